From an optimization exercise on the open Yosys and OpenROAD flow, aimed at small area, a short achievable clock period and few clock cycles; shortcuts taken in it are not production practice. Where RTL was checked, it was by simulation tests only, not by an equivalence proof against the original. Order is by start time. A run may have started before the one above it ended, and the first run may already hold edits. The series may have gaps, and a smaller design here may also do less where the tests do not look. For runs 2 to 8, 12, 13, 17 to 20, 23 and 32, only the layout was checked, not whether the RTL still works. Power figures rest on the tool's default switching activity, not on a simulated workload.

===== flow/config.mk =====
export PLATFORM = sky130hd
export DESIGN_NAME = alu_unit
export DESIGN_NICKNAME = alu_unit
export VERILOG_FILES = /design/flow/design.v
export SDC_FILE = /design/flow/constraint.sdc
export NUM_CORES = 4
export LEC_CHECK = 0
export CAP_MARGIN = 20
export CORE_MARGIN = 2
export CORE_UTILIZATION = 40
export SLEW_MARGIN = 20

===== flow/constraint.sdc =====
create_clock -name core_clock -period 70.0 [get_ports {clk}]
set_input_delay 14.0000 -clock core_clock [delete_from_list [all_inputs] [get_ports {clk}]]
set_output_delay 14.0000 -clock core_clock [all_outputs]
set_load 0.01 [all_outputs]

===== flow/design.v =====
`timescale 1ns / 1ps
module full_adder(
    input a,
    input b,
    input cin,
    output reg Propagate,
    output reg Generate,
    output reg Sum
    );
always@*
begin
    Propagate = a ^ b;
    Generate = a & b;    
    Sum = cin ^ (a ^ b);
end
endmodule
`timescale 1ns / 1ps
module four_bit_cla_adder(
    input [3:0] a,
    input [3:0] b,
    input cin,
    output reg [3:0] r,
    output reg gout,
    output reg pout
    );
wire p0, g0, p1, g1, c1, p2, g2, c2, p3, g3, c3;
wire [3:0] temp_sum;
assign c1 = g0 | (p0 & cin);
assign c2 = g1 | (g0 & p1) | (p1 & p0 & cin);
assign c3 = g2 | (g1 & p2) | (g0 & p1 & p2) | (p2 & p1 & p0 & cin);
full_adder f0(.a(a[0]), .b(b[0]), .cin(cin), .Propagate(p0), .Generate(g0), .Sum(temp_sum[0]));
full_adder f1(.a(a[1]), .b(b[1]), .cin(c1), .Propagate(p1), .Generate(g1), .Sum(temp_sum[1]));
full_adder f2(.a(a[2]), .b(b[2]), .cin(c2), .Propagate(p2), .Generate(g2), .Sum(temp_sum[2]));
full_adder f3(.a(a[3]), .b(b[3]), .cin(c3), .Propagate(p3), .Generate(g3), .Sum(temp_sum[3]));
always@*
begin
    r = temp_sum;
    gout = (g0 & p1 & p2 & p3) | (g1 & p2 & p3) | (g2 & p3) | g3;
    pout = p0 & p1 & p2 & p3;
end
endmodule
`timescale 1ns / 1ps
module sixteen_bit_cla_adder(
    input [15:0] a,
    input [15:0] b,
    input cin,
    output reg [15:0] r,
    output reg cout
    );
wire [3:0] a0;
wire [3:0] a1;
wire [3:0] a2;
wire [3:0] a3;
wire [3:0] b0;
wire [3:0] b1;
wire [3:0] b2;
wire [3:0] b3;
wire gw, gx, gy, gz;
wire pw, px, py, pz;
wire c4, c8, c12;
wire [3:0]r4;
wire [3:0]r8; 
wire [3:0]r12; 
wire [3:0]r16;
assign a0 = a[3:0];
assign a1 = a[7:4];
assign a2 = a[11:8];
assign a3 = a[15:12];
assign b0 = b[3:0];
assign b1 = b[7:4];
assign b2 = b[11:8];
assign b3 = b[15:12];
four_bit_cla_adder fb0(.a(a0), .b(b0), .cin(cin), .r(r4), .gout(gw), .pout(pw));
four_bit_cla_adder fb1(.a(a1), .b(b1), .cin(c4), .r(r8), .gout(gx), .pout(px));
four_bit_cla_adder fb2(.a(a2), .b(b2), .cin(c8), .r(r12), .gout(gy), .pout(py));
four_bit_cla_adder fb3(.a(a3), .b(b3), .cin(c12), .r(r16), .gout(gz), .pout(pz));
assign c4 = gw | (cin & pw);
assign c8 = gx | (gw & px) | (cin & pw & px);
assign c12 = gy | (gx & py) | (gw & px & py) | (cin & pw & px & py);
always@*
begin
r = { r16, r12, r8, r4 };
cout = gz | (gy & pz) | (gx & py & pz) | (gw & px & py & pz) | (cin & pw & px & py & pz);
end
endmodule
`timescale 1ns / 1ps
module subtracter(
    input [15:0] a,
    input [15:0] b,
    input cin,
    output reg [15:0] r,
    output reg cout
    );
wire [15:0] flip_b;
wire [15:0] temp_r;
wire temp_cout;
assign flip_b = ~b + 1;
sixteen_bit_cla_adder adder_for_subtract(.a(a), .b(flip_b), .cin(cin), .r(temp_r), .cout(temp_cout));
always@*
begin
    if (a >= b) 
    begin
        r = temp_r;
        cout = temp_cout;
    end
    else
    begin  
        r = 0;
        cout = 1;
    end
end
endmodule
`timescale 1ns / 1ps
module multiplier(
    input [15:0] a,
    input [15:0] b,
    output reg [15:0] r
    );
reg [31:0] extend_r;
reg [31:0] extend_a;
wire [15:0] zeros;
integer i;
assign zeros = 16'b0;
always@*
begin
    extend_r = 0;
    extend_a = { zeros, a };
    for (i = 0; i <= 16; i = i + 1)
    begin
        if (b[i] == 1)
        begin
            extend_r = extend_r + extend_a;
        end
        extend_a = extend_a << 1;
    end
    r = extend_r[15:0];
end
endmodule
`timescale 1ns / 1ps
module divider(
    input [15:0] a,
    input [15:0] b,
    output reg [15:0] q,
    output reg [15:0] r
    );
integer i;
reg signed [33:0] remainder;
reg [31:0] divisor;
always@*
begin
    remainder = a;
    divisor = { b, 16'b0 };
    q = 0;
    for (i = 0; i <= 16; i = i + 1)
    begin
        remainder = remainder - divisor;
        if (remainder >= 0)
        begin
            q = q << 1;
            q[0] = 1;
        end
        else
        begin
            remainder = remainder + divisor;
            q = q << 1;
            q[0] = 0;
        end
        divisor = divisor >> 1;
    end
    r = remainder;
end
endmodule
`timescale 1ns / 1ps
module alu(
    input [15:0] a,
    input [15:0] b,
    input [2:0] op,
    output reg [15:0] r
    );
wire [15:0] add_result;
wire [15:0] sub_result;
wire [15:0] mul_result;
wire [15:0] div_result;
wire carry, remainder;
sixteen_bit_cla_adder adder(.a(a), .b(b), .cin(1'b0), .r(add_result), .cout());
subtracter subtracter(.a(a), .b(b), .cin(1'b0), .r(sub_result), .cout());
multiplier multiplier(.a(a), .b(b), .r(mul_result));
divider divider(.a(a), .b(b), .q(div_result), .r(remainder));
always@*
begin
    case(op)
        3'b000:
        begin
            r = 16'b0;
        end
        3'b001:
        begin
            r = add_result;
        end
        3'b010:
        begin
            r = sub_result;
        end
        3'b011:
        begin
            r = mul_result;
        end
        3'b100:
        begin
            r = div_result;
        end
        default: r = 16'b0;
    endcase
end
endmodule
`timescale 1ns / 1ps
module alu_unit(
    input clk,
    input rst,
    input in_valid,
    output in_ready,
    input [15:0] a,
    input [15:0] b,
    input [2:0] op,
    output reg out_valid,
    output reg [15:0] r
    );
reg [15:0] a_q;
reg [15:0] b_q;
reg [2:0] op_q;
reg v_q;
wire [15:0] alu_r;
assign in_ready = 1'b1;
alu alu(.a(a_q), .b(b_q), .op(op_q), .r(alu_r));
always@(posedge clk)
begin
    if (rst)
    begin
        v_q <= 1'b0;
        out_valid <= 1'b0;
    end
    else
    begin
        v_q <= in_valid;
        out_valid <= v_q;
    end
end
always@(posedge clk)
begin
    if (in_valid)
    begin
        a_q <= a;
        b_q <= b;
        op_q <= op;
    end
    if (v_q)
        r <= alu_r;
end
endmodule

===== flow/run.sh =====
#!/bin/bash
# synth_recipe.tcl (not shown) runs the flow's synth.tcl, then flattens the netlist and writes it again
# the make line also repeats each setting of config.mk as NAME=value (left out here)
make -C /OpenROAD-flow-scripts/flow DESIGN_CONFIG=/design/flow/config.mk WORK_HOME=/design/flow/orfs CLKGATE_MAP_FILE= SYNTH_SCRIPT=/design/flow/synth_recipe.tcl finish

==> flow_summary.yaml, run 1 <==
outcome:
  outcome: "timing/DRC/antenna clean"
cts:
  clkLatencyLatePin_ns: 0.37
  clkSlewWorstSetupHoldPaths_ns: 0.11
  cts.path.max_buffers: 2
  cts_tree: "yes"
  htree_levels: 2
  cts_buffers: 5
  clock-sinks: 53
  cts-root-buf: "clkbuf_16"
synthesis:
  yosys.area_share.simple_pct: 20.9
  synth_nets: 6698
  synth-seq-cells: 53
  synth_compound_area_share_pct: 29.2
  yosys_warnings: 10
  yosysSeqAreaShare_pct: 3.68
  synth_fa_ha_area_share_pct: 21.8
  synth_edf_count: 51
  ys_async_sr_fraction_pct: 0
  avgSynthCellArea_um2: 7.19
  ys.flop_type: "edfxtp_1"
  synth_top_family_by_area: "compound AO/OA/AOI/OAI gates"
  synth_area_um2: 42800
  ys_types: 140
  synth_xor_xnor_area_share_pct: 15.6
  synth.area.mux_share_pct: 3.21
  synthCells: 5945
worst_setup_path:
  slowest_stage: "a21oi_1"
  cpMostUsedCell: "o21bai_1"
  timing.rr.end: "r[0]"
  crit_fanout: 31
  r2r-start: "b_q[1]"
  start_kind: "flop"
  cp-end-kind: "flop"
  cp_data_required_time_ns: 70.08
  path_class: "reg -> reg"
  regToRegSetupSlack_ns: 5.15
  cp_slowest_stage_delay_ns: 0.57
  crit_path_start: "b_q[1]"
  cp-endpoint: "r[0]"
  crit_family: "compound AO/OA/AOI/OAI gates"
  reg2regPathDepth: 375
  worst_ep_arrival_time_ns: 64.93
  path_buf_inv: 14
  worst-path-stages: 375
global_route:
  overflow: 0
  grt_pass1_vias: 40000
  antenna_found_initial: 5
  grt_max_degree: 45
  grt_pass1_wl_um: 217000
  grt_usage_pct: 24.5
timing:
  holdWs_ns: 0.739
  setup_viol: 0
  final.period_utilization_pct: 92.6
  clock.fmax_mhz: 15.4
  skew_ns: 0.0333
  relSlewSlack_pct: 27.3
  min_period_ns: 64.85
  max_slew.worst_pin.slew_ns: 1.09
  hold_viol: 0
  slew_violations: 0
  setup_tns_ns: 0
routing:
  vias: 43600
  routedWlPerCell_um: 18.8
  wl_met2_um: 64200
  via_per_inst: 5.82
  drt_wl_total_um: 140000
  m1WireLength_um: 65300
  ant_nets: 0
  drtIter0Drc: 3083
  top_layer_used: "met5"
  drc: 0
  first_pass_iters: 9
  wl_met3_um: 6980
final_layout:
  multi_input_area_um2: 39400
  final_common_cell: "ha_1"
  fillCellCount: 10800
  area_growth_syn_to_layout_pct: 9.94
  drive_above_1_share_pct: 8.84
  nNetsFinal: 6847
  final_cell_mix: "ha_1 (663), a21oi_1 (637), nor2_1 (521)"
  register_area_um2: 1570
floorplanning:
  initial_core_util_pct: 40.4
  row_count: 119
  die-area_um2: 110000
  die_h_um: 331
  core_um2: 106000
  die_w_um: 331
  io_pins: 56
min_path:
  hold_path_class: "reg -> reg"
job:
  maxCapViolations: 0
placement:
  io_buffers: 54
  finalWeightedCongestion: 0.934
  dpl.hpwl_um: 108000
-- what timing repair did --
item                                   4_1_cts  5_1_grt
setup endpoints to repair                    1        2
endpoints found under the hold margin        0        0
gates resized for setup                     16      120
setup buffers                                0       79
pin swaps                                    1       53
gates cloned                                 0        6
hold buffers                                 0        0
-- final cells by class --
cell class                 instances  area share [%]
antenna                            1         0.00532
clock buffer                       6           0.295
clock inverter                     2          0.0799
inverter                         468            3.75
multi-input combinational       5278            83.8
sequential                        53            3.35
tap                             1391            3.70
timing repair buffer             288            5.04
-- sequential cells by signal, summed over array words and instances (netlist names) --
register and flops:
r 16, out_valid 1, a_q 16, b_q 16
op_q 3, v_q 1
-- per-layer routing --
metal / vias up / track usage [%]
li1: 21900 / -
met1: 20400 / 33.5
met2: 1103 / 41.5
met3: 196 / 1.88
met4: 2 / 6.31
met5: - / 0
-- kinds of logic after synthesis --
logic type / after synthesis
multiplexers: 127
adder cells (fa/ha/maj): 715
AND/OR/NAND/NOR: 1746
other: 1
XOR/XNOR: 744
AO/OA/AOI/OAI: 1942
flip-flops: 53
buffers and inverters: 617
-- worst min-delay path by stage --
| stage | to | slack [ns] | from | cells after the start |
|---|---|---|---|---|
| floorplan | r[12] | 0.60 | op_q[2] | 2 |
| global placement | r[7] | 1.04 | v_q | 0 |
| detailed placement | r[7] | 0.76 | v_q | 0 |
| CTS | r[8] | 0.75 | v_q | 0 |
| global route | r[8] | 0.77 | v_q | 0 |
| finish | r[8] | 0.74 | v_q | 0 |
-- worst register-to-register path, delay by kind of cell (launching register included) --
kind,cells,cell delay [ns]
xor gates and xnor gates,20,3.36
DFF,1,0.40
and+or+nand+nor,96,15.55
muxes,7,1.49
adders and majority gates,18,6.05
buffers and inverters,14,2.28
AOI/OAI and AO/OA,220,35.39
-- cells in the mapped netlist (all sizes together) (15+ instances only) --
cell	n	share of area (%)
xnor2	512	11
nand2	355	3.1
nor2b	75	1.1
clkbuf	91	0.80
a21boi	32	0.57
o21ai	405	4.8
nor3b	15	0.28
and4	21	0.43
nand2b	105	1.5
edfxtp	51	3.6
nor2	530	4.7
inv	464	4.1
a31o	15	0.31
a211o	15	0.31
o31ai	43	0.77
a21o	162	2.8
nand3b	15	0.26
nor4b	16	0.36
a21oi	686	8.1
a211oi	52	0.96
ha	664	19
a31oi	30	0.47
o221ai	30	0.64
nand3	142	1.7
and2	73	1.1
mux2	52	1.4
or3	30	0.45
a2111oi	26	0.67
mux2i	74	1.8
buf	58	0.73
o2111ai	18	0.38
nand4	42	0.65
nor3	114	1.5
nor4	61	1.1
and3	45	0.66
or4	18	0.34
xor2	224	4.6
o21a	44	0.77
o211ai	44	0.80
a22oi	15	0.28
o22ai	15	0.25
fa	51	2.4
or2	50	0.73
o21bai	164	2.9
-- per-stage QoR --
step / std cells / util (%) / instance area, um^2 / setup WS [ns]
4_1_cts: 7400 / 43.3 / 45800 / 0.0462
6_report: 7487 / 44.5 / 47000 / 5.15
2_1_floorplan: 5945 / - / 42800 / 0.0607
5_1_grt: 7486 / 44.5 / 47000 / -0.350
3_3_place_gp: 7392 / 43.1 / 45600 / 0.545
3_5_place_dp: 7392 / 43.1 / 45600 / -1.17
Testbench counts, summed over its fixed seeds: cycles 4,016.
Power of run 1 is left out: the tool's default activity adds up to more than one toggle a clock period on the data nets, which glitch-free logic cannot reach.
==> run 2: changes to the inputs <==
==> flow/design.v (replaced) <==
`timescale 1ns / 1ps
module alu_unit(
    input clk,
    input rst,
    input in_valid,
    output in_ready,
    input [15:0] a,
    input [15:0] b,
    input [2:0] op,
    output reg out_valid,
    output reg [15:0] r
    );
assign in_ready = 1'b1;
reg [15:0] a_q, b_q;
reg [2:0] op_q;
reg v0;
always @(posedge clk) begin
    a_q <= a;
    b_q <= b;
    op_q <= op;
    v0 <= in_valid & ~rst;
end
wire mul0 = op_q == 3'd3;
wire div0 = op_q == 3'd4;
wire add0 = op_q == 3'd1;
wire sub0 = op_q == 3'd2;
wire [15:0] y0 = mul0 ? a_q : (add0 ? b_q : ~b_q);
wire [15:0] x16 = mul0 ? 16'd0 : a_q;
wire [15:0] aux16 = b_q;
wire [1:0] s15;
wire g15_0_0 = (x16[15] & y0[0]) | ((div0 | sub0) & (x16[15] ^ y0[0]));
wire p15_0_0 = x16[15] ^ y0[0];
assign s15[0] = p15_0_0 ^ (div0 | sub0);
assign s15[1] = g15_0_0;
wire sel15 = mul0 ? aux16[15] : (div0 & s15[1] & &y0[15:1]);
wire [15:0] x15 = sel15 ? {s15[0:0], x16[14:0]} : x16;
wire [2:0] s14;
wire g14_0_0 = (x15[14] & y0[0]) | ((div0 | sub0) & (x15[14] ^ y0[0]));
wire p14_0_0 = x15[14] ^ y0[0];
wire g14_1_1 = x15[15] & y0[1];
wire p14_1_1 = x15[15] ^ y0[1];
wire g14_1_0 = g14_1_1 | (p14_1_1 & g14_0_0);
wire p14_1_0 = p14_1_1 & p14_0_0;
assign s14[0] = p14_0_0 ^ (div0 | sub0);
assign s14[1] = p14_1_1 ^ g14_0_0;
assign s14[2] = g14_1_0;
wire sel14 = mul0 ? aux16[14] : (div0 & s14[2] & &y0[15:2]);
wire [15:0] x14 = sel14 ? {s14[1:0], x15[13:0]} : x15;
wire [3:0] s13;
wire g13_0_0 = (x14[13] & y0[0]) | ((div0 | sub0) & (x14[13] ^ y0[0]));
wire p13_0_0 = x14[13] ^ y0[0];
wire g13_1_1 = x14[14] & y0[1];
wire p13_1_1 = x14[14] ^ y0[1];
wire g13_2_2 = x14[15] & y0[2];
wire p13_2_2 = x14[15] ^ y0[2];
wire g13_1_0 = g13_1_1 | (p13_1_1 & g13_0_0);
wire p13_1_0 = p13_1_1 & p13_0_0;
wire g13_2_0 = g13_2_2 | (p13_2_2 & g13_1_0);
wire p13_2_0 = p13_2_2 & p13_1_0;
assign s13[0] = p13_0_0 ^ (div0 | sub0);
assign s13[1] = p13_1_1 ^ g13_0_0;
assign s13[2] = p13_2_2 ^ g13_1_0;
assign s13[3] = g13_2_0;
wire sel13 = mul0 ? aux16[13] : (div0 & s13[3] & &y0[15:3]);
wire [15:0] x13 = sel13 ? {s13[2:0], x14[12:0]} : x14;
wire [4:0] s12;
wire g12_0_0 = (x13[12] & y0[0]) | ((div0 | sub0) & (x13[12] ^ y0[0]));
wire p12_0_0 = x13[12] ^ y0[0];
wire g12_1_1 = x13[13] & y0[1];
wire p12_1_1 = x13[13] ^ y0[1];
wire g12_2_2 = x13[14] & y0[2];
wire p12_2_2 = x13[14] ^ y0[2];
wire g12_3_3 = x13[15] & y0[3];
wire p12_3_3 = x13[15] ^ y0[3];
wire g12_1_0 = g12_1_1 | (p12_1_1 & g12_0_0);
wire p12_1_0 = p12_1_1 & p12_0_0;
wire g12_3_2 = g12_3_3 | (p12_3_3 & g12_2_2);
wire p12_3_2 = p12_3_3 & p12_2_2;
wire g12_3_0 = g12_3_2 | (p12_3_2 & g12_1_0);
wire p12_3_0 = p12_3_2 & p12_1_0;
wire g12_2_0 = g12_2_2 | (p12_2_2 & g12_1_0);
wire p12_2_0 = p12_2_2 & p12_1_0;
assign s12[0] = p12_0_0 ^ (div0 | sub0);
assign s12[1] = p12_1_1 ^ g12_0_0;
assign s12[2] = p12_2_2 ^ g12_1_0;
assign s12[3] = p12_3_3 ^ g12_2_0;
assign s12[4] = g12_3_0;
wire sel12 = mul0 ? aux16[12] : (div0 & s12[4] & &y0[15:4]);
wire [15:0] x12 = sel12 ? {s12[3:0], x13[11:0]} : x13;
wire [5:0] s11;
wire g11_0_0 = (x12[11] & y0[0]) | ((div0 | sub0) & (x12[11] ^ y0[0]));
wire p11_0_0 = x12[11] ^ y0[0];
wire g11_1_1 = x12[12] & y0[1];
wire p11_1_1 = x12[12] ^ y0[1];
wire g11_2_2 = x12[13] & y0[2];
wire p11_2_2 = x12[13] ^ y0[2];
wire g11_3_3 = x12[14] & y0[3];
wire p11_3_3 = x12[14] ^ y0[3];
wire g11_4_4 = x12[15] & y0[4];
wire p11_4_4 = x12[15] ^ y0[4];
wire g11_1_0 = g11_1_1 | (p11_1_1 & g11_0_0);
wire p11_1_0 = p11_1_1 & p11_0_0;
wire g11_3_2 = g11_3_3 | (p11_3_3 & g11_2_2);
wire p11_3_2 = p11_3_3 & p11_2_2;
wire g11_3_0 = g11_3_2 | (p11_3_2 & g11_1_0);
wire p11_3_0 = p11_3_2 & p11_1_0;
wire g11_2_0 = g11_2_2 | (p11_2_2 & g11_1_0);
wire p11_2_0 = p11_2_2 & p11_1_0;
wire g11_4_0 = g11_4_4 | (p11_4_4 & g11_3_0);
wire p11_4_0 = p11_4_4 & p11_3_0;
assign s11[0] = p11_0_0 ^ (div0 | sub0);
assign s11[1] = p11_1_1 ^ g11_0_0;
assign s11[2] = p11_2_2 ^ g11_1_0;
assign s11[3] = p11_3_3 ^ g11_2_0;
assign s11[4] = p11_4_4 ^ g11_3_0;
assign s11[5] = g11_4_0;
wire sel11 = mul0 ? aux16[11] : (div0 & s11[5] & &y0[15:5]);
wire [15:0] x11 = sel11 ? {s11[4:0], x12[10:0]} : x12;
wire [6:0] s10;
wire g10_0_0 = (x11[10] & y0[0]) | ((div0 | sub0) & (x11[10] ^ y0[0]));
wire p10_0_0 = x11[10] ^ y0[0];
wire g10_1_1 = x11[11] & y0[1];
wire p10_1_1 = x11[11] ^ y0[1];
wire g10_2_2 = x11[12] & y0[2];
wire p10_2_2 = x11[12] ^ y0[2];
wire g10_3_3 = x11[13] & y0[3];
wire p10_3_3 = x11[13] ^ y0[3];
wire g10_4_4 = x11[14] & y0[4];
wire p10_4_4 = x11[14] ^ y0[4];
wire g10_5_5 = x11[15] & y0[5];
wire p10_5_5 = x11[15] ^ y0[5];
wire g10_1_0 = g10_1_1 | (p10_1_1 & g10_0_0);
wire p10_1_0 = p10_1_1 & p10_0_0;
wire g10_3_2 = g10_3_3 | (p10_3_3 & g10_2_2);
wire p10_3_2 = p10_3_3 & p10_2_2;
wire g10_5_4 = g10_5_5 | (p10_5_5 & g10_4_4);
wire p10_5_4 = p10_5_5 & p10_4_4;
wire g10_3_0 = g10_3_2 | (p10_3_2 & g10_1_0);
wire p10_3_0 = p10_3_2 & p10_1_0;
wire g10_5_0 = g10_5_4 | (p10_5_4 & g10_3_0);
wire p10_5_0 = p10_5_4 & p10_3_0;
wire g10_2_0 = g10_2_2 | (p10_2_2 & g10_1_0);
wire p10_2_0 = p10_2_2 & p10_1_0;
wire g10_4_0 = g10_4_4 | (p10_4_4 & g10_3_0);
wire p10_4_0 = p10_4_4 & p10_3_0;
assign s10[0] = p10_0_0 ^ (div0 | sub0);
assign s10[1] = p10_1_1 ^ g10_0_0;
assign s10[2] = p10_2_2 ^ g10_1_0;
assign s10[3] = p10_3_3 ^ g10_2_0;
assign s10[4] = p10_4_4 ^ g10_3_0;
assign s10[5] = p10_5_5 ^ g10_4_0;
assign s10[6] = g10_5_0;
wire sel10 = mul0 ? aux16[10] : (div0 & s10[6] & &y0[15:6]);
wire [15:0] x10 = sel10 ? {s10[5:0], x11[9:0]} : x11;
wire [7:0] s9;
wire g9_0_0 = (x10[9] & y0[0]) | ((div0 | sub0) & (x10[9] ^ y0[0]));
wire p9_0_0 = x10[9] ^ y0[0];
wire g9_1_1 = x10[10] & y0[1];
wire p9_1_1 = x10[10] ^ y0[1];
wire g9_2_2 = x10[11] & y0[2];
wire p9_2_2 = x10[11] ^ y0[2];
wire g9_3_3 = x10[12] & y0[3];
wire p9_3_3 = x10[12] ^ y0[3];
wire g9_4_4 = x10[13] & y0[4];
wire p9_4_4 = x10[13] ^ y0[4];
wire g9_5_5 = x10[14] & y0[5];
wire p9_5_5 = x10[14] ^ y0[5];
wire g9_6_6 = x10[15] & y0[6];
wire p9_6_6 = x10[15] ^ y0[6];
wire g9_1_0 = g9_1_1 | (p9_1_1 & g9_0_0);
wire p9_1_0 = p9_1_1 & p9_0_0;
wire g9_3_2 = g9_3_3 | (p9_3_3 & g9_2_2);
wire p9_3_2 = p9_3_3 & p9_2_2;
wire g9_5_4 = g9_5_5 | (p9_5_5 & g9_4_4);
wire p9_5_4 = p9_5_5 & p9_4_4;
wire g9_3_0 = g9_3_2 | (p9_3_2 & g9_1_0);
wire p9_3_0 = p9_3_2 & p9_1_0;
wire g9_5_0 = g9_5_4 | (p9_5_4 & g9_3_0);
wire p9_5_0 = p9_5_4 & p9_3_0;
wire g9_2_0 = g9_2_2 | (p9_2_2 & g9_1_0);
wire p9_2_0 = p9_2_2 & p9_1_0;
wire g9_4_0 = g9_4_4 | (p9_4_4 & g9_3_0);
wire p9_4_0 = p9_4_4 & p9_3_0;
wire g9_6_0 = g9_6_6 | (p9_6_6 & g9_5_0);
wire p9_6_0 = p9_6_6 & p9_5_0;
assign s9[0] = p9_0_0 ^ (div0 | sub0);
assign s9[1] = p9_1_1 ^ g9_0_0;
assign s9[2] = p9_2_2 ^ g9_1_0;
assign s9[3] = p9_3_3 ^ g9_2_0;
assign s9[4] = p9_4_4 ^ g9_3_0;
assign s9[5] = p9_5_5 ^ g9_4_0;
assign s9[6] = p9_6_6 ^ g9_5_0;
assign s9[7] = g9_6_0;
wire sel9 = mul0 ? aux16[9] : (div0 & s9[7] & &y0[15:7]);
wire [15:0] x9 = sel9 ? {s9[6:0], x10[8:0]} : x10;
wire [8:0] s8;
wire g8_0_0 = (x9[8] & y0[0]) | ((div0 | sub0) & (x9[8] ^ y0[0]));
wire p8_0_0 = x9[8] ^ y0[0];
wire g8_1_1 = x9[9] & y0[1];
wire p8_1_1 = x9[9] ^ y0[1];
wire g8_2_2 = x9[10] & y0[2];
wire p8_2_2 = x9[10] ^ y0[2];
wire g8_3_3 = x9[11] & y0[3];
wire p8_3_3 = x9[11] ^ y0[3];
wire g8_4_4 = x9[12] & y0[4];
wire p8_4_4 = x9[12] ^ y0[4];
wire g8_5_5 = x9[13] & y0[5];
wire p8_5_5 = x9[13] ^ y0[5];
wire g8_6_6 = x9[14] & y0[6];
wire p8_6_6 = x9[14] ^ y0[6];
wire g8_7_7 = x9[15] & y0[7];
wire p8_7_7 = x9[15] ^ y0[7];
wire g8_1_0 = g8_1_1 | (p8_1_1 & g8_0_0);
wire p8_1_0 = p8_1_1 & p8_0_0;
wire g8_3_2 = g8_3_3 | (p8_3_3 & g8_2_2);
wire p8_3_2 = p8_3_3 & p8_2_2;
wire g8_5_4 = g8_5_5 | (p8_5_5 & g8_4_4);
wire p8_5_4 = p8_5_5 & p8_4_4;
wire g8_7_6 = g8_7_7 | (p8_7_7 & g8_6_6);
wire p8_7_6 = p8_7_7 & p8_6_6;
wire g8_3_0 = g8_3_2 | (p8_3_2 & g8_1_0);
wire p8_3_0 = p8_3_2 & p8_1_0;
wire g8_7_4 = g8_7_6 | (p8_7_6 & g8_5_4);
wire p8_7_4 = p8_7_6 & p8_5_4;
wire g8_7_0 = g8_7_4 | (p8_7_4 & g8_3_0);
wire p8_7_0 = p8_7_4 & p8_3_0;
wire g8_5_0 = g8_5_4 | (p8_5_4 & g8_3_0);
wire p8_5_0 = p8_5_4 & p8_3_0;
wire g8_2_0 = g8_2_2 | (p8_2_2 & g8_1_0);
wire p8_2_0 = p8_2_2 & p8_1_0;
wire g8_4_0 = g8_4_4 | (p8_4_4 & g8_3_0);
wire p8_4_0 = p8_4_4 & p8_3_0;
wire g8_6_0 = g8_6_6 | (p8_6_6 & g8_5_0);
wire p8_6_0 = p8_6_6 & p8_5_0;
assign s8[0] = p8_0_0 ^ (div0 | sub0);
assign s8[1] = p8_1_1 ^ g8_0_0;
assign s8[2] = p8_2_2 ^ g8_1_0;
assign s8[3] = p8_3_3 ^ g8_2_0;
assign s8[4] = p8_4_4 ^ g8_3_0;
assign s8[5] = p8_5_5 ^ g8_4_0;
assign s8[6] = p8_6_6 ^ g8_5_0;
assign s8[7] = p8_7_7 ^ g8_6_0;
assign s8[8] = g8_7_0;
wire sel8 = mul0 ? aux16[8] : (div0 & s8[8] & &y0[15:8]);
wire [15:0] x8 = sel8 ? {s8[7:0], x9[7:0]} : x9;
reg [15:0] xr1, y1, aux1;
reg mul1, div1, add1, sub1, v1;
always @(posedge clk) begin
    xr1 <= x8;
    y1 <= y0;
    aux1 <= {sel15, sel14, sel13, sel12, sel11, sel10, sel9, sel8, aux16[7:0]};
    mul1 <= mul0;
    div1 <= div0;
    add1 <= add0;
    sub1 <= sub0;
    v1 <= v0 & ~rst;
end
wire [9:0] s7;
wire g7_0_0 = (xr1[7] & y1[0]) | ((div1 | sub1) & (xr1[7] ^ y1[0]));
wire p7_0_0 = xr1[7] ^ y1[0];
wire g7_1_1 = xr1[8] & y1[1];
wire p7_1_1 = xr1[8] ^ y1[1];
wire g7_2_2 = xr1[9] & y1[2];
wire p7_2_2 = xr1[9] ^ y1[2];
wire g7_3_3 = xr1[10] & y1[3];
wire p7_3_3 = xr1[10] ^ y1[3];
wire g7_4_4 = xr1[11] & y1[4];
wire p7_4_4 = xr1[11] ^ y1[4];
wire g7_5_5 = xr1[12] & y1[5];
wire p7_5_5 = xr1[12] ^ y1[5];
wire g7_6_6 = xr1[13] & y1[6];
wire p7_6_6 = xr1[13] ^ y1[6];
wire g7_7_7 = xr1[14] & y1[7];
wire p7_7_7 = xr1[14] ^ y1[7];
wire g7_8_8 = xr1[15] & y1[8];
wire p7_8_8 = xr1[15] ^ y1[8];
wire g7_1_0 = g7_1_1 | (p7_1_1 & g7_0_0);
wire p7_1_0 = p7_1_1 & p7_0_0;
wire g7_3_2 = g7_3_3 | (p7_3_3 & g7_2_2);
wire p7_3_2 = p7_3_3 & p7_2_2;
wire g7_5_4 = g7_5_5 | (p7_5_5 & g7_4_4);
wire p7_5_4 = p7_5_5 & p7_4_4;
wire g7_7_6 = g7_7_7 | (p7_7_7 & g7_6_6);
wire p7_7_6 = p7_7_7 & p7_6_6;
wire g7_3_0 = g7_3_2 | (p7_3_2 & g7_1_0);
wire p7_3_0 = p7_3_2 & p7_1_0;
wire g7_7_4 = g7_7_6 | (p7_7_6 & g7_5_4);
wire p7_7_4 = p7_7_6 & p7_5_4;
wire g7_7_0 = g7_7_4 | (p7_7_4 & g7_3_0);
wire p7_7_0 = p7_7_4 & p7_3_0;
wire g7_5_0 = g7_5_4 | (p7_5_4 & g7_3_0);
wire p7_5_0 = p7_5_4 & p7_3_0;
wire g7_2_0 = g7_2_2 | (p7_2_2 & g7_1_0);
wire p7_2_0 = p7_2_2 & p7_1_0;
wire g7_4_0 = g7_4_4 | (p7_4_4 & g7_3_0);
wire p7_4_0 = p7_4_4 & p7_3_0;
wire g7_6_0 = g7_6_6 | (p7_6_6 & g7_5_0);
wire p7_6_0 = p7_6_6 & p7_5_0;
wire g7_8_0 = g7_8_8 | (p7_8_8 & g7_7_0);
wire p7_8_0 = p7_8_8 & p7_7_0;
assign s7[0] = p7_0_0 ^ (div1 | sub1);
assign s7[1] = p7_1_1 ^ g7_0_0;
assign s7[2] = p7_2_2 ^ g7_1_0;
assign s7[3] = p7_3_3 ^ g7_2_0;
assign s7[4] = p7_4_4 ^ g7_3_0;
assign s7[5] = p7_5_5 ^ g7_4_0;
assign s7[6] = p7_6_6 ^ g7_5_0;
assign s7[7] = p7_7_7 ^ g7_6_0;
assign s7[8] = p7_8_8 ^ g7_7_0;
assign s7[9] = g7_8_0;
wire sel7 = mul1 ? aux1[7] : (div1 & s7[9] & &y1[15:9]);
wire [15:0] x7 = sel7 ? {s7[8:0], xr1[6:0]} : xr1;
wire [10:0] s6;
wire g6_0_0 = (x7[6] & y1[0]) | ((div1 | sub1) & (x7[6] ^ y1[0]));
wire p6_0_0 = x7[6] ^ y1[0];
wire g6_1_1 = x7[7] & y1[1];
wire p6_1_1 = x7[7] ^ y1[1];
wire g6_2_2 = x7[8] & y1[2];
wire p6_2_2 = x7[8] ^ y1[2];
wire g6_3_3 = x7[9] & y1[3];
wire p6_3_3 = x7[9] ^ y1[3];
wire g6_4_4 = x7[10] & y1[4];
wire p6_4_4 = x7[10] ^ y1[4];
wire g6_5_5 = x7[11] & y1[5];
wire p6_5_5 = x7[11] ^ y1[5];
wire g6_6_6 = x7[12] & y1[6];
wire p6_6_6 = x7[12] ^ y1[6];
wire g6_7_7 = x7[13] & y1[7];
wire p6_7_7 = x7[13] ^ y1[7];
wire g6_8_8 = x7[14] & y1[8];
wire p6_8_8 = x7[14] ^ y1[8];
wire g6_9_9 = x7[15] & y1[9];
wire p6_9_9 = x7[15] ^ y1[9];
wire g6_1_0 = g6_1_1 | (p6_1_1 & g6_0_0);
wire p6_1_0 = p6_1_1 & p6_0_0;
wire g6_3_2 = g6_3_3 | (p6_3_3 & g6_2_2);
wire p6_3_2 = p6_3_3 & p6_2_2;
wire g6_5_4 = g6_5_5 | (p6_5_5 & g6_4_4);
wire p6_5_4 = p6_5_5 & p6_4_4;
wire g6_7_6 = g6_7_7 | (p6_7_7 & g6_6_6);
wire p6_7_6 = p6_7_7 & p6_6_6;
wire g6_9_8 = g6_9_9 | (p6_9_9 & g6_8_8);
wire p6_9_8 = p6_9_9 & p6_8_8;
wire g6_3_0 = g6_3_2 | (p6_3_2 & g6_1_0);
wire p6_3_0 = p6_3_2 & p6_1_0;
wire g6_7_4 = g6_7_6 | (p6_7_6 & g6_5_4);
wire p6_7_4 = p6_7_6 & p6_5_4;
wire g6_7_0 = g6_7_4 | (p6_7_4 & g6_3_0);
wire p6_7_0 = p6_7_4 & p6_3_0;
wire g6_5_0 = g6_5_4 | (p6_5_4 & g6_3_0);
wire p6_5_0 = p6_5_4 & p6_3_0;
wire g6_9_0 = g6_9_8 | (p6_9_8 & g6_7_0);
wire p6_9_0 = p6_9_8 & p6_7_0;
wire g6_2_0 = g6_2_2 | (p6_2_2 & g6_1_0);
wire p6_2_0 = p6_2_2 & p6_1_0;
wire g6_4_0 = g6_4_4 | (p6_4_4 & g6_3_0);
wire p6_4_0 = p6_4_4 & p6_3_0;
wire g6_6_0 = g6_6_6 | (p6_6_6 & g6_5_0);
wire p6_6_0 = p6_6_6 & p6_5_0;
wire g6_8_0 = g6_8_8 | (p6_8_8 & g6_7_0);
wire p6_8_0 = p6_8_8 & p6_7_0;
assign s6[0] = p6_0_0 ^ (div1 | sub1);
assign s6[1] = p6_1_1 ^ g6_0_0;
assign s6[2] = p6_2_2 ^ g6_1_0;
assign s6[3] = p6_3_3 ^ g6_2_0;
assign s6[4] = p6_4_4 ^ g6_3_0;
assign s6[5] = p6_5_5 ^ g6_4_0;
assign s6[6] = p6_6_6 ^ g6_5_0;
assign s6[7] = p6_7_7 ^ g6_6_0;
assign s6[8] = p6_8_8 ^ g6_7_0;
assign s6[9] = p6_9_9 ^ g6_8_0;
assign s6[10] = g6_9_0;
wire sel6 = mul1 ? aux1[6] : (div1 & s6[10] & &y1[15:10]);
wire [15:0] x6 = sel6 ? {s6[9:0], x7[5:0]} : x7;
wire [11:0] s5;
wire g5_0_0 = (x6[5] & y1[0]) | ((div1 | sub1) & (x6[5] ^ y1[0]));
wire p5_0_0 = x6[5] ^ y1[0];
wire g5_1_1 = x6[6] & y1[1];
wire p5_1_1 = x6[6] ^ y1[1];
wire g5_2_2 = x6[7] & y1[2];
wire p5_2_2 = x6[7] ^ y1[2];
wire g5_3_3 = x6[8] & y1[3];
wire p5_3_3 = x6[8] ^ y1[3];
wire g5_4_4 = x6[9] & y1[4];
wire p5_4_4 = x6[9] ^ y1[4];
wire g5_5_5 = x6[10] & y1[5];
wire p5_5_5 = x6[10] ^ y1[5];
wire g5_6_6 = x6[11] & y1[6];
wire p5_6_6 = x6[11] ^ y1[6];
wire g5_7_7 = x6[12] & y1[7];
wire p5_7_7 = x6[12] ^ y1[7];
wire g5_8_8 = x6[13] & y1[8];
wire p5_8_8 = x6[13] ^ y1[8];
wire g5_9_9 = x6[14] & y1[9];
wire p5_9_9 = x6[14] ^ y1[9];
wire g5_10_10 = x6[15] & y1[10];
wire p5_10_10 = x6[15] ^ y1[10];
wire g5_1_0 = g5_1_1 | (p5_1_1 & g5_0_0);
wire p5_1_0 = p5_1_1 & p5_0_0;
wire g5_3_2 = g5_3_3 | (p5_3_3 & g5_2_2);
wire p5_3_2 = p5_3_3 & p5_2_2;
wire g5_5_4 = g5_5_5 | (p5_5_5 & g5_4_4);
wire p5_5_4 = p5_5_5 & p5_4_4;
wire g5_7_6 = g5_7_7 | (p5_7_7 & g5_6_6);
wire p5_7_6 = p5_7_7 & p5_6_6;
wire g5_9_8 = g5_9_9 | (p5_9_9 & g5_8_8);
wire p5_9_8 = p5_9_9 & p5_8_8;
wire g5_3_0 = g5_3_2 | (p5_3_2 & g5_1_0);
wire p5_3_0 = p5_3_2 & p5_1_0;
wire g5_7_4 = g5_7_6 | (p5_7_6 & g5_5_4);
wire p5_7_4 = p5_7_6 & p5_5_4;
wire g5_7_0 = g5_7_4 | (p5_7_4 & g5_3_0);
wire p5_7_0 = p5_7_4 & p5_3_0;
wire g5_5_0 = g5_5_4 | (p5_5_4 & g5_3_0);
wire p5_5_0 = p5_5_4 & p5_3_0;
wire g5_9_0 = g5_9_8 | (p5_9_8 & g5_7_0);
wire p5_9_0 = p5_9_8 & p5_7_0;
wire g5_2_0 = g5_2_2 | (p5_2_2 & g5_1_0);
wire p5_2_0 = p5_2_2 & p5_1_0;
wire g5_4_0 = g5_4_4 | (p5_4_4 & g5_3_0);
wire p5_4_0 = p5_4_4 & p5_3_0;
wire g5_6_0 = g5_6_6 | (p5_6_6 & g5_5_0);
wire p5_6_0 = p5_6_6 & p5_5_0;
wire g5_8_0 = g5_8_8 | (p5_8_8 & g5_7_0);
wire p5_8_0 = p5_8_8 & p5_7_0;
wire g5_10_0 = g5_10_10 | (p5_10_10 & g5_9_0);
wire p5_10_0 = p5_10_10 & p5_9_0;
assign s5[0] = p5_0_0 ^ (div1 | sub1);
assign s5[1] = p5_1_1 ^ g5_0_0;
assign s5[2] = p5_2_2 ^ g5_1_0;
assign s5[3] = p5_3_3 ^ g5_2_0;
assign s5[4] = p5_4_4 ^ g5_3_0;
assign s5[5] = p5_5_5 ^ g5_4_0;
assign s5[6] = p5_6_6 ^ g5_5_0;
assign s5[7] = p5_7_7 ^ g5_6_0;
assign s5[8] = p5_8_8 ^ g5_7_0;
assign s5[9] = p5_9_9 ^ g5_8_0;
assign s5[10] = p5_10_10 ^ g5_9_0;
assign s5[11] = g5_10_0;
wire sel5 = mul1 ? aux1[5] : (div1 & s5[11] & &y1[15:11]);
wire [15:0] x5 = sel5 ? {s5[10:0], x6[4:0]} : x6;
wire [12:0] s4;
wire g4_0_0 = (x5[4] & y1[0]) | ((div1 | sub1) & (x5[4] ^ y1[0]));
wire p4_0_0 = x5[4] ^ y1[0];
wire g4_1_1 = x5[5] & y1[1];
wire p4_1_1 = x5[5] ^ y1[1];
wire g4_2_2 = x5[6] & y1[2];
wire p4_2_2 = x5[6] ^ y1[2];
wire g4_3_3 = x5[7] & y1[3];
wire p4_3_3 = x5[7] ^ y1[3];
wire g4_4_4 = x5[8] & y1[4];
wire p4_4_4 = x5[8] ^ y1[4];
wire g4_5_5 = x5[9] & y1[5];
wire p4_5_5 = x5[9] ^ y1[5];
wire g4_6_6 = x5[10] & y1[6];
wire p4_6_6 = x5[10] ^ y1[6];
wire g4_7_7 = x5[11] & y1[7];
wire p4_7_7 = x5[11] ^ y1[7];
wire g4_8_8 = x5[12] & y1[8];
wire p4_8_8 = x5[12] ^ y1[8];
wire g4_9_9 = x5[13] & y1[9];
wire p4_9_9 = x5[13] ^ y1[9];
wire g4_10_10 = x5[14] & y1[10];
wire p4_10_10 = x5[14] ^ y1[10];
wire g4_11_11 = x5[15] & y1[11];
wire p4_11_11 = x5[15] ^ y1[11];
wire g4_1_0 = g4_1_1 | (p4_1_1 & g4_0_0);
wire p4_1_0 = p4_1_1 & p4_0_0;
wire g4_3_2 = g4_3_3 | (p4_3_3 & g4_2_2);
wire p4_3_2 = p4_3_3 & p4_2_2;
wire g4_5_4 = g4_5_5 | (p4_5_5 & g4_4_4);
wire p4_5_4 = p4_5_5 & p4_4_4;
wire g4_7_6 = g4_7_7 | (p4_7_7 & g4_6_6);
wire p4_7_6 = p4_7_7 & p4_6_6;
wire g4_9_8 = g4_9_9 | (p4_9_9 & g4_8_8);
wire p4_9_8 = p4_9_9 & p4_8_8;
wire g4_11_10 = g4_11_11 | (p4_11_11 & g4_10_10);
wire p4_11_10 = p4_11_11 & p4_10_10;
wire g4_3_0 = g4_3_2 | (p4_3_2 & g4_1_0);
wire p4_3_0 = p4_3_2 & p4_1_0;
wire g4_7_4 = g4_7_6 | (p4_7_6 & g4_5_4);
wire p4_7_4 = p4_7_6 & p4_5_4;
wire g4_11_8 = g4_11_10 | (p4_11_10 & g4_9_8);
wire p4_11_8 = p4_11_10 & p4_9_8;
wire g4_7_0 = g4_7_4 | (p4_7_4 & g4_3_0);
wire p4_7_0 = p4_7_4 & p4_3_0;
wire g4_11_0 = g4_11_8 | (p4_11_8 & g4_7_0);
wire p4_11_0 = p4_11_8 & p4_7_0;
wire g4_5_0 = g4_5_4 | (p4_5_4 & g4_3_0);
wire p4_5_0 = p4_5_4 & p4_3_0;
wire g4_9_0 = g4_9_8 | (p4_9_8 & g4_7_0);
wire p4_9_0 = p4_9_8 & p4_7_0;
wire g4_2_0 = g4_2_2 | (p4_2_2 & g4_1_0);
wire p4_2_0 = p4_2_2 & p4_1_0;
wire g4_4_0 = g4_4_4 | (p4_4_4 & g4_3_0);
wire p4_4_0 = p4_4_4 & p4_3_0;
wire g4_6_0 = g4_6_6 | (p4_6_6 & g4_5_0);
wire p4_6_0 = p4_6_6 & p4_5_0;
wire g4_8_0 = g4_8_8 | (p4_8_8 & g4_7_0);
wire p4_8_0 = p4_8_8 & p4_7_0;
wire g4_10_0 = g4_10_10 | (p4_10_10 & g4_9_0);
wire p4_10_0 = p4_10_10 & p4_9_0;
assign s4[0] = p4_0_0 ^ (div1 | sub1);
assign s4[1] = p4_1_1 ^ g4_0_0;
assign s4[2] = p4_2_2 ^ g4_1_0;
assign s4[3] = p4_3_3 ^ g4_2_0;
assign s4[4] = p4_4_4 ^ g4_3_0;
assign s4[5] = p4_5_5 ^ g4_4_0;
assign s4[6] = p4_6_6 ^ g4_5_0;
assign s4[7] = p4_7_7 ^ g4_6_0;
assign s4[8] = p4_8_8 ^ g4_7_0;
assign s4[9] = p4_9_9 ^ g4_8_0;
assign s4[10] = p4_10_10 ^ g4_9_0;
assign s4[11] = p4_11_11 ^ g4_10_0;
assign s4[12] = g4_11_0;
wire sel4 = mul1 ? aux1[4] : (div1 & s4[12] & &y1[15:12]);
wire [15:0] x4 = sel4 ? {s4[11:0], x5[3:0]} : x5;
wire [13:0] s3;
wire g3_0_0 = (x4[3] & y1[0]) | ((div1 | sub1) & (x4[3] ^ y1[0]));
wire p3_0_0 = x4[3] ^ y1[0];
wire g3_1_1 = x4[4] & y1[1];
wire p3_1_1 = x4[4] ^ y1[1];
wire g3_2_2 = x4[5] & y1[2];
wire p3_2_2 = x4[5] ^ y1[2];
wire g3_3_3 = x4[6] & y1[3];
wire p3_3_3 = x4[6] ^ y1[3];
wire g3_4_4 = x4[7] & y1[4];
wire p3_4_4 = x4[7] ^ y1[4];
wire g3_5_5 = x4[8] & y1[5];
wire p3_5_5 = x4[8] ^ y1[5];
wire g3_6_6 = x4[9] & y1[6];
wire p3_6_6 = x4[9] ^ y1[6];
wire g3_7_7 = x4[10] & y1[7];
wire p3_7_7 = x4[10] ^ y1[7];
wire g3_8_8 = x4[11] & y1[8];
wire p3_8_8 = x4[11] ^ y1[8];
wire g3_9_9 = x4[12] & y1[9];
wire p3_9_9 = x4[12] ^ y1[9];
wire g3_10_10 = x4[13] & y1[10];
wire p3_10_10 = x4[13] ^ y1[10];
wire g3_11_11 = x4[14] & y1[11];
wire p3_11_11 = x4[14] ^ y1[11];
wire g3_12_12 = x4[15] & y1[12];
wire p3_12_12 = x4[15] ^ y1[12];
wire g3_1_0 = g3_1_1 | (p3_1_1 & g3_0_0);
wire p3_1_0 = p3_1_1 & p3_0_0;
wire g3_3_2 = g3_3_3 | (p3_3_3 & g3_2_2);
wire p3_3_2 = p3_3_3 & p3_2_2;
wire g3_5_4 = g3_5_5 | (p3_5_5 & g3_4_4);
wire p3_5_4 = p3_5_5 & p3_4_4;
wire g3_7_6 = g3_7_7 | (p3_7_7 & g3_6_6);
wire p3_7_6 = p3_7_7 & p3_6_6;
wire g3_9_8 = g3_9_9 | (p3_9_9 & g3_8_8);
wire p3_9_8 = p3_9_9 & p3_8_8;
wire g3_11_10 = g3_11_11 | (p3_11_11 & g3_10_10);
wire p3_11_10 = p3_11_11 & p3_10_10;
wire g3_3_0 = g3_3_2 | (p3_3_2 & g3_1_0);
wire p3_3_0 = p3_3_2 & p3_1_0;
wire g3_7_4 = g3_7_6 | (p3_7_6 & g3_5_4);
wire p3_7_4 = p3_7_6 & p3_5_4;
wire g3_11_8 = g3_11_10 | (p3_11_10 & g3_9_8);
wire p3_11_8 = p3_11_10 & p3_9_8;
wire g3_7_0 = g3_7_4 | (p3_7_4 & g3_3_0);
wire p3_7_0 = p3_7_4 & p3_3_0;
wire g3_11_0 = g3_11_8 | (p3_11_8 & g3_7_0);
wire p3_11_0 = p3_11_8 & p3_7_0;
wire g3_5_0 = g3_5_4 | (p3_5_4 & g3_3_0);
wire p3_5_0 = p3_5_4 & p3_3_0;
wire g3_9_0 = g3_9_8 | (p3_9_8 & g3_7_0);
wire p3_9_0 = p3_9_8 & p3_7_0;
wire g3_2_0 = g3_2_2 | (p3_2_2 & g3_1_0);
wire p3_2_0 = p3_2_2 & p3_1_0;
wire g3_4_0 = g3_4_4 | (p3_4_4 & g3_3_0);
wire p3_4_0 = p3_4_4 & p3_3_0;
wire g3_6_0 = g3_6_6 | (p3_6_6 & g3_5_0);
wire p3_6_0 = p3_6_6 & p3_5_0;
wire g3_8_0 = g3_8_8 | (p3_8_8 & g3_7_0);
wire p3_8_0 = p3_8_8 & p3_7_0;
wire g3_10_0 = g3_10_10 | (p3_10_10 & g3_9_0);
wire p3_10_0 = p3_10_10 & p3_9_0;
wire g3_12_0 = g3_12_12 | (p3_12_12 & g3_11_0);
wire p3_12_0 = p3_12_12 & p3_11_0;
assign s3[0] = p3_0_0 ^ (div1 | sub1);
assign s3[1] = p3_1_1 ^ g3_0_0;
assign s3[2] = p3_2_2 ^ g3_1_0;
assign s3[3] = p3_3_3 ^ g3_2_0;
assign s3[4] = p3_4_4 ^ g3_3_0;
assign s3[5] = p3_5_5 ^ g3_4_0;
assign s3[6] = p3_6_6 ^ g3_5_0;
assign s3[7] = p3_7_7 ^ g3_6_0;
assign s3[8] = p3_8_8 ^ g3_7_0;
assign s3[9] = p3_9_9 ^ g3_8_0;
assign s3[10] = p3_10_10 ^ g3_9_0;
assign s3[11] = p3_11_11 ^ g3_10_0;
assign s3[12] = p3_12_12 ^ g3_11_0;
assign s3[13] = g3_12_0;
wire sel3 = mul1 ? aux1[3] : (div1 & s3[13] & &y1[15:13]);
wire [15:0] x3 = sel3 ? {s3[12:0], x4[2:0]} : x4;
wire [14:0] s2;
wire g2_0_0 = (x3[2] & y1[0]) | ((div1 | sub1) & (x3[2] ^ y1[0]));
wire p2_0_0 = x3[2] ^ y1[0];
wire g2_1_1 = x3[3] & y1[1];
wire p2_1_1 = x3[3] ^ y1[1];
wire g2_2_2 = x3[4] & y1[2];
wire p2_2_2 = x3[4] ^ y1[2];
wire g2_3_3 = x3[5] & y1[3];
wire p2_3_3 = x3[5] ^ y1[3];
wire g2_4_4 = x3[6] & y1[4];
wire p2_4_4 = x3[6] ^ y1[4];
wire g2_5_5 = x3[7] & y1[5];
wire p2_5_5 = x3[7] ^ y1[5];
wire g2_6_6 = x3[8] & y1[6];
wire p2_6_6 = x3[8] ^ y1[6];
wire g2_7_7 = x3[9] & y1[7];
wire p2_7_7 = x3[9] ^ y1[7];
wire g2_8_8 = x3[10] & y1[8];
wire p2_8_8 = x3[10] ^ y1[8];
wire g2_9_9 = x3[11] & y1[9];
wire p2_9_9 = x3[11] ^ y1[9];
wire g2_10_10 = x3[12] & y1[10];
wire p2_10_10 = x3[12] ^ y1[10];
wire g2_11_11 = x3[13] & y1[11];
wire p2_11_11 = x3[13] ^ y1[11];
wire g2_12_12 = x3[14] & y1[12];
wire p2_12_12 = x3[14] ^ y1[12];
wire g2_13_13 = x3[15] & y1[13];
wire p2_13_13 = x3[15] ^ y1[13];
wire g2_1_0 = g2_1_1 | (p2_1_1 & g2_0_0);
wire p2_1_0 = p2_1_1 & p2_0_0;
wire g2_3_2 = g2_3_3 | (p2_3_3 & g2_2_2);
wire p2_3_2 = p2_3_3 & p2_2_2;
wire g2_5_4 = g2_5_5 | (p2_5_5 & g2_4_4);
wire p2_5_4 = p2_5_5 & p2_4_4;
wire g2_7_6 = g2_7_7 | (p2_7_7 & g2_6_6);
wire p2_7_6 = p2_7_7 & p2_6_6;
wire g2_9_8 = g2_9_9 | (p2_9_9 & g2_8_8);
wire p2_9_8 = p2_9_9 & p2_8_8;
wire g2_11_10 = g2_11_11 | (p2_11_11 & g2_10_10);
wire p2_11_10 = p2_11_11 & p2_10_10;
wire g2_13_12 = g2_13_13 | (p2_13_13 & g2_12_12);
wire p2_13_12 = p2_13_13 & p2_12_12;
wire g2_3_0 = g2_3_2 | (p2_3_2 & g2_1_0);
wire p2_3_0 = p2_3_2 & p2_1_0;
wire g2_7_4 = g2_7_6 | (p2_7_6 & g2_5_4);
wire p2_7_4 = p2_7_6 & p2_5_4;
wire g2_11_8 = g2_11_10 | (p2_11_10 & g2_9_8);
wire p2_11_8 = p2_11_10 & p2_9_8;
wire g2_7_0 = g2_7_4 | (p2_7_4 & g2_3_0);
wire p2_7_0 = p2_7_4 & p2_3_0;
wire g2_11_0 = g2_11_8 | (p2_11_8 & g2_7_0);
wire p2_11_0 = p2_11_8 & p2_7_0;
wire g2_5_0 = g2_5_4 | (p2_5_4 & g2_3_0);
wire p2_5_0 = p2_5_4 & p2_3_0;
wire g2_9_0 = g2_9_8 | (p2_9_8 & g2_7_0);
wire p2_9_0 = p2_9_8 & p2_7_0;
wire g2_13_0 = g2_13_12 | (p2_13_12 & g2_11_0);
wire p2_13_0 = p2_13_12 & p2_11_0;
wire g2_2_0 = g2_2_2 | (p2_2_2 & g2_1_0);
wire p2_2_0 = p2_2_2 & p2_1_0;
wire g2_4_0 = g2_4_4 | (p2_4_4 & g2_3_0);
wire p2_4_0 = p2_4_4 & p2_3_0;
wire g2_6_0 = g2_6_6 | (p2_6_6 & g2_5_0);
wire p2_6_0 = p2_6_6 & p2_5_0;
wire g2_8_0 = g2_8_8 | (p2_8_8 & g2_7_0);
wire p2_8_0 = p2_8_8 & p2_7_0;
wire g2_10_0 = g2_10_10 | (p2_10_10 & g2_9_0);
wire p2_10_0 = p2_10_10 & p2_9_0;
wire g2_12_0 = g2_12_12 | (p2_12_12 & g2_11_0);
wire p2_12_0 = p2_12_12 & p2_11_0;
assign s2[0] = p2_0_0 ^ (div1 | sub1);
assign s2[1] = p2_1_1 ^ g2_0_0;
assign s2[2] = p2_2_2 ^ g2_1_0;
assign s2[3] = p2_3_3 ^ g2_2_0;
assign s2[4] = p2_4_4 ^ g2_3_0;
assign s2[5] = p2_5_5 ^ g2_4_0;
assign s2[6] = p2_6_6 ^ g2_5_0;
assign s2[7] = p2_7_7 ^ g2_6_0;
assign s2[8] = p2_8_8 ^ g2_7_0;
assign s2[9] = p2_9_9 ^ g2_8_0;
assign s2[10] = p2_10_10 ^ g2_9_0;
assign s2[11] = p2_11_11 ^ g2_10_0;
assign s2[12] = p2_12_12 ^ g2_11_0;
assign s2[13] = p2_13_13 ^ g2_12_0;
assign s2[14] = g2_13_0;
wire sel2 = mul1 ? aux1[2] : (div1 & s2[14] & &y1[15:14]);
wire [15:0] x2 = sel2 ? {s2[13:0], x3[1:0]} : x3;
wire [15:0] s1;
wire g1_0_0 = (x2[1] & y1[0]) | ((div1 | sub1) & (x2[1] ^ y1[0]));
wire p1_0_0 = x2[1] ^ y1[0];
wire g1_1_1 = x2[2] & y1[1];
wire p1_1_1 = x2[2] ^ y1[1];
wire g1_2_2 = x2[3] & y1[2];
wire p1_2_2 = x2[3] ^ y1[2];
wire g1_3_3 = x2[4] & y1[3];
wire p1_3_3 = x2[4] ^ y1[3];
wire g1_4_4 = x2[5] & y1[4];
wire p1_4_4 = x2[5] ^ y1[4];
wire g1_5_5 = x2[6] & y1[5];
wire p1_5_5 = x2[6] ^ y1[5];
wire g1_6_6 = x2[7] & y1[6];
wire p1_6_6 = x2[7] ^ y1[6];
wire g1_7_7 = x2[8] & y1[7];
wire p1_7_7 = x2[8] ^ y1[7];
wire g1_8_8 = x2[9] & y1[8];
wire p1_8_8 = x2[9] ^ y1[8];
wire g1_9_9 = x2[10] & y1[9];
wire p1_9_9 = x2[10] ^ y1[9];
wire g1_10_10 = x2[11] & y1[10];
wire p1_10_10 = x2[11] ^ y1[10];
wire g1_11_11 = x2[12] & y1[11];
wire p1_11_11 = x2[12] ^ y1[11];
wire g1_12_12 = x2[13] & y1[12];
wire p1_12_12 = x2[13] ^ y1[12];
wire g1_13_13 = x2[14] & y1[13];
wire p1_13_13 = x2[14] ^ y1[13];
wire g1_14_14 = x2[15] & y1[14];
wire p1_14_14 = x2[15] ^ y1[14];
wire g1_1_0 = g1_1_1 | (p1_1_1 & g1_0_0);
wire p1_1_0 = p1_1_1 & p1_0_0;
wire g1_3_2 = g1_3_3 | (p1_3_3 & g1_2_2);
wire p1_3_2 = p1_3_3 & p1_2_2;
wire g1_5_4 = g1_5_5 | (p1_5_5 & g1_4_4);
wire p1_5_4 = p1_5_5 & p1_4_4;
wire g1_7_6 = g1_7_7 | (p1_7_7 & g1_6_6);
wire p1_7_6 = p1_7_7 & p1_6_6;
wire g1_9_8 = g1_9_9 | (p1_9_9 & g1_8_8);
wire p1_9_8 = p1_9_9 & p1_8_8;
wire g1_11_10 = g1_11_11 | (p1_11_11 & g1_10_10);
wire p1_11_10 = p1_11_11 & p1_10_10;
wire g1_13_12 = g1_13_13 | (p1_13_13 & g1_12_12);
wire p1_13_12 = p1_13_13 & p1_12_12;
wire g1_3_0 = g1_3_2 | (p1_3_2 & g1_1_0);
wire p1_3_0 = p1_3_2 & p1_1_0;
wire g1_7_4 = g1_7_6 | (p1_7_6 & g1_5_4);
wire p1_7_4 = p1_7_6 & p1_5_4;
wire g1_11_8 = g1_11_10 | (p1_11_10 & g1_9_8);
wire p1_11_8 = p1_11_10 & p1_9_8;
wire g1_7_0 = g1_7_4 | (p1_7_4 & g1_3_0);
wire p1_7_0 = p1_7_4 & p1_3_0;
wire g1_11_0 = g1_11_8 | (p1_11_8 & g1_7_0);
wire p1_11_0 = p1_11_8 & p1_7_0;
wire g1_5_0 = g1_5_4 | (p1_5_4 & g1_3_0);
wire p1_5_0 = p1_5_4 & p1_3_0;
wire g1_9_0 = g1_9_8 | (p1_9_8 & g1_7_0);
wire p1_9_0 = p1_9_8 & p1_7_0;
wire g1_13_0 = g1_13_12 | (p1_13_12 & g1_11_0);
wire p1_13_0 = p1_13_12 & p1_11_0;
wire g1_2_0 = g1_2_2 | (p1_2_2 & g1_1_0);
wire p1_2_0 = p1_2_2 & p1_1_0;
wire g1_4_0 = g1_4_4 | (p1_4_4 & g1_3_0);
wire p1_4_0 = p1_4_4 & p1_3_0;
wire g1_6_0 = g1_6_6 | (p1_6_6 & g1_5_0);
wire p1_6_0 = p1_6_6 & p1_5_0;
wire g1_8_0 = g1_8_8 | (p1_8_8 & g1_7_0);
wire p1_8_0 = p1_8_8 & p1_7_0;
wire g1_10_0 = g1_10_10 | (p1_10_10 & g1_9_0);
wire p1_10_0 = p1_10_10 & p1_9_0;
wire g1_12_0 = g1_12_12 | (p1_12_12 & g1_11_0);
wire p1_12_0 = p1_12_12 & p1_11_0;
wire g1_14_0 = g1_14_14 | (p1_14_14 & g1_13_0);
wire p1_14_0 = p1_14_14 & p1_13_0;
assign s1[0] = p1_0_0 ^ (div1 | sub1);
assign s1[1] = p1_1_1 ^ g1_0_0;
assign s1[2] = p1_2_2 ^ g1_1_0;
assign s1[3] = p1_3_3 ^ g1_2_0;
assign s1[4] = p1_4_4 ^ g1_3_0;
assign s1[5] = p1_5_5 ^ g1_4_0;
assign s1[6] = p1_6_6 ^ g1_5_0;
assign s1[7] = p1_7_7 ^ g1_6_0;
assign s1[8] = p1_8_8 ^ g1_7_0;
assign s1[9] = p1_9_9 ^ g1_8_0;
assign s1[10] = p1_10_10 ^ g1_9_0;
assign s1[11] = p1_11_11 ^ g1_10_0;
assign s1[12] = p1_12_12 ^ g1_11_0;
assign s1[13] = p1_13_13 ^ g1_12_0;
assign s1[14] = p1_14_14 ^ g1_13_0;
assign s1[15] = g1_14_0;
wire sel1 = mul1 ? aux1[1] : (div1 & s1[15] & &y1[15:15]);
wire [15:0] x1 = sel1 ? {s1[14:0], x2[0:0]} : x2;
wire [16:0] s0;
wire g0_0_0 = (x1[0] & y1[0]) | ((div1 | sub1) & (x1[0] ^ y1[0]));
wire p0_0_0 = x1[0] ^ y1[0];
wire g0_1_1 = x1[1] & y1[1];
wire p0_1_1 = x1[1] ^ y1[1];
wire g0_2_2 = x1[2] & y1[2];
wire p0_2_2 = x1[2] ^ y1[2];
wire g0_3_3 = x1[3] & y1[3];
wire p0_3_3 = x1[3] ^ y1[3];
wire g0_4_4 = x1[4] & y1[4];
wire p0_4_4 = x1[4] ^ y1[4];
wire g0_5_5 = x1[5] & y1[5];
wire p0_5_5 = x1[5] ^ y1[5];
wire g0_6_6 = x1[6] & y1[6];
wire p0_6_6 = x1[6] ^ y1[6];
wire g0_7_7 = x1[7] & y1[7];
wire p0_7_7 = x1[7] ^ y1[7];
wire g0_8_8 = x1[8] & y1[8];
wire p0_8_8 = x1[8] ^ y1[8];
wire g0_9_9 = x1[9] & y1[9];
wire p0_9_9 = x1[9] ^ y1[9];
wire g0_10_10 = x1[10] & y1[10];
wire p0_10_10 = x1[10] ^ y1[10];
wire g0_11_11 = x1[11] & y1[11];
wire p0_11_11 = x1[11] ^ y1[11];
wire g0_12_12 = x1[12] & y1[12];
wire p0_12_12 = x1[12] ^ y1[12];
wire g0_13_13 = x1[13] & y1[13];
wire p0_13_13 = x1[13] ^ y1[13];
wire g0_14_14 = x1[14] & y1[14];
wire p0_14_14 = x1[14] ^ y1[14];
wire g0_15_15 = x1[15] & y1[15];
wire p0_15_15 = x1[15] ^ y1[15];
wire g0_1_0 = g0_1_1 | (p0_1_1 & g0_0_0);
wire p0_1_0 = p0_1_1 & p0_0_0;
wire g0_3_2 = g0_3_3 | (p0_3_3 & g0_2_2);
wire p0_3_2 = p0_3_3 & p0_2_2;
wire g0_5_4 = g0_5_5 | (p0_5_5 & g0_4_4);
wire p0_5_4 = p0_5_5 & p0_4_4;
wire g0_7_6 = g0_7_7 | (p0_7_7 & g0_6_6);
wire p0_7_6 = p0_7_7 & p0_6_6;
wire g0_9_8 = g0_9_9 | (p0_9_9 & g0_8_8);
wire p0_9_8 = p0_9_9 & p0_8_8;
wire g0_11_10 = g0_11_11 | (p0_11_11 & g0_10_10);
wire p0_11_10 = p0_11_11 & p0_10_10;
wire g0_13_12 = g0_13_13 | (p0_13_13 & g0_12_12);
wire p0_13_12 = p0_13_13 & p0_12_12;
wire g0_15_14 = g0_15_15 | (p0_15_15 & g0_14_14);
wire p0_15_14 = p0_15_15 & p0_14_14;
wire g0_3_0 = g0_3_2 | (p0_3_2 & g0_1_0);
wire p0_3_0 = p0_3_2 & p0_1_0;
wire g0_7_4 = g0_7_6 | (p0_7_6 & g0_5_4);
wire p0_7_4 = p0_7_6 & p0_5_4;
wire g0_11_8 = g0_11_10 | (p0_11_10 & g0_9_8);
wire p0_11_8 = p0_11_10 & p0_9_8;
wire g0_15_12 = g0_15_14 | (p0_15_14 & g0_13_12);
wire p0_15_12 = p0_15_14 & p0_13_12;
wire g0_7_0 = g0_7_4 | (p0_7_4 & g0_3_0);
wire p0_7_0 = p0_7_4 & p0_3_0;
wire g0_15_8 = g0_15_12 | (p0_15_12 & g0_11_8);
wire p0_15_8 = p0_15_12 & p0_11_8;
wire g0_15_0 = g0_15_8 | (p0_15_8 & g0_7_0);
wire p0_15_0 = p0_15_8 & p0_7_0;
wire g0_11_0 = g0_11_8 | (p0_11_8 & g0_7_0);
wire p0_11_0 = p0_11_8 & p0_7_0;
wire g0_5_0 = g0_5_4 | (p0_5_4 & g0_3_0);
wire p0_5_0 = p0_5_4 & p0_3_0;
wire g0_9_0 = g0_9_8 | (p0_9_8 & g0_7_0);
wire p0_9_0 = p0_9_8 & p0_7_0;
wire g0_13_0 = g0_13_12 | (p0_13_12 & g0_11_0);
wire p0_13_0 = p0_13_12 & p0_11_0;
wire g0_2_0 = g0_2_2 | (p0_2_2 & g0_1_0);
wire p0_2_0 = p0_2_2 & p0_1_0;
wire g0_4_0 = g0_4_4 | (p0_4_4 & g0_3_0);
wire p0_4_0 = p0_4_4 & p0_3_0;
wire g0_6_0 = g0_6_6 | (p0_6_6 & g0_5_0);
wire p0_6_0 = p0_6_6 & p0_5_0;
wire g0_8_0 = g0_8_8 | (p0_8_8 & g0_7_0);
wire p0_8_0 = p0_8_8 & p0_7_0;
wire g0_10_0 = g0_10_10 | (p0_10_10 & g0_9_0);
wire p0_10_0 = p0_10_10 & p0_9_0;
wire g0_12_0 = g0_12_12 | (p0_12_12 & g0_11_0);
wire p0_12_0 = p0_12_12 & p0_11_0;
wire g0_14_0 = g0_14_14 | (p0_14_14 & g0_13_0);
wire p0_14_0 = p0_14_14 & p0_13_0;
assign s0[0] = p0_0_0 ^ (div1 | sub1);
assign s0[1] = p0_1_1 ^ g0_0_0;
assign s0[2] = p0_2_2 ^ g0_1_0;
assign s0[3] = p0_3_3 ^ g0_2_0;
assign s0[4] = p0_4_4 ^ g0_3_0;
assign s0[5] = p0_5_5 ^ g0_4_0;
assign s0[6] = p0_6_6 ^ g0_5_0;
assign s0[7] = p0_7_7 ^ g0_6_0;
assign s0[8] = p0_8_8 ^ g0_7_0;
assign s0[9] = p0_9_9 ^ g0_8_0;
assign s0[10] = p0_10_10 ^ g0_9_0;
assign s0[11] = p0_11_11 ^ g0_10_0;
assign s0[12] = p0_12_12 ^ g0_11_0;
assign s0[13] = p0_13_13 ^ g0_12_0;
assign s0[14] = p0_14_14 ^ g0_13_0;
assign s0[15] = p0_15_15 ^ g0_14_0;
assign s0[16] = g0_15_0;
wire sel0 = mul1 ? aux1[0] : (div1 & s0[16] & 1'b1) | add1 | (sub1 & s0[16]);
wire [15:0] x0 = sel0 ? s0[15:0] : x1;
wire [15:0] q = {aux1[15:8], sel7, sel6, sel5, sel4, sel3, sel2, sel1, sel0};
wire [15:0] res = div1 ? q :
                  (mul1 | add1 | (sub1 & sel0)) ? x0 : 16'd0;
always @(posedge clk) begin
    r <= res;
    out_valid <= v1 & ~rst;
end
endmodule
--- a/flow/config.mk
+++ b/flow/config.mk
@@ -5,6 +5,7 @@
 export SDC_FILE = /design/flow/constraint.sdc
 export NUM_CORES = 4
 export LEC_CHECK = 0
+export ABC_AREA = 1
 export CAP_MARGIN = 20
 export CORE_MARGIN = 2
 export CORE_UTILIZATION = 40
==> flow_summary.yaml, run 2 <==
synthesis:
  synth_area_um2: 9870
  yosysSeqAreaShare_pct: 21.5
  synth_top_cell_by_area: "dfxtp_1"
  ys_async_sr_fraction_pct: 0
  synth_top_area_share_pct: 21.5
  synth-seq-cells: 106
  synth_most_common_cell: "nand2_1"
  avgSynthCellArea_um2: 7.63
  synthTopCellsByArea: "dfxtp_1 (21%), fa_1 (18%), nand2_1 (14%)"
  synth_nets: 1517
  ys_types: 54
  ys.flop_type: "dfxtp_1"
  synth_common_cells: "nand2_1 (374), inv_1 (139), nand3_1 (125)"
  yosys_warnings: 1
  synth_edf_count: 0
  synthCells: 1294
worst_setup_path:
  cp_data_required_time_ns: 70.25
  regToRegSetupSlack_ns: 47.74
  path_class: "reg -> reg"
  cp-end-kind: "flop"
  cpMostUsedCell: "nand2_1"
  reg2regPathDepth: 126
  crit_path_start: "div1"
  cp_slowest_stage_delay_ns: 0.61
  start_kind: "flop"
  worst_ep_arrival_time_ns: 22.51
  r2r-start: "div1"
  timing.rr.end: "r[3]"
  slowest_stage: "nand2_1"
  crit_fanout: 27
timing:
  min_period_ns: 22.26
  relSlewSlack_pct: 45.9
  rsz0062_at_grt: "false"
  hold_viol: 0
  max_slew.worst_pin.slew_ns: 0.810
  slew_violations: 0
  skew_ns: 0.0124
  holdWs_ns: 0.359
  setup_viol: 0
  clock.fmax_mhz: 44.9
  fin_ws_ns: 47.74
  setup_tns_ns: 0
  final.period_utilization_pct: 31.8
job:
  maxCapViolations: 0
routing:
  vias: 8501
  drtIter0Drc: 567
  drt_wl_total_um: 27900
  drc: 0
  first_pass_iters: 5
  via_per_inst: 5.09
  ant_nets: 0
  routedWlPerCell_um: 16.7
final_layout:
  instances_no_fill: 1671
  nNetsFinal: 1565
  final_common_cell: "nand2_1"
  fin_area_um2: 11000
  final_util_pct: 45.5
  area_growth_syn_to_layout_pct: 11.9
  final_cell_mix: "nand2_1 (374), inv_1 (139), nand3_1 (125)"
  drive_above_1_share_pct: 6.68
  n_antenna_cell: 0
global_route:
  grt_usage_pct: 22.5
  antenna_found_initial: 0
  grt_pass1_vias: 8532
  grt_pass1_wl_um: 45300
  overflow: 0
  grt_max_degree: 29
cts:
  cts.path.max_buffers: 2
  cts_tree: "yes"
  cts_setup_buffers: 0
  htree_levels: 3
  cts_hold_buf: 0
  ctsResizeCount: 0
  clkSlewWorstSetupHoldPaths_ns: 0.08
  clkLatencyLatePin_ns: 0.36
  cts-root-buf: "clkbuf_16"
  cts_buffers: 9
  clock-sinks: 106
floorplanning:
  core_um2: 24200
  die_w_um: 161
  row_count: 57
  die_h_um: 161
  die-area_um2: 26000
  initial_core_util_pct: 40.7
  io_pins: 56
placement:
  placed_cells: 1655
  dpl_cell_area_um2: 10700
  finalWeightedCongestion: 0.924
  dpl.hpwl_um: 22700
  post-place-ws_ns: 47.84
  io_buffers: 54
min_path:
  worstHoldEndpoint: "aux1[2]"
  min-delay-start: "b_q[2]"
  hold_path_class: "reg -> reg"
  hold_depth: 0
power:
  p_leak_nw: 5.53
  total_power_mw: 0.250
  peakVddDrop_mv: 0.0122
  power_density_nw_per_um2: 22.7
outcome:
  outcome: "timing/DRC/antenna clean"
run 2: final cells by class:
| class | instances | area (um^2) |
|---|---|---|
| clock buffers | 10 | 239 |
| clock inverters | 6 | 57.6 |
| fillers | 2474 | 13200 |
| inverters | 150 | 568 |
| multi-input cells | 1014 | 7050 |
| flip-flops and latches | 106 | 2120 |
| well taps | 324 | 405 |
| repair buffers | 61 | 593 |
run 2: critical path: cells and delay by family, from the launching register on:
kind | cells | cell delay [ns]
AOI/OAI and AO/OA | 26 | 4.95
adders and majority gates | 13 | 4.82
buffers and inverters | 14 | 3.13
DFF | 1 | 0.31
and+or+nand+nor | 73 | 8.87
run 2: how the worst max path moves through the flow:
stage	endpoint	slack [ns]
floorplan	r[15]	52.67
global placement	r[3]	48.71
detailed placement	r[3]	47.84
CTS	r[3]	47.83
global route	r[3]	44.93
finish	r[3]	47.74
run 2: per-layer routing:
layer  vias up  track usage, %  share of wire (%)
met3        42            2.62                4.6
met5         -               0                  0
met4         0            6.01                2.1
met2       219            38.4                 48
met1      3991            30.3                 46
li1       4249               -                  -
run 2: logic make-up (layout without fill, tap and decap cells):
group / after synthesis / after routing / synth area share, %
AND/OR/NAND/NOR: 652 / 652 / 29.2
adder cells (fa/ha/maj): 185 / 185 / 30.1
buffers and inverters: 174 / 227 / 7.04
AO/OA/AOI/OAI: 129 / 129 / 7.82
flip-flops: 106 / 106 / 21.5
XOR/XNOR: 46 / 46 / 4.08
other: 1 / 1 / 0.0380
multiplexers: 1 / 1 / 0.228
run 2: where the power goes:
| group | switching (mW) | internal (mW) |
|---|---|---|
| Sequential | 0.00608 | 0.0653 |
| Clock | 0.0254 | 0.0259 |
| Combinational | 0.0748 | 0.0531 |
| Total | 0.106 | 0.144 |
==> run 3: changes to the inputs <==
--- a/flow/design.v
+++ b/flow/design.v
@@ -116,19 +116,31 @@
 assign s11[5] = g11_4_0;
 wire sel11 = mul0 ? aux16[11] : (div0 & s11[5] & &y0[15:5]);
 wire [15:0] x11 = sel11 ? {s11[4:0], x12[10:0]} : x12;
+reg [15:0] xr1, y1, aux1;
+reg mul1, div1, add1, sub1, v1;
+always @(posedge clk) begin
+    xr1 <= x11;
+    y1 <= y0;
+    aux1 <= {sel15, sel14, sel13, sel12, sel11, aux16[10:0]};
+    mul1 <= mul0;
+    div1 <= div0;
+    add1 <= add0;
+    sub1 <= sub0;
+    v1 <= v0 & ~rst;
+end
 wire [6:0] s10;
-wire g10_0_0 = (x11[10] & y0[0]) | ((div0 | sub0) & (x11[10] ^ y0[0]));
-wire p10_0_0 = x11[10] ^ y0[0];
-wire g10_1_1 = x11[11] & y0[1];
-wire p10_1_1 = x11[11] ^ y0[1];
-wire g10_2_2 = x11[12] & y0[2];
-wire p10_2_2 = x11[12] ^ y0[2];
-wire g10_3_3 = x11[13] & y0[3];
-wire p10_3_3 = x11[13] ^ y0[3];
-wire g10_4_4 = x11[14] & y0[4];
-wire p10_4_4 = x11[14] ^ y0[4];
-wire g10_5_5 = x11[15] & y0[5];
-wire p10_5_5 = x11[15] ^ y0[5];
+wire g10_0_0 = (xr1[10] & y1[0]) | ((div1 | sub1) & (xr1[10] ^ y1[0]));
+wire p10_0_0 = xr1[10] ^ y1[0];
+wire g10_1_1 = xr1[11] & y1[1];
+wire p10_1_1 = xr1[11] ^ y1[1];
+wire g10_2_2 = xr1[12] & y1[2];
+wire p10_2_2 = xr1[12] ^ y1[2];
+wire g10_3_3 = xr1[13] & y1[3];
+wire p10_3_3 = xr1[13] ^ y1[3];
+wire g10_4_4 = xr1[14] & y1[4];
+wire p10_4_4 = xr1[14] ^ y1[4];
+wire g10_5_5 = xr1[15] & y1[5];
+wire p10_5_5 = xr1[15] ^ y1[5];
 wire g10_1_0 = g10_1_1 | (p10_1_1 & g10_0_0);
 wire p10_1_0 = p10_1_1 & p10_0_0;
 wire g10_3_2 = g10_3_3 | (p10_3_3 & g10_2_2);
@@ -143,30 +155,30 @@
 wire p10_2_0 = p10_2_2 & p10_1_0;
 wire g10_4_0 = g10_4_4 | (p10_4_4 & g10_3_0);
 wire p10_4_0 = p10_4_4 & p10_3_0;
-assign s10[0] = p10_0_0 ^ (div0 | sub0);
+assign s10[0] = p10_0_0 ^ (div1 | sub1);
 assign s10[1] = p10_1_1 ^ g10_0_0;
 assign s10[2] = p10_2_2 ^ g10_1_0;
 assign s10[3] = p10_3_3 ^ g10_2_0;
 assign s10[4] = p10_4_4 ^ g10_3_0;
 assign s10[5] = p10_5_5 ^ g10_4_0;
 assign s10[6] = g10_5_0;
-wire sel10 = mul0 ? aux16[10] : (div0 & s10[6] & &y0[15:6]);
-wire [15:0] x10 = sel10 ? {s10[5:0], x11[9:0]} : x11;
+wire sel10 = mul1 ? aux1[10] : (div1 & s10[6] & &y1[15:6]);
+wire [15:0] x10 = sel10 ? {s10[5:0], xr1[9:0]} : xr1;
 wire [7:0] s9;
-wire g9_0_0 = (x10[9] & y0[0]) | ((div0 | sub0) & (x10[9] ^ y0[0]));
-wire p9_0_0 = x10[9] ^ y0[0];
-wire g9_1_1 = x10[10] & y0[1];
-wire p9_1_1 = x10[10] ^ y0[1];
-wire g9_2_2 = x10[11] & y0[2];
-wire p9_2_2 = x10[11] ^ y0[2];
-wire g9_3_3 = x10[12] & y0[3];
-wire p9_3_3 = x10[12] ^ y0[3];
-wire g9_4_4 = x10[13] & y0[4];
-wire p9_4_4 = x10[13] ^ y0[4];
-wire g9_5_5 = x10[14] & y0[5];
-wire p9_5_5 = x10[14] ^ y0[5];
-wire g9_6_6 = x10[15] & y0[6];
-wire p9_6_6 = x10[15] ^ y0[6];
+wire g9_0_0 = (x10[9] & y1[0]) | ((div1 | sub1) & (x10[9] ^ y1[0]));
+wire p9_0_0 = x10[9] ^ y1[0];
+wire g9_1_1 = x10[10] & y1[1];
+wire p9_1_1 = x10[10] ^ y1[1];
+wire g9_2_2 = x10[11] & y1[2];
+wire p9_2_2 = x10[11] ^ y1[2];
+wire g9_3_3 = x10[12] & y1[3];
+wire p9_3_3 = x10[12] ^ y1[3];
+wire g9_4_4 = x10[13] & y1[4];
+wire p9_4_4 = x10[13] ^ y1[4];
+wire g9_5_5 = x10[14] & y1[5];
+wire p9_5_5 = x10[14] ^ y1[5];
+wire g9_6_6 = x10[15] & y1[6];
+wire p9_6_6 = x10[15] ^ y1[6];
 wire g9_1_0 = g9_1_1 | (p9_1_1 & g9_0_0);
 wire p9_1_0 = p9_1_1 & p9_0_0;
 wire g9_3_2 = g9_3_3 | (p9_3_3 & g9_2_2);
@@ -183,7 +195,7 @@
 wire p9_4_0 = p9_4_4 & p9_3_0;
 wire g9_6_0 = g9_6_6 | (p9_6_6 & g9_5_0);
 wire p9_6_0 = p9_6_6 & p9_5_0;
-assign s9[0] = p9_0_0 ^ (div0 | sub0);
+assign s9[0] = p9_0_0 ^ (div1 | sub1);
 assign s9[1] = p9_1_1 ^ g9_0_0;
 assign s9[2] = p9_2_2 ^ g9_1_0;
 assign s9[3] = p9_3_3 ^ g9_2_0;
@@ -191,25 +203,25 @@
 assign s9[5] = p9_5_5 ^ g9_4_0;
 assign s9[6] = p9_6_6 ^ g9_5_0;
 assign s9[7] = g9_6_0;
-wire sel9 = mul0 ? aux16[9] : (div0 & s9[7] & &y0[15:7]);
+wire sel9 = mul1 ? aux1[9] : (div1 & s9[7] & &y1[15:7]);
 wire [15:0] x9 = sel9 ? {s9[6:0], x10[8:0]} : x10;
 wire [8:0] s8;
-wire g8_0_0 = (x9[8] & y0[0]) | ((div0 | sub0) & (x9[8] ^ y0[0]));
-wire p8_0_0 = x9[8] ^ y0[0];
-wire g8_1_1 = x9[9] & y0[1];
-wire p8_1_1 = x9[9] ^ y0[1];
-wire g8_2_2 = x9[10] & y0[2];
-wire p8_2_2 = x9[10] ^ y0[2];
-wire g8_3_3 = x9[11] & y0[3];
-wire p8_3_3 = x9[11] ^ y0[3];
-wire g8_4_4 = x9[12] & y0[4];
-wire p8_4_4 = x9[12] ^ y0[4];
-wire g8_5_5 = x9[13] & y0[5];
-wire p8_5_5 = x9[13] ^ y0[5];
-wire g8_6_6 = x9[14] & y0[6];
-wire p8_6_6 = x9[14] ^ y0[6];
-wire g8_7_7 = x9[15] & y0[7];
-wire p8_7_7 = x9[15] ^ y0[7];
+wire g8_0_0 = (x9[8] & y1[0]) | ((div1 | sub1) & (x9[8] ^ y1[0]));
+wire p8_0_0 = x9[8] ^ y1[0];
+wire g8_1_1 = x9[9] & y1[1];
+wire p8_1_1 = x9[9] ^ y1[1];
+wire g8_2_2 = x9[10] & y1[2];
+wire p8_2_2 = x9[10] ^ y1[2];
+wire g8_3_3 = x9[11] & y1[3];
+wire p8_3_3 = x9[11] ^ y1[3];
+wire g8_4_4 = x9[12] & y1[4];
+wire p8_4_4 = x9[12] ^ y1[4];
+wire g8_5_5 = x9[13] & y1[5];
+wire p8_5_5 = x9[13] ^ y1[5];
+wire g8_6_6 = x9[14] & y1[6];
+wire p8_6_6 = x9[14] ^ y1[6];
+wire g8_7_7 = x9[15] & y1[7];
+wire p8_7_7 = x9[15] ^ y1[7];
 wire g8_1_0 = g8_1_1 | (p8_1_1 & g8_0_0);
 wire p8_1_0 = p8_1_1 & p8_0_0;
 wire g8_3_2 = g8_3_3 | (p8_3_3 & g8_2_2);
@@ -232,7 +244,7 @@
 wire p8_4_0 = p8_4_4 & p8_3_0;
 wire g8_6_0 = g8_6_6 | (p8_6_6 & g8_5_0);
 wire p8_6_0 = p8_6_6 & p8_5_0;
-assign s8[0] = p8_0_0 ^ (div0 | sub0);
+assign s8[0] = p8_0_0 ^ (div1 | sub1);
 assign s8[1] = p8_1_1 ^ g8_0_0;
 assign s8[2] = p8_2_2 ^ g8_1_0;
 assign s8[3] = p8_3_3 ^ g8_2_0;
@@ -241,39 +253,27 @@
 assign s8[6] = p8_6_6 ^ g8_5_0;
 assign s8[7] = p8_7_7 ^ g8_6_0;
 assign s8[8] = g8_7_0;
-wire sel8 = mul0 ? aux16[8] : (div0 & s8[8] & &y0[15:8]);
+wire sel8 = mul1 ? aux1[8] : (div1 & s8[8] & &y1[15:8]);
 wire [15:0] x8 = sel8 ? {s8[7:0], x9[7:0]} : x9;
-reg [15:0] xr1, y1, aux1;
-reg mul1, div1, add1, sub1, v1;
-always @(posedge clk) begin
-    xr1 <= x8;
-    y1 <= y0;
-    aux1 <= {sel15, sel14, sel13, sel12, sel11, sel10, sel9, sel8, aux16[7:0]};
-    mul1 <= mul0;
-    div1 <= div0;
-    add1 <= add0;
-    sub1 <= sub0;
-    v1 <= v0 & ~rst;
-end
 wire [9:0] s7;
-wire g7_0_0 = (xr1[7] & y1[0]) | ((div1 | sub1) & (xr1[7] ^ y1[0]));
-wire p7_0_0 = xr1[7] ^ y1[0];
-wire g7_1_1 = xr1[8] & y1[1];
-wire p7_1_1 = xr1[8] ^ y1[1];
-wire g7_2_2 = xr1[9] & y1[2];
-wire p7_2_2 = xr1[9] ^ y1[2];
-wire g7_3_3 = xr1[10] & y1[3];
-wire p7_3_3 = xr1[10] ^ y1[3];
-wire g7_4_4 = xr1[11] & y1[4];
-wire p7_4_4 = xr1[11] ^ y1[4];
-wire g7_5_5 = xr1[12] & y1[5];
-wire p7_5_5 = xr1[12] ^ y1[5];
-wire g7_6_6 = xr1[13] & y1[6];
-wire p7_6_6 = xr1[13] ^ y1[6];
-wire g7_7_7 = xr1[14] & y1[7];
-wire p7_7_7 = xr1[14] ^ y1[7];
-wire g7_8_8 = xr1[15] & y1[8];
-wire p7_8_8 = xr1[15] ^ y1[8];
+wire g7_0_0 = (x8[7] & y1[0]) | ((div1 | sub1) & (x8[7] ^ y1[0]));
+wire p7_0_0 = x8[7] ^ y1[0];
+wire g7_1_1 = x8[8] & y1[1];
+wire p7_1_1 = x8[8] ^ y1[1];
+wire g7_2_2 = x8[9] & y1[2];
+wire p7_2_2 = x8[9] ^ y1[2];
+wire g7_3_3 = x8[10] & y1[3];
+wire p7_3_3 = x8[10] ^ y1[3];
+wire g7_4_4 = x8[11] & y1[4];
+wire p7_4_4 = x8[11] ^ y1[4];
+wire g7_5_5 = x8[12] & y1[5];
+wire p7_5_5 = x8[12] ^ y1[5];
+wire g7_6_6 = x8[13] & y1[6];
+wire p7_6_6 = x8[13] ^ y1[6];
+wire g7_7_7 = x8[14] & y1[7];
+wire p7_7_7 = x8[14] ^ y1[7];
+wire g7_8_8 = x8[15] & y1[8];
+wire p7_8_8 = x8[15] ^ y1[8];
 wire g7_1_0 = g7_1_1 | (p7_1_1 & g7_0_0);
 wire p7_1_0 = p7_1_1 & p7_0_0;
 wire g7_3_2 = g7_3_3 | (p7_3_3 & g7_2_2);
@@ -309,7 +309,7 @@
 assign s7[8] = p7_8_8 ^ g7_7_0;
 assign s7[9] = g7_8_0;
 wire sel7 = mul1 ? aux1[7] : (div1 & s7[9] & &y1[15:9]);
-wire [15:0] x7 = sel7 ? {s7[8:0], xr1[6:0]} : xr1;
+wire [15:0] x7 = sel7 ? {s7[8:0], x8[6:0]} : x8;
 wire [10:0] s6;
 wire g6_0_0 = (x7[6] & y1[0]) | ((div1 | sub1) & (x7[6] ^ y1[0]));
 wire p6_0_0 = x7[6] ^ y1[0];
@@ -439,31 +439,43 @@
 assign s5[11] = g5_10_0;
 wire sel5 = mul1 ? aux1[5] : (div1 & s5[11] & &y1[15:11]);
 wire [15:0] x5 = sel5 ? {s5[10:0], x6[4:0]} : x6;
+reg [15:0] xr2, y2, aux2;
+reg mul2, div2, add2, sub2, v2;
+always @(posedge clk) begin
+    xr2 <= x5;
+    y2 <= y1;
+    aux2 <= {aux1[15:11], sel10, sel9, sel8, sel7, sel6, sel5, aux1[4:0]};
+    mul2 <= mul1;
+    div2 <= div1;
+    add2 <= add1;
+    sub2 <= sub1;
+    v2 <= v1 & ~rst;
+end
 wire [12:0] s4;
-wire g4_0_0 = (x5[4] & y1[0]) | ((div1 | sub1) & (x5[4] ^ y1[0]));
-wire p4_0_0 = x5[4] ^ y1[0];
-wire g4_1_1 = x5[5] & y1[1];
-wire p4_1_1 = x5[5] ^ y1[1];
-wire g4_2_2 = x5[6] & y1[2];
-wire p4_2_2 = x5[6] ^ y1[2];
-wire g4_3_3 = x5[7] & y1[3];
-wire p4_3_3 = x5[7] ^ y1[3];
-wire g4_4_4 = x5[8] & y1[4];
-wire p4_4_4 = x5[8] ^ y1[4];
-wire g4_5_5 = x5[9] & y1[5];
-wire p4_5_5 = x5[9] ^ y1[5];
-wire g4_6_6 = x5[10] & y1[6];
-wire p4_6_6 = x5[10] ^ y1[6];
-wire g4_7_7 = x5[11] & y1[7];
-wire p4_7_7 = x5[11] ^ y1[7];
-wire g4_8_8 = x5[12] & y1[8];
-wire p4_8_8 = x5[12] ^ y1[8];
-wire g4_9_9 = x5[13] & y1[9];
-wire p4_9_9 = x5[13] ^ y1[9];
-wire g4_10_10 = x5[14] & y1[10];
-wire p4_10_10 = x5[14] ^ y1[10];
-wire g4_11_11 = x5[15] & y1[11];
-wire p4_11_11 = x5[15] ^ y1[11];
+wire g4_0_0 = (xr2[4] & y2[0]) | ((div2 | sub2) & (xr2[4] ^ y2[0]));
+wire p4_0_0 = xr2[4] ^ y2[0];
+wire g4_1_1 = xr2[5] & y2[1];
+wire p4_1_1 = xr2[5] ^ y2[1];
+wire g4_2_2 = xr2[6] & y2[2];
+wire p4_2_2 = xr2[6] ^ y2[2];
+wire g4_3_3 = xr2[7] & y2[3];
+wire p4_3_3 = xr2[7] ^ y2[3];
+wire g4_4_4 = xr2[8] & y2[4];
+wire p4_4_4 = xr2[8] ^ y2[4];
+wire g4_5_5 = xr2[9] & y2[5];
+wire p4_5_5 = xr2[9] ^ y2[5];
+wire g4_6_6 = xr2[10] & y2[6];
+wire p4_6_6 = xr2[10] ^ y2[6];
+wire g4_7_7 = xr2[11] & y2[7];
+wire p4_7_7 = xr2[11] ^ y2[7];
+wire g4_8_8 = xr2[12] & y2[8];
+wire p4_8_8 = xr2[12] ^ y2[8];
+wire g4_9_9 = xr2[13] & y2[9];
+wire p4_9_9 = xr2[13] ^ y2[9];
+wire g4_10_10 = xr2[14] & y2[10];
+wire p4_10_10 = xr2[14] ^ y2[10];
+wire g4_11_11 = xr2[15] & y2[11];
+wire p4_11_11 = xr2[15] ^ y2[11];
 wire g4_1_0 = g4_1_1 | (p4_1_1 & g4_0_0);
 wire p4_1_0 = p4_1_1 & p4_0_0;
 wire g4_3_2 = g4_3_3 | (p4_3_3 & g4_2_2);
@@ -500,7 +512,7 @@
 wire p4_8_0 = p4_8_8 & p4_7_0;
 wire g4_10_0 = g4_10_10 | (p4_10_10 & g4_9_0);
 wire p4_10_0 = p4_10_10 & p4_9_0;
-assign s4[0] = p4_0_0 ^ (div1 | sub1);
+assign s4[0] = p4_0_0 ^ (div2 | sub2);
 assign s4[1] = p4_1_1 ^ g4_0_0;
 assign s4[2] = p4_2_2 ^ g4_1_0;
 assign s4[3] = p4_3_3 ^ g4_2_0;
@@ -513,35 +525,35 @@
 assign s4[10] = p4_10_10 ^ g4_9_0;
 assign s4[11] = p4_11_11 ^ g4_10_0;
 assign s4[12] = g4_11_0;
-wire sel4 = mul1 ? aux1[4] : (div1 & s4[12] & &y1[15:12]);
-wire [15:0] x4 = sel4 ? {s4[11:0], x5[3:0]} : x5;
+wire sel4 = mul2 ? aux2[4] : (div2 & s4[12] & &y2[15:12]);
+wire [15:0] x4 = sel4 ? {s4[11:0], xr2[3:0]} : xr2;
 wire [13:0] s3;
-wire g3_0_0 = (x4[3] & y1[0]) | ((div1 | sub1) & (x4[3] ^ y1[0]));
-wire p3_0_0 = x4[3] ^ y1[0];
-wire g3_1_1 = x4[4] & y1[1];
-wire p3_1_1 = x4[4] ^ y1[1];
-wire g3_2_2 = x4[5] & y1[2];
-wire p3_2_2 = x4[5] ^ y1[2];
-wire g3_3_3 = x4[6] & y1[3];
-wire p3_3_3 = x4[6] ^ y1[3];
-wire g3_4_4 = x4[7] & y1[4];
-wire p3_4_4 = x4[7] ^ y1[4];
-wire g3_5_5 = x4[8] & y1[5];
-wire p3_5_5 = x4[8] ^ y1[5];
-wire g3_6_6 = x4[9] & y1[6];
-wire p3_6_6 = x4[9] ^ y1[6];
-wire g3_7_7 = x4[10] & y1[7];
-wire p3_7_7 = x4[10] ^ y1[7];
-wire g3_8_8 = x4[11] & y1[8];
-wire p3_8_8 = x4[11] ^ y1[8];
-wire g3_9_9 = x4[12] & y1[9];
-wire p3_9_9 = x4[12] ^ y1[9];
-wire g3_10_10 = x4[13] & y1[10];
-wire p3_10_10 = x4[13] ^ y1[10];
-wire g3_11_11 = x4[14] & y1[11];
-wire p3_11_11 = x4[14] ^ y1[11];
-wire g3_12_12 = x4[15] & y1[12];
-wire p3_12_12 = x4[15] ^ y1[12];
+wire g3_0_0 = (x4[3] & y2[0]) | ((div2 | sub2) & (x4[3] ^ y2[0]));
+wire p3_0_0 = x4[3] ^ y2[0];
+wire g3_1_1 = x4[4] & y2[1];
+wire p3_1_1 = x4[4] ^ y2[1];
+wire g3_2_2 = x4[5] & y2[2];
+wire p3_2_2 = x4[5] ^ y2[2];
+wire g3_3_3 = x4[6] & y2[3];
+wire p3_3_3 = x4[6] ^ y2[3];
+wire g3_4_4 = x4[7] & y2[4];
+wire p3_4_4 = x4[7] ^ y2[4];
+wire g3_5_5 = x4[8] & y2[5];
+wire p3_5_5 = x4[8] ^ y2[5];
+wire g3_6_6 = x4[9] & y2[6];
+wire p3_6_6 = x4[9] ^ y2[6];
+wire g3_7_7 = x4[10] & y2[7];
+wire p3_7_7 = x4[10] ^ y2[7];
+wire g3_8_8 = x4[11] & y2[8];
+wire p3_8_8 = x4[11] ^ y2[8];
+wire g3_9_9 = x4[12] & y2[9];
+wire p3_9_9 = x4[12] ^ y2[9];
+wire g3_10_10 = x4[13] & y2[10];
+wire p3_10_10 = x4[13] ^ y2[10];
+wire g3_11_11 = x4[14] & y2[11];
+wire p3_11_11 = x4[14] ^ y2[11];
+wire g3_12_12 = x4[15] & y2[12];
+wire p3_12_12 = x4[15] ^ y2[12];
 wire g3_1_0 = g3_1_1 | (p3_1_1 & g3_0_0);
 wire p3_1_0 = p3_1_1 & p3_0_0;
 wire g3_3_2 = g3_3_3 | (p3_3_3 & g3_2_2);
@@ -580,7 +592,7 @@
 wire p3_10_0 = p3_10_10 & p3_9_0;
 wire g3_12_0 = g3_12_12 | (p3_12_12 & g3_11_0);
 wire p3_12_0 = p3_12_12 & p3_11_0;
-assign s3[0] = p3_0_0 ^ (div1 | sub1);
+assign s3[0] = p3_0_0 ^ (div2 | sub2);
 assign s3[1] = p3_1_1 ^ g3_0_0;
 assign s3[2] = p3_2_2 ^ g3_1_0;
 assign s3[3] = p3_3_3 ^ g3_2_0;
@@ -594,37 +606,37 @@
 assign s3[11] = p3_11_11 ^ g3_10_0;
 assign s3[12] = p3_12_12 ^ g3_11_0;
 assign s3[13] = g3_12_0;
-wire sel3 = mul1 ? aux1[3] : (div1 & s3[13] & &y1[15:13]);
+wire sel3 = mul2 ? aux2[3] : (div2 & s3[13] & &y2[15:13]);
 wire [15:0] x3 = sel3 ? {s3[12:0], x4[2:0]} : x4;
 wire [14:0] s2;
-wire g2_0_0 = (x3[2] & y1[0]) | ((div1 | sub1) & (x3[2] ^ y1[0]));
-wire p2_0_0 = x3[2] ^ y1[0];
-wire g2_1_1 = x3[3] & y1[1];
-wire p2_1_1 = x3[3] ^ y1[1];
-wire g2_2_2 = x3[4] & y1[2];
-wire p2_2_2 = x3[4] ^ y1[2];
-wire g2_3_3 = x3[5] & y1[3];
-wire p2_3_3 = x3[5] ^ y1[3];
-wire g2_4_4 = x3[6] & y1[4];
-wire p2_4_4 = x3[6] ^ y1[4];
-wire g2_5_5 = x3[7] & y1[5];
-wire p2_5_5 = x3[7] ^ y1[5];
-wire g2_6_6 = x3[8] & y1[6];
-wire p2_6_6 = x3[8] ^ y1[6];
-wire g2_7_7 = x3[9] & y1[7];
-wire p2_7_7 = x3[9] ^ y1[7];
-wire g2_8_8 = x3[10] & y1[8];
-wire p2_8_8 = x3[10] ^ y1[8];
-wire g2_9_9 = x3[11] & y1[9];
-wire p2_9_9 = x3[11] ^ y1[9];
-wire g2_10_10 = x3[12] & y1[10];
-wire p2_10_10 = x3[12] ^ y1[10];
-wire g2_11_11 = x3[13] & y1[11];
-wire p2_11_11 = x3[13] ^ y1[11];
-wire g2_12_12 = x3[14] & y1[12];
-wire p2_12_12 = x3[14] ^ y1[12];
-wire g2_13_13 = x3[15] & y1[13];
-wire p2_13_13 = x3[15] ^ y1[13];
+wire g2_0_0 = (x3[2] & y2[0]) | ((div2 | sub2) & (x3[2] ^ y2[0]));
+wire p2_0_0 = x3[2] ^ y2[0];
+wire g2_1_1 = x3[3] & y2[1];
+wire p2_1_1 = x3[3] ^ y2[1];
+wire g2_2_2 = x3[4] & y2[2];
+wire p2_2_2 = x3[4] ^ y2[2];
+wire g2_3_3 = x3[5] & y2[3];
+wire p2_3_3 = x3[5] ^ y2[3];
+wire g2_4_4 = x3[6] & y2[4];
+wire p2_4_4 = x3[6] ^ y2[4];
+wire g2_5_5 = x3[7] & y2[5];
+wire p2_5_5 = x3[7] ^ y2[5];
+wire g2_6_6 = x3[8] & y2[6];
+wire p2_6_6 = x3[8] ^ y2[6];
+wire g2_7_7 = x3[9] & y2[7];
+wire p2_7_7 = x3[9] ^ y2[7];
+wire g2_8_8 = x3[10] & y2[8];
+wire p2_8_8 = x3[10] ^ y2[8];
+wire g2_9_9 = x3[11] & y2[9];
+wire p2_9_9 = x3[11] ^ y2[9];
+wire g2_10_10 = x3[12] & y2[10];
+wire p2_10_10 = x3[12] ^ y2[10];
+wire g2_11_11 = x3[13] & y2[11];
+wire p2_11_11 = x3[13] ^ y2[11];
+wire g2_12_12 = x3[14] & y2[12];
+wire p2_12_12 = x3[14] ^ y2[12];
+wire g2_13_13 = x3[15] & y2[13];
+wire p2_13_13 = x3[15] ^ y2[13];
 wire g2_1_0 = g2_1_1 | (p2_1_1 & g2_0_0);
 wire p2_1_0 = p2_1_1 & p2_0_0;
 wire g2_3_2 = g2_3_3 | (p2_3_3 & g2_2_2);
@@ -667,7 +679,7 @@
 wire p2_10_0 = p2_10_10 & p2_9_0;
 wire g2_12_0 = g2_12_12 | (p2_12_12 & g2_11_0);
 wire p2_12_0 = p2_12_12 & p2_11_0;
-assign s2[0] = p2_0_0 ^ (div1 | sub1);
+assign s2[0] = p2_0_0 ^ (div2 | sub2);
 assign s2[1] = p2_1_1 ^ g2_0_0;
 assign s2[2] = p2_2_2 ^ g2_1_0;
 assign s2[3] = p2_3_3 ^ g2_2_0;
@@ -682,39 +694,39 @@
 assign s2[12] = p2_12_12 ^ g2_11_0;
 assign s2[13] = p2_13_13 ^ g2_12_0;
 assign s2[14] = g2_13_0;
-wire sel2 = mul1 ? aux1[2] : (div1 & s2[14] & &y1[15:14]);
+wire sel2 = mul2 ? aux2[2] : (div2 & s2[14] & &y2[15:14]);
 wire [15:0] x2 = sel2 ? {s2[13:0], x3[1:0]} : x3;
 wire [15:0] s1;
-wire g1_0_0 = (x2[1] & y1[0]) | ((div1 | sub1) & (x2[1] ^ y1[0]));
-wire p1_0_0 = x2[1] ^ y1[0];
-wire g1_1_1 = x2[2] & y1[1];
-wire p1_1_1 = x2[2] ^ y1[1];
-wire g1_2_2 = x2[3] & y1[2];
-wire p1_2_2 = x2[3] ^ y1[2];
-wire g1_3_3 = x2[4] & y1[3];
-wire p1_3_3 = x2[4] ^ y1[3];
-wire g1_4_4 = x2[5] & y1[4];
-wire p1_4_4 = x2[5] ^ y1[4];
-wire g1_5_5 = x2[6] & y1[5];
-wire p1_5_5 = x2[6] ^ y1[5];
-wire g1_6_6 = x2[7] & y1[6];
-wire p1_6_6 = x2[7] ^ y1[6];
-wire g1_7_7 = x2[8] & y1[7];
-wire p1_7_7 = x2[8] ^ y1[7];
-wire g1_8_8 = x2[9] & y1[8];
-wire p1_8_8 = x2[9] ^ y1[8];
-wire g1_9_9 = x2[10] & y1[9];
-wire p1_9_9 = x2[10] ^ y1[9];
-wire g1_10_10 = x2[11] & y1[10];
-wire p1_10_10 = x2[11] ^ y1[10];
-wire g1_11_11 = x2[12] & y1[11];
-wire p1_11_11 = x2[12] ^ y1[11];
-wire g1_12_12 = x2[13] & y1[12];
-wire p1_12_12 = x2[13] ^ y1[12];
-wire g1_13_13 = x2[14] & y1[13];
-wire p1_13_13 = x2[14] ^ y1[13];
-wire g1_14_14 = x2[15] & y1[14];
-wire p1_14_14 = x2[15] ^ y1[14];
+wire g1_0_0 = (x2[1] & y2[0]) | ((div2 | sub2) & (x2[1] ^ y2[0]));
+wire p1_0_0 = x2[1] ^ y2[0];
+wire g1_1_1 = x2[2] & y2[1];
+wire p1_1_1 = x2[2] ^ y2[1];
+wire g1_2_2 = x2[3] & y2[2];
+wire p1_2_2 = x2[3] ^ y2[2];
+wire g1_3_3 = x2[4] & y2[3];
+wire p1_3_3 = x2[4] ^ y2[3];
+wire g1_4_4 = x2[5] & y2[4];
+wire p1_4_4 = x2[5] ^ y2[4];
+wire g1_5_5 = x2[6] & y2[5];
+wire p1_5_5 = x2[6] ^ y2[5];
+wire g1_6_6 = x2[7] & y2[6];
+wire p1_6_6 = x2[7] ^ y2[6];
+wire g1_7_7 = x2[8] & y2[7];
+wire p1_7_7 = x2[8] ^ y2[7];
+wire g1_8_8 = x2[9] & y2[8];
+wire p1_8_8 = x2[9] ^ y2[8];
+wire g1_9_9 = x2[10] & y2[9];
+wire p1_9_9 = x2[10] ^ y2[9];
+wire g1_10_10 = x2[11] & y2[10];
+wire p1_10_10 = x2[11] ^ y2[10];
+wire g1_11_11 = x2[12] & y2[11];
+wire p1_11_11 = x2[12] ^ y2[11];
+wire g1_12_12 = x2[13] & y2[12];
+wire p1_12_12 = x2[13] ^ y2[12];
+wire g1_13_13 = x2[14] & y2[13];
+wire p1_13_13 = x2[14] ^ y2[13];
+wire g1_14_14 = x2[15] & y2[14];
+wire p1_14_14 = x2[15] ^ y2[14];
 wire g1_1_0 = g1_1_1 | (p1_1_1 & g1_0_0);
 wire p1_1_0 = p1_1_1 & p1_0_0;
 wire g1_3_2 = g1_3_3 | (p1_3_3 & g1_2_2);
@@ -759,7 +771,7 @@
 wire p1_12_0 = p1_12_12 & p1_11_0;
 wire g1_14_0 = g1_14_14 | (p1_14_14 & g1_13_0);
 wire p1_14_0 = p1_14_14 & p1_13_0;
-assign s1[0] = p1_0_0 ^ (div1 | sub1);
+assign s1[0] = p1_0_0 ^ (div2 | sub2);
 assign s1[1] = p1_1_1 ^ g1_0_0;
 assign s1[2] = p1_2_2 ^ g1_1_0;
 assign s1[3] = p1_3_3 ^ g1_2_0;
@@ -775,41 +787,41 @@
 assign s1[13] = p1_13_13 ^ g1_12_0;
 assign s1[14] = p1_14_14 ^ g1_13_0;
 assign s1[15] = g1_14_0;
-wire sel1 = mul1 ? aux1[1] : (div1 & s1[15] & &y1[15:15]);
+wire sel1 = mul2 ? aux2[1] : (div2 & s1[15] & &y2[15:15]);
 wire [15:0] x1 = sel1 ? {s1[14:0], x2[0:0]} : x2;
 wire [16:0] s0;
-wire g0_0_0 = (x1[0] & y1[0]) | ((div1 | sub1) & (x1[0] ^ y1[0]));
-wire p0_0_0 = x1[0] ^ y1[0];
-wire g0_1_1 = x1[1] & y1[1];
-wire p0_1_1 = x1[1] ^ y1[1];
-wire g0_2_2 = x1[2] & y1[2];
-wire p0_2_2 = x1[2] ^ y1[2];
-wire g0_3_3 = x1[3] & y1[3];
-wire p0_3_3 = x1[3] ^ y1[3];
-wire g0_4_4 = x1[4] & y1[4];
-wire p0_4_4 = x1[4] ^ y1[4];
-wire g0_5_5 = x1[5] & y1[5];
-wire p0_5_5 = x1[5] ^ y1[5];
-wire g0_6_6 = x1[6] & y1[6];
-wire p0_6_6 = x1[6] ^ y1[6];
-wire g0_7_7 = x1[7] & y1[7];
-wire p0_7_7 = x1[7] ^ y1[7];
-wire g0_8_8 = x1[8] & y1[8];
-wire p0_8_8 = x1[8] ^ y1[8];
-wire g0_9_9 = x1[9] & y1[9];
-wire p0_9_9 = x1[9] ^ y1[9];
-wire g0_10_10 = x1[10] & y1[10];
-wire p0_10_10 = x1[10] ^ y1[10];
-wire g0_11_11 = x1[11] & y1[11];
-wire p0_11_11 = x1[11] ^ y1[11];
-wire g0_12_12 = x1[12] & y1[12];
-wire p0_12_12 = x1[12] ^ y1[12];
-wire g0_13_13 = x1[13] & y1[13];
-wire p0_13_13 = x1[13] ^ y1[13];
-wire g0_14_14 = x1[14] & y1[14];
-wire p0_14_14 = x1[14] ^ y1[14];
-wire g0_15_15 = x1[15] & y1[15];
-wire p0_15_15 = x1[15] ^ y1[15];
+wire g0_0_0 = (x1[0] & y2[0]) | ((div2 | sub2) & (x1[0] ^ y2[0]));
+wire p0_0_0 = x1[0] ^ y2[0];
+wire g0_1_1 = x1[1] & y2[1];
+wire p0_1_1 = x1[1] ^ y2[1];
+wire g0_2_2 = x1[2] & y2[2];
+wire p0_2_2 = x1[2] ^ y2[2];
+wire g0_3_3 = x1[3] & y2[3];
+wire p0_3_3 = x1[3] ^ y2[3];
+wire g0_4_4 = x1[4] & y2[4];
+wire p0_4_4 = x1[4] ^ y2[4];
+wire g0_5_5 = x1[5] & y2[5];
+wire p0_5_5 = x1[5] ^ y2[5];
+wire g0_6_6 = x1[6] & y2[6];
+wire p0_6_6 = x1[6] ^ y2[6];
+wire g0_7_7 = x1[7] & y2[7];
+wire p0_7_7 = x1[7] ^ y2[7];
+wire g0_8_8 = x1[8] & y2[8];
+wire p0_8_8 = x1[8] ^ y2[8];
+wire g0_9_9 = x1[9] & y2[9];
+wire p0_9_9 = x1[9] ^ y2[9];
+wire g0_10_10 = x1[10] & y2[10];
+wire p0_10_10 = x1[10] ^ y2[10];
+wire g0_11_11 = x1[11] & y2[11];
+wire p0_11_11 = x1[11] ^ y2[11];
+wire g0_12_12 = x1[12] & y2[12];
+wire p0_12_12 = x1[12] ^ y2[12];
+wire g0_13_13 = x1[13] & y2[13];
+wire p0_13_13 = x1[13] ^ y2[13];
+wire g0_14_14 = x1[14] & y2[14];
+wire p0_14_14 = x1[14] ^ y2[14];
+wire g0_15_15 = x1[15] & y2[15];
+wire p0_15_15 = x1[15] ^ y2[15];
 wire g0_1_0 = g0_1_1 | (p0_1_1 & g0_0_0);
 wire p0_1_0 = p0_1_1 & p0_0_0;
 wire g0_3_2 = g0_3_3 | (p0_3_3 & g0_2_2);
@@ -862,7 +874,7 @@
 wire p0_12_0 = p0_12_12 & p0_11_0;
 wire g0_14_0 = g0_14_14 | (p0_14_14 & g0_13_0);
 wire p0_14_0 = p0_14_14 & p0_13_0;
-assign s0[0] = p0_0_0 ^ (div1 | sub1);
+assign s0[0] = p0_0_0 ^ (div2 | sub2);
 assign s0[1] = p0_1_1 ^ g0_0_0;
 assign s0[2] = p0_2_2 ^ g0_1_0;
 assign s0[3] = p0_3_3 ^ g0_2_0;
@@ -879,13 +891,13 @@
 assign s0[14] = p0_14_14 ^ g0_13_0;
 assign s0[15] = p0_15_15 ^ g0_14_0;
 assign s0[16] = g0_15_0;
-wire sel0 = mul1 ? aux1[0] : (div1 & s0[16] & 1'b1) | add1 | (sub1 & s0[16]);
+wire sel0 = mul2 ? aux2[0] : (div2 & s0[16] & 1'b1) | add2 | (sub2 & s0[16]);
 wire [15:0] x0 = sel0 ? s0[15:0] : x1;
-wire [15:0] q = {aux1[15:8], sel7, sel6, sel5, sel4, sel3, sel2, sel1, sel0};
-wire [15:0] res = div1 ? q :
-                  (mul1 | add1 | (sub1 & sel0)) ? x0 : 16'd0;
+wire [15:0] q = {aux2[15:5], sel4, sel3, sel2, sel1, sel0};
+wire [15:0] res = div2 ? q :
+                  (mul2 | add2 | (sub2 & sel0)) ? x0 : 16'd0;
 always @(posedge clk) begin
     r <= res;
-    out_valid <= v1 & ~rst;
+    out_valid <= v2 & ~rst;
 end
 endmodule
==> flow_summary.yaml, run 3 <==
outcome:
  outcome: "timing/DRC/antenna clean"
worst_setup_path:
  slowest_stage: "clkdlybuf4s50_1"
  path_class: "reg -> out"
  start_kind: "flop"
  path_buf_inv: 1
  regToRegSetupSlack_ns: 55.82
  cp-end-kind: "output port"
  timing.rr.end: "r[3]"
  path_cells: "clkdlybuf4s50_1"
  cp_data_required_time_ns: 56.00
  worst-path-stages: 1
  cp_slowest_stage_delay_ns: 0.56
  crit_family: "buffers and inverters"
  r2r-start: "div2"
  worst_ep_arrival_time_ns: 1.36
  crit_fanout: 1
  reg2regPathDepth: 79
global_route:
  grt_max_degree: 24
  grt_pass1_wl_um: 45900
  antenna_found_initial: 0
  overflow: 0
  grt_usage_pct: 20.3
  grt_pass1_vias: 9000
synthesis:
  ys.flop_type: "dfxtp_1"
  synth_edf_count: 0
  avgSynthCellArea_um2: 7.99
  synth-seq-cells: 159
  yosys_warnings: 1
  synth_nets: 1600
  synthTopCellsByArea: "dfxtp_1 (29%), fa_1 (16%), nand2_1 (13%)"
  synth_most_common_cell: "nand2_1"
  synth_common_cells: "nand2_1 (380), inv_1 (167), dfxtp_1 (159)"
  synth_top_area_share_pct: 28.9
  synth_top_cell_by_area: "dfxtp_1"
  yosysSeqAreaShare_pct: 28.9
  ys_types: 49
  synth_area_um2: 11000
  ys_async_sr_fraction_pct: 0
  synthCells: 1377
power:
  peakVddDrop_mv: 0.0158
  swShare_pct: 37.5
  clkPwrFrac_pct: 28.5
  internal_power_mw: 0.203
  combinationalPowerShare_pct: 38.9
  p_leak_nw: 6.22
  power_density_nw_per_um2: 26.1
  p_sw_mw: 0.122
  total_power_mw: 0.326
  power_frac_seq_pct: 32.6
cts:
  ctsResizeCount: 0
  clock-sinks: 159
  cts_setup_buffers: 0
  cts_tree: "yes"
  clkLatencyLatePin_ns: 0.43
  htree_levels: 4
  cts_hold_buf: 0
  clkSlewWorstSetupHoldPaths_ns: 0.08
  cts_buffers: 17
  cts-root-buf: "clkbuf_16"
  cts.path.max_buffers: 2
floorplanning:
  die_w_um: 170
  die-area_um2: 28900
  row_count: 60
  initial_core_util_pct: 40.8
  io_pins: 56
  core_um2: 27000
  die_h_um: 170
routing:
  wl_met3_um: 959
  drtIter0Drc: 547
  first_pass_iters: 6
  ant_nets: 0
  routedWlPerCell_um: 15.6
  top_layer_used: "met4"
  m1WireLength_um: 12500
  wl_met2_um: 13800
  drc: 0
  drt_wl_total_um: 27800
  vias: 8888
  via_per_inst: 4.98
placement:
  io_buffers: 54
  dpl_cell_area_um2: 11900
  post-place-ws_ns: 55.06
  finalWeightedCongestion: 0.946
  placed_cells: 1753
  dpl.hpwl_um: 22900
timing:
  setup_viol: 0
  relSlewSlack_pct: 48.3
  clock.fmax_mhz: 65.1
  rsz0062_at_grt: "false"
  holdWs_ns: 0.316
  hold_viol: 0
  skew_ns: 0.0192
  max_slew.worst_pin.slew_ns: 0.774
  setup_tns_ns: 0
  final.period_utilization_pct: 21.9
  fin_ws_ns: 54.64
  slew_violations: 0
  min_period_ns: 15.36
min_path:
  hold_depth: 0
  worstHoldEndpoint: "aux2[4]"
  min-delay-start: "aux1[4]"
  hold_path_class: "reg -> reg"
final_layout:
  final_cell_mix: "nand2_1 (380), inv_1 (167), dfxtp_1 (159)"
  final_common_cell: "nand2_1"
  area_growth_syn_to_layout_pct: 13.5
  nNetsFinal: 1654
  fin_area_um2: 12500
  n_antenna_cell: 0
  drive_above_1_share_pct: 6.65
  instances_no_fill: 1784
  final_util_pct: 46.3
job:
  maxCapViolations: 0
run 3: cell type report:
class                           count  area, um^2
Timing Repair Buffer               62         601
Fill cell                        2567       14500
Multi-Input combinational cell   1014        7030
Clock buffer                       18         439
Inverter                          177         664
Tap cell                          341         427
Clock inverter                     13         148
Sequential cell                   159        3180
run 3: cell families (layout without fill, tap and decap cells):
kind of cell               Yosys count  count (layout)  share of synthesized area (%)
buffers and inverters              204             270                           7.24
other                                1               1                         0.0341
DFF                                159             159                           28.9
xor gates and xnor gates            49              49                           3.90
adders and majority gates          185             185                           27.0
AOI/OAI and AO/OA                  107             107                           5.82
and+or+nand+nor                    671             671                           27.0
muxes                                1               1                         0.0909
run 3: metal layers:
metal	up-vias	GRT usage, %
li1	4514	-
met1	4161	26.0
met2	179	36.3
met3	34	2.28
met4	0	5.87
met5	-	0
run 3: power by group through the flow:
stage | clock network [mW] | registers (mW) | logic [mW]
final | 0.0927 | 0.106 | 0.127
after global routing | 0.0990 | 0.107 | 0.146
after CTS | 0.0948 | 0.106 | 0.127
after detailed placement | 0 | 0.108 | 0.126
after global placement | 0 | 0.108 | 0.125
after floorplan | 0 | 0.106 | 0.0950
run 3: worst max path at each step:
stage	start	endpoint	slack, ns
2_1_floorplan	out_valid	out_valid	55.67
3_3_place_gp	r[8]	r[8]	55.06
3_5_place_dp	r[8]	r[8]	55.06
4_1_cts	r[8]	r[8]	54.58
5_1_grt	div2	r[3]	54.30
6_report	r[8]	r[8]	54.64
run 3: worst reg2reg max path: cells and delay by family, from the launching register on:
kind / cells / cell delay [ns]
AOI/OAI and AO/OA: 14 / 2.89
adders and majority gates: 8 / 2.87
buffers and inverters: 10 / 2.19
DFF: 1 / 0.29
and+or+nand+nor: 47 / 5.79
==> run 4: changes to the inputs <==
==> flow/flow/run.sh (new file) <==
#!/bin/bash
# Standard layout flow, with its output logged to standard.log.
bash standard.sh > standard.log 2>&1
==> flow/standard.sh (new file) <==
#!/bin/bash
# synth_recipe.tcl (not shown) runs the flow's synth.tcl, then flattens the netlist and writes it again
# the make line also repeats each setting of config.mk as NAME=value (left out here)
make -C /OpenROAD-flow-scripts/flow DESIGN_CONFIG=/design/flow/config.mk WORK_HOME=/design/flow/orfs CLKGATE_MAP_FILE= SYNTH_SCRIPT=/design/flow/synth_recipe.tcl "${@:-finish}"
removed: flow/run.sh
==> flow_summary.yaml, run 4 <==
outcome:
  outcome: "timing/DRC/antenna clean"
synthesis:
  synth_area_um2: 11000
  ys_types: 49
  synth_edf_count: 0
  yosysSeqAreaShare_pct: 28.9
  yosys_warnings: 1
  ys_async_sr_fraction_pct: 0
  synth_most_common_cell: "nand2_1"
  synth_top_area_share_pct: 28.9
  synth_top_cell_by_area: "dfxtp_1"
  avgSynthCellArea_um2: 7.99
  synthCells: 1377
  synth-seq-cells: 159
  synthTopCellsByArea: "dfxtp_1 (29%), fa_1 (16%), nand2_1 (13%)"
  ys.flop_type: "dfxtp_1"
  synth_nets: 1600
  synth_common_cells: "nand2_1 (380), inv_1 (167), dfxtp_1 (159)"
worst_setup_path:
  cp-end-kind: "output port"
  cp_data_required_time_ns: 56.00
  start_kind: "flop"
  cp_slowest_stage_delay_ns: 0.56
  path_buf_inv: 1
  path_class: "reg -> out"
  crit_fanout: 1
  crit_family: "buffers and inverters"
  regToRegSetupSlack_ns: 55.82
  worst_ep_arrival_time_ns: 1.36
  path_cells: "clkdlybuf4s50_1"
  slowest_stage: "clkdlybuf4s50_1"
cts:
  clock-sinks: 159
  cts_setup_buffers: 0
  cts-root-buf: "clkbuf_16"
  cts.path.max_buffers: 2
  cts_tree: "yes"
  clkLatencyLatePin_ns: 0.43
  clkSlewWorstSetupHoldPaths_ns: 0.08
  cts_hold_buf: 0
  ctsResizeCount: 0
  htree_levels: 4
  cts_buffers: 17
final_layout:
  fillCellCount: 2567
  area_growth_syn_to_layout_pct: 13.5
  final_cell_mix: "nand2_1 (380), inv_1 (167), dfxtp_1 (159)"
  final_common_cell: "nand2_1"
  drive_above_1_share_pct: 6.65
  nNetsFinal: 1654
  n_antenna_cell: 0
timing:
  min_period_ns: 15.36
  max_slew.worst_pin.slew_ns: 0.774
  final.period_utilization_pct: 21.9
  clock.fmax_mhz: 65.1
  relSlewSlack_pct: 48.3
  rsz0062_at_grt: "false"
  slew_violations: 0
  setup_viol: 0
  hold_viol: 0
  skew_ns: 0.0192
  setup_tns_ns: 0
power:
  power_frac_seq_pct: 32.6
  p_leak_nw: 6.22
  combinationalPowerShare_pct: 38.9
  total_power_mw: 0.326
  p_sw_mw: 0.122
  clkPwrFrac_pct: 28.5
  swShare_pct: 37.5
  power_density_nw_per_um2: 26.1
  peakVddDrop_mv: 0.0158
  internal_power_mw: 0.203
global_route:
  grt_pass1_wl_um: 45900
  grt_usage_pct: 20.3
  antenna_found_initial: 0
  grt_pass1_vias: 9000
  overflow: 0
  grt_max_degree: 24
routing:
  drt_wl_total_um: 27800
  drtIter0Drc: 547
  ant_nets: 0
  drc: 0
  via_per_inst: 4.98
  first_pass_iters: 6
  routedWlPerCell_um: 15.6
  vias: 8888
floorplanning:
  die_h_um: 170
  core_um2: 27000
  io_pins: 56
  die-area_um2: 28900
  initial_core_util_pct: 40.8
  row_count: 60
  die_w_um: 170
job:
  maxCapViolations: 0
min_path:
  hold_path_class: "reg -> reg"
placement:
  finalWeightedCongestion: 0.946
  io_buffers: 54
  dpl.hpwl_um: 22900
[run 4: cell counts after synthesis]
No cell type changed its count.
[run 4: path summary, 6_finish.rpt]
check	startpoint	end	cells after the start
setup / recovery	r[8]	r[8]	1
hold / removal	aux1[4]	aux2[4]	0
setup reg to reg	div2	r[3]	79
hold reg to reg	aux1[4]	aux2[4]	0
[run 4: power by group through the flow]
stage | Clock [mW] | Combinational, mW | Sequential (mW)
after floorplan | 0 | 0.0950 | 0.106
final | 0.0927 | 0.127 | 0.106
after global placement | 0 | 0.125 | 0.108
after CTS | 0.0948 | 0.127 | 0.106
after global routing | 0.0990 | 0.146 | 0.107
after detailed placement | 0 | 0.126 | 0.108
[run 4: kinds of logic (layout without fill, tap and decap cells)]
kind of cell	count (synthesis)	count (layout)	synth area share, %
fa+ha+maj	185	185	27.0
flops	159	159	28.9
mux	1	1	0.0909
simple gates	671	671	27.0
other cells	1	1	0.0341
compound gates	107	107	5.82
buf+inv	204	270	7.24
xor+xnor	49	49	3.90
[run 4: stage by stage]
step | instance area [um^2] | std cells | setup WS [ns] | util [%] | hold WS (ns)
after global routing | 12500 | 1784 | 54.30 | 46.3 | 0.324
after floorplan | 11000 | 1377 | 55.67 | - | 0.310
after detailed placement | 11900 | 1753 | 55.06 | 44.2 | 0.313
after global placement | 11900 | 1753 | 55.06 | 44.2 | 0.311
final | 12500 | 1784 | 54.64 | 46.3 | 0.316
after CTS | 12500 | 1784 | 54.58 | 46.3 | 0.318
[run 4: cell type report]
class / instances / area, um^2 / share of cell area, %
Clock inverter: 13 / 148 / 1.18
Clock buffer: 18 / 439 / 3.52
Tap cell: 341 / 427 / 3.42
Timing Repair Buffer: 62 / 601 / 4.81
Multi-Input combinational cell: 1014 / 7030 / 56.3
Inverter: 177 / 664 / 5.32
Sequential cell: 159 / 3180 / 25.5
[run 4: per-layer routing]
metal,global-route usage [%],up-vias,wire (um)
met4,5.87,0,480
met2,36.3,179,13800
met1,26.0,4161,12500
met3,2.28,34,959
li1,-,4514,-
met5,0,-,0
==> run 5: changes to the inputs <==
==> flow/flow/run.sh (replaced) <==
#!/bin/bash
# Standard layout flow, with the resizer asked to leave 55 ns of setup
# slack (a 15 ns critical path) instead of the default margin.
bash standard.sh SETUP_SLACK_MARGIN=55 finish > standard.log 2>&1
==> flow_summary.yaml, run 5 <==
routing:
  routedWlPerCell_um: 15.6
  top_layer_used: "met4"
  m1WireLength_um: 12500
  first_pass_iters: 5
  drt_wl_total_um: 27900
  wl_met2_um: 13900
  wl_met3_um: 1010
  ant_nets: 0
  drtIter0Drc: 546
  drc: 0
  via_per_inst: 5.00
  vias: 8922
placement:
  placed_cells: 1753
  post-place-ws_ns: 55.06
  dpl.hpwl_um: 22900
  finalWeightedCongestion: 0.946
  io_buffers: 54
timing:
  final.period_utilization_pct: 21.4
  min_period_ns: 14.97
  clock.fmax_mhz: 66.8
  rsz0062_at_grt: "false"
  slew_violations: 0
  max_slew.worst_pin.slew_ns: 0.774
  hold_viol: 0
  setup_viol: 0
  holdWs_ns: 0.318
  setup_tns_ns: 0
  relSlewSlack_pct: 48.3
  skew_ns: 0.0191
  fin_ws_ns: 55.03
floorplanning:
  row_count: 60
  die-area_um2: 28900
  core_um2: 27000
  die_h_um: 170
  io_pins: 56
  initial_core_util_pct: 40.8
  die_w_um: 170
synthesis:
  synth_edf_count: 0
  synth_area_um2: 11000
  yosysSeqAreaShare_pct: 28.9
  yosys_warnings: 1
  synth_top_area_share_pct: 28.9
  ys.flop_type: "dfxtp_1"
  avgSynthCellArea_um2: 7.99
  synth_top_cell_by_area: "dfxtp_1"
  ys_async_sr_fraction_pct: 0
  synth_common_cells: "nand2_1 (380), inv_1 (167), dfxtp_1 (159)"
  ys_types: 49
  synth_nets: 1600
  synth_most_common_cell: "nand2_1"
  synthTopCellsByArea: "dfxtp_1 (29%), fa_1 (16%), nand2_1 (13%)"
  synthCells: 1377
  synth-seq-cells: 159
power:
  swShare_pct: 37.7
  p_sw_mw: 0.122
  power_frac_seq_pct: 32.7
  p_leak_nw: 6.24
  combinationalPowerShare_pct: 38.8
  internal_power_mw: 0.202
  clkPwrFrac_pct: 28.5
  peakVddDrop_mv: 0.0156
  power_density_nw_per_um2: 26.1
final_layout:
  nNetsFinal: 1654
  final_cell_mix: "nand2_1 (378), inv_1 (166), nand3_1 (158)"
  final_common_cell: "nand2_1"
  drive_above_1_share_pct: 8.32
  n_antenna_cell: 0
  instances_no_fill: 1784
  area_growth_syn_to_layout_pct: 13.1
  fillCellCount: 2570
worst_setup_path:
  crit_fanout: 1
  crit_family: "flip-flops"
  cp-end-kind: "output port"
  path_class: "reg -> out"
  worst_ep_arrival_time_ns: 0.97
  slowest_stage: "dfxtp_1"
  path_buf_inv: 1
  start_kind: "flop"
  path_cells: "clkdlybuf4s15_1"
  cp_data_required_time_ns: 56.00
  cp_slowest_stage_delay_ns: 0.31
cts:
  cts_hold_buf: 0
  cts-root-buf: "clkbuf_16"
  cts_buffers: 17
  htree_levels: 4
  clkLatencyLatePin_ns: 0.43
  cts.path.max_buffers: 2
  clock-sinks: 159
  clkSlewWorstSetupHoldPaths_ns: 0.08
  cts_tree: "yes"
outcome:
  outcome: "timing/DRC/antenna clean"
global_route:
  grt_max_degree: 24
  antenna_found_initial: 0
  grt_pass1_wl_um: 45900
  grt_pass1_vias: 9000
  overflow: 0
  grt_usage_pct: 20.3
job:
  maxCapViolations: 0
min_path:
  hold_path_class: "reg -> reg"
==> run 5: logic make-up after synthesis <==
| family | synth area share (%) |
|---|---|
| other cells | 0.0341 |
| xor+xnor | 3.90 |
| buf+inv | 7.24 |
| compound gates | 5.82 |
| fa+ha+maj | 27.0 |
| simple gates | 27.0 |
| mux | 0.0909 |
| flops | 28.9 |
==> run 5: worst paths after layout <==
path | end | cells after the start | slack, ns | startpoint
min reg2reg | aux2[4] | 0 | 0.32 | aux1[4]
max reg2reg | r[3] | 81 | 56.39 | div2
min | aux2[4] | 0 | 0.32 | aux1[4]
max | r[4] | 1 | 55.03 | r[4]
==> run 5: per-layer routing <==
metal	vias to the layer above	global-route usage, %
li1	4517	-
met3	31	2.28
met4	0	5.87
met5	-	0
met1	4173	26.0
met2	201	36.3
==> run 5: per-stage QoR <==
step	power [mW]	util, %	instance area, um^2
global placement	0.234	44.2	11900
global route	0.352	46.2	12500
finish	0.325	46.2	12500
CTS	0.328	46.3	12500
detailed placement	0.235	44.2	11900
floorplan	0.201	-	11000
==> run 5: what timing repair did <==
| item | CTS | global route |
|---|---|---|
| setup endpoints to repair | 17 | 34 |
| buffers inserted | 0 | 0 |
| resized for setup | 51 | 15 |
==> run 5: layout make-up <==
class | count | area [um^2] | area share, %
multi-input cells | 1014 | 7040 | 56.5
inverters | 177 | 672 | 5.40
well taps | 341 | 427 | 3.43
flip-flops and latches | 159 | 3190 | 25.6
repair buffers | 62 | 538 | 4.32
clock buffers | 18 | 439 | 3.53
clock inverters | 13 | 148 | 1.19
==> run 5: power groups by stage <==
stage | clock, mW | combinational [mW] | sequential (mW)
3_3_place_gp | 0 | 0.125 | 0.108
4_1_cts | 0.0948 | 0.126 | 0.106
2_1_floorplan | 0 | 0.0950 | 0.106
6_report | 0.0927 | 0.126 | 0.106
5_1_grt | 0.0990 | 0.146 | 0.107
3_5_place_dp | 0 | 0.126 | 0.108
--- run 6: outline of the changes from run 5 ---
flow/design.v: 903 -> 915 lines; modules unchanged: 0
  alu_unit: edited, 902 -> 914 lines, not shown
==> flow/flow/run.sh (replaced) <==
#!/bin/bash
# Standard layout flow with: plain buf_1 port buffers, and the resizer asked
# to leave 55 ns of setup slack (a 15 ns critical path).
bash standard.sh SETUP_SLACK_MARGIN=55 "BUFFER_PORTS_ARGS=-buffer_cell sky130_fd_sc_hd__buf_1" finish > standard.log 2>&1
==> flow_summary.yaml, run 6 <==
synthesis:
  synth_area_um2: 10800
  ys_types: 47
  synthCells: 1408
  yosysSeqAreaShare_pct: 26.4
  synth_common_cells: "nand2_1 (411), inv_1 (175), nand3_1 (151)"
  synth-seq-cells: 143
  synth_most_common_cell: "nand2_1"
  synthTopCellsByArea: "dfxtp_1 (26%), fa_1 (16%), nand2_1 (14%)"
  synth_top_cell_by_area: "dfxtp_1"
  yosys_warnings: 1
  synth_nets: 1631
  ys.flop_type: "dfxtp_1"
  synth_edf_count: 0
  synth_top_area_share_pct: 26.4
  ys_async_sr_fraction_pct: 0
  avgSynthCellArea_um2: 7.70
outcome:
  outcome: "timing/DRC/antenna clean"
routing:
  drc: 0
  ant_nets: 0
  drt_wl_total_um: 25700
  drtIter0Drc: 531
  via_per_inst: 4.90
  routedWlPerCell_um: 14.2
  first_pass_iters: 5
  vias: 8887
cts:
  clock-sinks: 143
  clkLatencyLatePin_ns: 0.42
  cts_tree: "yes"
  cts.path.max_buffers: 2
  cts_setup_buffers: 0
  htree_levels: 4
  clkSlewWorstSetupHoldPaths_ns: 0.07
  cts-root-buf: "clkbuf_16"
  cts_buffers: 17
timing:
  setup_tns_ns: 0
  clock.fmax_mhz: 67.2
  fin_ws_ns: 55.12
  slew_violations: 0
  setup_viol: 0
  final.period_utilization_pct: 21.3
  min_period_ns: 14.88
  skew_ns: 0.0136
  relSlewSlack_pct: 41.3
  rsz0062_at_grt: "false"
  hold_viol: 0
  max_slew.worst_pin.slew_ns: 0.877
final_layout:
  instances_no_fill: 1812
  n_antenna_cell: 0
  final_cell_mix: "nand2_1 (409), inv_1 (173), nand3_1 (151)"
  final_common_cell: "nand2_1"
  nNetsFinal: 1681
  drive_above_1_share_pct: 6.53
  area_growth_syn_to_layout_pct: 10.4
  final_util_pct: 44.6
floorplanning:
  die_h_um: 169
  core_um2: 26800
  die_w_um: 169
  die-area_um2: 28400
  io_pins: 56
  initial_core_util_pct: 40.5
  row_count: 60
global_route:
  grt_pass1_wl_um: 42900
  grt_usage_pct: 18.9
  antenna_found_initial: 0
  grt_pass1_vias: 8738
  overflow: 0
  grt_max_degree: 28
worst_setup_path:
  path_class: "reg -> out"
  path_buf_inv: 1
  slowest_stage: "dfxtp_1"
  path_cells: "buf_1"
  cp-end-kind: "output port"
  start_kind: "flop"
  cp_data_required_time_ns: 56.00
  crit_family: "flip-flops"
  crit_fanout: 1
  worst_ep_arrival_time_ns: 0.88
  cp_slowest_stage_delay_ns: 0.31
placement:
  io_buffers: 54
  dpl.hpwl_um: 21100
  post-place-ws_ns: 55.55
  finalWeightedCongestion: 0.904
  placed_cells: 1780
power:
  power_density_nw_per_um2: 25.4
  p_leak_nw: 6.08
  peakVddDrop_mv: 0.0146
min_path:
  hold_path_class: "reg -> reg"
job:
  maxCapViolations: 0
[run 6: area by class of cell]
class                   count  area, um^2
multi-input cells        1046        7120
flip-flops and latches    143        2860
fillers                  2722       14800
inverters                 189         717
repair buffers             61         255
well taps                 341         427
clock buffers              18         439
clock inverters            14         144
[run 6: what timing repair did]
action / 4_1_cts / 5_1_grt
hold buffers: 0 / 0
gates resized for setup: 0 / 6
setup endpoints to repair: 0 / 16
[run 6: path summary, 6_finish.rpt]
kind | from | slack, ns | endpoint | depth (start not counted)
max | r[14] | 55.12 | r[14] | 1
min | q1[14] | 0.33 | q2[14] | 0
max reg2reg | div2 | 56.51 | r[14] | 80
min reg2reg | q1[14] | 0.33 | q2[14] | 0
[run 6: routing by layer]
layer	up-vias	wire length (um)	GRT usage, %
met5	-	0	0
met4	0	350	4.31
met3	24	784	3.02
met2	162	12300	32.6
met1	4113	12200	25.0
li1	4588	-	-
[run 6: stage by stage]
| step | power (mW) | cell area (um^2) | hold WS [ns] |
|---|---|---|---|
| 3_3_place_gp | 0.216 | 11400 | 0.310 |
| 5_1_grt | 0.332 | 12000 | 0.331 |
| 4_1_cts | 0.307 | 11900 | 0.328 |
| 6_report | 0.304 | 12000 | 0.327 |
| 2_1_floorplan | 0.192 | 10800 | 0.310 |
| 3_5_place_dp | 0.219 | 11400 | 0.312 |
[run 6: kinds of logic after synthesis]
family,Yosys count,share of synthesized area (%)
buffers and inverters,219,8.07
DFF,143,26.4
other,1,0.0346
AOI/OAI and AO/OA,117,6.39
adders and majority gates,185,27.4
xor gates and xnor gates,47,3.80
muxes,1,0.0923
and+or+nand+nor,695,27.8
[run 6: power by group]
group | switching [mW] | internal (mW) | total, mW | leakage, nW
sequential | 0.00745 | 0.0885 | 0.0959 | 1.20
clock | 0.0385 | 0.0482 | 0.0867 | 0.277
combinational | 0.0710 | 0.0504 | 0.121 | 4.61
total | 0.117 | 0.187 | 0.304 | 6.08
==> run 7: changes to the inputs <==
==> flow/flow/run.sh (replaced) <==
#!/bin/bash
# Standard layout flow (buf_1 port buffers, clkbuf_8 clock buffers, resizer aims at 55 ns setup slack), logged to standard.log.
bash standard.sh SETUP_SLACK_MARGIN=55 "BUFFER_PORTS_ARGS=-buffer_cell sky130_fd_sc_hd__buf_1" CTS_BUF_LIST=sky130_fd_sc_hd__clkbuf_8 finish > standard.log 2>&1
==> flow_summary.yaml, run 7 <==
synthesis:
  yosysSeqAreaShare_pct: 26.4
  ys_async_sr_fraction_pct: 0
  synth.area.mux_share_pct: 0.0923
  synth_area_um2: 10800
  synth_top_area_share_pct: 26.4
  synth_nets: 1631
  synthTopCellsByArea: "dfxtp_1 (26%), fa_1 (16%), nand2_1 (14%)"
  synth_compound_area_share_pct: 6.39
  synthCells: 1408
  yosys_warnings: 1
  synth_most_common_cell: "nand2_1"
  synth_top_cell_by_area: "dfxtp_1"
  synth-seq-cells: 143
  ys_types: 47
  ys.flop_type: "dfxtp_1"
  synth_top_family_by_area: "simple AND/OR/NAND/NOR gates"
  yosys.area_share.simple_pct: 27.8
  synth_common_cells: "nand2_1 (411), inv_1 (175), nand3_1 (151)"
  avgSynthCellArea_um2: 7.70
  synth_edf_count: 0
  synth_xor_xnor_area_share_pct: 3.80
  synth_fa_ha_area_share_pct: 27.4
global_route:
  grt_max_degree: 28
  overflow: 0
  antenna_found_initial: 0
  grt_pass1_vias: 8675
  grt_pass1_wl_um: 42800
  grt_usage_pct: 18.8
timing:
  skew_ns: 0.0129
  relSlewSlack_pct: 39.3
  min_period_ns: 14.92
  holdWs_ns: 0.333
  slew_violations: 0
  rsz0062_at_grt: "false"
  clock.fmax_mhz: 67.0
  setup_viol: 0
  setup_tns_ns: 0
  hold_viol: 0
  final.period_utilization_pct: 21.3
  max_slew.worst_pin.slew_ns: 0.907
final_layout:
  final_common_cell: "nand2_1"
  register_area_um2: 2860
  area_growth_syn_to_layout_pct: 8.57
  instances_no_fill: 1812
  final_cell_mix: "nand2_1 (409), inv_1 (174), nand3_1 (151)"
  nNetsFinal: 1681
  multi_input_area_um2: 7120
  drive_above_1_share_pct: 6.46
  final_util_pct: 43.9
  n_antenna_cell: 0
  fillCellCount: 2747
worst_setup_path:
  worst_ep_arrival_time_ns: 0.92
  path_cells: "buf_1"
  crit_fanout: 1
  path_class: "reg -> out"
  start_kind: "flop"
  cp_slowest_stage_delay_ns: 0.32
  cp-end-kind: "output port"
  crit_family: "flip-flops"
  path_buf_inv: 1
  cp_data_required_time_ns: 56.00
  slowest_stage: "dfxtp_1"
floorplanning:
  die-area_um2: 28400
  core_um2: 26800
  die_w_um: 169
  initial_core_util_pct: 40.5
  row_count: 60
  io_pins: 56
  die_h_um: 169
routing:
  vias: 8844
  drt_wl_total_um: 25600
  routedWlPerCell_um: 14.1
  drtIter0Drc: 500
  drc: 0
  via_per_inst: 4.88
  first_pass_iters: 5
  ant_nets: 0
placement:
  io_buffers: 54
  placed_cells: 1780
  dpl.hpwl_um: 21100
  finalWeightedCongestion: 0.904
cts:
  clkSlewWorstSetupHoldPaths_ns: 0.09
  htree_levels: 4
  cts_tree: "yes"
  cts_buffers: 17
  cts-root-buf: "clkbuf_8"
  cts_setup_buffers: 0
  clock-sinks: 143
  cts.path.max_buffers: 2
  clkLatencyLatePin_ns: 0.44
min_path:
  hold_path_class: "reg -> reg"
power:
  power_density_nw_per_um2: 23.8
  peakVddDrop_mv: 0.0139
  p_leak_nw: 5.99
job:
  maxCapViolations: 0
outcome:
  outcome: "timing/DRC/antenna clean"
## run 7: cell type report
class	count	area share (%)
inverter	189	6.06
timing repair buffer	61	2.17
sequential	143	24.3
tap	341	3.62
multi-input combinational	1046	60.5
clock buffer	18	2.10
clock inverter	14	1.22
## run 7: cells by family after synthesis
logic type | count (synthesis)
flops | 143
xor+xnor | 47
mux | 1
simple gates | 695
other cells | 1
buf+inv | 219
compound gates | 117
fa+ha+maj | 185
## run 7: metal layers
metal  global-route usage [%]  share of wire (%)
met5                        0                  0
met4                     3.71                1.1
met3                     2.76                2.6
met2                     32.8                 48
met1                     25.0                 48
## run 7: what timing repair did
item                                    CTS  global route
endpoints found under the setup margin    0            16
resized for setup                         0             5
hold buffers                              0             0
## run 7: worst reg2reg max path, delay by kind of cell (launching register included)
kind	cells	cell delay, ns
AO/OA/AOI/OAI	11	2.29
adder cells (fa/ha/maj)	9	2.98
buffers and inverters	12	2.10
flip-flops	1	0.31
AND/OR/NAND/NOR	49	5.74
## run 7: where the power goes
group          leakage, nW  internal [mW]  switching, mW
combinational         4.61         0.0503         0.0709
sequential            1.20         0.0884        0.00747
clock                0.190         0.0274         0.0356
## run 7: worst paths after layout
check               from      to  slack (ns)  cells after the start
setup reg to reg    div2   r[14]       56.47                     81
hold / removal    q1[13]  q2[13]        0.33                      0
setup / recovery   r[15]   r[15]       55.08                      1
hold reg to reg   q1[13]  q2[13]        0.33                      0
## run 7: metrics by stage
stage | setup WS, ns | power (mW) | area (um^2)
2_1_floorplan | 55.67 | 0.192 | 10800
3_3_place_gp | 55.57 | 0.216 | 11400
3_5_place_dp | 55.55 | 0.219 | 11400
4_1_cts | 55.05 | 0.283 | 11800
5_1_grt | 55.00 | 0.307 | 11800
6_report | 55.08 | 0.280 | 11800
--- run 8: outline of the changes from run 7 ---
flow/design.v: 915 -> 953 lines; modules unchanged: 0
  alu_unit: edited, 914 -> 952 lines, not shown
==> flow/flow/run.sh (replaced) <==
#!/bin/bash
# Standard layout flow (buf_1 port buffers, resizer aims at 55 ns setup slack), logged to standard.log.
bash standard.sh SETUP_SLACK_MARGIN=55 "BUFFER_PORTS_ARGS=-buffer_cell sky130_fd_sc_hd__buf_1" finish > standard.log 2>&1
==> flow_summary.yaml, run 8 <==
worst_setup_path:
  start_kind: "flop"
  cp_data_required_time_ns: 56.00
  reg2regPathDepth: 105
  worst-path-stages: 1
  crit_fanout: 1
  regToRegSetupSlack_ns: 55.69
  crit_family: "flip-flops"
  path_buf_inv: 1
  cp_slowest_stage_delay_ns: 0.40
  path_cells: "buf_1"
  worst_ep_arrival_time_ns: 0.93
  cp-end-kind: "output port"
  path_class: "reg -> out"
  slowest_stage: "dfxtp_1"
final_layout:
  instances_no_fill: 1774
  drive_above_1_share_pct: 21.4
  fillCellCount: 2295
  area_growth_syn_to_layout_pct: 23.2
  final_cell_mix: "nand2_1 (346), inv_1 (149), nand3_1 (117)"
  nNetsFinal: 1647
  final_util_pct: 50.4
  final_common_cell: "nand2_1"
  n_antenna_cell: 0
  fin_area_um2: 11900
synthesis:
  avgSynthCellArea_um2: 7.22
  ys_types: 55
  synth_top_area_share_pct: 20.3
  synth_top_cell_by_area: "dfxtp_1"
  synth.area.mux_share_pct: 0.104
  synthCells: 1338
  ys.flop_type: "dfxtp_1"
  synth_area_um2: 9660
  ys_async_sr_fraction_pct: 0
  synth_top_family_by_area: "simple AND/OR/NAND/NOR gates"
  yosysSeqAreaShare_pct: 20.3
  synth_edf_count: 0
  synth_compound_area_share_pct: 8.08
  synth_most_common_cell: "nand2_1"
  synthTopCellsByArea: "dfxtp_1 (20%), nand2_1 (15%), ha_1 (13%)"
  synth_fa_ha_area_share_pct: 25.0
  synth_common_cells: "nand2_1 (393), inv_1 (158), nand3_1 (134)"
  synth_nets: 1535
  yosys.area_share.simple_pct: 32.4
  synth_xor_xnor_area_share_pct: 6.44
  synth-seq-cells: 98
  yosys_warnings: 1
floorplanning:
  io_pins: 56
  die_w_um: 159
  row_count: 56
  die_h_um: 159
  initial_core_util_pct: 40.9
  core_um2: 23600
  die-area_um2: 25400
placement:
  placed_cells: 1700
  dpl.hpwl_um: 21100
  post-place-ws_ns: 50.45
  finalWeightedCongestion: 0.900
  dpl_cell_area_um2: 10200
  io_buffers: 54
timing:
  clock.fmax_mhz: 67.0
  setup_viol: 0
  holdWs_ns: 0.326
  final.period_utilization_pct: 21.3
  setup_tns_ns: 0
  slew_violations: 0
  fin_ws_ns: 55.07
  rsz0062_at_grt: "false"
  hold_viol: 0
  min_period_ns: 14.93
  relSlewSlack_pct: 41.3
  max_slew.worst_pin.slew_ns: 0.873
  skew_ns: 0.0117
routing:
  drt_wl_total_um: 28500
  via_per_inst: 5.08
  drc: 0
  first_pass_iters: 5
  drtIter0Drc: 541
  routedWlPerCell_um: 16.1
  ant_nets: 0
  vias: 9004
power:
  p_leak_nw: 5.89
  power_density_nw_per_um2: 23.8
  total_power_mw: 0.283
  peakVddDrop_mv: 0.0120
cts:
  cts_buffers: 9
  clkSlewWorstSetupHoldPaths_ns: 0.07
  clock-sinks: 98
  cts-root-buf: "clkbuf_16"
  htree_levels: 3
  cts_hold_buf: 0
  cts_tree: "yes"
  cts.path.max_buffers: 2
  clkLatencyLatePin_ns: 0.35
global_route:
  grt_pass1_wl_um: 44000
  antenna_found_initial: 0
  overflow: 0
  grt_pass1_vias: 8642
  grt_max_degree: 21
  grt_usage_pct: 21.8
outcome:
  outcome: "timing/DRC/antenna clean"
job:
  maxCapViolations: 0
min_path:
  hold_path_class: "reg -> reg"
  hold_depth: 0
[run 8: cell families after synthesis]
| group | after synthesis |
|---|---|
| multiplexers | 1 |
| AND/OR/NAND/NOR | 692 |
| flip-flops | 98 |
| adder cells (fa/ha/maj) | 159 |
| XOR/XNOR | 68 |
| other | 1 |
| AO/OA/AOI/OAI | 131 |
| buffers and inverters | 188 |
[run 8: final timing paths]
check        startpoint    end
max reg2reg        mul1   r[2]
min reg2reg      a_q[2]  x1[2]
min              a_q[2]  x1[2]
max                r[8]   r[8]
[run 8: layout make-up]
type	instances	area, um^2	share of cell area (%)
Timing Repair Buffer	117	787	6.62
Clock buffer	11	233	1.96
Tap cell	319	399	3.36
Sequential cell	98	1980	16.6
Multi-Input combinational cell	1056	7780	65.4
Inverter	168	656	5.51
Clock inverter	5	61.3	0.515
[run 8: layer usage]
layer,GRT usage [%],wire length (um),up-vias
met1,27.9,12500,4203
met2,37.3,13600,221
met5,0,0,-
li1,-,-,4513
met3,3.44,1380,67
met4,7.23,991,0
[run 8: timing repair]
| item | 4_1_cts | 5_1_grt |
|---|---|---|
| pin swaps | 11 | 40 |
| setup buffers | 25 | 27 |
| gates resized for setup | 72 | 148 |
| cloned | 4 | 2 |
| setup endpoints to repair | 16 | 16 |
[run 8: power by group]
group	internal (mW)	leakage, nW	switching (mW)
combinational	0.0705	4.92	0.0959
clock	0.0281	0.145	0.0223
sequential	0.0604	0.821	0.00565
total	0.159	5.89	0.124
--- run 9: outline of the changes from run 8 ---
flow/design.v: 953 -> 915 lines; modules unchanged: 0
  alu_unit: edited, 952 -> 914 lines, not shown
==> flow/flow/run.sh (replaced) <==
#!/bin/bash
# Standard layout flow (buf_1 port buffers, clkbuf_8 clock buffers, resizer aims at 55 ns setup slack), logged to standard.log.
bash standard.sh SETUP_SLACK_MARGIN=55 "BUFFER_PORTS_ARGS=-buffer_cell sky130_fd_sc_hd__buf_1" CTS_BUF_LIST=sky130_fd_sc_hd__clkbuf_8 finish > standard.log 2>&1
==> flow_summary.yaml, run 9 <==
global_route:
  overflow: 0
  grt_pass1_vias: 8669
  antenna_found_initial: 0
  grt_max_degree: 26
  grt_usage_pct: 19.1
  grt_pass1_wl_um: 42500
worst_setup_path:
  cp_data_required_time_ns: 56.00
  path_buf_inv: 1
  slowest_stage: "dfxtp_2"
  cp-end-kind: "output port"
  path_cells: "buf_6"
  path_class: "reg -> out"
  worst_ep_arrival_time_ns: 0.95
  start_kind: "flop"
  timing.rr.end: "x2[6]"
  crit_family: "flip-flops"
  regToRegSetupSlack_ns: 56.18
  crit_path_start: "r[12]"
  r2r-start: "div1"
  reg2regPathDepth: 74
  cp_slowest_stage_delay_ns: 0.38
  crit_fanout: 1
routing:
  routedWlPerCell_um: 14.5
  first_pass_iters: 5
  vias: 8620
  ant_nets: 0
  via_per_inst: 4.90
  drtIter0Drc: 412
  drc: 0
  drt_wl_total_um: 25500
synthesis:
  synthCells: 1350
  ys.flop_type: "dfxtp_1"
  yosysSeqAreaShare_pct: 27.1
  ys_types: 47
  synth_most_common_cell: "nand2_1"
  synth_area_um2: 10600
  synth_edf_count: 0
  synth-seq-cells: 143
  synthTopCellsByArea: "dfxtp_1 (27%), fa_1 (16%), nand2_1 (14%)"
  avgSynthCellArea_um2: 7.82
  synth_nets: 1568
  synth_top_cell_by_area: "dfxtp_1"
  synth_common_cells: "nand2_1 (396), inv_1 (173), dfxtp_1 (143)"
  synth_top_area_share_pct: 27.1
  yosys_warnings: 1
  ys_async_sr_fraction_pct: 0
final_layout:
  final_common_cell: "nand2_1"
  final_cell_mix: "nand2_1 (391), inv_1 (169), nand3_1 (142), dfxtp_1 (142), ha_1 (98)"
  n_antenna_cell: 0
  area_growth_syn_to_layout_pct: 9.43
  fin_area_um2: 11500
  drive_above_1_share_pct: 7.24
  nNetsFinal: 1628
min_path:
  hold_depth: 0
  min-delay-start: "add1"
  hold_path_class: "reg -> reg"
  worstHoldEndpoint: "add2"
timing:
  min_period_ns: 14.95
  setup_viol: 0
  final.period_utilization_pct: 21.4
  max_slew.worst_pin.slew_ns: 0.812
  setup_tns_ns: 0
  rsz0062_at_grt: "true"
  skew_ns: 0.0178
  slew_violations: 0
  clock.fmax_mhz: 66.9
  holdWs_ns: 0.322
  relSlewSlack_pct: 45.8
  hold_viol: 0
cts:
  cts_hold_buf: 0
  clkSlewWorstSetupHoldPaths_ns: 0.09
  cts.path.max_buffers: 2
  cts_tree: "yes"
  clkLatencyLatePin_ns: 0.45
  clock-sinks: 143
  cts_buffers: 17
  htree_levels: 4
  cts-root-buf: "clkbuf_8"
power:
  power_density_nw_per_um2: 24.8
  p_leak_nw: 5.86
  peakVddDrop_mv: 0.0149
floorplanning:
  die_h_um: 166
  initial_core_util_pct: 40.6
  die_w_um: 166
  io_pins: 56
  die-area_um2: 27700
  row_count: 59
  core_um2: 26000
placement:
  io_buffers: 54
  finalWeightedCongestion: 0.912
  dpl_cell_area_um2: 11100
  dpl.hpwl_um: 20800
job:
  maxCapViolations: 0
outcome:
  outcome: "timing/DRC/antenna clean"
==> run 9: kinds of logic after synthesis <==
logic type,Yosys count,share of synthesized area [%]
simple gates,657,27.0
buf+inv,205,7.80
fa+ha+maj,180,27.2
flops,143,27.1
compound gates,103,5.73
xor+xnor,60,4.98
other cells,1,0.0355
mux,1,0.0949
==> run 9: metal layers <==
metal | wire (um) | vias up | GRT usage [%]
met4 | 592 | 0 | 5.70
li1 | - | 4407 | -
met5 | 0 | - | 0
met2 | 12200 | 164 | 32.9
met1 | 11800 | 4004 | 24.6
met3 | 892 | 45 | 3.37
==> run 9: what timing repair did <==
action / 4_1_cts / 5_1_grt
gates cloned: 0 / 0
buffers inserted: 0 / 6
setup endpoints to repair: 1 / 29
resized for setup: 2 / 16
==> run 9: final cells by class <==
| type | instances | area [um^2] |
|---|---|---|
| repair buffers | 66 | 300 |
| inverters | 180 | 691 |
| multi-input cells | 1002 | 6890 |
| flip-flops and latches | 143 | 2860 |
| clock buffers | 17 | 234 |
| clock inverters | 15 | 149 |
| fillers | 2664 | 14400 |
| well taps | 335 | 419 |
==> run 9: worst max path at each step <==
stage	endpoint	slack, ns	depth (start not counted)
detailed placement	x2[6]	55.07	72
finish	r[12]	55.05	1
floorplan	out_valid	55.67	0
global route	x2[6]	54.99	74
global placement	x2[6]	55.17	72
CTS	x2[6]	55.01	72
==> run 9: where the power goes <==
group | internal (mW) | switching [mW] | total (mW)
clock | 0.0292 | 0.0357 | 0.0649
combinational | 0.0521 | 0.0732 | 0.125
sequential | 0.0885 | 0.00822 | 0.0967
==> run 9: metrics by stage <==
stage                     util [%]  worst slack (ns)  instances  power, mW
after floorplan                  -             55.67       1350      0.194
after global placement        42.6             55.17       1720      0.221
after detailed placement      42.6             55.07       1720      0.223
after CTS                     44.1             55.01       1752      0.289
after global routing          44.4             54.99       1758      0.314
final                         44.4             55.05       1758      0.287
Testbench counts for the RTL of run 9, summed over its fixed seeds: cycles 4,032.
## Run 10: large edit since run 9, in outline
flow/design.v: 915 -> 952 lines; modules unchanged: 0
  alu_unit: edited, 914 -> 951 lines, shown in part
==> module alu_unit, changes in run 10, first 51 of 1178 lines <==
@@ -24,7 +24,7 @@
 wire add0 = op_q == 3'd1;
 wire sub0 = op_q == 3'd2;
 wire [15:0] y0 = b_q ^ {16{div0 | sub0}};
-wire [15:0] x0 = {a_q[15:11] & {5{~mul0}}, a_q[10:0]};
+wire [15:0] x0 = {a_q[15:7] & {9{~mul0}}, a_q[6:0]};
 wire [1:0] s15;
 wire g15_0_0 = (x0[15] & y0[0]) | ((div0 | sub0) & (x0[15] ^ y0[0]));
 wire p15_0_0 = x0[15] ^ y0[0];
@@ -74,10 +74,10 @@
 wire p12_1_0 = p12_1_1 & p12_0_0;
 wire g12_3_2 = g12_3_3 | (p12_3_3 & g12_2_2);
 wire p12_3_2 = p12_3_3 & p12_2_2;
-wire g12_3_0 = g12_3_2 | (p12_3_2 & g12_1_0);
-wire p12_3_0 = p12_3_2 & p12_1_0;
 wire g12_2_0 = g12_2_2 | (p12_2_2 & g12_1_0);
 wire p12_2_0 = p12_2_2 & p12_1_0;
+wire g12_3_0 = g12_3_2 | (p12_3_2 & g12_1_0);
+wire p12_3_0 = p12_3_2 & p12_1_0;
 assign s12[0] = p12_0_0 ^ (div0 | sub0);
 assign s12[1] = p12_1_1 ^ g12_0_0;
 assign s12[2] = p12_2_2 ^ g12_1_0;
@@ -100,10 +100,10 @@
 wire p11_1_0 = p11_1_1 & p11_0_0;
 wire g11_3_2 = g11_3_3 | (p11_3_3 & g11_2_2);
 wire p11_3_2 = p11_3_3 & p11_2_2;
-wire g11_3_0 = g11_3_2 | (p11_3_2 & g11_1_0);
-wire p11_3_0 = p11_3_2 & p11_1_0;
 wire g11_2_0 = g11_2_2 | (p11_2_2 & g11_1_0);
 wire p11_2_0 = p11_2_2 & p11_1_0;
+wire g11_3_0 = g11_3_2 | (p11_3_2 & g11_1_0);
+wire p11_3_0 = p11_3_2 & p11_1_0;
 wire g11_4_0 = g11_4_4 | (p11_4_4 & g11_3_0);
 wire p11_4_0 = p11_4_4 & p11_3_0;
 assign s11[0] = p11_0_0 ^ (div0 | sub0);
@@ -114,89 +114,76 @@
 assign s11[5] = g11_4_0;
 wire sel11 = mul0 ? a_q[11] : (div0 & s11[5] & &y0[15:5]);
 wire [15:0] x_11 = sel11 ? {s11[4:0], x_12[10:0]} : x_12;
-reg [15:0] x1, y1;
-reg [15:11] q1;
-reg mul1, div1, add1, sub1, v1;
-always @(posedge clk) begin
-    x1 <= x_11;
-    y1 <= y0;
-    q1 <= {sel15, sel14, sel13, sel12, sel11};
-    mul1 <= mul0;
-    div1 <= div0;
-    add1 <= add0;
-    sub1 <= sub0;
-    v1 <= v0 & ~rst;
==> flow_summary.yaml, run 10 <==
outcome:
  outcome: "timing/DRC/antenna clean"
floorplanning:
  io_pins: 56
  initial_core_util_pct: 40.9
  die_h_um: 159
  die_w_um: 159
  die-area_um2: 25200
  row_count: 56
  core_um2: 23500
synthesis:
  ys_async_sr_fraction_pct: 0
  synth_top_area_share_pct: 20.7
  synth_top_cell_by_area: "dfxtp_1"
  ys.flop_type: "dfxtp_1"
  synth_most_common_cell: "nand2_1"
  synthTopCellsByArea: "dfxtp_1 (21%), nand2_1 (15%), ha_1 (13%)"
  yosys_warnings: 1
  ys_types: 52
  synth_edf_count: 0
  yosysSeqAreaShare_pct: 20.7
  synth_area_um2: 9590
  synth-seq-cells: 99
  synthCells: 1334
  synth_nets: 1530
  avgSynthCellArea_um2: 7.19
  synth_common_cells: "nand2_1 (382), inv_1 (165), nand3_1 (142)"
timing:
  max_slew.worst_pin.slew_ns: 0.904
  min_period_ns: 14.94
  setup_viol: 0
  skew_ns: 0.0149
  holdWs_ns: 0.332
  rsz0062_at_grt: "false"
  fin_ws_ns: 55.06
  final.period_utilization_pct: 21.3
  hold_viol: 0
  clock.fmax_mhz: 66.9
  slew_violations: 0
  setup_tns_ns: 0
  relSlewSlack_pct: 39.6
final_layout:
  drive_above_1_share_pct: 13.7
  n_antenna_cell: 0
  final_common_cell: "nand2_1"
  area_growth_syn_to_layout_pct: 15.4
  fin_area_um2: 11100
  final_util_pct: 47.1
  nNetsFinal: 1625
  instances_no_fill: 1753
  final_cell_mix: "nand2_1 (373), inv_1 (157), nand3_1 (139)"
cts:
  clock-sinks: 99
  cts_tree: "yes"
  cts-root-buf: "clkbuf_8"
  clkLatencyLatePin_ns: 0.40
  htree_levels: 3
  cts_buffers: 9
  clkSlewWorstSetupHoldPaths_ns: 0.11
  cts.path.max_buffers: 2
worst_setup_path:
  regToRegSetupSlack_ns: 55.95
  cp-end-kind: "output port"
  timing.rr.end: "x1[15]"
  slowest_stage: "dfxtp_2"
  path_cells: "buf_1"
  reg2regPathDepth: 83
  crit_family: "flip-flops"
  cp_data_required_time_ns: 56.00
  r2r-start: "op_q[0]"
  cp_slowest_stage_delay_ns: 0.38
  crit_fanout: 1
  path_class: "reg -> out"
  start_kind: "flop"
  worst_ep_arrival_time_ns: 0.94
  path_buf_inv: 1
global_route:
  grt_pass1_vias: 8116
  grt_usage_pct: 20.9
  grt_max_degree: 25
  overflow: 0
  grt_pass1_wl_um: 42000
  antenna_found_initial: 0
power:
  internal_power_mw: 0.136
  p_sw_mw: 0.113
  combinationalPowerShare_pct: 55.5
  peakVddDrop_mv: 0.0108
  p_leak_nw: 5.66
  power_frac_seq_pct: 27.3
  total_power_mw: 0.249
  clkPwrFrac_pct: 17.2
  swShare_pct: 45.5
  power_density_nw_per_um2: 22.5
placement:
  dpl.hpwl_um: 20900
  dpl_cell_area_um2: 10100
  post-place-ws_ns: 51.27
  finalWeightedCongestion: 0.979
  io_buffers: 54
  placed_cells: 1686
routing:
  drc: 0
  via_per_inst: 4.98
  ant_nets: 0
  first_pass_iters: 5
  drtIter0Drc: 609
  drt_wl_total_um: 27000
  routedWlPerCell_um: 15.4
  vias: 8727
min_path:
  hold_depth: 0
  min-delay-start: "a_q[2]"
  hold_path_class: "reg -> reg"
  worstHoldEndpoint: "x1[2]"
job:
  maxCapViolations: 0
run 10: changes by cell type after synthesis, sizes merged, moves of 6 or more:
cell   change
dfxtp     -44
o21ai     +27
fa        -26
nor2      +19
xor2      +17
and2      +12
nand2      -8
inv        -6
nand4      -6
run 10: worst max-delay path by stage:
stage / startpoint / endpoint / slack [ns] / cells past startpoint
5_1_grt: sub1 / r[2] / 54.90 / 115
3_5_place_dp: div1 / r[7] / 51.27 / 117
4_1_cts: div1 / r[7] / 54.98 / 117
3_3_place_gp: div1 / r[7] / 52.02 / 117
6_report: r[8] / r[8] / 55.06 / 1
2_1_floorplan: out_valid / out_valid / 55.67 / 0
run 10: logic make-up after synthesis:
| kind of cell | share of synthesized area, % |
|---|---|
| simple gates | 31.3 |
| compound gates | 7.65 |
| fa+ha+maj | 25.0 |
| flops | 20.7 |
| buf+inv | 8.30 |
| xor+xnor | 6.97 |
| other cells | 0.0391 |
| mux | 0.104 |
run 10: power by group through the flow:
stage	Sequential, mW	Clock (mW)	Combinational (mW)
6_report	0.0681	0.0429	0.138
5_1_grt	0.0688	0.0462	0.159
4_1_cts	0.0681	0.0443	0.132
3_5_place_dp	0.0693	0	0.130
3_3_place_gp	0.0694	0	0.128
2_1_floorplan	0.0667	0	0.102
run 10: metal layers:
layer	part of all wire (%)	track usage [%]	vias to the layer above	wire, um
met2	48	35.0	240	12800
met3	4.7	2.80	50	1280
met4	2.7	7.09	0	726
met1	45	27.9	3988	12200
li1	-	-	4449	-
met5	0	0	-	0
run 10: area by class of cell:
| cell class | instances | area (um^2) |
|---|---|---|
| tap | 319 | 399 |
| fill | 2350 | 12400 |
| multi-input combinational | 1042 | 7140 |
| clock buffer | 9 | 124 |
| sequential | 99 | 2000 |
| clock inverter | 7 | 103 |
| timing repair buffer | 102 | 602 |
| inverter | 175 | 696 |
run 10: timing repair:
action                     in CTS  in global routing
setup endpoints to repair      25                 26
pin swaps                       0                 11
cloned                          0                  7
setup buffers                   2                 42
resized for setup              33                 67
hold buffers                    0                  0
Testbench counts for the RTL of run 10, summed over its fixed seeds: cycles 4,024.
==> run 11: changes to the inputs <==
==> flow/flow/run.sh (replaced) <==
#!/bin/bash
# Standard layout flow in two parts, logged to standard_1.log and
# standard_2.log: synthesis to placement with the default repair margin,
# then clock tree, routing and finish with the resizer asked to leave 55 ns
# of setup slack. Port buffers are buf_1, clock buffers clkbuf_8.
A=("BUFFER_PORTS_ARGS=-buffer_cell sky130_fd_sc_hd__buf_1" CTS_BUF_LIST=sky130_fd_sc_hd__clkbuf_8)
bash standard.sh "${A[@]}" place > standard_1.log 2>&1
bash standard.sh "${A[@]}" SETUP_SLACK_MARGIN=55 finish > standard_2.log 2>&1
==> flow_summary.yaml, run 11 <==
synthesis:
  synth_top_cell_by_area: "dfxtp_1"
  synth_nets: 1530
  synth_area_um2: 9590
  synth_top_area_share_pct: 20.7
  synth-seq-cells: 99
  yosys_warnings: 1
  yosysSeqAreaShare_pct: 20.7
  synth_common_cells: "nand2_1 (382), inv_1 (165), nand3_1 (142)"
  ys.flop_type: "dfxtp_1"
  avgSynthCellArea_um2: 7.19
  synthTopCellsByArea: "dfxtp_1 (21%), nand2_1 (15%), ha_1 (13%)"
  ys_types: 52
  synth_edf_count: 0
  synthCells: 1334
  ys_async_sr_fraction_pct: 0
  synth_most_common_cell: "nand2_1"
worst_setup_path:
  crit_path_start: "r[8]"
  start_kind: "flop"
  timing.rr.end: "x1[15]"
  crit_fanout: 1
  crit_family: "flip-flops"
  path_cells: "buf_1"
  worst-path-stages: 1
  cp_slowest_stage_delay_ns: 0.38
  slowest_stage: "dfxtp_2"
  path_class: "reg -> out"
  path_buf_inv: 1
  reg2regPathDepth: 83
  cp-endpoint: "r[8]"
  worst_ep_arrival_time_ns: 0.94
  r2r-start: "op_q[0]"
  regToRegSetupSlack_ns: 55.95
  cp_data_required_time_ns: 56.00
  cp-end-kind: "output port"
cts:
  cts.path.max_buffers: 2
  cts_hold_buf: 0
  clkSlewWorstSetupHoldPaths_ns: 0.11
  clkLatencyLatePin_ns: 0.40
  clock-sinks: 99
  cts-root-buf: "clkbuf_8"
  cts_buffers: 9
  cts_tree: "yes"
  htree_levels: 3
final_layout:
  area_growth_syn_to_layout_pct: 15.4
  final_util_pct: 47.1
  n_antenna_cell: 0
  instances_no_fill: 1753
  fin_area_um2: 11100
  fillCellCount: 2350
  drive_above_1_share_pct: 13.7
  final_common_cell: "nand2_1"
  final_cell_mix: "nand2_1 (373), inv_1 (157), nand3_1 (139)"
  nNetsFinal: 1625
  register_area_um2: 2000
  multi_input_area_um2: 7140
routing:
  routedWlPerCell_um: 15.4
  first_pass_iters: 5
  via_per_inst: 4.98
  drt_wl_total_um: 27000
  ant_nets: 0
  drtIter0Drc: 609
  vias: 8727
  drc: 0
power:
  total_power_mw: 0.249
  power_density_nw_per_um2: 22.5
  peakVddDrop_mv: 0.0108
  p_leak_nw: 5.66
timing:
  setup_viol: 0
  setup_tns_ns: 0
  slew_violations: 0
  max_slew.worst_pin.slew_ns: 0.904
  clock.fmax_mhz: 66.9
  final.period_utilization_pct: 21.3
  holdWs_ns: 0.332
  hold_viol: 0
  fin_ws_ns: 55.06
  rsz0062_at_grt: "false"
  relSlewSlack_pct: 39.6
  skew_ns: 0.0149
  min_period_ns: 14.94
global_route:
  grt_max_degree: 25
  antenna_found_initial: 0
  grt_usage_pct: 20.9
  overflow: 0
  grt_pass1_vias: 8116
  grt_pass1_wl_um: 42000
floorplanning:
  core_um2: 23500
  die-area_um2: 25200
  die_w_um: 159
  initial_core_util_pct: 40.9
  row_count: 56
  io_pins: 56
  die_h_um: 159
placement:
  io_buffers: 54
  dpl.hpwl_um: 20900
  placed_cells: 1686
  dpl_cell_area_um2: 10100
  post-place-ws_ns: 51.27
  finalWeightedCongestion: 0.979
min_path:
  hold_path_class: "reg -> reg"
job:
  maxCapViolations: 0
outcome:
  outcome: "timing/DRC/antenna clean"
run 11: cell counts in the layout (fill, tap and decap cells not counted):
Identical to the previous run, type by type.
run 11: cell type report:
type	instances	share of cell area, %
multi-input combinational	1042	64.6
inverter	175	6.29
timing repair buffer	102	5.44
clock inverter	7	0.927
clock buffer	9	1.12
sequential	99	18.0
tap	319	3.61
run 11: worst min-delay path by stage:
stage                      start     to  slack [ns]  cells after the start
final                     a_q[2]  x1[2]        0.33                      0
after global routing      a_q[5]  x1[5]        0.35                      0
after CTS                 a_q[2]  x1[2]        0.34                      0
after detailed placement  a_q[2]  x1[2]        0.31                      0
after global placement    a_q[1]  x1[1]        0.31                      0
after floorplan           a_q[0]  x1[0]        0.31                      0
run 11: kinds of logic (layout without fill, tap and decap cells):
logic type | after synthesis | count (layout) | share of synthesized area (%)
and+or+nand+nor | 678 | 685 | 31.3
buffers and inverters | 200 | 293 | 8.30
AOI/OAI and AO/OA | 125 | 125 | 7.65
muxes | 1 | 1 | 0.104
other | 1 | 1 | 0.0391
adders and majority gates | 158 | 158 | 25.0
DFF | 99 | 99 | 20.7
xor gates and xnor gates | 72 | 72 | 6.97
run 11: worst register-to-register path: cells and delay by family, from the launching register on:
family                   cells  cell delay (ns)
AND/OR/NAND/NOR             46             5.63
adder cells (fa/ha/maj)     12             4.76
AO/OA/AOI/OAI               16             2.08
buffers and inverters        6             0.58
XOR/XNOR                     3             0.54
flip-flops                   1             0.40
run 11: report_power, final:
group	switching, mW	total, mW	internal (mW)
Clock	0.0251	0.0429	0.0178
Combinational	0.0815	0.138	0.0569
Sequential	0.00681	0.0681	0.0613
run 11: routing by layer:
layer	wire, um	track usage [%]	up-vias
li1	-	-	4449
met1	12200	27.9	3988
met2	12800	35.0	240
met3	1280	2.80	50
met4	726	7.09	0
met5	0	0	-
run 11: what timing repair did:
item | CTS | global route
endpoints found under the setup margin | 25 | 26
gates cloned | 0 | 7
pin swaps | 0 | 11
setup buffers | 2 | 42
gates resized for setup | 33 | 67
==> run 12: changes to the inputs <==
--- a/flow/design.v
+++ b/flow/design.v
@@ -25,7 +25,7 @@
 wire add0 = op_q == 3'd1;
 wire sub0 = op_q == 3'd2;
 wire [15:0] y0 = b_q ^ {16{div0 | sub0}};
-wire [15:0] x0 = {a_q[15:7] & {9{~mul0}}, a_q[6:0]};
+wire [15:0] x0 = {a_q[15:6] & {10{~mul0}}, a_q[5:0]};
 wire [1:0] s15;
 wire g15_0_0 = (x0[15] & y0[0]) | ((div0 | sub0) & (x0[15] ^ y0[0]));
 wire p15_0_0 = x0[15] ^ y0[0];
@@ -303,41 +303,27 @@
 assign s7[9] = g7_8_0;
 wire sel7 = mul0 ? a_q[7] : (div0 & s7[9] & &y0[15:9]);
 wire [15:0] x_7 = sel7 ? {s7[8:0], x_8[6:0]} : x_8;
-reg [15:0] x1, y1;
-reg [15:7] q1;
-reg mul1, div1, add1, sub1, v1;
-always @(posedge clk) begin
-    x1 <= x_7;
-    y1 <= y0;
-    q1 <= {sel15, sel14, sel13, sel12, sel11, sel10, sel9, sel8, sel7};
-    mul1 <= mul0;
-    div1 <= div0;
-    add1 <= add0;
-    sub1 <= sub0;
-    v1 <= v0 & ~rst;
-end
-wire xl6 = ~mul1 & x1[6];
 wire [10:0] s6;
-wire g6_0_0 = (xl6 & y1[0]) | ((div1 | sub1) & (xl6 ^ y1[0]));
-wire p6_0_0 = xl6 ^ y1[0];
-wire g6_1_1 = x1[7] & y1[1];
-wire p6_1_1 = x1[7] ^ y1[1];
-wire g6_2_2 = x1[8] & y1[2];
-wire p6_2_2 = x1[8] ^ y1[2];
-wire g6_3_3 = x1[9] & y1[3];
-wire p6_3_3 = x1[9] ^ y1[3];
-wire g6_4_4 = x1[10] & y1[4];
-wire p6_4_4 = x1[10] ^ y1[4];
-wire g6_5_5 = x1[11] & y1[5];
-wire p6_5_5 = x1[11] ^ y1[5];
-wire g6_6_6 = x1[12] & y1[6];
-wire p6_6_6 = x1[12] ^ y1[6];
-wire g6_7_7 = x1[13] & y1[7];
-wire p6_7_7 = x1[13] ^ y1[7];
-wire g6_8_8 = x1[14] & y1[8];
-wire p6_8_8 = x1[14] ^ y1[8];
-wire g6_9_9 = x1[15] & y1[9];
-wire p6_9_9 = x1[15] ^ y1[9];
+wire g6_0_0 = (x_7[6] & y0[0]) | ((div0 | sub0) & (x_7[6] ^ y0[0]));
+wire p6_0_0 = x_7[6] ^ y0[0];
+wire g6_1_1 = x_7[7] & y0[1];
+wire p6_1_1 = x_7[7] ^ y0[1];
+wire g6_2_2 = x_7[8] & y0[2];
+wire p6_2_2 = x_7[8] ^ y0[2];
+wire g6_3_3 = x_7[9] & y0[3];
+wire p6_3_3 = x_7[9] ^ y0[3];
+wire g6_4_4 = x_7[10] & y0[4];
+wire p6_4_4 = x_7[10] ^ y0[4];
+wire g6_5_5 = x_7[11] & y0[5];
+wire p6_5_5 = x_7[11] ^ y0[5];
+wire g6_6_6 = x_7[12] & y0[6];
+wire p6_6_6 = x_7[12] ^ y0[6];
+wire g6_7_7 = x_7[13] & y0[7];
+wire p6_7_7 = x_7[13] ^ y0[7];
+wire g6_8_8 = x_7[14] & y0[8];
+wire p6_8_8 = x_7[14] ^ y0[8];
+wire g6_9_9 = x_7[15] & y0[9];
+wire p6_9_9 = x_7[15] ^ y0[9];
 wire g6_1_0 = g6_1_1 | (p6_1_1 & g6_0_0);
 wire p6_1_0 = p6_1_1 & p6_0_0;
 wire g6_3_2 = g6_3_3 | (p6_3_3 & g6_2_2);
@@ -368,7 +354,7 @@
 wire p6_8_0 = p6_8_8 & p6_7_0;
 wire g6_9_0 = g6_9_8 | (p6_9_8 & g6_7_0);
 wire p6_9_0 = p6_9_8 & p6_7_0;
-assign s6[0] = p6_0_0 ^ (div1 | sub1);
+assign s6[0] = p6_0_0 ^ (div0 | sub0);
 assign s6[1] = p6_1_1 ^ g6_0_0;
 assign s6[2] = p6_2_2 ^ g6_1_0;
 assign s6[3] = p6_3_3 ^ g6_2_0;
@@ -379,32 +365,45 @@
 assign s6[8] = p6_8_8 ^ g6_7_0;
 assign s6[9] = p6_9_9 ^ g6_8_0;
 assign s6[10] = g6_9_0;
-wire sel6 = mul1 ? x1[6] : (div1 & s6[10] & &y1[15:10]);
-wire [15:0] x_6 = sel6 ? {s6[9:0], x1[5:0]} : x1;
-wire xl5 = ~mul1 & x_6[5];
+wire sel6 = mul0 ? a_q[6] : (div0 & s6[10] & &y0[15:10]);
+wire [15:0] x_6 = sel6 ? {s6[9:0], x_7[5:0]} : x_7;
+reg [15:0] x1, y1;
+reg [15:6] q1;
+reg mul1, div1, add1, sub1, v1;
+always @(posedge clk) begin
+    x1 <= x_6;
+    y1 <= y0;
+    q1 <= {sel15, sel14, sel13, sel12, sel11, sel10, sel9, sel8, sel7, sel6};
+    mul1 <= mul0;
+    div1 <= div0;
+    add1 <= add0;
+    sub1 <= sub0;
+    v1 <= v0 & ~rst;
+end
+wire xl5 = ~mul1 & x1[5];
 wire [11:0] s5;
 wire g5_0_0 = (xl5 & y1[0]) | ((div1 | sub1) & (xl5 ^ y1[0]));
 wire p5_0_0 = xl5 ^ y1[0];
-wire g5_1_1 = x_6[6] & y1[1];
-wire p5_1_1 = x_6[6] ^ y1[1];
-wire g5_2_2 = x_6[7] & y1[2];
-wire p5_2_2 = x_6[7] ^ y1[2];
-wire g5_3_3 = x_6[8] & y1[3];
-wire p5_3_3 = x_6[8] ^ y1[3];
-wire g5_4_4 = x_6[9] & y1[4];
-wire p5_4_4 = x_6[9] ^ y1[4];
-wire g5_5_5 = x_6[10] & y1[5];
-wire p5_5_5 = x_6[10] ^ y1[5];
-wire g5_6_6 = x_6[11] & y1[6];
-wire p5_6_6 = x_6[11] ^ y1[6];
-wire g5_7_7 = x_6[12] & y1[7];
-wire p5_7_7 = x_6[12] ^ y1[7];
-wire g5_8_8 = x_6[13] & y1[8];
-wire p5_8_8 = x_6[13] ^ y1[8];
-wire g5_9_9 = x_6[14] & y1[9];
-wire p5_9_9 = x_6[14] ^ y1[9];
-wire g5_10_10 = x_6[15] & y1[10];
-wire p5_10_10 = x_6[15] ^ y1[10];
+wire g5_1_1 = x1[6] & y1[1];
+wire p5_1_1 = x1[6] ^ y1[1];
+wire g5_2_2 = x1[7] & y1[2];
+wire p5_2_2 = x1[7] ^ y1[2];
+wire g5_3_3 = x1[8] & y1[3];
+wire p5_3_3 = x1[8] ^ y1[3];
+wire g5_4_4 = x1[9] & y1[4];
+wire p5_4_4 = x1[9] ^ y1[4];
+wire g5_5_5 = x1[10] & y1[5];
+wire p5_5_5 = x1[10] ^ y1[5];
+wire g5_6_6 = x1[11] & y1[6];
+wire p5_6_6 = x1[11] ^ y1[6];
+wire g5_7_7 = x1[12] & y1[7];
+wire p5_7_7 = x1[12] ^ y1[7];
+wire g5_8_8 = x1[13] & y1[8];
+wire p5_8_8 = x1[13] ^ y1[8];
+wire g5_9_9 = x1[14] & y1[9];
+wire p5_9_9 = x1[14] ^ y1[9];
+wire g5_10_10 = x1[15] & y1[10];
+wire p5_10_10 = x1[15] ^ y1[10];
 wire g5_1_0 = g5_1_1 | (p5_1_1 & g5_0_0);
 wire p5_1_0 = p5_1_1 & p5_0_0;
 wire g5_3_2 = g5_3_3 | (p5_3_3 & g5_2_2);
@@ -451,8 +450,8 @@
 assign s5[9] = p5_9_9 ^ g5_8_0;
 assign s5[10] = p5_10_10 ^ g5_9_0;
 assign s5[11] = g5_10_0;
-wire sel5 = mul1 ? x_6[5] : (div1 & s5[11] & &y1[15:11]);
-wire [15:0] x_5 = sel5 ? {s5[10:0], x_6[4:0]} : x_6;
+wire sel5 = mul1 ? x1[5] : (div1 & s5[11] & &y1[15:11]);
+wire [15:0] x_5 = sel5 ? {s5[10:0], x1[4:0]} : x1;
 wire xl4 = ~mul1 & x_5[4];
 wire [12:0] s4;
 wire g4_0_0 = (xl4 & y1[0]) | ((div1 | sub1) & (xl4 ^ y1[0]));
@@ -942,7 +941,7 @@
 assign s0[16] = g0_15_0;
 wire sel0 = mul1 ? x_1[0] : (div1 & s0[16] & 1'b1) | add1 | (sub1 & s0[16]);
 wire [15:0] x_0 = sel0 ? s0[15:0] : {x_1[15:1], xl0};
-wire [15:0] q = {q1[15:7], sel6, sel5, sel4, sel3, sel2, sel1, sel0};
+wire [15:0] q = {q1[15:6], sel5, sel4, sel3, sel2, sel1, sel0};
 wire [15:0] res = div1 ? q :
                   (mul1 | add1 | (sub1 & sel0)) ? x_0 : 16'd0;
 always @(posedge clk) begin
==> flow/flow/run.sh (replaced) <==
#!/bin/bash
# Standard layout flow (buf_1 port buffers, clkbuf_8 clock buffers, resizer aims at 55 ns setup slack), logged to standard.log.
bash standard.sh SETUP_SLACK_MARGIN=55 "BUFFER_PORTS_ARGS=-buffer_cell sky130_fd_sc_hd__buf_1" CTS_BUF_LIST=sky130_fd_sc_hd__clkbuf_8 finish > standard.log 2>&1
==> flow_summary.yaml, run 12 <==
routing:
  via_per_inst: 5.06
  drt_wl_total_um: 29300
  first_pass_iters: 6
  vias: 9152
  ant_nets: 0
  routedWlPerCell_um: 16.2
  drc: 0
  drtIter0Drc: 612
synthesis:
  synthTopCellsByArea: "dfxtp_1 (21%), nand2_1 (14%), ha_1 (14%)"
  synth_most_common_cell: "nand2_1"
  synth_top_area_share_pct: 21.2
  ys_async_sr_fraction_pct: 0
  synth_common_cells: "nand2_1 (363), inv_1 (150), nand3_1 (122)"
  synth_area_um2: 9430
  yosysSeqAreaShare_pct: 21.2
  ys.flop_type: "dfxtp_1"
  ys_types: 50
  synthCells: 1294
  yosys_warnings: 1
  synth_top_cell_by_area: "dfxtp_1"
  synth-seq-cells: 100
  synth_nets: 1489
  avgSynthCellArea_um2: 7.28
  synth_edf_count: 0
power:
  combinationalPowerShare_pct: 60.7
  swShare_pct: 44.4
  clkPwrFrac_pct: 14.7
  p_sw_mw: 0.124
  power_frac_seq_pct: 24.5
  power_density_nw_per_um2: 22.4
  p_leak_nw: 6.09
  internal_power_mw: 0.155
  peakVddDrop_mv: 0.0135
final_layout:
  drive_above_1_share_pct: 29.3
  instances_no_fill: 1807
  nNetsFinal: 1679
  n_antenna_cell: 0
  final_common_cell: "nand2_1"
  area_growth_syn_to_layout_pct: 32.2
  fin_area_um2: 12500
  fillCellCount: 2104
  final_cell_mix: "nand2_1 (312), buf_4 (131), inv_1 (128)"
worst_setup_path:
  crit_fanout: 14
  cp-end-kind: "flop"
  cp_data_required_time_ns: 70.28
  worst_ep_arrival_time_ns: 15.70
  slowest_stage: "fa_1"
  path_class: "reg -> reg"
  reg2regPathDepth: 108
  r2r-start: "op_q[1]"
  cp_slowest_stage_delay_ns: 0.43
  cpMostUsedCell: "nand2_2"
  crit_path_start: "op_q[1]"
  start_kind: "flop"
cts:
  cts-root-buf: "clkbuf_8"
  clkSlewWorstSetupHoldPaths_ns: 0.12
  clkLatencyLatePin_ns: 0.40
  htree_levels: 3
  cts.path.max_buffers: 2
  cts_tree: "yes"
  clock-sinks: 100
  cts_buffers: 9
  cts_hold_buf: 0
placement:
  dpl.hpwl_um: 20000
  finalWeightedCongestion: 0.902
  io_buffers: 54
  dpl_cell_area_um2: 9980
  placed_cells: 1647
timing:
  max_slew.worst_pin.slew_ns: 0.894
  rsz0062_at_grt: "true"
  final.period_utilization_pct: 22.0
  setup_viol: 0
  min_period_ns: 15.41
  clock.fmax_mhz: 64.9
  relSlewSlack_pct: 40.3
  setup_tns_ns: 0
  slew_violations: 0
  hold_viol: 0
  holdWs_ns: 0.336
  skew_ns: 0.0255
floorplanning:
  die_w_um: 158
  row_count: 56
  die_h_um: 158
  core_um2: 23300
  io_pins: 56
  die-area_um2: 24800
  initial_core_util_pct: 40.4
min_path:
  min-delay-start: "a_q[3]"
  hold_path_class: "reg -> reg"
  hold_depth: 0
global_route:
  antenna_found_initial: 0
  grt_usage_pct: 23.0
  grt_pass1_vias: 8733
  grt_pass1_wl_um: 44300
  overflow: 0
  grt_max_degree: 31
job:
  maxCapViolations: 0
outcome:
  outcome: "timing/DRC/antenna clean"
[run 12: power groups by stage]
stage               Combinational [mW]  Clock [mW]  Sequential (mW)
global route                     0.190      0.0443           0.0692
detailed placement               0.133           0           0.0695
CTS                              0.151      0.0427           0.0684
global placement                 0.133           0           0.0696
floorplan                        0.106           0           0.0676
finish                           0.169      0.0411           0.0684
[run 12: path summary, 6_finish.rpt]
path / endpoint / slack (ns)
min reg2reg: x1[3] / 0.34
max: x1[10] / 54.59
max reg2reg: x1[10] / 54.59
min: x1[3] / 0.34
[run 12: logic make-up after synthesis]
| logic type | share of synthesized area [%] |
|---|---|
| adders and majority gates | 25.2 |
| AOI/OAI and AO/OA | 8.80 |
| muxes | 0.239 |
| other | 0.0398 |
| and+or+nand+nor | 30.1 |
| xor gates and xnor gates | 6.48 |
| buffers and inverters | 7.85 |
| DFF | 21.2 |
[run 12: worst max-delay path, delay by kind of cell (launching register included)]
| family | cells | cell delay (ns) |
|---|---|---|
| AND/OR/NAND/NOR | 57 | 6.00 |
| adder cells (fa/ha/maj) | 13 | 4.26 |
| AO/OA/AOI/OAI | 18 | 2.58 |
| buffers and inverters | 18 | 1.73 |
| flip-flops | 1 | 0.40 |
| XOR/XNOR | 2 | 0.27 |
[run 12: area by class of cell]
type                            count  area (um^2)  area share, %
Tap cell                          319          399           3.20
Clock buffer                        9          124          0.994
Multi-Input combinational cell   1008         7710           61.9
Inverter                          160          677           5.43
Sequential cell                   100         2020           16.2
Clock inverter                      6         83.8          0.673
Timing Repair Buffer              205         1450           11.6
[run 12: per-stage QoR]
step	utilization [%]	worst slack, ns	power, mW
global placement	42.8	51.29	0.203
global route	53.4	53.93	0.303
floorplan	-	55.01	0.173
detailed placement	42.8	51.35	0.203
finish	53.4	54.59	0.279
CTS	49.9	54.75	0.263
[run 12: timing repair]
action / CTS / global route
buffers inserted: 100 / 43
endpoints found under the hold margin: 0 / 0
resized for setup: 165 / 118
cloned: 1 / 1
setup endpoints to repair: 30 / 29
pin swaps: 95 / 83
[run 12: routing by layer]
layer | global-route usage [%] | vias to the layer above | wire length (um)
met3 | 3.36 | 78 | 1480
met2 | 39.7 | 286 | 14200
met5 | 0 | - | 0
met4 | 8.31 | 0 | 1070
met1 | 29.2 | 4263 | 12500
li1 | - | 4525 | -
==> run 13: changes to the inputs <==
--- a/flow/design.v
+++ b/flow/design.v
@@ -25,7 +25,7 @@
 wire add0 = op_q == 3'd1;
 wire sub0 = op_q == 3'd2;
 wire [15:0] y0 = b_q ^ {16{div0 | sub0}};
-wire [15:0] x0 = {a_q[15:6] & {10{~mul0}}, a_q[5:0]};
+wire [15:0] x0 = {a_q[15:7] & {9{~mul0}}, a_q[6:0]};
 wire [1:0] s15;
 wire g15_0_0 = (x0[15] & y0[0]) | ((div0 | sub0) & (x0[15] ^ y0[0]));
 wire p15_0_0 = x0[15] ^ y0[0];
@@ -75,10 +75,10 @@
 wire p12_1_0 = p12_1_1 & p12_0_0;
 wire g12_3_2 = g12_3_3 | (p12_3_3 & g12_2_2);
 wire p12_3_2 = p12_3_3 & p12_2_2;
-wire g12_2_0 = g12_2_2 | (p12_2_2 & g12_1_0);
-wire p12_2_0 = p12_2_2 & p12_1_0;
 wire g12_3_0 = g12_3_2 | (p12_3_2 & g12_1_0);
 wire p12_3_0 = p12_3_2 & p12_1_0;
+wire g12_2_0 = g12_2_2 | (p12_2_2 & g12_1_0);
+wire p12_2_0 = p12_2_2 & p12_1_0;
 assign s12[0] = p12_0_0 ^ (div0 | sub0);
 assign s12[1] = p12_1_1 ^ g12_0_0;
 assign s12[2] = p12_2_2 ^ g12_1_0;
@@ -101,10 +101,10 @@
 wire p11_1_0 = p11_1_1 & p11_0_0;
 wire g11_3_2 = g11_3_3 | (p11_3_3 & g11_2_2);
 wire p11_3_2 = p11_3_3 & p11_2_2;
-wire g11_2_0 = g11_2_2 | (p11_2_2 & g11_1_0);
-wire p11_2_0 = p11_2_2 & p11_1_0;
 wire g11_3_0 = g11_3_2 | (p11_3_2 & g11_1_0);
 wire p11_3_0 = p11_3_2 & p11_1_0;
+wire g11_2_0 = g11_2_2 | (p11_2_2 & g11_1_0);
+wire p11_2_0 = p11_2_2 & p11_1_0;
 wire g11_4_0 = g11_4_4 | (p11_4_4 & g11_3_0);
 wire p11_4_0 = p11_4_4 & p11_3_0;
 assign s11[0] = p11_0_0 ^ (div0 | sub0);
@@ -134,14 +134,14 @@
 wire p10_3_2 = p10_3_3 & p10_2_2;
 wire g10_5_4 = g10_5_5 | (p10_5_5 & g10_4_4);
 wire p10_5_4 = p10_5_5 & p10_4_4;
-wire g10_2_0 = g10_2_2 | (p10_2_2 & g10_1_0);
-wire p10_2_0 = p10_2_2 & p10_1_0;
 wire g10_3_0 = g10_3_2 | (p10_3_2 & g10_1_0);
 wire p10_3_0 = p10_3_2 & p10_1_0;
-wire g10_4_0 = g10_4_4 | (p10_4_4 & g10_3_0);
-wire p10_4_0 = p10_4_4 & p10_3_0;
 wire g10_5_0 = g10_5_4 | (p10_5_4 & g10_3_0);
 wire p10_5_0 = p10_5_4 & p10_3_0;
+wire g10_2_0 = g10_2_2 | (p10_2_2 & g10_1_0);
+wire p10_2_0 = p10_2_2 & p10_1_0;
+wire g10_4_0 = g10_4_4 | (p10_4_4 & g10_3_0);
+wire p10_4_0 = p10_4_4 & p10_3_0;
 assign s10[0] = p10_0_0 ^ (div0 | sub0);
 assign s10[1] = p10_1_1 ^ g10_0_0;
 assign s10[2] = p10_2_2 ^ g10_1_0;
@@ -172,18 +172,16 @@
 wire p9_3_2 = p9_3_3 & p9_2_2;
 wire g9_5_4 = g9_5_5 | (p9_5_5 & g9_4_4);
 wire p9_5_4 = p9_5_5 & p9_4_4;
-wire g9_2_0 = g9_2_2 | (p9_2_2 & g9_1_0);
-wire p9_2_0 = p9_2_2 & p9_1_0;
 wire g9_3_0 = g9_3_2 | (p9_3_2 & g9_1_0);
 wire p9_3_0 = p9_3_2 & p9_1_0;
-wire g9_6_4 = g9_6_6 | (p9_6_6 & g9_5_4);
-wire p9_6_4 = p9_6_6 & p9_5_4;
-wire g9_4_0 = g9_4_4 | (p9_4_4 & g9_3_0);
-wire p9_4_0 = p9_4_4 & p9_3_0;
 wire g9_5_0 = g9_5_4 | (p9_5_4 & g9_3_0);
 wire p9_5_0 = p9_5_4 & p9_3_0;
-wire g9_6_0 = g9_6_4 | (p9_6_4 & g9_3_0);
-wire p9_6_0 = p9_6_4 & p9_3_0;
+wire g9_2_0 = g9_2_2 | (p9_2_2 & g9_1_0);
+wire p9_2_0 = p9_2_2 & p9_1_0;
+wire g9_4_0 = g9_4_4 | (p9_4_4 & g9_3_0);
+wire p9_4_0 = p9_4_4 & p9_3_0;
+wire g9_6_0 = g9_6_6 | (p9_6_6 & g9_5_0);
+wire p9_6_0 = p9_6_6 & p9_5_0;
 assign s9[0] = p9_0_0 ^ (div0 | sub0);
 assign s9[1] = p9_1_1 ^ g9_0_0;
 assign s9[2] = p9_2_2 ^ g9_1_0;
@@ -219,22 +217,20 @@
 wire p8_5_4 = p8_5_5 & p8_4_4;
 wire g8_7_6 = g8_7_7 | (p8_7_7 & g8_6_6);
 wire p8_7_6 = p8_7_7 & p8_6_6;
-wire g8_2_0 = g8_2_2 | (p8_2_2 & g8_1_0);
-wire p8_2_0 = p8_2_2 & p8_1_0;
 wire g8_3_0 = g8_3_2 | (p8_3_2 & g8_1_0);
 wire p8_3_0 = p8_3_2 & p8_1_0;
-wire g8_6_4 = g8_6_6 | (p8_6_6 & g8_5_4);
-wire p8_6_4 = p8_6_6 & p8_5_4;
 wire g8_7_4 = g8_7_6 | (p8_7_6 & g8_5_4);
 wire p8_7_4 = p8_7_6 & p8_5_4;
-wire g8_4_0 = g8_4_4 | (p8_4_4 & g8_3_0);
-wire p8_4_0 = p8_4_4 & p8_3_0;
-wire g8_5_0 = g8_5_4 | (p8_5_4 & g8_3_0);
-wire p8_5_0 = p8_5_4 & p8_3_0;
-wire g8_6_0 = g8_6_4 | (p8_6_4 & g8_3_0);
-wire p8_6_0 = p8_6_4 & p8_3_0;
 wire g8_7_0 = g8_7_4 | (p8_7_4 & g8_3_0);
 wire p8_7_0 = p8_7_4 & p8_3_0;
+wire g8_5_0 = g8_5_4 | (p8_5_4 & g8_3_0);
+wire p8_5_0 = p8_5_4 & p8_3_0;
+wire g8_2_0 = g8_2_2 | (p8_2_2 & g8_1_0);
+wire p8_2_0 = p8_2_2 & p8_1_0;
+wire g8_4_0 = g8_4_4 | (p8_4_4 & g8_3_0);
+wire p8_4_0 = p8_4_4 & p8_3_0;
+wire g8_6_0 = g8_6_6 | (p8_6_6 & g8_5_0);
+wire p8_6_0 = p8_6_6 & p8_5_0;
 assign s8[0] = p8_0_0 ^ (div0 | sub0);
 assign s8[1] = p8_1_1 ^ g8_0_0;
 assign s8[2] = p8_2_2 ^ g8_1_0;
@@ -303,27 +299,41 @@
 assign s7[9] = g7_8_0;
 wire sel7 = mul0 ? a_q[7] : (div0 & s7[9] & &y0[15:9]);
 wire [15:0] x_7 = sel7 ? {s7[8:0], x_8[6:0]} : x_8;
+reg [15:0] x1, y1;
+reg [15:7] q1;
+reg mul1, div1, add1, sub1, v1;
+always @(posedge clk) begin
+    x1 <= x_7;
+    y1 <= y0;
+    q1 <= {sel15, sel14, sel13, sel12, sel11, sel10, sel9, sel8, sel7};
+    mul1 <= mul0;
+    div1 <= div0;
+    add1 <= add0;
+    sub1 <= sub0;
+    v1 <= v0 & ~rst;
+end
+wire xl6 = ~mul1 & x1[6];
 wire [10:0] s6;
-wire g6_0_0 = (x_7[6] & y0[0]) | ((div0 | sub0) & (x_7[6] ^ y0[0]));
-wire p6_0_0 = x_7[6] ^ y0[0];
-wire g6_1_1 = x_7[7] & y0[1];
-wire p6_1_1 = x_7[7] ^ y0[1];
-wire g6_2_2 = x_7[8] & y0[2];
-wire p6_2_2 = x_7[8] ^ y0[2];
-wire g6_3_3 = x_7[9] & y0[3];
-wire p6_3_3 = x_7[9] ^ y0[3];
-wire g6_4_4 = x_7[10] & y0[4];
-wire p6_4_4 = x_7[10] ^ y0[4];
-wire g6_5_5 = x_7[11] & y0[5];
-wire p6_5_5 = x_7[11] ^ y0[5];
-wire g6_6_6 = x_7[12] & y0[6];
-wire p6_6_6 = x_7[12] ^ y0[6];
-wire g6_7_7 = x_7[13] & y0[7];
-wire p6_7_7 = x_7[13] ^ y0[7];
-wire g6_8_8 = x_7[14] & y0[8];
-wire p6_8_8 = x_7[14] ^ y0[8];
-wire g6_9_9 = x_7[15] & y0[9];
-wire p6_9_9 = x_7[15] ^ y0[9];
+wire g6_0_0 = (xl6 & y1[0]) | ((div1 | sub1) & (xl6 ^ y1[0]));
+wire p6_0_0 = xl6 ^ y1[0];
+wire g6_1_1 = x1[7] & y1[1];
+wire p6_1_1 = x1[7] ^ y1[1];
+wire g6_2_2 = x1[8] & y1[2];
+wire p6_2_2 = x1[8] ^ y1[2];
+wire g6_3_3 = x1[9] & y1[3];
+wire p6_3_3 = x1[9] ^ y1[3];
+wire g6_4_4 = x1[10] & y1[4];
+wire p6_4_4 = x1[10] ^ y1[4];
+wire g6_5_5 = x1[11] & y1[5];
+wire p6_5_5 = x1[11] ^ y1[5];
+wire g6_6_6 = x1[12] & y1[6];
+wire p6_6_6 = x1[12] ^ y1[6];
+wire g6_7_7 = x1[13] & y1[7];
+wire p6_7_7 = x1[13] ^ y1[7];
+wire g6_8_8 = x1[14] & y1[8];
+wire p6_8_8 = x1[14] ^ y1[8];
+wire g6_9_9 = x1[15] & y1[9];
+wire p6_9_9 = x1[15] ^ y1[9];
 wire g6_1_0 = g6_1_1 | (p6_1_1 & g6_0_0);
 wire p6_1_0 = p6_1_1 & p6_0_0;
 wire g6_3_2 = g6_3_3 | (p6_3_3 & g6_2_2);
@@ -354,7 +364,7 @@
 wire p6_8_0 = p6_8_8 & p6_7_0;
 wire g6_9_0 = g6_9_8 | (p6_9_8 & g6_7_0);
 wire p6_9_0 = p6_9_8 & p6_7_0;
-assign s6[0] = p6_0_0 ^ (div0 | sub0);
+assign s6[0] = p6_0_0 ^ (div1 | sub1);
 assign s6[1] = p6_1_1 ^ g6_0_0;
 assign s6[2] = p6_2_2 ^ g6_1_0;
 assign s6[3] = p6_3_3 ^ g6_2_0;
@@ -365,45 +375,32 @@
 assign s6[8] = p6_8_8 ^ g6_7_0;
 assign s6[9] = p6_9_9 ^ g6_8_0;
 assign s6[10] = g6_9_0;
-wire sel6 = mul0 ? a_q[6] : (div0 & s6[10] & &y0[15:10]);
-wire [15:0] x_6 = sel6 ? {s6[9:0], x_7[5:0]} : x_7;
-reg [15:0] x1, y1;
-reg [15:6] q1;
-reg mul1, div1, add1, sub1, v1;
-always @(posedge clk) begin
-    x1 <= x_6;
-    y1 <= y0;
-    q1 <= {sel15, sel14, sel13, sel12, sel11, sel10, sel9, sel8, sel7, sel6};
-    mul1 <= mul0;
-    div1 <= div0;
-    add1 <= add0;
-    sub1 <= sub0;
-    v1 <= v0 & ~rst;
-end
-wire xl5 = ~mul1 & x1[5];
+wire sel6 = mul1 ? x1[6] : (div1 & s6[10] & &y1[15:10]);
+wire [15:0] x_6 = sel6 ? {s6[9:0], x1[5:0]} : x1;
+wire xl5 = ~mul1 & x_6[5];
 wire [11:0] s5;
 wire g5_0_0 = (xl5 & y1[0]) | ((div1 | sub1) & (xl5 ^ y1[0]));
 wire p5_0_0 = xl5 ^ y1[0];
-wire g5_1_1 = x1[6] & y1[1];
-wire p5_1_1 = x1[6] ^ y1[1];
-wire g5_2_2 = x1[7] & y1[2];
-wire p5_2_2 = x1[7] ^ y1[2];
-wire g5_3_3 = x1[8] & y1[3];
-wire p5_3_3 = x1[8] ^ y1[3];
-wire g5_4_4 = x1[9] & y1[4];
-wire p5_4_4 = x1[9] ^ y1[4];
-wire g5_5_5 = x1[10] & y1[5];
-wire p5_5_5 = x1[10] ^ y1[5];
-wire g5_6_6 = x1[11] & y1[6];
-wire p5_6_6 = x1[11] ^ y1[6];
-wire g5_7_7 = x1[12] & y1[7];
-wire p5_7_7 = x1[12] ^ y1[7];
-wire g5_8_8 = x1[13] & y1[8];
-wire p5_8_8 = x1[13] ^ y1[8];
-wire g5_9_9 = x1[14] & y1[9];
-wire p5_9_9 = x1[14] ^ y1[9];
-wire g5_10_10 = x1[15] & y1[10];
-wire p5_10_10 = x1[15] ^ y1[10];
+wire g5_1_1 = x_6[6] & y1[1];
+wire p5_1_1 = x_6[6] ^ y1[1];
+wire g5_2_2 = x_6[7] & y1[2];
+wire p5_2_2 = x_6[7] ^ y1[2];
+wire g5_3_3 = x_6[8] & y1[3];
+wire p5_3_3 = x_6[8] ^ y1[3];
+wire g5_4_4 = x_6[9] & y1[4];
+wire p5_4_4 = x_6[9] ^ y1[4];
+wire g5_5_5 = x_6[10] & y1[5];
+wire p5_5_5 = x_6[10] ^ y1[5];
+wire g5_6_6 = x_6[11] & y1[6];
+wire p5_6_6 = x_6[11] ^ y1[6];
+wire g5_7_7 = x_6[12] & y1[7];
+wire p5_7_7 = x_6[12] ^ y1[7];
+wire g5_8_8 = x_6[13] & y1[8];
+wire p5_8_8 = x_6[13] ^ y1[8];
+wire g5_9_9 = x_6[14] & y1[9];
+wire p5_9_9 = x_6[14] ^ y1[9];
+wire g5_10_10 = x_6[15] & y1[10];
+wire p5_10_10 = x_6[15] ^ y1[10];
 wire g5_1_0 = g5_1_1 | (p5_1_1 & g5_0_0);
 wire p5_1_0 = p5_1_1 & p5_0_0;
 wire g5_3_2 = g5_3_3 | (p5_3_3 & g5_2_2);
@@ -450,8 +447,8 @@
 assign s5[9] = p5_9_9 ^ g5_8_0;
 assign s5[10] = p5_10_10 ^ g5_9_0;
 assign s5[11] = g5_10_0;
-wire sel5 = mul1 ? x1[5] : (div1 & s5[11] & &y1[15:11]);
-wire [15:0] x_5 = sel5 ? {s5[10:0], x1[4:0]} : x1;
+wire sel5 = mul1 ? x_6[5] : (div1 & s5[11] & &y1[15:11]);
+wire [15:0] x_5 = sel5 ? {s5[10:0], x_6[4:0]} : x_6;
 wire xl4 = ~mul1 & x_5[4];
 wire [12:0] s4;
 wire g4_0_0 = (xl4 & y1[0]) | ((div1 | sub1) & (xl4 ^ y1[0]));
@@ -941,7 +938,7 @@
 assign s0[16] = g0_15_0;
 wire sel0 = mul1 ? x_1[0] : (div1 & s0[16] & 1'b1) | add1 | (sub1 & s0[16]);
 wire [15:0] x_0 = sel0 ? s0[15:0] : {x_1[15:1], xl0};
-wire [15:0] q = {q1[15:6], sel5, sel4, sel3, sel2, sel1, sel0};
+wire [15:0] q = {q1[15:7], sel6, sel5, sel4, sel3, sel2, sel1, sel0};
 wire [15:0] res = div1 ? q :
                   (mul1 | add1 | (sub1 & sel0)) ? x_0 : 16'd0;
 always @(posedge clk) begin
==> flow_summary.yaml, run 13 <==
synthesis:
  synth_most_common_cell: "nand2_1"
  yosys_warnings: 1
  synth_common_cells: "nand2_1 (401), inv_1 (164), nand3_1 (138)"
  yosysSeqAreaShare_pct: 20.6
  synth_top_area_share_pct: 20.6
  synth_nets: 1540
  avgSynthCellArea_um2: 7.15
  synth_area_um2: 9600
  synth-seq-cells: 99
  ys_async_sr_fraction_pct: 0
  synthTopCellsByArea: "dfxtp_1 (21%), nand2_1 (16%), ha_1 (13%)"
  ys_types: 52
  ys.flop_type: "dfxtp_1"
  synth_edf_count: 0
  synthCells: 1343
  synth_top_cell_by_area: "dfxtp_1"
final_layout:
  area_growth_syn_to_layout_pct: 19.9
  nNetsFinal: 1658
  drive_above_1_share_pct: 18.2
  n_antenna_cell: 0
  final_cell_mix: "nand2_1 (380), inv_1 (155), nand3_1 (131)"
  final_common_cell: "nand2_1"
worst_setup_path:
  cp_slowest_stage_delay_ns: 0.34
  cp-end-kind: "output port"
  slowest_stage: "dfxtp_1"
  path_class: "reg -> out"
  crit_fanout: 1
  path_cells: "buf_1"
  start_kind: "flop"
  worst_ep_arrival_time_ns: 0.89
  path_buf_inv: 1
  cp_data_required_time_ns: 56.00
  crit_family: "flip-flops"
global_route:
  overflow: 0
  grt_usage_pct: 22.2
  grt_pass1_vias: 8761
  grt_max_degree: 24
  grt_pass1_wl_um: 44600
  antenna_found_initial: 0
routing:
  ant_nets: 0
  first_pass_iters: 5
  via_per_inst: 5.10
  drt_wl_total_um: 28300
  vias: 9102
  routedWlPerCell_um: 15.8
  drc: 0
  drtIter0Drc: 490
timing:
  holdWs_ns: 0.328
  min_period_ns: 14.89
  hold_viol: 0
  final.period_utilization_pct: 21.3
  setup_viol: 0
  clock.fmax_mhz: 67.2
  max_slew.worst_pin.slew_ns: 0.688
  skew_ns: 0.0132
  setup_tns_ns: 0
  rsz0062_at_grt: "true"
  fin_ws_ns: 55.11
  relSlewSlack_pct: 54.1
  slew_violations: 0
power:
  total_power_mw: 0.247
  p_sw_mw: 0.111
  swShare_pct: 44.8
  combinationalPowerShare_pct: 58.1
  p_leak_nw: 5.85
  peakVddDrop_mv: 0.0127
  power_density_nw_per_um2: 21.4
  internal_power_mw: 0.136
  clkPwrFrac_pct: 14.9
  power_frac_seq_pct: 27.0
placement:
  dpl.hpwl_um: 21700
  post-place-ws_ns: 52.16
  io_buffers: 54
  finalWeightedCongestion: 0.964
min_path:
  hold_path_class: "reg -> reg"
cts:
  cts.path.max_buffers: 2
  clkLatencyLatePin_ns: 0.38
  cts-root-buf: "clkbuf_8"
  htree_levels: 3
  cts_buffers: 9
  cts_tree: "yes"
  clock-sinks: 99
  cts_hold_buf: 0
  clkSlewWorstSetupHoldPaths_ns: 0.10
floorplanning:
  io_pins: 56
  row_count: 56
  core_um2: 23500
  die_w_um: 159
  initial_core_util_pct: 40.8
  die_h_um: 159
  die-area_um2: 25300
job:
  maxCapViolations: 0
outcome:
  outcome: "timing/DRC/antenna clean"
## run 13: power groups by stage
stage	clock (mW)	combinational, mW	sequential (mW)
CTS	0.0382	0.133	0.0665
finish	0.0368	0.143	0.0666
global placement	0	0.127	0.0678
floorplan	0	0.0988	0.0665
detailed placement	0	0.129	0.0677
global route	0.0406	0.164	0.0672
## run 13: final timing paths
path | startpoint | end | slack [ns] | cells after the start
worst min register to register | a_q[5] | x1[5] | 0.33 | 0
worst min-delay path | a_q[5] | x1[5] | 0.33 | 0
worst max register to register | op_q[1] | x1[12] | 55.84 | 90
worst max-delay path | r[6] | r[6] | 55.11 | 1
## run 13: per-layer routing
layer,up-vias,part of all wire (%),GRT usage [%]
met4,0,2.3,6.53
met2,269,47,37.5
li1,4521,-,-
met3,45,5.3,3.81
met1,4267,46,29.2
met5,-,0,0
## run 13: timing repair
| action | 4_1_cts | 5_1_grt |
|---|---|---|
| endpoints found under the setup margin | 26 | 26 |
| setup buffers | 18 | 48 |
| resized for setup | 56 | 102 |
| pin swaps | 7 | 39 |
| gates cloned | 2 | 7 |
## run 13: final cells by class
cell class                      instances  area [um^2]
Fill cell                            2422        12000
Clock buffer                            9          124
Multi-Input combinational cell       1051         7450
Clock inverter                          7         70.1
Timing Repair Buffer                  128          796
Timing Repair inverter                  1         7.51
Inverter                              171          662
Sequential cell                        99         2000
Tap cell                              319          399
## run 13: kinds of logic after synthesis
group | count (synthesis) | share of synthesized area (%)
buffers and inverters | 199 | 8.25
adders and majority gates | 159 | 25.3
muxes | 1 | 0.104
and+or+nand+nor | 697 | 31.8
other | 1 | 0.0391
AOI/OAI and AO/OA | 120 | 7.63
DFF | 99 | 20.6
xor gates and xnor gates | 67 | 6.27
## run 13: metrics by stage
stage / util, % / area, um^2 / instances
global placement: 42.9 / 10100 / 1693
detailed placement: 42.9 / 10100 / 1694
finish: 48.9 / 11500 / 1785
CTS: 45.2 / 10700 / 1730
floorplan: - / 9600 / 1343
global route: 48.9 / 11500 / 1785
## run 13: worst reg2reg max path, delay by kind of cell (launching register included)
kind | cells | cell delay [ns]
buf+inv | 9 | 1.09
compound gates | 21 | 3.16
simple gates | 45 | 4.68
xor+xnor | 3 | 0.50
fa+ha+maj | 12 | 4.29
flops | 1 | 0.39
==> run 14: changes to the inputs <==
==> flow/design.v: back to that of run 10 <==
==> flow/flow/run.sh (replaced) <==
#!/bin/bash
# Layout flow: the standard flow, except that synthesis maps with the
# ABC script in flow/abc_area.script (area-oriented mapping, no ABC
# buffering/upsizing; the resizer later fixes timing on the placed design).
# Then: buf_1 port buffers, clkbuf_8 clock buffers, and the resizer asked
# to leave 55 ns of setup slack. Each part logs to its own file.
set -e
rm -rf scripts_abc
cp -r "$FLOW_HOME/scripts" scripts_abc
cp flow/abc_area.script scripts_abc/abc_area.script
A=("BUFFER_PORTS_ARGS=-buffer_cell sky130_fd_sc_hd__buf_1" CTS_BUF_LIST=sky130_fd_sc_hd__clkbuf_8 SETUP_SLACK_MARGIN=55 )
bash standard.sh "${A[@]}" SCRIPTS_DIR=$PWD/scripts_abc synth > synth.log 2>&1
bash standard.sh "${A[@]}" finish > standard.log 2>&1
==> flow/flow/abc_area.script (new file) <==
strash
dch
map -a
strash
dch
map -a
strash
dch -f
map -a
topo
stime -c
==> flow_summary.yaml, run 14 <==
synthesis:
  yosys_warnings: 1
  ys_types: 34
  avgSynthCellArea_um2: 7.96
  ys.flop_type: "dfxtp_1"
  synth_most_common_cell: "nand2_1"
  synth_nets: 1218
  synth_edf_count: 0
  synth_area_um2: 8140
  synth-seq-cells: 99
  synthTopCellsByArea: "dfxtp_1 (24%), ha_1 (16%), fa_1 (14%)"
  synth_top_cell_by_area: "dfxtp_1"
  synth_top_area_share_pct: 24.4
  synthCells: 1022
  ys_async_sr_fraction_pct: 0
  yosysSeqAreaShare_pct: 24.4
  synth_common_cells: "nand2_1 (199), clkinv_1 (123), nor2_1 (107)"
global_route:
  grt_max_degree: 21
  grt_usage_pct: 25.5
  antenna_found_initial: 0
  grt_pass1_vias: 8532
  grt_pass1_wl_um: 43400
  overflow: 0
worst_setup_path:
  cp-end-kind: "flop"
  cp_data_required_time_ns: 70.29
  start_kind: "flop"
  cp_slowest_stage_delay_ns: 0.74
  cpMostUsedCell: "buf_4"
  path_class: "reg -> reg"
  slowest_stage: "clkinv_1"
  reg2regPathDepth: 133
  regToRegSetupSlack_ns: 50.84
  crit_fanout: 11
  worst_ep_arrival_time_ns: 19.45
  r2r-start: "mul1"
  timing.rr.end: "r[15]"
floorplanning:
  row_count: 52
  die-area_um2: 21500
  die_h_um: 147
  io_pins: 56
  die_w_um: 147
  core_um2: 20100
  initial_core_util_pct: 40.5
min_path:
  worstHoldEndpoint: "x1[6]"
  hold_depth: 0
  hold_path_class: "reg -> reg"
  min-delay-start: "a_q[6]"
routing:
  drc: 0
  drt_wl_total_um: 30500
  routedWlPerCell_um: 18.2
  drtIter0Drc: 522
  ant_nets: 0
  vias: 8900
  first_pass_iters: 5
  via_per_inst: 5.32
final_layout:
  instances_no_fill: 1673
  n_antenna_cell: 0
  fillCellCount: 1500
  final_common_cell: "buf_4"
  drive_above_1_share_pct: 45.5
  nNetsFinal: 1594
  final_cell_mix: "buf_4 (277), nand2_1 (160), ha_1 (92)"
  area_growth_syn_to_layout_pct: 60.1
job:
  maxCapViolations: 0
power:
  p_leak_nw: 5.76
  power_density_nw_per_um2: 26.4
  peakVddDrop_mv: 0.0126
timing:
  final.period_utilization_pct: 27.4
  slew_violations: 0
  setup_viol: 0
  clock.fmax_mhz: 52.2
  relSlewSlack_pct: 28.3
  skew_ns: 0.0137
  max_slew.worst_pin.slew_ns: 1.07
  rsz0062_at_grt: "true"
  hold_viol: 0
  min_period_ns: 19.16
  setup_tns_ns: 0
placement:
  io_buffers: 54
  dpl.hpwl_um: 16600
  placed_cells: 1348
  finalWeightedCongestion: 0.868
cts:
  clock-sinks: 99
  cts-root-buf: "clkbuf_8"
  clkLatencyLatePin_ns: 0.40
  htree_levels: 3
  cts_tree: "yes"
  cts.path.max_buffers: 2
  cts_buffers: 9
  clkSlewWorstSetupHoldPaths_ns: 0.11
outcome:
  outcome: "timing/DRC/antenna clean"
## run 14: changes by cell type after synthesis, moves of 17 or more
cell	change
and2_1	-21
clkinv_1	+121
inv_1	-164
nand2_1	-202
nand3_1	-125
nor2_1	+42
o21ai_0	+70
or2_2	-17
## run 14: critical path: cells and delay by family (launching register included)
kind	cells	cell delay, ns
and+or+nand+nor	39	3.97
adders and majority gates	7	2.38
AOI/OAI and AO/OA	49	7.51
DFF	1	0.46
buffers and inverters	38	4.66
## run 14: how the worst max path moves through the flow
stage	cells after the start	slack [ns]	endpoint	from
3_3_place_gp	140	49.66	r[6]	mul1
2_1_floorplan	142	52.03	r[8]	div1
4_1_cts	145	52.13	r[5]	sub1
6_report	133	50.84	r[15]	mul1
3_5_place_dp	140	49.21	r[5]	mul1
5_1_grt	146	49.96	r[15]	div1
## run 14: cell families (layout without fill, tap and decap cells)
group	Yosys count	count (layout)	share of synthesized area, %
and+or+nand+nor	342	342	16.6
AOI/OAI and AO/OA	223	224	15.6
adders and majority gates	158	158	29.5
buffers and inverters	124	504	5.77
DFF	99	99	24.4
xor gates and xnor gates	71	71	7.64
muxes	4	4	0.492
other	1	1	0.0461
## run 14: power breakdown
group	internal, mW	total, mW	switching (mW)
clock	0.0142	0.0384	0.0242
sequential	0.0614	0.0682	0.00682
combinational	0.120	0.237	0.117
## run 14: area by class of cell
type	count	area (um^2)	share of cell area (%)
multi-input cells	800	7230	55.6
repair buffers	356	2630	20.2
flip-flops and latches	99	2000	15.3
inverters	123	561	4.30
well taps	270	338	2.59
clock buffers	9	124	0.951
clock inverters	7	80.1	0.615
repair inverters	9	61.3	0.471
## run 14: repair_timing
item                       CTS  global route
setup buffers              222            76
hold buffers                 0             0
cloned                      10             1
setup endpoints to repair   27            27
gates resized for setup    201           178
pin swaps                   79           123
## run 14: layer usage
layer  global-route usage, %  up-vias  wire, um
met5                       0        -         0
met4                    12.3        0      1960
met3                    4.06      160      2160
met2                    43.0      404     14900
met1                    31.8     4194     11500
li1                        -     4142         -
## run 14: through the flow
step | cell area, um^2 | util [%] | setup slack [ns] | total power [mW] | hold slack (ns)
floorplan | 8500 | - | 52.03 | 0.164 | 0.310
global placement | 9060 | 45.1 | 49.66 | 0.187 | 0.312
detailed placement | 9060 | 45.1 | 49.21 | 0.190 | 0.314
CTS | 11700 | 58.4 | 52.13 | 0.294 | 0.341
global route | 13000 | 64.8 | 49.96 | 0.365 | 0.342
finish | 13000 | 64.8 | 50.84 | 0.344 | 0.337
Testbench counts for the RTL of run 14, summed over its fixed seeds: cycles 4,024.
==> run 15: changes to the inputs <==
--- a/flow/flow/run.sh
+++ b/flow/flow/run.sh
@@ -8,6 +8,6 @@
 rm -rf scripts_abc
 cp -r "$FLOW_HOME/scripts" scripts_abc
 cp flow/abc_area.script scripts_abc/abc_area.script
-A=("BUFFER_PORTS_ARGS=-buffer_cell sky130_fd_sc_hd__buf_1" CTS_BUF_LIST=sky130_fd_sc_hd__clkbuf_8 SETUP_SLACK_MARGIN=55 )
+A=("BUFFER_PORTS_ARGS=-buffer_cell sky130_fd_sc_hd__buf_1" CTS_BUF_LIST=sky130_fd_sc_hd__clkbuf_8 SETUP_SLACK_MARGIN=55 ABC_CLOCK_PERIOD_IN_PS=13000)
 bash standard.sh "${A[@]}" SCRIPTS_DIR=$PWD/scripts_abc synth > synth.log 2>&1
 bash standard.sh "${A[@]}" finish > standard.log 2>&1
==> flow/flow/abc_area.script (replaced) <==
strash
dch
map -a
topo
stime -c
buffer -c
upsize -c
dnsize -c
==> flow_summary.yaml, run 15 <==
placement:
  finalWeightedCongestion: 0.869
  dpl.hpwl_um: 17500
  placed_cells: 1381
  dpl_cell_area_um2: 9380
  io_buffers: 54
  post-place-ws_ns: 50.84
timing:
  setup_viol: 0
  skew_ns: 0.0134
  fin_ws_ns: 53.01
  hold_viol: 0
  min_period_ns: 16.99
  final.period_utilization_pct: 24.3
  rsz0062_at_grt: "true"
  slew_violations: 0
  setup_tns_ns: 0
  relSlewSlack_pct: 48.7
  clock.fmax_mhz: 58.8
  max_slew.worst_pin.slew_ns: 0.768
cts:
  clock-sinks: 99
  clkLatencyLatePin_ns: 0.40
  htree_levels: 3
  cts_tree: "yes"
  cts-root-buf: "clkbuf_8"
  clkSlewWorstSetupHoldPaths_ns: 0.12
  cts_buffers: 9
  cts.path.max_buffers: 2
final_layout:
  area_growth_syn_to_layout_pct: 48.2
  fin_area_um2: 12900
  multi_input_area_um2: 7450
  fillCellCount: 1676
  n_antenna_cell: 0
  drive_above_1_share_pct: 40.9
  register_area_um2: 2000
  final_common_cell: "buf_4"
  nNetsFinal: 1564
  instances_no_fill: 1648
  final_cell_mix: "buf_4 (221), nand2_1 (175), ha_1 (91)"
synthesis:
  synth_most_common_cell: "nand2_1"
  ys_types: 59
  synthCells: 1066
  ys_async_sr_fraction_pct: 0
  yosys_warnings: 1
  ys.flop_type: "dfxtp_1"
  synth_common_cells: "nand2_1 (200), inv_1 (107), ha_1 (102)"
  synthTopCellsByArea: "dfxtp_1 (23%), ha_1 (15%), fa_1 (13%)"
  synth-seq-cells: 99
  avgSynthCellArea_um2: 8.14
  synth_top_area_share_pct: 22.8
  yosysSeqAreaShare_pct: 22.8
  synth_area_um2: 8680
  synth_nets: 1262
  synth_edf_count: 0
  synth_top_cell_by_area: "dfxtp_1"
floorplanning:
  die-area_um2: 22900
  core_um2: 21200
  die_w_um: 151
  die_h_um: 151
  row_count: 53
  io_pins: 56
  initial_core_util_pct: 41.0
job:
  maxCapViolations: 0
power:
  p_sw_mw: 0.153
  internal_power_mw: 0.183
  power_frac_seq_pct: 20.6
  power_density_nw_per_um2: 26.1
  swShare_pct: 45.5
  p_leak_nw: 5.89
  clkPwrFrac_pct: 12.0
  combinationalPowerShare_pct: 67.4
  peakVddDrop_mv: 0.0121
worst_setup_path:
  regToRegSetupSlack_ns: 53.01
  cp_data_required_time_ns: 70.30
  path_buf_inv: 31
  cp_slowest_stage_delay_ns: 0.37
  worst-path-stages: 116
  cpMostUsedCell: "buf_4"
  timing.rr.end: "r[4]"
  path_class: "reg -> reg"
  cp-endpoint: "r[4]"
  crit_path_start: "div1"
  worst_ep_arrival_time_ns: 17.30
  crit_fanout: 8
  crit_family: "compound AO/OA/AOI/OAI gates"
  start_kind: "flop"
  cp-end-kind: "flop"
  slowest_stage: "dfxtp_4"
  r2r-start: "div1"
  reg2regPathDepth: 116
global_route:
  grt_pass1_wl_um: 42900
  grt_usage_pct: 24.6
  antenna_found_initial: 0
  grt_max_degree: 22
  grt_pass1_vias: 8476
  overflow: 0
outcome:
  outcome: "timing/DRC/antenna clean"
routing:
  ant_nets: 0
  vias: 9038
  drtIter0Drc: 635
  first_pass_iters: 5
  via_per_inst: 5.48
  drc: 0
  drt_wl_total_um: 31400
  routedWlPerCell_um: 19.0
min_path:
  hold_path_class: "reg -> reg"
-- run 15: cell types whose count changed after synthesis, sizes merged, moves of 7 or more --
cell	delta
a21oi	+14
buf	+15
clkbuf	+7
clkinv	-119
inv	+116
o21ai	-9
o21bai	-8
-- run 15: logic make-up (layout without fill, tap and decap cells) --
kind of cell	after synthesis	after routing	synth area share (%)
other	1	1	0.0432
AOI/OAI and AO/OA	226	226	16.8
muxes	4	4	0.504
DFF	99	99	22.8
buffers and inverters	143	448	6.83
and+or+nand+nor	356	358	17.4
adders and majority gates	158	158	27.6
xor gates and xnor gates	79	79	8.06
-- run 15: through the flow --
stage               hold slack, ns  power (mW)  util, %
floorplan                    0.310       0.178        -
global placement             0.313       0.207     44.3
detailed placement           0.314       0.208     44.3
CTS                          0.343       0.299     56.0
global route                 0.343       0.356     60.8
finish                       0.339       0.335     60.8
-- run 15: how the worst min path moves through the flow --
stage / startpoint / end / cells past startpoint
finish: a_q[6] / x1[6] / 0
global placement: a_q[1] / x1[1] / 0
global route: a_q[5] / x1[5] / 0
floorplan: a_q[0] / x1[0] / 0
CTS: a_q[2] / x1[2] / 0
detailed placement: a_q[4] / x1[4] / 0
-- run 15: layer usage --
metal / wire length (um) / vias up / track usage (%)
met1: 11300 / 4230 / 28.5
li1: - / 4149 / -
met3: 2360 / 196 / 4.28
met5: 0 / - / 0
met4: 2380 / 0 / 12.5
met2: 15300 / 463 / 43.6
-- run 15: layout make-up --
class	count	share of cell area, %
multi-input cells	826	57.9
inverters	120	3.97
clock inverters	7	0.690
repair buffers	309	18.1
repair inverters	3	0.165
flip-flops and latches	99	15.6
clock buffers	9	0.962
well taps	275	2.67
-- run 15: timing repair --
item	4_1_cts	5_1_grt
endpoints found under the hold margin	0	0
hold buffers	0	0
gates resized for setup	184	111
endpoints found under the setup margin	26	26
buffers inserted	183	62
cloned	6	0
pin swaps	97	105
-- run 15: power groups by stage --
stage | Sequential, mW | Combinational (mW) | Clock, mW
6_report | 0.0693 | 0.226 | 0.0403
5_1_grt | 0.0698 | 0.243 | 0.0433
4_1_cts | 0.0684 | 0.190 | 0.0414
3_5_place_dp | 0.0695 | 0.138 | 0
3_3_place_gp | 0.0694 | 0.137 | 0
2_1_floorplan | 0.0674 | 0.111 | 0
==> run 16: changes to the inputs <==
==> flow/design.v: back to that of run 9 <==
--- a/flow/flow/run.sh
+++ b/flow/flow/run.sh
@@ -8,6 +8,6 @@
 rm -rf scripts_abc
 cp -r "$FLOW_HOME/scripts" scripts_abc
 cp flow/abc_area.script scripts_abc/abc_area.script
-A=("BUFFER_PORTS_ARGS=-buffer_cell sky130_fd_sc_hd__buf_1" CTS_BUF_LIST=sky130_fd_sc_hd__clkbuf_8 SETUP_SLACK_MARGIN=55 ABC_CLOCK_PERIOD_IN_PS=13000)
+A=("BUFFER_PORTS_ARGS=-buffer_cell sky130_fd_sc_hd__buf_1" CTS_BUF_LIST=sky130_fd_sc_hd__clkbuf_8 SETUP_SLACK_MARGIN=55 )
 bash standard.sh "${A[@]}" SCRIPTS_DIR=$PWD/scripts_abc synth > synth.log 2>&1
 bash standard.sh "${A[@]}" finish > standard.log 2>&1
==> flow/flow/abc_area.script (replaced) <==
strash
dch
map -a
strash
dch
map -a
strash
dch -f
map -a
topo
stime -c
==> flow_summary.yaml, run 16 <==
outcome:
  outcome: "timing/DRC/antenna clean"
worst_setup_path:
  path_class: "reg -> out"
  reg2regPathDepth: 84
  cp_slowest_stage_delay_ns: 0.36
  cp-end-kind: "output port"
  crit_fanout: 1
  worst_ep_arrival_time_ns: 0.96
  timing.rr.end: "r[14]"
  start_kind: "flop"
  crit_path_start: "r[3]"
  worst-path-stages: 1
  slowest_stage: "dfxtp_1"
  path_buf_inv: 1
  path_cells: "buf_2"
  cp_data_required_time_ns: 56.00
  regToRegSetupSlack_ns: 56.45
  crit_family: "flip-flops"
  r2r-start: "div2"
synthesis:
  synth_top_area_share_pct: 30.7
  synth_edf_count: 0
  synth-seq-cells: 143
  ys_types: 33
  ys_async_sr_fraction_pct: 0
  synthCells: 1054
  yosys_warnings: 1
  synth_nets: 1272
  yosysSeqAreaShare_pct: 30.7
  synth_most_common_cell: "nand2_1"
  synth_top_cell_by_area: "dfxtp_1"
  avgSynthCellArea_um2: 8.85
  ys.flop_type: "dfxtp_1"
  synth_common_cells: "nand2_1 (211), dfxtp_1 (143), clkinv_1 (123)"
  synthTopCellsByArea: "dfxtp_1 (31%), fa_1 (18%), ha_1 (13%)"
  synth_area_um2: 9320
final_layout:
  fin_area_um2: 10700
  nNetsFinal: 1370
  n_antenna_cell: 0
  drive_above_1_share_pct: 10.6
  final_common_cell: "nand2_1"
  area_growth_syn_to_layout_pct: 14.7
  final_cell_mix: "nand2_1 (211), dfxtp_1 (136), clkinv_1 (115)"
  fillCellCount: 2193
timing:
  clock.fmax_mhz: 66.8
  max_slew.worst_pin.slew_ns: 0.950
  relSlewSlack_pct: 36.2
  setup_viol: 0
  min_period_ns: 14.96
  slew_violations: 0
  final.period_utilization_pct: 21.4
  hold_viol: 0
  skew_ns: 0.0103
  setup_tns_ns: 0
  rsz0062_at_grt: "false"
cts:
  clkLatencyLatePin_ns: 0.45
  cts_buffers: 17
  cts-root-buf: "clkbuf_8"
  cts.path.max_buffers: 2
  clkSlewWorstSetupHoldPaths_ns: 0.09
  htree_levels: 4
  clock-sinks: 143
  cts_tree: "yes"
power:
  total_power_mw: 0.285
  peakVddDrop_mv: 0.0173
  p_leak_nw: 4.51
  power_density_nw_per_um2: 26.7
routing:
  drt_wl_total_um: 22600
  routedWlPerCell_um: 15.3
  drtIter0Drc: 412
  first_pass_iters: 5
  drc: 0
  via_per_inst: 4.91
  vias: 7250
  ant_nets: 0
placement:
  io_buffers: 54
  finalWeightedCongestion: 0.900
  dpl_cell_area_um2: 9950
  dpl.hpwl_um: 17600
global_route:
  grt_pass1_wl_um: 35900
  antenna_found_initial: 0
  grt_pass1_vias: 6920
  grt_usage_pct: 19.2
  overflow: 0
  grt_max_degree: 21
floorplanning:
  die_h_um: 157
  initial_core_util_pct: 40.9
  row_count: 55
  die_w_um: 157
  die-area_um2: 24500
  core_um2: 22800
  io_pins: 56
min_path:
  min-delay-start: "a_q[10]"
  worstHoldEndpoint: "x1[10]"
  hold_path_class: "reg -> reg"
  hold_depth: 0
job:
  maxCapViolations: 0
## run 16: cell count changes in the layout (fill, tap and decap cells not counted), moves of 22 or more
cell	change
inv_1	-90
dfxtp_1	+47
clkinv_1	+113
nor2_4	-22
fa_1	+38
o21ai_0	+55
nand2_1	+36
buf_6	-23
o21ai_2	-30
o21ai_1	-24
buf_4	-202
nand2_2	-22
## run 16: power breakdown
| part | leakage [nW] | internal (mW) | switching [mW] |
|---|---|---|---|
| clock | 0.187 | 0.0263 | 0.0356 |
| combinational | 3.12 | 0.0531 | 0.0710 |
| sequential | 1.20 | 0.0890 | 0.0104 |
## run 16: cell families after synthesis
| family | count (synthesis) | synth area share (%) |
|---|---|---|
| adder cells (fa/ha/maj) | 180 | 30.8 |
| AO/OA/AOI/OAI | 208 | 12.7 |
| XOR/XNOR | 66 | 6.20 |
| AND/OR/NAND/NOR | 326 | 13.9 |
| flip-flops | 143 | 30.7 |
| buffers and inverters | 124 | 5.03 |
| other | 1 | 0.0402 |
| multiplexers | 6 | 0.671 |
## run 16: worst max path at each step
stage | endpoint | slack [ns]
finish | r[3] | 55.04
global route | r[5] | 54.99
CTS | r[8] | 55.00
detailed placement | r[15] | 51.94
global placement | r[8] | 52.69
floorplan | r[11] | 55.16
## run 16: metal layers
metal,global-route usage [%],vias up,routed length [um]
li1,-,3693,-
met1,26.3,3347,10600
met2,30.1,180,10200
met3,4.10,30,1340
met4,6.82,0,507
met5,0,-,0
## run 16: layout make-up
class	count	area, um^2	share of cell area, %
Clock buffer	17	234	2.19
Clock inverter	15	154	1.44
Inverter	123	479	4.48
Multi-Input combinational cell	790	6160	57.7
Sequential cell	143	2870	26.9
Tap cell	313	392	3.66
Timing Repair Buffer	74	383	3.58
Timing Repair inverter	3	12.5	0.117
## run 16: per-stage QoR
step	cells	utilization (%)	setup WS (ns)	hold WS [ns]
2_1_floorplan	1054	-	55.16	0.310
3_3_place_gp	1424	43.7	52.69	0.310
3_5_place_dp	1424	43.7	51.94	0.312
4_1_cts	1470	46.2	55.00	0.334
5_1_grt	1478	46.9	54.99	0.337
6_report	1478	46.9	55.04	0.329
## run 16: timing repair
action                                  in CTS  in global routing
endpoints found under the setup margin      37                 29
setup buffers                               11                  5
gates cloned                                 3                  3
pin swaps                                    3                  3
hold buffers                                 0                  0
gates resized for setup                     39                 36
Testbench counts for the RTL of run 16, summed over its fixed seeds: cycles 4,032.
==> run 17: changes to the inputs <==
--- a/flow/design.v
+++ b/flow/design.v
@@ -25,7 +25,7 @@
 wire add0 = op_q == 3'd1;
 wire sub0 = op_q == 3'd2;
 wire [15:0] y0 = b_q ^ {16{div0 | sub0}};
-wire [15:0] x0 = {a_q[15:11] & {5{~mul0}}, a_q[10:0]};
+wire [15:0] x0 = {a_q[15:9] & {7{~mul0}}, a_q[8:0]};
 wire [1:0] s15;
 wire g15_0_0 = (x0[15] & y0[0]) | ((div0 | sub0) & (x0[15] ^ y0[0]));
 wire p15_0_0 = x0[15] ^ y0[0];
@@ -115,33 +115,19 @@
 assign s11[5] = g11_4_0;
 wire sel11 = mul0 ? a_q[11] : (div0 & s11[5] & &y0[15:5]);
 wire [15:0] x_11 = sel11 ? {s11[4:0], x_12[10:0]} : x_12;
-reg [15:0] x1, y1;
-reg [15:11] q1;
-reg mul1, div1, add1, sub1, v1;
-always @(posedge clk) begin
-    x1 <= x_11;
-    y1 <= y0;
-    q1 <= {sel15, sel14, sel13, sel12, sel11};
-    mul1 <= mul0;
-    div1 <= div0;
-    add1 <= add0;
-    sub1 <= sub0;
-    v1 <= v0 & ~rst;
-end
-wire xl10 = ~mul1 & x1[10];
 wire [6:0] s10;
-wire g10_0_0 = (xl10 & y1[0]) | ((div1 | sub1) & (xl10 ^ y1[0]));
-wire p10_0_0 = xl10 ^ y1[0];
-wire g10_1_1 = x1[11] & y1[1];
-wire p10_1_1 = x1[11] ^ y1[1];
-wire g10_2_2 = x1[12] & y1[2];
-wire p10_2_2 = x1[12] ^ y1[2];
-wire g10_3_3 = x1[13] & y1[3];
-wire p10_3_3 = x1[13] ^ y1[3];
-wire g10_4_4 = x1[14] & y1[4];
-wire p10_4_4 = x1[14] ^ y1[4];
-wire g10_5_5 = x1[15] & y1[5];
-wire p10_5_5 = x1[15] ^ y1[5];
+wire g10_0_0 = (x_11[10] & y0[0]) | ((div0 | sub0) & (x_11[10] ^ y0[0]));
+wire p10_0_0 = x_11[10] ^ y0[0];
+wire g10_1_1 = x_11[11] & y0[1];
+wire p10_1_1 = x_11[11] ^ y0[1];
+wire g10_2_2 = x_11[12] & y0[2];
+wire p10_2_2 = x_11[12] ^ y0[2];
+wire g10_3_3 = x_11[13] & y0[3];
+wire p10_3_3 = x_11[13] ^ y0[3];
+wire g10_4_4 = x_11[14] & y0[4];
+wire p10_4_4 = x_11[14] ^ y0[4];
+wire g10_5_5 = x_11[15] & y0[5];
+wire p10_5_5 = x_11[15] ^ y0[5];
 wire g10_1_0 = g10_1_1 | (p10_1_1 & g10_0_0);
 wire p10_1_0 = p10_1_1 & p10_0_0;
 wire g10_3_2 = g10_3_3 | (p10_3_3 & g10_2_2);
@@ -156,31 +142,30 @@
 wire p10_2_0 = p10_2_2 & p10_1_0;
 wire g10_4_0 = g10_4_4 | (p10_4_4 & g10_3_0);
 wire p10_4_0 = p10_4_4 & p10_3_0;
-assign s10[0] = p10_0_0 ^ (div1 | sub1);
+assign s10[0] = p10_0_0 ^ (div0 | sub0);
 assign s10[1] = p10_1_1 ^ g10_0_0;
 assign s10[2] = p10_2_2 ^ g10_1_0;
 assign s10[3] = p10_3_3 ^ g10_2_0;
 assign s10[4] = p10_4_4 ^ g10_3_0;
 assign s10[5] = p10_5_5 ^ g10_4_0;
 assign s10[6] = g10_5_0;
-wire sel10 = mul1 ? x1[10] : (div1 & s10[6] & &y1[15:6]);
-wire [15:0] x_10 = sel10 ? {s10[5:0], x1[9:0]} : x1;
-wire xl9 = ~mul1 & x_10[9];
+wire sel10 = mul0 ? a_q[10] : (div0 & s10[6] & &y0[15:6]);
+wire [15:0] x_10 = sel10 ? {s10[5:0], x_11[9:0]} : x_11;
 wire [7:0] s9;
-wire g9_0_0 = (xl9 & y1[0]) | ((div1 | sub1) & (xl9 ^ y1[0]));
-wire p9_0_0 = xl9 ^ y1[0];
-wire g9_1_1 = x_10[10] & y1[1];
-wire p9_1_1 = x_10[10] ^ y1[1];
-wire g9_2_2 = x_10[11] & y1[2];
-wire p9_2_2 = x_10[11] ^ y1[2];
-wire g9_3_3 = x_10[12] & y1[3];
-wire p9_3_3 = x_10[12] ^ y1[3];
-wire g9_4_4 = x_10[13] & y1[4];
-wire p9_4_4 = x_10[13] ^ y1[4];
-wire g9_5_5 = x_10[14] & y1[5];
-wire p9_5_5 = x_10[14] ^ y1[5];
-wire g9_6_6 = x_10[15] & y1[6];
-wire p9_6_6 = x_10[15] ^ y1[6];
+wire g9_0_0 = (x_10[9] & y0[0]) | ((div0 | sub0) & (x_10[9] ^ y0[0]));
+wire p9_0_0 = x_10[9] ^ y0[0];
+wire g9_1_1 = x_10[10] & y0[1];
+wire p9_1_1 = x_10[10] ^ y0[1];
+wire g9_2_2 = x_10[11] & y0[2];
+wire p9_2_2 = x_10[11] ^ y0[2];
+wire g9_3_3 = x_10[12] & y0[3];
+wire p9_3_3 = x_10[12] ^ y0[3];
+wire g9_4_4 = x_10[13] & y0[4];
+wire p9_4_4 = x_10[13] ^ y0[4];
+wire g9_5_5 = x_10[14] & y0[5];
+wire p9_5_5 = x_10[14] ^ y0[5];
+wire g9_6_6 = x_10[15] & y0[6];
+wire p9_6_6 = x_10[15] ^ y0[6];
 wire g9_1_0 = g9_1_1 | (p9_1_1 & g9_0_0);
 wire p9_1_0 = p9_1_1 & p9_0_0;
 wire g9_3_2 = g9_3_3 | (p9_3_3 & g9_2_2);
@@ -197,7 +182,7 @@
 wire p9_4_0 = p9_4_4 & p9_3_0;
 wire g9_6_0 = g9_6_6 | (p9_6_6 & g9_5_0);
 wire p9_6_0 = p9_6_6 & p9_5_0;
-assign s9[0] = p9_0_0 ^ (div1 | sub1);
+assign s9[0] = p9_0_0 ^ (div0 | sub0);
 assign s9[1] = p9_1_1 ^ g9_0_0;
 assign s9[2] = p9_2_2 ^ g9_1_0;
 assign s9[3] = p9_3_3 ^ g9_2_0;
@@ -205,26 +190,39 @@
 assign s9[5] = p9_5_5 ^ g9_4_0;
 assign s9[6] = p9_6_6 ^ g9_5_0;
 assign s9[7] = g9_6_0;
-wire sel9 = mul1 ? x_10[9] : (div1 & s9[7] & &y1[15:7]);
+wire sel9 = mul0 ? a_q[9] : (div0 & s9[7] & &y0[15:7]);
 wire [15:0] x_9 = sel9 ? {s9[6:0], x_10[8:0]} : x_10;
-wire xl8 = ~mul1 & x_9[8];
+reg [15:0] x1, y1;
+reg [15:9] q1;
+reg mul1, div1, add1, sub1, v1;
+always @(posedge clk) begin
+    x1 <= x_9;
+    y1 <= y0;
+    q1 <= {sel15, sel14, sel13, sel12, sel11, sel10, sel9};
+    mul1 <= mul0;
+    div1 <= div0;
+    add1 <= add0;
+    sub1 <= sub0;
+    v1 <= v0 & ~rst;
+end
+wire xl8 = ~mul1 & x1[8];
 wire [8:0] s8;
 wire g8_0_0 = (xl8 & y1[0]) | ((div1 | sub1) & (xl8 ^ y1[0]));
 wire p8_0_0 = xl8 ^ y1[0];
-wire g8_1_1 = x_9[9] & y1[1];
-wire p8_1_1 = x_9[9] ^ y1[1];
-wire g8_2_2 = x_9[10] & y1[2];
-wire p8_2_2 = x_9[10] ^ y1[2];
-wire g8_3_3 = x_9[11] & y1[3];
-wire p8_3_3 = x_9[11] ^ y1[3];
-wire g8_4_4 = x_9[12] & y1[4];
-wire p8_4_4 = x_9[12] ^ y1[4];
-wire g8_5_5 = x_9[13] & y1[5];
-wire p8_5_5 = x_9[13] ^ y1[5];
-wire g8_6_6 = x_9[14] & y1[6];
-wire p8_6_6 = x_9[14] ^ y1[6];
-wire g8_7_7 = x_9[15] & y1[7];
-wire p8_7_7 = x_9[15] ^ y1[7];
+wire g8_1_1 = x1[9] & y1[1];
+wire p8_1_1 = x1[9] ^ y1[1];
+wire g8_2_2 = x1[10] & y1[2];
+wire p8_2_2 = x1[10] ^ y1[2];
+wire g8_3_3 = x1[11] & y1[3];
+wire p8_3_3 = x1[11] ^ y1[3];
+wire g8_4_4 = x1[12] & y1[4];
+wire p8_4_4 = x1[12] ^ y1[4];
+wire g8_5_5 = x1[13] & y1[5];
+wire p8_5_5 = x1[13] ^ y1[5];
+wire g8_6_6 = x1[14] & y1[6];
+wire p8_6_6 = x1[14] ^ y1[6];
+wire g8_7_7 = x1[15] & y1[7];
+wire p8_7_7 = x1[15] ^ y1[7];
 wire g8_1_0 = g8_1_1 | (p8_1_1 & g8_0_0);
 wire p8_1_0 = p8_1_1 & p8_0_0;
 wire g8_3_2 = g8_3_3 | (p8_3_3 & g8_2_2);
@@ -256,8 +254,8 @@
 assign s8[6] = p8_6_6 ^ g8_5_0;
 assign s8[7] = p8_7_7 ^ g8_6_0;
 assign s8[8] = g8_7_0;
-wire sel8 = mul1 ? x_9[8] : (div1 & s8[8] & &y1[15:8]);
-wire [15:0] x_8 = sel8 ? {s8[7:0], x_9[7:0]} : x_9;
+wire sel8 = mul1 ? x1[8] : (div1 & s8[8] & &y1[15:8]);
+wire [15:0] x_8 = sel8 ? {s8[7:0], x1[7:0]} : x1;
 wire xl7 = ~mul1 & x_8[7];
 wire [9:0] s7;
 wire g7_0_0 = (xl7 & y1[0]) | ((div1 | sub1) & (xl7 ^ y1[0]));
@@ -445,45 +443,32 @@
 assign s5[11] = g5_10_0;
 wire sel5 = mul1 ? x_6[5] : (div1 & s5[11] & &y1[15:11]);
 wire [15:0] x_5 = sel5 ? {s5[10:0], x_6[4:0]} : x_6;
-reg [15:0] x2, y2;
-reg [15:5] q2;
-reg mul2, div2, add2, sub2, v2;
-always @(posedge clk) begin
-    x2 <= x_5;
-    y2 <= y1;
-    q2 <= {q1[15:11], sel10, sel9, sel8, sel7, sel6, sel5};
-    mul2 <= mul1;
-    div2 <= div1;
-    add2 <= add1;
-    sub2 <= sub1;
-    v2 <= v1 & ~rst;
-end
-wire xl4 = ~mul2 & x2[4];
+wire xl4 = ~mul1 & x_5[4];
 wire [12:0] s4;
-wire g4_0_0 = (xl4 & y2[0]) | ((div2 | sub2) & (xl4 ^ y2[0]));
-wire p4_0_0 = xl4 ^ y2[0];
-wire g4_1_1 = x2[5] & y2[1];
-wire p4_1_1 = x2[5] ^ y2[1];
-wire g4_2_2 = x2[6] & y2[2];
-wire p4_2_2 = x2[6] ^ y2[2];
-wire g4_3_3 = x2[7] & y2[3];
-wire p4_3_3 = x2[7] ^ y2[3];
-wire g4_4_4 = x2[8] & y2[4];
-wire p4_4_4 = x2[8] ^ y2[4];
-wire g4_5_5 = x2[9] & y2[5];
-wire p4_5_5 = x2[9] ^ y2[5];
-wire g4_6_6 = x2[10] & y2[6];
-wire p4_6_6 = x2[10] ^ y2[6];
-wire g4_7_7 = x2[11] & y2[7];
-wire p4_7_7 = x2[11] ^ y2[7];
-wire g4_8_8 = x2[12] & y2[8];
-wire p4_8_8 = x2[12] ^ y2[8];
-wire g4_9_9 = x2[13] & y2[9];
-wire p4_9_9 = x2[13] ^ y2[9];
-wire g4_10_10 = x2[14] & y2[10];
-wire p4_10_10 = x2[14] ^ y2[10];
-wire g4_11_11 = x2[15] & y2[11];
-wire p4_11_11 = x2[15] ^ y2[11];
+wire g4_0_0 = (xl4 & y1[0]) | ((div1 | sub1) & (xl4 ^ y1[0]));
+wire p4_0_0 = xl4 ^ y1[0];
+wire g4_1_1 = x_5[5] & y1[1];
+wire p4_1_1 = x_5[5] ^ y1[1];
+wire g4_2_2 = x_5[6] & y1[2];
+wire p4_2_2 = x_5[6] ^ y1[2];
+wire g4_3_3 = x_5[7] & y1[3];
+wire p4_3_3 = x_5[7] ^ y1[3];
+wire g4_4_4 = x_5[8] & y1[4];
+wire p4_4_4 = x_5[8] ^ y1[4];
+wire g4_5_5 = x_5[9] & y1[5];
+wire p4_5_5 = x_5[9] ^ y1[5];
+wire g4_6_6 = x_5[10] & y1[6];
+wire p4_6_6 = x_5[10] ^ y1[6];
+wire g4_7_7 = x_5[11] & y1[7];
+wire p4_7_7 = x_5[11] ^ y1[7];
+wire g4_8_8 = x_5[12] & y1[8];
+wire p4_8_8 = x_5[12] ^ y1[8];
+wire g4_9_9 = x_5[13] & y1[9];
+wire p4_9_9 = x_5[13] ^ y1[9];
+wire g4_10_10 = x_5[14] & y1[10];
+wire p4_10_10 = x_5[14] ^ y1[10];
+wire g4_11_11 = x_5[15] & y1[11];
+wire p4_11_11 = x_5[15] ^ y1[11];
 wire g4_1_0 = g4_1_1 | (p4_1_1 & g4_0_0);
 wire p4_1_0 = p4_1_1 & p4_0_0;
 wire g4_3_2 = g4_3_3 | (p4_3_3 & g4_2_2);
@@ -520,7 +505,7 @@
 wire p4_8_0 = p4_8_8 & p4_7_0;
 wire g4_10_0 = g4_10_10 | (p4_10_10 & g4_9_0);
 wire p4_10_0 = p4_10_10 & p4_9_0;
-assign s4[0] = p4_0_0 ^ (div2 | sub2);
+assign s4[0] = p4_0_0 ^ (div1 | sub1);
 assign s4[1] = p4_1_1 ^ g4_0_0;
 assign s4[2] = p4_2_2 ^ g4_1_0;
 assign s4[3] = p4_3_3 ^ g4_2_0;
@@ -533,36 +518,36 @@
 assign s4[10] = p4_10_10 ^ g4_9_0;
 assign s4[11] = p4_11_11 ^ g4_10_0;
 assign s4[12] = g4_11_0;
-wire sel4 = mul2 ? x2[4] : (div2 & s4[12] & &y2[15:12]);
-wire [15:0] x_4 = sel4 ? {s4[11:0], x2[3:0]} : x2;
-wire xl3 = ~mul2 & x_4[3];
+wire sel4 = mul1 ? x_5[4] : (div1 & s4[12] & &y1[15:12]);
+wire [15:0] x_4 = sel4 ? {s4[11:0], x_5[3:0]} : x_5;
+wire xl3 = ~mul1 & x_4[3];
 wire [13:0] s3;
-wire g3_0_0 = (xl3 & y2[0]) | ((div2 | sub2) & (xl3 ^ y2[0]));
-wire p3_0_0 = xl3 ^ y2[0];
-wire g3_1_1 = x_4[4] & y2[1];
-wire p3_1_1 = x_4[4] ^ y2[1];
-wire g3_2_2 = x_4[5] & y2[2];
-wire p3_2_2 = x_4[5] ^ y2[2];
-wire g3_3_3 = x_4[6] & y2[3];
-wire p3_3_3 = x_4[6] ^ y2[3];
-wire g3_4_4 = x_4[7] & y2[4];
-wire p3_4_4 = x_4[7] ^ y2[4];
-wire g3_5_5 = x_4[8] & y2[5];
-wire p3_5_5 = x_4[8] ^ y2[5];
-wire g3_6_6 = x_4[9] & y2[6];
-wire p3_6_6 = x_4[9] ^ y2[6];
-wire g3_7_7 = x_4[10] & y2[7];
-wire p3_7_7 = x_4[10] ^ y2[7];
-wire g3_8_8 = x_4[11] & y2[8];
-wire p3_8_8 = x_4[11] ^ y2[8];
-wire g3_9_9 = x_4[12] & y2[9];
-wire p3_9_9 = x_4[12] ^ y2[9];
-wire g3_10_10 = x_4[13] & y2[10];
-wire p3_10_10 = x_4[13] ^ y2[10];
-wire g3_11_11 = x_4[14] & y2[11];
-wire p3_11_11 = x_4[14] ^ y2[11];
-wire g3_12_12 = x_4[15] & y2[12];
-wire p3_12_12 = x_4[15] ^ y2[12];
+wire g3_0_0 = (xl3 & y1[0]) | ((div1 | sub1) & (xl3 ^ y1[0]));
+wire p3_0_0 = xl3 ^ y1[0];
+wire g3_1_1 = x_4[4] & y1[1];
+wire p3_1_1 = x_4[4] ^ y1[1];
+wire g3_2_2 = x_4[5] & y1[2];
+wire p3_2_2 = x_4[5] ^ y1[2];
+wire g3_3_3 = x_4[6] & y1[3];
+wire p3_3_3 = x_4[6] ^ y1[3];
+wire g3_4_4 = x_4[7] & y1[4];
+wire p3_4_4 = x_4[7] ^ y1[4];
+wire g3_5_5 = x_4[8] & y1[5];
+wire p3_5_5 = x_4[8] ^ y1[5];
+wire g3_6_6 = x_4[9] & y1[6];
+wire p3_6_6 = x_4[9] ^ y1[6];
+wire g3_7_7 = x_4[10] & y1[7];
+wire p3_7_7 = x_4[10] ^ y1[7];
+wire g3_8_8 = x_4[11] & y1[8];
+wire p3_8_8 = x_4[11] ^ y1[8];
+wire g3_9_9 = x_4[12] & y1[9];
+wire p3_9_9 = x_4[12] ^ y1[9];
+wire g3_10_10 = x_4[13] & y1[10];
+wire p3_10_10 = x_4[13] ^ y1[10];
+wire g3_11_11 = x_4[14] & y1[11];
+wire p3_11_11 = x_4[14] ^ y1[11];
+wire g3_12_12 = x_4[15] & y1[12];
+wire p3_12_12 = x_4[15] ^ y1[12];
 wire g3_1_0 = g3_1_1 | (p3_1_1 & g3_0_0);
 wire p3_1_0 = p3_1_1 & p3_0_0;
 wire g3_3_2 = g3_3_3 | (p3_3_3 & g3_2_2);
@@ -601,7 +586,7 @@
 wire p3_10_0 = p3_10_10 & p3_9_0;
 wire g3_12_0 = g3_12_12 | (p3_12_12 & g3_11_0);
 wire p3_12_0 = p3_12_12 & p3_11_0;
-assign s3[0] = p3_0_0 ^ (div2 | sub2);
+assign s3[0] = p3_0_0 ^ (div1 | sub1);
 assign s3[1] = p3_1_1 ^ g3_0_0;
 assign s3[2] = p3_2_2 ^ g3_1_0;
 assign s3[3] = p3_3_3 ^ g3_2_0;
@@ -615,38 +600,51 @@
 assign s3[11] = p3_11_11 ^ g3_10_0;
 assign s3[12] = p3_12_12 ^ g3_11_0;
 assign s3[13] = g3_12_0;
-wire sel3 = mul2 ? x_4[3] : (div2 & s3[13] & &y2[15:13]);
+wire sel3 = mul1 ? x_4[3] : (div1 & s3[13] & &y1[15:13]);
 wire [15:0] x_3 = sel3 ? {s3[12:0], x_4[2:0]} : x_4;
-wire xl2 = ~mul2 & x_3[2];
+reg [15:0] x2, y2;
+reg [15:3] q2;
+reg mul2, div2, add2, sub2, v2;
+always @(posedge clk) begin
+    x2 <= x_3;
+    y2 <= y1;
+    q2 <= {q1[15:9], sel8, sel7, sel6, sel5, sel4, sel3};
+    mul2 <= mul1;
+    div2 <= div1;
+    add2 <= add1;
+    sub2 <= sub1;
+    v2 <= v1 & ~rst;
+end
+wire xl2 = ~mul2 & x2[2];
 wire [14:0] s2;
 wire g2_0_0 = (xl2 & y2[0]) | ((div2 | sub2) & (xl2 ^ y2[0]));
 wire p2_0_0 = xl2 ^ y2[0];
-wire g2_1_1 = x_3[3] & y2[1];
-wire p2_1_1 = x_3[3] ^ y2[1];
-wire g2_2_2 = x_3[4] & y2[2];
-wire p2_2_2 = x_3[4] ^ y2[2];
-wire g2_3_3 = x_3[5] & y2[3];
-wire p2_3_3 = x_3[5] ^ y2[3];
-wire g2_4_4 = x_3[6] & y2[4];
-wire p2_4_4 = x_3[6] ^ y2[4];
-wire g2_5_5 = x_3[7] & y2[5];
-wire p2_5_5 = x_3[7] ^ y2[5];
-wire g2_6_6 = x_3[8] & y2[6];
-wire p2_6_6 = x_3[8] ^ y2[6];
-wire g2_7_7 = x_3[9] & y2[7];
-wire p2_7_7 = x_3[9] ^ y2[7];
-wire g2_8_8 = x_3[10] & y2[8];
-wire p2_8_8 = x_3[10] ^ y2[8];
-wire g2_9_9 = x_3[11] & y2[9];
-wire p2_9_9 = x_3[11] ^ y2[9];
-wire g2_10_10 = x_3[12] & y2[10];
-wire p2_10_10 = x_3[12] ^ y2[10];
-wire g2_11_11 = x_3[13] & y2[11];
-wire p2_11_11 = x_3[13] ^ y2[11];
-wire g2_12_12 = x_3[14] & y2[12];
-wire p2_12_12 = x_3[14] ^ y2[12];
-wire g2_13_13 = x_3[15] & y2[13];
-wire p2_13_13 = x_3[15] ^ y2[13];
+wire g2_1_1 = x2[3] & y2[1];
+wire p2_1_1 = x2[3] ^ y2[1];
+wire g2_2_2 = x2[4] & y2[2];
+wire p2_2_2 = x2[4] ^ y2[2];
+wire g2_3_3 = x2[5] & y2[3];
+wire p2_3_3 = x2[5] ^ y2[3];
+wire g2_4_4 = x2[6] & y2[4];
+wire p2_4_4 = x2[6] ^ y2[4];
+wire g2_5_5 = x2[7] & y2[5];
+wire p2_5_5 = x2[7] ^ y2[5];
+wire g2_6_6 = x2[8] & y2[6];
+wire p2_6_6 = x2[8] ^ y2[6];
+wire g2_7_7 = x2[9] & y2[7];
+wire p2_7_7 = x2[9] ^ y2[7];
+wire g2_8_8 = x2[10] & y2[8];
+wire p2_8_8 = x2[10] ^ y2[8];
+wire g2_9_9 = x2[11] & y2[9];
+wire p2_9_9 = x2[11] ^ y2[9];
+wire g2_10_10 = x2[12] & y2[10];
+wire p2_10_10 = x2[12] ^ y2[10];
+wire g2_11_11 = x2[13] & y2[11];
+wire p2_11_11 = x2[13] ^ y2[11];
+wire g2_12_12 = x2[14] & y2[12];
+wire p2_12_12 = x2[14] ^ y2[12];
+wire g2_13_13 = x2[15] & y2[13];
+wire p2_13_13 = x2[15] ^ y2[13];
 wire g2_1_0 = g2_1_1 | (p2_1_1 & g2_0_0);
 wire p2_1_0 = p2_1_1 & p2_0_0;
 wire g2_3_2 = g2_3_3 | (p2_3_3 & g2_2_2);
@@ -704,8 +702,8 @@
 assign s2[12] = p2_12_12 ^ g2_11_0;
 assign s2[13] = p2_13_13 ^ g2_12_0;
 assign s2[14] = g2_13_0;
-wire sel2 = mul2 ? x_3[2] : (div2 & s2[14] & &y2[15:14]);
-wire [15:0] x_2 = sel2 ? {s2[13:0], x_3[1:0]} : x_3;
+wire sel2 = mul2 ? x2[2] : (div2 & s2[14] & &y2[15:14]);
+wire [15:0] x_2 = sel2 ? {s2[13:0], x2[1:0]} : x2;
 wire xl1 = ~mul2 & x_2[1];
 wire [15:0] s1;
 wire g1_0_0 = (xl1 & y2[0]) | ((div2 | sub2) & (xl1 ^ y2[0]));
@@ -905,7 +903,7 @@
 assign s0[16] = g0_15_0;
 wire sel0 = mul2 ? x_1[0] : (div2 & s0[16] & 1'b1) | add2 | (sub2 & s0[16]);
 wire [15:0] x_0 = sel0 ? s0[15:0] : {x_1[15:1], xl0};
-wire [15:0] q = {q2[15:5], sel4, sel3, sel2, sel1, sel0};
+wire [15:0] q = {q2[15:3], sel2, sel1, sel0};
 wire [15:0] res = div2 ? q :
                   (mul2 | add2 | (sub2 & sel0)) ? x_0 : 16'd0;
 always @(posedge clk) begin
==> flow_summary.yaml, run 17 <==
worst_setup_path:
  worst-path-stages: 1
  worst_ep_arrival_time_ns: 0.94
  cp-end-kind: "output port"
  path_cells: "buf_1"
  path_class: "reg -> out"
  crit_family: "flip-flops"
  reg2regPathDepth: 81
  start_kind: "flop"
  cp_slowest_stage_delay_ns: 0.34
  slowest_stage: "dfxtp_1"
  path_buf_inv: 1
  crit_fanout: 1
  cp_data_required_time_ns: 56.00
timing:
  skew_ns: 0.0209
  final.period_utilization_pct: 21.3
  slew_violations: 0
  clock.fmax_mhz: 66.9
  setup_viol: 0
  max_slew.worst_pin.slew_ns: 0.930
  rsz0062_at_grt: "false"
  relSlewSlack_pct: 37.3
  hold_viol: 0
  setup_tns_ns: 0
  holdWs_ns: 0.320
  min_period_ns: 14.94
routing:
  first_pass_iters: 5
  vias: 7404
  drt_wl_total_um: 22400
  drtIter0Drc: 415
  via_per_inst: 4.97
  drc: 0
  routedWlPerCell_um: 15.0
  ant_nets: 0
power:
  power_density_nw_per_um2: 27.2
  p_leak_nw: 4.47
  peakVddDrop_mv: 0.0160
floorplanning:
  initial_core_util_pct: 40.4
  row_count: 56
  core_um2: 23300
  die_h_um: 157
  die-area_um2: 24700
  die_w_um: 157
  io_pins: 56
cts:
  clkSlewWorstSetupHoldPaths_ns: 0.09
  clock-sinks: 147
  cts_buffers: 17
  htree_levels: 4
  cts-root-buf: "clkbuf_8"
  clkLatencyLatePin_ns: 0.47
  cts_tree: "yes"
  cts.path.max_buffers: 2
outcome:
  outcome: "timing/DRC/antenna clean"
synthesis:
  synth_area_um2: 9390
  synth_nets: 1278
  synthCells: 1062
  ys_types: 35
  synth_top_cell_by_area: "dfxtp_1"
  synth_most_common_cell: "nand2_1"
  yosys_warnings: 1
  synth_common_cells: "nand2_1 (199), dfxtp_1 (147), clkinv_1 (133)"
  synth-seq-cells: 147
  ys.flop_type: "dfxtp_1"
  avgSynthCellArea_um2: 8.84
  synthTopCellsByArea: "dfxtp_1 (31%), fa_1 (17%), ha_1 (13%)"
  ys_async_sr_fraction_pct: 0
  synth_edf_count: 0
  synth_top_area_share_pct: 31.3
  yosysSeqAreaShare_pct: 31.3
global_route:
  grt_usage_pct: 19.6
  busiest_layer: "met2"
  met1_usage_pct: 26.3
  antenna_found_initial: 0
  met3_usage_pct: 4.32
  grt_pass1_vias: 7409
  grt_max_degree: 28
  overflow: 0
  use_met2_pct: 32.1
  grt_pass1_wl_um: 37600
final_layout:
  final_cell_mix: "nand2_1 (199), dfxtp_1 (144), clkinv_1 (126)"
  nNetsFinal: 1375
  area_growth_syn_to_layout_pct: 14.0
  drive_above_1_share_pct: 8.70
  n_antenna_cell: 0
  final_common_cell: "nand2_1"
job:
  maxCapViolations: 0
min_path:
  hold_path_class: "reg -> reg"
  hold_depth: 0
placement:
  io_buffers: 54
  finalWeightedCongestion: 0.906
  dpl.hpwl_um: 17500
-- run 17: changes by cell type in the layout (fill, tap and decap cells not counted), moves of 8 or more --
cell      change
o21ai_0      +12
xnor2_1       +8
clkinv_1     +11
buf_1         +8
a21oi_1      +18
dfxtp_1       +8
nand2_1      -12
nand3_1       -9
buf_2         -8
-- run 17: layer usage --
layer  routed length, um  share of wire (%)
met5                   0                  0
met4                 367                1.6
met1               10500                 47
met2               10500                 47
met3                1070                4.8
-- run 17: cells by family after synthesis --
kind of cell	Yosys count	synth area share, %
xor gates and xnor gates	67	6.25
and+or+nand+nor	301	12.7
DFF	147	31.3
adders and majority gates	178	30.1
buffers and inverters	134	5.40
AOI/OAI and AO/OA	227	13.4
other	1	0.0399
muxes	7	0.760
-- run 17: worst reg2reg max path, delay by kind of cell (launching register included) --
family	cells	cell delay (ns)
buf+inv	15	1.93
flops	1	0.33
mux	1	0.35
simple gates	15	1.36
fa+ha+maj	10	3.20
compound gates	40	6.49
-- run 17: cell type report --
cell class	count	area (um^2)
Tap cell	319	399
Timing Repair Buffer	77	402
Timing Repair inverter	1	5.00
Sequential cell	147	2950
Multi-Input combinational cell	782	6050
Fill cell	2322	12600
Inverter	133	514
Clock buffer	18	248
Clock inverter	14	139
-- run 17: power breakdown --
group	switching, mW	total, mW	internal [mW]
registers	0.00848	0.100	0.0919
logic	0.0702	0.124	0.0535
clock network	0.0373	0.0674	0.0300
-- run 17: metrics by stage --
| stage | power (mW) | utilization [%] | instances | cell area, um^2 | worst slack, ns |
|---|---|---|---|---|---|
| 2_1_floorplan | 0.193 | - | 1062 | 9390 | 55.26 |
| 3_3_place_gp | 0.221 | 43.2 | 1444 | 10100 | 54.07 |
| 3_5_place_dp | 0.223 | 43.2 | 1444 | 10100 | 53.33 |
| 4_1_cts | 0.292 | 45.2 | 1479 | 10500 | 55.02 |
| 5_1_grt | 0.319 | 46.0 | 1491 | 10700 | 54.96 |
| 6_report | 0.292 | 46.0 | 1491 | 10700 | 55.06 |
-- run 17: timing repair --
action | in CTS | in global routing
pin swaps | 0 | 2
hold buffers | 0 | 0
setup endpoints to repair | 14 | 23
gates cloned | 0 | 2
buffers inserted | 3 | 10
resized for setup | 14 | 37
-- run 17: final timing paths --
kind	startpoint	slack (ns)	end
worst min-delay path	a_q[2]	0.32	x1[2]
worst max register to register	x1[8]	56.21	x2[13]
worst min register to register	a_q[2]	0.32	x1[2]
worst max-delay path	r[7]	55.06	r[7]
==> run 18: changes to the inputs <==
--- a/flow/design.v
+++ b/flow/design.v
@@ -520,34 +520,47 @@
 assign s4[12] = g4_11_0;
 wire sel4 = mul1 ? x_5[4] : (div1 & s4[12] & &y1[15:12]);
 wire [15:0] x_4 = sel4 ? {s4[11:0], x_5[3:0]} : x_5;
-wire xl3 = ~mul1 & x_4[3];
+reg [15:0] x2, y2;
+reg [15:4] q2;
+reg mul2, div2, add2, sub2, v2;
+always @(posedge clk) begin
+    x2 <= x_4;
+    y2 <= y1;
+    q2 <= {q1[15:9], sel8, sel7, sel6, sel5, sel4};
+    mul2 <= mul1;
+    div2 <= div1;
+    add2 <= add1;
+    sub2 <= sub1;
+    v2 <= v1 & ~rst;
+end
+wire xl3 = ~mul2 & x2[3];
 wire [13:0] s3;
-wire g3_0_0 = (xl3 & y1[0]) | ((div1 | sub1) & (xl3 ^ y1[0]));
-wire p3_0_0 = xl3 ^ y1[0];
-wire g3_1_1 = x_4[4] & y1[1];
-wire p3_1_1 = x_4[4] ^ y1[1];
-wire g3_2_2 = x_4[5] & y1[2];
-wire p3_2_2 = x_4[5] ^ y1[2];
-wire g3_3_3 = x_4[6] & y1[3];
-wire p3_3_3 = x_4[6] ^ y1[3];
-wire g3_4_4 = x_4[7] & y1[4];
-wire p3_4_4 = x_4[7] ^ y1[4];
-wire g3_5_5 = x_4[8] & y1[5];
-wire p3_5_5 = x_4[8] ^ y1[5];
-wire g3_6_6 = x_4[9] & y1[6];
-wire p3_6_6 = x_4[9] ^ y1[6];
-wire g3_7_7 = x_4[10] & y1[7];
-wire p3_7_7 = x_4[10] ^ y1[7];
-wire g3_8_8 = x_4[11] & y1[8];
-wire p3_8_8 = x_4[11] ^ y1[8];
-wire g3_9_9 = x_4[12] & y1[9];
-wire p3_9_9 = x_4[12] ^ y1[9];
-wire g3_10_10 = x_4[13] & y1[10];
-wire p3_10_10 = x_4[13] ^ y1[10];
-wire g3_11_11 = x_4[14] & y1[11];
-wire p3_11_11 = x_4[14] ^ y1[11];
-wire g3_12_12 = x_4[15] & y1[12];
-wire p3_12_12 = x_4[15] ^ y1[12];
+wire g3_0_0 = (xl3 & y2[0]) | ((div2 | sub2) & (xl3 ^ y2[0]));
+wire p3_0_0 = xl3 ^ y2[0];
+wire g3_1_1 = x2[4] & y2[1];
+wire p3_1_1 = x2[4] ^ y2[1];
+wire g3_2_2 = x2[5] & y2[2];
+wire p3_2_2 = x2[5] ^ y2[2];
+wire g3_3_3 = x2[6] & y2[3];
+wire p3_3_3 = x2[6] ^ y2[3];
+wire g3_4_4 = x2[7] & y2[4];
+wire p3_4_4 = x2[7] ^ y2[4];
+wire g3_5_5 = x2[8] & y2[5];
+wire p3_5_5 = x2[8] ^ y2[5];
+wire g3_6_6 = x2[9] & y2[6];
+wire p3_6_6 = x2[9] ^ y2[6];
+wire g3_7_7 = x2[10] & y2[7];
+wire p3_7_7 = x2[10] ^ y2[7];
+wire g3_8_8 = x2[11] & y2[8];
+wire p3_8_8 = x2[11] ^ y2[8];
+wire g3_9_9 = x2[12] & y2[9];
+wire p3_9_9 = x2[12] ^ y2[9];
+wire g3_10_10 = x2[13] & y2[10];
+wire p3_10_10 = x2[13] ^ y2[10];
+wire g3_11_11 = x2[14] & y2[11];
+wire p3_11_11 = x2[14] ^ y2[11];
+wire g3_12_12 = x2[15] & y2[12];
+wire p3_12_12 = x2[15] ^ y2[12];
 wire g3_1_0 = g3_1_1 | (p3_1_1 & g3_0_0);
 wire p3_1_0 = p3_1_1 & p3_0_0;
 wire g3_3_2 = g3_3_3 | (p3_3_3 & g3_2_2);
@@ -586,7 +599,7 @@
 wire p3_10_0 = p3_10_10 & p3_9_0;
 wire g3_12_0 = g3_12_12 | (p3_12_12 & g3_11_0);
 wire p3_12_0 = p3_12_12 & p3_11_0;
-assign s3[0] = p3_0_0 ^ (div1 | sub1);
+assign s3[0] = p3_0_0 ^ (div2 | sub2);
 assign s3[1] = p3_1_1 ^ g3_0_0;
 assign s3[2] = p3_2_2 ^ g3_1_0;
 assign s3[3] = p3_3_3 ^ g3_2_0;
@@ -600,51 +613,38 @@
 assign s3[11] = p3_11_11 ^ g3_10_0;
 assign s3[12] = p3_12_12 ^ g3_11_0;
 assign s3[13] = g3_12_0;
-wire sel3 = mul1 ? x_4[3] : (div1 & s3[13] & &y1[15:13]);
-wire [15:0] x_3 = sel3 ? {s3[12:0], x_4[2:0]} : x_4;
-reg [15:0] x2, y2;
-reg [15:3] q2;
-reg mul2, div2, add2, sub2, v2;
-always @(posedge clk) begin
-    x2 <= x_3;
-    y2 <= y1;
-    q2 <= {q1[15:9], sel8, sel7, sel6, sel5, sel4, sel3};
-    mul2 <= mul1;
-    div2 <= div1;
-    add2 <= add1;
-    sub2 <= sub1;
-    v2 <= v1 & ~rst;
-end
-wire xl2 = ~mul2 & x2[2];
+wire sel3 = mul2 ? x2[3] : (div2 & s3[13] & &y2[15:13]);
+wire [15:0] x_3 = sel3 ? {s3[12:0], x2[2:0]} : x2;
+wire xl2 = ~mul2 & x_3[2];
 wire [14:0] s2;
 wire g2_0_0 = (xl2 & y2[0]) | ((div2 | sub2) & (xl2 ^ y2[0]));
 wire p2_0_0 = xl2 ^ y2[0];
-wire g2_1_1 = x2[3] & y2[1];
-wire p2_1_1 = x2[3] ^ y2[1];
-wire g2_2_2 = x2[4] & y2[2];
-wire p2_2_2 = x2[4] ^ y2[2];
-wire g2_3_3 = x2[5] & y2[3];
-wire p2_3_3 = x2[5] ^ y2[3];
-wire g2_4_4 = x2[6] & y2[4];
-wire p2_4_4 = x2[6] ^ y2[4];
-wire g2_5_5 = x2[7] & y2[5];
-wire p2_5_5 = x2[7] ^ y2[5];
-wire g2_6_6 = x2[8] & y2[6];
-wire p2_6_6 = x2[8] ^ y2[6];
-wire g2_7_7 = x2[9] & y2[7];
-wire p2_7_7 = x2[9] ^ y2[7];
-wire g2_8_8 = x2[10] & y2[8];
-wire p2_8_8 = x2[10] ^ y2[8];
-wire g2_9_9 = x2[11] & y2[9];
-wire p2_9_9 = x2[11] ^ y2[9];
-wire g2_10_10 = x2[12] & y2[10];
-wire p2_10_10 = x2[12] ^ y2[10];
-wire g2_11_11 = x2[13] & y2[11];
-wire p2_11_11 = x2[13] ^ y2[11];
-wire g2_12_12 = x2[14] & y2[12];
-wire p2_12_12 = x2[14] ^ y2[12];
-wire g2_13_13 = x2[15] & y2[13];
-wire p2_13_13 = x2[15] ^ y2[13];
+wire g2_1_1 = x_3[3] & y2[1];
+wire p2_1_1 = x_3[3] ^ y2[1];
+wire g2_2_2 = x_3[4] & y2[2];
+wire p2_2_2 = x_3[4] ^ y2[2];
+wire g2_3_3 = x_3[5] & y2[3];
+wire p2_3_3 = x_3[5] ^ y2[3];
+wire g2_4_4 = x_3[6] & y2[4];
+wire p2_4_4 = x_3[6] ^ y2[4];
+wire g2_5_5 = x_3[7] & y2[5];
+wire p2_5_5 = x_3[7] ^ y2[5];
+wire g2_6_6 = x_3[8] & y2[6];
+wire p2_6_6 = x_3[8] ^ y2[6];
+wire g2_7_7 = x_3[9] & y2[7];
+wire p2_7_7 = x_3[9] ^ y2[7];
+wire g2_8_8 = x_3[10] & y2[8];
+wire p2_8_8 = x_3[10] ^ y2[8];
+wire g2_9_9 = x_3[11] & y2[9];
+wire p2_9_9 = x_3[11] ^ y2[9];
+wire g2_10_10 = x_3[12] & y2[10];
+wire p2_10_10 = x_3[12] ^ y2[10];
+wire g2_11_11 = x_3[13] & y2[11];
+wire p2_11_11 = x_3[13] ^ y2[11];
+wire g2_12_12 = x_3[14] & y2[12];
+wire p2_12_12 = x_3[14] ^ y2[12];
+wire g2_13_13 = x_3[15] & y2[13];
+wire p2_13_13 = x_3[15] ^ y2[13];
 wire g2_1_0 = g2_1_1 | (p2_1_1 & g2_0_0);
 wire p2_1_0 = p2_1_1 & p2_0_0;
 wire g2_3_2 = g2_3_3 | (p2_3_3 & g2_2_2);
@@ -702,8 +702,8 @@
 assign s2[12] = p2_12_12 ^ g2_11_0;
 assign s2[13] = p2_13_13 ^ g2_12_0;
 assign s2[14] = g2_13_0;
-wire sel2 = mul2 ? x2[2] : (div2 & s2[14] & &y2[15:14]);
-wire [15:0] x_2 = sel2 ? {s2[13:0], x2[1:0]} : x2;
+wire sel2 = mul2 ? x_3[2] : (div2 & s2[14] & &y2[15:14]);
+wire [15:0] x_2 = sel2 ? {s2[13:0], x_3[1:0]} : x_3;
 wire xl1 = ~mul2 & x_2[1];
 wire [15:0] s1;
 wire g1_0_0 = (xl1 & y2[0]) | ((div2 | sub2) & (xl1 ^ y2[0]));
@@ -903,7 +903,7 @@
 assign s0[16] = g0_15_0;
 wire sel0 = mul2 ? x_1[0] : (div2 & s0[16] & 1'b1) | add2 | (sub2 & s0[16]);
 wire [15:0] x_0 = sel0 ? s0[15:0] : {x_1[15:1], xl0};
-wire [15:0] q = {q2[15:3], sel2, sel1, sel0};
+wire [15:0] q = {q2[15:4], sel3, sel2, sel1, sel0};
 wire [15:0] res = div2 ? q :
                   (mul2 | add2 | (sub2 & sel0)) ? x_0 : 16'd0;
 always @(posedge clk) begin
==> flow_summary.yaml, run 18 <==
synthesis:
  ys_types: 38
  ys_async_sr_fraction_pct: 0
  synth_common_cells: "nand2_1 (193), clkinv_1 (147), dfxtp_1 (146)"
  synth_top_cell_by_area: "dfxtp_1"
  synth_area_um2: 9440
  synth_nets: 1282
  synth_most_common_cell: "nand2_1"
  synthCells: 1066
  synth-seq-cells: 146
  synth_top_area_share_pct: 31.0
  synthTopCellsByArea: "dfxtp_1 (31%), fa_1 (17%), ha_1 (13%)"
  yosys_warnings: 1
  avgSynthCellArea_um2: 8.85
  yosysSeqAreaShare_pct: 31.0
  synth_edf_count: 0
  ys.flop_type: "dfxtp_1"
cts:
  cts.path.max_buffers: 2
  cts_hold_buf: 0
  cts_tree: "yes"
  cts-root-buf: "clkbuf_8"
  htree_levels: 4
  clkLatencyLatePin_ns: 0.46
  clock-sinks: 146
  cts_buffers: 17
  clkSlewWorstSetupHoldPaths_ns: 0.10
routing:
  drtIter0Drc: 329
  ant_nets: 0
  via_per_inst: 4.86
  vias: 7214
  first_pass_iters: 5
  routedWlPerCell_um: 14.8
  drc: 0
  drt_wl_total_um: 21900
worst_setup_path:
  crit_family: "flip-flops"
  regToRegSetupSlack_ns: 56.39
  slowest_stage: "dfxtp_2"
  worst_ep_arrival_time_ns: 0.97
  reg2regPathDepth: 80
  r2r-start: "div2"
  path_cells: "buf_2"
  cp_slowest_stage_delay_ns: 0.37
  cp-end-kind: "output port"
  cp_data_required_time_ns: 56.00
  timing.rr.end: "r[0]"
  crit_fanout: 1
  path_buf_inv: 1
  start_kind: "flop"
  path_class: "reg -> out"
floorplanning:
  io_pins: 56
  core_um2: 23300
  die-area_um2: 24800
  die_h_um: 158
  die_w_um: 158
  row_count: 56
  initial_core_util_pct: 40.5
timing:
  hold_viol: 0
  rsz0062_at_grt: "true"
  clock.fmax_mhz: 66.8
  holdWs_ns: 0.314
  min_period_ns: 14.97
  setup_viol: 0
  slew_violations: 0
  relSlewSlack_pct: 49.9
  max_slew.worst_pin.slew_ns: 0.749
  setup_tns_ns: 0
  final.period_utilization_pct: 21.4
  skew_ns: 0.0222
global_route:
  overflow: 0
  grt_pass1_wl_um: 36500
  antenna_found_initial: 0
  grt_max_degree: 32
  grt_usage_pct: 19.0
  grt_pass1_vias: 7293
power:
  clkPwrFrac_pct: 22.4
  peakVddDrop_mv: 0.0131
  total_power_mw: 0.283
  power_frac_seq_pct: 35.5
  p_leak_nw: 4.48
  power_density_nw_per_um2: 26.7
  p_sw_mw: 0.113
  swShare_pct: 39.8
  combinationalPowerShare_pct: 42.1
  internal_power_mw: 0.170
final_layout:
  final_cell_mix: "nand2_1 (192), clkinv_1 (140), dfxtp_1 (140)"
  area_growth_syn_to_layout_pct: 12.3
  final_common_cell: "nand2_1"
  n_antenna_cell: 0
  nNetsFinal: 1367
  drive_above_1_share_pct: 7.99
placement:
  io_buffers: 54
  dpl.hpwl_um: 17900
  finalWeightedCongestion: 0.920
min_path:
  worstHoldEndpoint: "x1[3]"
  hold_depth: 0
  min-delay-start: "a_q[3]"
  hold_path_class: "reg -> reg"
outcome:
  outcome: "timing/DRC/antenna clean"
job:
  maxCapViolations: 0
-- run 18: changes by cell type after synthesis, sizes merged, moves of 4 or more --
cell    delta
o21a       +5
nand2      -6
nor2       -4
xor2      +16
or2        +4
a21oi      -9
o22ai      -4
xnor2     -15
o21ai      -6
clkinv    +14
o211ai     +6
-- run 18: worst max-delay path by stage --
stage                     startpoint   end  slack, ns  cells past startpoint
final                           r[9]  r[9]      55.03                      1
after global routing            div2  r[0]      54.96                     80
after detailed placement        div2  r[0]      54.75                     79
after floorplan                 div2  r[0]      55.37                     76
after CTS                       div2  r[0]      54.97                     79
after global placement          div2  r[0]      55.24                     79
-- run 18: cells by family (layout without fill, tap and decap cells) --
| family | count (synthesis) | in the layout | share of synthesized area [%] |
|---|---|---|---|
| simple gates | 294 | 294 | 12.5 |
| compound gates | 226 | 226 | 13.8 |
| fa+ha+maj | 178 | 178 | 30.0 |
| buf+inv | 148 | 246 | 5.93 |
| flops | 146 | 146 | 31.0 |
| xor+xnor | 68 | 68 | 6.31 |
| mux | 5 | 5 | 0.557 |
| other cells | 1 | 1 | 0.0397 |
-- run 18: cell type report --
class,instances,area (um^2)
tap,319,399
sequential,146,2930
fill,2309,12700
clock inverter,13,111
clock buffer,19,262
timing repair buffer,66,308
timing repair inverter,1,5.00
inverter,147,573
multi-input combinational,772,6020
-- run 18: power groups by stage --
stage	combinational, mW	sequential [mW]	clock, mW
global route	0.140	0.102	0.0687
finish	0.119	0.100	0.0635
detailed placement	0.118	0.102	0
floorplan	0.0922	0.0994	0
CTS	0.119	0.101	0.0652
global placement	0.116	0.103	0
-- run 18: per-stage QoR --
step                cell area, um^2  cells  utilization, %  worst slack, ns
finish                        10600   1483            45.4            55.03
global route                  10600   1483            45.4            54.96
CTS                           10500   1479            45.0            54.97
detailed placement            10100   1447            43.3            54.75
global placement              10100   1447            43.3            55.24
floorplan                      9440   1066               -            55.37
-- run 18: per-layer routing --
metal	wire, um	global-route usage, %	vias to the layer above
met5	0	0	-
met4	584	7.19	0
met3	772	2.74	35
met2	10700	32.9	150
met1	9790	24.0	3351
li1	-	-	3678
-- run 18: timing repair --
action	CTS	global route
endpoints found under the setup margin	22	40
gates resized for setup	12	26
cloned	0	1
buffers inserted	0	3
endpoints found under the hold margin	0	0
==> run 19: changes to the inputs <==
==> flow/flow/abc_area.script (replaced) <==
strash
dch
map -a
strash
dch
amap
topo
stime -c
==> flow_summary.yaml, run 19 <==
outcome:
  outcome: "timing/DRC/antenna clean"
cts:
  htree_levels: 4
  clkSlewWorstSetupHoldPaths_ns: 0.09
  cts_tree: "yes"
  cts-root-buf: "clkbuf_8"
  cts_buffers: 17
  clkLatencyLatePin_ns: 0.47
  cts.path.max_buffers: 2
  clock-sinks: 146
  cts_hold_buf: 0
synthesis:
  ys_async_sr_fraction_pct: 0
  synth_edf_count: 0
  ys.flop_type: "dfxtp_1"
  synth_top_area_share_pct: 32.0
  yosys_warnings: 1
  synth-seq-cells: 146
  synth_area_um2: 9120
  synthCells: 979
  ys_types: 38
  synthTopCellsByArea: "dfxtp_1 (32%), fa_1 (18%), ha_1 (13%)"
  synth_most_common_cell: "dfxtp_1"
  synth_common_cells: "dfxtp_1 (146), clkinv_1 (136), ha_1 (98)"
  yosysSeqAreaShare_pct: 32.0
  synth_top_cell_by_area: "dfxtp_1"
  avgSynthCellArea_um2: 9.32
  synth_nets: 1195
worst_setup_path:
  worst-path-stages: 1
  cp-endpoint: "r[15]"
  path_cells: "buf_1"
  cp_data_required_time_ns: 56.00
  cp_slowest_stage_delay_ns: 0.33
  reg2regPathDepth: 63
  crit_path_start: "r[15]"
  path_class: "reg -> out"
  timing.rr.end: "x1[10]"
  regToRegSetupSlack_ns: 56.15
  cp-end-kind: "output port"
  crit_family: "flip-flops"
  worst_ep_arrival_time_ns: 0.93
  r2r-start: "op_q[1]"
  path_buf_inv: 1
  crit_fanout: 1
  start_kind: "flop"
  slowest_stage: "dfxtp_1"
power:
  p_leak_nw: 4.16
  peakVddDrop_mv: 0.0127
  power_density_nw_per_um2: 25.8
routing:
  drc: 0
  drtIter0Drc: 349
  vias: 7126
  routedWlPerCell_um: 16.5
  first_pass_iters: 5
  drt_wl_total_um: 22500
  ant_nets: 0
  via_per_inst: 5.23
timing:
  setup_viol: 0
  min_period_ns: 14.93
  skew_ns: 0.0187
  rsz0062_at_grt: "true"
  setup_tns_ns: 0
  relSlewSlack_pct: 45.4
  slew_violations: 0
  final.period_utilization_pct: 21.3
  max_slew.worst_pin.slew_ns: 0.813
  hold_viol: 0
  clock.fmax_mhz: 67.0
  holdWs_ns: 0.323
placement:
  io_buffers: 54
  finalWeightedCongestion: 0.874
  dpl.hpwl_um: 18100
final_layout:
  n_antenna_cell: 0
  area_growth_syn_to_layout_pct: 13.7
  nNetsFinal: 1281
  final_common_cell: "dfxtp_1"
  final_cell_mix: "dfxtp_1 (146), clkinv_1 (125), ha_1 (98)"
  drive_above_1_share_pct: 7.88
floorplanning:
  initial_core_util_pct: 40.5
  die_w_um: 155
  row_count: 55
  io_pins: 56
  die_h_um: 155
  die-area_um2: 24000
  core_um2: 22500
global_route:
  grt_pass1_wl_um: 36500
  grt_usage_pct: 19.5
  grt_max_degree: 35
  overflow: 0
  grt_pass1_vias: 6874
  antenna_found_initial: 0
job:
  maxCapViolations: 0
min_path:
  hold_path_class: "reg -> reg"
-- run 19: changes by cell type after synthesis, sizes merged, moves of 6 or more --
cell,before,now
a21o,7,13
a21oi,68,85
a22o,0,12
clkinv,147,136
nand2,193,64
nand3,16,9
nor2,65,91
nor2b,0,11
o21a,7,1
o21ai,98,62
o22a,1,26
o22ai,2,70
xnor2,34,4
xor2,34,0
-- run 19: routing by layer --
layer / up-vias / GRT usage, % / routed length (um)
li1: 3640 / - / -
met1: 3323 / 26.3 / 10500
met2: 132 / 32.0 / 10700
met3: 31 / 3.70 / 883
met4: 0 / 5.38 / 440
met5: - / 0 / 0
-- run 19: where the power goes --
group          switching (mW)  internal [mW]
logic                  0.0612         0.0442
clock network          0.0375         0.0273
registers             0.00742         0.0901
-- run 19: how the worst min path moves through the flow --
stage / startpoint / endpoint / slack, ns / cells after the start
finish: a_q[2] / x1[2] / 0.32 / 0
global route: a_q[2] / x1[2] / 0.33 / 0
CTS: a_q[2] / x1[2] / 0.33 / 0
detailed placement: x1[1] / x2[1] / 0.31 / 0
global placement: x1[1] / x2[1] / 0.31 / 0
floorplan: add1 / add2 / 0.31 / 0
-- run 19: cell type report --
cell class | count | area, um^2
sequential | 146 | 2920
fill | 2183 | 12100
inverter | 136 | 526
tap | 285 | 357
clock inverter | 14 | 136
multi-input combinational | 696 | 5870
timing repair buffer | 68 | 308
clock buffer | 18 | 248
-- run 19: worst register-to-register path, delay by kind of cell, from the launching register on --
family / cells / cell delay, ns
AOI/OAI and AO/OA: 20 / 4.27
and+or+nand+nor: 23 / 3.65
adders and majority gates: 9 / 3.64
buffers and inverters: 11 / 1.81
DFF: 1 / 0.36
-- run 19: kinds of logic after synthesis --
family	synth area share [%]
AND/OR/NAND/NOR	9.31
flip-flops	32.0
XOR/XNOR	0.384
other	0.0411
AO/OA/AOI/OAI	21.6
buffers and inverters	5.68
adder cells (fa/ha/maj)	31.0
-- run 19: stage by stage --
stage / instances / setup slack [ns] / utilization, % / total power, mW / instance area, um^2
6_report: 1363 / 55.07 / 46.1 / 0.268 / 10400
3_3_place_gp: 1326 / 53.44 / 43.3 / 0.200 / 9750
2_1_floorplan: 979 / 55.49 / - / 0.175 / 9120
5_1_grt: 1363 / 54.97 / 46.1 / 0.290 / 10400
3_5_place_dp: 1326 / 53.48 / 43.3 / 0.201 / 9750
4_1_cts: 1358 / 55.03 / 45.3 / 0.267 / 10200
-- run 19: what timing repair did --
item                                    CTS  global route
setup buffers                             0             5
endpoints found under the setup margin   34            37
resized for setup                        17            36
pin swaps                                 0             1
==> run 20: changes to the inputs <==
==> flow/flow/abc_area.script (replaced) <==
strash
dch
amap
strash
dch
amap
topo
stime -c
==> flow_summary.yaml, run 20 <==
placement:
  io_buffers: 54
  placed_cells: 1324
  dpl.hpwl_um: 18300
  dpl_cell_area_um2: 9730
  finalWeightedCongestion: 0.947
synthesis:
  synth_top_area_share_pct: 32.2
  yosys_warnings: 1
  synthTopCellsByArea: "dfxtp_1 (32%), fa_1 (18%), ha_1 (14%)"
  ys_async_sr_fraction_pct: 0
  ys_types: 39
  yosysSeqAreaShare_pct: 32.2
  synth-seq-cells: 146
  synth_area_um2: 9080
  synthCells: 976
  ys.flop_type: "dfxtp_1"
  synth_nets: 1192
  synth_common_cells: "dfxtp_1 (146), clkinv_1 (128), nor2_1 (116)"
  synth_top_cell_by_area: "dfxtp_1"
  synth_most_common_cell: "dfxtp_1"
  avgSynthCellArea_um2: 9.31
  synth_edf_count: 0
floorplanning:
  die_h_um: 155
  row_count: 55
  die_w_um: 155
  initial_core_util_pct: 40.5
  io_pins: 56
  core_um2: 22400
  die-area_um2: 23900
worst_setup_path:
  crit_fanout: 1
  slowest_stage: "dfxtp_2"
  crit_family: "flip-flops"
  path_buf_inv: 1
  cp_data_required_time_ns: 56.00
  path_class: "reg -> out"
  start_kind: "flop"
  cp_slowest_stage_delay_ns: 0.37
  path_cells: "buf_2"
  worst_ep_arrival_time_ns: 0.97
  cp-end-kind: "output port"
power:
  peakVddDrop_mv: 0.0167
  p_leak_nw: 4.18
  power_density_nw_per_um2: 27.1
routing:
  routedWlPerCell_um: 17.2
  drtIter0Drc: 453
  first_pass_iters: 6
  via_per_inst: 5.32
  ant_nets: 0
  drt_wl_total_um: 23700
  drc: 0
  vias: 7301
global_route:
  antenna_found_initial: 0
  grt_pass1_wl_um: 38400
  grt_pass1_vias: 7237
  grt_usage_pct: 20.7
  overflow: 0
  grt_max_degree: 26
final_layout:
  area_growth_syn_to_layout_pct: 14.5
  nNetsFinal: 1290
  multi_input_area_um2: 5810
  instances_no_fill: 1372
  fin_area_um2: 10400
  fillCellCount: 2177
  register_area_um2: 2930
  final_cell_mix: "dfxtp_1 (141), clkinv_1 (120), nor2_1 (114)"
  final_common_cell: "dfxtp_1"
  n_antenna_cell: 0
  drive_above_1_share_pct: 8.92
job:
  maxCapViolations: 0
timing:
  clock.fmax_mhz: 66.8
  rsz0062_at_grt: "false"
  slew_violations: 0
  setup_tns_ns: 0
  skew_ns: 0.0204
  hold_viol: 0
  min_period_ns: 14.97
  setup_viol: 0
  relSlewSlack_pct: 50.9
  final.period_utilization_pct: 21.4
  max_slew.worst_pin.slew_ns: 0.737
cts:
  htree_levels: 4
  cts_hold_buf: 0
  clock-sinks: 146
  cts_tree: "yes"
  cts.path.max_buffers: 2
  cts_buffers: 17
  clkLatencyLatePin_ns: 0.47
  cts-root-buf: "clkbuf_8"
  clkSlewWorstSetupHoldPaths_ns: 0.08
min_path:
  hold_path_class: "reg -> reg"
outcome:
  outcome: "timing/DRC/antenna clean"
==> run 20: layout make-up <==
type	instances	share of cell area [%]
Multi-Input combinational cell	701	55.9
Sequential cell	146	28.2
Inverter	128	4.79
Timing Repair Buffer	78	3.78
Tap cell	285	3.43
Clock buffer	17	2.25
Clock inverter	15	1.61
Timing Repair inverter	2	0.0963
==> run 20: cells by family after synthesis <==
family	after synthesis	synth area share [%]
buf+inv	129	5.37
simple gates	212	9.63
flops	146	32.2
other cells	1	0.0413
fa+ha+maj	178	31.1
compound gates	310	21.6
==> run 20: power breakdown <==
part	switching [mW]	total (mW)	leakage, nW	internal, mW
combinational	0.0663	0.115	2.74	0.0489
clock	0.0378	0.0678	0.209	0.0300
sequential	0.00846	0.0988	1.22	0.0904
==> run 20: metal layers <==
layer,GRT usage [%],share of wire [%]
met1,27.9,46
met2,34.3,47
met3,3.28,4.3
met4,6.79,2.5
met5,0,0
==> run 20: path summary, 6_finish.rpt <==
kind	from	slack [ns]	cells after the start	endpoint
worst min-delay path	q1[9]	0.33	0	q2[9]
worst max-delay path	r[8]	55.03	1	r[8]
worst min register to register	q1[9]	0.33	0	q2[9]
worst max register to register	op_q[0]	56.20	61	x1[14]
==> run 20: timing repair <==
item | 4_1_cts | 5_1_grt
gates cloned | 0 | 2
gates resized for setup | 10 | 32
buffers inserted | 4 | 10
endpoints found under the setup margin | 27 | 42
pin swaps | 1 | 2
==> run 20: per-stage QoR <==
stage	total power, mW	util, %	hold WS [ns]	setup slack [ns]
CTS	0.279	45.4	0.334	55.01
detailed placement	0.210	43.4	0.312	54.35
global route	0.306	46.3	0.341	54.99
floorplan	0.181	-	0.310	55.32
finish	0.282	46.3	0.332	55.03
global placement	0.208	43.4	0.310	54.63
==> run 21: changes to the inputs <==
--- a/flow/design.v
+++ b/flow/design.v
@@ -24,6 +24,8 @@
 wire div0 = op_q == 3'd4;
 wire add0 = op_q == 3'd1;
 wire sub0 = op_q == 3'd2;
+wire [2:0] k0 = ~v0 ? 3'b000 : div0 ? 3'b100 : sub0 ? 3'b101 :
+                mul0 ? 3'b110 : add0 ? 3'b111 : 3'b001;
 wire [15:0] y0 = b_q ^ {16{div0 | sub0}};
 wire [15:0] x0 = {a_q[15:9] & {7{~mul0}}, a_q[8:0]};
 wire [1:0] s15;
@@ -75,10 +77,10 @@
 wire p12_1_0 = p12_1_1 & p12_0_0;
 wire g12_3_2 = g12_3_3 | (p12_3_3 & g12_2_2);
 wire p12_3_2 = p12_3_3 & p12_2_2;
-wire g12_3_0 = g12_3_2 | (p12_3_2 & g12_1_0);
-wire p12_3_0 = p12_3_2 & p12_1_0;
 wire g12_2_0 = g12_2_2 | (p12_2_2 & g12_1_0);
 wire p12_2_0 = p12_2_2 & p12_1_0;
+wire g12_3_0 = g12_3_2 | (p12_3_2 & g12_1_0);
+wire p12_3_0 = p12_3_2 & p12_1_0;
 assign s12[0] = p12_0_0 ^ (div0 | sub0);
 assign s12[1] = p12_1_1 ^ g12_0_0;
 assign s12[2] = p12_2_2 ^ g12_1_0;
@@ -101,10 +103,10 @@
 wire p11_1_0 = p11_1_1 & p11_0_0;
 wire g11_3_2 = g11_3_3 | (p11_3_3 & g11_2_2);
 wire p11_3_2 = p11_3_3 & p11_2_2;
-wire g11_3_0 = g11_3_2 | (p11_3_2 & g11_1_0);
-wire p11_3_0 = p11_3_2 & p11_1_0;
 wire g11_2_0 = g11_2_2 | (p11_2_2 & g11_1_0);
 wire p11_2_0 = p11_2_2 & p11_1_0;
+wire g11_3_0 = g11_3_2 | (p11_3_2 & g11_1_0);
+wire p11_3_0 = p11_3_2 & p11_1_0;
 wire g11_4_0 = g11_4_4 | (p11_4_4 & g11_3_0);
 wire p11_4_0 = p11_4_4 & p11_3_0;
 assign s11[0] = p11_0_0 ^ (div0 | sub0);
@@ -134,14 +136,14 @@
 wire p10_3_2 = p10_3_3 & p10_2_2;
 wire g10_5_4 = g10_5_5 | (p10_5_5 & g10_4_4);
 wire p10_5_4 = p10_5_5 & p10_4_4;
-wire g10_3_0 = g10_3_2 | (p10_3_2 & g10_1_0);
-wire p10_3_0 = p10_3_2 & p10_1_0;
-wire g10_5_0 = g10_5_4 | (p10_5_4 & g10_3_0);
-wire p10_5_0 = p10_5_4 & p10_3_0;
 wire g10_2_0 = g10_2_2 | (p10_2_2 & g10_1_0);
 wire p10_2_0 = p10_2_2 & p10_1_0;
+wire g10_3_0 = g10_3_2 | (p10_3_2 & g10_1_0);
+wire p10_3_0 = p10_3_2 & p10_1_0;
 wire g10_4_0 = g10_4_4 | (p10_4_4 & g10_3_0);
 wire p10_4_0 = p10_4_4 & p10_3_0;
+wire g10_5_0 = g10_5_4 | (p10_5_4 & g10_3_0);
+wire p10_5_0 = p10_5_4 & p10_3_0;
 assign s10[0] = p10_0_0 ^ (div0 | sub0);
 assign s10[1] = p10_1_1 ^ g10_0_0;
 assign s10[2] = p10_2_2 ^ g10_1_0;
@@ -172,16 +174,18 @@
 wire p9_3_2 = p9_3_3 & p9_2_2;
 wire g9_5_4 = g9_5_5 | (p9_5_5 & g9_4_4);
 wire p9_5_4 = p9_5_5 & p9_4_4;
-wire g9_3_0 = g9_3_2 | (p9_3_2 & g9_1_0);
-wire p9_3_0 = p9_3_2 & p9_1_0;
-wire g9_5_0 = g9_5_4 | (p9_5_4 & g9_3_0);
-wire p9_5_0 = p9_5_4 & p9_3_0;
 wire g9_2_0 = g9_2_2 | (p9_2_2 & g9_1_0);
 wire p9_2_0 = p9_2_2 & p9_1_0;
+wire g9_3_0 = g9_3_2 | (p9_3_2 & g9_1_0);
+wire p9_3_0 = p9_3_2 & p9_1_0;
+wire g9_6_4 = g9_6_6 | (p9_6_6 & g9_5_4);
+wire p9_6_4 = p9_6_6 & p9_5_4;
 wire g9_4_0 = g9_4_4 | (p9_4_4 & g9_3_0);
 wire p9_4_0 = p9_4_4 & p9_3_0;
-wire g9_6_0 = g9_6_6 | (p9_6_6 & g9_5_0);
-wire p9_6_0 = p9_6_6 & p9_5_0;
+wire g9_5_0 = g9_5_4 | (p9_5_4 & g9_3_0);
+wire p9_5_0 = p9_5_4 & p9_3_0;
+wire g9_6_0 = g9_6_4 | (p9_6_4 & g9_3_0);
+wire p9_6_0 = p9_6_4 & p9_3_0;
 assign s9[0] = p9_0_0 ^ (div0 | sub0);
 assign s9[1] = p9_1_1 ^ g9_0_0;
 assign s9[2] = p9_2_2 ^ g9_1_0;
@@ -194,17 +198,18 @@
 wire [15:0] x_9 = sel9 ? {s9[6:0], x_10[8:0]} : x_10;
 reg [15:0] x1, y1;
 reg [15:9] q1;
-reg mul1, div1, add1, sub1, v1;
+reg [2:0] k1;
 always @(posedge clk) begin
     x1 <= x_9;
     y1 <= y0;
     q1 <= {sel15, sel14, sel13, sel12, sel11, sel10, sel9};
-    mul1 <= mul0;
-    div1 <= div0;
-    add1 <= add0;
-    sub1 <= sub0;
-    v1 <= v0 & ~rst;
+    k1 <= rst ? 3'd0 : k0;
 end
+wire mul1 = k1 == 3'b110;
+wire div1 = k1 == 3'b100;
+wire add1 = k1 == 3'b111;
+wire sub1 = k1 == 3'b101;
+wire v1 = |k1;
 wire xl8 = ~mul1 & x1[8];
 wire [8:0] s8;
 wire g8_0_0 = (xl8 & y1[0]) | ((div1 | sub1) & (xl8 ^ y1[0]));
@@ -231,20 +236,22 @@
 wire p8_5_4 = p8_5_5 & p8_4_4;
 wire g8_7_6 = g8_7_7 | (p8_7_7 & g8_6_6);
 wire p8_7_6 = p8_7_7 & p8_6_6;
+wire g8_2_0 = g8_2_2 | (p8_2_2 & g8_1_0);
+wire p8_2_0 = p8_2_2 & p8_1_0;
 wire g8_3_0 = g8_3_2 | (p8_3_2 & g8_1_0);
 wire p8_3_0 = p8_3_2 & p8_1_0;
+wire g8_6_4 = g8_6_6 | (p8_6_6 & g8_5_4);
+wire p8_6_4 = p8_6_6 & p8_5_4;
 wire g8_7_4 = g8_7_6 | (p8_7_6 & g8_5_4);
 wire p8_7_4 = p8_7_6 & p8_5_4;
-wire g8_7_0 = g8_7_4 | (p8_7_4 & g8_3_0);
-wire p8_7_0 = p8_7_4 & p8_3_0;
-wire g8_5_0 = g8_5_4 | (p8_5_4 & g8_3_0);
-wire p8_5_0 = p8_5_4 & p8_3_0;
-wire g8_2_0 = g8_2_2 | (p8_2_2 & g8_1_0);
-wire p8_2_0 = p8_2_2 & p8_1_0;
 wire g8_4_0 = g8_4_4 | (p8_4_4 & g8_3_0);
 wire p8_4_0 = p8_4_4 & p8_3_0;
-wire g8_6_0 = g8_6_6 | (p8_6_6 & g8_5_0);
-wire p8_6_0 = p8_6_6 & p8_5_0;
+wire g8_5_0 = g8_5_4 | (p8_5_4 & g8_3_0);
+wire p8_5_0 = p8_5_4 & p8_3_0;
+wire g8_6_0 = g8_6_4 | (p8_6_4 & g8_3_0);
+wire p8_6_0 = p8_6_4 & p8_3_0;
+wire g8_7_0 = g8_7_4 | (p8_7_4 & g8_3_0);
+wire p8_7_0 = p8_7_4 & p8_3_0;
 assign s8[0] = p8_0_0 ^ (div1 | sub1);
 assign s8[1] = p8_1_1 ^ g8_0_0;
 assign s8[2] = p8_2_2 ^ g8_1_0;
@@ -284,20 +291,22 @@
 wire p7_5_4 = p7_5_5 & p7_4_4;
 wire g7_7_6 = g7_7_7 | (p7_7_7 & g7_6_6);
 wire p7_7_6 = p7_7_7 & p7_6_6;
+wire g7_2_0 = g7_2_2 | (p7_2_2 & g7_1_0);
+wire p7_2_0 = p7_2_2 & p7_1_0;
 wire g7_3_0 = g7_3_2 | (p7_3_2 & g7_1_0);
 wire p7_3_0 = p7_3_2 & p7_1_0;
+wire g7_6_4 = g7_6_6 | (p7_6_6 & g7_5_4);
+wire p7_6_4 = p7_6_6 & p7_5_4;
 wire g7_7_4 = g7_7_6 | (p7_7_6 & g7_5_4);
 wire p7_7_4 = p7_7_6 & p7_5_4;
-wire g7_7_0 = g7_7_4 | (p7_7_4 & g7_3_0);
-wire p7_7_0 = p7_7_4 & p7_3_0;
-wire g7_5_0 = g7_5_4 | (p7_5_4 & g7_3_0);
-wire p7_5_0 = p7_5_4 & p7_3_0;
-wire g7_2_0 = g7_2_2 | (p7_2_2 & g7_1_0);
-wire p7_2_0 = p7_2_2 & p7_1_0;
 wire g7_4_0 = g7_4_4 | (p7_4_4 & g7_3_0);
 wire p7_4_0 = p7_4_4 & p7_3_0;
-wire g7_6_0 = g7_6_6 | (p7_6_6 & g7_5_0);
-wire p7_6_0 = p7_6_6 & p7_5_0;
+wire g7_5_0 = g7_5_4 | (p7_5_4 & g7_3_0);
+wire p7_5_0 = p7_5_4 & p7_3_0;
+wire g7_6_0 = g7_6_4 | (p7_6_4 & g7_3_0);
+wire p7_6_0 = p7_6_4 & p7_3_0;
+wire g7_7_0 = g7_7_4 | (p7_7_4 & g7_3_0);
+wire p7_7_0 = p7_7_4 & p7_3_0;
 wire g7_8_0 = g7_8_8 | (p7_8_8 & g7_7_0);
 wire p7_8_0 = p7_8_8 & p7_7_0;
 assign s7[0] = p7_0_0 ^ (div1 | sub1);
@@ -344,24 +353,26 @@
 wire p6_7_6 = p6_7_7 & p6_6_6;
 wire g6_9_8 = g6_9_9 | (p6_9_9 & g6_8_8);
 wire p6_9_8 = p6_9_9 & p6_8_8;
+wire g6_2_0 = g6_2_2 | (p6_2_2 & g6_1_0);
+wire p6_2_0 = p6_2_2 & p6_1_0;
 wire g6_3_0 = g6_3_2 | (p6_3_2 & g6_1_0);
 wire p6_3_0 = p6_3_2 & p6_1_0;
+wire g6_6_4 = g6_6_6 | (p6_6_6 & g6_5_4);
+wire p6_6_4 = p6_6_6 & p6_5_4;
 wire g6_7_4 = g6_7_6 | (p6_7_6 & g6_5_4);
 wire p6_7_4 = p6_7_6 & p6_5_4;
-wire g6_7_0 = g6_7_4 | (p6_7_4 & g6_3_0);
-wire p6_7_0 = p6_7_4 & p6_3_0;
-wire g6_5_0 = g6_5_4 | (p6_5_4 & g6_3_0);
-wire p6_5_0 = p6_5_4 & p6_3_0;
-wire g6_9_0 = g6_9_8 | (p6_9_8 & g6_7_0);
-wire p6_9_0 = p6_9_8 & p6_7_0;
-wire g6_2_0 = g6_2_2 | (p6_2_2 & g6_1_0);
-wire p6_2_0 = p6_2_2 & p6_1_0;
 wire g6_4_0 = g6_4_4 | (p6_4_4 & g6_3_0);
 wire p6_4_0 = p6_4_4 & p6_3_0;
-wire g6_6_0 = g6_6_6 | (p6_6_6 & g6_5_0);
-wire p6_6_0 = p6_6_6 & p6_5_0;
+wire g6_5_0 = g6_5_4 | (p6_5_4 & g6_3_0);
+wire p6_5_0 = p6_5_4 & p6_3_0;
+wire g6_6_0 = g6_6_4 | (p6_6_4 & g6_3_0);
+wire p6_6_0 = p6_6_4 & p6_3_0;
+wire g6_7_0 = g6_7_4 | (p6_7_4 & g6_3_0);
+wire p6_7_0 = p6_7_4 & p6_3_0;
 wire g6_8_0 = g6_8_8 | (p6_8_8 & g6_7_0);
 wire p6_8_0 = p6_8_8 & p6_7_0;
+wire g6_9_0 = g6_9_8 | (p6_9_8 & g6_7_0);
+wire p6_9_0 = p6_9_8 & p6_7_0;
 assign s6[0] = p6_0_0 ^ (div1 | sub1);
 assign s6[1] = p6_1_1 ^ g6_0_0;
 assign s6[2] = p6_2_2 ^ g6_1_0;
@@ -409,26 +420,30 @@
 wire p5_7_6 = p5_7_7 & p5_6_6;
 wire g5_9_8 = g5_9_9 | (p5_9_9 & g5_8_8);
 wire p5_9_8 = p5_9_9 & p5_8_8;
+wire g5_2_0 = g5_2_2 | (p5_2_2 & g5_1_0);
+wire p5_2_0 = p5_2_2 & p5_1_0;
 wire g5_3_0 = g5_3_2 | (p5_3_2 & g5_1_0);
 wire p5_3_0 = p5_3_2 & p5_1_0;
+wire g5_6_4 = g5_6_6 | (p5_6_6 & g5_5_4);
+wire p5_6_4 = p5_6_6 & p5_5_4;
 wire g5_7_4 = g5_7_6 | (p5_7_6 & g5_5_4);
 wire p5_7_4 = p5_7_6 & p5_5_4;
-wire g5_7_0 = g5_7_4 | (p5_7_4 & g5_3_0);
-wire p5_7_0 = p5_7_4 & p5_3_0;
-wire g5_5_0 = g5_5_4 | (p5_5_4 & g5_3_0);
-wire p5_5_0 = p5_5_4 & p5_3_0;
-wire g5_9_0 = g5_9_8 | (p5_9_8 & g5_7_0);
-wire p5_9_0 = p5_9_8 & p5_7_0;
-wire g5_2_0 = g5_2_2 | (p5_2_2 & g5_1_0);
-wire p5_2_0 = p5_2_2 & p5_1_0;
+wire g5_10_8 = g5_10_10 | (p5_10_10 & g5_9_8);
+wire p5_10_8 = p5_10_10 & p5_9_8;
 wire g5_4_0 = g5_4_4 | (p5_4_4 & g5_3_0);
 wire p5_4_0 = p5_4_4 & p5_3_0;
-wire g5_6_0 = g5_6_6 | (p5_6_6 & g5_5_0);
-wire p5_6_0 = p5_6_6 & p5_5_0;
+wire g5_5_0 = g5_5_4 | (p5_5_4 & g5_3_0);
+wire p5_5_0 = p5_5_4 & p5_3_0;
+wire g5_6_0 = g5_6_4 | (p5_6_4 & g5_3_0);
+wire p5_6_0 = p5_6_4 & p5_3_0;
+wire g5_7_0 = g5_7_4 | (p5_7_4 & g5_3_0);
+wire p5_7_0 = p5_7_4 & p5_3_0;
 wire g5_8_0 = g5_8_8 | (p5_8_8 & g5_7_0);
 wire p5_8_0 = p5_8_8 & p5_7_0;
-wire g5_10_0 = g5_10_10 | (p5_10_10 & g5_9_0);
-wire p5_10_0 = p5_10_10 & p5_9_0;
+wire g5_9_0 = g5_9_8 | (p5_9_8 & g5_7_0);
+wire p5_9_0 = p5_9_8 & p5_7_0;
+wire g5_10_0 = g5_10_8 | (p5_10_8 & g5_7_0);
+wire p5_10_0 = p5_10_8 & p5_7_0;
 assign s5[0] = p5_0_0 ^ (div1 | sub1);
 assign s5[1] = p5_1_1 ^ g5_0_0;
 assign s5[2] = p5_2_2 ^ g5_1_0;
@@ -481,30 +496,34 @@
 wire p4_9_8 = p4_9_9 & p4_8_8;
 wire g4_11_10 = g4_11_11 | (p4_11_11 & g4_10_10);
 wire p4_11_10 = p4_11_11 & p4_10_10;
+wire g4_2_0 = g4_2_2 | (p4_2_2 & g4_1_0);
+wire p4_2_0 = p4_2_2 & p4_1_0;
 wire g4_3_0 = g4_3_2 | (p4_3_2 & g4_1_0);
 wire p4_3_0 = p4_3_2 & p4_1_0;
+wire g4_6_4 = g4_6_6 | (p4_6_6 & g4_5_4);
+wire p4_6_4 = p4_6_6 & p4_5_4;
 wire g4_7_4 = g4_7_6 | (p4_7_6 & g4_5_4);
 wire p4_7_4 = p4_7_6 & p4_5_4;
+wire g4_10_8 = g4_10_10 | (p4_10_10 & g4_9_8);
+wire p4_10_8 = p4_10_10 & p4_9_8;
 wire g4_11_8 = g4_11_10 | (p4_11_10 & g4_9_8);
 wire p4_11_8 = p4_11_10 & p4_9_8;
-wire g4_7_0 = g4_7_4 | (p4_7_4 & g4_3_0);
-wire p4_7_0 = p4_7_4 & p4_3_0;
-wire g4_11_0 = g4_11_8 | (p4_11_8 & g4_7_0);
-wire p4_11_0 = p4_11_8 & p4_7_0;
-wire g4_5_0 = g4_5_4 | (p4_5_4 & g4_3_0);
-wire p4_5_0 = p4_5_4 & p4_3_0;
-wire g4_9_0 = g4_9_8 | (p4_9_8 & g4_7_0);
-wire p4_9_0 = p4_9_8 & p4_7_0;
-wire g4_2_0 = g4_2_2 | (p4_2_2 & g4_1_0);
-wire p4_2_0 = p4_2_2 & p4_1_0;
 wire g4_4_0 = g4_4_4 | (p4_4_4 & g4_3_0);
 wire p4_4_0 = p4_4_4 & p4_3_0;
-wire g4_6_0 = g4_6_6 | (p4_6_6 & g4_5_0);
-wire p4_6_0 = p4_6_6 & p4_5_0;
+wire g4_5_0 = g4_5_4 | (p4_5_4 & g4_3_0);
+wire p4_5_0 = p4_5_4 & p4_3_0;
+wire g4_6_0 = g4_6_4 | (p4_6_4 & g4_3_0);
+wire p4_6_0 = p4_6_4 & p4_3_0;
+wire g4_7_0 = g4_7_4 | (p4_7_4 & g4_3_0);
+wire p4_7_0 = p4_7_4 & p4_3_0;
 wire g4_8_0 = g4_8_8 | (p4_8_8 & g4_7_0);
 wire p4_8_0 = p4_8_8 & p4_7_0;
-wire g4_10_0 = g4_10_10 | (p4_10_10 & g4_9_0);
-wire p4_10_0 = p4_10_10 & p4_9_0;
+wire g4_9_0 = g4_9_8 | (p4_9_8 & g4_7_0);
+wire p4_9_0 = p4_9_8 & p4_7_0;
+wire g4_10_0 = g4_10_8 | (p4_10_8 & g4_7_0);
+wire p4_10_0 = p4_10_8 & p4_7_0;
+wire g4_11_0 = g4_11_8 | (p4_11_8 & g4_7_0);
+wire p4_11_0 = p4_11_8 & p4_7_0;
 assign s4[0] = p4_0_0 ^ (div1 | sub1);
 assign s4[1] = p4_1_1 ^ g4_0_0;
 assign s4[2] = p4_2_2 ^ g4_1_0;
@@ -522,17 +541,18 @@
 wire [15:0] x_4 = sel4 ? {s4[11:0], x_5[3:0]} : x_5;
 reg [15:0] x2, y2;
 reg [15:4] q2;
-reg mul2, div2, add2, sub2, v2;
+reg [2:0] k2;
 always @(posedge clk) begin
     x2 <= x_4;
     y2 <= y1;
     q2 <= {q1[15:9], sel8, sel7, sel6, sel5, sel4};
-    mul2 <= mul1;
-    div2 <= div1;
-    add2 <= add1;
-    sub2 <= sub1;
-    v2 <= v1 & ~rst;
+    k2 <= rst ? 3'd0 : k1;
 end
+wire mul2 = k2 == 3'b110;
+wire div2 = k2 == 3'b100;
+wire add2 = k2 == 3'b111;
+wire sub2 = k2 == 3'b101;
+wire v2 = |k2;
 wire xl3 = ~mul2 & x2[3];
 wire [13:0] s3;
 wire g3_0_0 = (xl3 & y2[0]) | ((div2 | sub2) & (xl3 ^ y2[0]));
@@ -573,32 +593,38 @@
 wire p3_9_8 = p3_9_9 & p3_8_8;
 wire g3_11_10 = g3_11_11 | (p3_11_11 & g3_10_10);
 wire p3_11_10 = p3_11_11 & p3_10_10;
+wire g3_2_0 = g3_2_2 | (p3_2_2 & g3_1_0);
+wire p3_2_0 = p3_2_2 & p3_1_0;
 wire g3_3_0 = g3_3_2 | (p3_3_2 & g3_1_0);
 wire p3_3_0 = p3_3_2 & p3_1_0;
+wire g3_6_4 = g3_6_6 | (p3_6_6 & g3_5_4);
+wire p3_6_4 = p3_6_6 & p3_5_4;
 wire g3_7_4 = g3_7_6 | (p3_7_6 & g3_5_4);
 wire p3_7_4 = p3_7_6 & p3_5_4;
+wire g3_10_8 = g3_10_10 | (p3_10_10 & g3_9_8);
+wire p3_10_8 = p3_10_10 & p3_9_8;
 wire g3_11_8 = g3_11_10 | (p3_11_10 & g3_9_8);
 wire p3_11_8 = p3_11_10 & p3_9_8;
-wire g3_7_0 = g3_7_4 | (p3_7_4 & g3_3_0);
-wire p3_7_0 = p3_7_4 & p3_3_0;
-wire g3_11_0 = g3_11_8 | (p3_11_8 & g3_7_0);
-wire p3_11_0 = p3_11_8 & p3_7_0;
-wire g3_5_0 = g3_5_4 | (p3_5_4 & g3_3_0);
-wire p3_5_0 = p3_5_4 & p3_3_0;
-wire g3_9_0 = g3_9_8 | (p3_9_8 & g3_7_0);
-wire p3_9_0 = p3_9_8 & p3_7_0;
-wire g3_2_0 = g3_2_2 | (p3_2_2 & g3_1_0);
-wire p3_2_0 = p3_2_2 & p3_1_0;
 wire g3_4_0 = g3_4_4 | (p3_4_4 & g3_3_0);
 wire p3_4_0 = p3_4_4 & p3_3_0;
-wire g3_6_0 = g3_6_6 | (p3_6_6 & g3_5_0);
-wire p3_6_0 = p3_6_6 & p3_5_0;
+wire g3_5_0 = g3_5_4 | (p3_5_4 & g3_3_0);
+wire p3_5_0 = p3_5_4 & p3_3_0;
+wire g3_6_0 = g3_6_4 | (p3_6_4 & g3_3_0);
+wire p3_6_0 = p3_6_4 & p3_3_0;
+wire g3_7_0 = g3_7_4 | (p3_7_4 & g3_3_0);
+wire p3_7_0 = p3_7_4 & p3_3_0;
+wire g3_12_8 = g3_12_12 | (p3_12_12 & g3_11_8);
+wire p3_12_8 = p3_12_12 & p3_11_8;
 wire g3_8_0 = g3_8_8 | (p3_8_8 & g3_7_0);
 wire p3_8_0 = p3_8_8 & p3_7_0;
-wire g3_10_0 = g3_10_10 | (p3_10_10 & g3_9_0);
-wire p3_10_0 = p3_10_10 & p3_9_0;
-wire g3_12_0 = g3_12_12 | (p3_12_12 & g3_11_0);
-wire p3_12_0 = p3_12_12 & p3_11_0;
+wire g3_9_0 = g3_9_8 | (p3_9_8 & g3_7_0);
+wire p3_9_0 = p3_9_8 & p3_7_0;
+wire g3_10_0 = g3_10_8 | (p3_10_8 & g3_7_0);
+wire p3_10_0 = p3_10_8 & p3_7_0;
+wire g3_11_0 = g3_11_8 | (p3_11_8 & g3_7_0);
+wire p3_11_0 = p3_11_8 & p3_7_0;
+wire g3_12_0 = g3_12_8 | (p3_12_8 & g3_7_0);
+wire p3_12_0 = p3_12_8 & p3_7_0;
 assign s3[0] = p3_0_0 ^ (div2 | sub2);
 assign s3[1] = p3_1_1 ^ g3_0_0;
 assign s3[2] = p3_2_2 ^ g3_1_0;
@@ -659,34 +685,42 @@
 wire p2_11_10 = p2_11_11 & p2_10_10;
 wire g2_13_12 = g2_13_13 | (p2_13_13 & g2_12_12);
 wire p2_13_12 = p2_13_13 & p2_12_12;
+wire g2_2_0 = g2_2_2 | (p2_2_2 & g2_1_0);
+wire p2_2_0 = p2_2_2 & p2_1_0;
 wire g2_3_0 = g2_3_2 | (p2_3_2 & g2_1_0);
 wire p2_3_0 = p2_3_2 & p2_1_0;
+wire g2_6_4 = g2_6_6 | (p2_6_6 & g2_5_4);
+wire p2_6_4 = p2_6_6 & p2_5_4;
 wire g2_7_4 = g2_7_6 | (p2_7_6 & g2_5_4);
 wire p2_7_4 = p2_7_6 & p2_5_4;
+wire g2_10_8 = g2_10_10 | (p2_10_10 & g2_9_8);
+wire p2_10_8 = p2_10_10 & p2_9_8;
 wire g2_11_8 = g2_11_10 | (p2_11_10 & g2_9_8);
 wire p2_11_8 = p2_11_10 & p2_9_8;
-wire g2_7_0 = g2_7_4 | (p2_7_4 & g2_3_0);
-wire p2_7_0 = p2_7_4 & p2_3_0;
-wire g2_11_0 = g2_11_8 | (p2_11_8 & g2_7_0);
-wire p2_11_0 = p2_11_8 & p2_7_0;
-wire g2_5_0 = g2_5_4 | (p2_5_4 & g2_3_0);
-wire p2_5_0 = p2_5_4 & p2_3_0;
-wire g2_9_0 = g2_9_8 | (p2_9_8 & g2_7_0);
-wire p2_9_0 = p2_9_8 & p2_7_0;
-wire g2_13_0 = g2_13_12 | (p2_13_12 & g2_11_0);
-wire p2_13_0 = p2_13_12 & p2_11_0;
-wire g2_2_0 = g2_2_2 | (p2_2_2 & g2_1_0);
-wire p2_2_0 = p2_2_2 & p2_1_0;
 wire g2_4_0 = g2_4_4 | (p2_4_4 & g2_3_0);
 wire p2_4_0 = p2_4_4 & p2_3_0;
-wire g2_6_0 = g2_6_6 | (p2_6_6 & g2_5_0);
-wire p2_6_0 = p2_6_6 & p2_5_0;
+wire g2_5_0 = g2_5_4 | (p2_5_4 & g2_3_0);
+wire p2_5_0 = p2_5_4 & p2_3_0;
+wire g2_6_0 = g2_6_4 | (p2_6_4 & g2_3_0);
+wire p2_6_0 = p2_6_4 & p2_3_0;
+wire g2_7_0 = g2_7_4 | (p2_7_4 & g2_3_0);
+wire p2_7_0 = p2_7_4 & p2_3_0;
+wire g2_12_8 = g2_12_12 | (p2_12_12 & g2_11_8);
+wire p2_12_8 = p2_12_12 & p2_11_8;
+wire g2_13_8 = g2_13_12 | (p2_13_12 & g2_11_8);
+wire p2_13_8 = p2_13_12 & p2_11_8;
 wire g2_8_0 = g2_8_8 | (p2_8_8 & g2_7_0);
 wire p2_8_0 = p2_8_8 & p2_7_0;
-wire g2_10_0 = g2_10_10 | (p2_10_10 & g2_9_0);
-wire p2_10_0 = p2_10_10 & p2_9_0;
-wire g2_12_0 = g2_12_12 | (p2_12_12 & g2_11_0);
-wire p2_12_0 = p2_12_12 & p2_11_0;
+wire g2_9_0 = g2_9_8 | (p2_9_8 & g2_7_0);
+wire p2_9_0 = p2_9_8 & p2_7_0;
+wire g2_10_0 = g2_10_8 | (p2_10_8 & g2_7_0);
+wire p2_10_0 = p2_10_8 & p2_7_0;
+wire g2_11_0 = g2_11_8 | (p2_11_8 & g2_7_0);
+wire p2_11_0 = p2_11_8 & p2_7_0;
+wire g2_12_0 = g2_12_8 | (p2_12_8 & g2_7_0);
+wire p2_12_0 = p2_12_8 & p2_7_0;
+wire g2_13_0 = g2_13_8 | (p2_13_8 & g2_7_0);
+wire p2_13_0 = p2_13_8 & p2_7_0;
 assign s2[0] = p2_0_0 ^ (div2 | sub2);
 assign s2[1] = p2_1_1 ^ g2_0_0;
 assign s2[2] = p2_2_2 ^ g2_1_0;
@@ -750,36 +784,48 @@
 wire p1_11_10 = p1_11_11 & p1_10_10;
 wire g1_13_12 = g1_13_13 | (p1_13_13 & g1_12_12);
 wire p1_13_12 = p1_13_13 & p1_12_12;
+wire g1_2_0 = g1_2_2 | (p1_2_2 & g1_1_0);
+wire p1_2_0 = p1_2_2 & p1_1_0;
 wire g1_3_0 = g1_3_2 | (p1_3_2 & g1_1_0);
 wire p1_3_0 = p1_3_2 & p1_1_0;
+wire g1_6_4 = g1_6_6 | (p1_6_6 & g1_5_4);
+wire p1_6_4 = p1_6_6 & p1_5_4;
 wire g1_7_4 = g1_7_6 | (p1_7_6 & g1_5_4);
 wire p1_7_4 = p1_7_6 & p1_5_4;
+wire g1_10_8 = g1_10_10 | (p1_10_10 & g1_9_8);
+wire p1_10_8 = p1_10_10 & p1_9_8;
 wire g1_11_8 = g1_11_10 | (p1_11_10 & g1_9_8);
 wire p1_11_8 = p1_11_10 & p1_9_8;
-wire g1_7_0 = g1_7_4 | (p1_7_4 & g1_3_0);
-wire p1_7_0 = p1_7_4 & p1_3_0;
-wire g1_11_0 = g1_11_8 | (p1_11_8 & g1_7_0);
-wire p1_11_0 = p1_11_8 & p1_7_0;
-wire g1_5_0 = g1_5_4 | (p1_5_4 & g1_3_0);
-wire p1_5_0 = p1_5_4 & p1_3_0;
-wire g1_9_0 = g1_9_8 | (p1_9_8 & g1_7_0);
-wire p1_9_0 = p1_9_8 & p1_7_0;
-wire g1_13_0 = g1_13_12 | (p1_13_12 & g1_11_0);
-wire p1_13_0 = p1_13_12 & p1_11_0;
-wire g1_2_0 = g1_2_2 | (p1_2_2 & g1_1_0);
-wire p1_2_0 = p1_2_2 & p1_1_0;
+wire g1_14_12 = g1_14_14 | (p1_14_14 & g1_13_12);
+wire p1_14_12 = p1_14_14 & p1_13_12;
 wire g1_4_0 = g1_4_4 | (p1_4_4 & g1_3_0);
 wire p1_4_0 = p1_4_4 & p1_3_0;
-wire g1_6_0 = g1_6_6 | (p1_6_6 & g1_5_0);
-wire p1_6_0 = p1_6_6 & p1_5_0;
+wire g1_5_0 = g1_5_4 | (p1_5_4 & g1_3_0);
+wire p1_5_0 = p1_5_4 & p1_3_0;
+wire g1_6_0 = g1_6_4 | (p1_6_4 & g1_3_0);
+wire p1_6_0 = p1_6_4 & p1_3_0;
+wire g1_7_0 = g1_7_4 | (p1_7_4 & g1_3_0);
+wire p1_7_0 = p1_7_4 & p1_3_0;
+wire g1_12_8 = g1_12_12 | (p1_12_12 & g1_11_8);
+wire p1_12_8 = p1_12_12 & p1_11_8;
+wire g1_13_8 = g1_13_12 | (p1_13_12 & g1_11_8);
+wire p1_13_8 = p1_13_12 & p1_11_8;
+wire g1_14_8 = g1_14_12 | (p1_14_12 & g1_11_8);
+wire p1_14_8 = p1_14_12 & p1_11_8;
 wire g1_8_0 = g1_8_8 | (p1_8_8 & g1_7_0);
 wire p1_8_0 = p1_8_8 & p1_7_0;
-wire g1_10_0 = g1_10_10 | (p1_10_10 & g1_9_0);
-wire p1_10_0 = p1_10_10 & p1_9_0;
-wire g1_12_0 = g1_12_12 | (p1_12_12 & g1_11_0);
-wire p1_12_0 = p1_12_12 & p1_11_0;
-wire g1_14_0 = g1_14_14 | (p1_14_14 & g1_13_0);
-wire p1_14_0 = p1_14_14 & p1_13_0;
+wire g1_9_0 = g1_9_8 | (p1_9_8 & g1_7_0);
+wire p1_9_0 = p1_9_8 & p1_7_0;
+wire g1_10_0 = g1_10_8 | (p1_10_8 & g1_7_0);
+wire p1_10_0 = p1_10_8 & p1_7_0;
+wire g1_11_0 = g1_11_8 | (p1_11_8 & g1_7_0);
+wire p1_11_0 = p1_11_8 & p1_7_0;
+wire g1_12_0 = g1_12_8 | (p1_12_8 & g1_7_0);
+wire p1_12_0 = p1_12_8 & p1_7_0;
+wire g1_13_0 = g1_13_8 | (p1_13_8 & g1_7_0);
+wire p1_13_0 = p1_13_8 & p1_7_0;
+wire g1_14_0 = g1_14_8 | (p1_14_8 & g1_7_0);
+wire p1_14_0 = p1_14_8 & p1_7_0;
 assign s1[0] = p1_0_0 ^ (div2 | sub2);
 assign s1[1] = p1_1_1 ^ g1_0_0;
 assign s1[2] = p1_2_2 ^ g1_1_0;
@@ -848,42 +894,54 @@
 wire p0_13_12 = p0_13_13 & p0_12_12;
 wire g0_15_14 = g0_15_15 | (p0_15_15 & g0_14_14);
 wire p0_15_14 = p0_15_15 & p0_14_14;
+wire g0_2_0 = g0_2_2 | (p0_2_2 & g0_1_0);
+wire p0_2_0 = p0_2_2 & p0_1_0;
 wire g0_3_0 = g0_3_2 | (p0_3_2 & g0_1_0);
 wire p0_3_0 = p0_3_2 & p0_1_0;
+wire g0_6_4 = g0_6_6 | (p0_6_6 & g0_5_4);
+wire p0_6_4 = p0_6_6 & p0_5_4;
 wire g0_7_4 = g0_7_6 | (p0_7_6 & g0_5_4);
 wire p0_7_4 = p0_7_6 & p0_5_4;
+wire g0_10_8 = g0_10_10 | (p0_10_10 & g0_9_8);
+wire p0_10_8 = p0_10_10 & p0_9_8;
 wire g0_11_8 = g0_11_10 | (p0_11_10 & g0_9_8);
 wire p0_11_8 = p0_11_10 & p0_9_8;
+wire g0_14_12 = g0_14_14 | (p0_14_14 & g0_13_12);
+wire p0_14_12 = p0_14_14 & p0_13_12;
 wire g0_15_12 = g0_15_14 | (p0_15_14 & g0_13_12);
 wire p0_15_12 = p0_15_14 & p0_13_12;
+wire g0_4_0 = g0_4_4 | (p0_4_4 & g0_3_0);
+wire p0_4_0 = p0_4_4 & p0_3_0;
+wire g0_5_0 = g0_5_4 | (p0_5_4 & g0_3_0);
+wire p0_5_0 = p0_5_4 & p0_3_0;
+wire g0_6_0 = g0_6_4 | (p0_6_4 & g0_3_0);
+wire p0_6_0 = p0_6_4 & p0_3_0;
 wire g0_7_0 = g0_7_4 | (p0_7_4 & g0_3_0);
 wire p0_7_0 = p0_7_4 & p0_3_0;
+wire g0_12_8 = g0_12_12 | (p0_12_12 & g0_11_8);
+wire p0_12_8 = p0_12_12 & p0_11_8;
+wire g0_13_8 = g0_13_12 | (p0_13_12 & g0_11_8);
+wire p0_13_8 = p0_13_12 & p0_11_8;
+wire g0_14_8 = g0_14_12 | (p0_14_12 & g0_11_8);
+wire p0_14_8 = p0_14_12 & p0_11_8;
 wire g0_15_8 = g0_15_12 | (p0_15_12 & g0_11_8);
 wire p0_15_8 = p0_15_12 & p0_11_8;
-wire g0_15_0 = g0_15_8 | (p0_15_8 & g0_7_0);
-wire p0_15_0 = p0_15_8 & p0_7_0;
-wire g0_11_0 = g0_11_8 | (p0_11_8 & g0_7_0);
-wire p0_11_0 = p0_11_8 & p0_7_0;
-wire g0_5_0 = g0_5_4 | (p0_5_4 & g0_3_0);
-wire p0_5_0 = p0_5_4 & p0_3_0;
-wire g0_9_0 = g0_9_8 | (p0_9_8 & g0_7_0);
-wire p0_9_0 = p0_9_8 & p0_7_0;
-wire g0_13_0 = g0_13_12 | (p0_13_12 & g0_11_0);
-wire p0_13_0 = p0_13_12 & p0_11_0;
-wire g0_2_0 = g0_2_2 | (p0_2_2 & g0_1_0);
-wire p0_2_0 = p0_2_2 & p0_1_0;
-wire g0_4_0 = g0_4_4 | (p0_4_4 & g0_3_0);
-wire p0_4_0 = p0_4_4 & p0_3_0;
-wire g0_6_0 = g0_6_6 | (p0_6_6 & g0_5_0);
-wire p0_6_0 = p0_6_6 & p0_5_0;
 wire g0_8_0 = g0_8_8 | (p0_8_8 & g0_7_0);
 wire p0_8_0 = p0_8_8 & p0_7_0;
-wire g0_10_0 = g0_10_10 | (p0_10_10 & g0_9_0);
-wire p0_10_0 = p0_10_10 & p0_9_0;
-wire g0_12_0 = g0_12_12 | (p0_12_12 & g0_11_0);
-wire p0_12_0 = p0_12_12 & p0_11_0;
-wire g0_14_0 = g0_14_14 | (p0_14_14 & g0_13_0);
-wire p0_14_0 = p0_14_14 & p0_13_0;
+wire g0_9_0 = g0_9_8 | (p0_9_8 & g0_7_0);
+wire p0_9_0 = p0_9_8 & p0_7_0;
+wire g0_10_0 = g0_10_8 | (p0_10_8 & g0_7_0);
+wire p0_10_0 = p0_10_8 & p0_7_0;
+wire g0_11_0 = g0_11_8 | (p0_11_8 & g0_7_0);
+wire p0_11_0 = p0_11_8 & p0_7_0;
+wire g0_12_0 = g0_12_8 | (p0_12_8 & g0_7_0);
+wire p0_12_0 = p0_12_8 & p0_7_0;
+wire g0_13_0 = g0_13_8 | (p0_13_8 & g0_7_0);
+wire p0_13_0 = p0_13_8 & p0_7_0;
+wire g0_14_0 = g0_14_8 | (p0_14_8 & g0_7_0);
+wire p0_14_0 = p0_14_8 & p0_7_0;
+wire g0_15_0 = g0_15_8 | (p0_15_8 & g0_7_0);
+wire p0_15_0 = p0_15_8 & p0_7_0;
 assign s0[0] = p0_0_0 ^ (div2 | sub2);
 assign s0[1] = p0_1_1 ^ g0_0_0;
 assign s0[2] = p0_2_2 ^ g0_1_0;
==> flow/flow/abc_area.script (replaced) <==
strash
dch
map -a
strash
dch
amap
topo
stime -c
==> flow_summary.yaml, run 21 <==
outcome:
  outcome: "timing/DRC/antenna clean"
timing:
  max_slew.worst_pin.slew_ns: 0.873
  clock.fmax_mhz: 67.0
  setup_viol: 0
  holdWs_ns: 0.329
  hold_viol: 0
  skew_ns: 0.0115
  setup_tns_ns: 0
  rsz0062_at_grt: "true"
  final.period_utilization_pct: 21.3
  fin_ws_ns: 55.07
  slew_violations: 0
  relSlewSlack_pct: 41.8
  min_period_ns: 14.93
cts:
  cts-root-buf: "clkbuf_8"
  clock-sinks: 142
  cts_hold_buf: 0
  clkLatencyLatePin_ns: 0.45
  cts_buffers: 17
  clkSlewWorstSetupHoldPaths_ns: 0.09
  htree_levels: 4
  cts.path.max_buffers: 2
  cts_tree: "yes"
final_layout:
  final_cell_mix: "dfxtp_1 (140), clkinv_1 (133), nor2_1 (105)"
  instances_no_fill: 1423
  n_antenna_cell: 0
  fillCellCount: 2086
  final_common_cell: "dfxtp_1"
  nNetsFinal: 1328
  area_growth_syn_to_layout_pct: 16.9
  drive_above_1_share_pct: 10.2
placement:
  dpl.hpwl_um: 18100
  io_buffers: 54
  post-place-ws_ns: 54.00
  placed_cells: 1366
  finalWeightedCongestion: 0.909
power:
  power_density_nw_per_um2: 22.9
  peakVddDrop_mv: 0.0143
  p_leak_nw: 4.23
  total_power_mw: 0.238
routing:
  routedWlPerCell_um: 16.1
  vias: 7335
  via_per_inst: 5.15
  drc: 0
  first_pass_iters: 5
  drt_wl_total_um: 22900
  ant_nets: 0
  drtIter0Drc: 466
job:
  maxCapViolations: 0
synthesis:
  ys_async_sr_fraction_pct: 0
  synthTopCellsByArea: "dfxtp_1 (32%), ha_1 (14%), fa_1 (13%)"
  ys.flop_type: "dfxtp_1"
  synth_common_cells: "clkinv_1 (145), dfxtp_1 (142), nor2_1 (108)"
  synth_top_area_share_pct: 32.0
  ys_types: 39
  synth_most_common_cell: "clkinv_1"
  synth_nets: 1222
  yosys_warnings: 1
  yosysSeqAreaShare_pct: 32.0
  synth-seq-cells: 142
  synthCells: 1024
  synth_top_cell_by_area: "dfxtp_1"
  avgSynthCellArea_um2: 8.68
  synth_edf_count: 0
  synth_area_um2: 8890
worst_setup_path:
  crit_family: "flip-flops"
  cp-end-kind: "output port"
  start_kind: "flop"
  slowest_stage: "dfxtp_1"
  path_class: "reg -> out"
  path_cells: "buf_2"
  cp_slowest_stage_delay_ns: 0.34
  crit_fanout: 1
  worst-path-stages: 1
  reg2regPathDepth: 78
  cp_data_required_time_ns: 56.00
  worst_ep_arrival_time_ns: 0.93
  path_buf_inv: 1
  regToRegSetupSlack_ns: 55.98
floorplanning:
  die-area_um2: 23400
  io_pins: 56
  row_count: 54
  die_h_um: 153
  die_w_um: 153
  core_um2: 21800
  initial_core_util_pct: 40.7
global_route:
  grt_pass1_wl_um: 36600
  overflow: 0
  antenna_found_initial: 0
  grt_pass1_vias: 6998
  grt_max_degree: 21
  grt_usage_pct: 19.8
min_path:
  hold_path_class: "reg -> reg"
  hold_depth: 0
run 21: cell types whose count changed after synthesis, moves of 6 or more:
cell / delta
or2_0: +6
o211ai_1: -7
nand2_1: +17
nor3_1: +6
nor2_1: -8
a32o_1: -6
clkinv_1: +17
fa_1: -22
o21ai_0: +45
o22a_1: -16
run 21: report_power, final:
group,internal [mW],switching (mW)
clock,0.0373,0.0363
combinational,0.0311,0.0410
sequential,0.0857,0.00670
run 21: worst paths after layout:
kind | end | start
min | x1[1] | a_q[1]
max | r[9] | r[9]
min reg2reg | x1[1] | a_q[1]
max reg2reg | r[8] | k2[2]
run 21: kinds of logic (layout without fill, tap and decap cells):
| group | after synthesis | count (layout) | synth area share [%] |
|---|---|---|---|
| AO/OA/AOI/OAI | 334 | 335 | 22.8 |
| AND/OR/NAND/NOR | 237 | 237 | 11.2 |
| adder cells (fa/ha/maj) | 160 | 160 | 27.4 |
| buffers and inverters | 146 | 264 | 6.21 |
| flip-flops | 142 | 142 | 32.0 |
| XOR/XNOR | 4 | 4 | 0.394 |
| other | 1 | 1 | 0.0422 |
run 21: stage by stage:
step	utilization (%)	cell area, um^2
final	47.6	10400
after CTS	46.1	10100
after detailed placement	43.6	9520
after global placement	43.6	9520
after global routing	47.6	10400
after floorplan	-	8900
run 21: repair_timing:
item,CTS,global route
gates cloned,1,1
gates resized for setup,20,52
pin swaps,1,7
buffers inserted,3,20
endpoints found under the setup margin,40,40
run 21: metal layers:
layer	routed length, um	global-route usage [%]	up-vias	part of all wire, %
met1	10800	27.2	3327	47
met2	10600	31.7	167	46
met4	486	5.51	0	2.1
met5	0	0	-	0
li1	-	-	3809	-
met3	993	3.88	32	4.3
run 21: area by class of cell:
class	instances	area, um^2	area share [%]
Clock buffer	17	234	2.25
Multi-Input combinational cell	737	5730	55.1
Tap cell	280	350	3.37
Inverter	145	571	5.49
Clock inverter	15	209	2.01
Timing Repair inverter	1	7.51	0.0722
Timing Repair Buffer	86	449	4.32
Sequential cell	142	2850	27.4
Testbench counts for the RTL of run 21, summed over its fixed seeds: cycles 4,032.
==> run 22: changes to the inputs <==
==> flow/flow/abc_area.script (replaced) <==
strash
dch
amap
strash
dch
amap
topo
stime -c
==> flow_summary.yaml, run 22 <==
floorplanning:
  core_um2: 21700
  die_w_um: 152
  die_h_um: 152
  row_count: 54
  die-area_um2: 23100
  initial_core_util_pct: 40.5
  io_pins: 56
final_layout:
  nNetsFinal: 1302
  final_cell_mix: "dfxtp_1 (139), nor2_1 (117), a21oi_1 (116)"
  fillCellCount: 2110
  area_growth_syn_to_layout_pct: 14.7
  final_common_cell: "dfxtp_1"
  fin_area_um2: 10100
  n_antenna_cell: 0
  drive_above_1_share_pct: 8.42
timing:
  skew_ns: 0.0198
  relSlewSlack_pct: 29.5
  slew_violations: 0
  fin_ws_ns: 55.04
  setup_viol: 0
  rsz0062_at_grt: "false"
  clock.fmax_mhz: 66.9
  final.period_utilization_pct: 21.4
  max_slew.worst_pin.slew_ns: 1.05
  setup_tns_ns: 0
  min_period_ns: 14.96
  hold_viol: 0
cts:
  htree_levels: 4
  cts.path.max_buffers: 2
  clock-sinks: 142
  clkSlewWorstSetupHoldPaths_ns: 0.09
  cts_tree: "yes"
  clkLatencyLatePin_ns: 0.45
  cts-root-buf: "clkbuf_8"
  cts_buffers: 17
global_route:
  overflow: 0
  grt_pass1_vias: 6855
  grt_max_degree: 24
  grt_pass1_wl_um: 36500
  grt_usage_pct: 20.0
  antenna_found_initial: 0
  use_met2_pct: 32.5
  met1_usage_pct: 27.0
  met3_usage_pct: 3.74
  busiest_layer: "met2"
placement:
  finalWeightedCongestion: 0.910
  dpl_cell_area_um2: 9410
  io_buffers: 54
  post-place-ws_ns: 54.17
  dpl.hpwl_um: 17800
synthesis:
  synth_top_cell_by_area: "dfxtp_1"
  synth_fa_ha_area_share_pct: 27.8
  synth_area_um2: 8770
  synth_nets: 1205
  synth_common_cells: "dfxtp_1 (142), clkinv_1 (123), a21oi_1 (121)"
  synth_top_area_share_pct: 32.4
  ys_async_sr_fraction_pct: 0
  avgSynthCellArea_um2: 8.71
  yosys_warnings: 1
  synthCells: 1007
  ys.flop_type: "dfxtp_1"
  synthTopCellsByArea: "dfxtp_1 (32%), ha_1 (15%), fa_1 (13%)"
  synth_edf_count: 0
  synth_most_common_cell: "dfxtp_1"
  synth-seq-cells: 142
  yosys.area_share.simple_pct: 11.3
  yosysSeqAreaShare_pct: 32.4
  synth_top_family_by_area: "adder cells"
  ys_types: 34
  synth_compound_area_share_pct: 23.1
  synth_xor_xnor_area_share_pct: 0
  synth.area.mux_share_pct: 0
power:
  peakVddDrop_mv: 0.0134
  power_density_nw_per_um2: 22.8
  p_leak_nw: 4.08
worst_setup_path:
  path_buf_inv: 1
  crit_family: "flip-flops"
  cp-end-kind: "output port"
  path_class: "reg -> out"
  worst_ep_arrival_time_ns: 0.96
  cp_slowest_stage_delay_ns: 0.35
  cp_data_required_time_ns: 56.00
  start_kind: "flop"
  crit_fanout: 1
  path_cells: "buf_1"
  slowest_stage: "dfxtp_1"
routing:
  drtIter0Drc: 351
  routedWlPerCell_um: 16.5
  drt_wl_total_um: 23000
  vias: 7293
  ant_nets: 0
  drc: 0
  via_per_inst: 5.22
  first_pass_iters: 4
min_path:
  hold_path_class: "reg -> reg"
job:
  maxCapViolations: 0
outcome:
  outcome: "timing/DRC/antenna clean"
## run 22: kinds of logic (layout without fill, tap and decap cells)
family,count (synthesis),in the layout
other,1,1
buffers and inverters,124,233
adders and majority gates,160,160
AOI/OAI and AO/OA,341,341
DFF,142,142
and+or+nand+nor,239,239
## run 22: report_power, final
| group | total (mW) | switching (mW) | internal [mW] |
|---|---|---|---|
| logic | 0.0735 | 0.0421 | 0.0314 |
| clock network | 0.0635 | 0.0338 | 0.0297 |
| registers | 0.0924 | 0.00664 | 0.0857 |
## run 22: final cells by class
class / instances / area (um^2) / area share (%)
multi-input combinational: 741 / 5600 / 55.6
sequential: 142 / 2850 / 28.3
inverter: 123 / 492 / 4.89
timing repair buffer: 79 / 397 / 3.94
tap: 280 / 350 / 3.48
clock buffer: 18 / 248 / 2.46
clock inverter: 13 / 130 / 1.29
## run 22: layer usage
layer | wire, um | up-vias
li1 | - | 3779
met1 | 10700 | 3347
met2 | 10800 | 138
met3 | 913 | 29
met4 | 478 | 0
met5 | 0 | -
## run 22: timing repair
action | in CTS | in global routing
setup buffers | 0 | 14
resized for setup | 12 | 46
hold buffers | 0 | 0
endpoints found under the hold margin | 0 | 0
pin swaps | 0 | 2
setup endpoints to repair | 20 | 40
## run 22: per-stage QoR
stage	hold WS [ns]	util, %	instances	total power [mW]
floorplan	0.310	-	1007	0.148
global placement	0.311	43.4	1351	0.164
detailed placement	0.312	43.4	1351	0.166
CTS	0.334	45.2	1382	0.230
global route	0.337	46.4	1396	0.247
finish	0.332	46.4	1396	0.229
## run 22: path summary, 6_finish.rpt
check	start	endpoint	slack [ns]	cells past startpoint
hold / removal	a_q[8]	x1[8]	0.33	0
hold reg to reg	a_q[8]	x1[8]	0.33	0
setup / recovery	r[3]	r[3]	55.04	1
setup reg to reg	k2[2]	r[5]	56.33	82
==> run 23: changes to the inputs <==
--- a/flow/design.v
+++ b/flow/design.v
@@ -27,7 +27,7 @@
 wire [2:0] k0 = ~v0 ? 3'b000 : div0 ? 3'b100 : sub0 ? 3'b101 :
                 mul0 ? 3'b110 : add0 ? 3'b111 : 3'b001;
 wire [15:0] y0 = b_q ^ {16{div0 | sub0}};
-wire [15:0] x0 = {a_q[15:9] & {7{~mul0}}, a_q[8:0]};
+wire [15:0] x0 = {a_q[15:10] & {6{~mul0}}, a_q[9:0]};
 wire [1:0] s15;
 wire g15_0_0 = (x0[15] & y0[0]) | ((div0 | sub0) & (x0[15] ^ y0[0]));
 wire p15_0_0 = x0[15] ^ y0[0];
@@ -153,21 +153,36 @@
 assign s10[6] = g10_5_0;
 wire sel10 = mul0 ? a_q[10] : (div0 & s10[6] & &y0[15:6]);
 wire [15:0] x_10 = sel10 ? {s10[5:0], x_11[9:0]} : x_11;
+reg [15:0] x1, y1;
+reg [15:10] q1;
+reg [2:0] k1;
+always @(posedge clk) begin
+    x1 <= x_10;
+    y1 <= y0;
+    q1 <= {sel15, sel14, sel13, sel12, sel11, sel10};
+    k1 <= rst ? 3'd0 : k0;
+end
+wire mul1 = k1 == 3'b110;
+wire div1 = k1 == 3'b100;
+wire add1 = k1 == 3'b111;
+wire sub1 = k1 == 3'b101;
+wire v1 = |k1;
+wire xl9 = ~mul1 & x1[9];
 wire [7:0] s9;
-wire g9_0_0 = (x_10[9] & y0[0]) | ((div0 | sub0) & (x_10[9] ^ y0[0]));
-wire p9_0_0 = x_10[9] ^ y0[0];
-wire g9_1_1 = x_10[10] & y0[1];
-wire p9_1_1 = x_10[10] ^ y0[1];
-wire g9_2_2 = x_10[11] & y0[2];
-wire p9_2_2 = x_10[11] ^ y0[2];
-wire g9_3_3 = x_10[12] & y0[3];
-wire p9_3_3 = x_10[12] ^ y0[3];
-wire g9_4_4 = x_10[13] & y0[4];
-wire p9_4_4 = x_10[13] ^ y0[4];
-wire g9_5_5 = x_10[14] & y0[5];
-wire p9_5_5 = x_10[14] ^ y0[5];
-wire g9_6_6 = x_10[15] & y0[6];
-wire p9_6_6 = x_10[15] ^ y0[6];
+wire g9_0_0 = (xl9 & y1[0]) | ((div1 | sub1) & (xl9 ^ y1[0]));
+wire p9_0_0 = xl9 ^ y1[0];
+wire g9_1_1 = x1[10] & y1[1];
+wire p9_1_1 = x1[10] ^ y1[1];
+wire g9_2_2 = x1[11] & y1[2];
+wire p9_2_2 = x1[11] ^ y1[2];
+wire g9_3_3 = x1[12] & y1[3];
+wire p9_3_3 = x1[12] ^ y1[3];
+wire g9_4_4 = x1[13] & y1[4];
+wire p9_4_4 = x1[13] ^ y1[4];
+wire g9_5_5 = x1[14] & y1[5];
+wire p9_5_5 = x1[14] ^ y1[5];
+wire g9_6_6 = x1[15] & y1[6];
+wire p9_6_6 = x1[15] ^ y1[6];
 wire g9_1_0 = g9_1_1 | (p9_1_1 & g9_0_0);
 wire p9_1_0 = p9_1_1 & p9_0_0;
 wire g9_3_2 = g9_3_3 | (p9_3_3 & g9_2_2);
@@ -186,7 +201,7 @@
 wire p9_5_0 = p9_5_4 & p9_3_0;
 wire g9_6_0 = g9_6_4 | (p9_6_4 & g9_3_0);
 wire p9_6_0 = p9_6_4 & p9_3_0;
-assign s9[0] = p9_0_0 ^ (div0 | sub0);
+assign s9[0] = p9_0_0 ^ (div1 | sub1);
 assign s9[1] = p9_1_1 ^ g9_0_0;
 assign s9[2] = p9_2_2 ^ g9_1_0;
 assign s9[3] = p9_3_3 ^ g9_2_0;
@@ -194,40 +209,26 @@
 assign s9[5] = p9_5_5 ^ g9_4_0;
 assign s9[6] = p9_6_6 ^ g9_5_0;
 assign s9[7] = g9_6_0;
-wire sel9 = mul0 ? a_q[9] : (div0 & s9[7] & &y0[15:7]);
-wire [15:0] x_9 = sel9 ? {s9[6:0], x_10[8:0]} : x_10;
-reg [15:0] x1, y1;
-reg [15:9] q1;
-reg [2:0] k1;
-always @(posedge clk) begin
-    x1 <= x_9;
-    y1 <= y0;
-    q1 <= {sel15, sel14, sel13, sel12, sel11, sel10, sel9};
-    k1 <= rst ? 3'd0 : k0;
-end
-wire mul1 = k1 == 3'b110;
-wire div1 = k1 == 3'b100;
-wire add1 = k1 == 3'b111;
-wire sub1 = k1 == 3'b101;
-wire v1 = |k1;
-wire xl8 = ~mul1 & x1[8];
+wire sel9 = mul1 ? x1[9] : (div1 & s9[7] & &y1[15:7]);
+wire [15:0] x_9 = sel9 ? {s9[6:0], x1[8:0]} : x1;
+wire xl8 = ~mul1 & x_9[8];
 wire [8:0] s8;
 wire g8_0_0 = (xl8 & y1[0]) | ((div1 | sub1) & (xl8 ^ y1[0]));
 wire p8_0_0 = xl8 ^ y1[0];
-wire g8_1_1 = x1[9] & y1[1];
-wire p8_1_1 = x1[9] ^ y1[1];
-wire g8_2_2 = x1[10] & y1[2];
-wire p8_2_2 = x1[10] ^ y1[2];
-wire g8_3_3 = x1[11] & y1[3];
-wire p8_3_3 = x1[11] ^ y1[3];
-wire g8_4_4 = x1[12] & y1[4];
-wire p8_4_4 = x1[12] ^ y1[4];
-wire g8_5_5 = x1[13] & y1[5];
-wire p8_5_5 = x1[13] ^ y1[5];
-wire g8_6_6 = x1[14] & y1[6];
-wire p8_6_6 = x1[14] ^ y1[6];
-wire g8_7_7 = x1[15] & y1[7];
-wire p8_7_7 = x1[15] ^ y1[7];
+wire g8_1_1 = x_9[9] & y1[1];
+wire p8_1_1 = x_9[9] ^ y1[1];
+wire g8_2_2 = x_9[10] & y1[2];
+wire p8_2_2 = x_9[10] ^ y1[2];
+wire g8_3_3 = x_9[11] & y1[3];
+wire p8_3_3 = x_9[11] ^ y1[3];
+wire g8_4_4 = x_9[12] & y1[4];
+wire p8_4_4 = x_9[12] ^ y1[4];
+wire g8_5_5 = x_9[13] & y1[5];
+wire p8_5_5 = x_9[13] ^ y1[5];
+wire g8_6_6 = x_9[14] & y1[6];
+wire p8_6_6 = x_9[14] ^ y1[6];
+wire g8_7_7 = x_9[15] & y1[7];
+wire p8_7_7 = x_9[15] ^ y1[7];
 wire g8_1_0 = g8_1_1 | (p8_1_1 & g8_0_0);
 wire p8_1_0 = p8_1_1 & p8_0_0;
 wire g8_3_2 = g8_3_3 | (p8_3_3 & g8_2_2);
@@ -261,8 +262,8 @@
 assign s8[6] = p8_6_6 ^ g8_5_0;
 assign s8[7] = p8_7_7 ^ g8_6_0;
 assign s8[8] = g8_7_0;
-wire sel8 = mul1 ? x1[8] : (div1 & s8[8] & &y1[15:8]);
-wire [15:0] x_8 = sel8 ? {s8[7:0], x1[7:0]} : x1;
+wire sel8 = mul1 ? x_9[8] : (div1 & s8[8] & &y1[15:8]);
+wire [15:0] x_8 = sel8 ? {s8[7:0], x_9[7:0]} : x_9;
 wire xl7 = ~mul1 & x_8[7];
 wire [9:0] s7;
 wire g7_0_0 = (xl7 & y1[0]) | ((div1 | sub1) & (xl7 ^ y1[0]));
@@ -545,7 +546,7 @@
 always @(posedge clk) begin
     x2 <= x_4;
     y2 <= y1;
-    q2 <= {q1[15:9], sel8, sel7, sel6, sel5, sel4};
+    q2 <= {q1[15:10], sel9, sel8, sel7, sel6, sel5, sel4};
     k2 <= rst ? 3'd0 : k1;
 end
 wire mul2 = k2 == 3'b110;
==> flow_summary.yaml, run 23 <==
outcome:
  outcome: "timing/DRC/antenna clean"
synthesis:
  ys_async_sr_fraction_pct: 0
  synth_top_cell_by_area: "dfxtp_1"
  synth_xor_xnor_area_share_pct: 0.100
  synth_common_cells: "dfxtp_1 (141), clkinv_1 (117), nor2_1 (115)"
  ys.flop_type: "dfxtp_1"
  synth_top_area_share_pct: 32.2
  yosysSeqAreaShare_pct: 32.2
  synthTopCellsByArea: "dfxtp_1 (32%), ha_1 (15%), fa_1 (13%)"
  synth_top_family_by_area: "adder cells"
  synth_nets: 1187
  synth-seq-cells: 141
  yosys_warnings: 1
  synth_fa_ha_area_share_pct: 28.1
  synthCells: 988
  avgSynthCellArea_um2: 8.87
  synth_compound_area_share_pct: 23.3
  synth.area.mux_share_pct: 0
  synth_edf_count: 0
  ys_types: 39
  yosys.area_share.simple_pct: 11.2
  synth_most_common_cell: "dfxtp_1"
  synth_area_um2: 8760
routing:
  drc: 0
  drt_wl_total_um: 22400
  ant_nets: 0
  vias: 7295
  routedWlPerCell_um: 16.1
  drtIter0Drc: 352
  first_pass_iters: 5
  via_per_inst: 5.24
cts:
  cts_buffers: 17
  cts.path.max_buffers: 2
  htree_levels: 4
  cts_hold_buf: 0
  cts_tree: "yes"
  clock-sinks: 141
  cts-root-buf: "clkbuf_8"
  clkSlewWorstSetupHoldPaths_ns: 0.09
  clkLatencyLatePin_ns: 0.46
timing:
  relSlewSlack_pct: 39.4
  setup_tns_ns: 0
  final.period_utilization_pct: 21.4
  rsz0062_at_grt: "false"
  min_period_ns: 14.96
  max_slew.worst_pin.slew_ns: 0.900
  setup_viol: 0
  slew_violations: 0
  fin_ws_ns: 55.04
  clock.fmax_mhz: 66.8
  skew_ns: 0.0161
  hold_viol: 0
global_route:
  grt_max_degree: 31
  busiest_layer: "met2"
  met1_usage_pct: 26.1
  antenna_found_initial: 0
  met3_usage_pct: 3.82
  grt_usage_pct: 19.5
  grt_pass1_wl_um: 36000
  use_met2_pct: 32.6
  overflow: 0
  grt_pass1_vias: 7008
floorplanning:
  die_h_um: 152
  initial_core_util_pct: 40.4
  row_count: 54
  core_um2: 21700
  die_w_um: 152
  die-area_um2: 23100
  io_pins: 56
power:
  peakVddDrop_mv: 0.0163
  power_density_nw_per_um2: 22.4
  p_leak_nw: 4.19
final_layout:
  final_cell_mix: "dfxtp_1 (135), nor2_1 (110), clkinv_1 (103)"
  n_antenna_cell: 0
  nNetsFinal: 1298
  drive_above_1_share_pct: 12.2
  final_common_cell: "dfxtp_1"
  fillCellCount: 2065
  fin_area_um2: 10400
  area_growth_syn_to_layout_pct: 18.4
worst_setup_path:
  regToRegSetupSlack_ns: 56.01
  path_buf_inv: 1
  crit_fanout: 1
  reg2regPathDepth: 83
  r2r-start: "k1[2]"
  path_class: "reg -> out"
  path_cells: "buf_2"
  slowest_stage: "dfxtp_1"
  cp-end-kind: "output port"
  worst_ep_arrival_time_ns: 0.96
  crit_family: "flip-flops"
  cp_data_required_time_ns: 56.00
  cp_slowest_stage_delay_ns: 0.37
  start_kind: "flop"
  timing.rr.end: "x2[6]"
placement:
  finalWeightedCongestion: 0.890
  dpl_cell_area_um2: 9380
  io_buffers: 54
  dpl.hpwl_um: 16800
  post-place-ws_ns: 51.98
min_path:
  worstHoldEndpoint: "x2[0]"
  hold_path_class: "reg -> reg"
  min-delay-start: "x1[0]"
  hold_depth: 0
job:
  maxCapViolations: 0
## run 23: cell count changes in the layout (fill, tap and decap cells not counted), moves of 5 or more
cell	delta
clkinv_1	-8
a21oi_2	+7
a21oi_1	-20
buf_4	+10
o22ai_1	-5
nor2_1	-7
o21ai_0	-14
## run 23: layout make-up
| class | count | area (um^2) | share of cell area, % |
|---|---|---|---|
| clock buffer | 17 | 234 | 2.26 |
| clock inverter | 14 | 181 | 1.75 |
| inverter | 117 | 485 | 4.68 |
| multi-input combinational | 729 | 5770 | 55.6 |
| sequential | 141 | 2830 | 27.3 |
| tap | 280 | 350 | 3.38 |
| timing repair buffer | 92 | 512 | 4.94 |
| timing repair inverter | 1 | 5.00 | 0.0483 |
## run 23: worst max-delay path by stage
stage          endpoint  cells after the start  startpoint  slack [ns]
5_1_grt           r[14]                     81       k2[2]       54.91
4_1_cts          x2[13]                     84       k1[1]       55.00
6_report           r[9]                      1        r[9]       55.04
2_1_floorplan     r[11]                     78       k2[2]       55.00
3_3_place_gp     x2[11]                     82       k1[2]       51.26
3_5_place_dp     x2[13]                     83       k1[2]       51.98
## run 23: logic make-up (layout without fill, tap and decap cells)
family / Yosys count / after routing
compound gates: 333 / 333
simple gates: 233 / 233
other cells: 1 / 1
fa+ha+maj: 161 / 161
xor+xnor: 1 / 1
buf+inv: 118 / 241
flops: 141 / 141
## run 23: routing by layer
metal,vias to the layer above,wire length (um)
li1,3752,-
met1,3384,10500
met2,142,10900
met3,17,706
met4,0,219
met5,-,0
## run 23: report_power, final
part           total, mW  leakage (nW)  switching (mW)  internal [mW]
registers         0.0915          1.18         0.00645         0.0850
clock network     0.0694         0.208          0.0335         0.0358
logic             0.0715          2.80          0.0403         0.0312
## run 23: through the flow
| stage | utilization, % | hold slack, ns | total power [mW] | std cells |
|---|---|---|---|---|
| detailed placement | 43.2 | 0.312 | 0.160 | 1327 |
| global placement | 43.2 | 0.311 | 0.159 | 1326 |
| CTS | 46.0 | 0.320 | 0.230 | 1366 |
| global route | 47.8 | 0.333 | 0.249 | 1391 |
| finish | 47.8 | 0.319 | 0.232 | 1391 |
| floorplan | - | 0.310 | 0.145 | 988 |
## run 23: repair_timing
| item | CTS | global route |
|---|---|---|
| setup buffers | 8 | 24 |
| endpoints found under the setup margin | 32 | 35 |
| resized for setup | 39 | 63 |
| gates cloned | 0 | 1 |
| pin swaps | 4 | 10 |
==> run 24: changes to the inputs <==
==> flow/design.v: back to that of run 21 <==
--- a/flow/config.mk
+++ b/flow/config.mk
@@ -8,5 +8,5 @@
 export ABC_AREA = 1
 export CAP_MARGIN = 20
 export CORE_MARGIN = 2
-export CORE_UTILIZATION = 40
+export CORE_UTILIZATION = 60
 export SLEW_MARGIN = 20
==> flow_summary.yaml, run 24 <==
floorplanning:
  die_w_um: 125
  io_pins: 56
  initial_core_util_pct: 60.8
  die-area_um2: 15600
  row_count: 44
  core_um2: 14400
  die_h_um: 125
final_layout:
  nNetsFinal: 1294
  fin_area_um2: 9950
  final_util_pct: 69.0
  area_growth_syn_to_layout_pct: 13.4
  drive_above_1_share_pct: 7.49
  final_common_cell: "dfxtp_1"
  n_antenna_cell: 0
  final_cell_mix: "dfxtp_1 (141), nor2_1 (116), a21oi_1 (112)"
timing:
  rsz0062_at_grt: "false"
  fin_ws_ns: 55.06
  hold_viol: 0
  setup_viol: 0
  skew_ns: 0.0173
  max_slew.worst_pin.slew_ns: 0.649
  relSlewSlack_pct: 56.7
  final.period_utilization_pct: 21.3
  setup_tns_ns: 0
  slew_violations: 0
  clock.fmax_mhz: 66.9
  min_period_ns: 14.94
cts:
  clock-sinks: 142
  clkLatencyLatePin_ns: 0.44
  cts_buffers: 17
  clkSlewWorstSetupHoldPaths_ns: 0.08
  htree_levels: 4
  cts-root-buf: "clkbuf_8"
  cts.path.max_buffers: 2
  cts_tree: "yes"
synthesis:
  synth_common_cells: "dfxtp_1 (142), clkinv_1 (123), a21oi_1 (121)"
  yosysSeqAreaShare_pct: 32.4
  synth-seq-cells: 142
  synthTopCellsByArea: "dfxtp_1 (32%), ha_1 (15%), fa_1 (13%)"
  ys.flop_type: "dfxtp_1"
  synth_top_cell_by_area: "dfxtp_1"
  synth_most_common_cell: "dfxtp_1"
  ys_async_sr_fraction_pct: 0
  synth_nets: 1205
  synth_edf_count: 0
  synth_area_um2: 8770
  avgSynthCellArea_um2: 8.71
  synth_top_area_share_pct: 32.4
  synthCells: 1007
  yosys_warnings: 1
  ys_types: 34
power:
  power_frac_seq_pct: 38.5
  clkPwrFrac_pct: 30.8
  p_leak_nw: 4.06
  power_density_nw_per_um2: 23.9
  total_power_mw: 0.238
  combinationalPowerShare_pct: 30.8
  peakVddDrop_mv: 0.0244
  swShare_pct: 32.9
  internal_power_mw: 0.160
  p_sw_mw: 0.0782
routing:
  drt_wl_total_um: 20700
  routedWlPerCell_um: 16.0
  via_per_inst: 5.68
  ant_nets: 0
  first_pass_iters: 5
  drc: 0
  drtIter0Drc: 515
  vias: 7339
global_route:
  antenna_found_initial: 0
  grt_usage_pct: 27.6
  overflow: 0
  grt_max_degree: 33
  grt_pass1_vias: 6975
  grt_pass1_wl_um: 34600
worst_setup_path:
  crit_family: "flip-flops"
  path_class: "reg -> out"
  worst_ep_arrival_time_ns: 0.94
  cp-end-kind: "output port"
  start_kind: "flop"
  slowest_stage: "dfxtp_1"
  path_cells: "buf_1"
  cp_data_required_time_ns: 56.00
  cp_slowest_stage_delay_ns: 0.36
  crit_fanout: 1
  path_buf_inv: 1
placement:
  finalWeightedCongestion: 0.910
  dpl.hpwl_um: 16000
  dpl_cell_area_um2: 9300
  post-place-ws_ns: 53.98
  io_buffers: 54
min_path:
  hold_path_class: "reg -> reg"
job:
  maxCapViolations: 0
outcome:
  outcome: "timing/DRC/antenna clean"
run 24: changes by cell type in the layout (fill, tap and decap cells not counted), moves of 5 or more:
| cell | change |
|---|---|
| a21oi_1 | +16 |
| dfxtp_1 | +6 |
| nor2_1 | +6 |
| o22ai_1 | +6 |
| buf_4 | -18 |
| clkinv_1 | +8 |
| dfxtp_2 | -5 |
| o21ai_0 | +15 |
run 24: power by group through the flow:
stage / clock [mW] / combinational, mW / sequential (mW)
6_report: 0.0732 / 0.0732 / 0.0916
4_1_cts: 0.0744 / 0.0713 / 0.0917
3_5_place_dp: 0 / 0.0704 / 0.0935
5_1_grt: 0.0781 / 0.0850 / 0.0924
2_1_floorplan: 0 / 0.0570 / 0.0912
3_3_place_gp: 0 / 0.0688 / 0.0934
run 24: layout make-up:
class                      count  area (um^2)
multi-input combinational    741         5600
fill                        1234         4470
sequential                   142         2840
inverter                     123          495
timing repair buffer          71          332
clock buffer                  21          289
tap                          184          230
clock inverter                10          161
run 24: logic make-up (layout without fill, tap and decap cells):
family	count (synthesis)	after routing	share of synthesized area [%]
AND/OR/NAND/NOR	239	239	11.3
adder cells (fa/ha/maj)	160	160	27.8
buffers and inverters	124	225	5.35
flip-flops	142	142	32.4
other	1	1	0.0427
AO/OA/AOI/OAI	341	341	23.1
run 24: per-layer routing:
metal	up-vias	global-route usage, %	part of all wire [%]
met5	-	0	0
met1	3403	37.9	47
li1	3761	-	-
met2	155	45.6	47
met3	20	4.98	4.7
met4	0	6.54	1.3
run 24: worst register-to-register path, delay by kind of cell, from the launching register on:
family | cells | cell delay [ns]
AO/OA/AOI/OAI | 40 | 7.00
adder cells (fa/ha/maj) | 5 | 1.68
buffers and inverters | 10 | 1.68
flip-flops | 1 | 0.35
AND/OR/NAND/NOR | 29 | 3.07
run 24: timing repair:
item	CTS	global route
resized for setup	14	45
setup endpoints to repair	22	38
pin swaps	0	2
buffers inserted	0	4
endpoints found under the hold margin	0	0
hold buffers	0	0
run 24: worst paths after layout:
| kind | startpoint | to | slack [ns] | depth (start not counted) |
|---|---|---|---|---|
| worst min-delay path | x1[0] | x2[0] | 0.32 | 0 |
| worst max register to register | k2[2] | r[5] | 56.11 | 84 |
| worst min register to register | x1[0] | x2[0] | 0.32 | 0 |
| worst max-delay path | r[9] | r[9] | 55.06 | 1 |
run 24: per-stage QoR:
step,std cells,hold WS (ns)
after floorplan,1007,0.310
after global placement,1257,0.310
after detailed placement,1257,0.312
after CTS,1288,0.321
after global routing,1292,0.337
final,1292,0.323
Testbench counts for the RTL of run 24, summed over its fixed seeds: cycles 4,032.
==> run 25: changes to the inputs <==
==> flow/flow/run.sh (replaced) <==
#!/bin/bash
# Layout flow: the standard flow, except that synthesis maps with the
# ABC script in flow/abc_area.script (area-oriented mapping, no ABC
# buffering/upsizing; the resizer later fixes timing on the placed design).
# Then: buf_1 port buffers, clkbuf_4/clkbuf_8 clock buffers, and the resizer asked
# to leave 55 ns of setup slack. Each part logs to its own file.
set -e
rm -rf scripts_abc
cp -r "$FLOW_HOME/scripts" scripts_abc
cp flow/abc_area.script scripts_abc/abc_area.script
A=("BUFFER_PORTS_ARGS=-buffer_cell sky130_fd_sc_hd__buf_1" "CTS_BUF_LIST=sky130_fd_sc_hd__clkbuf_4 sky130_fd_sc_hd__clkbuf_8" SETUP_SLACK_MARGIN=55 )
bash standard.sh "${A[@]}" SCRIPTS_DIR=$PWD/scripts_abc synth > synth.log 2>&1
bash standard.sh "${A[@]}" finish > standard.log 2>&1
--- a/flow/config.mk
+++ b/flow/config.mk
@@ -8,5 +8,5 @@
 export ABC_AREA = 1
 export CAP_MARGIN = 20
 export CORE_MARGIN = 2
-export CORE_UTILIZATION = 60
+export CORE_UTILIZATION = 40
 export SLEW_MARGIN = 20
==> flow_summary.yaml, run 25 <==
outcome:
  outcome: "timing/DRC/antenna clean"
synthesis:
  synth_nets: 1205
  ys_types: 34
  ys_async_sr_fraction_pct: 0
  yosys_warnings: 1
  synth_common_cells: "dfxtp_1 (142), clkinv_1 (123), a21oi_1 (121)"
  avgSynthCellArea_um2: 8.71
  synthCells: 1007
  synth_top_cell_by_area: "dfxtp_1"
  synth_most_common_cell: "dfxtp_1"
  synth_edf_count: 0
  synth_top_area_share_pct: 32.4
  synth_area_um2: 8770
  synthTopCellsByArea: "dfxtp_1 (32%), ha_1 (15%), fa_1 (13%)"
  yosysSeqAreaShare_pct: 32.4
  ys.flop_type: "dfxtp_1"
  synth-seq-cells: 142
cts:
  clock-sinks: 142
  cts.path.max_buffers: 2
  cts_tree: "yes"
  cts-root-buf: "clkbuf_8"
  clkSlewWorstSetupHoldPaths_ns: 0.09
  clkLatencyLatePin_ns: 0.45
  cts_buffers: 17
  htree_levels: 4
final_layout:
  final_common_cell: "dfxtp_1"
  n_antenna_cell: 0
  nNetsFinal: 1302
  area_growth_syn_to_layout_pct: 14.7
  drive_above_1_share_pct: 8.51
  final_util_pct: 46.4
  final_cell_mix: "dfxtp_1 (139), nor2_1 (117), a21oi_1 (116)"
timing:
  setup_tns_ns: 0
  final.period_utilization_pct: 21.4
  min_period_ns: 14.96
  relSlewSlack_pct: 28.7
  hold_viol: 0
  setup_viol: 0
  slew_violations: 0
  max_slew.worst_pin.slew_ns: 1.06
  rsz0062_at_grt: "false"
  clock.fmax_mhz: 66.9
  skew_ns: 0.0200
global_route:
  antenna_found_initial: 0
  overflow: 0
  grt_pass1_wl_um: 36500
  grt_max_degree: 24
  grt_pass1_vias: 6856
  grt_usage_pct: 20.0
power:
  p_leak_nw: 4.08
  power_density_nw_per_um2: 22.9
  peakVddDrop_mv: 0.0134
floorplanning:
  die-area_um2: 23100
  initial_core_util_pct: 40.5
  io_pins: 56
  die_h_um: 152
  row_count: 54
  core_um2: 21700
  die_w_um: 152
worst_setup_path:
  path_buf_inv: 1
  slowest_stage: "dfxtp_1"
  path_cells: "buf_1"
  cp_slowest_stage_delay_ns: 0.35
  crit_fanout: 1
  start_kind: "flop"
  crit_family: "flip-flops"
  worst_ep_arrival_time_ns: 0.96
  cp_data_required_time_ns: 56.00
  cp-end-kind: "output port"
  path_class: "reg -> out"
routing:
  vias: 7292
  drt_wl_total_um: 23000
  via_per_inst: 5.22
  routedWlPerCell_um: 16.5
  first_pass_iters: 4
  drc: 0
  drtIter0Drc: 362
  ant_nets: 0
min_path:
  hold_path_class: "reg -> reg"
job:
  maxCapViolations: 0
placement:
  finalWeightedCongestion: 0.910
  dpl.hpwl_um: 17800
  io_buffers: 54
## run 25: timing repair
item,CTS,global route
resized for setup,12,46
pin swaps,0,2
setup buffers,0,14
endpoints found under the setup margin,20,40
gates cloned,0,0
hold buffers,0,0
## run 25: kinds of logic (layout without fill, tap and decap cells)
family	after synthesis	count (layout)	share of synthesized area, %
buffers and inverters	124	233	5.35
adder cells (fa/ha/maj)	160	160	27.8
other	1	1	0.0427
AND/OR/NAND/NOR	239	239	11.3
AO/OA/AOI/OAI	341	341	23.1
flip-flops	142	142	32.4
## run 25: layout make-up
type | count | area (um^2)
timing repair buffer | 79 | 397
fill | 2110 | 11600
clock buffer | 19 | 255
sequential | 142 | 2850
inverter | 123 | 492
tap | 280 | 350
clock inverter | 12 | 126
multi-input combinational | 741 | 5600
## run 25: power breakdown
part / switching (mW) / internal, mW / leakage (nW)
clock network: 0.0339 / 0.0303 / 0.195
logic: 0.0420 / 0.0315 / 2.70
registers: 0.00666 / 0.0857 / 1.19
total: 0.0826 / 0.147 / 4.08
## run 25: worst paths after layout
kind | start | endpoint | slack, ns | depth (start not counted)
hold / removal | a_q[8] | x1[8] | 0.33 | 0
setup reg to reg | k2[2] | r[5] | 56.32 | 82
hold reg to reg | a_q[8] | x1[8] | 0.33 | 0
setup / recovery | r[3] | r[3] | 55.04 | 1
## run 25: stage by stage
step | total power [mW] | cells | setup slack, ns | cell area (um^2) | hold WS [ns]
2_1_floorplan | 0.148 | 1007 | 55.31 | 8770 | 0.310
3_3_place_gp | 0.164 | 1351 | 54.50 | 9410 | 0.311
3_5_place_dp | 0.166 | 1351 | 54.17 | 9410 | 0.312
4_1_cts | 0.230 | 1382 | 55.01 | 9810 | 0.334
5_1_grt | 0.248 | 1396 | 54.93 | 10100 | 0.337
6_report | 0.230 | 1396 | 55.04 | 10100 | 0.332
## run 25: per-layer routing
metal | vias to the layer above | wire [um] | global-route usage [%]
met5 | - | 0 | 0
met1 | 3350 | 10700 | 27.0
met4 | 0 | 467 | 6.45
met3 | 27 | 927 | 3.74
met2 | 137 | 10900 | 32.5
li1 | 3778 | - | -
==> run 26: changes to the inputs <==
==> flow/flow/run.sh (replaced) <==
#!/bin/bash
# Layout flow: the standard flow, except that synthesis maps with the
# ABC script in flow/abc_area.script (area-oriented mapping, no ABC
# buffering/upsizing; the resizer later fixes timing on the placed design).
# Then: buf_1 port buffers, clkbuf_8 clock buffers, and the resizer asked
# to leave 55 ns of setup slack. Each part logs to its own file.
set -e
rm -rf scripts_abc
cp -r "$FLOW_HOME/scripts" scripts_abc
cp flow/abc_area.script scripts_abc/abc_area.script
A=("BUFFER_PORTS_ARGS=-buffer_cell sky130_fd_sc_hd__buf_1" CTS_BUF_LIST=sky130_fd_sc_hd__clkbuf_8 SETUP_SLACK_MARGIN=55 SETUP_MOVE_SEQUENCE=unbuffer,sizeup,swap,buffer)
bash standard.sh "${A[@]}" SCRIPTS_DIR=$PWD/scripts_abc synth > synth.log 2>&1
bash standard.sh "${A[@]}" finish > standard.log 2>&1
==> flow_summary.yaml, run 26 <==
synthesis:
  avgSynthCellArea_um2: 8.71
  synth_top_cell_by_area: "dfxtp_1"
  synthTopCellsByArea: "dfxtp_1 (32%), ha_1 (15%), fa_1 (13%)"
  synth_most_common_cell: "dfxtp_1"
  ys.flop_type: "dfxtp_1"
  synth_edf_count: 0
  synth_common_cells: "dfxtp_1 (142), clkinv_1 (123), a21oi_1 (121)"
  synthCells: 1007
  synth-seq-cells: 142
  ys_types: 34
  synth_nets: 1205
  ys_async_sr_fraction_pct: 0
  yosys_warnings: 1
  synth_area_um2: 8770
  yosysSeqAreaShare_pct: 32.4
  synth_top_area_share_pct: 32.4
final_layout:
  final_common_cell: "dfxtp_1"
  area_growth_syn_to_layout_pct: 14.7
  nNetsFinal: 1302
  n_antenna_cell: 0
  final_cell_mix: "dfxtp_1 (139), nor2_1 (117), a21oi_1 (116)"
  drive_above_1_share_pct: 8.42
floorplanning:
  die_h_um: 152
  io_pins: 56
  core_um2: 21700
  die_w_um: 152
  initial_core_util_pct: 40.5
  die-area_um2: 23100
  row_count: 54
power:
  peakVddDrop_mv: 0.0134
  power_density_nw_per_um2: 22.8
  p_leak_nw: 4.08
  total_power_mw: 0.229
timing:
  rsz0062_at_grt: "false"
  min_period_ns: 14.96
  relSlewSlack_pct: 29.5
  clock.fmax_mhz: 66.9
  setup_viol: 0
  slew_violations: 0
  hold_viol: 0
  max_slew.worst_pin.slew_ns: 1.05
  final.period_utilization_pct: 21.4
  skew_ns: 0.0198
  setup_tns_ns: 0
worst_setup_path:
  start_kind: "flop"
  cp_slowest_stage_delay_ns: 0.35
  crit_fanout: 1
  crit_family: "flip-flops"
  worst-path-stages: 1
  path_class: "reg -> out"
  path_buf_inv: 1
  path_cells: "buf_1"
  worst_ep_arrival_time_ns: 0.96
  cp_data_required_time_ns: 56.00
  slowest_stage: "dfxtp_1"
  reg2regPathDepth: 82
  cp-end-kind: "output port"
job:
  maxCapViolations: 0
placement:
  finalWeightedCongestion: 0.910
  io_buffers: 54
  dpl.hpwl_um: 17800
global_route:
  grt_pass1_wl_um: 36500
  antenna_found_initial: 0
  overflow: 0
  grt_max_degree: 24
  grt_usage_pct: 20.0
  grt_pass1_vias: 6855
outcome:
  outcome: "timing/DRC/antenna clean"
min_path:
  hold_depth: 0
  hold_path_class: "reg -> reg"
routing:
  routedWlPerCell_um: 16.5
  first_pass_iters: 4
  drtIter0Drc: 351
  vias: 7293
  drt_wl_total_um: 23000
  drc: 0
  via_per_inst: 5.22
  ant_nets: 0
cts:
  cts_tree: "yes"
  htree_levels: 4
  clock-sinks: 142
  cts-root-buf: "clkbuf_8"
  cts.path.max_buffers: 2
  cts_hold_buf: 0
  cts_buffers: 17
  clkSlewWorstSetupHoldPaths_ns: 0.09
  clkLatencyLatePin_ns: 0.45
## run 26: what timing repair did
item	in CTS	in global routing
hold endpoints to repair	0	0
setup endpoints to repair	20	40
gates resized for setup	12	46
setup buffers	0	14
pin swaps	0	2
## run 26: cell families after synthesis
| family | after synthesis | synth area share [%] |
|---|---|---|
| adders and majority gates | 160 | 27.8 |
| DFF | 142 | 32.4 |
| and+or+nand+nor | 239 | 11.3 |
| other | 1 | 0.0427 |
| buffers and inverters | 124 | 5.35 |
| AOI/OAI and AO/OA | 341 | 23.1 |
## run 26: area by class of cell
| cell class | instances | area (um^2) |
|---|---|---|
| Fill cell | 2110 | 11600 |
| Multi-Input combinational cell | 741 | 5600 |
| Sequential cell | 142 | 2850 |
| Inverter | 123 | 492 |
| Timing Repair Buffer | 79 | 397 |
| Tap cell | 280 | 350 |
| Clock buffer | 18 | 248 |
| Clock inverter | 13 | 130 |
## run 26: final timing paths
path           end   start  slack (ns)
max reg2reg   r[5]   k2[2]       56.33
min reg2reg  x1[8]  a_q[8]        0.33
max           r[3]    r[3]       55.04
min          x1[8]  a_q[8]        0.33
## run 26: per-layer routing
layer	wire length [um]	track usage [%]	vias to the layer above
met4	478	6.45	0
li1	-	-	3779
met5	0	0	-
met3	913	3.74	29
met1	10700	27.0	3347
met2	10800	32.5	138
## run 26: report_power, final
group | internal (mW) | total (mW) | switching (mW) | leakage [nW]
clock network | 0.0297 | 0.0635 | 0.0338 | 0.196
registers | 0.0857 | 0.0924 | 0.00664 | 1.19
logic | 0.0314 | 0.0735 | 0.0421 | 2.70
total | 0.147 | 0.229 | 0.0825 | 4.08
## run 26: stage by stage
stage          setup WS, ns  instances  hold WS [ns]  instance area (um^2)  utilization, %
2_1_floorplan         55.31       1007         0.310                  8770               -
3_3_place_gp          54.50       1351         0.311                  9410            43.4
3_5_place_dp          54.17       1351         0.312                  9410            43.4
4_1_cts               55.01       1382         0.334                  9810            45.2
5_1_grt               54.93       1396         0.337                 10100            46.4
6_report              55.04       1396         0.332                 10100            46.4
==> run 27: changes to the inputs <==
--- a/flow/flow/run.sh
+++ b/flow/flow/run.sh
@@ -8,6 +8,6 @@
 rm -rf scripts_abc
 cp -r "$FLOW_HOME/scripts" scripts_abc
 cp flow/abc_area.script scripts_abc/abc_area.script
-A=("BUFFER_PORTS_ARGS=-buffer_cell sky130_fd_sc_hd__buf_1" CTS_BUF_LIST=sky130_fd_sc_hd__clkbuf_8 SETUP_SLACK_MARGIN=55 SETUP_MOVE_SEQUENCE=unbuffer,sizeup,swap,buffer)
+A=("BUFFER_PORTS_ARGS=-buffer_cell sky130_fd_sc_hd__buf_1" CTS_BUF_LIST=sky130_fd_sc_hd__clkbuf_8 SETUP_SLACK_MARGIN=55 SKIP_GATE_CLONING=1)
 bash standard.sh "${A[@]}" SCRIPTS_DIR=$PWD/scripts_abc synth > synth.log 2>&1
 bash standard.sh "${A[@]}" finish > standard.log 2>&1
==> flow_summary.yaml, run 27 <==
timing:
  setup_viol: 0
  min_period_ns: 14.96
  hold_viol: 0
  max_slew.worst_pin.slew_ns: 1.05
  final.period_utilization_pct: 21.4
  setup_tns_ns: 0
  rsz0062_at_grt: "false"
  slew_violations: 0
  skew_ns: 0.0198
  clock.fmax_mhz: 66.9
  relSlewSlack_pct: 29.5
worst_setup_path:
  start_kind: "flop"
  cp_slowest_stage_delay_ns: 0.35
  path_cells: "buf_1"
  worst_ep_arrival_time_ns: 0.96
  slowest_stage: "dfxtp_1"
  cp-end-kind: "output port"
  crit_fanout: 1
  path_buf_inv: 1
  path_class: "reg -> out"
  cp_data_required_time_ns: 56.00
  crit_family: "flip-flops"
synthesis:
  ys_types: 34
  ys.flop_type: "dfxtp_1"
  synth_top_cell_by_area: "dfxtp_1"
  synthCells: 1007
  synthTopCellsByArea: "dfxtp_1 (32%), ha_1 (15%), fa_1 (13%)"
  synth_most_common_cell: "dfxtp_1"
  synth_common_cells: "dfxtp_1 (142), clkinv_1 (123), a21oi_1 (121)"
  synth_nets: 1205
  synth-seq-cells: 142
  ys_async_sr_fraction_pct: 0
  synth_area_um2: 8770
  yosys_warnings: 1
  synth_edf_count: 0
  avgSynthCellArea_um2: 8.71
  yosysSeqAreaShare_pct: 32.4
  synth_top_area_share_pct: 32.4
routing:
  routedWlPerCell_um: 16.5
  first_pass_iters: 4
  drt_wl_total_um: 23000
  drc: 0
  vias: 7293
  via_per_inst: 5.22
  ant_nets: 0
  drtIter0Drc: 351
global_route:
  grt_max_degree: 24
  overflow: 0
  antenna_found_initial: 0
  grt_pass1_vias: 6855
  grt_pass1_wl_um: 36500
  grt_usage_pct: 20.0
final_layout:
  final_common_cell: "dfxtp_1"
  instances_no_fill: 1396
  final_cell_mix: "dfxtp_1 (139), nor2_1 (117), a21oi_1 (116)"
  nNetsFinal: 1302
  drive_above_1_share_pct: 8.42
  n_antenna_cell: 0
  area_growth_syn_to_layout_pct: 14.7
cts:
  cts_buffers: 17
  cts-root-buf: "clkbuf_8"
  cts.path.max_buffers: 2
  clkLatencyLatePin_ns: 0.45
  htree_levels: 4
  clock-sinks: 142
  clkSlewWorstSetupHoldPaths_ns: 0.09
  cts_tree: "yes"
floorplanning:
  die-area_um2: 23100
  row_count: 54
  initial_core_util_pct: 40.5
  core_um2: 21700
  die_h_um: 152
  die_w_um: 152
  io_pins: 56
min_path:
  hold_path_class: "reg -> reg"
outcome:
  outcome: "timing/DRC/antenna clean"
placement:
  dpl.hpwl_um: 17800
  placed_cells: 1351
  finalWeightedCongestion: 0.910
  io_buffers: 54
power:
  p_leak_nw: 4.08
  power_density_nw_per_um2: 22.8
  peakVddDrop_mv: 0.0134
  total_power_mw: 0.229
job:
  maxCapViolations: 0
==> run 27: cell counts after synthesis <==
Identical to the previous run, type by type.
==> run 27: stage by stage <==
stage	instance area (um^2)	util (%)	setup WS [ns]	hold slack [ns]
6_report	10100	46.4	55.04	0.332
5_1_grt	10100	46.4	54.93	0.337
4_1_cts	9810	45.2	55.01	0.334
3_5_place_dp	9410	43.4	54.17	0.312
3_3_place_gp	9410	43.4	54.50	0.311
2_1_floorplan	8770	-	55.31	0.310
==> run 27: metal layers <==
layer  GRT usage [%]  part of all wire, %  up-vias
met5               0                    0        -
met4            6.45                  2.1        0
met3            3.74                  4.0       29
met2            32.5                   47      138
met1            27.0                   47     3347
li1                -                    -     3779
==> run 27: logic make-up (layout without fill, tap and decap cells) <==
| kind of cell | count (synthesis) | after routing | synth area share [%] |
|---|---|---|---|
| other | 1 | 1 | 0.0427 |
| AND/OR/NAND/NOR | 239 | 239 | 11.3 |
| adder cells (fa/ha/maj) | 160 | 160 | 27.8 |
| AO/OA/AOI/OAI | 341 | 341 | 23.1 |
| flip-flops | 142 | 142 | 32.4 |
| buffers and inverters | 124 | 233 | 5.35 |
==> run 27: area by class of cell <==
class	count	area (um^2)
flip-flops and latches	142	2850
clock inverters	13	130
clock buffers	18	248
repair buffers	79	397
multi-input cells	741	5600
well taps	280	350
fillers	2110	11600
inverters	123	492
==> run 27: worst paths after layout <==
kind	startpoint	endpoint	slack, ns	depth (start not counted)
worst min-delay path	a_q[8]	x1[8]	0.33	0
worst max-delay path	r[3]	r[3]	55.04	1
worst min register to register	a_q[8]	x1[8]	0.33	0
worst max register to register	k2[2]	r[5]	56.33	82
==> run 27: timing repair <==
| item | in CTS | in global routing |
|---|---|---|
| endpoints found under the setup margin | 20 | 40 |
| cloned | 0 | 0 |
| pin swaps | 0 | 2 |
| setup buffers | 0 | 14 |
| resized for setup | 12 | 46 |
| hold buffers | 0 | 0 |
==> run 27: power breakdown <==
part	internal, mW	switching (mW)	leakage (nW)	total, mW
Clock	0.0297	0.0338	0.196	0.0635
Combinational	0.0314	0.0421	2.70	0.0735
Sequential	0.0857	0.00664	1.19	0.0924
Total	0.147	0.0825	4.08	0.229
==> run 28: changes to the inputs <==
==> flow/flow/run.sh (replaced) <==
#!/bin/bash
# Layout flow: the standard flow, except that synthesis maps with the
# ABC script in flow/abc_area.script (area-oriented mapping, no ABC
# buffering/upsizing; the resizer later fixes timing on the placed design).
# Then: buf_1 port buffers, clkbuf_8 clock buffers, and the resizer asked
# to leave 55.2 ns of setup slack. Each part logs to its own file.
set -e
rm -rf scripts_abc
cp -r "$FLOW_HOME/scripts" scripts_abc
cp flow/abc_area.script scripts_abc/abc_area.script
A=("BUFFER_PORTS_ARGS=-buffer_cell sky130_fd_sc_hd__buf_1" CTS_BUF_LIST=sky130_fd_sc_hd__clkbuf_8 SETUP_SLACK_MARGIN=55.2 )
bash standard.sh "${A[@]}" SCRIPTS_DIR=$PWD/scripts_abc synth > synth.log 2>&1
bash standard.sh "${A[@]}" finish > standard.log 2>&1
==> flow_summary.yaml, run 28 <==
final_layout:
  nNetsFinal: 1307
  final_common_cell: "dfxtp_1"
  area_growth_syn_to_layout_pct: 16.3
  n_antenna_cell: 0
  final_cell_mix: "dfxtp_1 (132), nor2_1 (117), a21oi_1 (115)"
  drive_above_1_share_pct: 10.7
  fillCellCount: 2097
outcome:
  outcome: "timing/DRC/antenna clean"
cts:
  clkSlewWorstSetupHoldPaths_ns: 0.09
  cts_hold_buf: 0
  clkLatencyLatePin_ns: 0.45
  cts-root-buf: "clkbuf_8"
  cts_buffers: 17
  cts.path.max_buffers: 2
  clock-sinks: 142
  htree_levels: 4
  cts_tree: "yes"
timing:
  setup_viol: 0
  relSlewSlack_pct: 29.0
  slew_violations: 0
  max_slew.worst_pin.slew_ns: 1.06
  holdWs_ns: 0.332
  setup_tns_ns: 0
  hold_viol: 0
  min_period_ns: 14.92
  rsz0062_at_grt: "true"
  clock.fmax_mhz: 67.0
  final.period_utilization_pct: 21.3
  skew_ns: 0.0201
power:
  p_leak_nw: 4.16
  power_density_nw_per_um2: 22.5
  peakVddDrop_mv: 0.0134
  total_power_mw: 0.230
routing:
  drc: 0
  routedWlPerCell_um: 16.5
  drt_wl_total_um: 23100
  ant_nets: 0
  first_pass_iters: 5
  vias: 7319
  via_per_inst: 5.22
  drtIter0Drc: 362
synthesis:
  synth_fa_ha_area_share_pct: 27.8
  synth_nets: 1205
  avgSynthCellArea_um2: 8.71
  synth_xor_xnor_area_share_pct: 0
  synthCells: 1007
  yosys.area_share.simple_pct: 11.3
  yosysSeqAreaShare_pct: 32.4
  synth-seq-cells: 142
  synth.area.mux_share_pct: 0
  synth_top_cell_by_area: "dfxtp_1"
  synth_compound_area_share_pct: 23.1
  synth_common_cells: "dfxtp_1 (142), clkinv_1 (123), a21oi_1 (121)"
  synth_top_family_by_area: "adder cells"
  synth_most_common_cell: "dfxtp_1"
  ys_async_sr_fraction_pct: 0
  yosys_warnings: 1
  synthTopCellsByArea: "dfxtp_1 (32%), ha_1 (15%), fa_1 (13%)"
  synth_top_area_share_pct: 32.4
  ys_types: 34
  ys.flop_type: "dfxtp_1"
  synth_edf_count: 0
  synth_area_um2: 8770
placement:
  io_buffers: 54
  dpl.hpwl_um: 17800
  finalWeightedCongestion: 0.910
floorplanning:
  die_h_um: 152
  die-area_um2: 23100
  row_count: 54
  core_um2: 21700
  io_pins: 56
  initial_core_util_pct: 40.5
  die_w_um: 152
global_route:
  overflow: 0
  grt_usage_pct: 20.0
  grt_max_degree: 24
  grt_pass1_vias: 6832
  grt_pass1_wl_um: 36500
  antenna_found_initial: 0
worst_setup_path:
  cp-end-kind: "output port"
  start_kind: "flop"
  path_cells: "buf_6"
  cp_slowest_stage_delay_ns: 0.37
  crit_fanout: 1
  slowest_stage: "dfxtp_4"
  cp_data_required_time_ns: 56.00
  path_class: "reg -> out"
  path_buf_inv: 1
  regToRegSetupSlack_ns: 56.46
  crit_family: "flip-flops"
  worst_ep_arrival_time_ns: 0.92
job:
  maxCapViolations: 0
min_path:
  hold_path_class: "reg -> reg"
-- run 28: cells by family after synthesis --
logic type	after synthesis
adder cells (fa/ha/maj)	160
flip-flops	142
buffers and inverters	124
AO/OA/AOI/OAI	341
other	1
AND/OR/NAND/NOR	239
-- run 28: final timing paths --
kind	start	cells after the start	end
min	a_q[8]	0	x1[8]
max reg2reg	k2[2]	82	r[4]
min reg2reg	a_q[8]	0	x1[8]
max	r[8]	1	r[8]
-- run 28: area by class of cell --
class | instances | area (um^2) | share of cell area (%)
clock buffer | 18 | 248 | 2.43
sequential | 142 | 2860 | 28.0
clock inverter | 13 | 130 | 1.28
inverter | 123 | 492 | 4.82
tap | 280 | 350 | 3.43
multi-input combinational | 741 | 5610 | 55.0
timing repair buffer | 83 | 504 | 4.94
timing repair inverter | 1 | 5.00 | 0.0491
-- run 28: metal layers --
layer	vias up	share of wire (%)	global-route usage (%)
li1	3786	-	-
met2	141	48	32.9
met4	0	1.5	5.74
met3	25	4.6	3.68
met5	-	0	0
met1	3367	46	27.1
-- run 28: what timing repair did --
action	CTS	global route
gates cloned	0	1
setup buffers	0	18
setup endpoints to repair	39	54
pin swaps	0	3
resized for setup	45	47
-- run 28: through the flow --
| step | cells | cell area, um^2 | worst slack [ns] | utilization [%] |
|---|---|---|---|---|
| detailed placement | 1351 | 9410 | 54.17 | 43.4 |
| floorplan | 1007 | 8770 | 55.31 | - |
| CTS | 1382 | 9900 | 55.04 | 45.7 |
| global route | 1401 | 10200 | 55.04 | 47.0 |
| global placement | 1351 | 9410 | 54.50 | 43.4 |
| finish | 1401 | 10200 | 55.08 | 47.0 |
-- run 28: worst register-to-register path, delay by kind of cell, from the launching register on --
kind,cells,cell delay (ns)
simple gates,28,2.86
buf+inv,9,1.44
fa+ha+maj,5,1.70
compound gates,40,7.02
flops,1,0.37
-- run 28: report_power, final --
group          total, mW  internal [mW]  switching [mW]  leakage (nW)
combinational     0.0737         0.0316          0.0421          2.78
clock             0.0636         0.0297          0.0339         0.196
sequential        0.0923         0.0857         0.00667          1.19
total              0.230          0.147          0.0827          4.16
==> run 29: changes to the inputs <==
==> flow/flow/run.sh (replaced) <==
#!/bin/bash
# Layout flow: the standard flow, except that synthesis maps with the
# ABC script in flow/abc_area.script (area-oriented mapping, no ABC
# buffering/upsizing; the resizer later fixes timing on the placed design).
# Then: buf_1 port buffers, clkbuf_8 clock buffers, and the resizer asked
# to leave 55.1 ns of setup slack. Each part logs to its own file.
set -e
rm -rf scripts_abc
cp -r "$FLOW_HOME/scripts" scripts_abc
cp flow/abc_area.script scripts_abc/abc_area.script
A=("BUFFER_PORTS_ARGS=-buffer_cell sky130_fd_sc_hd__buf_1" CTS_BUF_LIST=sky130_fd_sc_hd__clkbuf_8 SETUP_SLACK_MARGIN=55.1 )
bash standard.sh "${A[@]}" SCRIPTS_DIR=$PWD/scripts_abc synth > synth.log 2>&1
bash standard.sh "${A[@]}" finish > standard.log 2>&1
==> flow_summary.yaml, run 29 <==
outcome:
  outcome: "timing/DRC/antenna clean"
synthesis:
  avgSynthCellArea_um2: 8.71
  yosysSeqAreaShare_pct: 32.4
  synth_top_area_share_pct: 32.4
  synth_common_cells: "dfxtp_1 (142), clkinv_1 (123), a21oi_1 (121)"
  ys.flop_type: "dfxtp_1"
  synth_top_cell_by_area: "dfxtp_1"
  synthTopCellsByArea: "dfxtp_1 (32%), ha_1 (15%), fa_1 (13%)"
  synth_nets: 1205
  synthCells: 1007
  synth_edf_count: 0
  synth_area_um2: 8770
  ys_types: 34
  yosys_warnings: 1
  synth-seq-cells: 142
  ys_async_sr_fraction_pct: 0
  synth_most_common_cell: "dfxtp_1"
final_layout:
  area_growth_syn_to_layout_pct: 15.8
  final_cell_mix: "dfxtp_1 (132), nor2_1 (117), a21oi_1 (116)"
  final_common_cell: "dfxtp_1"
  register_area_um2: 2860
  drive_above_1_share_pct: 10.2
  final_util_pct: 46.9
  multi_input_area_um2: 5600
  n_antenna_cell: 0
  fillCellCount: 2098
  nNetsFinal: 1303
min_path:
  min-delay-start: "a_q[8]"
  hold_depth: 0
  worstHoldEndpoint: "x1[8]"
  hold_path_class: "reg -> reg"
cts:
  cts_tree: "yes"
  htree_levels: 4
  cts-root-buf: "clkbuf_8"
  cts.path.max_buffers: 2
  clock-sinks: 142
  cts_buffers: 17
  clkLatencyLatePin_ns: 0.45
  clkSlewWorstSetupHoldPaths_ns: 0.09
placement:
  dpl.hpwl_um: 17800
  finalWeightedCongestion: 0.910
  post-place-ws_ns: 54.17
  io_buffers: 54
worst_setup_path:
  cp-end-kind: "output port"
  start_kind: "flop"
  timing.rr.end: "r[4]"
  path_class: "reg -> out"
  path_buf_inv: 1
  r2r-start: "k2[2]"
  regToRegSetupSlack_ns: 56.32
  cp_data_required_time_ns: 56.00
  cp_slowest_stage_delay_ns: 0.38
  slowest_stage: "dfxtp_2"
  crit_family: "flip-flops"
  path_cells: "buf_6"
  crit_fanout: 1
  worst_ep_arrival_time_ns: 0.93
  reg2regPathDepth: 81
power:
  power_density_nw_per_um2: 22.6
  peakVddDrop_mv: 0.0135
  p_leak_nw: 4.15
global_route:
  overflow: 0
  grt_pass1_vias: 6828
  grt_max_degree: 24
  antenna_found_initial: 0
  grt_pass1_wl_um: 36500
  grt_usage_pct: 20.0
routing:
  first_pass_iters: 5
  vias: 7283
  via_per_inst: 5.21
  drtIter0Drc: 408
  ant_nets: 0
  drc: 0
  drt_wl_total_um: 23000
  routedWlPerCell_um: 16.5
timing:
  fin_ws_ns: 55.07
  max_slew.worst_pin.slew_ns: 1.06
  slew_violations: 0
  setup_tns_ns: 0
  min_period_ns: 14.93
  skew_ns: 0.0183
  rsz0062_at_grt: "true"
  relSlewSlack_pct: 29.0
  final.period_utilization_pct: 21.3
  clock.fmax_mhz: 67.0
  setup_viol: 0
  hold_viol: 0
floorplanning:
  die_w_um: 152
  row_count: 54
  core_um2: 21700
  die-area_um2: 23100
  initial_core_util_pct: 40.5
  io_pins: 56
  die_h_um: 152
job:
  maxCapViolations: 0
[run 29: through the flow]
stage	total power, mW	hold slack (ns)	instances	area (um^2)
floorplan	0.148	0.310	1007	8770
global placement	0.164	0.311	1351	9410
detailed placement	0.166	0.312	1351	9410
CTS	0.230	0.334	1382	9900
global route	0.248	0.337	1397	10200
finish	0.230	0.332	1397	10200
[run 29: cells by family (layout without fill, tap and decap cells)]
logic type | after synthesis | in the layout | synth area share, %
and+or+nand+nor | 239 | 239 | 11.3
other | 1 | 1 | 0.0427
buffers and inverters | 124 | 234 | 5.35
DFF | 142 | 142 | 32.4
adders and majority gates | 160 | 160 | 27.8
AOI/OAI and AO/OA | 341 | 341 | 23.1
[run 29: cell type report]
type                            count  area share (%)
Inverter                          123            4.84
Clock inverter                     13            1.28
Multi-Input combinational cell    741            55.1
Timing Repair Buffer               80            4.74
Clock buffer                       18            2.44
Sequential cell                   142            28.1
Tap cell                          280            3.45
[run 29: power by group]
part	switching [mW]	total [mW]	internal [mW]	leakage, nW
logic	0.0421	0.0736	0.0315	2.76
registers	0.00667	0.0923	0.0857	1.19
clock network	0.0340	0.0637	0.0297	0.196
[run 29: worst max path at each step]
| stage | startpoint | endpoint | slack [ns] | cells past startpoint |
|---|---|---|---|---|
| 6_report | r[9] | r[9] | 55.07 | 1 |
| 4_1_cts | r[8] | r[8] | 55.04 | 1 |
| 3_3_place_gp | k2[2] | r[0] | 54.50 | 84 |
| 2_1_floorplan | k2[2] | r[11] | 55.31 | 81 |
| 5_1_grt | k2[2] | r[0] | 54.95 | 84 |
| 3_5_place_dp | k2[2] | r[0] | 54.17 | 83 |
[run 29: repair_timing]
item,4_1_cts,5_1_grt
setup buffers,0,15
cloned,0,0
endpoints found under the hold margin,0,0
hold buffers,0,0
pin swaps,0,2
gates resized for setup,44,46
endpoints found under the setup margin,37,53
[run 29: metal layers]
layer  routed length, um  global-route usage, %  part of all wire [%]
met4                 386                   5.74                   1.7
met2               11000                   32.9                    48
met5                   0                      0                     0
met1               10700                   27.0                    47
met3                 943                   3.68                   4.1
==> run 30: changes to the inputs <==
==> flow/flow/run.sh (replaced) <==
#!/bin/bash
# Layout flow: the standard flow, except that synthesis maps with the
# ABC script in flow/abc_area.script (area-oriented mapping, no ABC
# buffering/upsizing; the resizer later fixes timing on the placed design).
# Then: buf_1 port buffers, clkbuf_8 clock buffers, and the resizer asked
# to leave 55 ns of setup slack. Each part logs to its own file.
set -e
rm -rf scripts_abc
cp -r "$FLOW_HOME/scripts" scripts_abc
cp flow/abc_area.script scripts_abc/abc_area.script
A=("BUFFER_PORTS_ARGS=-buffer_cell sky130_fd_sc_hd__buf_1" CTS_BUF_LIST=sky130_fd_sc_hd__clkbuf_8 SETUP_SLACK_MARGIN=55 GPL_TIMING_DRIVEN=0)
bash standard.sh "${A[@]}" SCRIPTS_DIR=$PWD/scripts_abc synth > synth.log 2>&1
bash standard.sh "${A[@]}" finish > standard.log 2>&1
==> flow_summary.yaml, run 30 <==
synthesis:
  synth_edf_count: 0
  synth_fa_ha_area_share_pct: 27.8
  synth_most_common_cell: "dfxtp_1"
  yosys.area_share.simple_pct: 11.3
  synth_area_um2: 8770
  synth_top_cell_by_area: "dfxtp_1"
  ys.flop_type: "dfxtp_1"
  synth_nets: 1205
  synth_top_area_share_pct: 32.4
  synth_top_family_by_area: "adder cells"
  synth.area.mux_share_pct: 0
  synth_xor_xnor_area_share_pct: 0
  synth_common_cells: "dfxtp_1 (142), clkinv_1 (123), a21oi_1 (121)"
  ys_types: 34
  ys_async_sr_fraction_pct: 0
  synthTopCellsByArea: "dfxtp_1 (32%), ha_1 (15%), fa_1 (13%)"
  synth_compound_area_share_pct: 23.1
  synth-seq-cells: 142
  yosys_warnings: 1
  avgSynthCellArea_um2: 8.71
  yosysSeqAreaShare_pct: 32.4
  synthCells: 1007
worst_setup_path:
  reg2regPathDepth: 82
  crit_family: "flip-flops"
  path_cells: "buf_1"
  r2r-start: "k2[2]"
  cp-end-kind: "output port"
  start_kind: "flop"
  path_buf_inv: 1
  regToRegSetupSlack_ns: 55.95
  crit_path_start: "r[10]"
  slowest_stage: "dfxtp_1"
  path_class: "reg -> out"
  timing.rr.end: "r[9]"
  worst_ep_arrival_time_ns: 0.92
  cp-endpoint: "r[10]"
  crit_fanout: 1
  worst-path-stages: 1
  cp_data_required_time_ns: 56.00
  cp_slowest_stage_delay_ns: 0.33
timing:
  final.period_utilization_pct: 21.3
  clock.fmax_mhz: 67.0
  skew_ns: 0.0161
  setup_viol: 0
  hold_viol: 0
  max_slew.worst_pin.slew_ns: 0.784
  setup_tns_ns: 0
  slew_violations: 0
  min_period_ns: 14.92
  relSlewSlack_pct: 47.4
  rsz0062_at_grt: "false"
routing:
  drtIter0Drc: 327
  drt_wl_total_um: 21400
  first_pass_iters: 5
  routedWlPerCell_um: 15.2
  ant_nets: 0
  vias: 7356
  drc: 0
  via_per_inst: 5.25
global_route:
  grt_usage_pct: 18.6
  overflow: 0
  antenna_found_initial: 0
  grt_max_degree: 33
  grt_pass1_vias: 6888
  grt_pass1_wl_um: 34600
final_layout:
  final_cell_mix: "dfxtp_1 (141), nor2_1 (117), a21oi_1 (115)"
  drive_above_1_share_pct: 9.71
  n_antenna_cell: 0
  fillCellCount: 2127
  fin_area_um2: 10200
  final_common_cell: "dfxtp_1"
  area_growth_syn_to_layout_pct: 16.7
  nNetsFinal: 1307
power:
  power_density_nw_per_um2: 22.7
  p_leak_nw: 4.12
  peakVddDrop_mv: 0.0118
floorplanning:
  core_um2: 21700
  io_pins: 56
  die-area_um2: 23100
  die_h_um: 152
  row_count: 54
  initial_core_util_pct: 40.5
  die_w_um: 152
cts:
  cts-root-buf: "clkbuf_8"
  cts_hold_buf: 0
  htree_levels: 4
  cts_tree: "yes"
  clkLatencyLatePin_ns: 0.45
  clkSlewWorstSetupHoldPaths_ns: 0.09
  cts_buffers: 17
  clock-sinks: 142
  cts.path.max_buffers: 2
placement:
  finalWeightedCongestion: 0.862
  dpl_cell_area_um2: 9380
  dpl.hpwl_um: 16300
  io_buffers: 54
min_path:
  hold_path_class: "reg -> reg"
  min-delay-start: "x1[2]"
job:
  maxCapViolations: 0
outcome:
  outcome: "timing/DRC/antenna clean"
-- run 30: cell counts after synthesis --
No cell type changed its count.
-- run 30: what timing repair did --
item / in CTS / in global routing
resized for setup: 30 / 38
setup buffers: 7 / 16
gates cloned: 1 / 1
pin swaps: 0 / 5
setup endpoints to repair: 35 / 37
-- run 30: worst min-delay path by stage --
stage	slack (ns)	to	cells after the start
2_1_floorplan	0.31	q2[10]	0
3_3_place_gp	0.31	q2[10]	0
3_5_place_dp	0.31	x1[7]	0
4_1_cts	0.33	q2[9]	0
5_1_grt	0.34	q2[10]	0
6_report	0.33	x2[2]	0
-- run 30: area by class of cell --
type                            count  area (um^2)  area share [%]
Clock inverter                     13          149            1.45
Buffer                              1         7.51          0.0733
Clock buffer                       19          262            2.56
Timing Repair inverter              2         12.5           0.122
Multi-Input combinational cell    741         5680            55.5
Timing Repair Buffer               81          434            4.24
Inverter                          123          494            4.83
Tap cell                          280          350            3.42
Sequential cell                   142         2840            27.8
-- run 30: cell families after synthesis --
family          count (synthesis)
other cells                     1
flops                         142
simple gates                  239
buf+inv                       124
compound gates                341
fa+ha+maj                     160
-- run 30: worst reg2reg max path, delay by kind of cell (launching register included) --
kind,cells,cell delay (ns)
AO/OA/AOI/OAI,41,7.68
AND/OR/NAND/NOR,26,2.87
adder cells (fa/ha/maj),5,1.62
buffers and inverters,10,1.43
flip-flops,1,0.35
-- run 30: power by group --
group          internal (mW)  switching (mW)
logic                 0.0317          0.0415
registers             0.0858         0.00589
clock network         0.0315          0.0358
-- run 30: metrics by stage --
step	total power, mW	instances	utilization (%)	hold slack (ns)	setup WS [ns]
after floorplan	0.148	1007	-	0.310	55.31
after global placement	0.161	1341	43.0	0.312	49.57
after detailed placement	0.164	1345	43.2	0.313	52.74
after CTS	0.232	1385	45.8	0.334	54.95
after global routing	0.250	1402	47.2	0.340	54.94
final	0.232	1402	47.2	0.332	55.08
-- run 30: metal layers --
layer	vias up	GRT usage (%)	wire, um
met2	123	31.4	10300
li1	3786	-	-
met4	0	4.94	403
met5	-	0	0
met1	3419	24.4	10100
met3	28	3.37	583
==> run 31: changes to the inputs <==
--- a/flow/flow/run.sh
+++ b/flow/flow/run.sh
@@ -8,6 +8,6 @@
 rm -rf scripts_abc
 cp -r "$FLOW_HOME/scripts" scripts_abc
 cp flow/abc_area.script scripts_abc/abc_area.script
-A=("BUFFER_PORTS_ARGS=-buffer_cell sky130_fd_sc_hd__buf_1" CTS_BUF_LIST=sky130_fd_sc_hd__clkbuf_8 SETUP_SLACK_MARGIN=55 GPL_TIMING_DRIVEN=0)
+A=("BUFFER_PORTS_ARGS=-buffer_cell sky130_fd_sc_hd__buf_1" CTS_BUF_LIST=sky130_fd_sc_hd__clkbuf_8 SETUP_SLACK_MARGIN=55 GPL_ROUTABILITY_DRIVEN=0)
 bash standard.sh "${A[@]}" SCRIPTS_DIR=$PWD/scripts_abc synth > synth.log 2>&1
 bash standard.sh "${A[@]}" finish > standard.log 2>&1
==> flow_summary.yaml, run 31 <==
routing:
  drc: 0
  drtIter0Drc: 390
  routedWlPerCell_um: 16.0
  via_per_inst: 5.18
  first_pass_iters: 4
  ant_nets: 0
  drt_wl_total_um: 22200
  vias: 7209
final_layout:
  final_util_pct: 46.0
  final_cell_mix: "dfxtp_1 (137), nor2_1 (118), a21oi_1 (116)"
  drive_above_1_share_pct: 7.65
  final_common_cell: "dfxtp_1"
  nNetsFinal: 1297
  n_antenna_cell: 0
  multi_input_area_um2: 5560
  area_growth_syn_to_layout_pct: 13.8
  instances_no_fill: 1391
  register_area_um2: 2850
  fillCellCount: 2094
synthesis:
  synth_edf_count: 0
  avgSynthCellArea_um2: 8.71
  synthTopCellsByArea: "dfxtp_1 (32%), ha_1 (15%), fa_1 (13%)"
  ys.flop_type: "dfxtp_1"
  synth_top_cell_by_area: "dfxtp_1"
  synth-seq-cells: 142
  ys_types: 34
  synthCells: 1007
  synth_nets: 1205
  yosys_warnings: 1
  synth_area_um2: 8770
  synth_top_area_share_pct: 32.4
  yosysSeqAreaShare_pct: 32.4
  ys_async_sr_fraction_pct: 0
  synth_common_cells: "dfxtp_1 (142), clkinv_1 (123), a21oi_1 (121)"
  synth_most_common_cell: "dfxtp_1"
cts:
  cts.path.max_buffers: 2
  cts_hold_buf: 0
  cts-root-buf: "clkbuf_8"
  cts_tree: "yes"
  htree_levels: 4
  clkLatencyLatePin_ns: 0.45
  clkSlewWorstSetupHoldPaths_ns: 0.10
  clock-sinks: 142
  cts_buffers: 17
timing:
  clock.fmax_mhz: 66.9
  min_period_ns: 14.95
  setup_tns_ns: 0
  setup_viol: 0
  hold_viol: 0
  max_slew.worst_pin.slew_ns: 1.04
  slew_violations: 0
  rsz0062_at_grt: "false"
  relSlewSlack_pct: 30.1
  fin_ws_ns: 55.05
  skew_ns: 0.0212
  final.period_utilization_pct: 21.4
placement:
  post-place-ws_ns: 54.69
  placed_cells: 1352
  io_buffers: 54
  dpl.hpwl_um: 17400
floorplanning:
  io_pins: 56
  row_count: 54
  die_h_um: 152
  die-area_um2: 23100
  core_um2: 21700
  die_w_um: 152
  initial_core_util_pct: 40.5
worst_setup_path:
  crit_path_start: "r[5]"
  worst_ep_arrival_time_ns: 0.95
  slowest_stage: "dfxtp_2"
  r2r-start: "k1[2]"
  path_class: "reg -> out"
  path_buf_inv: 1
  reg2regPathDepth: 77
  start_kind: "flop"
  cp-end-kind: "output port"
  crit_family: "flip-flops"
  crit_fanout: 1
  timing.rr.end: "x2[4]"
  cp_data_required_time_ns: 56.00
  path_cells: "buf_2"
  cp_slowest_stage_delay_ns: 0.36
  regToRegSetupSlack_ns: 56.34
  worst-path-stages: 1
  cp-endpoint: "r[5]"
job:
  maxCapViolations: 0
power:
  total_power_mw: 0.229
  p_leak_nw: 4.04
  power_density_nw_per_um2: 23.0
  peakVddDrop_mv: 0.0134
global_route:
  grt_max_degree: 24
  antenna_found_initial: 0
  grt_usage_pct: 19.6
  grt_pass1_vias: 6786
  overflow: 0
  grt_pass1_wl_um: 35800
outcome:
  outcome: "timing/DRC/antenna clean"
min_path:
  hold_path_class: "reg -> reg"
-- run 31: per-layer routing --
metal / GRT usage [%] / up-vias / wire (um)
li1: - / 3757 / -
met1: 27.2 / 3288 / 10600
met2: 32.0 / 142 / 10400
met3: 3.19 / 22 / 949
met4: 4.90 / 0 / 260
met5: 0 / - / 0
-- run 31: how the worst min path moves through the flow --
stage                      start  endpoint  slack [ns]  depth (start not counted)
after global routing      a_q[6]     x1[6]        0.34                          0
after CTS                 a_q[0]     x1[0]        0.32                          0
final                     a_q[0]     x1[0]        0.32                          0
after global placement    a_q[6]     x1[6]        0.31                          0
after detailed placement  q1[13]    q2[13]        0.31                          0
after floorplan           q1[10]    q2[10]        0.31                          0
-- run 31: worst reg2reg max path, delay by kind of cell (launching register included) --
family                     cells  cell delay (ns)
and+or+nand+nor               26             3.09
AOI/OAI and AO/OA             30             5.07
adders and majority gates      7             2.30
DFF                            1             0.32
buffers and inverters         14             2.82
-- run 31: area by class of cell --
class | count | share of cell area (%)
multi-input cells | 741 | 55.7
flip-flops and latches | 142 | 28.5
inverters | 123 | 4.86
repair buffers | 74 | 3.61
well taps | 280 | 3.51
clock buffers | 18 | 2.48
clock inverters | 13 | 1.33
-- run 31: stage by stage --
step           hold slack (ns)  cell area, um^2
3_3_place_gp             0.310             9410
5_1_grt                  0.338             9980
4_1_cts                  0.320             9810
3_5_place_dp             0.312             9410
6_report                 0.321             9980
2_1_floorplan            0.310             8770
-- run 31: power breakdown --
group	switching, mW	internal [mW]
sequential	0.00662	0.0857
combinational	0.0417	0.0312
clock	0.0342	0.0297
total	0.0825	0.147
-- run 31: what timing repair did --
action                                  in CTS  in global routing
cloned                                       0                  0
pin swaps                                    0                  1
setup buffers                                0                  8
gates resized for setup                      9                 40
endpoints found under the setup margin      21                 42
-- run 31: cell families (layout without fill, tap and decap cells) --
| kind of cell | count (synthesis) | after routing | share of synthesized area [%] |
|---|---|---|---|
| AO/OA/AOI/OAI | 341 | 341 | 23.1 |
| adder cells (fa/ha/maj) | 160 | 160 | 27.8 |
| flip-flops | 142 | 142 | 32.4 |
| AND/OR/NAND/NOR | 239 | 239 | 11.3 |
| other | 1 | 1 | 0.0427 |
| buffers and inverters | 124 | 228 | 5.35 |
==> run 32: changes to the inputs <==
--- a/flow/design.v
+++ b/flow/design.v
@@ -11,21 +11,20 @@
     output reg [15:0] r
     );
 assign in_ready = 1'b1;
+wire [2:0] k_in = ~in_valid | rst ? 3'b000 :
+                  op == 3'd4 ? 3'b100 : op == 3'd2 ? 3'b101 :
+                  op == 3'd3 ? 3'b110 : op == 3'd1 ? 3'b111 : 3'b001;
 reg [15:0] a_q, b_q;
-reg [2:0] op_q;
-reg v0;
+reg [2:0] k0;
 always @(posedge clk) begin
     a_q <= a;
     b_q <= b;
-    op_q <= op;
-    v0 <= in_valid & ~rst;
+    k0 <= k_in;
 end
-wire mul0 = op_q == 3'd3;
-wire div0 = op_q == 3'd4;
-wire add0 = op_q == 3'd1;
-wire sub0 = op_q == 3'd2;
-wire [2:0] k0 = ~v0 ? 3'b000 : div0 ? 3'b100 : sub0 ? 3'b101 :
-                mul0 ? 3'b110 : add0 ? 3'b111 : 3'b001;
+wire mul0 = k0 == 3'b110;
+wire div0 = k0 == 3'b100;
+wire add0 = k0 == 3'b111;
+wire sub0 = k0 == 3'b101;
 wire [15:0] y0 = b_q ^ {16{div0 | sub0}};
 wire [15:0] x0 = {a_q[15:9] & {7{~mul0}}, a_q[8:0]};
 wire [1:0] s15;
==> flow_summary.yaml, run 32 <==
outcome:
  outcome: "timing/DRC/antenna clean"
global_route:
  grt_pass1_wl_um: 36300
  use_met2_pct: 32.0
  busiest_layer: "met2"
  met3_usage_pct: 3.24
  overflow: 0
  met1_usage_pct: 26.9
  grt_usage_pct: 19.7
  grt_max_degree: 25
  grt_pass1_vias: 6964
  antenna_found_initial: 0
min_path:
  hold_path_class: "reg -> reg"
  hold_depth: 0
routing:
  drtIter0Drc: 399
  drt_wl_total_um: 22700
  via_per_inst: 5.29
  first_pass_iters: 5
  drc: 0
  ant_nets: 0
  routedWlPerCell_um: 16.1
  vias: 7452
placement:
  io_buffers: 54
  dpl.hpwl_um: 18100
floorplanning:
  core_um2: 21800
  die-area_um2: 23300
  row_count: 54
  io_pins: 56
  initial_core_util_pct: 40.6
  die_h_um: 153
  die_w_um: 153
worst_setup_path:
  crit_fanout: 1
  crit_family: "flip-flops"
  cp-end-kind: "output port"
  path_cells: "buf_2"
  worst-path-stages: 1
  cp_slowest_stage_delay_ns: 0.35
  path_buf_inv: 1
  path_class: "reg -> out"
  worst_ep_arrival_time_ns: 0.96
  reg2regPathDepth: 78
  cp_data_required_time_ns: 56.00
  start_kind: "flop"
  slowest_stage: "dfxtp_1"
synthesis:
  avgSynthCellArea_um2: 8.65
  synth_top_area_share_pct: 32.0
  synth_edf_count: 0
  synth_common_cells: "dfxtp_1 (141), nor2_1 (133), a21oi_1 (124), clkinv_1 (124), ha_1 (102)"
  synth_nets: 1218
  synth-seq-cells: 141
  synth_area_um2: 8820
  synthTopCellsByArea: "dfxtp_1 (32%), ha_1 (14%), fa_1 (13%)"
  synthCells: 1020
  synth_most_common_cell: "dfxtp_1"
  synth_top_cell_by_area: "dfxtp_1"
  yosysSeqAreaShare_pct: 32.0
  ys.flop_type: "dfxtp_1"
  ys_types: 37
  ys_async_sr_fraction_pct: 0
  yosys_warnings: 1
cts:
  clkLatencyLatePin_ns: 0.46
  cts.path.max_buffers: 2
  cts_buffers: 17
  cts_tree: "yes"
  htree_levels: 4
  cts-root-buf: "clkbuf_8"
  clkSlewWorstSetupHoldPaths_ns: 0.09
  clock-sinks: 141
timing:
  max_slew.worst_pin.slew_ns: 0.753
  setup_tns_ns: 0
  rsz0062_at_grt: "false"
  setup_viol: 0
  slew_violations: 0
  final.period_utilization_pct: 21.4
  skew_ns: 0.0189
  hold_viol: 0
  clock.fmax_mhz: 66.9
  min_period_ns: 14.96
  relSlewSlack_pct: 49.8
final_layout:
  final_common_cell: "dfxtp_1"
  area_growth_syn_to_layout_pct: 14.4
  final_util_pct: 46.4
  nNetsFinal: 1313
  drive_above_1_share_pct: 8.07
  fillCellCount: 2146
  final_cell_mix: "dfxtp_1 (137), nor2_1 (130), a21oi_1 (121)"
  n_antenna_cell: 0
job:
  maxCapViolations: 0
power:
  power_density_nw_per_um2: 20.5
  peakVddDrop_mv: 0.0140
  p_leak_nw: 4.11
## run 32: cell types whose count changed after synthesis, sizes merged, moves of 3 or more
cell	change
nor2	+13
or3	+3
nor4	+3
a21oi	+3
o21ai	-7
a31oi	-3
## run 32: logic make-up (layout without fill, tap and decap cells)
family          Yosys count  in the layout  synth area share [%]
compound gates          340            340                  23.1
simple gates            253            253                  11.8
fa+ha+maj               160            160                  27.6
flops                   141            141                  32.0
buf+inv                 125            233                  5.36
other cells               1              1                0.0425
## run 32: area by class of cell
cell class              instances  area, um^2  area share [%]
flip-flops and latches        141        2830            28.0
clock inverters                14         149            1.48
clock buffers                  18         248            2.46
repair buffers                 77         388            3.84
multi-input cells             754        5640            55.9
well taps                     280         350            3.47
inverters                     124         489            4.85
## run 32: what timing repair did
action                     4_1_cts  5_1_grt
hold buffers                     0        0
buffers inserted                 0       11
pin swaps                        0        2
hold endpoints to repair         0        0
resized for setup               12       31
setup endpoints to repair       28       42
## run 32: path summary, 6_finish.rpt
check / to / slack [ns] / from
worst min register to register: x1[0] / 0.33 / a_q[0]
worst min-delay path: x1[0] / 0.33 / a_q[0]
worst max register to register: r[5] / 56.19 / k2[2]
worst max-delay path: r[3] / 55.04 / r[3]
## run 32: stage by stage
stage	worst slack, ns	std cells	power, mW	hold slack, ns	instance area [um^2]
after floorplan	55.11	1020	0.129	0.310	8830
after global placement	54.30	1365	0.141	0.310	9470
after detailed placement	53.83	1365	0.142	0.312	9470
after CTS	55.01	1397	0.208	0.329	9900
after global routing	54.95	1408	0.221	0.344	10100
final	55.04	1408	0.206	0.325	10100
## run 32: layer usage
metal / part of all wire (%) / wire length, um / vias to the layer above
li1: - / - / 3790
met1: 46 / 10400 / 3464
met2: 47 / 10700 / 162
met3: 4.9 / 1110 / 36
met4: 2.3 / 519 / 0
met5: 0 / 0 / -
## run 32: power by group
part | internal (mW) | total (mW) | switching (mW) | leakage (nW)
clock network | 0.0303 | 0.0651 | 0.0348 | 0.197
logic | 0.0220 | 0.0517 | 0.0297 | 2.74
registers | 0.0840 | 0.0895 | 0.00551 | 1.18
==> run 33: changes to the inputs <==
--- a/flow/design.v
+++ b/flow/design.v
@@ -11,20 +11,21 @@
     output reg [15:0] r
     );
 assign in_ready = 1'b1;
-wire [2:0] k_in = ~in_valid | rst ? 3'b000 :
-                  op == 3'd4 ? 3'b100 : op == 3'd2 ? 3'b101 :
-                  op == 3'd3 ? 3'b110 : op == 3'd1 ? 3'b111 : 3'b001;
 reg [15:0] a_q, b_q;
-reg [2:0] k0;
+reg [2:0] op_q;
+reg v0;
 always @(posedge clk) begin
     a_q <= a;
     b_q <= b;
-    k0 <= k_in;
+    op_q <= op;
+    v0 <= in_valid & ~rst;
 end
-wire mul0 = k0 == 3'b110;
-wire div0 = k0 == 3'b100;
-wire add0 = k0 == 3'b111;
-wire sub0 = k0 == 3'b101;
+wire mul0 = op_q == 3'd3;
+wire div0 = op_q == 3'd4;
+wire add0 = op_q == 3'd1;
+wire sub0 = op_q == 3'd2;
+wire [2:0] k0 = ~v0 ? 3'b000 : div0 ? 3'b100 : sub0 ? 3'b101 :
+                mul0 ? 3'b110 : add0 ? 3'b111 : 3'b001;
 wire [15:0] y0 = b_q ^ {16{div0 | sub0}};
 wire [15:0] x0 = {a_q[15:9] & {7{~mul0}}, a_q[8:0]};
 wire [1:0] s15;
--- a/flow/config.mk
+++ b/flow/config.mk
@@ -8,5 +8,5 @@
 export ABC_AREA = 1
 export CAP_MARGIN = 20
 export CORE_MARGIN = 2
-export CORE_UTILIZATION = 40
+export CORE_UTILIZATION = 30
 export SLEW_MARGIN = 20
==> flow_summary.yaml, run 33 <==
synthesis:
  synth_top_cell_by_area: "dfxtp_1"
  ys.flop_type: "dfxtp_1"
  yosys_warnings: 1
  synth_most_common_cell: "dfxtp_1"
  synth_top_area_share_pct: 32.4
  synth_xor_xnor_area_share_pct: 0
  avgSynthCellArea_um2: 8.71
  yosys.area_share.simple_pct: 11.3
  synth_common_cells: "dfxtp_1 (142), clkinv_1 (123), a21oi_1 (121)"
  synth_area_um2: 8770
  synthCells: 1007
  synth_compound_area_share_pct: 23.1
  synth_fa_ha_area_share_pct: 27.8
  synth_nets: 1205
  synth-seq-cells: 142
  synth.area.mux_share_pct: 0
  ys_async_sr_fraction_pct: 0
  synth_top_family_by_area: "adder cells"
  yosysSeqAreaShare_pct: 32.4
  ys_types: 34
  synth_edf_count: 0
  synthTopCellsByArea: "dfxtp_1 (32%), ha_1 (15%), fa_1 (13%)"
timing:
  holdWs_ns: 0.322
  max_slew.worst_pin.slew_ns: 1.04
  setup_tns_ns: 0
  fin_ws_ns: 55.06
  hold_viol: 0
  min_period_ns: 14.94
  rsz0062_at_grt: "false"
  setup_viol: 0
  skew_ns: 0.0164
  clock.fmax_mhz: 66.9
  final.period_utilization_pct: 21.3
  slew_violations: 0
  relSlewSlack_pct: 30.4
worst_setup_path:
  cp-end-kind: "output port"
  worst_ep_arrival_time_ns: 0.94
  slowest_stage: "dfxtp_4"
  r2r-start: "k2[2]"
  worst-path-stages: 1
  regToRegSetupSlack_ns: 56.20
  cp_slowest_stage_delay_ns: 0.37
  path_buf_inv: 1
  start_kind: "flop"
  path_class: "reg -> out"
  path_cells: "buf_6"
  crit_path_start: "r[8]"
  cp-endpoint: "r[8]"
  reg2regPathDepth: 84
  cp_data_required_time_ns: 56.00
  crit_family: "flip-flops"
  crit_fanout: 1
  timing.rr.end: "r[5]"
placement:
  dpl.hpwl_um: 17900
  dpl_cell_area_um2: 9540
  post-place-ws_ns: 54.07
  io_buffers: 54
final_layout:
  drive_above_1_share_pct: 9.74
  n_antenna_cell: 0
  fin_area_um2: 10300
  final_common_cell: "dfxtp_1"
  nNetsFinal: 1304
  area_growth_syn_to_layout_pct: 17.0
  final_cell_mix: "dfxtp_1 (137), nor2_1 (116), clkinv_1 (115)"
power:
  power_frac_seq_pct: 39.5
  peakVddDrop_mv: 0.0121
  total_power_mw: 0.233
  combinationalPowerShare_pct: 32.2
  p_leak_nw: 4.12
  swShare_pct: 37.8
  p_sw_mw: 0.0880
  clkPwrFrac_pct: 28.2
  internal_power_mw: 0.145
  power_density_nw_per_um2: 22.7
cts:
  clkLatencyLatePin_ns: 0.46
  clkSlewWorstSetupHoldPaths_ns: 0.10
  htree_levels: 4
  clock-sinks: 142
  cts_tree: "yes"
  cts-root-buf: "clkbuf_8"
  cts.path.max_buffers: 2
  cts_buffers: 17
  cts_hold_buf: 0
floorplanning:
  io_pins: 56
  core_um2: 28800
  die_h_um: 175
  row_count: 62
  initial_core_util_pct: 30.5
  die_w_um: 175
  die-area_um2: 30600
routing:
  drc: 0
  drt_wl_total_um: 23100
  first_pass_iters: 5
  routedWlPerCell_um: 15.4
  drtIter0Drc: 452
  vias: 7508
  ant_nets: 0
  via_per_inst: 5.00
global_route:
  grt_pass1_vias: 7150
  grt_max_degree: 33
  grt_pass1_wl_um: 37100
  overflow: 0
  antenna_found_initial: 0
  grt_usage_pct: 15.3
job:
  maxCapViolations: 0
min_path:
  hold_path_class: "reg -> reg"
outcome:
  outcome: "timing/DRC/antenna clean"
-- run 33: cell types whose count changed after synthesis, moves of 3 or more --
| cell | before | now |
|---|---|---|
| nor4_1 | 3 | 0 |
| a21oi_1 | 124 | 121 |
| o21ai_0 | 63 | 70 |
| or3_1 | 3 | 0 |
| a31oi_1 | 2 | 5 |
| nor2_1 | 133 | 120 |
-- run 33: worst min-delay path by stage --
stage | startpoint | end | cells after the start
4_1_cts | x1[1] | x2[1] | 0
3_3_place_gp | x1[0] | x2[0] | 0
6_report | x1[1] | x2[1] | 0
2_1_floorplan | q1[10] | q2[10] | 0
5_1_grt | x1[1] | x2[1] | 0
3_5_place_dp | a_q[0] | x1[0] | 0
-- run 33: what timing repair did --
action | CTS | global route
setup endpoints to repair | 25 | 43
cloned | 0 | 1
resized for setup | 28 | 49
endpoints found under the hold margin | 0 | 0
buffers inserted | 0 | 15
pin swaps | 0 | 5
-- run 33: logic make-up after synthesis --
| group | count (synthesis) |
|---|---|
| AOI/OAI and AO/OA | 341 |
| and+or+nand+nor | 239 |
| adders and majority gates | 160 |
| DFF | 142 |
| buffers and inverters | 124 |
| other | 1 |
-- run 33: per-stage QoR --
stage               util [%]  cells
global route            35.7   1503
floorplan                  -   1007
detailed placement      33.1   1455
finish                  35.7   1503
CTS                     34.8   1487
global placement        33.1   1455
-- run 33: area by class of cell --
class                           count  area (um^2)
Timing Repair Buffer               80          440
Multi-Input combinational cell    741         5580
Timing Repair inverter              1         7.51
Clock buffer                       17          234
Clock inverter                     15          174
Tap cell                          384          480
Inverter                          123          492
Fill cell                        2936        18500
Sequential cell                   142         2850
-- run 33: power by group through the flow --
stage	clock network [mW]	logic [mW]	registers [mW]
global placement	0	0.0689	0.0941
floorplan	0	0.0570	0.0912
global route	0.0713	0.0867	0.0928
CTS	0.0676	0.0720	0.0921
detailed placement	0	0.0713	0.0941
finish	0.0658	0.0751	0.0921
-- run 33: layer usage --
| layer | share of wire [%] | routed length, um | track usage (%) | vias up |
|---|---|---|---|---|
| met1 | 45 | 10500 | 20.2 | 3485 |
| met4 | 1.4 | 321 | 4.03 | 0 |
| met2 | 48 | 11000 | 25.8 | 222 |
| li1 | - | - | - | 3774 |
| met5 | 0 | 0 | 0 | - |
| met3 | 5.4 | 1250 | 2.83 | 27 |
Testbench counts for the RTL of run 33, summed over its fixed seeds: cycles 4,032.
==> run 34: changes to the inputs <==
--- a/flow/config.mk
+++ b/flow/config.mk
@@ -8,5 +8,5 @@
 export ABC_AREA = 1
 export CAP_MARGIN = 20
 export CORE_MARGIN = 2
-export CORE_UTILIZATION = 30
+export CORE_UTILIZATION = 50
 export SLEW_MARGIN = 20
==> flow_summary.yaml, run 34 <==
outcome:
  outcome: "timing/DRC/antenna clean"
synthesis:
  synth_most_common_cell: "dfxtp_1"
  ys_async_sr_fraction_pct: 0
  synth_edf_count: 0
  ys_types: 34
  yosysSeqAreaShare_pct: 32.4
  ys.flop_type: "dfxtp_1"
  synth_common_cells: "dfxtp_1 (142), clkinv_1 (123), a21oi_1 (121)"
  synth_nets: 1205
  synthTopCellsByArea: "dfxtp_1 (32%), ha_1 (15%), fa_1 (13%)"
  synth-seq-cells: 142
  yosys_warnings: 1
  synthCells: 1007
  avgSynthCellArea_um2: 8.71
  synth_area_um2: 8770
  synth_top_cell_by_area: "dfxtp_1"
  synth_top_area_share_pct: 32.4
floorplanning:
  core_um2: 17200
  die-area_um2: 18600
  initial_core_util_pct: 50.9
  io_pins: 56
  die_w_um: 136
  row_count: 48
  die_h_um: 136
routing:
  drc: 0
  routedWlPerCell_um: 16.3
  drt_wl_total_um: 21900
  drtIter0Drc: 444
  vias: 7269
  ant_nets: 0
  first_pass_iters: 5
  via_per_inst: 5.41
timing:
  hold_viol: 0
  final.period_utilization_pct: 21.4
  setup_viol: 0
  rsz0062_at_grt: "false"
  slew_violations: 0
  skew_ns: 0.0166
  max_slew.worst_pin.slew_ns: 0.850
  clock.fmax_mhz: 66.9
  setup_tns_ns: 0
  min_period_ns: 14.95
  relSlewSlack_pct: 42.9
power:
  total_power_mw: 0.226
  peakVddDrop_mv: 0.0137
  p_leak_nw: 4.06
  power_density_nw_per_um2: 22.7
worst_setup_path:
  path_class: "reg -> out"
  crit_family: "flip-flops"
  cp_slowest_stage_delay_ns: 0.36
  cp-end-kind: "output port"
  start_kind: "flop"
  reg2regPathDepth: 84
  cp_data_required_time_ns: 56.00
  worst_ep_arrival_time_ns: 0.95
  timing.rr.end: "r[5]"
  crit_fanout: 1
  path_buf_inv: 1
  slowest_stage: "dfxtp_1"
  r2r-start: "k2[2]"
  path_cells: "buf_2"
  regToRegSetupSlack_ns: 56.09
placement:
  dpl.hpwl_um: 17400
  placed_cells: 1298
  io_buffers: 54
  dpl_cell_area_um2: 9350
cts:
  cts_hold_buf: 0
  clkSlewWorstSetupHoldPaths_ns: 0.09
  cts_buffers: 17
  htree_levels: 4
  clkLatencyLatePin_ns: 0.45
  cts.path.max_buffers: 2
  cts_tree: "yes"
  clock-sinks: 142
  cts-root-buf: "clkbuf_8"
min_path:
  hold_depth: 0
  min-delay-start: "q1[11]"
  worstHoldEndpoint: "q2[11]"
  hold_path_class: "reg -> reg"
job:
  maxCapViolations: 0
final_layout:
  drive_above_1_share_pct: 7.86
  final_common_cell: "dfxtp_1"
  fin_area_um2: 9940
  nNetsFinal: 1304
  final_cell_mix: "dfxtp_1 (141), nor2_1 (118), a21oi_1 (116)"
  n_antenna_cell: 0
  area_growth_syn_to_layout_pct: 13.2
  instances_no_fill: 1344
global_route:
  grt_pass1_wl_um: 34900
  grt_pass1_vias: 6670
  overflow: 0
  antenna_found_initial: 0
  grt_usage_pct: 24.7
  grt_max_degree: 33
## run 34: cell types whose count changed in the layout (fill, tap and decap cells not counted), sizes merged
cell      before  now
clkinv       123  118
clkinvlp       4    5
clkbuf        20   22
inv           12   14
## run 34: through the flow
stage	setup slack [ns]	hold slack [ns]	util [%]
after CTS	55.00	0.322	56.4
after detailed placement	54.66	0.312	54.2
after global routing	54.89	0.327	57.6
after floorplan	55.31	0.310	-
final	55.05	0.324	57.6
after global placement	54.98	0.310	54.2
## run 34: layout make-up
type	instances	area, um^2
clock buffers	18	248
clock inverters	14	118
fillers	1569	7300
inverters	123	485
multi-input cells	741	5550
flip-flops and latches	142	2840
well taps	225	282
repair buffers	81	412
## run 34: what timing repair did
item                                   4_1_cts  5_1_grt
pin swaps                                    0        2
setup endpoints to repair                   24       39
resized for setup                            6       38
endpoints found under the hold margin        0        0
setup buffers                                0       14
## run 34: worst max path at each step
stage          startpoint      to  slack (ns)  cells past startpoint
6_report             r[9]    r[9]       55.05                      1
5_1_grt             k2[2]    r[5]       54.89                     84
4_1_cts              r[7]    r[7]       55.00                      1
3_5_place_dp        k2[1]    r[3]       54.66                     86
3_3_place_gp      op_q[2]  x1[14]       54.98                     62
2_1_floorplan       k2[2]   r[11]       55.31                     81
## run 34: layer usage
metal / up-vias / share of wire [%] / GRT usage, %
met3: 47 / 3.6 / 4.18
met4: 0 / 2.6 / 9.26
li1: 3766 / - / -
met2: 163 / 47 / 39.7
met5: - / 0 / 0
met1: 3293 / 47 / 33.4
## run 34: logic make-up (layout without fill, tap and decap cells)
group	count (synthesis)	in the layout	share of synthesized area [%]
and+or+nand+nor	239	239	11.3
AOI/OAI and AO/OA	341	341	23.1
DFF	142	142	32.4
other	1	1	0.0427
adders and majority gates	160	160	27.8
buffers and inverters	124	236	5.35
## run 34: report_power, final
part / total [mW] / internal (mW) / switching (mW)
clock: 0.0609 / 0.0266 / 0.0343
sequential: 0.0923 / 0.0857 / 0.00657
combinational: 0.0727 / 0.0312 / 0.0415

==> separate check: timing with driven ports <==
The flow's constraints put no driver on any port. The routed layouts listed below were extracted and timed again, unchanged, in two steps.
Step 1 (the two cells are an assumption about what drives the block):
set clk [get_ports {clk}]
set_driving_cell -lib_cell sky130_fd_sc_hd__clkbuf_16 $clk
set_driving_cell -lib_cell sky130_fd_sc_hd__buf_2 [delete_from_list [all_inputs] $clk]
Step 2 adds t to the input delays and takes it off the output delays; t is the mean of the earliest and latest rising clock arrival at the registers after step 1. Input paths then give back, and output paths get back, about the clock's delay inside the block.
Slacks: no drivers / after step 1 / after step 2; pairs: no drivers / after step 1.
run	t, ns	setup slack, ns	worst setup path at the end	latest minus earliest clock arrival (ns)	cell pins on the clock port's net
run 1	0.403	5.150 / 5.150 / 5.150	register to register	0.033 / 0.034	1
run 2	0.401	47.737 / 47.737 / 47.737	register to register	0.013 / 0.013	1
run 3	0.471	54.636 / 54.589 / 55.060	register to output	0.019 / 0.019	1
run 4	0.471	54.636 / 54.589 / 55.060	register to output	0.019 / 0.019	1
run 5	0.468	55.033 / 54.986 / 55.303	input to register	0.019 / 0.019	1
run 6	0.460	55.122 / 55.077 / 55.537	register to output	0.014 / 0.014	1
run 7	0.479	55.085 / 55.044 / 55.523	register to output	0.015 / 0.015	1
run 8	0.394	55.072 / 55.025 / 55.419	register to output	0.013 / 0.012	1
run 9	0.487	55.054 / 55.012 / 55.499	register to output	0.019 / 0.019	1
run 10	0.430	55.061 / 55.020 / 55.450	register to output	0.015 / 0.014	1
run 11	0.430	55.061 / 55.020 / 55.450	register to output	0.015 / 0.014	1
run 12	0.433	54.589 / 54.589 / 54.589	register to register	0.025 / 0.026	1
run 13	0.413	55.111 / 55.072 / 55.485	register to output	0.014 / 0.013	1
run 14	0.426	50.836 / 50.836 / 50.836	register to register	0.015 / 0.014	1
run 15	0.438	53.006 / 53.006 / 53.006	register to register	0.013 / 0.013	1
run 16	0.486	55.038 / 54.997 / 55.483	register to output	0.011 / 0.012	1
run 17	0.493	55.056 / 55.020 / 55.513	register to output	0.022 / 0.021	1
run 18	0.493	55.034 / 54.995 / 55.488	register to output	0.022 / 0.022	1
run 19	0.495	55.072 / 55.031 / 55.526	register to output	0.023 / 0.022	1
run 20	0.498	55.032 / 54.995 / 55.493	register to output	0.020 / 0.020	1
run 21	0.480	55.070 / 55.031 / 55.220	input to register	0.012 / 0.012	1
run 22	0.476	55.043 / 55.004 / 55.337	input to register	0.021 / 0.022	1
run 23	0.493	55.038 / 54.995 / 55.340	input to register	0.016 / 0.017	1
run 24	0.469	55.060 / 55.019 / 55.346	input to register	0.017 / 0.017	1
run 25	0.477	55.044 / 55.003 / 55.337	input to register	0.021 / 0.021	1
run 26	0.476	55.043 / 55.004 / 55.337	input to register	0.021 / 0.022	1
run 27	0.476	55.043 / 55.004 / 55.337	input to register	0.021 / 0.022	1
run 28	0.477	55.076 / 55.036 / 55.338	input to register	0.022 / 0.022	1
run 29	0.478	55.070 / 55.031 / 55.336	input to register	0.019 / 0.019	1
run 30	0.482	55.077 / 55.040 / 55.370	input to register	0.016 / 0.016	1
run 31	0.482	55.048 / 55.009 / 55.340	input to register	0.021 / 0.021	1
run 32	0.491	55.042 / 55.002 / 55.271	input to register	0.019 / 0.019	1
run 33	0.498	55.056 / 55.012 / 55.322	input to register	0.021 / 0.021	1
run 34	0.486	55.053 / 55.011 / 55.345	input to register	0.017 / 0.017	1
After both steps setup and hold are still met in every run listed.
